This is an optimization exercise on Yosys and OpenROAD, whose aim is small area, a short achievable clock period and few clock cycles per item, not a production implementation.
In this exercise RTL edits were held to simulation tests only and were not proved equivalent to the original.
The runs stand in the order in which they began. Some may have run side by side, so a run need not build on the results above it, and the first need not be the original design.
The series may have gaps, and a smaller design here may also do less where the tests do not look.

==> flow/design.v <==
module lstm #(parameter INPUT_SZ   =  2,
                  parameter HIDDEN_SZ  =  4,
                  parameter OUTPUT_SZ  =  1, 
                  parameter QN        =  6,
                  parameter QM        = 11,
                  parameter DSP48_PER_ROW_G = 4,
                  parameter DSP48_PER_ROW_M = 2)
                 (inputVec,
                  trainingFlag,
                  clock,
                  reset,
                  newSample,
                  dataoutReady,
                  outputVec);
    parameter BITWIDTH           = QN + QM + 1;
    parameter INPUT_BITWIDTH     = BITWIDTH*INPUT_SZ;
    parameter LAYER_BITWIDTH     = BITWIDTH*HIDDEN_SZ;
    parameter MULT_BITWIDTH      = (2*BITWIDTH+2);
    parameter ELEMWISE_BITWIDTH  = MULT_BITWIDTH*HIDDEN_SZ;
    parameter OUTPUT_BITWIDTH    = OUTPUT_SZ * BITWIDTH;  
	parameter ADDR_BITWIDTH      = log2(HIDDEN_SZ);
	parameter ADDR_BITWIDTH_X    = log2(INPUT_SZ);
	parameter MUX_BITWIDTH		  = log2(DSP48_PER_ROW_M);
	parameter N_DSP48            = HIDDEN_SZ/DSP48_PER_ROW_M;
    input [INPUT_BITWIDTH-1:0]       inputVec;
    input                            trainingFlag;
    input                            clock;
    input                            reset;
    input                            newSample;
    output reg                       dataoutReady;
    output reg [LAYER_BITWIDTH-1:0] outputVec;
    wire   [ADDR_BITWIDTH_X-1:0] colAddressRead_wZX;
    wire   [ADDR_BITWIDTH-1:0]   colAddressRead_wZY;
    wire   [ADDR_BITWIDTH_X-1:0] colAddressRead_wIX;
    wire   [ADDR_BITWIDTH-1:0]   colAddressRead_wIY;
    wire   [ADDR_BITWIDTH_X-1:0] colAddressRead_wFX;
    wire   [ADDR_BITWIDTH-1:0]   colAddressRead_wFY;
    wire   [ADDR_BITWIDTH_X-1:0] colAddressRead_wOX;
    wire   [ADDR_BITWIDTH-1:0]   colAddressRead_wOY;
    wire   [LAYER_BITWIDTH-1:0]  wZX_out;
    wire   [LAYER_BITWIDTH-1:0]  wZY_out;
    wire   [LAYER_BITWIDTH-1:0]  wIX_out;
    wire   [LAYER_BITWIDTH-1:0]  wIY_out;
    wire   [LAYER_BITWIDTH-1:0]  wFX_out;
    wire   [LAYER_BITWIDTH-1:0]  wFY_out;
    wire   [LAYER_BITWIDTH-1:0]  wOX_out;
    wire   [LAYER_BITWIDTH-1:0]  wOY_out;
    wire   [LAYER_BITWIDTH-1:0]  gate_Z;
    wire   [LAYER_BITWIDTH-1:0]  gate_I;
    wire   [LAYER_BITWIDTH-1:0]  gate_F;
    wire   [LAYER_BITWIDTH-1:0]  gate_O;
    wire                         gateReady_Z;
    wire                         gateReady_I;
    wire                         gateReady_F;
    wire                         gateReady_O;
    reg                          beginCalc;
    reg                          z_ready;
    reg                          f_ready;
    reg                          y_ready;
    reg signed [LAYER_BITWIDTH-1:0]    prevLayerOut;
    reg signed [BITWIDTH-1:0]    inputVecSample;
    reg signed [BITWIDTH-1:0]    prevOutVecSample;
    wire signed [LAYER_BITWIDTH-1:0] bZ;
    wire signed [LAYER_BITWIDTH-1:0] bI;
    wire signed [LAYER_BITWIDTH-1:0] bF;
    wire signed [LAYER_BITWIDTH-1:0] bO;
    reg                          endState;
    reg [LAYER_BITWIDTH-1:0] biasROM [0:31];
    initial begin
        $readmemh("weights.hex", biasROM);
    end
    assign bZ = biasROM[6];
    assign bI = biasROM[14];
    assign bF = biasROM[22];
    assign bO = biasROM[30];
    reg signed [ELEMWISE_BITWIDTH-1:0] elemWiseMult_out;
    reg [1:0] muxStageSelector;
    reg signed  [LAYER_BITWIDTH-1:0] ZI_prod;
    reg signed  [LAYER_BITWIDTH-1:0] CF_prod;
    reg signed [LAYER_BITWIDTH-1:0] layer_C;
    reg signed  [LAYER_BITWIDTH-1:0] prev_C;
    reg signed  [MUX_BITWIDTH-1:0] rowMux;
    reg signed  [MUX_BITWIDTH-1:0] NEXTrowMux;
    reg signed  [LAYER_BITWIDTH-1:0] elemWise_op1;
    reg signed  [LAYER_BITWIDTH-1:0] elemWise_op2;
    reg signed  [LAYER_BITWIDTH-1:0] elemWise_mult1;
    wire signed  [LAYER_BITWIDTH-1:0] elemWise_mult2;
    reg  signed  [LAYER_BITWIDTH-1:0] elemWise_mult1_FF;
    reg  signed  [LAYER_BITWIDTH-1:0] elemWise_mult2_FF;
    wire signed  [LAYER_BITWIDTH-1:0] tanh_result;
    wire reset_sigm;
    wire reset_tanh;
    reg  sigmoidEnable;
    reg  tanhEnable;
	  assign reset_sigm = reset || !sigmoidEnable;
	  assign reset_tanh = reset || !tanhEnable;
    integer j;
    gate #(INPUT_SZ, HIDDEN_SZ, QN, QM, DSP48_PER_ROW_G) GATE_Z (inputVecSample, prevOutVecSample, wZX_out, wZY_out, bZ, beginCalc,
                                                             clock, reset, colAddressRead_wZX, colAddressRead_wZY, gateReady_Z, gate_Z);
    weightRAM  #(HIDDEN_SZ,  INPUT_SZ, BITWIDTH, 0)  WRAM_Z_X (colAddressRead_wZX, clock, wZX_out);
    weightRAM  #(HIDDEN_SZ, HIDDEN_SZ, BITWIDTH, 2)  WRAM_Z_Y (colAddressRead_wZY, clock, wZY_out);
    gate #(INPUT_SZ, HIDDEN_SZ, QN, QM, DSP48_PER_ROW_G) GATE_I (inputVecSample, prevOutVecSample, wIX_out, wIY_out, bI, beginCalc,
                                                             clock, reset, colAddressRead_wIX, colAddressRead_wIY, gateReady_I, gate_I);
    weightRAM  #(HIDDEN_SZ,  INPUT_SZ, BITWIDTH, 8)  WRAM_I_X (colAddressRead_wIX, clock, wIX_out);
    weightRAM  #(HIDDEN_SZ, HIDDEN_SZ, BITWIDTH, 10)  WRAM_I_Y (colAddressRead_wIY, clock, wIY_out);
    gate #(INPUT_SZ, HIDDEN_SZ, QN, QM, DSP48_PER_ROW_G) GATE_F (inputVecSample, prevOutVecSample, wFX_out, wFY_out, bF, beginCalc,
                                                             clock, reset, colAddressRead_wFX, colAddressRead_wFY, gateReady_F, gate_F);
    weightRAM  #(HIDDEN_SZ,  INPUT_SZ, BITWIDTH, 16)  WRAM_F_X (colAddressRead_wFX, clock, wFX_out);
    weightRAM  #(HIDDEN_SZ, HIDDEN_SZ, BITWIDTH, 18)  WRAM_F_Y (colAddressRead_wFY, clock, wFY_out);
    gate #(INPUT_SZ, HIDDEN_SZ, QN, QM, DSP48_PER_ROW_G) GATE_O (inputVecSample, prevOutVecSample, wOX_out, wOY_out, bO, beginCalc,
                                                             clock, reset, colAddressRead_wOX, colAddressRead_wOY, gateReady_O, gate_O);
    weightRAM  #(HIDDEN_SZ,  INPUT_SZ, BITWIDTH, 24)  WRAM_O_X (colAddressRead_wOX, clock, wOX_out);
    weightRAM  #(HIDDEN_SZ, HIDDEN_SZ, BITWIDTH, 26)  WRAM_O_Y (colAddressRead_wOY, clock, wOY_out);
    genvar i;
    generate
        for (i = 0; i < HIDDEN_SZ; i = i + 1) begin
            sigmoid #(QN,QM) sigmoid_i (elemWise_op2[i*BITWIDTH +: BITWIDTH], clock, reset_sigm, elemWise_mult2[i*BITWIDTH +: BITWIDTH]);
        end
    endgenerate
    generate
        for (i = 0; i < HIDDEN_SZ; i = i + 1) begin
            tanh #(QN,QM) tanh_i (elemWise_op1[i*BITWIDTH +: BITWIDTH], clock, reset_tanh, tanh_result[i*BITWIDTH +: BITWIDTH]);
        end
    endgenerate
	always @(posedge clock) begin
        if( reset == 1'b1) begin
            inputVecSample   <= {BITWIDTH{1'b0}};
            prevOutVecSample <= {BITWIDTH{1'b0}};
        end
        else begin
            inputVecSample   <= inputVec[colAddressRead_wZX*BITWIDTH +: BITWIDTH];
            prevOutVecSample <= prevLayerOut[colAddressRead_wZY*BITWIDTH +: BITWIDTH]; 
        end
    end
    always @(posedge clock) begin
        case (muxStageSelector)
            2'd0 : begin
                elemWise_op1 <= gate_Z;
                elemWise_op2 <= gate_I;
            end
            2'd1 : begin
                elemWise_op1 <= 18'b0;
                elemWise_op2 <= gate_F;
            end
            2'd2 : begin
                elemWise_op1 <= layer_C;
                elemWise_op2 <= gate_O;
            end
            default : begin
				elemWise_op1 <= gate_Z;
                elemWise_op2 <= gate_I;
            end
        endcase
    end
    always @(posedge clock) begin
        if(muxStageSelector == 2'd1)
            elemWise_mult1 <= prev_C;
        else
            elemWise_mult1 <= tanh_result;
    end
    always @(posedge clock) begin
		if(reset) begin
			ZI_prod <= {LAYER_BITWIDTH{1'b0}};
		end
        else if (z_ready) begin
            for(j=0; j < HIDDEN_SZ; j = j + 1) begin
                ZI_prod[j*BITWIDTH +: BITWIDTH] <= elemWiseMult_out[j*MULT_BITWIDTH +: MULT_BITWIDTH] >>> QM;
            end
        end
	end
    always @(posedge clock) begin
		if(reset) begin
			CF_prod <= {LAYER_BITWIDTH{1'b0}};
		end
        else if (f_ready) begin
            for(j=0; j < HIDDEN_SZ; j = j + 1) begin
                CF_prod[j*BITWIDTH +: BITWIDTH] <= elemWiseMult_out[j*MULT_BITWIDTH +: MULT_BITWIDTH] >>> QM;
            end
        end
	end
    always @(posedge clock) begin
		if(reset) begin
			prevLayerOut <= {LAYER_BITWIDTH{1'b0}};
		end
        else if (y_ready) begin
            for(j=0; j < HIDDEN_SZ; j = j + 1) begin
                prevLayerOut[j*BITWIDTH +: BITWIDTH] <= elemWiseMult_out[j*MULT_BITWIDTH +: MULT_BITWIDTH] >>> QM;
            end
        end
	end
    always @(*) begin
        for(j=0; j < HIDDEN_SZ; j = j + 1) begin
            layer_C[j*BITWIDTH +: BITWIDTH] = ZI_prod[j*BITWIDTH +: BITWIDTH] +  CF_prod[j*BITWIDTH +: BITWIDTH];
        end
    end
    always @(posedge clock) begin
        if (reset)
    		prev_C <= {LAYER_BITWIDTH{1'b0}};
        else if(y_ready)
            prev_C <= layer_C;
	end
    always @(posedge clock) begin
		elemWise_mult2_FF <= elemWise_mult2;
	end
    always @(posedge clock) begin
        for(j=0; j < HIDDEN_SZ; j = j + 1) begin
            elemWiseMult_out[j*MULT_BITWIDTH +: MULT_BITWIDTH] <= ($signed(elemWise_mult2_FF[j*BITWIDTH +: BITWIDTH]) *
																							 $signed(elemWise_mult1[j*BITWIDTH +: BITWIDTH]));
        end
    end
	always @(*) begin
		outputVec = prevLayerOut;
	end
    always @(posedge clock) begin
        if (reset)
            dataoutReady <= 1'b0;
        else
            dataoutReady <= endState;
    end
    parameter IDLE             = 5'd0;
    parameter GATE_CALC_INIT   = 5'd1;
    parameter GATE_CALC        = 5'd2;
    parameter NON_LIN_1A_PIPE  = 5'd3;
    parameter NON_LIN_1A       = 5'd4;
    parameter NON_LIN_2A       = 5'd5;
    parameter NON_LIN_3A       = 5'd6;
    parameter NON_LIN_4A       = 5'd7;
    parameter NON_LIN_5A       = 5'd8;
    parameter ELEM_PROD_A_PIPE = 5'd9;
    parameter ELEM_PROD_A      = 5'd10;
    parameter NON_LIN_1B_PIPE  = 5'd11;
    parameter NON_LIN_1B       = 5'd12;
    parameter NON_LIN_2B       = 5'd13;
    parameter NON_LIN_3B       = 5'd14;
    parameter NON_LIN_4B       = 5'd15;
    parameter NON_LIN_5B       = 5'd16;
    parameter ELEM_PROD_B_PIPE = 5'd17;
    parameter ELEM_PROD_B      = 5'd18;
    parameter NON_LIN_1C_PIPE  = 5'd19;
    parameter NON_LIN_1C_PIPE2 = 5'd20;
    parameter NON_LIN_1C       = 5'd21;
    parameter NON_LIN_2C       = 5'd22;
    parameter NON_LIN_3C       = 5'd23;
    parameter NON_LIN_4C       = 5'd24;
    parameter NON_LIN_5C       = 5'd25;
    parameter ELEM_PROD_C_PIPE = 5'd26;
    parameter ELEM_PROD_C      = 5'd27;
    parameter END              = 5'd28;
    reg [4:0] state;
    reg [4:0] NEXTstate;
    always @(posedge clock) begin
		if (reset == 1'b1) begin
			state  <= IDLE;
		end
		else begin
			state  <= NEXTstate;
		end
	end
	always @(*) begin
		case(state)
			IDLE :
			begin
				if ( newSample == 1'b1) begin
					NEXTstate = GATE_CALC_INIT;
				end
				else begin
					NEXTstate = IDLE;
				end
			end
			GATE_CALC_INIT:
			begin
				NEXTstate = GATE_CALC;
			end
			GATE_CALC:
			begin
				if (gateReady_Z == 1'b1 || gateReady_I == 1'b1 || gateReady_F == 1'b1 || gateReady_O == 1'b1) begin
					NEXTstate = NON_LIN_1A_PIPE;
				end
				else begin
					NEXTstate = GATE_CALC;
				end
			end
			NON_LIN_1A_PIPE:
			begin
				NEXTstate = NON_LIN_1A;
			end
			NON_LIN_1A:
			begin
				NEXTstate = NON_LIN_2A;
			end
			NON_LIN_2A:
			begin
				NEXTstate = NON_LIN_3A;
			end
			NON_LIN_3A:
			begin
				NEXTstate = NON_LIN_4A;
			end
			NON_LIN_4A:
			begin
				NEXTstate = NON_LIN_5A;
			end
			NON_LIN_5A:
			begin
				NEXTstate = ELEM_PROD_A_PIPE;
			end
			ELEM_PROD_A_PIPE:
			begin
					NEXTstate  = ELEM_PROD_A;
			end
			ELEM_PROD_A:
			begin
					NEXTstate  = NON_LIN_1B_PIPE;
			end
			NON_LIN_1B_PIPE:
			begin
				NEXTstate = NON_LIN_1B;
			end
			NON_LIN_1B:
			begin
				NEXTstate = NON_LIN_2B;
			end
			NON_LIN_2B:
			begin
				NEXTstate = NON_LIN_3B;
			end
			NON_LIN_3B:
			begin
				NEXTstate = NON_LIN_4B;
			end
			NON_LIN_4B:
			begin
				NEXTstate = NON_LIN_5B;
			end
			NON_LIN_5B:
			begin
				NEXTstate = ELEM_PROD_B_PIPE;
			end
			ELEM_PROD_B_PIPE:
			begin
					NEXTstate  = ELEM_PROD_B;
			end
			ELEM_PROD_B:
			begin
					NEXTstate  = NON_LIN_1C_PIPE;
			end
			NON_LIN_1C_PIPE:
			begin
				NEXTstate = NON_LIN_1C_PIPE2;
			end
			NON_LIN_1C_PIPE2:
			begin
				NEXTstate = NON_LIN_1C;
			end
			NON_LIN_1C:
			begin
				NEXTstate = NON_LIN_2C;
			end
			NON_LIN_2C:
			begin
				NEXTstate = NON_LIN_3C;
			end
			NON_LIN_3C:
			begin
				NEXTstate = NON_LIN_4C;
			end
			NON_LIN_4C:
			begin
				NEXTstate = NON_LIN_5C;
			end
			NON_LIN_5C:
			begin
				NEXTstate = ELEM_PROD_C_PIPE;
			end
			ELEM_PROD_C_PIPE:
			begin
					NEXTstate  = ELEM_PROD_C;
			end
			ELEM_PROD_C:
			begin
					NEXTstate  = END;
			end
			END :
			begin
				NEXTstate = IDLE;
			end
			default:
			begin
				NEXTstate = IDLE;
			end
		endcase
	end
	always @(*) begin
		case(state)
			IDLE :
			begin
				beginCalc        = 1'b0;
				muxStageSelector = 2'b0;
				sigmoidEnable    = 1'b0;
				tanhEnable       = 1'b0;
				z_ready          = 1'b0;
				f_ready          = 1'b0;
				y_ready          = 1'b0;
				endState         = 1'b0;
			end
			GATE_CALC_INIT:
			begin
				beginCalc        = 1'b1;
				muxStageSelector = 2'b0;
				sigmoidEnable    = 1'b0;
				tanhEnable       = 1'b0;
				z_ready          = 1'b0;
				f_ready          = 1'b0;
				y_ready          = 1'b0;
				endState         = 1'b0;
			end
			GATE_CALC:
			begin
				beginCalc        = 1'b0;
				muxStageSelector = 2'b0;
				sigmoidEnable    = 1'b0;
				tanhEnable       = 1'b0;
				z_ready          = 1'b0;
				f_ready          = 1'b0;
				y_ready          = 1'b0;
				endState         = 1'b0;
			end
			NON_LIN_1A_PIPE:
			begin
				beginCalc        = 1'b0;
				muxStageSelector = 2'b0;
				sigmoidEnable    = 1'b0;
				tanhEnable       = 1'b0;
				z_ready          = 1'b0;
				f_ready          = 1'b0;
				y_ready          = 1'b0;
				endState         = 1'b0;
			end
			NON_LIN_1A:
			begin
				beginCalc        = 1'b0;
				muxStageSelector = 2'b0;
				sigmoidEnable    = 1'b1;
				tanhEnable       = 1'b1;
				z_ready          = 1'b0;
				f_ready          = 1'b0;
				y_ready          = 1'b0;
				endState         = 1'b0;
			end
			NON_LIN_2A:
			begin
				beginCalc        = 1'b0;
				muxStageSelector = 2'b0;
				sigmoidEnable    = 1'b1;
				tanhEnable       = 1'b1;
				z_ready          = 1'b0;
				f_ready          = 1'b0;
				y_ready          = 1'b0;
				endState         = 1'b0;
			end
			NON_LIN_3A:
			begin
				beginCalc        = 1'b0;
				muxStageSelector = 2'b0;
				sigmoidEnable    = 1'b1;
				tanhEnable       = 1'b1;
				z_ready          = 1'b0;
				f_ready          = 1'b0;
				y_ready          = 1'b0;
				endState         = 1'b0;
			end
			NON_LIN_4A:
			begin
				beginCalc        = 1'b0;
				muxStageSelector = 2'b0;
				sigmoidEnable    = 1'b1;
				tanhEnable       = 1'b1;
				z_ready          = 1'b0;
				f_ready          = 1'b0;
				y_ready          = 1'b0;
				endState         = 1'b0;
			end
			NON_LIN_5A:
			begin
				beginCalc        = 1'b0;
				muxStageSelector = 2'b0;
				sigmoidEnable    = 1'b1;
				tanhEnable       = 1'b1;
				z_ready          = 1'b0;
				f_ready          = 1'b0;
				y_ready          = 1'b0;
				endState         = 1'b0;
			end
			ELEM_PROD_A_PIPE:
			begin
				beginCalc        = 1'b0;
				muxStageSelector = 2'b0;
				sigmoidEnable    = 1'b0;
				tanhEnable       = 1'b0;
				z_ready          = 1'b0;
				f_ready          = 1'b0;
				y_ready          = 1'b0;
				endState         = 1'b0;
			end
			ELEM_PROD_A:
			begin
				beginCalc        = 1'b0;
				muxStageSelector = 2'b1;
				sigmoidEnable    = 1'b0;
				tanhEnable       = 1'b0;
				z_ready          = 1'b0;
				f_ready          = 1'b0;
				y_ready          = 1'b0;
				endState         = 1'b0;
			end
			NON_LIN_1B_PIPE:
			begin
				beginCalc        = 1'b0;
				muxStageSelector = 2'b1;
				sigmoidEnable    = 1'b0;
				tanhEnable       = 1'b0;
				z_ready          = 1'b1;
				f_ready          = 1'b0;
				y_ready          = 1'b0;
				endState         = 1'b0;
			end
			NON_LIN_1B:
			begin
				beginCalc        = 1'b0;
				muxStageSelector = 2'b1;
				sigmoidEnable    = 1'b1;
				tanhEnable       = 1'b0;
				z_ready          = 1'b0;
				f_ready          = 1'b0;
				y_ready          = 1'b0;
				endState         = 1'b0;
			end
			NON_LIN_2B:
			begin
				beginCalc        = 1'b0;
				muxStageSelector = 2'b1;
				sigmoidEnable    = 1'b1;
				tanhEnable       = 1'b0;
				z_ready          = 1'b0;
				f_ready          = 1'b0;
				y_ready          = 1'b0;
				endState         = 1'b0;
			end
			NON_LIN_3B:
			begin
				beginCalc        = 1'b0;
				muxStageSelector = 2'b1;
				sigmoidEnable    = 1'b1;
				tanhEnable       = 1'b0;
				z_ready          = 1'b0;
				f_ready          = 1'b0;
				y_ready          = 1'b0;
				endState         = 1'b0;
			end
			NON_LIN_4B:
			begin
				beginCalc        = 1'b0;
				muxStageSelector = 2'b1;
				sigmoidEnable    = 1'b1;
				tanhEnable       = 1'b0;
				z_ready          = 1'b0;
				f_ready          = 1'b0;
				y_ready          = 1'b0;
				endState         = 1'b0;
			end
			NON_LIN_5B:
			begin
				beginCalc        = 1'b0;
				muxStageSelector = 2'b1;
				sigmoidEnable    = 1'b1;
				tanhEnable       = 1'b0;
				z_ready          = 1'b0;
				f_ready          = 1'b0;
				y_ready          = 1'b0;
				endState         = 1'b0;
			end
			ELEM_PROD_B_PIPE:
			begin
				beginCalc        = 1'b0;
				muxStageSelector = 2'b1;
				sigmoidEnable    = 1'b0;
				tanhEnable       = 1'b0;
				z_ready          = 1'b0;
				f_ready          = 1'b0;
				y_ready          = 1'b0;
				endState         = 1'b0;
			end
			ELEM_PROD_B:
			begin
				beginCalc        = 1'b0;
				muxStageSelector = 2'd2;
				sigmoidEnable    = 1'b0;
				tanhEnable       = 1'b0;
				z_ready          = 1'b0;
				f_ready          = 1'b0;
				y_ready          = 1'b0;
				endState         = 1'b0;
			end
			NON_LIN_1C_PIPE:
			begin
				beginCalc        = 1'b0;
				muxStageSelector = 2'd2;
				sigmoidEnable    = 1'b0;
				tanhEnable       = 1'b0;
				z_ready          = 1'b0;
				f_ready          = 1'b1;
				y_ready          = 1'b0;
				endState         = 1'b0;
			end
			NON_LIN_1C_PIPE2:
			begin
				beginCalc        = 1'b0;
				muxStageSelector = 2'd2;
				sigmoidEnable    = 1'b0;
				tanhEnable       = 1'b0;
				z_ready          = 1'b0;
				f_ready          = 1'b0;
				y_ready          = 1'b0;
				endState         = 1'b0;
			end
			NON_LIN_1C:
			begin
				beginCalc        = 1'b0;
				muxStageSelector = 2'd2;
				sigmoidEnable    = 1'b1;
				tanhEnable       = 1'b1;
				z_ready          = 1'b0;
				f_ready          = 1'b0;
				y_ready          = 1'b0;
				endState         = 1'b0;
			end
			NON_LIN_2C:
			begin
				beginCalc        = 1'b0;
				muxStageSelector = 2'd2;
				sigmoidEnable    = 1'b1;
				tanhEnable       = 1'b1;
				z_ready          = 1'b0;
				f_ready          = 1'b0;
				y_ready          = 1'b0;
				endState         = 1'b0;
			end
			NON_LIN_3C:
			begin
				beginCalc        = 1'b0;
				muxStageSelector = 2'd2;
				sigmoidEnable    = 1'b1;
				tanhEnable       = 1'b1;
				z_ready          = 1'b0;
				f_ready          = 1'b0;
				y_ready          = 1'b0;
				endState         = 1'b0;
			end
			NON_LIN_4C:
			begin
				beginCalc        = 1'b0;
				muxStageSelector = 2'd2;
				sigmoidEnable    = 1'b1;
				tanhEnable       = 1'b1;
				z_ready          = 1'b0;
				f_ready          = 1'b0;
				y_ready          = 1'b0;
				endState         = 1'b0;
			end
			NON_LIN_5C:
			begin
				beginCalc        = 1'b0;
				muxStageSelector = 2'd2;
				sigmoidEnable    = 1'b1;
				tanhEnable       = 1'b1;
				z_ready          = 1'b0;
				f_ready          = 1'b0;
				y_ready          = 1'b0;
				endState         = 1'b0;
			end
			ELEM_PROD_C_PIPE:
			begin
				beginCalc        = 1'b0;
				muxStageSelector = 2'd2;
				sigmoidEnable    = 1'b0;
				tanhEnable       = 1'b0;
				z_ready          = 1'b0;
				f_ready          = 1'b0;
				y_ready          = 1'b0;
				endState         = 1'b0;
			end
			ELEM_PROD_C:
			begin
				beginCalc        = 1'b0;
				muxStageSelector = 2'd2;
				sigmoidEnable    = 1'b0;
				tanhEnable       = 1'b0;
				z_ready          = 1'b0;
				f_ready          = 1'b0;
				y_ready          = 1'b0;
				endState         = 1'b0;
			end
			END :
			begin
				beginCalc        = 1'b0;
				muxStageSelector = 2'd2;
				sigmoidEnable    = 1'b0;
				tanhEnable       = 1'b0;
				z_ready          = 1'b0;
				f_ready          = 1'b0;
				y_ready          = 1'b1;
				endState         = 1'b1;
			end
			default:
			begin
				beginCalc        = 1'b0;
				muxStageSelector = 2'b0;
				sigmoidEnable    = 1'b0;
				tanhEnable       = 1'b0;
				z_ready          = 1'b0;
				f_ready          = 1'b0;
				y_ready          = 1'b0;
				endState         = 1'b0;
			end
		endcase
	end
	function integer log2;
		input [31:0] argument;
		integer k;
		begin
			 log2 = -1;
			 k = argument;
			 while( k > 0 ) begin
				log2 = log2 + 1;
				k = k >> 1;
			 end
		end
	endfunction
endmodule
module gate     #(parameter INPUT_SZ  = 2, 
				  parameter HIDDEN_SZ = 16, 
				  parameter QN = 6,
                  parameter QM = 11,
				  parameter DSP48_PER_ROW = 4)
                 (inputVec,
                  prevLayerOut,
                  weightMem_X,
                  weightMem_Y,
                  biasVec,
                  beginCalc,
                  clock,
                  reset,
                  colAddress_X,
                  colAddress_Y,
                  dataReady_gate,
                  gateOutput);
    parameter BITWIDTH         = QN + QM + 1;
    parameter LAYER_BITWIDTH   = BITWIDTH*HIDDEN_SZ;
	parameter ADDR_BITWIDTH_X  = log2(INPUT_SZ);
	parameter ADDR_BITWIDTH    = log2(HIDDEN_SZ);
	parameter IDLE       = 3'd0;
	parameter CALC_XandY = 3'd1;
	parameter SUM_X      = 3'd2;
	parameter CALC_Y     = 3'd3;
	parameter SUM_Y      = 3'd4;
	input signed        [BITWIDTH-1:0]  inputVec;
	input signed        [BITWIDTH-1:0]  prevLayerOut;
	input signed  [LAYER_BITWIDTH-1:0]  weightMem_X;
	input signed  [LAYER_BITWIDTH-1:0]  weightMem_Y;
	input signed  [LAYER_BITWIDTH-1:0]  biasVec;
	input signed                        beginCalc;
	input                               clock;
	input                               reset;
	output wire        [ADDR_BITWIDTH_X-1:0] 	colAddress_X;
	output wire        [ADDR_BITWIDTH-1:0]  colAddress_Y;
	output reg	    					    dataReady_gate;
	output reg signed [LAYER_BITWIDTH-1:0]  gateOutput;
	wire signed [LAYER_BITWIDTH-1:0] outputVec_X;
	wire signed [LAYER_BITWIDTH-1:0] outputVec_Y;
	reg signed  [LAYER_BITWIDTH-1:0] adder_X;
	wire dataReady_X;
	wire dataReady_Y;
	wire reset_dotProd_X;
	wire reset_dotProd_Y;
	reg [2:0] state;
	reg [2:0] NEXTstate;
	integer i;
    reg enable_dotprodX;
		reg enable_dotprodY;
	assign reset_dotProd_X = reset || !enable_dotprodX;
	assign reset_dotProd_Y = reset || !enable_dotprodY;
    dot_prod  #(HIDDEN_SZ,INPUT_SZ,QN,QM,DSP48_PER_ROW)  DOTPROD_X (weightMem_X, inputVec, clock, reset_dotProd_X, dataReady_X, colAddress_X, outputVec_X);
    dot_prod  #(HIDDEN_SZ,HIDDEN_SZ,QN,QM,DSP48_PER_ROW) DOTPROD_Y (weightMem_Y, prevLayerOut, clock, reset_dotProd_Y, dataReady_Y, colAddress_Y, outputVec_Y);
    always @(posedge clock) begin
        if (reset == 1'b1) begin
            adder_X    <= {LAYER_BITWIDTH{1'b0}};
        end
        else if(dataReady_X) begin
            for (i = 0; i < HIDDEN_SZ; i = i + 1) begin
                adder_X[i*BITWIDTH +: BITWIDTH] <= outputVec_X[i*BITWIDTH +: BITWIDTH] + biasVec[i*BITWIDTH +: BITWIDTH];
            end
        end
	end
    always @(posedge clock) begin
        if (reset == 1'b1) begin
            gateOutput <= {LAYER_BITWIDTH{1'b0}};
        end
        else if(dataReady_Y) begin
            for (i = 0; i < HIDDEN_SZ; i = i + 1) begin
                gateOutput[i*BITWIDTH +: BITWIDTH] <= adder_X[i*BITWIDTH +: BITWIDTH] + outputVec_Y[i*BITWIDTH +: BITWIDTH];
            end
        end
	end
    always @(posedge clock) begin
		if (reset == 1'b1) begin
			state <= 3'd0;
		end
		else begin
			state <= NEXTstate;
		end
	end
	always @(*) begin
		case(state)
			IDLE :
			begin
				if ( beginCalc == 1'b1)
					NEXTstate = CALC_XandY;
				else
					NEXTstate = IDLE;
			end
			CALC_XandY :
			begin
				if (dataReady_X == 1'b1)
					NEXTstate = SUM_X;
				else
					NEXTstate = CALC_XandY;
			end
			SUM_X :
				NEXTstate = CALC_Y;
			CALC_Y :
			begin
				if (dataReady_Y == 1'b1)
					NEXTstate = SUM_Y;
				else
					NEXTstate = CALC_Y;
			end
			SUM_Y :
				NEXTstate = IDLE;
			default:
				NEXTstate = IDLE;
		endcase
	end
	always @(*) begin
		case (state)
			IDLE :
			begin
				enable_dotprodX = 1'b0;
				enable_dotprodY = 1'b0;
				dataReady_gate  = 1'b0;
			end
			CALC_XandY:
			begin
				enable_dotprodX = 1'b1;
				enable_dotprodY = 1'b1;
				dataReady_gate  = 1'b0;
			end
			SUM_X :
			begin
				enable_dotprodX = 1'b1;
				enable_dotprodY = 1'b1;
				dataReady_gate  = 1'b0;
			end
			CALC_Y :
			begin
				enable_dotprodX = 1'b0;
				enable_dotprodY = 1'b1;
				dataReady_gate  = 1'b0;
			end
			SUM_Y :
			begin
				enable_dotprodX = 1'b0;
				enable_dotprodY = 1'b1;
				dataReady_gate  = 1'b1;
			end
            default :
			begin
				enable_dotprodX = 1'b0;
				enable_dotprodY = 1'b1;
				dataReady_gate  = 1'b1;
			end
		endcase
	end
function integer log2;
    input [31:0] argument;
    integer i;
    begin
         log2 = -1;
         i = argument;
         while( i > 0 ) begin
            log2 = log2 + 1;
            i = i >> 1;
         end
    end
endfunction
endmodule
(* use_dsp48 = "yes" *) 
module dot_prod #(parameter NROW = 16,
                  parameter NCOL = 16,
                  parameter QN   = 6,
                  parameter QM   = 11,
                  parameter DSP48_PER_ROW    = 4)
                 (weightRow,
                  inputVector,
                  clk,
                  reset,
                  dataReadyF,
                  colAddress,
                  outputVector);
  parameter BITWIDTH              = QN + QM + 1;
	parameter ADDR_BITWIDTH         = log2(NCOL);
  parameter LAYER_BITWIDTH        = BITWIDTH*NROW;
  parameter N_DSP48               = NROW/DSP48_PER_ROW;
  parameter DSP48_INPUT_BITWIDTH  = BITWIDTH*N_DSP48;
  parameter DSP48_OUTPUT_BITWIDTH = (2*BITWIDTH+1)*NROW;
  parameter MAC_BITWIDTH          = (2*BITWIDTH+1);
	parameter MUX_BITWIDTH          = log2(DSP48_PER_ROW);
	input signed      [LAYER_BITWIDTH-1:0] weightRow;
	input signed      [BITWIDTH-1:0]       inputVector;
	input         clk;
	input         reset;
	output reg    dataReadyF;
	output reg          [ADDR_BITWIDTH-1:0]  colAddress;
	output reg signed  [LAYER_BITWIDTH-1:0] outputVector;
    reg dataReady;
    reg [MUX_BITWIDTH-1:0] rowMux;
    reg signed [BITWIDTH-1:0] inputVectorPipe;
    reg signed [BITWIDTH-1:0] inputVectorPipe2;
    reg signed [DSP48_INPUT_BITWIDTH -1:0]  weightMAC;
    reg signed [DSP48_OUTPUT_BITWIDTH -1:0] outputMAC;
    integer i;
    reg [2:0] state;
    reg [2:0] NEXTstate;
    reg [ADDR_BITWIDTH-1:0] NEXTcolAddress;
    reg [MUX_BITWIDTH-1:0] NEXTrowMux;
    reg [MUX_BITWIDTH-1:0] rowMuxP;
    reg [MUX_BITWIDTH-1:0] rowMuxP2;
    reg outputEn;
    reg outputEnP;
    reg outputEnP2;
    reg clearMAC;
    parameter IDLE = 3'd0;
    parameter IDLE_RDY = 3'd1;
    parameter CALC = 3'd2;
    parameter END_PIPE  = 3'd3;
    parameter END_PIPE2  = 3'd4;
    parameter END_PIPE3  = 3'd5;
    parameter END  = 3'd6;
    always @(posedge clk) begin
      outputEnP <= outputEn;
      outputEnP2 <= outputEnP;
    end
    always @(posedge clk) begin
      if (reset == 1'b1) begin
          weightMAC       <= {DSP48_INPUT_BITWIDTH{1'b0}};
          inputVectorPipe <= {BITWIDTH{1'b0}};
      end
      else begin
          for(i = 0; i < N_DSP48; i = i + 1) begin
              weightMAC[i*BITWIDTH +: BITWIDTH] <= weightRow[(i*DSP48_PER_ROW+rowMuxP)*BITWIDTH +: BITWIDTH];
          end
          inputVectorPipe  <= inputVector;
          inputVectorPipe2  <= inputVectorPipe;
      end
    end
	always @(posedge clk) begin
		if (reset == 1'b1)
            outputMAC <= {DSP48_OUTPUT_BITWIDTH{1'b0}};
        else
        if(outputEnP) begin
				for (i=0; i < N_DSP48; i = i + 1) begin
					outputMAC[(i*DSP48_PER_ROW+rowMuxP2)*MAC_BITWIDTH +: MAC_BITWIDTH] <= $signed(outputMAC[(i*DSP48_PER_ROW+rowMuxP2)*MAC_BITWIDTH +: MAC_BITWIDTH])
                                                                           + ($signed(weightMAC[i*BITWIDTH +: BITWIDTH]) * $signed(inputVectorPipe));
			  end
        end
  end
  always @(posedge clk) begin
	if (reset == 1'b1) begin
		outputVector <= {LAYER_BITWIDTH{1'b0}};
	end
	else if (dataReady) begin
		for(i = 0; i < NROW; i = i + 1) begin
			outputVector[i*BITWIDTH +: BITWIDTH] <= ($signed(outputMAC[i*MAC_BITWIDTH +: MAC_BITWIDTH]) >>> QM);
		end
	end
  end
	always @(posedge clk) begin
		dataReadyF <= dataReady;
    rowMuxP   <= rowMux;
    rowMuxP2  <= rowMuxP;
	end
  always @(posedge clk) begin
      if( reset == 1'b1) begin
          state <= 3'd0;
          colAddress <= {ADDR_BITWIDTH{1'b0}};
          rowMux     <= {MUX_BITWIDTH{1'b0}};
      end
      else begin
          state      <= NEXTstate;
          colAddress <= NEXTcolAddress;
          rowMux     <= NEXTrowMux;
      end
  end
  always @(*) begin
      case(state)
          IDLE :
              NEXTstate = CALC;
          CALC :
              if (colAddress == NCOL-1 && rowMux == DSP48_PER_ROW-1)
                  NEXTstate = END_PIPE;
              else
                  NEXTstate = CALC;
          END_PIPE :
              NEXTstate = END_PIPE2;
          END_PIPE2:
              NEXTstate = END_PIPE3;
          END_PIPE3:
              NEXTstate = END;
          END :
              NEXTstate = END;
          default:
              NEXTstate = IDLE;
      endcase
  end
  always @(*) begin
      case(state)
          IDLE :
          begin
              dataReady      = 1'b0;
              NEXTcolAddress = 1;
              NEXTrowMux     = {MUX_BITWIDTH{1'b0}};
              outputEn       = 1'b0;
              clearMAC       = 1'b1;
          end
          CALC :
          begin
              dataReady      = 1'b0;
              NEXTcolAddress = colAddress + 1;
              if( (colAddress == NCOL - 1) && (rowMux != DSP48_PER_ROW-1)) begin
                  NEXTrowMux = rowMux + 1;
              end
              else begin
                  NEXTrowMux = rowMux;
              end
              outputEn       = 1'b1;
              clearMAC       = 1'b0;
          end
          END_PIPE :
          begin
              dataReady      = 1'b0;
              NEXTcolAddress = {ADDR_BITWIDTH{1'b0}};
              NEXTrowMux     = DSP48_PER_ROW-1;
              outputEn       = 1'b1;
              clearMAC       = 1'b0;
          end
          END_PIPE2 :
          begin
              dataReady      = 1'b0;
              NEXTcolAddress = {ADDR_BITWIDTH{1'b0}};
              NEXTrowMux     = DSP48_PER_ROW-1;
              outputEn       = 1'b1;
              clearMAC       = 1'b0;
          end
          END_PIPE3 :
          begin
              dataReady      = 1'b1;
              NEXTcolAddress = {ADDR_BITWIDTH{1'b0}};
              NEXTrowMux     = DSP48_PER_ROW-1;
              outputEn       = 1'b0;
              clearMAC       = 1'b0;
          end
          END :
          begin
              dataReady      = 1'b0;
              NEXTcolAddress = {ADDR_BITWIDTH{1'b0}};
              NEXTrowMux     = DSP48_PER_ROW-1;
              outputEn       = 1'b0;
              clearMAC       = 1'b0;
          end
          default:
          begin
              dataReady      = 1'b0;
              NEXTcolAddress = {ADDR_BITWIDTH{1'b0}};
              NEXTrowMux     = {MUX_BITWIDTH{1'b0}};
              outputEn       = 1'b0;
              clearMAC       = 1'b1;
          end
      endcase
  end
function integer log2;
	input [31:0] argument;
	integer k;
	begin
		 log2 = -1;
		 k = argument;
		 while( k > 0 ) begin
			log2 = log2 + 1;
			k = k >> 1;
		 end
	end
endfunction
endmodule
module weightRAM #(parameter NROW = 16,
                   parameter NCOL = 16,
                   parameter BITWIDTH = 18,
                   parameter BASE = 0)
                  (addressOut,
                   clock,
                   rowOut);
    parameter OUTPUT_PORT_SIZE = BITWIDTH*NROW;
    parameter ADDR_BITWIDTH    = log2(NCOL);
    input       [ADDR_BITWIDTH-1:0]     addressOut;
    input                               clock;
    output reg  [OUTPUT_PORT_SIZE-1:0]  rowOut;
    reg [OUTPUT_PORT_SIZE-1:0] ROM_matrix [0:31];
    initial begin
        $readmemh("weights.hex", ROM_matrix);
    end
    always @(posedge clock) begin
        rowOut <= ROM_matrix[BASE + addressOut];
    end
function integer log2;
    input [31:0] argument;
    integer i;
    begin
         log2 = -1;
         i = argument;
         while( i > 0 ) begin
            log2 = log2 + 1;
            i = i >> 1;
         end
    end
endfunction
endmodule
module sigmoid  #(parameter QN = 6,
                  parameter QM = 11) 
                 (input signed  [QN+QM:0] operand,
                  input                 clock,
                  input                 reset,
                  output reg signed [QN+QM:0] result);
    parameter BITWIDTH = QN + QM + 1;
    localparam signed [QN+QM:0] p0_i1 = 18'b000000000110100000;
    localparam signed [QN+QM:0] p1_i1 = 18'b000000000010010011;
    localparam signed [QN+QM:0] p2_i1 = 18'b000000000000001101;
    localparam signed [QN+QM:0] p0_i2 = 18'b000000010000000100;    
    localparam signed [QN+QM:0] p1_i2 = 18'b000000001000101110;
    localparam signed [QN+QM:0] p2_i2 = 18'b000000000001010011;
    localparam signed [QN+QM:0] p0_i3 = 18'b000000001111111100;
    localparam signed [QN+QM:0] p1_i3 = 18'b000000001000101110;
    localparam signed [QN+QM:0] p2_i3 = 18'b111111111110101101;
    localparam signed [QN+QM:0] p0_i4 = 18'b000000011001100000;
    localparam signed [QN+QM:0] p1_i4 = 18'b000000000010010011;
    localparam signed [QN+QM:0] p2_i4 = 18'b111111111111110011;
    reg signed [QN+QM:0] p2;
    reg signed [QN+QM:0] p1;
    reg signed [QN+QM:0] p0;
    reg state;
    reg signed [2*BITWIDTH:0] outputMAC;
    reg signed [BITWIDTH-1:0] multiplierMux;
    reg signed [BITWIDTH-1:0] adderMux;
    reg interval_mux_active;
	reg [2:0] STATE;
	reg [2:0] NEXT_STATE;
	parameter IDLE            = 3'd0;
	parameter INTERVAL_CHOICE = 3'd1;
	parameter COEF_CHOICE     = 3'd2;
	parameter MAC1 = 3'd3;
	parameter MAC2 = 3'd4;
	parameter END  = 3'd5;
    always @(*) begin
		if(reset) begin
			p2 <= 18'd0;
			p1 <= 18'd0;
			p0 <= 18'd0;
		end
		else begin
			if (operand < $signed(18'b111101000000000000)) begin
				p2 <= 18'd0;  
				p1 <= 18'd0;   
				p0 <= 18'd0;   
			end
			else if (operand < $signed(18'b111110100000000000)) begin
				p2 <= p2_i1;
				p1 <= p1_i1;
				p0 <= p0_i1;
			end
			else if (operand < $signed(18'd0)) begin
				p2 <= p2_i2;
				p1 <= p1_i2;
				p0 <= p0_i2;
			end
			else if (operand < $signed(18'b000001100000000000)) begin
				p2 <= p2_i3;
				p1 <= p1_i3;
				p0 <= p0_i3;
			end
			else if (operand < $signed(18'b000011000000000000)) begin
				p2 <= p2_i4;
				p1 <= p1_i4;
				p0 <= p0_i4;
			end
			else begin
				p2 <= 18'd0;
				p1 <= 18'd0;
				p0 <= 18'b000000100000000000;
			end
		end
    end
    always @(posedge clock) begin
        if(reset) begin
            multiplierMux <= 18'd0;
            adderMux      <= 18'd0;
        end
        else begin
            if (state == 1'b0) begin
                multiplierMux <= p2;
                adderMux <= p1;
            end
            else begin
                multiplierMux <= result;
                adderMux <= p0;
            end
        end
    end
    always @(posedge clock) begin
		if(reset) begin
			outputMAC <= 37'b0;
		end 
		else begin
			outputMAC <= operand*multiplierMux;
		end
	end
	always @(*) begin
		result = (outputMAC >>> QM) + adderMux;
	end
    always @(posedge clock) begin
		if(reset) begin
			STATE <= IDLE;
		end
		else begin
			STATE <= NEXT_STATE;
		end
	end
	always @(*) begin
		case(STATE)
		IDLE:
		begin
			interval_mux_active = 1;
			state =0;
		end
		INTERVAL_CHOICE:
		begin
			interval_mux_active = 1;
			state =0;
		end
		COEF_CHOICE:
		begin
			interval_mux_active = 0;
			state =0;
		end
		MAC1:
		begin
			interval_mux_active = 0;
			state = 1;
		end
		MAC2:
		begin
			interval_mux_active = 0;
			state = 1;
		end	
		END:
		begin
			interval_mux_active = 0;
			state = 1;
		end
		default:
		begin
			interval_mux_active = 0;
			state = 0;
		end
		endcase
	end
	always @(*) begin
		case(STATE)
		IDLE:
		begin
			NEXT_STATE = INTERVAL_CHOICE;
		end
		INTERVAL_CHOICE:
		begin
			NEXT_STATE = COEF_CHOICE;
		end
		COEF_CHOICE:
		begin
			NEXT_STATE = MAC1;
		end
		MAC1:
		begin
			NEXT_STATE = MAC2;
		end
		MAC2:
		begin
			NEXT_STATE = END;
		end	
		END:
		begin
			NEXT_STATE = IDLE;
		end
		default:
		begin
			NEXT_STATE = IDLE;
		end
		endcase
	end		
endmodule
module tanh     #(parameter QN = 6,
                  parameter QM = 11) 
                 (input signed  [QN+QM:0] operand,
                  input                 clock,
                  input                 reset,
                  output reg  [QN+QM:0] result);
    parameter BITWIDTH = QN + QM + 1;
    localparam signed [QN+QM:0] p0_i1 = 18'b111111110011010001;
    localparam signed [QN+QM:0] p1_i1 = 18'b000000001110111001;
    localparam signed [QN+QM:0] p2_i1 = 18'b000000000010111000;
    localparam signed [QN+QM:0] p0_i2 = 18'b000000000000000110;    
    localparam signed [QN+QM:0] p1_i2 = 18'b000000100010101100;
    localparam signed [QN+QM:0] p2_i2 = 18'b000000001010000111;
    localparam signed [QN+QM:0] p0_i3 = 18'b111111111111111001;
    localparam signed [QN+QM:0] p1_i3 = 18'b000000100010101111;
    localparam signed [QN+QM:0] p2_i3 = 18'b111111110101110111;
    localparam signed [QN+QM:0] p0_i4 = 18'b000000001100110001;
    localparam signed [QN+QM:0] p1_i4 = 18'b000000001110111001;
    localparam signed [QN+QM:0] p2_i4 = 18'b111111111101000111;
    reg signed [QN+QM:0] p2;
    reg signed [QN+QM:0] p1;
    reg signed [QN+QM:0] p0;
    reg state;
    reg signed [2*BITWIDTH:0] outputMAC;
    reg signed [BITWIDTH-1:0] multiplierMux;
    reg signed [BITWIDTH-1:0] adderMux;
    reg interval_mux_active;
	reg [2:0] STATE;
	reg [2:0] NEXT_STATE;
	parameter IDLE            = 3'd0;
	parameter INTERVAL_CHOICE = 3'd1;
	parameter COEF_CHOICE     = 3'd2;
	parameter MAC1 = 3'd3;
	parameter MAC2 = 3'd4;
	parameter END  = 3'd5;
    always @(*) begin
		if(reset) begin
			p2 <= 18'd0;
			p1 <= 18'd0;
			p0 <= 18'd0; 
		end
		else begin
			if (operand < $signed(18'b111110100000000000)) begin
				p2 <= 18'd0;  
				p1 <= 18'd0;   
				p0 <= 18'b111111100000000000;   
			end
			else if (operand < $signed(18'b111111100000000000)) begin
				p2 <= p2_i1;
				p1 <= p1_i1;
				p0 <= p0_i1;
			end
			else if (operand < $signed(18'd0)) begin
				p2 <= p2_i2;
				p1 <= p1_i2;
				p0 <= p0_i2;
			end
			else if (operand < $signed(18'b000000100000000000)) begin
				p2 <= p2_i3;
				p1 <= p1_i3;
				p0 <= p0_i3;
			end
			else if (operand < $signed(18'b000001100000000000)) begin
				p2 <= p2_i4;
				p1 <= p1_i4;
				p0 <= p0_i4;
			end
			else begin
				p2 <= 18'd0;
				p1 <= 18'd0;
				p0 <= 18'b000000100000000000;
			end
		end
    end
    always @(posedge clock) begin
        if(reset) begin
            multiplierMux <= 18'd0;
            adderMux      <= 18'd0;
        end
        else begin
            if (state == 1'b0) begin
                multiplierMux <= p2;
                adderMux <= p1;
            end
            else begin
                multiplierMux <= result;
                adderMux <= p0;
            end
        end
    end
    always @(posedge clock) begin
		if(reset) begin
			outputMAC <= 37'b0;
		end 
		else begin
			outputMAC <= operand*multiplierMux;
		end
	end
	always @(*) begin
		result = (outputMAC >>> QM) + adderMux;
	end
    always @(posedge clock) begin
		if(reset) begin
			STATE <= IDLE;
		end
		else begin
			STATE <= NEXT_STATE;
		end
	end
	always @(*) begin
		case(STATE)
		IDLE:
		begin
			interval_mux_active = 1;
			state =0;
		end
		INTERVAL_CHOICE:
		begin
			interval_mux_active = 1;
			state =0;
		end
		COEF_CHOICE:
		begin
			interval_mux_active = 0;
			state =0;
		end
		MAC1:
		begin
			interval_mux_active = 0;
			state = 1;
		end
		MAC2:
		begin
			interval_mux_active = 0;
			state = 1;
		end	
		END:
		begin
			interval_mux_active = 0;
			state = 1;
		end
		default:
		begin
			interval_mux_active = 0;
			state = 0;
		end
		endcase
	end
	always @(*) begin
		case(STATE)
		IDLE:
		begin
			NEXT_STATE = INTERVAL_CHOICE;
		end
		INTERVAL_CHOICE:
		begin
			NEXT_STATE = COEF_CHOICE;
		end
		COEF_CHOICE:
		begin
			NEXT_STATE = MAC1;
		end
		MAC1:
		begin
			NEXT_STATE = MAC2;
		end
		MAC2:
		begin
			NEXT_STATE = END;
		end	
		END:
		begin
			NEXT_STATE = IDLE;
		end
		default:
		begin
			NEXT_STATE = IDLE;
		end
		endcase
	end		
endmodule
==> flow/weights.hex <==
001b7ff4ffeac40132
006080396ffb6bfda1
005d7fc8400203fd1e
ff548049100e1bfeb5
000d7fd8500d840451
00f90012000c1ffbfd
ffb7bfea3ffad80010
000000000000000000
ffebfffffff64bfbc6
febdbfff60077ffae8
fea8ffa96004b402b3
ff59003d0ff4980527
004a404f8ff07fff1d
ff5c003c7015bffc39
0078ffefaffe3000fe
000000000000000000
fecb3ffcf0104402e8
ff7f80284ff1cbfe3f
ffa9ffd81014fc0369
ff26c02d2005e003f2
feabbff5aff4a3fb32
00ca00020ff8cbfcef
0207c085f01dd00832
000000000000000000
0069ffb81fed4bfabc
feadffd67002f7fbc9
00aec0563ff7e8006a
fee10047b008e7fc79
ffef8026601233fac0
ff70403540050c044a
0035c00b20047fff81
000000000000000000
==> flow/run.sh <==
#!/bin/bash
# synth_recipe.tcl (not shown) runs the flow's synth.tcl, then flattens the netlist and writes it again
# the make line also repeats each setting of config.mk as NAME=value (left out here)
make -C /OpenROAD-flow-scripts/flow DESIGN_CONFIG=/design/flow/config.mk WORK_HOME=/design/flow/orfs CLKGATE_MAP_FILE= SYNTH_SCRIPT=/design/flow/synth_recipe.tcl finish
==> flow/config.mk <==
export PLATFORM = sky130hd
export DESIGN_NAME = lstm
export DESIGN_NICKNAME = lstm
export VERILOG_FILES = /design/flow/design.v
export SDC_FILE = /design/flow/constraint.sdc
export NUM_CORES = 4
export LEC_CHECK = 0
export CAP_MARGIN = 20
export CORE_MARGIN = 2
export CORE_UTILIZATION = 45
export PLACE_DENSITY = 0.6
export SLEW_MARGIN = 20
==> flow/constraint.sdc <==
create_clock -name core_clock -period 12.0 [get_ports {clock}]
set_input_delay 2.4000 -clock core_clock [delete_from_list [all_inputs] [get_ports {clock}]]
set_output_delay 2.4000 -clock core_clock [all_outputs]
set_load 0.01 [all_outputs]
==> impl_metrics.tcl, run 1 <==
set metrics [dict create \
    cp_common_cell "fa_1" \
    rows 318 \
    area_growth_pct 7.18 \
    syn_inst 36300 \
    hold_viol 0 \
    clock_latency_ps 1100 \
    initial_core_util 0.451 \
    use_met2 0.406 \
    dr.first_iter.drc_count 17300 \
    cts-root-buf "clkbuf_16" \
    max_freq_mhz 127 \
    synth-seq-cells 3649 \
    cp_cell_sequence "and2_1 -> fa_1 -> fa_1 -> inv_1 -> fa_1 -> inv_1 -> fa_1 -> inv_1 -> fa_1 -> inv_1 -> fa_1 -> ha_1 -> ha_1 -> o21a_1 -> o21a_1 -> o21ai_0 -> o21ai_0 -> a21oi_1 -> and3_1 -> o41ai_1 -> a21o_1 -> a21oi_1 -> xnor2_1 -> a32o_1" \
    post_cts_buffers 0 \
    clock_skew_ps 90.2 \
    post_dp_cell_area_um2 348000 \
    synthTopCellsByCount "inv_1, fa_1, nand2_1" \
    cap_violations 0 \
    setup_viol 0 \
    die_h_um 871 \
    synth_nets 43900 \
    cts_tree "done" \
    grt_pass1_wl_um 1480000 \
    reg2regPathDepth 24 \
    crit_type "flop to flop" \
    cts.clk_slew.worst_paths_ps 60 \
    syn_area_um2 338000 \
    place_congestion 0.912 \
    hold_path_class "flop to flop" \
    dp.cells 44900 \
    nFillCells 70500 \
    rsz0062_at_grt "no" \
    critPathMaxStageDelay_ps 910 \
    synth_edf_count 0 \
    min_period_over_period 0.656 \
    via_per_inst 5.33 \
    synth.largest_area_cell "fa_1" \
    first_pass_iters 8 \
    wl_per_cell_um 20.7 \
    final_area_um2 362000 \
    yosys_warnings 14 \
    port_buffers 111 \
    synth.most_common_cell "inv_1" \
    drive_above_1_share 0.0429 \
    crit_path_end_kind "flop" \
    crit_required_ps 12960 \
    tightest_slew_ps 1310 \
    grtUsageMet1 0.335 \
    die-area_um2 758000 \
    finalNonFillerCells 45700 \
    synth_flop_cell "dfxtp_1" \
    clkSinkCount 3649 \
    numCtsBuffers 412 \
    post_cts_resized 0 \
    grt_max_degree 171 \
    hold_slack_ps 374 \
    final_nets 43000 \
    final.setup.tns_ps 0 \
    ctsHoldBuffers 0 \
    h-tree-depth 5 \
    holdPathStages 0 \
    post-route-drc-count 0 \
    grt_overflow 0 \
    synth.distinct_cells 91 \
    critical_path_arrival_ps 8830 \
    grt_pass1_vias 255000 \
    grtUsageTotal 0.248 \
    use_met3 0.0310 \
    async_reset_ff_frac 0 \
    vias 244000 \
    slew_viol_final 0 \
    cp_max_fo 18 \
    netlist.area_leader.share 0.310 \
    ys_seq_area_frac 0.216 \
    grt-busiest-layer "met2" \
    synthTopCellsByArea "fa_1, dfxtp_1, ha_1, inv_1, nand2_1" \
    drtAntennaViolNets 0 \
    coreArea_um2 749000 \
    dp_hpwl_um 737000 \
    slew_headroom 0.116 \
    min_period_ps 7870 \
    slowest_stage "dfxtp_1" \
    clk_path_buf_depth 4 \
    status "finished clean" \
    avgSynthCellArea_um2 9.31 \
    cp-start-kind "flop" \
    die_w_um 871 \
    antenna_found_initial 65 \
    wirelength_um 944000 \
    num_io_pins 113 \
]
-- path summary, 6_finish.rpt --
check	slack, ps	start	to
worst max-delay path	4130	GATE_F.DOTPROD_X.weightMAC[9]	GATE_F.DOTPROD_X.outputMAC[65]
worst min-delay path	370	GATE_Z.DOTPROD_X.rowMux[1]	GATE_Z.DOTPROD_X.rowMuxP[1]
worst max register to register	4130	GATE_F.DOTPROD_X.weightMAC[9]	GATE_F.DOTPROD_X.outputMAC[65]
worst min register to register	370	GATE_Z.DOTPROD_X.rowMux[1]	GATE_Z.DOTPROD_X.rowMuxP[1]
-- state kept, by name, indices dropped and copies added (netlist names), 116 cells and up --
register                    cells
GATE_Z.DOTPROD_X.outputMAC    116
GATE_I.DOTPROD_X.outputMAC    116
GATE_O.DOTPROD_X.outputMAC    116
GATE_I.DOTPROD_Y.outputMAC    116
GATE_O.DOTPROD_Y.outputMAC    116
GATE_F.DOTPROD_Y.outputMAC    116
GATE_Z.DOTPROD_Y.outputMAC    116
GATE_F.DOTPROD_X.outputMAC    116
-- through the flow --
step,worst slack [ps],utilization
final,4130,0.484
after global routing,3850,0.484
after CTS,4200,0.483
after detailed placement,4270,0.464
after global placement,4340,0.464
after floorplan,5290,-
-- area by class of cell --
cell class | count | area, um2 | share of cell area
clock buffers | 577 | 12000 | 0.0330
flip-flops and latches | 3649 | 73100 | 0.202
repair buffers | 439 | 3690 | 0.0102
clock inverters | 181 | 2480 | 0.00684
well taps | 9920 | 12400 | 0.0343
inverters | 5803 | 21800 | 0.0601
multi-input cells | 25100 | 237000 | 0.653
diodes | 60 | 150 | 0.000414
-- critical path: cells and delay by family (launching register included) --
kind / cells / cell delay [ps]
fa+ha+maj: 8 / 3540
compound gates: 9 / 2030
flops: 1 / 910
xor+xnor: 1 / 590
simple gates: 2 / 500
buf+inv: 4 / 220
-- cell usage in the layout, fill, tap and decap left out, types with 36 or more instances in the layout --
master           count
inv_1             5793
diode_2             60
nor4_1              40
a32o_1             112
clkbuf_16          418
or2_2               76
bufinv_16           36
a22oi_1            779
clkbuf_1            69
a21o_1             229
nand2b_1           256
clkinv_2            56
o31ai_1             41
nor2_1            2547
ha_1              2307
nand2_1           4725
and3_1             101
and2_1            2414
clkdlybuf4s50_1    110
a31oi_1             90
dfxtp_1           3625
mux4_2             282
nand3_1            175
o21bai_1            95
nand4_1             62
o21a_1             125
nor2b_1            231
mux2i_1            635
clkbuf_8            90
xor2_1             420
a211oi_1           273
xnor2_1            966
nor3_1             239
o21ai_0            575
or3_1              111
buf_4              318
a22o_1              84
a21oi_1           1283
a311oi_1            73
fa_1              5228
-- cell families after synthesis --
| logic type | after synthesis | share of synthesized area |
|---|---|---|
| AND/OR/NAND/NOR | 11100 | 0.151 |
| buffers and inverters | 7609 | 0.0845 |
| adder cells (fa/ha/maj) | 7537 | 0.395 |
| AO/OA/AOI/OAI | 4069 | 0.0789 |
| flip-flops | 3649 | 0.216 |
| XOR/XNOR | 1388 | 0.0360 |
| multiplexers | 936 | 0.0382 |
| other | 1 | 0.0000111 |
-- layer usage --
layer / part of all wire / wire (um)
met1: 0.43 / 407000
met2: 0.46 / 436000
met3: 0.059 / 56000
met4: 0.048 / 45000
met5: 0.00016 / 151
Testbench counts, summed over its fixed seeds: cycles 15,688, items 320.
Power of run 1 is not shown: the default activity estimate is doubtful for this run.
==> inputs of run 2 (changes only) <==
==> flow/design.v (replaced) <==
module lstm (inputVec, trainingFlag, clock, reset, newSample, dataoutReady, outputVec);
    input  [35:0] inputVec;
    input         trainingFlag;
    input         clock;
    input         reset;
    input         newSample;
    output reg    dataoutReady;
    output [71:0] outputVec;
    localparam LAST = 6'd37;
    localparam A_X0 = 3'd0, A_X1 = 3'd1, A_HB = 3'd2, A_RHI = 3'd3, A_GV = 3'd4, A_C = 3'd5, A_O = 3'd6;
    localparam B_W = 2'd0, B_P2 = 2'd1, B_RLO = 2'd2, B_ZR = 2'd3;
    localparam K_ZERO = 3'd0, K_BIAS = 3'd1, K_ACC = 3'd2, K_MASK = 3'd3, K_P1 = 3'd4, K_P0 = 3'd5, K_ZR = 3'd6;
    localparam I_RHI = 2'd0, I_GV = 2'd1, I_C = 2'd2;
    reg        busy;
    reg [5:0]  cnt;
    reg [17:0] x0, x1;
    reg [2:0] asel;
    reg [1:0] bsel;
    reg [2:0] ksel;
    reg [1:0] isel;
    reg       ntanh;
    reg [4:0] waddr;
    reg [1:0] hidx;
    reg       gv_load, zr_load, c_load, o_load, h_load;
    wire [12:0] h_q [0:3];
    wire [12:0] hb = h_q[hidx];
    wire [71:0] wrow, brow;
    weightRAM ROM (.addr(waddr), .baddr({waddr[4:3], 3'd6}), .word(wrow), .bias(brow));
    always @(*) begin
        asel = 3'd0; bsel = 2'd0; ksel = 3'd0; isel = 2'd0; ntanh = 1'b0;
        waddr = 5'd0; hidx = 2'd0;
        gv_load = 1'b0; zr_load = 1'b0; c_load = 1'b0; o_load = 1'b0; h_load = 1'b0;
        case (cnt)
            6'd1:  begin asel = A_X0; bsel = B_W; ksel = K_BIAS; waddr = 5'd0; end
            6'd2:  begin asel = A_X1; bsel = B_W; ksel = K_ACC;  waddr = 5'd1; end
            6'd3:  begin asel = A_HB; bsel = B_W; ksel = K_MASK; waddr = 5'd2; hidx = 2'd0; end
            6'd4:  begin asel = A_HB; bsel = B_W; ksel = K_ACC;  waddr = 5'd3; hidx = 2'd1; end
            6'd5:  begin asel = A_HB; bsel = B_W; ksel = K_ACC;  waddr = 5'd4; hidx = 2'd2; end
            6'd6:  begin asel = A_HB; bsel = B_W; ksel = K_ACC;  waddr = 5'd5; hidx = 2'd3; end
            6'd7:  begin asel = A_RHI; bsel = B_P2; ksel = K_P1; isel = I_RHI; ntanh = 1'b1; gv_load = 1'b1; end
            6'd8:  begin asel = A_GV;  bsel = B_RLO; ksel = K_P0; isel = I_GV; ntanh = 1'b1; end
            6'd9:  begin asel = A_X0; bsel = B_W; ksel = K_BIAS; waddr = 5'd8; zr_load = 1'b1; end
            6'd10: begin asel = A_X1; bsel = B_W; ksel = K_ACC;  waddr = 5'd9; end
            6'd11: begin asel = A_HB; bsel = B_W; ksel = K_MASK; waddr = 5'd10; hidx = 2'd0; end
            6'd12: begin asel = A_HB; bsel = B_W; ksel = K_ACC;  waddr = 5'd11; hidx = 2'd1; end
            6'd13: begin asel = A_HB; bsel = B_W; ksel = K_ACC;  waddr = 5'd12; hidx = 2'd2; end
            6'd14: begin asel = A_HB; bsel = B_W; ksel = K_ACC;  waddr = 5'd13; hidx = 2'd3; end
            6'd15: begin asel = A_RHI; bsel = B_P2; ksel = K_P1; isel = I_RHI; gv_load = 1'b1; end
            6'd16: begin asel = A_GV;  bsel = B_RLO; ksel = K_P0; isel = I_GV; end
            6'd17: begin asel = A_RHI; bsel = B_ZR; ksel = K_ZERO; end
            6'd18: begin asel = A_X0; bsel = B_W; ksel = K_BIAS; waddr = 5'd16; zr_load = 1'b1; end
            6'd19: begin asel = A_X1; bsel = B_W; ksel = K_ACC;  waddr = 5'd17; end
            6'd20: begin asel = A_HB; bsel = B_W; ksel = K_MASK; waddr = 5'd18; hidx = 2'd0; end
            6'd21: begin asel = A_HB; bsel = B_W; ksel = K_ACC;  waddr = 5'd19; hidx = 2'd1; end
            6'd22: begin asel = A_HB; bsel = B_W; ksel = K_ACC;  waddr = 5'd20; hidx = 2'd2; end
            6'd23: begin asel = A_HB; bsel = B_W; ksel = K_ACC;  waddr = 5'd21; hidx = 2'd3; end
            6'd24: begin asel = A_RHI; bsel = B_P2; ksel = K_P1; isel = I_RHI; gv_load = 1'b1; end
            6'd25: begin asel = A_GV;  bsel = B_RLO; ksel = K_P0; isel = I_GV; end
            6'd26: begin asel = A_C; bsel = B_RLO; ksel = K_ZR; end
            6'd27: begin asel = A_X0; bsel = B_W; ksel = K_BIAS; waddr = 5'd24; c_load = 1'b1; end
            6'd28: begin asel = A_X1; bsel = B_W; ksel = K_ACC;  waddr = 5'd25; end
            6'd29: begin asel = A_HB; bsel = B_W; ksel = K_MASK; waddr = 5'd26; hidx = 2'd0; end
            6'd30: begin asel = A_HB; bsel = B_W; ksel = K_ACC;  waddr = 5'd27; hidx = 2'd1; end
            6'd31: begin asel = A_HB; bsel = B_W; ksel = K_ACC;  waddr = 5'd28; hidx = 2'd2; end
            6'd32: begin asel = A_HB; bsel = B_W; ksel = K_ACC;  waddr = 5'd29; hidx = 2'd3; end
            6'd33: begin asel = A_RHI; bsel = B_P2; ksel = K_P1; isel = I_RHI; gv_load = 1'b1; end
            6'd34: begin asel = A_GV;  bsel = B_RLO; ksel = K_P0; isel = I_GV; end
            6'd35: begin asel = A_C; bsel = B_P2; ksel = K_P1; isel = I_C; ntanh = 1'b1; o_load = 1'b1; end
            6'd36: begin asel = A_C; bsel = B_RLO; ksel = K_P0; isel = I_C; ntanh = 1'b1; end
            6'd37: begin asel = A_O; bsel = B_RLO; ksel = K_ZERO; h_load = 1'b1; end
            default: ;
        endcase
    end
    always @(posedge clock) begin
        x0 <= inputVec[17:0];
        x1 <= inputVec[35:18];
        if (reset) begin
            busy <= 1'b0;
            cnt <= 6'd0;
            dataoutReady <= 1'b0;
        end else begin
            dataoutReady <= busy && cnt == LAST;
            if (busy) begin
                if (cnt == LAST) begin
                    busy <= 1'b0;
                    cnt <= 6'd0;
                end else
                    cnt <= cnt + 6'd1;
            end else if (newSample) begin
                busy <= 1'b1;
                cnt <= 6'd1;
            end
        end
    end
    genvar r;
    generate
        for (r = 0; r < 4; r = r + 1) begin : U
            gate LANE (.clock(clock), .reset(reset),
                       .x0(x0), .x1(x1), .hb(hb),
                       .w(wrow[18*r +: 18]), .bias(brow[18*r +: 18]),
                       .asel(asel), .bsel(bsel), .ksel(ksel), .isel(isel), .ntanh(ntanh),
                       .gv_load(gv_load), .zr_load(zr_load), .c_load(c_load),
                       .o_load(o_load), .h_load(h_load),
                       .h(h_q[r]));
            assign outputVec[18*r +: 18] = {{5{h_q[r][12]}}, h_q[r]};
        end
    endgenerate
endmodule
module gate (clock, reset, x0, x1, hb, w, bias,
             asel, bsel, ksel, isel, ntanh,
             gv_load, zr_load, c_load, o_load, h_load, h);
    input             clock, reset;
    input      [17:0] x0, x1;
    input      [12:0] hb;
    input      [17:0] w, bias;
    input      [2:0]  asel;
    input      [1:0]  bsel;
    input      [2:0]  ksel;
    input      [1:0]  isel;
    input             ntanh;
    input             gv_load, zr_load, c_load, o_load, h_load;
    output reg [12:0] h;
    localparam A_X0 = 3'd0, A_X1 = 3'd1, A_HB = 3'd2, A_RHI = 3'd3, A_GV = 3'd4, A_C = 3'd5, A_O = 3'd6;
    localparam B_W = 2'd0, B_P2 = 2'd1, B_RLO = 2'd2, B_ZR = 2'd3;
    localparam K_ZERO = 3'd0, K_BIAS = 3'd1, K_ACC = 3'd2, K_MASK = 3'd3, K_P1 = 3'd4, K_P0 = 3'd5, K_ZR = 3'd6;
    localparam I_RHI = 2'd0, I_GV = 2'd1, I_C = 2'd2;
    reg  [28:0] R;
    reg  [17:0] gv, c;
    reg  [12:0] zr, o;
    wire [17:0] rhi = R[28:11];
    wire [12:0] rlo = R[23:11];
    reg  [17:0] nv;
    always @(*) begin
        case (isel)
            I_RHI:   nv = rhi;
            I_GV:    nv = gv;
            default: nv = c;
        endcase
    end
    wire [17:0] sp2, sp1, sp0, tp2, tp1, tp0;
    sigmoid SG (.operand(nv), .p2(sp2), .p1(sp1), .p0(sp0));
    tanh    TH (.operand(nv), .p2(tp2), .p1(tp1), .p0(tp0));
    wire [17:0] p2 = ntanh ? tp2 : sp2;
    wire [17:0] p1 = ntanh ? tp1 : sp1;
    wire [17:0] p0 = ntanh ? tp0 : sp0;
    reg [17:0] A;
    reg [12:0] B;
    reg [28:0] K;
    always @(*) begin
        case (asel)
            A_X0:    A = x0;
            A_X1:    A = x1;
            A_HB:    A = {{5{hb[12]}}, hb};
            A_RHI:   A = rhi;
            A_GV:    A = gv;
            A_C:     A = c;
            default: A = {{5{o[12]}}, o};
        endcase
        case (bsel)
            B_W:     B = w[12:0];
            B_P2:    B = p2[12:0];
            B_RLO:   B = rlo;
            default: B = zr;
        endcase
        case (ksel)
            K_BIAS:  K = {bias, 11'd0};
            K_ACC:   K = R;
            K_MASK:  K = {R[28:11], 11'd0};
            K_P1:    K = {p1, 11'd0};
            K_P0:    K = {p0, 11'd0};
            K_ZR:    K = {{5{zr[12]}}, zr, 11'd0};
            default: K = 29'd0;
        endcase
    end
    wire [28:0] Rn;
    dot_prod MAC (.a(A), .b(B), .k(K), .y(Rn));
    always @(posedge clock) begin
        R <= Rn;
        if (gv_load) gv <= rhi;
        if (zr_load) zr <= rlo;
        if (o_load)  o  <= rlo;
        if (reset) begin
            c <= 18'd0;
            h <= 13'd0;
        end else begin
            if (c_load) c <= rhi;
            if (h_load) h <= Rn[23:11];
        end
    end
endmodule
module dot_prod (a, b, k, y);
    input  signed [17:0] a;
    input  signed [12:0] b;
    input  signed [28:0] k;
    output signed [28:0] y;
    assign y = a * b + k;
endmodule
module weightRAM (addr, baddr, word, bias);
    input  [4:0]  addr, baddr;
    output [71:0] word, bias;
    reg [71:0] ROM_matrix [0:31];
    initial begin
        $readmemh("weights.hex", ROM_matrix);
    end
    assign word = ROM_matrix[addr];
    assign bias = ROM_matrix[baddr];
endmodule
module sigmoid (operand, p2, p1, p0);
    input  signed [17:0] operand;
    output reg signed [17:0] p2, p1, p0;
    always @(*) begin
        if (operand < -18'sd12288) begin p2 = 18'sd0; p1 = 18'sd0; p0 = 18'sd0; end
        else if (operand < -18'sd6144) begin p2 = 18'sd13; p1 = 18'sd147; p0 = 18'sd416; end
        else if (operand < 18'sd0) begin p2 = 18'sd83; p1 = 18'sd558; p0 = 18'sd1028; end
        else if (operand < 18'sd6144) begin p2 = -18'sd83; p1 = 18'sd558; p0 = 18'sd1020; end
        else if (operand < 18'sd12288) begin p2 = -18'sd13; p1 = 18'sd147; p0 = 18'sd1632; end
        else begin p2 = 18'sd0; p1 = 18'sd0; p0 = 18'sd2048; end
    end
endmodule
module tanh (operand, p2, p1, p0);
    input  signed [17:0] operand;
    output reg signed [17:0] p2, p1, p0;
    always @(*) begin
        if (operand < -18'sd6144) begin p2 = 18'sd0; p1 = 18'sd0; p0 = -18'sd2048; end
        else if (operand < -18'sd2048) begin p2 = 18'sd184; p1 = 18'sd953; p0 = -18'sd815; end
        else if (operand < 18'sd0) begin p2 = 18'sd647; p1 = 18'sd2220; p0 = 18'sd6; end
        else if (operand < 18'sd2048) begin p2 = -18'sd649; p1 = 18'sd2223; p0 = -18'sd7; end
        else if (operand < 18'sd6144) begin p2 = -18'sd185; p1 = 18'sd953; p0 = 18'sd817; end
        else begin p2 = 18'sd0; p1 = 18'sd0; p0 = 18'sd2048; end
    end
endmodule
==> run 2 against run 1 <==
  * Die area is 82% lower
  * Cell count is 81% lower
  * Sequential cell count is 3167 lower
  * Via count is 80% lower
  * Final area is 81% lower
  * Non-clock buffer count is 161 lower
  * Still clean
  * First-iteration DRC count is 73% lower
  * Global-route usage is 5.2 points higher
==> impl_metrics.tcl, run 2 <==
set metrics [dict create \
    status "finished clean" \
    crit_path_end_kind "flop" \
    wirelength_um 208000 \
    clk_path_buf_depth 3 \
    final_nets 8316 \
    synth.most_common_cell "inv_1" \
    cts-root-buf "clkbuf_16" \
    grt_overflow 0 \
    synthTopCellsByArea "fa_1, dfxtp_1, edfxtp_1, inv_1, ha_1" \
    synth-seq-cells 482 \
    min_period_ps 10800 \
    min_from "U[2].LANE.c[0]" \
    async_reset_ff_frac 0 \
    first_pass_iters 7 \
    wl_per_cell_um 23.7 \
    drive_above_1_share 0.0583 \
    crit_type "flop to flop" \
    num_io_pins 113 \
    final_common_cell "inv_1" \
    cts_tree "done" \
    slew_viol_final 0 \
    rows 135 \
    min_period_over_period 0.900 \
    syn_inst 6916 \
    yosys_warnings 5 \
    largest-register "U.LANE.R" \
    netlist.area_leader.share 0.308 \
    max_freq_mhz 92.6 \
    grt_max_degree 74 \
    largest_reg_flops 116 \
    cp_max_fo 18 \
    synth.largest_area_cell "fa_1" \
    slowest_stage "o31ai_1" \
    crit_required_ps 12560 \
    ys_seq_area_frac 0.185 \
    post_cts_resized 0 \
    drtAntennaViolNets 0 \
    grt_pass1_vias 50800 \
    slew_headroom 0.188 \
    coreArea_um2 136000 \
    reg2regPathDepth 37 \
    vias 49700 \
    final.setup.tns_ps 0 \
    place_congestion 1.03 \
    numCtsBuffers 60 \
    hold_viol 0 \
    port_buffers 111 \
    dr.first_iter.drc_count 4607 \
    post_cts_buffers 0 \
    cp-start-kind "flop" \
    final_cell_mix "inv_1, fa_1, nor2_1" \
    synth.distinct_cells 98 \
    die-area_um2 140000 \
    hold_path_class "flop to flop" \
    reg.largest.list "U.LANE.R x116, U.LANE.c x72, U.LANE.gv x72" \
    r2r_setup_slack_ps 1200 \
    cap_violations 0 \
    path_buf_inv 8 \
    cts.clk_slew.worst_paths_ps 60 \
    h-tree-depth 2 \
    critical_path_arrival_ps 11360 \
    clock_skew_ps 86.8 \
    grt_pass1_wl_um 319000 \
    antenna_found_initial 13 \
    grtUsageTotal 0.300 \
    clkSinkCount 482 \
    dp_hpwl_um 163000 \
    holdPathStages 2 \
    holdPathEnd "U[2].LANE.c[0]" \
    r2r-start "U[0].LANE.isel[1]" \
    post-route-drc-count 0 \
    syn_area_um2 61500 \
    synth_edf_count 176 \
    ctsHoldBuffers 0 \
    synth_nets 8286 \
    tightest_slew_ps 1210 \
    r2r_end "U[0].LANE.R[26]" \
    cp_top_family "adder cells" \
    synthTopCellsByCount "inv_1, fa_1, nor2_1" \
    clock_latency_ps 720 \
    avgSynthCellArea_um2 8.90 \
    via_per_inst 5.65 \
    rsz0062_at_grt "no" \
    initial_core_util 0.454 \
    setup_viol 0 \
    critPathMaxStageDelay_ps 660 \
    die_h_um 374 \
    synth_flop_cell "dfxtp_1" \
    area_growth_pct 9.01 \
    die_w_um 374 \
]
-- run 2: changes by cell type after synthesis, sizes merged, moves of 771 or more --
cell / before / now
a21oi: 1285 / 248
and2: 2414 / 48
nor2: 2559 / 778
clkbuf: 1704 / 209
fa: 5228 / 948
nand2: 4734 / 688
ha: 2309 / 382
a22oi: 779 / 8
xnor2: 967 / 126
inv: 5801 / 1319
dfxtp: 3649 / 306
-- run 2: worst max path at each step --
stage | endpoint | start | cells after the start | slack [ps]
6_report | U[0].LANE.R[26] | U[0].LANE.isel[1] | 37 | 1200
5_1_grt | U[0].LANE.R[26] | U[0].LANE.isel[1] | 37 | 500
4_1_cts | U[0].LANE.R[26] | U[0].LANE.isel[1] | 37 | 1340
3_5_place_dp | U[0].LANE.h[11] | U[0].LANE.isel[1] | 37 | 1420
3_3_place_gp | U[3].LANE.h[12] | U[0].LANE.isel[0] | 33 | 1340
2_1_floorplan | U[0].LANE.R[27] | U[0].LANE.isel[0] | 37 | 2890
-- run 2: layout make-up --
cell class	count	area [um2]
Fill cell	13000	68600
Antenna cell	6	15.0
Tap cell	1781	2230
Inverter	1324	4970
Clock inverter	27	344
Clock buffer	86	1780
Timing Repair Buffer	278	2370
Sequential cell	482	11400
Multi-Input combinational cell	4800	43900
-- run 2: through the flow --
step                       util  cells  setup slack (ps)  area (um2)  hold WS, ps
after CTS                 0.494   8777              1340       67100          499
final                     0.495   8784              1200       67100          495
after floorplan               -   6916              2890       61500          460
after global placement    0.479   8664              1340       64900          472
after global routing      0.494   8779               505       67100          509
after detailed placement  0.479   8664              1420       64900          485
-- run 2: cells by family (layout without fill, tap and decap cells) --
group,count (synthesis),count (layout),share of synthesized area
AOI/OAI and AO/OA,1094,1094,0.116
muxes,308,308,0.0546
xor gates and xnor gates,161,161,0.0236
other,0,6,0
adders and majority gates,1330,1330,0.386
DFF,482,482,0.185
buffers and inverters,1634,1715,0.102
and+or+nand+nor,1907,1907,0.133
-- run 2: routing by layer --
layer,global-route usage,vias to the layer above,share of wire
met5,0,-,0.00012
met4,0.113,4,0.042
met2,0.478,1893,0.46
li1,-,22100,-
met3,0.0435,377,0.073
met1,0.415,25300,0.43
-- run 2: worst min-delay path, stage by stage (launching register included) --
cell,delay [ps]
dfxtp_1,330
mux2i_1,60
nor2_1,70
Testbench counts for the RTL of run 2, summed over its fixed seeds: cycles 12,168, items 320.
Power of run 2 is not shown: default switching activity piles up to over one toggle a cycle in this logic, so the estimate is an artifact.
==> inputs of run 3 (changes only) <==
==> flow/design.v (replaced) <==
module lstm (inputVec, trainingFlag, clock, reset, newSample, dataoutReady, outputVec);
    input  [35:0] inputVec;
    input         trainingFlag;
    input         clock;
    input         reset;
    input         newSample;
    output reg    dataoutReady;
    output [71:0] outputVec;
    localparam LAST = 6'd40;
    reg        busy;
    reg [5:0]  cnt;
    reg [17:0] x0, x1;
    wire       start = !busy && newSample;
    wire [5:0] cnt_n = reset ? 6'd0 : busy ? (cnt == LAST ? 6'd0 : cnt + 6'd1) : (newSample ? 6'd1 : 6'd0);
    wire [5:0] cnt_p = busy ? cnt + 6'd1 : 6'd1;
    reg [2:0] asel_n, bsel_n, esel_n;
    reg       psrc_n, ntanh_n;
    reg [4:0] waddr_n;
    reg [1:0] hidx_n;
    reg [1:0] kk_n;
    reg [7:0] en_n;    
    always @(*) begin
        asel_n = 3'd0; bsel_n = 3'd0; esel_n = 3'd0; psrc_n = 1'b0; ntanh_n = 1'b0;
        waddr_n = 5'd0; hidx_n = 2'd0;
        case (cnt_p)
            6'd1: begin asel_n = 3'd0; bsel_n = 3'd0; esel_n = 3'd1; psrc_n = 1'b0; ntanh_n = 1'b0; waddr_n = 5'd0; hidx_n = 2'd0; end   
            6'd2: begin asel_n = 3'd1; bsel_n = 3'd0; esel_n = 3'd0; psrc_n = 1'b0; ntanh_n = 1'b0; waddr_n = 5'd1; hidx_n = 2'd0; end   
            6'd3: begin asel_n = 3'd2; bsel_n = 3'd0; esel_n = 3'd0; psrc_n = 1'b0; ntanh_n = 1'b0; waddr_n = 5'd2; hidx_n = 2'd0; end   
            6'd4: begin asel_n = 3'd2; bsel_n = 3'd0; esel_n = 3'd0; psrc_n = 1'b0; ntanh_n = 1'b0; waddr_n = 5'd3; hidx_n = 2'd1; end   
            6'd5: begin asel_n = 3'd2; bsel_n = 3'd0; esel_n = 3'd0; psrc_n = 1'b0; ntanh_n = 1'b0; waddr_n = 5'd4; hidx_n = 2'd2; end   
            6'd6: begin asel_n = 3'd2; bsel_n = 3'd0; esel_n = 3'd0; psrc_n = 1'b0; ntanh_n = 1'b0; waddr_n = 5'd5; hidx_n = 2'd3; end   
            6'd7: begin asel_n = 3'd0; bsel_n = 3'd0; esel_n = 3'd1; psrc_n = 1'b0; ntanh_n = 1'b0; waddr_n = 5'd8; hidx_n = 2'd0; end   
            6'd8: begin asel_n = 3'd1; bsel_n = 3'd0; esel_n = 3'd0; psrc_n = 1'b0; ntanh_n = 1'b0; waddr_n = 5'd9; hidx_n = 2'd0; end   
            6'd9: begin asel_n = 3'd3; bsel_n = 3'd1; esel_n = 3'd2; psrc_n = 1'b0; ntanh_n = 1'b1; waddr_n = 5'd0; hidx_n = 2'd0; end   
            6'd10: begin asel_n = 3'd2; bsel_n = 3'd0; esel_n = 3'd0; psrc_n = 1'b0; ntanh_n = 1'b0; waddr_n = 5'd10; hidx_n = 2'd0; end   
            6'd11: begin asel_n = 3'd3; bsel_n = 3'd2; esel_n = 3'd3; psrc_n = 1'b0; ntanh_n = 1'b1; waddr_n = 5'd0; hidx_n = 2'd0; end   
            6'd12: begin asel_n = 3'd2; bsel_n = 3'd0; esel_n = 3'd0; psrc_n = 1'b0; ntanh_n = 1'b0; waddr_n = 5'd11; hidx_n = 2'd1; end   
            6'd13: begin asel_n = 3'd2; bsel_n = 3'd0; esel_n = 3'd0; psrc_n = 1'b0; ntanh_n = 1'b0; waddr_n = 5'd12; hidx_n = 2'd2; end   
            6'd14: begin asel_n = 3'd2; bsel_n = 3'd0; esel_n = 3'd0; psrc_n = 1'b0; ntanh_n = 1'b0; waddr_n = 5'd13; hidx_n = 2'd3; end   
            6'd15: begin asel_n = 3'd0; bsel_n = 3'd0; esel_n = 3'd1; psrc_n = 1'b0; ntanh_n = 1'b0; waddr_n = 5'd16; hidx_n = 2'd0; end   
            6'd16: begin asel_n = 3'd1; bsel_n = 3'd0; esel_n = 3'd0; psrc_n = 1'b0; ntanh_n = 1'b0; waddr_n = 5'd17; hidx_n = 2'd0; end   
            6'd17: begin asel_n = 3'd3; bsel_n = 3'd1; esel_n = 3'd2; psrc_n = 1'b0; ntanh_n = 1'b0; waddr_n = 5'd0; hidx_n = 2'd0; end   
            6'd18: begin asel_n = 3'd2; bsel_n = 3'd0; esel_n = 3'd0; psrc_n = 1'b0; ntanh_n = 1'b0; waddr_n = 5'd18; hidx_n = 2'd0; end   
            6'd19: begin asel_n = 3'd3; bsel_n = 3'd2; esel_n = 3'd3; psrc_n = 1'b0; ntanh_n = 1'b0; waddr_n = 5'd0; hidx_n = 2'd0; end   
            6'd20: begin asel_n = 3'd2; bsel_n = 3'd0; esel_n = 3'd0; psrc_n = 1'b0; ntanh_n = 1'b0; waddr_n = 5'd19; hidx_n = 2'd1; end   
            6'd21: begin asel_n = 3'd5; bsel_n = 3'd3; esel_n = 3'd0; psrc_n = 1'b0; ntanh_n = 1'b0; waddr_n = 5'd0; hidx_n = 2'd0; end   
            6'd22: begin asel_n = 3'd2; bsel_n = 3'd0; esel_n = 3'd0; psrc_n = 1'b0; ntanh_n = 1'b0; waddr_n = 5'd20; hidx_n = 2'd2; end   
            6'd23: begin asel_n = 3'd2; bsel_n = 3'd0; esel_n = 3'd0; psrc_n = 1'b0; ntanh_n = 1'b0; waddr_n = 5'd21; hidx_n = 2'd3; end   
            6'd24: begin asel_n = 3'd0; bsel_n = 3'd0; esel_n = 3'd1; psrc_n = 1'b0; ntanh_n = 1'b0; waddr_n = 5'd24; hidx_n = 2'd0; end   
            6'd25: begin asel_n = 3'd1; bsel_n = 3'd0; esel_n = 3'd0; psrc_n = 1'b0; ntanh_n = 1'b0; waddr_n = 5'd25; hidx_n = 2'd0; end   
            6'd26: begin asel_n = 3'd3; bsel_n = 3'd1; esel_n = 3'd2; psrc_n = 1'b0; ntanh_n = 1'b0; waddr_n = 5'd0; hidx_n = 2'd0; end   
            6'd27: begin asel_n = 3'd2; bsel_n = 3'd0; esel_n = 3'd0; psrc_n = 1'b0; ntanh_n = 1'b0; waddr_n = 5'd26; hidx_n = 2'd0; end   
            6'd28: begin asel_n = 3'd3; bsel_n = 3'd2; esel_n = 3'd3; psrc_n = 1'b0; ntanh_n = 1'b0; waddr_n = 5'd0; hidx_n = 2'd0; end   
            6'd29: begin asel_n = 3'd2; bsel_n = 3'd0; esel_n = 3'd0; psrc_n = 1'b0; ntanh_n = 1'b0; waddr_n = 5'd27; hidx_n = 2'd1; end   
            6'd30: begin asel_n = 3'd4; bsel_n = 3'd4; esel_n = 3'd4; psrc_n = 1'b0; ntanh_n = 1'b0; waddr_n = 5'd0; hidx_n = 2'd0; end   
            6'd31: begin asel_n = 3'd2; bsel_n = 3'd0; esel_n = 3'd0; psrc_n = 1'b0; ntanh_n = 1'b0; waddr_n = 5'd28; hidx_n = 2'd2; end   
            6'd32: begin asel_n = 3'd2; bsel_n = 3'd0; esel_n = 3'd0; psrc_n = 1'b0; ntanh_n = 1'b0; waddr_n = 5'd29; hidx_n = 2'd3; end   
            6'd33: begin asel_n = 3'd4; bsel_n = 3'd1; esel_n = 3'd2; psrc_n = 1'b1; ntanh_n = 1'b1; waddr_n = 5'd0; hidx_n = 2'd0; end   
            6'd35: begin asel_n = 3'd3; bsel_n = 3'd1; esel_n = 3'd2; psrc_n = 1'b0; ntanh_n = 1'b0; waddr_n = 5'd0; hidx_n = 2'd0; end   
            6'd36: begin asel_n = 3'd4; bsel_n = 3'd2; esel_n = 3'd3; psrc_n = 1'b1; ntanh_n = 1'b1; waddr_n = 5'd0; hidx_n = 2'd0; end   
            6'd37: begin asel_n = 3'd3; bsel_n = 3'd2; esel_n = 3'd3; psrc_n = 1'b0; ntanh_n = 1'b0; waddr_n = 5'd0; hidx_n = 2'd0; end   
            6'd39: begin asel_n = 3'd6; bsel_n = 3'd4; esel_n = 3'd0; psrc_n = 1'b0; ntanh_n = 1'b0; waddr_n = 5'd0; hidx_n = 2'd0; end   
            default: ;
        endcase
    end
    always @(*) begin
        kk_n = 2'd0; en_n = 8'd0;
        case (cnt_p)
            6'd2: begin kk_n = 2'd0; en_n = 8'b00000001; end   
            6'd3: begin kk_n = 2'd1; en_n = 8'b00000001; end   
            6'd4: begin kk_n = 2'd2; en_n = 8'b00000001; end   
            6'd5: begin kk_n = 2'd1; en_n = 8'b00000001; end   
            6'd6: begin kk_n = 2'd1; en_n = 8'b00000001; end   
            6'd7: begin kk_n = 2'd1; en_n = 8'b00000011; end   
            6'd8: begin kk_n = 2'd0; en_n = 8'b00000001; end   
            6'd9: begin kk_n = 2'd1; en_n = 8'b00000001; end   
            6'd10: begin kk_n = 2'd0; en_n = 8'b00000100; end   
            6'd11: begin kk_n = 2'd2; en_n = 8'b00000001; end   
            6'd12: begin kk_n = 2'd0; en_n = 8'b00001000; end   
            6'd13: begin kk_n = 2'd1; en_n = 8'b00000001; end   
            6'd14: begin kk_n = 2'd1; en_n = 8'b00000001; end   
            6'd15: begin kk_n = 2'd1; en_n = 8'b00000011; end   
            6'd16: begin kk_n = 2'd0; en_n = 8'b00000001; end   
            6'd17: begin kk_n = 2'd1; en_n = 8'b00000001; end   
            6'd18: begin kk_n = 2'd0; en_n = 8'b00000100; end   
            6'd19: begin kk_n = 2'd2; en_n = 8'b00000001; end   
            6'd20: begin kk_n = 2'd0; en_n = 8'b00010000; end   
            6'd21: begin kk_n = 2'd1; en_n = 8'b00000001; end   
            6'd22: begin kk_n = 2'd0; en_n = 8'b00001000; end   
            6'd23: begin kk_n = 2'd1; en_n = 8'b00000001; end   
            6'd24: begin kk_n = 2'd1; en_n = 8'b00000011; end   
            6'd25: begin kk_n = 2'd0; en_n = 8'b00000001; end   
            6'd26: begin kk_n = 2'd1; en_n = 8'b00000001; end   
            6'd27: begin kk_n = 2'd0; en_n = 8'b00000100; end   
            6'd28: begin kk_n = 2'd2; en_n = 8'b00000001; end   
            6'd29: begin kk_n = 2'd0; en_n = 8'b00010000; end   
            6'd30: begin kk_n = 2'd1; en_n = 8'b00000001; end   
            6'd31: begin kk_n = 2'd0; en_n = 8'b01000000; end   
            6'd32: begin kk_n = 2'd1; en_n = 8'b00000001; end   
            6'd33: begin kk_n = 2'd1; en_n = 8'b00000011; end   
            6'd34: begin kk_n = 2'd0; en_n = 8'b00000100; end   
            6'd36: begin kk_n = 2'd0; en_n = 8'b00000100; end   
            6'd37: begin kk_n = 2'd0; en_n = 8'b00010000; end   
            6'd38: begin kk_n = 2'd0; en_n = 8'b00100000; end   
            6'd40: begin kk_n = 2'd0; en_n = 8'b10000000; end   
            default: ;
        endcase
    end
    reg [2:0] asel, bsel, esel;
    reg       psrc, ntanh;
    reg [4:0] waddr;
    reg [1:0] hidx;
    reg [1:0] kk;
    reg [7:0] en;
    always @(posedge clock) begin
        x0 <= inputVec[17:0];
        x1 <= inputVec[35:18];
        asel <= asel_n; bsel <= bsel_n; esel <= esel_n; psrc <= psrc_n; ntanh <= ntanh_n;
        waddr <= waddr_n; hidx <= hidx_n; kk <= kk_n;
        en <= reset ? 8'd0 : en_n;
        cnt <= cnt_n;
        if (reset) begin
            busy <= 1'b0;
            dataoutReady <= 1'b0;
        end else begin
            dataoutReady <= busy && cnt == LAST;
            if (busy) busy <= cnt != LAST;
            else busy <= newSample;
        end
    end
    wire [12:0] h_q [0:3];
    wire [12:0] hb = h_q[hidx];
    wire [71:0] wrow_n, brow;
    reg  [51:0] wq;
    weightRAM ROM (.addr(waddr_n), .baddr({waddr[4:3], 3'd6}), .word(wrow_n), .bias(brow));
    always @(posedge clock)
        wq <= {wrow_n[66:54], wrow_n[48:36], wrow_n[30:18], wrow_n[12:0]};
    genvar r;
    generate
        for (r = 0; r < 4; r = r + 1) begin : U
            gate LANE (.clock(clock), .reset(reset),
                       .x0(x0), .x1(x1), .hb(hb),
                       .w(wq[13*r +: 13]), .bias(brow[18*r +: 18]),
                       .asel(asel), .bsel(bsel), .esel(esel), .psrc(psrc), .ntanh(ntanh),
                       .kk(kk), .en(en), .h(h_q[r]));
            assign outputVec[18*r +: 18] = {{5{h_q[r][12]}}, h_q[r]};
        end
    endgenerate
endmodule
module gate (clock, reset, x0, x1, hb, w, bias,
             asel, bsel, esel, psrc, ntanh, kk, en, h);
    input             clock, reset;
    input      [17:0] x0, x1;
    input      [12:0] hb;
    input      [12:0] w;
    input      [17:0] bias;
    input      [2:0]  asel, bsel, esel;
    input             psrc, ntanh;
    input      [1:0]  kk;
    input      [7:0]  en;
    output reg [12:0] h;
    localparam A_X0 = 3'd0, A_X1 = 3'd1, A_HB = 3'd2, A_GV = 3'd3, A_C = 3'd4, A_Q = 3'd5, A_O = 3'd6;
    localparam B_W = 3'd0, B_P2 = 3'd1, B_T = 3'd2, B_ZR = 3'd3, B_Q = 3'd4;
    localparam E_ZERO = 3'd0, E_BIAS = 3'd1, E_P1 = 3'd2, E_P0 = 3'd3, E_ZR = 3'd4;
    reg  [28:0] R;
    reg  [17:0] gv, c;
    reg  [12:0] T, zr, q, o;
    wire [2:0] gsi_n, gti_n, cti_n;
    reg  [2:0] gsi, gti, cti;
    wire [17:0] sp2, sp1, sp0, tp2, tp1, tp0, cp2, cp1, cp0;
    sigmoid SG (.operand(gv), .idx(gsi_n), .sel(gsi), .p2(sp2), .p1(sp1), .p0(sp0));
    tanh    TG (.operand(gv), .idx(gti_n), .sel(gti), .p2(tp2), .p1(tp1), .p0(tp0));
    tanh    TC (.operand(c),  .idx(cti_n), .sel(cti), .p2(cp2), .p1(cp1), .p0(cp0));
    always @(posedge clock) begin
        gsi <= gsi_n;
        gti <= gti_n;
        cti <= cti_n;
    end
    wire [17:0] p2 = psrc ? cp2 : ntanh ? tp2 : sp2;
    wire [17:0] p1 = psrc ? cp1 : ntanh ? tp1 : sp1;
    wire [17:0] p0 = psrc ? cp0 : ntanh ? tp0 : sp0;
    reg [17:0] A;
    reg [12:0] B;
    reg [17:0] E;
    always @(*) begin
        case (asel)
            A_X0:    A = x0;
            A_X1:    A = x1;
            A_HB:    A = {{5{hb[12]}}, hb};
            A_GV:    A = gv;
            A_C:     A = c;
            A_Q:     A = {{5{q[12]}}, q};
            default: A = {{5{o[12]}}, o};
        endcase
        case (bsel)
            B_W:     B = w;
            B_P2:    B = p2[12:0];
            B_T:     B = T;
            B_ZR:    B = zr;
            default: B = q;
        endcase
        case (esel)
            E_BIAS:  E = bias;
            E_P1:    E = p1;
            E_P0:    E = p0;
            E_ZR:    E = {{5{zr[12]}}, zr};
            default: E = 18'd0;
        endcase
    end
    wire [28:0] s_n, c_n;
    dot_prod CSA (.a(A), .b(B), .e(E), .s(s_n), .c(c_n));
    reg  [28:0] S, C;
    always @(posedge clock) begin
        S <= s_n;
        C <= c_n;
    end
    wire [28:0] K = kk == 2'd1 ? R : kk == 2'd2 ? {R[28:11], 11'd0} : 29'd0;
    wire [28:0] Y = S + C + K;
    always @(posedge clock) begin
        if (en[0]) R  <= Y;
        if (en[1]) gv <= Y[28:11];
        if (en[2]) T  <= Y[23:11];
        if (en[3]) zr <= Y[23:11];
        if (en[4]) q  <= Y[23:11];
        if (en[5]) o  <= Y[23:11];
        if (reset) begin
            c <= 18'd0;
            h <= 13'd0;
        end else begin
            if (en[6]) c <= Y[28:11];
            if (en[7]) h <= Y[23:11];
        end
    end
endmodule
module dot_prod (a, b, e, s, c);
    input  [17:0] a;
    input  [12:0] b;
    input  [17:0] e;
    output [28:0] s, c;
    wire neg0 = b[1];
    wire one0 = b[0] ^ 1'b0;
    wire two0 = (b[1] & ~b[0] & ~1'b0) | (~b[1] & b[0] & 1'b0);
    wire pp0_0 = ((one0 & a[0])) ^ neg0;
    wire pp0_1 = ((one0 & a[1]) | (two0 & a[0])) ^ neg0;
    wire pp0_2 = ((one0 & a[2]) | (two0 & a[1])) ^ neg0;
    wire pp0_3 = ((one0 & a[3]) | (two0 & a[2])) ^ neg0;
    wire pp0_4 = ((one0 & a[4]) | (two0 & a[3])) ^ neg0;
    wire pp0_5 = ((one0 & a[5]) | (two0 & a[4])) ^ neg0;
    wire pp0_6 = ((one0 & a[6]) | (two0 & a[5])) ^ neg0;
    wire pp0_7 = ((one0 & a[7]) | (two0 & a[6])) ^ neg0;
    wire pp0_8 = ((one0 & a[8]) | (two0 & a[7])) ^ neg0;
    wire pp0_9 = ((one0 & a[9]) | (two0 & a[8])) ^ neg0;
    wire pp0_10 = ((one0 & a[10]) | (two0 & a[9])) ^ neg0;
    wire pp0_11 = ((one0 & a[11]) | (two0 & a[10])) ^ neg0;
    wire pp0_12 = ((one0 & a[12]) | (two0 & a[11])) ^ neg0;
    wire pp0_13 = ((one0 & a[13]) | (two0 & a[12])) ^ neg0;
    wire pp0_14 = ((one0 & a[14]) | (two0 & a[13])) ^ neg0;
    wire pp0_15 = ((one0 & a[15]) | (two0 & a[14])) ^ neg0;
    wire pp0_16 = ((one0 & a[16]) | (two0 & a[15])) ^ neg0;
    wire pp0_17 = ((one0 & a[17]) | (two0 & a[16])) ^ neg0;
    wire pp0_18 = ~(((one0 & a[17]) | (two0 & a[17])) ^ neg0);
    wire neg1 = b[3];
    wire one1 = b[2] ^ b[1];
    wire two1 = (b[3] & ~b[2] & ~b[1]) | (~b[3] & b[2] & b[1]);
    wire pp1_0 = ((one1 & a[0])) ^ neg1;
    wire pp1_1 = ((one1 & a[1]) | (two1 & a[0])) ^ neg1;
    wire pp1_2 = ((one1 & a[2]) | (two1 & a[1])) ^ neg1;
    wire pp1_3 = ((one1 & a[3]) | (two1 & a[2])) ^ neg1;
    wire pp1_4 = ((one1 & a[4]) | (two1 & a[3])) ^ neg1;
    wire pp1_5 = ((one1 & a[5]) | (two1 & a[4])) ^ neg1;
    wire pp1_6 = ((one1 & a[6]) | (two1 & a[5])) ^ neg1;
    wire pp1_7 = ((one1 & a[7]) | (two1 & a[6])) ^ neg1;
    wire pp1_8 = ((one1 & a[8]) | (two1 & a[7])) ^ neg1;
    wire pp1_9 = ((one1 & a[9]) | (two1 & a[8])) ^ neg1;
    wire pp1_10 = ((one1 & a[10]) | (two1 & a[9])) ^ neg1;
    wire pp1_11 = ((one1 & a[11]) | (two1 & a[10])) ^ neg1;
    wire pp1_12 = ((one1 & a[12]) | (two1 & a[11])) ^ neg1;
    wire pp1_13 = ((one1 & a[13]) | (two1 & a[12])) ^ neg1;
    wire pp1_14 = ((one1 & a[14]) | (two1 & a[13])) ^ neg1;
    wire pp1_15 = ((one1 & a[15]) | (two1 & a[14])) ^ neg1;
    wire pp1_16 = ((one1 & a[16]) | (two1 & a[15])) ^ neg1;
    wire pp1_17 = ((one1 & a[17]) | (two1 & a[16])) ^ neg1;
    wire pp1_18 = ~(((one1 & a[17]) | (two1 & a[17])) ^ neg1);
    wire neg2 = b[5];
    wire one2 = b[4] ^ b[3];
    wire two2 = (b[5] & ~b[4] & ~b[3]) | (~b[5] & b[4] & b[3]);
    wire pp2_0 = ((one2 & a[0])) ^ neg2;
    wire pp2_1 = ((one2 & a[1]) | (two2 & a[0])) ^ neg2;
    wire pp2_2 = ((one2 & a[2]) | (two2 & a[1])) ^ neg2;
    wire pp2_3 = ((one2 & a[3]) | (two2 & a[2])) ^ neg2;
    wire pp2_4 = ((one2 & a[4]) | (two2 & a[3])) ^ neg2;
    wire pp2_5 = ((one2 & a[5]) | (two2 & a[4])) ^ neg2;
    wire pp2_6 = ((one2 & a[6]) | (two2 & a[5])) ^ neg2;
    wire pp2_7 = ((one2 & a[7]) | (two2 & a[6])) ^ neg2;
    wire pp2_8 = ((one2 & a[8]) | (two2 & a[7])) ^ neg2;
    wire pp2_9 = ((one2 & a[9]) | (two2 & a[8])) ^ neg2;
    wire pp2_10 = ((one2 & a[10]) | (two2 & a[9])) ^ neg2;
    wire pp2_11 = ((one2 & a[11]) | (two2 & a[10])) ^ neg2;
    wire pp2_12 = ((one2 & a[12]) | (two2 & a[11])) ^ neg2;
    wire pp2_13 = ((one2 & a[13]) | (two2 & a[12])) ^ neg2;
    wire pp2_14 = ((one2 & a[14]) | (two2 & a[13])) ^ neg2;
    wire pp2_15 = ((one2 & a[15]) | (two2 & a[14])) ^ neg2;
    wire pp2_16 = ((one2 & a[16]) | (two2 & a[15])) ^ neg2;
    wire pp2_17 = ((one2 & a[17]) | (two2 & a[16])) ^ neg2;
    wire pp2_18 = ~(((one2 & a[17]) | (two2 & a[17])) ^ neg2);
    wire neg3 = b[7];
    wire one3 = b[6] ^ b[5];
    wire two3 = (b[7] & ~b[6] & ~b[5]) | (~b[7] & b[6] & b[5]);
    wire pp3_0 = ((one3 & a[0])) ^ neg3;
    wire pp3_1 = ((one3 & a[1]) | (two3 & a[0])) ^ neg3;
    wire pp3_2 = ((one3 & a[2]) | (two3 & a[1])) ^ neg3;
    wire pp3_3 = ((one3 & a[3]) | (two3 & a[2])) ^ neg3;
    wire pp3_4 = ((one3 & a[4]) | (two3 & a[3])) ^ neg3;
    wire pp3_5 = ((one3 & a[5]) | (two3 & a[4])) ^ neg3;
    wire pp3_6 = ((one3 & a[6]) | (two3 & a[5])) ^ neg3;
    wire pp3_7 = ((one3 & a[7]) | (two3 & a[6])) ^ neg3;
    wire pp3_8 = ((one3 & a[8]) | (two3 & a[7])) ^ neg3;
    wire pp3_9 = ((one3 & a[9]) | (two3 & a[8])) ^ neg3;
    wire pp3_10 = ((one3 & a[10]) | (two3 & a[9])) ^ neg3;
    wire pp3_11 = ((one3 & a[11]) | (two3 & a[10])) ^ neg3;
    wire pp3_12 = ((one3 & a[12]) | (two3 & a[11])) ^ neg3;
    wire pp3_13 = ((one3 & a[13]) | (two3 & a[12])) ^ neg3;
    wire pp3_14 = ((one3 & a[14]) | (two3 & a[13])) ^ neg3;
    wire pp3_15 = ((one3 & a[15]) | (two3 & a[14])) ^ neg3;
    wire pp3_16 = ((one3 & a[16]) | (two3 & a[15])) ^ neg3;
    wire pp3_17 = ((one3 & a[17]) | (two3 & a[16])) ^ neg3;
    wire pp3_18 = ~(((one3 & a[17]) | (two3 & a[17])) ^ neg3);
    wire neg4 = b[9];
    wire one4 = b[8] ^ b[7];
    wire two4 = (b[9] & ~b[8] & ~b[7]) | (~b[9] & b[8] & b[7]);
    wire pp4_0 = ((one4 & a[0])) ^ neg4;
    wire pp4_1 = ((one4 & a[1]) | (two4 & a[0])) ^ neg4;
    wire pp4_2 = ((one4 & a[2]) | (two4 & a[1])) ^ neg4;
    wire pp4_3 = ((one4 & a[3]) | (two4 & a[2])) ^ neg4;
    wire pp4_4 = ((one4 & a[4]) | (two4 & a[3])) ^ neg4;
    wire pp4_5 = ((one4 & a[5]) | (two4 & a[4])) ^ neg4;
    wire pp4_6 = ((one4 & a[6]) | (two4 & a[5])) ^ neg4;
    wire pp4_7 = ((one4 & a[7]) | (two4 & a[6])) ^ neg4;
    wire pp4_8 = ((one4 & a[8]) | (two4 & a[7])) ^ neg4;
    wire pp4_9 = ((one4 & a[9]) | (two4 & a[8])) ^ neg4;
    wire pp4_10 = ((one4 & a[10]) | (two4 & a[9])) ^ neg4;
    wire pp4_11 = ((one4 & a[11]) | (two4 & a[10])) ^ neg4;
    wire pp4_12 = ((one4 & a[12]) | (two4 & a[11])) ^ neg4;
    wire pp4_13 = ((one4 & a[13]) | (two4 & a[12])) ^ neg4;
    wire pp4_14 = ((one4 & a[14]) | (two4 & a[13])) ^ neg4;
    wire pp4_15 = ((one4 & a[15]) | (two4 & a[14])) ^ neg4;
    wire pp4_16 = ((one4 & a[16]) | (two4 & a[15])) ^ neg4;
    wire pp4_17 = ((one4 & a[17]) | (two4 & a[16])) ^ neg4;
    wire pp4_18 = ~(((one4 & a[17]) | (two4 & a[17])) ^ neg4);
    wire neg5 = b[11];
    wire one5 = b[10] ^ b[9];
    wire two5 = (b[11] & ~b[10] & ~b[9]) | (~b[11] & b[10] & b[9]);
    wire pp5_0 = ((one5 & a[0])) ^ neg5;
    wire pp5_1 = ((one5 & a[1]) | (two5 & a[0])) ^ neg5;
    wire pp5_2 = ((one5 & a[2]) | (two5 & a[1])) ^ neg5;
    wire pp5_3 = ((one5 & a[3]) | (two5 & a[2])) ^ neg5;
    wire pp5_4 = ((one5 & a[4]) | (two5 & a[3])) ^ neg5;
    wire pp5_5 = ((one5 & a[5]) | (two5 & a[4])) ^ neg5;
    wire pp5_6 = ((one5 & a[6]) | (two5 & a[5])) ^ neg5;
    wire pp5_7 = ((one5 & a[7]) | (two5 & a[6])) ^ neg5;
    wire pp5_8 = ((one5 & a[8]) | (two5 & a[7])) ^ neg5;
    wire pp5_9 = ((one5 & a[9]) | (two5 & a[8])) ^ neg5;
    wire pp5_10 = ((one5 & a[10]) | (two5 & a[9])) ^ neg5;
    wire pp5_11 = ((one5 & a[11]) | (two5 & a[10])) ^ neg5;
    wire pp5_12 = ((one5 & a[12]) | (two5 & a[11])) ^ neg5;
    wire pp5_13 = ((one5 & a[13]) | (two5 & a[12])) ^ neg5;
    wire pp5_14 = ((one5 & a[14]) | (two5 & a[13])) ^ neg5;
    wire pp5_15 = ((one5 & a[15]) | (two5 & a[14])) ^ neg5;
    wire pp5_16 = ((one5 & a[16]) | (two5 & a[15])) ^ neg5;
    wire pp5_17 = ((one5 & a[17]) | (two5 & a[16])) ^ neg5;
    wire pp5_18 = ~(((one5 & a[17]) | (two5 & a[17])) ^ neg5);
    wire neg6 = b[12];
    wire one6 = b[12] ^ b[11];
    wire two6 = (b[12] & ~b[12] & ~b[11]) | (~b[12] & b[12] & b[11]);
    wire pp6_0 = ((one6 & a[0])) ^ neg6;
    wire pp6_1 = ((one6 & a[1]) | (two6 & a[0])) ^ neg6;
    wire pp6_2 = ((one6 & a[2]) | (two6 & a[1])) ^ neg6;
    wire pp6_3 = ((one6 & a[3]) | (two6 & a[2])) ^ neg6;
    wire pp6_4 = ((one6 & a[4]) | (two6 & a[3])) ^ neg6;
    wire pp6_5 = ((one6 & a[5]) | (two6 & a[4])) ^ neg6;
    wire pp6_6 = ((one6 & a[6]) | (two6 & a[5])) ^ neg6;
    wire pp6_7 = ((one6 & a[7]) | (two6 & a[6])) ^ neg6;
    wire pp6_8 = ((one6 & a[8]) | (two6 & a[7])) ^ neg6;
    wire pp6_9 = ((one6 & a[9]) | (two6 & a[8])) ^ neg6;
    wire pp6_10 = ((one6 & a[10]) | (two6 & a[9])) ^ neg6;
    wire pp6_11 = ((one6 & a[11]) | (two6 & a[10])) ^ neg6;
    wire pp6_12 = ((one6 & a[12]) | (two6 & a[11])) ^ neg6;
    wire pp6_13 = ((one6 & a[13]) | (two6 & a[12])) ^ neg6;
    wire pp6_14 = ((one6 & a[14]) | (two6 & a[13])) ^ neg6;
    wire pp6_15 = ((one6 & a[15]) | (two6 & a[14])) ^ neg6;
    wire pp6_16 = ((one6 & a[16]) | (two6 & a[15])) ^ neg6;
    wire fs0 = pp0_10 ^ pp1_8;
    wire fc0 = pp0_10 & pp1_8;
    wire fs1 = pp0_11 ^ pp1_9 ^ pp2_7;
    wire fc1 = (pp0_11 & pp1_9) | (pp2_7 & (pp0_11 ^ pp1_9));
    wire fs2 = pp0_12 ^ pp1_10 ^ pp2_8;
    wire fc2 = (pp0_12 & pp1_10) | (pp2_8 & (pp0_12 ^ pp1_10));
    wire fs3 = pp3_6 ^ pp4_4 ^ pp5_2;
    wire fc3 = (pp3_6 & pp4_4) | (pp5_2 & (pp3_6 ^ pp4_4));
    wire fs4 = pp0_13 ^ pp1_11 ^ pp2_9;
    wire fc4 = (pp0_13 & pp1_11) | (pp2_9 & (pp0_13 ^ pp1_11));
    wire fs5 = pp3_7 ^ pp4_5 ^ pp5_3;
    wire fc5 = (pp3_7 & pp4_5) | (pp5_3 & (pp3_7 ^ pp4_5));
    wire fs6 = pp0_14 ^ pp1_12 ^ pp2_10;
    wire fc6 = (pp0_14 & pp1_12) | (pp2_10 & (pp0_14 ^ pp1_12));
    wire fs7 = pp3_8 ^ pp4_6 ^ pp5_4;
    wire fc7 = (pp3_8 & pp4_6) | (pp5_4 & (pp3_8 ^ pp4_6));
    wire fs8 = pp0_15 ^ pp1_13 ^ pp2_11;
    wire fc8 = (pp0_15 & pp1_13) | (pp2_11 & (pp0_15 ^ pp1_13));
    wire fs9 = pp3_9 ^ pp4_7 ^ pp5_5;
    wire fc9 = (pp3_9 & pp4_7) | (pp5_5 & (pp3_9 ^ pp4_7));
    wire fs10 = pp0_16 ^ pp1_14 ^ pp2_12;
    wire fc10 = (pp0_16 & pp1_14) | (pp2_12 & (pp0_16 ^ pp1_14));
    wire fs11 = pp3_10 ^ pp4_8 ^ pp5_6;
    wire fc11 = (pp3_10 & pp4_8) | (pp5_6 & (pp3_10 ^ pp4_8));
    wire fs12 = pp0_17 ^ pp1_15 ^ pp2_13;
    wire fc12 = (pp0_17 & pp1_15) | (pp2_13 & (pp0_17 ^ pp1_15));
    wire fs13 = pp3_11 ^ pp4_9 ^ pp5_7;
    wire fc13 = (pp3_11 & pp4_9) | (pp5_7 & (pp3_11 ^ pp4_9));
    wire fs14 = pp0_18 ^ pp1_16 ^ pp2_14;
    wire fc14 = (pp0_18 & pp1_16) | (pp2_14 & (pp0_18 ^ pp1_16));
    wire fs15 = pp3_12 ^ pp4_10 ^ pp5_8;
    wire fc15 = (pp3_12 & pp4_10) | (pp5_8 & (pp3_12 ^ pp4_10));
    wire fs16 = pp6_6 ^ e[7];
    wire fc16 = pp6_6 & e[7];
    wire fs17 = pp1_17 ^ pp2_15 ^ pp3_13;
    wire fc17 = (pp1_17 & pp2_15) | (pp3_13 & (pp1_17 ^ pp2_15));
    wire fs18 = pp4_11 ^ pp5_9 ^ pp6_7;
    wire fc18 = (pp4_11 & pp5_9) | (pp6_7 & (pp4_11 ^ pp5_9));
    wire fs19 = e[8] ^ 1'b1;
    wire fc19 = e[8] & 1'b1;
    wire fs20 = pp1_18 ^ pp2_16 ^ pp3_14;
    wire fc20 = (pp1_18 & pp2_16) | (pp3_14 & (pp1_18 ^ pp2_16));
    wire fs21 = pp4_12 ^ pp5_10 ^ pp6_8;
    wire fc21 = (pp4_12 & pp5_10) | (pp6_8 & (pp4_12 ^ pp5_10));
    wire fs22 = pp2_17 ^ pp3_15 ^ pp4_13;
    wire fc22 = (pp2_17 & pp3_15) | (pp4_13 & (pp2_17 ^ pp3_15));
    wire fs23 = pp5_11 ^ pp6_9;
    wire fc23 = pp5_11 & pp6_9;
    wire fs24 = pp2_18 ^ pp3_16 ^ pp4_14;
    wire fc24 = (pp2_18 & pp3_16) | (pp4_14 & (pp2_18 ^ pp3_16));
    wire fs25 = pp3_17 ^ pp4_15;
    wire fc25 = pp3_17 & pp4_15;
    wire fs26 = pp0_6 ^ pp1_4;
    wire fc26 = pp0_6 & pp1_4;
    wire fs27 = pp0_7 ^ pp1_5;
    wire fc27 = pp0_7 & pp1_5;
    wire fs28 = pp0_8 ^ pp1_6 ^ pp2_4;
    wire fc28 = (pp0_8 & pp1_6) | (pp2_4 & (pp0_8 ^ pp1_6));
    wire fs29 = pp3_2 ^ pp4_0;
    wire fc29 = pp3_2 & pp4_0;
    wire fs30 = pp0_9 ^ pp1_7 ^ pp2_5;
    wire fc30 = (pp0_9 & pp1_7) | (pp2_5 & (pp0_9 ^ pp1_7));
    wire fs31 = pp3_3 ^ pp4_1;
    wire fc31 = pp3_3 & pp4_1;
    wire fs32 = pp2_6 ^ pp3_4 ^ pp4_2;
    wire fc32 = (pp2_6 & pp3_4) | (pp4_2 & (pp2_6 ^ pp3_4));
    wire fs33 = pp5_0 ^ neg5 ^ fs0;
    wire fc33 = (pp5_0 & neg5) | (fs0 & (pp5_0 ^ neg5));
    wire fs34 = pp3_5 ^ pp4_3 ^ pp5_1;
    wire fc34 = (pp3_5 & pp4_3) | (pp5_1 & (pp3_5 ^ pp4_3));
    wire fs35 = e[0] ^ fs1 ^ fc0;
    wire fc35 = (e[0] & fs1) | (fc0 & (e[0] ^ fs1));
    wire fs36 = pp6_0 ^ neg6 ^ e[1];
    wire fc36 = (pp6_0 & neg6) | (e[1] & (pp6_0 ^ neg6));
    wire fs37 = fs2 ^ fs3 ^ fc1;
    wire fc37 = (fs2 & fs3) | (fc1 & (fs2 ^ fs3));
    wire fs38 = pp6_1 ^ e[2] ^ fs4;
    wire fc38 = (pp6_1 & e[2]) | (fs4 & (pp6_1 ^ e[2]));
    wire fs39 = fs5 ^ fc2 ^ fc3;
    wire fc39 = (fs5 & fc2) | (fc3 & (fs5 ^ fc2));
    wire fs40 = pp6_2 ^ e[3] ^ fs6;
    wire fc40 = (pp6_2 & e[3]) | (fs6 & (pp6_2 ^ e[3]));
    wire fs41 = fs7 ^ fc4 ^ fc5;
    wire fc41 = (fs7 & fc4) | (fc5 & (fs7 ^ fc4));
    wire fs42 = pp6_3 ^ e[4] ^ fs8;
    wire fc42 = (pp6_3 & e[4]) | (fs8 & (pp6_3 ^ e[4]));
    wire fs43 = fs9 ^ fc6 ^ fc7;
    wire fc43 = (fs9 & fc6) | (fc7 & (fs9 ^ fc6));
    wire fs44 = pp6_4 ^ e[5] ^ fs10;
    wire fc44 = (pp6_4 & e[5]) | (fs10 & (pp6_4 ^ e[5]));
    wire fs45 = fs11 ^ fc8 ^ fc9;
    wire fc45 = (fs11 & fc8) | (fc9 & (fs11 ^ fc8));
    wire fs46 = pp6_5 ^ e[6] ^ fs12;
    wire fc46 = (pp6_5 & e[6]) | (fs12 & (pp6_5 ^ e[6]));
    wire fs47 = fs13 ^ fc10 ^ fc11;
    wire fc47 = (fs13 & fc10) | (fc11 & (fs13 ^ fc10));
    wire fs48 = 1'b1 ^ fs14 ^ fs15;
    wire fc48 = (1'b1 & fs14) | (fs15 & (1'b1 ^ fs14));
    wire fs49 = fs16 ^ fc12 ^ fc13;
    wire fc49 = (fs16 & fc12) | (fc13 & (fs16 ^ fc12));
    wire fs50 = fs17 ^ fs18 ^ fs19;
    wire fc50 = (fs17 & fs18) | (fs19 & (fs17 ^ fs18));
    wire fs51 = fc14 ^ fc15 ^ fc16;
    wire fc51 = (fc14 & fc15) | (fc16 & (fc14 ^ fc15));
    wire fs52 = e[9] ^ fs20 ^ fs21;
    wire fc52 = (e[9] & fs20) | (fs21 & (e[9] ^ fs20));
    wire fs53 = fc17 ^ fc18 ^ fc19;
    wire fc53 = (fc17 & fc18) | (fc19 & (fc17 ^ fc18));
    wire fs54 = e[10] ^ 1'b1 ^ fs22;
    wire fc54 = (e[10] & 1'b1) | (fs22 & (e[10] ^ 1'b1));
    wire fs55 = fs23 ^ fc20 ^ fc21;
    wire fc55 = (fs23 & fc20) | (fc21 & (fs23 ^ fc20));
    wire fs56 = pp5_12 ^ pp6_10 ^ e[11];
    wire fc56 = (pp5_12 & pp6_10) | (e[11] & (pp5_12 ^ pp6_10));
    wire fs57 = fs24 ^ fc22 ^ fc23;
    wire fc57 = (fs24 & fc22) | (fc23 & (fs24 ^ fc22));
    wire fs58 = pp5_13 ^ pp6_11 ^ e[12];
    wire fc58 = (pp5_13 & pp6_11) | (e[12] & (pp5_13 ^ pp6_11));
    wire fs59 = 1'b1 ^ fs25 ^ fc24;
    wire fc59 = (1'b1 & fs25) | (fc24 & (1'b1 ^ fs25));
    wire fs60 = pp3_18 ^ pp4_16 ^ pp5_14;
    wire fc60 = (pp3_18 & pp4_16) | (pp5_14 & (pp3_18 ^ pp4_16));
    wire fs61 = pp6_12 ^ e[13] ^ fc25;
    wire fc61 = (pp6_12 & e[13]) | (fc25 & (pp6_12 ^ e[13]));
    wire fs62 = pp4_17 ^ pp5_15 ^ pp6_13;
    wire fc62 = (pp4_17 & pp5_15) | (pp6_13 & (pp4_17 ^ pp5_15));
    wire fs63 = e[14] ^ 1'b1;
    wire fc63 = e[14] & 1'b1;
    wire fs64 = pp4_18 ^ pp5_16 ^ pp6_14;
    wire fc64 = (pp4_18 & pp5_16) | (pp6_14 & (pp4_18 ^ pp5_16));
    wire fs65 = pp5_17 ^ pp6_15;
    wire fc65 = pp5_17 & pp6_15;
    wire fs66 = pp0_4 ^ pp1_2;
    wire fc66 = pp0_4 & pp1_2;
    wire fs67 = pp0_5 ^ pp1_3;
    wire fc67 = pp0_5 & pp1_3;
    wire fs68 = pp2_2 ^ pp3_0 ^ neg3;
    wire fc68 = (pp2_2 & pp3_0) | (neg3 & (pp2_2 ^ pp3_0));
    wire fs69 = pp2_3 ^ pp3_1 ^ fs27;
    wire fc69 = (pp2_3 & pp3_1) | (fs27 & (pp2_3 ^ pp3_1));
    wire fs70 = neg4 ^ fs28 ^ fs29;
    wire fc70 = (neg4 & fs28) | (fs29 & (neg4 ^ fs28));
    wire fs71 = fs30 ^ fs31 ^ fc28;
    wire fc71 = (fs30 & fs31) | (fc28 & (fs30 ^ fs31));
    wire fs72 = fs32 ^ fs33 ^ fc30;
    wire fc72 = (fs32 & fs33) | (fc30 & (fs32 ^ fs33));
    wire fs73 = fs34 ^ fs35 ^ fc32;
    wire fc73 = (fs34 & fs35) | (fc32 & (fs34 ^ fs35));
    wire fs74 = fs36 ^ fs37 ^ fc34;
    wire fc74 = (fs36 & fs37) | (fc34 & (fs36 ^ fs37));
    wire fs75 = fs38 ^ fs39 ^ fc36;
    wire fc75 = (fs38 & fs39) | (fc36 & (fs38 ^ fs39));
    wire fs76 = fs40 ^ fs41 ^ fc38;
    wire fc76 = (fs40 & fs41) | (fc38 & (fs40 ^ fs41));
    wire fs77 = fs42 ^ fs43 ^ fc40;
    wire fc77 = (fs42 & fs43) | (fc40 & (fs42 ^ fs43));
    wire fs78 = fs44 ^ fs45 ^ fc42;
    wire fc78 = (fs44 & fs45) | (fc42 & (fs44 ^ fs45));
    wire fs79 = fs46 ^ fs47 ^ fc44;
    wire fc79 = (fs46 & fs47) | (fc44 & (fs46 ^ fs47));
    wire fs80 = fs48 ^ fs49 ^ fc46;
    wire fc80 = (fs48 & fs49) | (fc46 & (fs48 ^ fs49));
    wire fs81 = fs50 ^ fs51 ^ fc48;
    wire fc81 = (fs50 & fs51) | (fc48 & (fs50 ^ fs51));
    wire fs82 = fs52 ^ fs53 ^ fc50;
    wire fc82 = (fs52 & fs53) | (fc50 & (fs52 ^ fs53));
    wire fs83 = fs54 ^ fs55 ^ fc52;
    wire fc83 = (fs54 & fs55) | (fc52 & (fs54 ^ fs55));
    wire fs84 = fs56 ^ fs57 ^ fc54;
    wire fc84 = (fs56 & fs57) | (fc54 & (fs56 ^ fs57));
    wire fs85 = fs58 ^ fs59 ^ fc56;
    wire fc85 = (fs58 & fs59) | (fc56 & (fs58 ^ fs59));
    wire fs86 = fs60 ^ fs61 ^ fc58;
    wire fc86 = (fs60 & fs61) | (fc58 & (fs60 ^ fs61));
    wire fs87 = fs62 ^ fs63 ^ fc60;
    wire fc87 = (fs62 & fs63) | (fc60 & (fs62 ^ fs63));
    wire fs88 = e[15] ^ fs64 ^ fc62;
    wire fc88 = (e[15] & fs64) | (fc62 & (e[15] ^ fs64));
    wire fs89 = e[16] ^ 1'b1 ^ fs65;
    wire fc89 = (e[16] & 1'b1) | (fs65 & (e[16] ^ 1'b1));
    wire fs90 = pp5_18 ^ pp6_16 ^ e[17];
    wire fc90 = (pp5_18 & pp6_16) | (e[17] & (pp5_18 ^ pp6_16));
    wire fs91 = pp0_2 ^ pp1_0;
    wire fc91 = pp0_2 & pp1_0;
    wire fs92 = pp0_3 ^ pp1_1;
    wire fc92 = pp0_3 & pp1_1;
    wire fs93 = pp2_0 ^ neg2 ^ fs66;
    wire fc93 = (pp2_0 & neg2) | (fs66 & (pp2_0 ^ neg2));
    wire fs94 = pp2_1 ^ fs67 ^ fc66;
    wire fc94 = (pp2_1 & fs67) | (fc66 & (pp2_1 ^ fs67));
    wire fs95 = fs26 ^ fs68 ^ fc67;
    wire fc95 = (fs26 & fs68) | (fc67 & (fs26 ^ fs68));
    wire fs96 = fc26 ^ fs69 ^ fc68;
    wire fc96 = (fc26 & fs69) | (fc68 & (fc26 ^ fs69));
    wire fs97 = fc27 ^ fs70 ^ fc69;
    wire fc97 = (fc27 & fs70) | (fc69 & (fc27 ^ fs70));
    wire fs98 = fc29 ^ fs71 ^ fc70;
    wire fc98 = (fc29 & fs71) | (fc70 & (fc29 ^ fs71));
    wire fs99 = fc31 ^ fs72 ^ fc71;
    wire fc99 = (fc31 & fs72) | (fc71 & (fc31 ^ fs72));
    wire fs100 = fc33 ^ fs73 ^ fc72;
    wire fc100 = (fc33 & fs73) | (fc72 & (fc33 ^ fs73));
    wire fs101 = fc35 ^ fs74 ^ fc73;
    wire fc101 = (fc35 & fs74) | (fc73 & (fc35 ^ fs74));
    wire fs102 = fc37 ^ fs75 ^ fc74;
    wire fc102 = (fc37 & fs75) | (fc74 & (fc37 ^ fs75));
    wire fs103 = fc39 ^ fs76 ^ fc75;
    wire fc103 = (fc39 & fs76) | (fc75 & (fc39 ^ fs76));
    wire fs104 = fc41 ^ fs77 ^ fc76;
    wire fc104 = (fc41 & fs77) | (fc76 & (fc41 ^ fs77));
    wire fs105 = fc43 ^ fs78 ^ fc77;
    wire fc105 = (fc43 & fs78) | (fc77 & (fc43 ^ fs78));
    wire fs106 = fc45 ^ fs79 ^ fc78;
    wire fc106 = (fc45 & fs79) | (fc78 & (fc45 ^ fs79));
    wire fs107 = fc47 ^ fs80 ^ fc79;
    wire fc107 = (fc47 & fs80) | (fc79 & (fc47 ^ fs80));
    wire fs108 = fc49 ^ fs81 ^ fc80;
    wire fc108 = (fc49 & fs81) | (fc80 & (fc49 ^ fs81));
    wire fs109 = fc51 ^ fs82 ^ fc81;
    wire fc109 = (fc51 & fs82) | (fc81 & (fc51 ^ fs82));
    wire fs110 = fc53 ^ fs83 ^ fc82;
    wire fc110 = (fc53 & fs83) | (fc82 & (fc53 ^ fs83));
    wire fs111 = fc55 ^ fs84 ^ fc83;
    wire fc111 = (fc55 & fs84) | (fc83 & (fc55 ^ fs84));
    wire fs112 = fc57 ^ fs85 ^ fc84;
    wire fc112 = (fc57 & fs85) | (fc84 & (fc57 ^ fs85));
    wire fs113 = fc59 ^ fs86 ^ fc85;
    wire fc113 = (fc59 & fs86) | (fc85 & (fc59 ^ fs86));
    wire fs114 = fc61 ^ fs87 ^ fc86;
    wire fc114 = (fc61 & fs87) | (fc86 & (fc61 ^ fs87));
    wire fs115 = fc63 ^ fs88 ^ fc87;
    wire fc115 = (fc63 & fs88) | (fc87 & (fc63 ^ fs88));
    wire fs116 = fc64 ^ fs89 ^ fc88;
    wire fc116 = (fc64 & fs89) | (fc88 & (fc64 ^ fs89));
    wire fs117 = fc65 ^ fs90 ^ fc89;
    wire fc117 = (fc65 & fs90) | (fc89 & (fc65 ^ fs90));
    assign s[0] = pp0_0;
    assign c[0] = neg0;
    assign s[1] = pp0_1;
    assign c[1] = 1'b0;
    assign s[2] = neg1;
    assign c[2] = fs91;
    assign s[3] = fs92;
    assign c[3] = fc91;
    assign s[4] = fs93;
    assign c[4] = fc92;
    assign s[5] = fs94;
    assign c[5] = fc93;
    assign s[6] = fs95;
    assign c[6] = fc94;
    assign s[7] = fs96;
    assign c[7] = fc95;
    assign s[8] = fs97;
    assign c[8] = fc96;
    assign s[9] = fs98;
    assign c[9] = fc97;
    assign s[10] = fs99;
    assign c[10] = fc98;
    assign s[11] = fs100;
    assign c[11] = fc99;
    assign s[12] = fs101;
    assign c[12] = fc100;
    assign s[13] = fs102;
    assign c[13] = fc101;
    assign s[14] = fs103;
    assign c[14] = fc102;
    assign s[15] = fs104;
    assign c[15] = fc103;
    assign s[16] = fs105;
    assign c[16] = fc104;
    assign s[17] = fs106;
    assign c[17] = fc105;
    assign s[18] = fs107;
    assign c[18] = fc106;
    assign s[19] = fs108;
    assign c[19] = fc107;
    assign s[20] = fs109;
    assign c[20] = fc108;
    assign s[21] = fs110;
    assign c[21] = fc109;
    assign s[22] = fs111;
    assign c[22] = fc110;
    assign s[23] = fs112;
    assign c[23] = fc111;
    assign s[24] = fs113;
    assign c[24] = fc112;
    assign s[25] = fs114;
    assign c[25] = fc113;
    assign s[26] = fs115;
    assign c[26] = fc114;
    assign s[27] = fs116;
    assign c[27] = fc115;
    assign s[28] = fs117;
    assign c[28] = fc116;
endmodule
module weightRAM (addr, baddr, word, bias);
    input  [4:0]  addr, baddr;
    output [71:0] word, bias;
    reg [71:0] ROM_matrix [0:31];
    initial begin
        $readmemh("weights.hex", ROM_matrix);
    end
    assign word = ROM_matrix[addr];
    assign bias = ROM_matrix[baddr];
endmodule
module sigmoid (operand, idx, sel, p2, p1, p0);
    input  signed [17:0] operand;
    output [2:0] idx;
    input  [2:0] sel;
    output reg signed [17:0] p2, p1, p0;
    assign idx = operand < -18'sd12288 ? 3'd0 :
                 operand < -18'sd6144 ? 3'd1 :
                 operand < 18'sd0 ? 3'd2 :
                 operand < 18'sd6144 ? 3'd3 :
                 operand < 18'sd12288 ? 3'd4 :
                 3'd5;
    always @(*) begin
        case (sel)
            3'd0: begin p2 = 18'sd0; p1 = 18'sd0; p0 = 18'sd0; end
            3'd1: begin p2 = 18'sd13; p1 = 18'sd147; p0 = 18'sd416; end
            3'd2: begin p2 = 18'sd83; p1 = 18'sd558; p0 = 18'sd1028; end
            3'd3: begin p2 = -18'sd83; p1 = 18'sd558; p0 = 18'sd1020; end
            3'd4: begin p2 = -18'sd13; p1 = 18'sd147; p0 = 18'sd1632; end
            default: begin p2 = 18'sd0; p1 = 18'sd0; p0 = 18'sd2048; end
        endcase
    end
endmodule
module tanh (operand, idx, sel, p2, p1, p0);
    input  signed [17:0] operand;
    output [2:0] idx;
    input  [2:0] sel;
    output reg signed [17:0] p2, p1, p0;
    assign idx = operand < -18'sd6144 ? 3'd0 :
                 operand < -18'sd2048 ? 3'd1 :
                 operand < 18'sd0 ? 3'd2 :
                 operand < 18'sd2048 ? 3'd3 :
                 operand < 18'sd6144 ? 3'd4 :
                 3'd5;
    always @(*) begin
        case (sel)
            3'd0: begin p2 = 18'sd0; p1 = 18'sd0; p0 = -18'sd2048; end
            3'd1: begin p2 = 18'sd184; p1 = 18'sd953; p0 = -18'sd815; end
            3'd2: begin p2 = 18'sd647; p1 = 18'sd2220; p0 = 18'sd6; end
            3'd3: begin p2 = -18'sd649; p1 = 18'sd2223; p0 = -18'sd7; end
            3'd4: begin p2 = -18'sd185; p1 = 18'sd953; p0 = 18'sd817; end
            default: begin p2 = 18'sd0; p1 = 18'sd0; p0 = 18'sd2048; end
        endcase
    end
endmodule
--- a/flow/config.mk
+++ b/flow/config.mk
@@ -5,8 +5,10 @@
 export SDC_FILE = /design/flow/constraint.sdc
 export NUM_CORES = 4
 export LEC_CHECK = 0
+export ABC_CLOCK_PERIOD_IN_PS = 5000
 export CAP_MARGIN = 20
 export CORE_MARGIN = 2
 export CORE_UTILIZATION = 45
 export PLACE_DENSITY = 0.6
+export SETUP_SLACK_MARGIN = 5
 export SLEW_MARGIN = 20
==> run 3 against run 2 <==
  * Via count increased by 34%
  * Wire length up 35%
  * Hold slack worse by 18 ps
  * Synthesized cell count rose by 20%
  * Register-to-register slack gained 3900 ps
  * First-iteration DRC count increased by 96%
  * Non-clock buffer count grew 62
  * Worst setup slack better by 3900 ps
==> impl_metrics.tcl, run 3 <==
set metrics [dict create \
    via_per_inst 6.45 \
    slew_viol_final 0 \
    coreArea_um2 161000 \
    crit_path_end_kind "flop" \
    grt_overflow 0 \
    final.setup.tns_ps 0 \
    yosys_warnings 5 \
    avgSynthCellArea_um2 8.76 \
    synthTopCellsByArea "edfxtp_1, dfxtp_1, fa_1, a21oi_1, inv_1" \
    wl_per_cell_um 27.2 \
    hold_viol 0 \
    cts.clk_slew.worst_paths_ps 60 \
    clock_skew_ps 50.8 \
    syn_area_um2 73000 \
    port_buffers 111 \
    first_pass_iters 9 \
    cap_violations 0 \
    rows 147 \
    post-route-drc-count 0 \
    crit_type "flop to flop" \
    dr.first_iter.drc_count 9027 \
    tightest_slew_ps 1360 \
    clk_path_buf_depth 3 \
    ys_seq_area_frac 0.306 \
    num_io_pins 113 \
    numCtsBuffers 107 \
    crit_required_ps 12630 \
    area_growth_pct 9.05 \
    cp_max_fo 55 \
    async_reset_ff_frac 0 \
    synth.distinct_cells 117 \
    dp_hpwl_um 199000 \
    cp-start-kind "flop" \
    status "finished clean" \
    clkSinkCount 916 \
    final_nets 8804 \
    die-area_um2 165000 \
    setup_viol 0 \
    grt_max_degree 75 \
    synth_edf_count 396 \
    cts-root-buf "clkbuf_16" \
    grt_pass1_wl_um 415000 \
    synth_flop_cell "dfxtp_1" \
    synthTopCellsByCount "inv_1, a21oi_1, nand2_1" \
    initial_core_util 0.454 \
    netlist.area_leader.share 0.163 \
    place_congestion 0.992 \
    drive_above_1_share 0.0803 \
    synth.most_common_cell "inv_1" \
    post_cts_buffers 0 \
    die_h_um 407 \
    wirelength_um 281000 \
    synth.largest_area_cell "edfxtp_1" \
    cts_tree "done" \
    hold_path_class "flop to flop" \
    syn_inst 8326 \
    final_common_cell "inv_1" \
    slew_headroom 0.0899 \
    antenna_found_initial 20 \
    final_cell_mix "inv_1, a21oi_1, nand2_1" \
    drtAntennaViolNets 0 \
    clock_latency_ps 790 \
    critical_path_arrival_ps 7540 \
    grt_pass1_vias 62400 \
    grtUsageTotal 0.334 \
    vias 66500 \
    min_period_ps 6910 \
    synth-seq-cells 916 \
    h-tree-depth 3 \
    synth_nets 9080 \
    min_period_over_period 0.576 \
    max_freq_mhz 145 \
    reg.largest.list "U.LANE.R x116, U.LANE.S x116, U.LANE.C x112" \
    rsz0062_at_grt "yes" \
    die_w_um 407 \
]
-- run 3: cell types whose count changed in the layout (fill, tap and decap cells not counted), sizes merged, moves of 89 or more --
cell	before	now
a22oi	8	97
inv	1327	849
nor2	778	483
o221ai	14	153
fa	948	488
o21ai	314	624
o22ai	65	334
a221oi	22	121
dfxtp	306	520
a21oi	248	717
ha	382	226
edfxtp	176	396
a31oi	30	124
-- run 3: stage by stage --
stage          setup slack (ps)  hold WS, ps  area, um2   util  cells
6_report                   5090          477      79600  0.495  10300
5_1_grt                    4960          492      79500  0.495  10300
4_1_cts                    5010          479      79400  0.494  10300
3_5_place_dp               4940          462      75800  0.471  10100
3_3_place_gp               4960          461      75700  0.471  10100
2_1_floorplan              7350          445      73000      -   8326
-- run 3: final cells by class --
type | instances | area (um2)
sequential | 916 | 22300
clock inverter | 54 | 652
multi-input combinational | 5838 | 44800
antenna | 14 | 35.0
timing repair buffer | 340 | 2840
tap | 2160 | 2700
clock buffer | 150 | 3030
inverter | 847 | 3200
fill | 15200 | 81200
-- run 3: path summary, 6_finish.rpt --
| kind | startpoint | end | slack, ps | cells past startpoint |
|---|---|---|---|---|
| max | ntanh | U[3].LANE.S[19] | 5090 | 17 |
| min | U[3].LANE.c[7] | U[3].LANE.c[7] | 480 | 2 |
| max reg2reg | ntanh | U[3].LANE.S[19] | 5090 | 17 |
| min reg2reg | U[3].LANE.c[7] | U[3].LANE.c[7] | 480 | 2 |
-- run 3: per-layer routing --
metal | vias to the layer above | GRT usage | part of all wire
met5 | - | 0 | 0.00026
li1 | 29300 | - | -
met2 | 3990 | 0.493 | 0.43
met4 | 10 | 0.135 | 0.042
met3 | 640 | 0.0683 | 0.11
met1 | 32600 | 0.475 | 0.42
-- run 3: cell families after synthesis --
kind of cell | count (synthesis) | synth area share
AOI/OAI and AO/OA | 2833 | 0.252
and+or+nand+nor | 1781 | 0.112
buffers and inverters | 1572 | 0.0872
DFF | 916 | 0.306
adders and majority gates | 762 | 0.179
muxes | 244 | 0.0366
xor gates and xnor gates | 218 | 0.0273
-- run 3: timing repair --
action,CTS,global route
hold buffers,0,0
setup endpoints to repair,8,53
gates resized for setup,1,8
-- run 3: worst max-delay path, cell delays in order (launching register included) --
cell,delay (ps)
dfxtp_1,570
buf_4,410
inv_1,320
buf_4,300
a311oi_1,120
o311a_1,380
o31ai_4,220
buf_4,540
inv_2,450
nand2_1,670
o22ai_1,180
o21ai_0,210
o21ai_1,120
fa_1,590
fa_1,460
fa_1,560
inv_1,60
fa_1,510
Testbench counts for the RTL of run 3, summed over its fixed seeds: cycles 13,128, items 320.
Power of run 3 is not shown: the default activity estimate is doubtful for this run.
==> inputs of run 4 (changes only) <==
--- a/flow/design.v
+++ b/flow/design.v
@@ -9,115 +9,160 @@
     localparam LAST = 6'd40;
     reg        busy;
     reg [5:0]  cnt;
-    reg [17:0] x0, x1;
-    wire       start = !busy && newSample;
     wire [5:0] cnt_n = reset ? 6'd0 : busy ? (cnt == LAST ? 6'd0 : cnt + 6'd1) : (newSample ? 6'd1 : 6'd0);
     wire [5:0] cnt_p = busy ? cnt + 6'd1 : 6'd1;
-    reg [2:0] asel_n, bsel_n, esel_n;
-    reg       psrc_n, ntanh_n;
-    reg [4:0] waddr_n;
-    reg [1:0] hidx_n;
+    wire [5:0] cnt_pp = (busy && !reset && cnt != LAST) ? cnt + 6'd2 : 6'd1;
+    reg  [2:0] xsrc_n, bsrc_n, esrc_n;
+    reg        psrc_n, ntanh_n;
+    reg  [4:0] waddr_n;
+    reg  [2:0] xsrc, bsrc, esrc;
+    reg        psrc, ntanh;
+    reg  [4:0] waddr;
+    always @(*) begin
+        xsrc_n = 3'd0; bsrc_n = 3'd0; esrc_n = 3'd0; psrc_n = 1'b0; ntanh_n = 1'b0; waddr_n = 5'd0;
+        case (cnt_pp)
+            6'd1: begin xsrc_n = 3'd0; bsrc_n = 3'd0; esrc_n = 3'd1; psrc_n = 1'b0; ntanh_n = 1'b0; waddr_n = 5'd0; end   
+            6'd2: begin xsrc_n = 3'd1; bsrc_n = 3'd0; esrc_n = 3'd0; psrc_n = 1'b0; ntanh_n = 1'b0; waddr_n = 5'd1; end   
+            6'd3: begin xsrc_n = 3'd2; bsrc_n = 3'd0; esrc_n = 3'd0; psrc_n = 1'b0; ntanh_n = 1'b0; waddr_n = 5'd2; end   
+            6'd4: begin xsrc_n = 3'd3; bsrc_n = 3'd0; esrc_n = 3'd0; psrc_n = 1'b0; ntanh_n = 1'b0; waddr_n = 5'd3; end   
+            6'd5: begin xsrc_n = 3'd4; bsrc_n = 3'd0; esrc_n = 3'd0; psrc_n = 1'b0; ntanh_n = 1'b0; waddr_n = 5'd4; end   
+            6'd6: begin xsrc_n = 3'd5; bsrc_n = 3'd0; esrc_n = 3'd0; psrc_n = 1'b0; ntanh_n = 1'b0; waddr_n = 5'd5; end   
+            6'd7: begin xsrc_n = 3'd0; bsrc_n = 3'd0; esrc_n = 3'd1; psrc_n = 1'b0; ntanh_n = 1'b0; waddr_n = 5'd8; end   
+            6'd8: begin xsrc_n = 3'd1; bsrc_n = 3'd0; esrc_n = 3'd0; psrc_n = 1'b0; ntanh_n = 1'b0; waddr_n = 5'd9; end   
+            6'd9: begin xsrc_n = 3'd0; bsrc_n = 3'd1; esrc_n = 3'd2; psrc_n = 1'b0; ntanh_n = 1'b1; waddr_n = 5'd0; end   
+            6'd10: begin xsrc_n = 3'd2; bsrc_n = 3'd0; esrc_n = 3'd0; psrc_n = 1'b0; ntanh_n = 1'b0; waddr_n = 5'd10; end   
+            6'd11: begin xsrc_n = 3'd0; bsrc_n = 3'd2; esrc_n = 3'd3; psrc_n = 1'b0; ntanh_n = 1'b1; waddr_n = 5'd0; end   
+            6'd12: begin xsrc_n = 3'd3; bsrc_n = 3'd0; esrc_n = 3'd0; psrc_n = 1'b0; ntanh_n = 1'b0; waddr_n = 5'd11; end   
+            6'd13: begin xsrc_n = 3'd4; bsrc_n = 3'd0; esrc_n = 3'd0; psrc_n = 1'b0; ntanh_n = 1'b0; waddr_n = 5'd12; end   
+            6'd14: begin xsrc_n = 3'd5; bsrc_n = 3'd0; esrc_n = 3'd0; psrc_n = 1'b0; ntanh_n = 1'b0; waddr_n = 5'd13; end   
+            6'd15: begin xsrc_n = 3'd0; bsrc_n = 3'd0; esrc_n = 3'd1; psrc_n = 1'b0; ntanh_n = 1'b0; waddr_n = 5'd16; end   
+            6'd16: begin xsrc_n = 3'd1; bsrc_n = 3'd0; esrc_n = 3'd0; psrc_n = 1'b0; ntanh_n = 1'b0; waddr_n = 5'd17; end   
+            6'd17: begin xsrc_n = 3'd0; bsrc_n = 3'd1; esrc_n = 3'd2; psrc_n = 1'b0; ntanh_n = 1'b0; waddr_n = 5'd0; end   
+            6'd18: begin xsrc_n = 3'd2; bsrc_n = 3'd0; esrc_n = 3'd0; psrc_n = 1'b0; ntanh_n = 1'b0; waddr_n = 5'd18; end   
+            6'd19: begin xsrc_n = 3'd0; bsrc_n = 3'd2; esrc_n = 3'd3; psrc_n = 1'b0; ntanh_n = 1'b0; waddr_n = 5'd0; end   
+            6'd20: begin xsrc_n = 3'd3; bsrc_n = 3'd0; esrc_n = 3'd0; psrc_n = 1'b0; ntanh_n = 1'b0; waddr_n = 5'd19; end   
+            6'd21: begin xsrc_n = 3'd0; bsrc_n = 3'd2; esrc_n = 3'd0; psrc_n = 1'b0; ntanh_n = 1'b0; waddr_n = 5'd0; end   
+            6'd22: begin xsrc_n = 3'd4; bsrc_n = 3'd0; esrc_n = 3'd0; psrc_n = 1'b0; ntanh_n = 1'b0; waddr_n = 5'd20; end   
+            6'd23: begin xsrc_n = 3'd5; bsrc_n = 3'd0; esrc_n = 3'd0; psrc_n = 1'b0; ntanh_n = 1'b0; waddr_n = 5'd21; end   
+            6'd24: begin xsrc_n = 3'd0; bsrc_n = 3'd0; esrc_n = 3'd1; psrc_n = 1'b0; ntanh_n = 1'b0; waddr_n = 5'd24; end   
+            6'd25: begin xsrc_n = 3'd1; bsrc_n = 3'd0; esrc_n = 3'd0; psrc_n = 1'b0; ntanh_n = 1'b0; waddr_n = 5'd25; end   
+            6'd26: begin xsrc_n = 3'd0; bsrc_n = 3'd1; esrc_n = 3'd2; psrc_n = 1'b0; ntanh_n = 1'b0; waddr_n = 5'd0; end   
+            6'd27: begin xsrc_n = 3'd2; bsrc_n = 3'd0; esrc_n = 3'd0; psrc_n = 1'b0; ntanh_n = 1'b0; waddr_n = 5'd26; end   
+            6'd28: begin xsrc_n = 3'd0; bsrc_n = 3'd2; esrc_n = 3'd3; psrc_n = 1'b0; ntanh_n = 1'b0; waddr_n = 5'd0; end   
+            6'd29: begin xsrc_n = 3'd3; bsrc_n = 3'd0; esrc_n = 3'd0; psrc_n = 1'b0; ntanh_n = 1'b0; waddr_n = 5'd27; end   
+            6'd30: begin xsrc_n = 3'd0; bsrc_n = 3'd2; esrc_n = 3'd4; psrc_n = 1'b0; ntanh_n = 1'b0; waddr_n = 5'd0; end   
+            6'd31: begin xsrc_n = 3'd4; bsrc_n = 3'd0; esrc_n = 3'd0; psrc_n = 1'b0; ntanh_n = 1'b0; waddr_n = 5'd28; end   
+            6'd32: begin xsrc_n = 3'd5; bsrc_n = 3'd0; esrc_n = 3'd0; psrc_n = 1'b0; ntanh_n = 1'b0; waddr_n = 5'd29; end   
+            6'd34: begin xsrc_n = 3'd0; bsrc_n = 3'd1; esrc_n = 3'd2; psrc_n = 1'b1; ntanh_n = 1'b1; waddr_n = 5'd0; end   
+            6'd35: begin xsrc_n = 3'd0; bsrc_n = 3'd1; esrc_n = 3'd2; psrc_n = 1'b0; ntanh_n = 1'b0; waddr_n = 5'd0; end   
+            6'd36: begin xsrc_n = 3'd0; bsrc_n = 3'd2; esrc_n = 3'd3; psrc_n = 1'b1; ntanh_n = 1'b1; waddr_n = 5'd0; end   
+            6'd37: begin xsrc_n = 3'd0; bsrc_n = 3'd2; esrc_n = 3'd3; psrc_n = 1'b0; ntanh_n = 1'b0; waddr_n = 5'd0; end   
+            6'd39: begin xsrc_n = 3'd0; bsrc_n = 3'd2; esrc_n = 3'd0; psrc_n = 1'b0; ntanh_n = 1'b0; waddr_n = 5'd0; end   
+            default: ;
+        endcase
+    end
+    always @(posedge clock) begin
+        if (!busy && newSample && !reset) begin
+            xsrc <= 3'd1; bsrc <= 3'd0; esrc <= 3'd0; psrc <= 1'b0; ntanh <= 1'b0; waddr <= 5'd1;
+        end else begin
+            xsrc <= xsrc_n; bsrc <= bsrc_n; esrc <= esrc_n; psrc <= psrc_n; ntanh <= ntanh_n; waddr <= waddr_n;
+        end
+    end
+    reg [1:0] asel_n;
     reg [1:0] kk_n;
-    reg [7:0] en_n;    
+    reg [4:0] en_n;    
     always @(*) begin
-        asel_n = 3'd0; bsel_n = 3'd0; esel_n = 3'd0; psrc_n = 1'b0; ntanh_n = 1'b0;
-        waddr_n = 5'd0; hidx_n = 2'd0;
+        asel_n = 2'd0;
         case (cnt_p)
-            6'd1: begin asel_n = 3'd0; bsel_n = 3'd0; esel_n = 3'd1; psrc_n = 1'b0; ntanh_n = 1'b0; waddr_n = 5'd0; hidx_n = 2'd0; end   
-            6'd2: begin asel_n = 3'd1; bsel_n = 3'd0; esel_n = 3'd0; psrc_n = 1'b0; ntanh_n = 1'b0; waddr_n = 5'd1; hidx_n = 2'd0; end   
-            6'd3: begin asel_n = 3'd2; bsel_n = 3'd0; esel_n = 3'd0; psrc_n = 1'b0; ntanh_n = 1'b0; waddr_n = 5'd2; hidx_n = 2'd0; end   
-            6'd4: begin asel_n = 3'd2; bsel_n = 3'd0; esel_n = 3'd0; psrc_n = 1'b0; ntanh_n = 1'b0; waddr_n = 5'd3; hidx_n = 2'd1; end   
-            6'd5: begin asel_n = 3'd2; bsel_n = 3'd0; esel_n = 3'd0; psrc_n = 1'b0; ntanh_n = 1'b0; waddr_n = 5'd4; hidx_n = 2'd2; end   
-            6'd6: begin asel_n = 3'd2; bsel_n = 3'd0; esel_n = 3'd0; psrc_n = 1'b0; ntanh_n = 1'b0; waddr_n = 5'd5; hidx_n = 2'd3; end   
-            6'd7: begin asel_n = 3'd0; bsel_n = 3'd0; esel_n = 3'd1; psrc_n = 1'b0; ntanh_n = 1'b0; waddr_n = 5'd8; hidx_n = 2'd0; end   
-            6'd8: begin asel_n = 3'd1; bsel_n = 3'd0; esel_n = 3'd0; psrc_n = 1'b0; ntanh_n = 1'b0; waddr_n = 5'd9; hidx_n = 2'd0; end   
-            6'd9: begin asel_n = 3'd3; bsel_n = 3'd1; esel_n = 3'd2; psrc_n = 1'b0; ntanh_n = 1'b1; waddr_n = 5'd0; hidx_n = 2'd0; end   
-            6'd10: begin asel_n = 3'd2; bsel_n = 3'd0; esel_n = 3'd0; psrc_n = 1'b0; ntanh_n = 1'b0; waddr_n = 5'd10; hidx_n = 2'd0; end   
-            6'd11: begin asel_n = 3'd3; bsel_n = 3'd2; esel_n = 3'd3; psrc_n = 1'b0; ntanh_n = 1'b1; waddr_n = 5'd0; hidx_n = 2'd0; end   
-            6'd12: begin asel_n = 3'd2; bsel_n = 3'd0; esel_n = 3'd0; psrc_n = 1'b0; ntanh_n = 1'b0; waddr_n = 5'd11; hidx_n = 2'd1; end   
-            6'd13: begin asel_n = 3'd2; bsel_n = 3'd0; esel_n = 3'd0; psrc_n = 1'b0; ntanh_n = 1'b0; waddr_n = 5'd12; hidx_n = 2'd2; end   
-            6'd14: begin asel_n = 3'd2; bsel_n = 3'd0; esel_n = 3'd0; psrc_n = 1'b0; ntanh_n = 1'b0; waddr_n = 5'd13; hidx_n = 2'd3; end   
-            6'd15: begin asel_n = 3'd0; bsel_n = 3'd0; esel_n = 3'd1; psrc_n = 1'b0; ntanh_n = 1'b0; waddr_n = 5'd16; hidx_n = 2'd0; end   
-            6'd16: begin asel_n = 3'd1; bsel_n = 3'd0; esel_n = 3'd0; psrc_n = 1'b0; ntanh_n = 1'b0; waddr_n = 5'd17; hidx_n = 2'd0; end   
-            6'd17: begin asel_n = 3'd3; bsel_n = 3'd1; esel_n = 3'd2; psrc_n = 1'b0; ntanh_n = 1'b0; waddr_n = 5'd0; hidx_n = 2'd0; end   
-            6'd18: begin asel_n = 3'd2; bsel_n = 3'd0; esel_n = 3'd0; psrc_n = 1'b0; ntanh_n = 1'b0; waddr_n = 5'd18; hidx_n = 2'd0; end   
-            6'd19: begin asel_n = 3'd3; bsel_n = 3'd2; esel_n = 3'd3; psrc_n = 1'b0; ntanh_n = 1'b0; waddr_n = 5'd0; hidx_n = 2'd0; end   
-            6'd20: begin asel_n = 3'd2; bsel_n = 3'd0; esel_n = 3'd0; psrc_n = 1'b0; ntanh_n = 1'b0; waddr_n = 5'd19; hidx_n = 2'd1; end   
-            6'd21: begin asel_n = 3'd5; bsel_n = 3'd3; esel_n = 3'd0; psrc_n = 1'b0; ntanh_n = 1'b0; waddr_n = 5'd0; hidx_n = 2'd0; end   
-            6'd22: begin asel_n = 3'd2; bsel_n = 3'd0; esel_n = 3'd0; psrc_n = 1'b0; ntanh_n = 1'b0; waddr_n = 5'd20; hidx_n = 2'd2; end   
-            6'd23: begin asel_n = 3'd2; bsel_n = 3'd0; esel_n = 3'd0; psrc_n = 1'b0; ntanh_n = 1'b0; waddr_n = 5'd21; hidx_n = 2'd3; end   
-            6'd24: begin asel_n = 3'd0; bsel_n = 3'd0; esel_n = 3'd1; psrc_n = 1'b0; ntanh_n = 1'b0; waddr_n = 5'd24; hidx_n = 2'd0; end   
-            6'd25: begin asel_n = 3'd1; bsel_n = 3'd0; esel_n = 3'd0; psrc_n = 1'b0; ntanh_n = 1'b0; waddr_n = 5'd25; hidx_n = 2'd0; end   
-            6'd26: begin asel_n = 3'd3; bsel_n = 3'd1; esel_n = 3'd2; psrc_n = 1'b0; ntanh_n = 1'b0; waddr_n = 5'd0; hidx_n = 2'd0; end   
-            6'd27: begin asel_n = 3'd2; bsel_n = 3'd0; esel_n = 3'd0; psrc_n = 1'b0; ntanh_n = 1'b0; waddr_n = 5'd26; hidx_n = 2'd0; end   
-            6'd28: begin asel_n = 3'd3; bsel_n = 3'd2; esel_n = 3'd3; psrc_n = 1'b0; ntanh_n = 1'b0; waddr_n = 5'd0; hidx_n = 2'd0; end   
-            6'd29: begin asel_n = 3'd2; bsel_n = 3'd0; esel_n = 3'd0; psrc_n = 1'b0; ntanh_n = 1'b0; waddr_n = 5'd27; hidx_n = 2'd1; end   
-            6'd30: begin asel_n = 3'd4; bsel_n = 3'd4; esel_n = 3'd4; psrc_n = 1'b0; ntanh_n = 1'b0; waddr_n = 5'd0; hidx_n = 2'd0; end   
-            6'd31: begin asel_n = 3'd2; bsel_n = 3'd0; esel_n = 3'd0; psrc_n = 1'b0; ntanh_n = 1'b0; waddr_n = 5'd28; hidx_n = 2'd2; end   
-            6'd32: begin asel_n = 3'd2; bsel_n = 3'd0; esel_n = 3'd0; psrc_n = 1'b0; ntanh_n = 1'b0; waddr_n = 5'd29; hidx_n = 2'd3; end   
-            6'd33: begin asel_n = 3'd4; bsel_n = 3'd1; esel_n = 3'd2; psrc_n = 1'b1; ntanh_n = 1'b1; waddr_n = 5'd0; hidx_n = 2'd0; end   
-            6'd35: begin asel_n = 3'd3; bsel_n = 3'd1; esel_n = 3'd2; psrc_n = 1'b0; ntanh_n = 1'b0; waddr_n = 5'd0; hidx_n = 2'd0; end   
-            6'd36: begin asel_n = 3'd4; bsel_n = 3'd2; esel_n = 3'd3; psrc_n = 1'b1; ntanh_n = 1'b1; waddr_n = 5'd0; hidx_n = 2'd0; end   
-            6'd37: begin asel_n = 3'd3; bsel_n = 3'd2; esel_n = 3'd3; psrc_n = 1'b0; ntanh_n = 1'b0; waddr_n = 5'd0; hidx_n = 2'd0; end   
-            6'd39: begin asel_n = 3'd6; bsel_n = 3'd4; esel_n = 3'd0; psrc_n = 1'b0; ntanh_n = 1'b0; waddr_n = 5'd0; hidx_n = 2'd0; end   
+            6'd1: asel_n = 2'd0;   
+            6'd2: asel_n = 2'd0;   
+            6'd3: asel_n = 2'd0;   
+            6'd4: asel_n = 2'd0;   
+            6'd5: asel_n = 2'd0;   
+            6'd6: asel_n = 2'd0;   
+            6'd7: asel_n = 2'd0;   
+            6'd8: asel_n = 2'd0;   
+            6'd9: asel_n = 2'd1;   
+            6'd10: asel_n = 2'd0;   
+            6'd11: asel_n = 2'd1;   
+            6'd12: asel_n = 2'd0;   
+            6'd13: asel_n = 2'd0;   
+            6'd14: asel_n = 2'd0;   
+            6'd15: asel_n = 2'd0;   
+            6'd16: asel_n = 2'd0;   
+            6'd17: asel_n = 2'd1;   
+            6'd18: asel_n = 2'd0;   
+            6'd19: asel_n = 2'd1;   
+            6'd20: asel_n = 2'd0;   
+            6'd21: asel_n = 2'd3;   
+            6'd22: asel_n = 2'd0;   
+            6'd23: asel_n = 2'd0;   
+            6'd24: asel_n = 2'd0;   
+            6'd25: asel_n = 2'd0;   
+            6'd26: asel_n = 2'd1;   
+            6'd27: asel_n = 2'd0;   
+            6'd28: asel_n = 2'd1;   
+            6'd29: asel_n = 2'd0;   
+            6'd30: asel_n = 2'd2;   
+            6'd31: asel_n = 2'd0;   
+            6'd32: asel_n = 2'd0;   
+            6'd34: asel_n = 2'd2;   
+            6'd35: asel_n = 2'd1;   
+            6'd36: asel_n = 2'd2;   
+            6'd37: asel_n = 2'd1;   
+            6'd39: asel_n = 2'd3;   
             default: ;
         endcase
     end
     always @(*) begin
-        kk_n = 2'd0; en_n = 8'd0;
+        kk_n = 2'd0; en_n = 5'd0;
         case (cnt_p)
-            6'd2: begin kk_n = 2'd0; en_n = 8'b00000001; end   
-            6'd3: begin kk_n = 2'd1; en_n = 8'b00000001; end   
-            6'd4: begin kk_n = 2'd2; en_n = 8'b00000001; end   
-            6'd5: begin kk_n = 2'd1; en_n = 8'b00000001; end   
-            6'd6: begin kk_n = 2'd1; en_n = 8'b00000001; end   
-            6'd7: begin kk_n = 2'd1; en_n = 8'b00000011; end   
-            6'd8: begin kk_n = 2'd0; en_n = 8'b00000001; end   
-            6'd9: begin kk_n = 2'd1; en_n = 8'b00000001; end   
-            6'd10: begin kk_n = 2'd0; en_n = 8'b00000100; end   
-            6'd11: begin kk_n = 2'd2; en_n = 8'b00000001; end   
-            6'd12: begin kk_n = 2'd0; en_n = 8'b00001000; end   
-            6'd13: begin kk_n = 2'd1; en_n = 8'b00000001; end   
-            6'd14: begin kk_n = 2'd1; en_n = 8'b00000001; end   
-            6'd15: begin kk_n = 2'd1; en_n = 8'b00000011; end   
-            6'd16: begin kk_n = 2'd0; en_n = 8'b00000001; end   
-            6'd17: begin kk_n = 2'd1; en_n = 8'b00000001; end   
-            6'd18: begin kk_n = 2'd0; en_n = 8'b00000100; end   
-            6'd19: begin kk_n = 2'd2; en_n = 8'b00000001; end   
-            6'd20: begin kk_n = 2'd0; en_n = 8'b00010000; end   
-            6'd21: begin kk_n = 2'd1; en_n = 8'b00000001; end   
-            6'd22: begin kk_n = 2'd0; en_n = 8'b00001000; end   
-            6'd23: begin kk_n = 2'd1; en_n = 8'b00000001; end   
-            6'd24: begin kk_n = 2'd1; en_n = 8'b00000011; end   
-            6'd25: begin kk_n = 2'd0; en_n = 8'b00000001; end   
-            6'd26: begin kk_n = 2'd1; en_n = 8'b00000001; end   
-            6'd27: begin kk_n = 2'd0; en_n = 8'b00000100; end   
-            6'd28: begin kk_n = 2'd2; en_n = 8'b00000001; end   
-            6'd29: begin kk_n = 2'd0; en_n = 8'b00010000; end   
-            6'd30: begin kk_n = 2'd1; en_n = 8'b00000001; end   
-            6'd31: begin kk_n = 2'd0; en_n = 8'b01000000; end   
-            6'd32: begin kk_n = 2'd1; en_n = 8'b00000001; end   
-            6'd33: begin kk_n = 2'd1; en_n = 8'b00000011; end   
-            6'd34: begin kk_n = 2'd0; en_n = 8'b00000100; end   
-            6'd36: begin kk_n = 2'd0; en_n = 8'b00000100; end   
-            6'd37: begin kk_n = 2'd0; en_n = 8'b00010000; end   
-            6'd38: begin kk_n = 2'd0; en_n = 8'b00100000; end   
-            6'd40: begin kk_n = 2'd0; en_n = 8'b10000000; end   
+            6'd2: begin kk_n = 2'd0; en_n = 5'b00001; end   
+            6'd3: begin kk_n = 2'd1; en_n = 5'b00001; end   
+            6'd4: begin kk_n = 2'd2; en_n = 5'b00001; end   
+            6'd5: begin kk_n = 2'd1; en_n = 5'b00001; end   
+            6'd6: begin kk_n = 2'd1; en_n = 5'b00001; end   
+            6'd7: begin kk_n = 2'd1; en_n = 5'b00011; end   
+            6'd8: begin kk_n = 2'd0; en_n = 5'b00001; end   
+            6'd9: begin kk_n = 2'd1; en_n = 5'b00001; end   
+            6'd10: begin kk_n = 2'd0; en_n = 5'b00000; end   
+            6'd11: begin kk_n = 2'd2; en_n = 5'b00001; end   
+            6'd12: begin kk_n = 2'd0; en_n = 5'b00100; end   
+            6'd13: begin kk_n = 2'd1; en_n = 5'b00001; end   
+            6'd14: begin kk_n = 2'd1; en_n = 5'b00001; end   
+            6'd15: begin kk_n = 2'd1; en_n = 5'b00011; end   
+            6'd16: begin kk_n = 2'd0; en_n = 5'b00001; end   
+            6'd17: begin kk_n = 2'd1; en_n = 5'b00001; end   
+            6'd18: begin kk_n = 2'd0; en_n = 5'b00000; end   
+            6'd19: begin kk_n = 2'd2; en_n = 5'b00001; end   
+            6'd20: begin kk_n = 2'd0; en_n = 5'b00000; end   
+            6'd21: begin kk_n = 2'd1; en_n = 5'b00001; end   
+            6'd22: begin kk_n = 2'd0; en_n = 5'b00100; end   
+            6'd23: begin kk_n = 2'd1; en_n = 5'b00001; end   
+            6'd24: begin kk_n = 2'd1; en_n = 5'b00011; end   
+            6'd25: begin kk_n = 2'd0; en_n = 5'b00001; end   
+            6'd26: begin kk_n = 2'd1; en_n = 5'b00001; end   
+            6'd27: begin kk_n = 2'd0; en_n = 5'b00000; end   
+            6'd28: begin kk_n = 2'd2; en_n = 5'b00001; end   
+            6'd29: begin kk_n = 2'd0; en_n = 5'b00000; end   
+            6'd30: begin kk_n = 2'd1; en_n = 5'b00001; end   
+            6'd31: begin kk_n = 2'd0; en_n = 5'b01000; end   
+            6'd32: begin kk_n = 2'd1; en_n = 5'b00001; end   
+            6'd33: begin kk_n = 2'd1; en_n = 5'b00011; end   
+            6'd35: begin kk_n = 2'd0; en_n = 5'b00000; end   
+            6'd36: begin kk_n = 2'd0; en_n = 5'b00000; end   
+            6'd37: begin kk_n = 2'd0; en_n = 5'b00100; end   
+            6'd38: begin kk_n = 2'd0; en_n = 5'b00000; end   
+            6'd40: begin kk_n = 2'd0; en_n = 5'b10000; end   
             default: ;
         endcase
     end
-    reg [2:0] asel, bsel, esel;
-    reg       psrc, ntanh;
-    reg [4:0] waddr;
-    reg [1:0] hidx;
-    reg [1:0] kk;
-    reg [7:0] en;
-    always @(posedge clock) begin
-        x0 <= inputVec[17:0];
-        x1 <= inputVec[35:18];
-        asel <= asel_n; bsel <= bsel_n; esel <= esel_n; psrc <= psrc_n; ntanh <= ntanh_n;
-        waddr <= waddr_n; hidx <= hidx_n; kk <= kk_n;
-        en <= reset ? 8'd0 : en_n;
+    reg [1:0] asel, kk;
+    reg [4:0] en;
+    always @(posedge clock) begin
+        asel <= asel_n;
+        kk <= kk_n;
+        en <= reset ? 5'd0 : en_n;
         cnt <= cnt_n;
         if (reset) begin
             busy <= 1'b0;
@@ -129,106 +174,102 @@
         end
     end
     wire [12:0] h_q [0:3];
-    wire [12:0] hb = h_q[hidx];
-    wire [71:0] wrow_n, brow;
-    reg  [51:0] wq;
-    weightRAM ROM (.addr(waddr_n), .baddr({waddr[4:3], 3'd6}), .word(wrow_n), .bias(brow));
-    always @(posedge clock)
-        wq <= {wrow_n[66:54], wrow_n[48:36], wrow_n[30:18], wrow_n[12:0]};
+    reg  [17:0] xb;
+    always @(posedge clock) begin
+        case (xsrc)
+            3'd0:    xb <= inputVec[17:0];
+            3'd1:    xb <= inputVec[35:18];
+            3'd2:    xb <= {{5{h_q[0][12]}}, h_q[0]};
+            3'd3:    xb <= {{5{h_q[1][12]}}, h_q[1]};
+            3'd4:    xb <= {{5{h_q[2][12]}}, h_q[2]};
+            default: xb <= {{5{h_q[3][12]}}, h_q[3]};
+        endcase
+    end
+    wire [71:0] wrow, brow;
+    weightRAM ROM (.addr(waddr), .baddr({waddr[4:3], 3'd6}), .word(wrow), .bias(brow));
     genvar r;
     generate
         for (r = 0; r < 4; r = r + 1) begin : U
-            gate LANE (.clock(clock), .reset(reset),
-                       .x0(x0), .x1(x1), .hb(hb),
-                       .w(wq[13*r +: 13]), .bias(brow[18*r +: 18]),
-                       .asel(asel), .bsel(bsel), .esel(esel), .psrc(psrc), .ntanh(ntanh),
-                       .kk(kk), .en(en), .h(h_q[r]));
+            gate LANE (.clock(clock), .reset(reset), .xb(xb),
+                       .w_n(wrow[18*r +: 13]), .bias_n(brow[18*r +: 18]),
+                       .bsrc(bsrc), .esrc(esrc), .psrc(psrc), .ntanh(ntanh),
+                       .asel(asel), .kk(kk), .en(en), .h(h_q[r]));
             assign outputVec[18*r +: 18] = {{5{h_q[r][12]}}, h_q[r]};
         end
     endgenerate
 endmodule
-module gate (clock, reset, x0, x1, hb, w, bias,
-             asel, bsel, esel, psrc, ntanh, kk, en, h);
+module gate (clock, reset, xb, w_n, bias_n, bsrc, esrc, psrc, ntanh,
+             asel, kk, en, h);
     input             clock, reset;
-    input      [17:0] x0, x1;
-    input      [12:0] hb;
-    input      [12:0] w;
-    input      [17:0] bias;
-    input      [2:0]  asel, bsel, esel;
+    input      [17:0] xb;
+    input      [12:0] w_n;
+    input      [17:0] bias_n;
+    input      [2:0]  bsrc, esrc;
     input             psrc, ntanh;
+    input      [1:0]  asel;
     input      [1:0]  kk;
-    input      [7:0]  en;
+    input      [4:0]  en;
     output reg [12:0] h;
-    localparam A_X0 = 3'd0, A_X1 = 3'd1, A_HB = 3'd2, A_GV = 3'd3, A_C = 3'd4, A_Q = 3'd5, A_O = 3'd6;
-    localparam B_W = 3'd0, B_P2 = 3'd1, B_T = 3'd2, B_ZR = 3'd3, B_Q = 3'd4;
+    localparam A_XB = 2'd0, A_GV = 2'd1, A_C = 2'd2, A_ZR = 2'd3;
+    localparam B_W = 3'd0, B_P2 = 3'd1, B_Y = 3'd2, B_ZR = 3'd3;
     localparam E_ZERO = 3'd0, E_BIAS = 3'd1, E_P1 = 3'd2, E_P0 = 3'd3, E_ZR = 3'd4;
     reg  [28:0] R;
     reg  [17:0] gv, c;
-    reg  [12:0] T, zr, q, o;
-    wire [2:0] gsi_n, gti_n, cti_n;
-    reg  [2:0] gsi, gti, cti;
-    wire [17:0] sp2, sp1, sp0, tp2, tp1, tp0, cp2, cp1, cp0;
-    sigmoid SG (.operand(gv), .idx(gsi_n), .sel(gsi), .p2(sp2), .p1(sp1), .p0(sp0));
-    tanh    TG (.operand(gv), .idx(gti_n), .sel(gti), .p2(tp2), .p1(tp1), .p0(tp0));
-    tanh    TC (.operand(c),  .idx(cti_n), .sel(cti), .p2(cp2), .p1(cp1), .p0(cp0));
-    always @(posedge clock) begin
-        gsi <= gsi_n;
-        gti <= gti_n;
-        cti <= cti_n;
-    end
-    wire [17:0] p2 = psrc ? cp2 : ntanh ? tp2 : sp2;
-    wire [17:0] p1 = psrc ? cp1 : ntanh ? tp1 : sp1;
-    wire [17:0] p0 = psrc ? cp0 : ntanh ? tp0 : sp0;
+    reg  [12:0] zr;
+    wire [28:0] Y;
+    wire [17:0] pv = psrc ? c : gv;
+    wire [2:0]  si, ti;
+    wire [17:0] sp2, sp1, sp0, tp2, tp1, tp0;
+    sigmoid SG (.operand(pv), .idx(si), .sel(si), .p2(sp2), .p1(sp1), .p0(sp0));
+    tanh    TG (.operand(pv), .idx(ti), .sel(ti), .p2(tp2), .p1(tp1), .p0(tp0));
+    wire [17:0] p2 = ntanh ? tp2 : sp2;
+    wire [17:0] p1 = ntanh ? tp1 : sp1;
+    wire [17:0] p0 = ntanh ? tp0 : sp0;
+    reg [12:0] bq;
+    reg [17:0] eq;
+    always @(posedge clock) begin
+        case (bsrc)
+            B_W:     bq <= w_n;
+            B_P2:    bq <= p2[12:0];
+            B_Y:     bq <= Y[23:11];
+            default: bq <= zr;
+        endcase
+        case (esrc)
+            E_BIAS:  eq <= bias_n;
+            E_P1:    eq <= p1;
+            E_P0:    eq <= p0;
+            E_ZR:    eq <= {{5{zr[12]}}, zr};
+            default: eq <= 18'd0;
+        endcase
+    end
     reg [17:0] A;
-    reg [12:0] B;
-    reg [17:0] E;
     always @(*) begin
         case (asel)
-            A_X0:    A = x0;
-            A_X1:    A = x1;
-            A_HB:    A = {{5{hb[12]}}, hb};
+            A_XB:    A = xb;
             A_GV:    A = gv;
             A_C:     A = c;
-            A_Q:     A = {{5{q[12]}}, q};
-            default: A = {{5{o[12]}}, o};
-        endcase
-        case (bsel)
-            B_W:     B = w;
-            B_P2:    B = p2[12:0];
-            B_T:     B = T;
-            B_ZR:    B = zr;
-            default: B = q;
-        endcase
-        case (esel)
-            E_BIAS:  E = bias;
-            E_P1:    E = p1;
-            E_P0:    E = p0;
-            E_ZR:    E = {{5{zr[12]}}, zr};
-            default: E = 18'd0;
+            default: A = {{5{zr[12]}}, zr};
         endcase
     end
     wire [28:0] s_n, c_n;
-    dot_prod CSA (.a(A), .b(B), .e(E), .s(s_n), .c(c_n));
+    dot_prod CSA (.a(A), .b(bq), .e(eq), .s(s_n), .c(c_n));
     reg  [28:0] S, C;
     always @(posedge clock) begin
         S <= s_n;
         C <= c_n;
     end
     wire [28:0] K = kk == 2'd1 ? R : kk == 2'd2 ? {R[28:11], 11'd0} : 29'd0;
-    wire [28:0] Y = S + C + K;
+    assign Y = S + C + K;
     always @(posedge clock) begin
         if (en[0]) R  <= Y;
         if (en[1]) gv <= Y[28:11];
-        if (en[2]) T  <= Y[23:11];
-        if (en[3]) zr <= Y[23:11];
-        if (en[4]) q  <= Y[23:11];
-        if (en[5]) o  <= Y[23:11];
+        if (en[2]) zr <= Y[23:11];
         if (reset) begin
             c <= 18'd0;
             h <= 13'd0;
         end else begin
-            if (en[6]) c <= Y[28:11];
-            if (en[7]) h <= Y[23:11];
+            if (en[3]) c <= Y[28:11];
+            if (en[4]) h <= Y[23:11];
         end
     end
 endmodule
==> run 4 against run 3 <==
  * Wire length fell by 14%
  * Synthesized cell count is 6.3% higher
  * Still clean
  * Critical path depth shrank 4
  * Via count shrank 2.6%
  * Maximum frequency grew 22%
==> impl_metrics.tcl, run 4 <==
set metrics [dict create \
    area_growth_pct 7.23 \
    min_period_ps 5650 \
    cts_tree "done" \
    final_cell_mix "a21oi_1, inv_1, nor2_1" \
    final_area_um2 75000 \
    cp_cell_sequence "buf_12 -> mux2_2 -> a21oi_1 -> nor2_1 -> a211oi_1 -> o22ai_1 -> fa_1 -> inv_1 -> fa_1 -> inv_1 -> fa_1 -> inv_1 -> fa_1" \
    endpoint "U[3].LANE.S[15]" \
    ctsHoldBuffers 0 \
    wirelength_um 241000 \
    tightest_slew_ps 1290 \
    synth.distinct_cells 101 \
    synth_nets 9609 \
    vias 64800 \
    r2r_setup_slack_ps 6350 \
    post-route-drc-count 0 \
    grt_overflow 0 \
    clock_skew_ps 24.6 \
    min_period_over_period 0.470 \
    hold_path_class "flop to flop" \
    grtUsageTotal 0.298 \
    slew_viol_final 0 \
    final_common_cell "a21oi_1" \
    synthTopCellsByArea "dfxtp_1, fa_1, edfxtp_1, a21oi_1, inv_1" \
    pre_cts_slack_ps 6190 \
    syn_inst 8847 \
    status "finished clean" \
    final.setup.tns_ps 0 \
    final_nets 9157 \
    hold_viol 0 \
    die-area_um2 159000 \
    cp_max_fo 127 \
    ys_seq_area_frac 0.247 \
    cap_violations 0 \
    grt_pass1_wl_um 367000 \
    r2r_end "U[3].LANE.S[15]" \
    clkSinkCount 743 \
    synth.most_common_cell "a21oi_1" \
    seq_area_um2 17400 \
    synth_top_family_by_area "compound AO/OA/AOI/OAI gates" \
    reg2regPathDepth 13 \
    place_congestion 1.02 \
    cp_common_cell "fa_1" \
    async_reset_ff_frac 0 \
    avgSynthCellArea_um2 7.90 \
    synth-adder-area-share 0.193 \
    synth_flop_cell "dfxtp_1" \
    cts.clk_slew.worst_paths_ps 60 \
    grt_pass1_vias 59500 \
    h-tree-depth 3 \
    holdPathStages 2 \
    rows 144 \
    clk_path_buf_depth 3 \
    rsz0062_at_grt "no" \
    post_cts_buffers 0 \
    cts-root-buf "clkbuf_16" \
    synth.largest_area_cell "dfxtp_1" \
    dp.cells 10300 \
    multi_input_area_um2 46100 \
    grt_max_degree 128 \
    reg.largest.list "U.LANE.R x116, U.LANE.S x116, U.LANE.C x112" \
    numCtsBuffers 86 \
    netlist.area_leader.share 0.144 \
    crit_start "asel[0]" \
    num_io_pins 113 \
    yosys_warnings 5 \
    nFillCells 15000 \
    die_w_um 398 \
    synthTopCellsByCount "a21oi_1, inv_1, nor2_1" \
    crit_type "flop to flop" \
    drtAntennaViolNets 0 \
    die_h_um 398 \
    crit_path_end_kind "flop" \
    synth-seq-cells 743 \
    r2r-start "asel[0]" \
    initial_core_util 0.453 \
    clock_latency_ps 700 \
    worst_slack_ps 6350 \
    synthSimpleGateAreaFrac 0.138 \
    dp_hpwl_um 174000 \
    syn_area_um2 69900 \
    dr.first_iter.drc_count 6852 \
    max_freq_mhz 177 \
    first_pass_iters 8 \
    crit_required_ps 12570 \
    post_dp_cell_area_um2 71900 \
    finalNonFillerCells 10500 \
    drive_above_1_share 0.0657 \
    setup_viol 0 \
    synth_edf_count 240 \
    critPathMaxStageDelay_ps 850 \
    coreArea_um2 154000 \
    wl_per_cell_um 22.9 \
    slowest_stage "a21oi_1" \
    port_buffers 111 \
    slew_headroom 0.141 \
    post_cts_resized 0 \
    synth_xor_area_frac 0.0317 \
    cp-start-kind "flop" \
    critical_path_arrival_ps 6220 \
    via_per_inst 6.16 \
    synthMuxAreaShare 0.0334 \
    synth_compound_area_frac 0.260 \
    antenna_found_initial 13 \
]
==> run 4: cell types whose count changed in the layout (fill, tap and decap cells not counted), moves of 95 or more <==
cell | previous run | this run
a211oi_1 | 88 | 301
nand2_1 | 669 | 777
edfxtp_1 | 396 | 240
a221oi_1 | 119 | 23
nor3_1 | 103 | 204
o21ai_0 | 585 | 348
o311a_1 | 3 | 98
a21oi_1 | 706 | 1073
nor2_1 | 463 | 807
==> run 4: area by class of cell <==
class	count	area share
flip-flops and latches	743	0.232
clock inverters	40	0.00519
well taps	2044	0.0341
clock buffers	122	0.0335
inverters	921	0.0461
multi-input cells	6353	0.615
repair buffers	290	0.0340
diodes	1	0.0000334
==> run 4: kinds of logic after synthesis <==
group | Yosys count
compound gates | 2877
xor+xnor | 253
fa+ha+maj | 802
buf+inv | 1751
flops | 743
mux | 199
simple gates | 2222
==> run 4: per-stage QoR <==
| step | hold WS (ps) | utilization |
|---|---|---|
| floorplan | 329 | - |
| global placement | 449 | 0.466 |
| detailed placement | 460 | 0.466 |
| CTS | 468 | 0.485 |
| global route | 498 | 0.486 |
| finish | 473 | 0.486 |
==> run 4: worst max-delay path: cells and delay by family (launching register included) <==
kind	cells	cell delay [ps]
AOI/OAI and AO/OA	3	1260
and+or+nand+nor	1	120
DFF	1	670
adders and majority gates	4	2070
buffers and inverters	4	560
muxes	1	440
==> run 4: worst min-delay path by stage <==
stage / from / endpoint
2_1_floorplan: U[0].LANE.bq[1] / U[0].LANE.C[0]
5_1_grt: U[2].LANE.c[9] / U[2].LANE.c[9]
3_5_place_dp: U[1].LANE.c[9] / U[1].LANE.c[9]
6_report: U[1].LANE.c[9] / U[1].LANE.c[9]
3_3_place_gp: U[1].LANE.c[9] / U[1].LANE.c[9]
4_1_cts: U[1].LANE.c[9] / U[1].LANE.c[9]
==> run 4: metal layers <==
| layer | track usage | vias up | share of wire |
|---|---|---|---|
| li1 | - | 29900 | - |
| met1 | 0.417 | 31600 | 0.44 |
| met2 | 0.469 | 2883 | 0.45 |
| met3 | 0.0497 | 385 | 0.081 |
| met4 | 0.0913 | 6 | 0.031 |
| met5 | 0 | - | 0.00021 |
Testbench counts for the RTL of run 4, summed over its fixed seeds: cycles 13,128, items 320.
Power of run 4 is not shown: the default activity estimate is doubtful for this run.
==> inputs of run 5 (changes only) <==
==> flow/flow/run.sh (new file) <==
#!/bin/bash
# The standard layout (standard.sh: the standard synthesis and ORFS
# flow, unchanged), with a larger setup-repair margin so that repair_timing
# keeps improving paths past what the 12 ns period alone asks for.
# ORFS writes each step's full log under orfs/logs; make's output goes to
# standard.log here.
bash standard.sh SETUP_SLACK_MARGIN=${FLOW_SETUP_MARGIN:-7.3} finish > standard.log 2>&1
==> flow/standard.sh (new file) <==
#!/bin/bash
# synth_recipe.tcl (not shown) runs the flow's synth.tcl, then flattens the netlist and writes it again
# the make line also repeats each setting of config.mk as NAME=value (left out here)
make -C /OpenROAD-flow-scripts/flow DESIGN_CONFIG=/design/flow/config.mk WORK_HOME=/design/flow/orfs CLKGATE_MAP_FILE= SYNTH_SCRIPT=/design/flow/synth_recipe.tcl "${@:-finish}"
removed: flow/run.sh
==> run 5 against run 4 <==
  * Wire length up 4.0%
  * Sequential share of layout area fell by 0.56 points
  * Non-clock buffer count rose by 61
  * Clock-buffer cell count unchanged
  * Core utilization up 1.2 points
==> impl_metrics.tcl, run 5 <==
set metrics [dict create \
    status "finished clean" \
    ctsHoldBuffers 0 \
    synth-seq-cells 743 \
    use_met3 0.0522 \
    via_per_inst 6.19 \
    async_reset_ff_frac 0 \
    rsz0062_at_grt "yes" \
    h-tree-depth 3 \
    synth_compound_area_frac 0.260 \
    num_io_pins 113 \
    avgSynthCellArea_um2 7.90 \
    critical_path_arrival_ps 5230 \
    synthMuxAreaShare 0.0334 \
    min_period_ps 4650 \
    cap_violations 0 \
    grt-busiest-layer "met2" \
    crit_required_ps 12590 \
    syn_inst 8847 \
    grtUsageMet1 0.424 \
    synth_edf_count 240 \
    first_pass_iters 9 \
    area_growth_pct 9.95 \
    synth.most_common_cell "a21oi_1" \
    final_nets 9227 \
    hold_viol 0 \
    wirelength_um 251000 \
    slew_headroom 0.110 \
    dp_hpwl_um 174000 \
    final.setup.tns_ps 0 \
    slew_viol_final 0 \
    netlist.area_leader.share 0.144 \
    antenna_found_initial 14 \
    synth_top_family_by_area "compound AO/OA/AOI/OAI gates" \
    die-area_um2 159000 \
    cts.clk_slew.worst_paths_ps 60 \
    ys_seq_area_frac 0.247 \
    synthTopCellsByArea "dfxtp_1, fa_1, edfxtp_1, a21oi_1, inv_1" \
    yosys_warnings 5 \
    grtUsageTotal 0.304 \
    clock_skew_ps 27.1 \
    rows 144 \
    grt_pass1_vias 60000 \
    hold_path_class "flop to flop" \
    initial_core_util 0.453 \
    cts_tree "done" \
    clock_latency_ps 710 \
    final_cell_mix "a21oi_1, inv_1, nor2_1" \
    grt_overflow 0 \
    drtAntennaViolNets 0 \
    use_met2 0.475 \
    grt_pass1_wl_um 374000 \
    tightest_slew_ps 1330 \
    port_buffers 111 \
    place_congestion 1.02 \
    reg.largest.list "U.LANE.R x116, U.LANE.S x116, U.LANE.C x112" \
    synth_xor_area_frac 0.0317 \
    synth_nets 9609 \
    wl_per_cell_um 23.7 \
    crit_path_end_kind "flop" \
    cp-start-kind "flop" \
    drive_above_1_share 0.0894 \
    post-route-drc-count 0 \
    setup_viol 0 \
    crit_type "flop to flop" \
    synthSimpleGateAreaFrac 0.138 \
    synth-adder-area-share 0.193 \
    syn_area_um2 69900 \
    synthTopCellsByCount "a21oi_1, inv_1, nor2_1" \
    die_h_um 398 \
    clk_path_buf_depth 3 \
    cp_max_fo 7 \
    cts-root-buf "clkbuf_16" \
    max_freq_mhz 215 \
    grt_max_degree 108 \
    synth.largest_area_cell "dfxtp_1" \
    coreArea_um2 154000 \
    numCtsBuffers 86 \
    min_period_over_period 0.387 \
    clkSinkCount 743 \
    die_w_um 398 \
    final_common_cell "a21oi_1" \
    synth.distinct_cells 101 \
    dr.first_iter.drc_count 7287 \
    vias 65600 \
    synth_flop_cell "dfxtp_1" \
]
==> run 5: cell counts after synthesis <==
No cell type changed its count.
==> run 5: critical path: stages (launching register included) <==
cell and delay [ps]:
dfxtp_4 430, buf_4 170, buf_12 140, nor2_2 390, buf_4 280, nor3_1 90, a21oi_1 150, buf_4 200
nor2_1 80, a211oi_1 240, o22ai_1 150, fa_1 570, inv_1 50, fa_1 500, fa_1 520, inv_1 50
fa_1 490, inv_1 30
==> run 5: worst paths after layout <==
kind	start	endpoint	slack [ps]	depth (start not counted)
min reg2reg	U[2].LANE.c[9]	U[2].LANE.c[9]	490	2
max	asel[0]	U[0].LANE.S[12]	7350	17
min	U[2].LANE.c[9]	U[2].LANE.c[9]	490	2
max reg2reg	asel[0]	U[0].LANE.S[12]	7350	17
==> run 5: metal layers <==
| metal | up-vias | share of wire |
|---|---|---|
| met1 | 31900 | 0.43 |
| li1 | 30100 | - |
| met4 | 10 | 0.036 |
| met5 | - | 0.00028 |
| met2 | 3101 | 0.45 |
| met3 | 469 | 0.088 |
==> run 5: per-stage QoR <==
stage          area (um2)  hold slack [ps]  instances  worst slack, ps  utilization
2_1_floorplan       69900              329       8847             7540            -
3_3_place_gp        71800              449      10300             6110        0.466
3_5_place_dp        71900              460      10300             6190        0.466
4_1_cts             75500              468      10500             7180        0.490
5_1_grt             76800              498      10600             7180        0.498
6_report            76900              486      10600             7350        0.498
==> run 5: cell families (layout without fill, tap and decap cells) <==
logic type,Yosys count,count (layout)
AOI/OAI and AO/OA,2877,2881
xor gates and xnor gates,253,253
adders and majority gates,802,802
buffers and inverters,1751,1435
DFF,743,743
muxes,199,203
other,0,6
and+or+nand+nor,2222,2222
==> run 5: timing repair <==
action                     in CTS  in global routing
gates cloned                    6                 10
pin swaps                       3                 20
buffers inserted               14                 45
resized for setup             113                149
setup endpoints to repair     417                222
==> run 5: final cells by class <==
cell class / count / area, um2
sequential: 743 / 17400
multi-input combinational: 6361 / 47100
fill: 14900 / 77400
timing repair inverter: 1 / 5.00
antenna: 6 / 15.0
clock inverter: 40 / 389
tap: 2044 / 2560
clock buffer: 122 / 2510
inverter: 921 / 3480
timing repair buffer: 351 / 3390
Power of run 5 is not shown: the default activity estimate is doubtful for this run.
==> inputs of run 6 (changes only) <==
--- a/flow/design.v
+++ b/flow/design.v
@@ -11,12 +11,13 @@
     reg [5:0]  cnt;
     wire [5:0] cnt_n = reset ? 6'd0 : busy ? (cnt == LAST ? 6'd0 : cnt + 6'd1) : (newSample ? 6'd1 : 6'd0);
     wire [5:0] cnt_p = busy ? cnt + 6'd1 : 6'd1;
-    wire [5:0] cnt_pp = (busy && !reset && cnt != LAST) ? cnt + 6'd2 : 6'd1;
+    wire [5:0] cnt_pp = (busy && cnt != LAST) ? cnt + 6'd2 : 6'd1;
     reg  [2:0] xsrc_n, bsrc_n, esrc_n;
     reg        psrc_n, ntanh_n;
     reg  [4:0] waddr_n;
-    reg  [2:0] xsrc, bsrc, esrc;
-    reg        psrc, ntanh;
+    reg  [2:0] xsrc;
+    reg  [2:0] bsrc_r, esrc_r;
+    reg        psrc_r, ntanh_r;
     reg  [4:0] waddr;
     always @(*) begin
         xsrc_n = 3'd0; bsrc_n = 3'd0; esrc_n = 3'd0; psrc_n = 1'b0; ntanh_n = 1'b0; waddr_n = 5'd0;
@@ -61,11 +62,23 @@
             default: ;
         endcase
     end
+    wire start = !busy && newSample && !reset;
+    always @(*) begin
+        if (reset) begin
+            bsrc_r = 3'd0; esrc_r = 3'd1; psrc_r = 1'b0; ntanh_r = 1'b0;
+        end else if (start) begin
+            bsrc_r = 3'd0; esrc_r = 3'd0; psrc_r = 1'b0; ntanh_r = 1'b0;
+        end else begin
+            bsrc_r = bsrc_n; esrc_r = esrc_n; psrc_r = psrc_n; ntanh_r = ntanh_n;
+        end
+    end
     always @(posedge clock) begin
-        if (!busy && newSample && !reset) begin
-            xsrc <= 3'd1; bsrc <= 3'd0; esrc <= 3'd0; psrc <= 1'b0; ntanh <= 1'b0; waddr <= 5'd1;
+        if (reset) begin
+            xsrc <= 3'd0; waddr <= 5'd0;
+        end else if (start) begin
+            xsrc <= 3'd1; waddr <= 5'd1;
         end else begin
-            xsrc <= xsrc_n; bsrc <= bsrc_n; esrc <= esrc_n; psrc <= psrc_n; ntanh <= ntanh_n; waddr <= waddr_n;
+            xsrc <= xsrc_n; waddr <= waddr_n;
         end
     end
     reg [1:0] asel_n;
@@ -157,12 +170,8 @@
             default: ;
         endcase
     end
-    reg [1:0] asel, kk;
-    reg [4:0] en;
+    wire [4:0] en_r = reset ? 5'd0 : en_n;
     always @(posedge clock) begin
-        asel <= asel_n;
-        kk <= kk_n;
-        en <= reset ? 5'd0 : en_n;
         cnt <= cnt_n;
         if (reset) begin
             busy <= 1'b0;
@@ -175,14 +184,14 @@
     end
     wire [12:0] h_q [0:3];
     reg  [17:0] xb;
-    always @(posedge clock) begin
+    always @(*) begin
         case (xsrc)
-            3'd0:    xb <= inputVec[17:0];
-            3'd1:    xb <= inputVec[35:18];
-            3'd2:    xb <= {{5{h_q[0][12]}}, h_q[0]};
-            3'd3:    xb <= {{5{h_q[1][12]}}, h_q[1]};
-            3'd4:    xb <= {{5{h_q[2][12]}}, h_q[2]};
-            default: xb <= {{5{h_q[3][12]}}, h_q[3]};
+            3'd0:    xb = inputVec[17:0];
+            3'd1:    xb = inputVec[35:18];
+            3'd2:    xb = {{5{h_q[0][12]}}, h_q[0]};
+            3'd3:    xb = {{5{h_q[1][12]}}, h_q[1]};
+            3'd4:    xb = {{5{h_q[2][12]}}, h_q[2]};
+            default: xb = {{5{h_q[3][12]}}, h_q[3]};
         endcase
     end
     wire [71:0] wrow, brow;
@@ -192,27 +201,35 @@
         for (r = 0; r < 4; r = r + 1) begin : U
             gate LANE (.clock(clock), .reset(reset), .xb(xb),
                        .w_n(wrow[18*r +: 13]), .bias_n(brow[18*r +: 18]),
-                       .bsrc(bsrc), .esrc(esrc), .psrc(psrc), .ntanh(ntanh),
-                       .asel(asel), .kk(kk), .en(en), .h(h_q[r]));
+                       .bsrc_n(bsrc_r), .esrc_n(esrc_r), .psrc_n(psrc_r), .ntanh_n(ntanh_r),
+                       .asel_n(asel_n), .kk_n(kk_n), .en_n(en_r), .h(h_q[r]));
             assign outputVec[18*r +: 18] = {{5{h_q[r][12]}}, h_q[r]};
         end
     endgenerate
 endmodule
-module gate (clock, reset, xb, w_n, bias_n, bsrc, esrc, psrc, ntanh,
-             asel, kk, en, h);
+module gate (clock, reset, xb, w_n, bias_n, bsrc_n, esrc_n, psrc_n, ntanh_n,
+             asel_n, kk_n, en_n, h);
     input             clock, reset;
     input      [17:0] xb;
     input      [12:0] w_n;
     input      [17:0] bias_n;
-    input      [2:0]  bsrc, esrc;
-    input             psrc, ntanh;
-    input      [1:0]  asel;
-    input      [1:0]  kk;
-    input      [4:0]  en;
+    input      [2:0]  bsrc_n, esrc_n;
+    input             psrc_n, ntanh_n;
+    input      [1:0]  asel_n;
+    input      [1:0]  kk_n;
+    input      [4:0]  en_n;
     output reg [12:0] h;
     localparam A_XB = 2'd0, A_GV = 2'd1, A_C = 2'd2, A_ZR = 2'd3;
     localparam B_W = 3'd0, B_P2 = 3'd1, B_Y = 3'd2, B_ZR = 3'd3;
     localparam E_ZERO = 3'd0, E_BIAS = 3'd1, E_P1 = 3'd2, E_P0 = 3'd3, E_ZR = 3'd4;
+    reg  [2:0]  bsrc, esrc;
+    reg         psrc, ntanh;
+    reg  [1:0]  kk;
+    reg  [4:0]  en;
+    always @(posedge clock) begin
+        bsrc <= bsrc_n; esrc <= esrc_n; psrc <= psrc_n; ntanh <= ntanh_n;
+        kk <= kk_n; en <= en_n;
+    end
     reg  [28:0] R;
     reg  [17:0] gv, c;
     reg  [12:0] zr;
@@ -225,15 +242,23 @@
     wire [17:0] p2 = ntanh ? tp2 : sp2;
     wire [17:0] p1 = ntanh ? tp1 : sp1;
     wire [17:0] p0 = ntanh ? tp0 : sp0;
-    reg [12:0] bq;
-    reg [17:0] eq;
-    always @(posedge clock) begin
+    reg  [12:0] b_n;
+    always @(*) begin
         case (bsrc)
-            B_W:     bq <= w_n;
-            B_P2:    bq <= p2[12:0];
-            B_Y:     bq <= Y[23:11];
-            default: bq <= zr;
+            B_W:     b_n = w_n;
+            B_P2:    b_n = p2[12:0];
+            B_Y:     b_n = Y[23:11];
+            default: b_n = zr;
         endcase
+    end
+    wire [6:0] bone_n, btwo_n, bneg_n;
+    booth_enc ENC (.b(b_n), .bone(bone_n), .btwo(btwo_n), .bneg(bneg_n));
+    reg  [6:0] bone, btwo, bneg;
+    reg [17:0] eq;
+    always @(posedge clock) begin
+        bone <= bone_n;
+        btwo <= btwo_n;
+        bneg <= bneg_n;
         case (esrc)
             E_BIAS:  eq <= bias_n;
             E_P1:    eq <= p1;
@@ -243,16 +268,16 @@
         endcase
     end
     reg [17:0] A;
-    always @(*) begin
-        case (asel)
-            A_XB:    A = xb;
-            A_GV:    A = gv;
-            A_C:     A = c;
-            default: A = {{5{zr[12]}}, zr};
+    always @(posedge clock) begin
+        case (asel_n)
+            A_XB:    A <= xb;
+            A_GV:    A <= gv;
+            A_C:     A <= c;
+            default: A <= {{5{zr[12]}}, zr};
         endcase
     end
     wire [28:0] s_n, c_n;
-    dot_prod CSA (.a(A), .b(bq), .e(eq), .s(s_n), .c(c_n));
+    dot_prod CSA (.a(A), .bone(bone), .btwo(btwo), .bneg(bneg), .e(eq), .s(s_n), .c(c_n));
     reg  [28:0] S, C;
     always @(posedge clock) begin
         S <= s_n;
@@ -273,14 +298,14 @@
         end
     end
 endmodule
-module dot_prod (a, b, e, s, c);
+module dot_prod (a, bone, btwo, bneg, e, s, c);
     input  [17:0] a;
-    input  [12:0] b;
+    input  [6:0] bone, btwo, bneg;
     input  [17:0] e;
     output [28:0] s, c;
-    wire neg0 = b[1];
-    wire one0 = b[0] ^ 1'b0;
-    wire two0 = (b[1] & ~b[0] & ~1'b0) | (~b[1] & b[0] & 1'b0);
+    wire neg0 = bneg[0];
+    wire one0 = bone[0];
+    wire two0 = btwo[0];
     wire pp0_0 = ((one0 & a[0])) ^ neg0;
     wire pp0_1 = ((one0 & a[1]) | (two0 & a[0])) ^ neg0;
     wire pp0_2 = ((one0 & a[2]) | (two0 & a[1])) ^ neg0;
@@ -300,9 +325,9 @@
     wire pp0_16 = ((one0 & a[16]) | (two0 & a[15])) ^ neg0;
     wire pp0_17 = ((one0 & a[17]) | (two0 & a[16])) ^ neg0;
     wire pp0_18 = ~(((one0 & a[17]) | (two0 & a[17])) ^ neg0);
-    wire neg1 = b[3];
-    wire one1 = b[2] ^ b[1];
-    wire two1 = (b[3] & ~b[2] & ~b[1]) | (~b[3] & b[2] & b[1]);
+    wire neg1 = bneg[1];
+    wire one1 = bone[1];
+    wire two1 = btwo[1];
     wire pp1_0 = ((one1 & a[0])) ^ neg1;
     wire pp1_1 = ((one1 & a[1]) | (two1 & a[0])) ^ neg1;
     wire pp1_2 = ((one1 & a[2]) | (two1 & a[1])) ^ neg1;
@@ -322,9 +347,9 @@
     wire pp1_16 = ((one1 & a[16]) | (two1 & a[15])) ^ neg1;
     wire pp1_17 = ((one1 & a[17]) | (two1 & a[16])) ^ neg1;
     wire pp1_18 = ~(((one1 & a[17]) | (two1 & a[17])) ^ neg1);
-    wire neg2 = b[5];
-    wire one2 = b[4] ^ b[3];
-    wire two2 = (b[5] & ~b[4] & ~b[3]) | (~b[5] & b[4] & b[3]);
+    wire neg2 = bneg[2];
+    wire one2 = bone[2];
+    wire two2 = btwo[2];
     wire pp2_0 = ((one2 & a[0])) ^ neg2;
     wire pp2_1 = ((one2 & a[1]) | (two2 & a[0])) ^ neg2;
     wire pp2_2 = ((one2 & a[2]) | (two2 & a[1])) ^ neg2;
@@ -344,9 +369,9 @@
     wire pp2_16 = ((one2 & a[16]) | (two2 & a[15])) ^ neg2;
     wire pp2_17 = ((one2 & a[17]) | (two2 & a[16])) ^ neg2;
     wire pp2_18 = ~(((one2 & a[17]) | (two2 & a[17])) ^ neg2);
-    wire neg3 = b[7];
-    wire one3 = b[6] ^ b[5];
-    wire two3 = (b[7] & ~b[6] & ~b[5]) | (~b[7] & b[6] & b[5]);
+    wire neg3 = bneg[3];
+    wire one3 = bone[3];
+    wire two3 = btwo[3];
     wire pp3_0 = ((one3 & a[0])) ^ neg3;
     wire pp3_1 = ((one3 & a[1]) | (two3 & a[0])) ^ neg3;
     wire pp3_2 = ((one3 & a[2]) | (two3 & a[1])) ^ neg3;
@@ -366,9 +391,9 @@
     wire pp3_16 = ((one3 & a[16]) | (two3 & a[15])) ^ neg3;
     wire pp3_17 = ((one3 & a[17]) | (two3 & a[16])) ^ neg3;
     wire pp3_18 = ~(((one3 & a[17]) | (two3 & a[17])) ^ neg3);
-    wire neg4 = b[9];
-    wire one4 = b[8] ^ b[7];
-    wire two4 = (b[9] & ~b[8] & ~b[7]) | (~b[9] & b[8] & b[7]);
+    wire neg4 = bneg[4];
+    wire one4 = bone[4];
+    wire two4 = btwo[4];
     wire pp4_0 = ((one4 & a[0])) ^ neg4;
     wire pp4_1 = ((one4 & a[1]) | (two4 & a[0])) ^ neg4;
     wire pp4_2 = ((one4 & a[2]) | (two4 & a[1])) ^ neg4;
@@ -388,9 +413,9 @@
     wire pp4_16 = ((one4 & a[16]) | (two4 & a[15])) ^ neg4;
     wire pp4_17 = ((one4 & a[17]) | (two4 & a[16])) ^ neg4;
     wire pp4_18 = ~(((one4 & a[17]) | (two4 & a[17])) ^ neg4);
-    wire neg5 = b[11];
-    wire one5 = b[10] ^ b[9];
-    wire two5 = (b[11] & ~b[10] & ~b[9]) | (~b[11] & b[10] & b[9]);
+    wire neg5 = bneg[5];
+    wire one5 = bone[5];
+    wire two5 = btwo[5];
     wire pp5_0 = ((one5 & a[0])) ^ neg5;
     wire pp5_1 = ((one5 & a[1]) | (two5 & a[0])) ^ neg5;
     wire pp5_2 = ((one5 & a[2]) | (two5 & a[1])) ^ neg5;
@@ -410,9 +435,9 @@
     wire pp5_16 = ((one5 & a[16]) | (two5 & a[15])) ^ neg5;
     wire pp5_17 = ((one5 & a[17]) | (two5 & a[16])) ^ neg5;
     wire pp5_18 = ~(((one5 & a[17]) | (two5 & a[17])) ^ neg5);
-    wire neg6 = b[12];
-    wire one6 = b[12] ^ b[11];
-    wire two6 = (b[12] & ~b[12] & ~b[11]) | (~b[12] & b[12] & b[11]);
+    wire neg6 = bneg[6];
+    wire one6 = bone[6];
+    wire two6 = btwo[6];
     wire pp6_0 = ((one6 & a[0])) ^ neg6;
     wire pp6_1 = ((one6 & a[1]) | (two6 & a[0])) ^ neg6;
     wire pp6_2 = ((one6 & a[2]) | (two6 & a[1])) ^ neg6;
@@ -725,6 +750,31 @@
     assign s[28] = fs117;
     assign c[28] = fc116;
 endmodule
+module booth_enc (b, bone, btwo, bneg);
+    input  [12:0] b;
+    output [6:0] bone, btwo, bneg;
+    assign bneg[0] = b[1];
+    assign bone[0] = b[0] ^ 1'b0;
+    assign btwo[0] = (b[1] & ~b[0] & ~1'b0) | (~b[1] & b[0] & 1'b0);
+    assign bneg[1] = b[3];
+    assign bone[1] = b[2] ^ b[1];
+    assign btwo[1] = (b[3] & ~b[2] & ~b[1]) | (~b[3] & b[2] & b[1]);
+    assign bneg[2] = b[5];
+    assign bone[2] = b[4] ^ b[3];
+    assign btwo[2] = (b[5] & ~b[4] & ~b[3]) | (~b[5] & b[4] & b[3]);
+    assign bneg[3] = b[7];
+    assign bone[3] = b[6] ^ b[5];
+    assign btwo[3] = (b[7] & ~b[6] & ~b[5]) | (~b[7] & b[6] & b[5]);
+    assign bneg[4] = b[9];
+    assign bone[4] = b[8] ^ b[7];
+    assign btwo[4] = (b[9] & ~b[8] & ~b[7]) | (~b[9] & b[8] & b[7]);
+    assign bneg[5] = b[11];
+    assign bone[5] = b[10] ^ b[9];
+    assign btwo[5] = (b[11] & ~b[10] & ~b[9]) | (~b[11] & b[10] & b[9]);
+    assign bneg[6] = b[12];
+    assign bone[6] = b[12] ^ b[11];
+    assign btwo[6] = (b[12] & ~b[12] & ~b[11]) | (~b[12] & b[12] & b[11]);
+endmodule
 module weightRAM (addr, baddr, word, bias);
     input  [4:0]  addr, baddr;
     output [71:0] word, bias;
==> flow/run.sh (new file) <==
#!/bin/bash
# synth_recipe.tcl (not shown) runs the flow's synth.tcl, then flattens the netlist and writes it again
# the make line also repeats each setting of config.mk as NAME=value (left out here)
make -C /OpenROAD-flow-scripts/flow DESIGN_CONFIG=/design/flow/config.mk WORK_HOME=/design/flow/orfs CLKGATE_MAP_FILE= SYNTH_SCRIPT=/design/flow/synth_recipe.tcl finish
removed: flow/flow/run.sh
removed: flow/standard.sh
==> run 6 against run 5 <==
  * Hold slack improved by 8.2 ps
  * Synthesized area shrank 12%
  * Maximum frequency is 16% lower
  * Critical path type unchanged
==> impl_metrics.tcl, run 6 <==
set metrics [dict create \
    status "finished clean" \
    synth_nets 7377 \
    first_pass_iters 11 \
    critical_path_arrival_ps 6130 \
    drtAntennaViolNets 0 \
    cap_violations 0 \
    cts_tree "done" \
    crit_start "U[3].LANE.kk[0]" \
    clock_latency_ps 720 \
    synth-seq-cells 837 \
    area_growth_pct 9.55 \
    hold_slack_ps 494 \
    synth.largest_area_cell "dfxtp_1" \
    cts.clk_slew.worst_paths_ps 60 \
    initial_core_util 0.452 \
    place_congestion 1.04 \
    netlist.area_leader.share 0.195 \
    coreArea_um2 135000 \
    yosys_warnings 5 \
    ys_seq_area_frac 0.313 \
    vias 49000 \
    tightest_slew_ps 1220 \
    numCtsBuffers 96 \
    synth_edf_count 240 \
    hold_viol 0 \
    r2r_setup_slack_ps 6470 \
    port_buffers 111 \
    drive_above_1_share 0.0573 \
    grt_overflow 0 \
    r2r_end "U[3].LANE.bone[5]" \
    min_from "U[3].LANE.c[9]" \
    final_nets 7233 \
    post_cts_resized 0 \
    wirelength_um 202000 \
    antenna_found_initial 18 \
    num_io_pins 113 \
    dr.first_iter.drc_count 5355 \
    wl_per_cell_um 24.2 \
    max_freq_mhz 181 \
    die-area_um2 139000 \
    ctsHoldBuffers 0 \
    crit_type "flop to flop" \
    slew_viol_final 0 \
    synth_flop_cell "dfxtp_1" \
    grtUsageTotal 0.287 \
    setup_viol 0 \
    nFillCells 12700 \
    post_cts_buffers 0 \
    reg.largest.list "U.LANE.R x116, U.LANE.S x116, U.LANE.C x112" \
    h-tree-depth 3 \
    post-route-drc-count 0 \
    cp-start-kind "flop" \
    hold_path_class "flop to flop" \
    crit_path_end_kind "flop" \
    synth.most_common_cell "inv_1" \
    dp_hpwl_um 146000 \
    grt_max_degree 81 \
    slew_headroom 0.185 \
    grt_pass1_wl_um 305000 \
    syn_inst 6629 \
    syn_area_um2 61200 \
    rows 135 \
    clk_path_buf_depth 3 \
    die_h_um 373 \
    final_cell_mix "inv_1, dfxtp_1, fa_1" \
    synth.distinct_cells 92 \
    cp_max_fo 44 \
    min_period_ps 5530 \
    holdPathEnd "U[3].LANE.c[9]" \
    synthTopCellsByArea "dfxtp_1, fa_1, edfxtp_1, inv_1, a22oi_1" \
    rsz0062_at_grt "no" \
    r2r-start "U[3].LANE.kk[0]" \
    holdPathStages 2 \
    min_period_over_period 0.461 \
    cts-root-buf "clkbuf_16" \
    reg2regPathDepth 15 \
    crit_required_ps 12600 \
    final.setup.tns_ps 0 \
    grt_pass1_vias 48300 \
    die_w_um 373 \
    clkSinkCount 837 \
    avgSynthCellArea_um2 9.23 \
    synthTopCellsByCount "inv_1, dfxtp_1, fa_1" \
    final_common_cell "inv_1" \
    via_per_inst 5.87 \
    clock_skew_ps 26.7 \
    async_reset_ff_frac 0 \
]
[run 6: cell count changes after synthesis, moves of 258 or more]
| cell | delta |
|---|---|
| a22oi_1 | +378 |
| o22ai_1 | -258 |
| nand2_1 | -296 |
| nor2_1 | -448 |
| xor2_1 | +287 |
| a21oi_1 | -729 |
| a211oi_1 | -267 |
| clkbuf_1 | -360 |
[run 6: logic make-up (layout without fill, tap and decap cells)]
logic type                 count (synthesis)  after routing  share of synthesized area
and+or+nand+nor                         1293           1293                     0.0955
adders and majority gates                708            708                      0.204
buffers and inverters                   1383           1321                     0.0866
AOI/OAI and AO/OA                       1541           1541                      0.171
muxes                                    186            186                     0.0319
DFF                                      837            837                      0.313
other                                      0              6                          0
xor gates and xnor gates                 681            681                     0.0975
[run 6: cell type report]
type,count,area [um2],share of cell area
multi-input cells,4409,36900,0.550
flip-flops and latches,837,19200,0.286
inverters,923,3460,0.0517
clock buffers,141,2930,0.0437
well taps,1781,2230,0.0332
repair buffers,218,1910,0.0285
clock inverters,39,414,0.00618
diodes,6,15.0,0.000224
[run 6: critical path, cell delays in order, from the launching register on]
cell and delay, ps:
dfxtp_1 430, nor2b_4 170, buf_4 540, and2_1 250, fa_1 430, ha_1 420
and4_1 250, nor3b_1 400, nor3_1 150, o21ai_1 650, nor4b_1 110, a211o_1 340
mux2_2 290, o21ai_0 620, nand2b_1 140, and2_1 190
[run 6: how the worst max path moves through the flow]
stage,to,cells past startpoint
final,U[3].LANE.bone[5],15
after global routing,U[2].LANE.bone[2],16
after CTS,U[3].LANE.bone[5],15
after detailed placement,U[2].LANE.bone[2],16
after global placement,U[3].LANE.bone[5],15
after floorplan,U[2].LANE.btwo[5],17
[run 6: metal layers]
layer	GRT usage	up-vias	part of all wire
li1	-	22000	-
met5	0	-	0.00046
met4	0.117	14	0.039
met1	0.402	24400	0.43
met2	0.436	2225	0.44
met3	0.0531	380	0.088
[run 6: stage by stage]
step | setup slack (ps) | util | instances | cell area (um2)
6_report | 6470 | 0.496 | 8354 | 67000
5_1_grt | 6180 | 0.495 | 8348 | 67000
4_1_cts | 6480 | 0.495 | 8348 | 67000
3_5_place_dp | 6540 | 0.471 | 8168 | 63700
3_3_place_gp | 6580 | 0.471 | 8167 | 63700
2_1_floorplan | 7780 | - | 6629 | 61200
Testbench counts for the RTL of run 6, summed over its fixed seeds: cycles 13,128, items 320.
Power of run 6 is not shown: the default activity estimate is doubtful for this run.
==> inputs of run 7 (changes only) <==
==> flow/flow/run.sh (new file) <==
#!/bin/bash
# The standard layout (standard.sh: the standard synthesis and ORFS
# flow, unchanged), with a larger setup-repair margin so that repair_timing
# keeps improving paths past what the 12 ns period alone asks for.
# ORFS writes each step's full log under orfs/logs; make's output goes to
# standard.log here.
bash standard.sh SETUP_SLACK_MARGIN=${FLOW_SETUP_MARGIN:-7.8} finish > standard.log 2>&1
==> flow/standard.sh (new file) <==
#!/bin/bash
# synth_recipe.tcl (not shown) runs the flow's synth.tcl, then flattens the netlist and writes it again
# the make line also repeats each setting of config.mk as NAME=value (left out here)
make -C /OpenROAD-flow-scripts/flow DESIGN_CONFIG=/design/flow/config.mk WORK_HOME=/design/flow/orfs CLKGATE_MAP_FILE= SYNTH_SCRIPT=/design/flow/synth_recipe.tcl "${@:-finish}"
removed: flow/run.sh
==> run 7 against run 6 <==
  * Synthesized cell count unchanged
  * Critical endpoint is now U[0].LANE.c[16]
  * Critical path type unchanged
  * Non-clock buffer count increased by 198
  * First-iteration DRC count decreased by 6.9%
  * Via count increased by 2.3%
==> impl_metrics.tcl, run 7 <==
set metrics [dict create \
    rsz0062_at_grt "yes" \
    grt_pass1_vias 48900 \
    seq_area_um2 19300 \
    cap_violations 0 \
    via_per_inst 5.87 \
    multi_input_area_um2 39400 \
    final_cell_mix "inv_1, dfxtp_1, fa_1" \
    clock_latency_ps 740 \
    cp_cell_sequence "nor2b_4 -> buf_12 -> buf_12 -> buf_16 -> nand2_4 -> fa_1 -> fa_2 -> nor2b_4 -> o31a_1 -> o211ai_1 -> o221ai_4 -> a221o_2 -> a21oi_4 -> o221ai_2 -> xor2_2 -> mux2i_1 -> nor2_1" \
    async_reset_ff_frac 0 \
    synth.most_common_cell "inv_1" \
    synth-seq-cells 837 \
    crit_type "flop to flop" \
    grt_pass1_wl_um 318000 \
    hold_path_class "flop to flop" \
    num_io_pins 113 \
    rows 135 \
    drive_above_1_share 0.134 \
    post-route-drc-count 0 \
    status "finished clean" \
    yosys_warnings 5 \
    first_pass_iters 7 \
    netlist.area_leader.share 0.195 \
    syn_area_um2 61200 \
    nFillCells 12100 \
    synth_nets 7377 \
    min_period_over_period 0.369 \
    synth.largest_area_cell "dfxtp_1" \
    dp_hpwl_um 147000 \
    synthTopCellsByArea "dfxtp_1, fa_1, edfxtp_1, inv_1, a22oi_1" \
    die_w_um 373 \
    h-tree-depth 3 \
    slew_headroom 0.215 \
    dr.first_iter.drc_count 4985 \
    crit_path_end_kind "flop" \
    clkSinkCount 837 \
    clk_path_buf_depth 3 \
    drtAntennaViolNets 0 \
    area_growth_pct 17.2 \
    final.setup.tns_ps 0 \
    clock_skew_ps 37.2 \
    synth_edf_count 240 \
    die-area_um2 139000 \
    antenna_found_initial 12 \
    cts_tree "done" \
    coreArea_um2 135000 \
    ys_seq_area_frac 0.313 \
    critPathMaxStageDelay_ps 550 \
    syn_inst 6629 \
    wirelength_um 214000 \
    hold_viol 0 \
    grtUsageTotal 0.301 \
    port_buffers 111 \
    avgSynthCellArea_um2 9.23 \
    initial_core_util 0.452 \
    synthTopCellsByCount "inv_1, dfxtp_1, fa_1" \
    vias 50100 \
    grt_max_degree 82 \
    synth_flop_cell "dfxtp_1" \
    final_common_cell "inv_1" \
    min_period_ps 4430 \
    setup_viol 0 \
    wl_per_cell_um 25.1 \
    cp-start-kind "flop" \
    grt_overflow 0 \
    numCtsBuffers 94 \
    final_nets 7429 \
    slowest_stage "a221o_2" \
    die_h_um 373 \
    tightest_slew_ps 1180 \
    cp_max_fo 7 \
    max_freq_mhz 226 \
    reg.largest.list "U.LANE.R x116, U.LANE.S x116, U.LANE.C x112" \
    critical_path_arrival_ps 5010 \
    place_congestion 1.03 \
    synth.distinct_cells 92 \
    crit_required_ps 12580 \
    slew_viol_final 0 \
    cts.clk_slew.worst_paths_ps 60 \
    cts-root-buf "clkbuf_16" \
]
## run 7: path summary, 6_finish.rpt
check                                     start               to  slack [ps]  cells past startpoint
worst max-delay path            U[3].LANE.kk[0]  U[0].LANE.c[16]        7570                     17
worst min-delay path             U[3].LANE.c[1]   U[3].LANE.c[1]         500                      2
worst max register to register  U[3].LANE.kk[0]  U[0].LANE.c[16]        7570                     17
worst min register to register   U[3].LANE.c[1]   U[3].LANE.c[1]         500                      2
## run 7: through the flow
step / instances / cell area [um2] / util / worst slack, ps / hold slack [ps]
floorplan: 6629 / 61200 / - / 7820 / 329
global placement: 8174 / 63700 / 0.471 / 6550 / 473
detailed placement: 8174 / 63700 / 0.471 / 6520 / 482
CTS: 8450 / 69700 / 0.515 / 7650 / 497
global route: 8544 / 71700 / 0.530 / 7520 / 516
finish: 8547 / 71700 / 0.530 / 7570 / 497
## run 7: layer usage
layer	up-vias	wire, um	GRT usage
met1	25100	91200	0.420
met2	2236	95000	0.457
li1	22400	-	-
met3	384	18900	0.0578
met5	-	45	0
met4	6	9300	0.122
## run 7: critical path, delay by kind of cell (launching register included)
family	cells	cell delay, ps
simple gates	4	300
fa+ha+maj	2	780
xor+xnor	1	200
flops	1	360
buf+inv	3	450
mux	1	160
compound gates	6	1980
## run 7: what timing repair did
item,CTS,global route
pin swaps,77,97
endpoints found under the setup margin,487,213
cloned,9,4
buffers inserted,90,88
resized for setup,345,251
hold buffers,0,0
## run 7: final cells by class
type                    count  share of cell area
multi-input cells        4409               0.549
flip-flops and latches    837               0.269
repair buffers            416              0.0587
inverters                 923              0.0483
clock buffers             129              0.0370
well taps                1781              0.0311
clock inverters            48             0.00746
diodes                      4            0.000140
## run 7: cells by family (layout without fill, tap and decap cells)
group,Yosys count,count (layout),share of synthesized area
compound gates,1541,1541,0.171
buf+inv,1383,1516,0.0866
simple gates,1293,1293,0.0955
flops,837,837,0.313
fa+ha+maj,708,708,0.204
xor+xnor,681,681,0.0975
mux,186,186,0.0319
other cells,0,4,0
Power of run 7 is not shown: the default activity estimate is doubtful for this run.
==> inputs of run 8 (changes only) <==
--- a/flow/design.v
+++ b/flow/design.v
@@ -131,37 +131,37 @@
         kk_n = 2'd0; en_n = 5'd0;
         case (cnt_p)
             6'd2: begin kk_n = 2'd0; en_n = 5'b00001; end   
-            6'd3: begin kk_n = 2'd1; en_n = 5'b00001; end   
+            6'd3: begin kk_n = 2'd3; en_n = 5'b00001; end   
             6'd4: begin kk_n = 2'd2; en_n = 5'b00001; end   
-            6'd5: begin kk_n = 2'd1; en_n = 5'b00001; end   
-            6'd6: begin kk_n = 2'd1; en_n = 5'b00001; end   
-            6'd7: begin kk_n = 2'd1; en_n = 5'b00011; end   
+            6'd5: begin kk_n = 2'd3; en_n = 5'b00001; end   
+            6'd6: begin kk_n = 2'd3; en_n = 5'b00001; end   
+            6'd7: begin kk_n = 2'd3; en_n = 5'b00011; end   
             6'd8: begin kk_n = 2'd0; en_n = 5'b00001; end   
-            6'd9: begin kk_n = 2'd1; en_n = 5'b00001; end   
+            6'd9: begin kk_n = 2'd3; en_n = 5'b00001; end   
             6'd10: begin kk_n = 2'd0; en_n = 5'b00000; end   
             6'd11: begin kk_n = 2'd2; en_n = 5'b00001; end   
             6'd12: begin kk_n = 2'd0; en_n = 5'b00100; end   
-            6'd13: begin kk_n = 2'd1; en_n = 5'b00001; end   
-            6'd14: begin kk_n = 2'd1; en_n = 5'b00001; end   
-            6'd15: begin kk_n = 2'd1; en_n = 5'b00011; end   
+            6'd13: begin kk_n = 2'd3; en_n = 5'b00001; end   
+            6'd14: begin kk_n = 2'd3; en_n = 5'b00001; end   
+            6'd15: begin kk_n = 2'd3; en_n = 5'b00011; end   
             6'd16: begin kk_n = 2'd0; en_n = 5'b00001; end   
-            6'd17: begin kk_n = 2'd1; en_n = 5'b00001; end   
+            6'd17: begin kk_n = 2'd3; en_n = 5'b00001; end   
             6'd18: begin kk_n = 2'd0; en_n = 5'b00000; end   
             6'd19: begin kk_n = 2'd2; en_n = 5'b00001; end   
             6'd20: begin kk_n = 2'd0; en_n = 5'b00000; end   
-            6'd21: begin kk_n = 2'd1; en_n = 5'b00001; end   
+            6'd21: begin kk_n = 2'd3; en_n = 5'b00001; end   
             6'd22: begin kk_n = 2'd0; en_n = 5'b00100; end   
-            6'd23: begin kk_n = 2'd1; en_n = 5'b00001; end   
-            6'd24: begin kk_n = 2'd1; en_n = 5'b00011; end   
+            6'd23: begin kk_n = 2'd3; en_n = 5'b00001; end   
+            6'd24: begin kk_n = 2'd3; en_n = 5'b00011; end   
             6'd25: begin kk_n = 2'd0; en_n = 5'b00001; end   
-            6'd26: begin kk_n = 2'd1; en_n = 5'b00001; end   
+            6'd26: begin kk_n = 2'd3; en_n = 5'b00001; end   
             6'd27: begin kk_n = 2'd0; en_n = 5'b00000; end   
             6'd28: begin kk_n = 2'd2; en_n = 5'b00001; end   
             6'd29: begin kk_n = 2'd0; en_n = 5'b00000; end   
-            6'd30: begin kk_n = 2'd1; en_n = 5'b00001; end   
+            6'd30: begin kk_n = 2'd3; en_n = 5'b00001; end   
             6'd31: begin kk_n = 2'd0; en_n = 5'b01000; end   
-            6'd32: begin kk_n = 2'd1; en_n = 5'b00001; end   
-            6'd33: begin kk_n = 2'd1; en_n = 5'b00011; end   
+            6'd32: begin kk_n = 2'd3; en_n = 5'b00001; end   
+            6'd33: begin kk_n = 2'd3; en_n = 5'b00011; end   
             6'd35: begin kk_n = 2'd0; en_n = 5'b00000; end   
             6'd36: begin kk_n = 2'd0; en_n = 5'b00000; end   
             6'd37: begin kk_n = 2'd0; en_n = 5'b00100; end   
@@ -283,11 +283,14 @@
         S <= s_n;
         C <= c_n;
     end
-    wire [28:0] K = kk == 2'd1 ? R : kk == 2'd2 ? {R[28:11], 11'd0} : 29'd0;
-    assign Y = S + C + K;
+    wire [28:0] K = {R[28:11] & {18{kk[1]}}, R[10:0] & {11{kk[0]}}};
+    wire [28:0] ks = S ^ C ^ K;
+    wire [28:0] kc = (S & C) | (S & K) | (C & K);
+    wire [28:0] Y3 = ks + {kc[27:0], 1'b0};
+    assign Y = S + C;              
     always @(posedge clock) begin
-        if (en[0]) R  <= Y;
-        if (en[1]) gv <= Y[28:11];
+        if (en[0]) R  <= Y3;
+        if (en[1]) gv <= Y3[28:11];
         if (en[2]) zr <= Y[23:11];
         if (reset) begin
             c <= 18'd0;
==> flow/flow/run.sh (replaced) <==
#!/bin/bash
# The standard layout (standard.sh: the standard synthesis and ORFS
# flow, unchanged), with a larger setup-repair margin so that repair_timing
# keeps improving paths past what the 12 ns period alone asks for.
# ORFS writes each step's full log under orfs/logs; make's output goes to
# standard.log here.
bash standard.sh SETUP_SLACK_MARGIN=${FLOW_SETUP_MARGIN:-8.0} finish > standard.log 2>&1
==> run 8 against run 7 <==
  * Still clean on timing, DRC and antenna
  * Via count up 4.8%
  * Non-clock buffer count down 63
  * Sequential share of layout area is 0.27 points lower
  * Die area up 3.8%
  * Clock skew grew 6.7 ps
  * Critical endpoint is now U[1].LANE.gv[17]
==> impl_metrics.tcl, run 8 <==
set metrics [dict create \
    final_nets 7596 \
    utilization 0.520 \
    cap_violations 0 \
    num_io_pins 113 \
    clock_skew_ps 43.9 \
    critPathMaxStageDelay_ps 500 \
    drive_above_1_share 0.119 \
    rsz0062_at_grt "yes" \
    antenna_found_initial 27 \
    synth.largest_area_cell "dfxtp_1" \
    final.setup.tns_ps 0 \
    final_area_um2 72700 \
    syn_inst 6741 \
    cp_max_fo 8 \
    place_congestion 1.05 \
    avgSynthCellArea_um2 9.43 \
    reg.largest.list "U.LANE.R x116, U.LANE.S x116, U.LANE.C x112" \
    min_period_ps 4170 \
    grtUsageTotal 0.307 \
    cts_tree "done" \
    synthTopCellsByCount "inv_1, dfxtp_1, nand2_1" \
    yosys_warnings 5 \
    cp_top_family "compound AO/OA/AOI/OAI gates" \
    first_pass_iters 6 \
    final_cell_mix "inv_1, dfxtp_1, nand2_1" \
    tightest_slew_ps 1380 \
    final_common_cell "inv_1" \
    grt_pass1_vias 51500 \
    async_reset_ff_frac 0 \
    min_period_over_period 0.347 \
    cts.clk_slew.worst_paths_ps 70 \
    cp-start-kind "flop" \
    max_freq_mhz 240 \
    dp.cells 8358 \
    ctsHoldBuffers 0 \
    crit_path_end_kind "flop" \
    ys_seq_area_frac 0.301 \
    slew_headroom 0.0758 \
    netlist.area_leader.share 0.188 \
    die-area_um2 144000 \
    multi_input_area_um2 42000 \
    synthTopCellsByArea "dfxtp_1, fa_1, edfxtp_1, ha_1, a22oi_1" \
    clk_path_buf_depth 3 \
    status "finished clean" \
    dr.first_iter.drc_count 6413 \
    critical_path_arrival_ps 4630 \
    vias 52500 \
    hold_path_class "flop to flop" \
    initial_core_util 0.454 \
    synth-seq-cells 837 \
    coreArea_um2 140000 \
    post_dp_cell_area_um2 66000 \
    nFillCells 12900 \
    syn_area_um2 63600 \
    setup_viol 0 \
    die_h_um 380 \
    grt_max_degree 89 \
    cp_cell_sequence "buf_12 -> buf_4 -> buf_16 -> buf_12 -> and2_4 -> fa_1 -> ha_4 -> o211ai_1 -> o211ai_1 -> a221oi_2 -> buf_4 -> o21ai_4 -> a41oi_2 -> buf_6 -> a211o_1 -> nand2_2 -> nor2_1 -> o21bai_2 -> xnor2_2" \
    crit_type "flop to flop" \
    rows 137 \
    path_buf_inv 6 \
    area_growth_pct 14.3 \
    cts-root-buf "clkbuf_16" \
    clock_latency_ps 750 \
    synth.distinct_cells 100 \
    port_buffers 111 \
    synth_edf_count 240 \
    h-tree-depth 3 \
    wirelength_um 227000 \
    die_w_um 380 \
    slew_viol_final 0 \
    finalNonFillerCells 8714 \
    dp_hpwl_um 158000 \
    synth_flop_cell "dfxtp_1" \
    numCtsBuffers 97 \
    seq_area_um2 19300 \
    grt_overflow 0 \
    hold_viol 0 \
    slowest_stage "fa_1" \
    synth.most_common_cell "inv_1" \
    post-route-drc-count 0 \
    synth_nets 7597 \
    grt_pass1_wl_um 335000 \
    wl_per_cell_um 26.1 \
    via_per_inst 6.03 \
    drtAntennaViolNets 0 \
    clkSinkCount 837 \
    crit_required_ps 12460 \
]
==> run 8: cell types whose count changed in the layout (fill, tap and decap cells not counted), moves of 33 or more <==
cell and change:
clkdlybuf4s50_1 -70, dlygate4sd2_1 +69, xnor2_1 +50, ha_1 +117
a32oi_1 +46, o221ai_1 -43, inv_1 -288, o21ai_0 +51
xor2_1 +33, a21oi_1 -33, and2_1 +66
==> run 8: what timing repair did <==
action / CTS / global route
setup buffers: 83 / 62
setup endpoints to repair: 356 / 176
cloned: 11 / 3
pin swaps: 73 / 110
resized for setup: 378 / 147
==> run 8: path summary, 6_finish.rpt <==
check | startpoint | endpoint | slack, ps | cells after the start
worst max-delay path | U[3].LANE.kk[0] | U[1].LANE.gv[17] | 7830 | 19
worst min-delay path | U[3].LANE.c[6] | U[3].LANE.A[6] | 470 | 2
worst max register to register | U[3].LANE.kk[0] | U[1].LANE.gv[17] | 7830 | 19
worst min register to register | U[3].LANE.c[6] | U[3].LANE.A[6] | 470 | 2
==> run 8: cell type report <==
class,instances,area share
well taps,1876,0.0323
clock inverters,53,0.00609
inverters,630,0.0327
multi-input cells,4821,0.578
clock buffers,131,0.0381
repair buffers,353,0.0468
flip-flops and latches,837,0.266
diodes,13,0.000448
==> run 8: logic make-up after synthesis <==
logic type	share of synthesized area
compound gates	0.176
mux	0.0292
fa+ha+maj	0.218
xor+xnor	0.101
simple gates	0.108
flops	0.301
buf+inv	0.0659
==> run 8: per-layer routing <==
| layer | vias to the layer above | wire length (um) | global-route usage | part of all wire |
|---|---|---|---|---|
| met5 | - | 156 | 0 | 0.00069 |
| li1 | 23300 | - | - | - |
| met1 | 26300 | 97100 | 0.428 | 0.43 |
| met3 | 440 | 21500 | 0.0656 | 0.095 |
| met4 | 24 | 9280 | 0.127 | 0.041 |
| met2 | 2517 | 99400 | 0.461 | 0.44 |
==> run 8: per-stage QoR <==
stage / setup WS [ps] / hold WS (ps)
after floorplan: 8060 / 329
after global placement: 6440 / 468
after detailed placement: 6420 / 477
after CTS: 7850 / 473
after global routing: 7660 / 505
final: 7830 / 475
==> run 8: worst min-delay path, cell delays in order, from the launching register on <==
cell and delay, ps:
dfxtp_1 310, nand2_1 50, a32oi_1 90
Testbench counts for the RTL of run 8, summed over its fixed seeds: cycles 13,128, items 320.
Power of run 8 is not shown: the default activity estimate is doubtful for this run.
==> inputs of run 9 (changes only) <==
--- a/flow/config.mk
+++ b/flow/config.mk
@@ -5,7 +5,7 @@
 export SDC_FILE = /design/flow/constraint.sdc
 export NUM_CORES = 4
 export LEC_CHECK = 0
-export ABC_CLOCK_PERIOD_IN_PS = 5000
+export ABC_AREA = 1
 export CAP_MARGIN = 20
 export CORE_MARGIN = 2
 export CORE_UTILIZATION = 45
==> run 9 against run 8 <==
  * Still clean
  * Highest routed layer unchanged
  * Final area is 0.90% lower
  * Maximum frequency rose by 5.3%
  * Worst setup slack improved by 210 ps
  * Die area increased by 3.3%
  * Sequential share of layout area up 0.17 points
  * Wire length increased by 8.2%
  * Synthesized cell count rose by 22%
  * Sequential cell count unchanged
  * Global-route usage rose by 1.9 points
==> impl_metrics.tcl, run 9 <==
set metrics [dict create \
    hold_viol 0 \
    tightest_slew_ps 1130 \
    clock_skew_ps 30.6 \
    synth_flop_cell "dfxtp_1" \
    hold_path_class "flop to flop" \
    crit_type "input port to flop" \
    grtUsageTotal 0.326 \
    ys_seq_area_frac 0.292 \
    met1Wirelength_um 106000 \
    dp_hpwl_um 191000 \
    synth-seq-cells 837 \
    max_freq_mhz 253 \
    dr_wl_met3_um 22400 \
    cap_violations 0 \
    cts.clk_slew.worst_paths_ps 70 \
    avgSynthCellArea_um2 7.97 \
    cp_cell_sequence "buf_4 -> inv_1 -> nand3_1 -> o21ai_0" \
    final_cell_mix "nand2_1, inv_1, xor2_1" \
    async_reset_ff_frac 0 \
    clock_latency_ps 730 \
    critPathMaxStageDelay_ps 790 \
    clk_path_buf_depth 3 \
    netlist.area_leader.share 0.182 \
    final_common_cell "nand2_1" \
    die_h_um 386 \
    r2r_end "U[3].LANE.A[12]" \
    synthTopCellsByArea "dfxtp_1, fa_1, edfxtp_1, nand2_1, xor2_1" \
    final.setup.tns_ps 0 \
    num_io_pins 113 \
    slowest_stage "inv_1" \
    nFillCells 14100 \
    critical_path_arrival_ps 4570 \
    reg.largest.list "U.LANE.R x116, U.LANE.S x116, U.LANE.C x112" \
    grt_max_degree 77 \
    reg2regPathDepth 9 \
    met2_length_um 108000 \
    slew_headroom 0.249 \
    crit_path_end_kind "flop" \
    vias 57700 \
    grt_overflow 0 \
    coreArea_um2 145000 \
    post-route-drc-count 0 \
    drive_above_1_share 0.0549 \
    synth.distinct_cells 63 \
    cts_tree "done" \
    die-area_um2 149000 \
    initial_core_util 0.452 \
    rows 140 \
    ctsHoldBuffers 0 \
    antenna_found_initial 24 \
    grt_pass1_wl_um 361000 \
    first_pass_iters 6 \
    cp_max_fo 61 \
    synth_edf_count 240 \
    wirelength_um 246000 \
    status "finished clean" \
    crit_start "reset" \
    setup_viol 0 \
    clkSinkCount 837 \
    port_buffers 111 \
    final_nets 9043 \
    die_w_um 386 \
    h-tree-depth 3 \
    cp-start-kind "input port" \
    synth.most_common_cell "nand2_1" \
    min_period_ps 3960 \
    slew_viol_final 0 \
    grt_pass1_vias 55100 \
    drtAntennaViolNets 0 \
    via_per_inst 5.66 \
    syn_area_um2 65700 \
    yosys_warnings 5 \
    place_congestion 1.05 \
    numCtsBuffers 97 \
    r2r-start "xsrc[1]" \
    synthTopCellsByCount "nand2_1, inv_1, xor2_1" \
    crit_required_ps 12610 \
    r2r_setup_slack_ps 8060 \
    wl_per_cell_um 24.1 \
    dr.first_iter.drc_count 6532 \
    endpoint "cnt[0]" \
    cts-root-buf "clkbuf_16" \
    top_layer "met5" \
    rsz0062_at_grt "yes" \
    min_period_over_period 0.330 \
    synth_nets 9094 \
    area_growth_pct 9.66 \
    syn_inst 8238 \
    synth.largest_area_cell "dfxtp_1" \
]
## run 9: metrics by stage
stage	cells	util	area (um2)	hold slack, ps	setup slack [ps]
final	10200	0.496	72000	456	8040
after floorplan	8238	-	65700	329	8390
after detailed placement	9973	0.470	68200	447	6980
after global placement	9972	0.470	68200	443	6990
after CTS	10200	0.494	71700	456	8010
after global routing	10200	0.496	72000	474	7940
## run 9: worst max-delay path, delay by kind of cell
family	cells	cell delay (ps)
AO/OA/AOI/OAI	1	120
buffers and inverters	2	1410
AND/OR/NAND/NOR	1	520
## run 9: cell families after synthesis
group,synth area share
flip-flops,0.292
buffers and inverters,0.101
AO/OA/AOI/OAI,0.121
XOR/XNOR,0.0940
AND/OR/NAND/NOR,0.179
adder cells (fa/ha/maj),0.211
multiplexers,0.00181
## run 9: layer usage
layer | up-vias | track usage
met4 | 14 | 0.104
met1 | 28000 | 0.458
met5 | - | 0
met2 | 2668 | 0.506
met3 | 418 | 0.0617
li1 | 26500 | -
## run 9: cell type report
type                    instances  area (um2)  share of cell area
diodes                          1        2.50           0.0000347
clock inverters                49         410             0.00570
clock buffers                 135        2870              0.0399
multi-input cells            5670       40100               0.556
flip-flops and latches        837       19300               0.268
well taps                    1917        2400              0.0333
repair buffers                194        1710              0.0237
inverters                    1387        5290              0.0734
## run 9: repair_timing
item,CTS,global route
pin swaps,1,2
buffers inserted,13,18
resized for setup,158,41
setup endpoints to repair,232,95
cloned,1,0
## run 9: worst min-delay path by stage
| stage | slack, ps | depth (start not counted) | startpoint | endpoint |
|---|---|---|---|---|
| 2_1_floorplan | 330 | 0 | U[0].LANE.bneg[0] | U[0].LANE.C[0] |
| 3_3_place_gp | 440 | 2 | U[3].LANE.c[10] | U[3].LANE.A[10] |
| 3_5_place_dp | 450 | 2 | U[0].LANE.c[3] | U[0].LANE.A[3] |
| 6_report | 460 | 2 | U[0].LANE.c[3] | U[0].LANE.A[3] |
| 5_1_grt | 470 | 2 | U[0].LANE.gv[8] | U[0].LANE.A[8] |
| 4_1_cts | 460 | 2 | U[0].LANE.gv[8] | U[0].LANE.A[8] |
Power of run 9 is not shown: the default activity estimate is doubtful for this run.
==> inputs of run 10 (changes only) <==
==> flow/flow/run.sh (replaced) <==
#!/bin/bash
# The standard layout (standard.sh: the standard synthesis and ORFS
# flow, unchanged), with a larger setup-repair margin so that repair_timing
# keeps improving paths past what the 12 ns period alone asks for.
# ORFS writes each step's full log under orfs/logs; make's output goes to
# standard.log here.
bash standard.sh SETUP_SLACK_MARGIN=${FLOW_SETUP_MARGIN:-8.4} finish > standard.log 2>&1
==> run 10 against run 9 <==
  * Clock skew up 14 ps
  * Worst setup slack better by 180 ps
  * First-iteration DRC count increased by 1.9%
  * Largest cell class unchanged
  * Cell count increased by 2.2%
  * Wire length increased by 9.8%
  * Still clean on timing, DRC and antenna
  * Sequential cell count did not move
  * Maximum frequency is 4.8% higher
  * Global-route usage up 2.7 points
  * Critical path depth shrank 2
  * Final area increased by 4.7%
==> impl_metrics.tcl, run 10 <==
set metrics [dict create \
    ctsHoldBuffers 0 \
    hold_viol 0 \
    synthTopCellsByArea "dfxtp_1, fa_1, edfxtp_1, nand2_1, xor2_1" \
    min_period_ps 3780 \
    h-tree-depth 3 \
    dr.first_iter.drc_count 6653 \
    cp_cell_sequence "buf_6 -> buf_6" \
    wirelength_um 270000 \
    cts_tree "done" \
    min_from "U[0].LANE.gv[10]" \
    critPathMaxStageDelay_ps 450 \
    final_nets 9264 \
    cp-start-kind "flop" \
    wl_per_cell_um 25.9 \
    crit_required_ps 9600 \
    async_reset_ff_frac 0 \
    crit_type "flop to output port" \
    clock_latency_ps 740 \
    grt_pass1_wl_um 384000 \
    cap_violations 0 \
    pre_cts_slack_ps 7010 \
    port_buffers 111 \
    cts-root-buf "clkbuf_16" \
    via_per_inst 5.69 \
    synth-seq-cells 837 \
    dp_hpwl_um 208000 \
    crit_start "U[3].LANE.h[12]" \
    final_common_cell "nand2_1" \
    grt_overflow 0 \
    area_growth_pct 14.8 \
    place_congestion 1.01 \
    hold_path_class "flop to flop" \
    ys_seq_area_frac 0.292 \
    slew_viol_final 0 \
    antenna_found_initial 13 \
    grt_pass1_vias 56400 \
    synth_flop_cell "dfxtp_1" \
    rows 140 \
    synth.most_common_cell "nand2_1" \
    slowest_stage "dfxtp_4" \
    clock_skew_ps 45.0 \
    syn_area_um2 65700 \
    drtAntennaViolNets 0 \
    final.setup.tns_ps 0 \
    clk_path_buf_depth 3 \
    synth.largest_area_cell "dfxtp_1" \
    slew_headroom 0.278 \
    status "finished clean" \
    worst_slack_ps 8220 \
    synth_edf_count 240 \
    rsz0062_at_grt "yes" \
    syn_inst 8238 \
    post-route-drc-count 0 \
    setup_viol 0 \
    grt_max_degree 77 \
    tightest_slew_ps 1080 \
    cts.clk_slew.worst_paths_ps 60 \
    crit_path_end_kind "output port" \
    die_w_um 386 \
    synth_nets 9094 \
    synthTopCellsByCount "nand2_1, inv_1, xor2_1" \
    cp_max_fo 7 \
    r2r-start "U[3].LANE.kk[0]" \
    coreArea_um2 145000 \
    synth.distinct_cells 63 \
    max_freq_mhz 265 \
    netlist.area_leader.share 0.182 \
    first_pass_iters 6 \
    die_h_um 386 \
    yosys_warnings 5 \
    cp_common_cell "buf_6" \
    avgSynthCellArea_um2 7.97 \
    critical_path_arrival_ps 1380 \
    die-area_um2 149000 \
    clkSinkCount 837 \
    num_io_pins 113 \
    final_cell_mix "nand2_1, inv_1, xor2_1" \
    numCtsBuffers 98 \
    vias 59300 \
    initial_core_util 0.452 \
    reg.largest.list "U.LANE.R x116, U.LANE.S x116, U.LANE.C x112" \
    drive_above_1_share 0.116 \
    min_period_over_period 0.315 \
    grtUsageTotal 0.353 \
]
-- run 10: cell counts after synthesis --
Identical to the previous run, type by type.
-- run 10: final timing paths --
path,end,slack [ps],cells after the start
hold / removal,U[0].LANE.A[10],460,2
setup / recovery,outputVec[66],8220,2
setup reg to reg,U[2].LANE.R[25],8340,18
hold reg to reg,U[0].LANE.A[10],460,2
-- run 10: worst max-delay path, delay by kind of cell, from the launching register on --
kind | cells | cell delay [ps]
buffers and inverters | 2 | 220
flip-flops | 1 | 450
-- run 10: repair_timing --
item,CTS,global route
setup endpoints to repair,529,352
pin swaps,14,33
resized for setup,685,220
hold endpoints to repair,0,0
buffers inserted,101,131
gates cloned,6,7
-- run 10: logic make-up after synthesis --
family	after synthesis	share of synthesized area
AOI/OAI and AO/OA	1382	0.121
xor gates and xnor gates	705	0.0940
adders and majority gates	816	0.211
buffers and inverters	1732	0.101
DFF	837	0.292
muxes	11	0.00181
and+or+nand+nor	2755	0.179
-- run 10: metal layers --
layer | wire length [um] | vias to the layer above | global-route usage
met5 | 42 | - | 0
met4 | 11800 | 6 | 0.123
met3 | 25000 | 478 | 0.0672
met2 | 122000 | 2918 | 0.562
met1 | 112000 | 28900 | 0.478
li1 | - | 27000 | -
-- run 10: cell type report --
| class | count | area, um2 |
|---|---|---|
| sequential | 837 | 19400 |
| clock buffer | 131 | 2770 |
| antenna | 7 | 17.5 |
| timing repair inverter | 5 | 30.0 |
| timing repair buffer | 407 | 3900 |
| multi-input combinational | 5672 | 40800 |
| inverter | 1387 | 5550 |
| fill | 14000 | 69800 |
| clock inverter | 51 | 512 |
| tap | 1917 | 2400 |
-- run 10: through the flow --
step,cells,hold WS (ps),area [um2],util
floorplan,8238,329,65700,-
global placement,9980,444,68300,0.470
detailed placement,9980,447,68300,0.470
CTS,10300,463,73400,0.505
global route,10400,468,75400,0.519
finish,10400,461,75400,0.519
Power of run 10 is not shown: the default activity estimate is doubtful for this run.
==> inputs of run 11 (changes only) <==
==> flow/flow/run.sh (replaced) <==
#!/bin/bash
# The standard layout (standard.sh: the standard synthesis and ORFS
# flow, unchanged), with a larger setup-repair margin so that repair_timing
# keeps improving paths past what the 12 ns period alone asks for.
# ORFS writes each step's full log under orfs/logs; make's output goes to
# standard.log here.
bash standard.sh SETUP_SLACK_MARGIN=${FLOW_SETUP_MARGIN:-8.0} finish > standard.log 2>&1
--- a/flow/config.mk
+++ b/flow/config.mk
@@ -8,7 +8,7 @@
 export ABC_AREA = 1
 export CAP_MARGIN = 20
 export CORE_MARGIN = 2
-export CORE_UTILIZATION = 45
-export PLACE_DENSITY = 0.6
+export CORE_UTILIZATION = 60
+export PLACE_DENSITY = 0.75
 export SETUP_SLACK_MARGIN = 5
 export SLEW_MARGIN = 20
==> run 11 against run 10 <==
  * Still clean on timing, DRC and antenna
  * Worst setup slack worse by 190 ps
  * Clock skew fell by 12 ps
  * Maximum frequency decreased by 4.9%
  * Final area is 5.6% lower
  * Sequential cell count stayed put
  * Global-route usage increased by 6.5 points
  * Clock-buffer cell count is 3 lower
  * Register-to-register slack got worse by 260 ps
  * Synthesized cell count unchanged
  * Critical path type is now input port to flop
==> impl_metrics.tcl, run 11 <==
set metrics [dict create \
    r2r_setup_slack_ps 8080 \
    slew_headroom 0.277 \
    grt_max_degree 73 \
    tightest_slew_ps 1080 \
    avgSynthCellArea_um2 7.97 \
    cp-start-kind "input port" \
    drive_above_1_share 0.0532 \
    critical_path_arrival_ps 4530 \
    setup_viol 0 \
    reg2regPathDepth 10 \
    synthTopCellsByArea "dfxtp_1, fa_1, edfxtp_1, nand2_1, xor2_1" \
    reg.largest.list "U.LANE.R x116, U.LANE.S x116, U.LANE.C x112" \
    slew_viol_final 0 \
    status "finished clean" \
    wl_per_cell_um 24.6 \
    worst_slack_ps 8030 \
    min_from "U[2].LANE.c[3]" \
    clock_skew_ps 32.9 \
    vias 59400 \
    crit_path_end_kind "flop" \
    netlist.area_leader.share 0.182 \
    cts.clk_slew.worst_paths_ps 60 \
    pre_cts_slack_ps 7330 \
    synth.most_common_cell "nand2_1" \
    via_per_inst 6.14 \
    final_cell_mix "nand2_1, inv_1, xor2_1" \
    final_nets 9037 \
    rsz0062_at_grt "yes" \
    synth.largest_area_cell "dfxtp_1" \
    antenna_found_initial 19 \
    cts-root-buf "clkbuf_16" \
    rows 121 \
    syn_inst 8238 \
    die_h_um 335 \
    dr.first_iter.drc_count 7966 \
    r2r-start "U[2].LANE.bone[3]" \
    wirelength_um 238000 \
    coreArea_um2 109000 \
    die-area_um2 112000 \
    synth_nets 9094 \
    die_w_um 335 \
    dp.cells 9473 \
    cts_tree "done" \
    clkSinkCount 837 \
    grt_pass1_wl_um 352000 \
    post-route-drc-count 0 \
    final.setup.tns_ps 0 \
    crit_type "input port to flop" \
    ctsHoldBuffers 0 \
    min_period_over_period 0.331 \
    numCtsBuffers 92 \
    yosys_warnings 5 \
    first_pass_iters 15 \
    hold_path_class "flop to flop" \
    synth_flop_cell "dfxtp_1" \
    max_freq_mhz 252 \
    clk_path_buf_depth 3 \
    finalNonFillerCells 9681 \
    place_congestion 1.07 \
    cp_max_fo 2 \
    cap_violations 0 \
    clock_latency_ps 700 \
    grt_overflow 0 \
    utilization 0.655 \
    syn_area_um2 65700 \
    drtAntennaViolNets 0 \
    synth_edf_count 240 \
    ys_seq_area_frac 0.292 \
    synthTopCellsByCount "nand2_1, inv_1, xor2_1" \
    hold_viol 0 \
    crit_required_ps 12560 \
    grtUsageTotal 0.418 \
    initial_core_util 0.604 \
    min_period_ps 3970 \
    final_common_cell "nand2_1" \
    async_reset_ff_frac 0 \
    holdPathEnd "U[2].LANE.A[3]" \
    dp_hpwl_um 183000 \
    area_growth_pct 8.38 \
    num_io_pins 113 \
    synth.distinct_cells 63 \
    holdPathStages 2 \
    h-tree-depth 3 \
    grt_pass1_vias 56600 \
    port_buffers 111 \
    r2r_end "U[2].LANE.S[20]" \
    synth-seq-cells 837 \
]
-- run 11: changes by cell type in the layout (fill, tap and decap cells not counted), sizes merged --
| cell | delta |
|---|---|
| clkbuf | -6 |
| dlymetal6s2s | -4 |
| clkinvlp | -44 |
| diode | +1 |
| nor2 | -1 |
| clkdlybuf4s50 | +7 |
| dlygate4sd2 | +67 |
| bufinv | +1 |
| inv | +14 |
| clkinv | +17 |
| buf | -282 |
-- run 11: cell families (layout without fill, tap and decap cells) --
family / Yosys count / in the layout / synth area share
mux: 11 / 11 / 0.00181
flops: 837 / 837 / 0.292
simple gates: 2755 / 2757 / 0.179
other cells: 0 / 8 / 0
xor+xnor: 705 / 705 / 0.0940
fa+ha+maj: 816 / 816 / 0.211
compound gates: 1382 / 1382 / 0.121
buf+inv: 1732 / 1751 / 0.101
-- run 11: what timing repair did --
item,4_1_cts,5_1_grt
pin swaps,1,2
endpoints found under the setup margin,220,148
gates cloned,1,1
buffers inserted,11,15
gates resized for setup,153,39
-- run 11: routing by layer --
metal / part of all wire / wire length, um / GRT usage
met1: 0.40 / 96400 / 0.590
met2: 0.42 / 99500 / 0.610
met3: 0.13 / 31800 / 0.119
met4: 0.043 / 10200 / 0.152
met5: 0.00077 / 184 / 0
-- run 11: area by class of cell --
class	count	area, um2
Clock inverter	44	483
Clock buffer	128	2680
Fill cell	9295	37500
Timing Repair Buffer	192	1680
Sequential cell	837	19300
Multi-Input combinational cell	5671	40000
Inverter	1387	5270
Tap cell	1414	1770
Antenna cell	8	20.0
-- run 11: worst max path at each step --
stage               depth (start not counted)         endpoint               from  slack (ps)
CTS                                         1    outputVec[16]    U[0].LANE.h[12]        7920
global placement                            6   U[1].LANE.A[8]       inputVec[26]        7030
floorplan                                  11  U[1].LANE.S[19]  U[1].LANE.bneg[4]        8390
global route                               15  U[3].LANE.A[17]             cnt[0]        8000
finish                                      7   U[0].LANE.A[8]       inputVec[26]        8030
detailed placement                          6  U[3].LANE.A[10]       inputVec[28]        7330
-- run 11: metrics by stage --
stage | hold WS, ps | area (um2)
6_report | 457 | 71200
5_1_grt | 480 | 71200
4_1_cts | 460 | 70900
3_5_place_dp | 447 | 67600
3_3_place_gp | 439 | 67600
2_1_floorplan | 329 | 65700
-- run 11: worst max-delay path, stage by stage --
cell and delay, ps:
clkdlybuf4s50_1 590, a221oi_1 370, nand2_1 130, o21ai_0 420, buf_2 290, buf_4 210
nand4_1 100
Power of run 11 is not shown: the default activity estimate is doubtful for this run.
==> inputs of run 12 (changes only) <==
--- a/flow/design.v
+++ b/flow/design.v
@@ -182,16 +182,16 @@
             else busy <= newSample;
         end
     end
-    wire [12:0] h_q [0:3];
+    wire [17:0] h_q [0:3];
     reg  [17:0] xb;
     always @(*) begin
         case (xsrc)
             3'd0:    xb = inputVec[17:0];
             3'd1:    xb = inputVec[35:18];
-            3'd2:    xb = {{5{h_q[0][12]}}, h_q[0]};
-            3'd3:    xb = {{5{h_q[1][12]}}, h_q[1]};
-            3'd4:    xb = {{5{h_q[2][12]}}, h_q[2]};
-            default: xb = {{5{h_q[3][12]}}, h_q[3]};
+            3'd2:    xb = h_q[0];
+            3'd3:    xb = h_q[1];
+            3'd4:    xb = h_q[2];
+            default: xb = h_q[3];
         endcase
     end
     wire [71:0] wrow, brow;
@@ -203,7 +203,7 @@
                        .w_n(wrow[18*r +: 13]), .bias_n(brow[18*r +: 18]),
                        .bsrc_n(bsrc_r), .esrc_n(esrc_r), .psrc_n(psrc_r), .ntanh_n(ntanh_r),
                        .asel_n(asel_n), .kk_n(kk_n), .en_n(en_r), .h(h_q[r]));
-            assign outputVec[18*r +: 18] = {{5{h_q[r][12]}}, h_q[r]};
+            assign outputVec[18*r +: 18] = h_q[r];
         end
     endgenerate
 endmodule
@@ -218,7 +218,7 @@
     input      [1:0]  asel_n;
     input      [1:0]  kk_n;
     input      [4:0]  en_n;
-    output reg [12:0] h;
+    output reg [17:0] h;
     localparam A_XB = 2'd0, A_GV = 2'd1, A_C = 2'd2, A_ZR = 2'd3;
     localparam B_W = 3'd0, B_P2 = 3'd1, B_Y = 3'd2, B_ZR = 3'd3;
     localparam E_ZERO = 3'd0, E_BIAS = 3'd1, E_P1 = 3'd2, E_P0 = 3'd3, E_ZR = 3'd4;
@@ -294,10 +294,10 @@
         if (en[2]) zr <= Y[23:11];
         if (reset) begin
             c <= 18'd0;
-            h <= 13'd0;
+            h <= 18'd0;
         end else begin
             if (en[3]) c <= Y[28:11];
-            if (en[4]) h <= Y[23:11];
+            if (en[4]) h <= Y[28:11];
         end
     end
 endmodule
==> flow/flow/run.sh (replaced) <==
#!/bin/bash
# The standard layout (standard.sh: the standard synthesis and ORFS
# flow, unchanged), with a larger setup-repair margin so that repair_timing
# keeps improving paths past what the 12 ns period alone asks for.
# ORFS writes each step's full log under orfs/logs; make's output goes to
# standard.log here.
bash standard.sh SETUP_SLACK_MARGIN=${FLOW_SETUP_MARGIN:-8.4} finish > standard.log 2>&1
--- a/flow/config.mk
+++ b/flow/config.mk
@@ -8,7 +8,7 @@
 export ABC_AREA = 1
 export CAP_MARGIN = 20
 export CORE_MARGIN = 2
-export CORE_UTILIZATION = 60
-export PLACE_DENSITY = 0.75
+export CORE_UTILIZATION = 45
+export PLACE_DENSITY = 0.6
 export SETUP_SLACK_MARGIN = 5
 export SLEW_MARGIN = 20
==> run 12 against run 11 <==
  * Still clean on timing, DRC and antenna
  * Final area is 6.1% higher
  * Worst setup slack better by 260 ps
  * Cell count is 7.9% higher
  * Via count is 0.37% lower
  * Sequential cell count is 20 higher
  * Wire length is 9.8% higher
  * Die area is 35% higher
  * Hold slack better by 19 ps
  * Global-route usage is 7.9 points lower
  * Register-to-register slack better by 330 ps
  * First-iteration DRC count is 23% lower
  * Critical path type is now flop to output port
  * Critical endpoint is now outputVec[29]
  * Highest routed layer unchanged
==> impl_metrics.tcl, run 12 <==
set metrics [dict create \
    cp-start-kind "flop" \
    port_buffers 111 \
    die_h_um 389 \
    area_growth_pct 13.4 \
    clkSinkCount 857 \
    vias 59200 \
    critical_path_arrival_ps 1320 \
    max_freq_mhz 269 \
    tightest_slew_ps 1360 \
    initial_core_util 0.452 \
    post-route-drc-count 0 \
    final_cell_mix "nand2_1, inv_1, xor2_1" \
    synth_edf_count 240 \
    final.setup.tns_ps 0 \
    holdPathStages 0 \
    clock_skew_ps 40.5 \
    rows 141 \
    cp_top_family "flip-flops" \
    min_period_ps 3720 \
    slowest_stage "dfxtp_4" \
    cts-root-buf "clkbuf_16" \
    wl_per_cell_um 25.0 \
    reg.largest.list "U.LANE.R x116, U.LANE.S x116, U.LANE.C x112" \
    synth.most_common_cell "nand2_1" \
    drive_above_1_share 0.111 \
    antenna_found_initial 16 \
    clock_latency_ps 730 \
    synth-seq-cells 857 \
    die_w_um 389 \
    async_reset_ff_frac 0 \
    r2r_setup_slack_ps 8410 \
    grtUsageTotal 0.339 \
    cts.clk_slew.worst_paths_ps 60 \
    crit_type "flop to output port" \
    hold_viol 0 \
    ctsHoldBuffers 0 \
    cap_violations 0 \
    min_period_over_period 0.310 \
    grt_max_degree 75 \
    synthTopCellsByArea "dfxtp_1, fa_1, edfxtp_1, xor2_1, nand2_1" \
    yosys_warnings 5 \
    synth_nets 9135 \
    grt_overflow 0 \
    hold_path_class "flop to flop" \
    dp_hpwl_um 203000 \
    r2r-start "U[3].LANE.A[7]" \
    grt_pass1_wl_um 380000 \
    crit_required_ps 9600 \
    r2r_end "U[3].LANE.S[15]" \
    path_buf_inv 1 \
    nFillCells 14200 \
    final_common_cell "nand2_1" \
    reg2regPathDepth 10 \
    setup_viol 0 \
    synth_flop_cell "dfxtp_1" \
    cts_tree "done" \
    rsz0062_at_grt "yes" \
    synthTopCellsByCount "nand2_1, inv_1, xor2_1" \
    critPathMaxStageDelay_ps 460 \
    num_io_pins 113 \
    min_from "U[3].LANE.bneg[1]" \
    dr.first_iter.drc_count 6153 \
    ys_seq_area_frac 0.293 \
    clk_path_buf_depth 3 \
    final_nets 9277 \
    drtAntennaViolNets 0 \
    h-tree-depth 3 \
    crit_path_end_kind "output port" \
    die-area_um2 151000 \
    wirelength_um 261000 \
    holdPathEnd "U[3].LANE.S[2]" \
    synth.distinct_cells 70 \
    grt_pass1_vias 56600 \
    numCtsBuffers 99 \
    cp_max_fo 2 \
    place_congestion 1.03 \
    avgSynthCellArea_um2 8.05 \
    via_per_inst 5.67 \
    first_pass_iters 6 \
    netlist.area_leader.share 0.185 \
    slew_headroom 0.0838 \
    status "finished clean" \
    cp_cell_sequence "buf_6" \
    coreArea_um2 147000 \
    synth.largest_area_cell "dfxtp_1" \
    slew_viol_final 0 \
    syn_area_um2 66700 \
    syn_inst 8279 \
]
-- run 12: cell type report --
type	instances	area, um2	area share
Timing Repair Buffer	374	3390	0.0449
Clock inverter	51	438	0.00580
Multi-Input combinational cell	5626	40800	0.540
Antenna cell	6	15.0	0.000199
Timing Repair inverter	4	22.5	0.000298
Clock buffer	134	2820	0.0373
Tap cell	1930	2410	0.0320
Inverter	1459	5770	0.0764
Sequential cell	857	19900	0.263
-- run 12: metrics by stage --
step,util,instances,hold slack (ps),setup WS [ps],instance area [um2]
2_1_floorplan,-,8279,329,8400,66700
3_3_place_gp,0.471,10000,467,7100,69300
3_5_place_dp,0.471,10000,459,7100,69300
4_1_cts,0.505,10400,476,8280,74300
5_1_grt,0.513,10400,476,8300,75500
6_report,0.513,10400,477,8280,75600
-- run 12: worst max path at each step --
stage,cells past startpoint,slack [ps],end,start
after floorplan,11,8400,ROM.bias[47],reset
after global placement,7,7100,U[0].LANE.A[8],inputVec[8]
after detailed placement,7,7100,U[2].LANE.A[8],inputVec[8]
after CTS,1,8280,outputVec[29],U[1].LANE.h[11]
after global routing,1,8300,outputVec[29],U[1].LANE.h[11]
final,1,8280,outputVec[29],U[1].LANE.h[11]
-- run 12: cells by family (layout without fill, tap and decap cells) --
| logic type | after synthesis | in the layout | share of synthesized area |
|---|---|---|---|
| compound gates | 1504 | 1504 | 0.133 |
| xor+xnor | 704 | 704 | 0.0926 |
| fa+ha+maj | 816 | 816 | 0.208 |
| buf+inv | 1796 | 2022 | 0.103 |
| flops | 857 | 857 | 0.293 |
| mux | 12 | 12 | 0.00195 |
| other cells | 0 | 6 | 0 |
| simple gates | 2590 | 2590 | 0.168 |
-- run 12: repair_timing --
action	CTS	global route
endpoints found under the setup margin	525	312
cloned	0	4
buffers inserted	124	75
gates resized for setup	647	168
pin swaps	19	17
-- run 12: per-layer routing --
layer	GRT usage	vias up	share of wire
met5	0	-	0.00015
met1	0.492	28900	0.44
met3	0.0710	357	0.10
met2	0.503	2769	0.42
li1	-	27200	-
met4	0.109	6	0.036
Testbench counts for the RTL of run 12, summed over its fixed seeds: cycles 13,128, items 320.
Power of run 12 is not shown: the default activity estimate is doubtful for this run.
==> inputs of run 13 (changes only) <==
--- a/flow/design.v
+++ b/flow/design.v
@@ -30,35 +30,35 @@
             6'd6: begin xsrc_n = 3'd5; bsrc_n = 3'd0; esrc_n = 3'd0; psrc_n = 1'b0; ntanh_n = 1'b0; waddr_n = 5'd5; end   
             6'd7: begin xsrc_n = 3'd0; bsrc_n = 3'd0; esrc_n = 3'd1; psrc_n = 1'b0; ntanh_n = 1'b0; waddr_n = 5'd8; end   
             6'd8: begin xsrc_n = 3'd1; bsrc_n = 3'd0; esrc_n = 3'd0; psrc_n = 1'b0; ntanh_n = 1'b0; waddr_n = 5'd9; end   
-            6'd9: begin xsrc_n = 3'd0; bsrc_n = 3'd1; esrc_n = 3'd2; psrc_n = 1'b0; ntanh_n = 1'b1; waddr_n = 5'd0; end   
+            6'd9: begin xsrc_n = 3'd2; bsrc_n = 3'd1; esrc_n = 3'd2; psrc_n = 1'b0; ntanh_n = 1'b1; waddr_n = 5'd0; end   
             6'd10: begin xsrc_n = 3'd2; bsrc_n = 3'd0; esrc_n = 3'd0; psrc_n = 1'b0; ntanh_n = 1'b0; waddr_n = 5'd10; end   
-            6'd11: begin xsrc_n = 3'd0; bsrc_n = 3'd2; esrc_n = 3'd3; psrc_n = 1'b0; ntanh_n = 1'b1; waddr_n = 5'd0; end   
+            6'd11: begin xsrc_n = 3'd2; bsrc_n = 3'd2; esrc_n = 3'd3; psrc_n = 1'b0; ntanh_n = 1'b1; waddr_n = 5'd0; end   
             6'd12: begin xsrc_n = 3'd3; bsrc_n = 3'd0; esrc_n = 3'd0; psrc_n = 1'b0; ntanh_n = 1'b0; waddr_n = 5'd11; end   
             6'd13: begin xsrc_n = 3'd4; bsrc_n = 3'd0; esrc_n = 3'd0; psrc_n = 1'b0; ntanh_n = 1'b0; waddr_n = 5'd12; end   
             6'd14: begin xsrc_n = 3'd5; bsrc_n = 3'd0; esrc_n = 3'd0; psrc_n = 1'b0; ntanh_n = 1'b0; waddr_n = 5'd13; end   
             6'd15: begin xsrc_n = 3'd0; bsrc_n = 3'd0; esrc_n = 3'd1; psrc_n = 1'b0; ntanh_n = 1'b0; waddr_n = 5'd16; end   
             6'd16: begin xsrc_n = 3'd1; bsrc_n = 3'd0; esrc_n = 3'd0; psrc_n = 1'b0; ntanh_n = 1'b0; waddr_n = 5'd17; end   
-            6'd17: begin xsrc_n = 3'd0; bsrc_n = 3'd1; esrc_n = 3'd2; psrc_n = 1'b0; ntanh_n = 1'b0; waddr_n = 5'd0; end   
+            6'd17: begin xsrc_n = 3'd2; bsrc_n = 3'd1; esrc_n = 3'd2; psrc_n = 1'b0; ntanh_n = 1'b0; waddr_n = 5'd0; end   
             6'd18: begin xsrc_n = 3'd2; bsrc_n = 3'd0; esrc_n = 3'd0; psrc_n = 1'b0; ntanh_n = 1'b0; waddr_n = 5'd18; end   
-            6'd19: begin xsrc_n = 3'd0; bsrc_n = 3'd2; esrc_n = 3'd3; psrc_n = 1'b0; ntanh_n = 1'b0; waddr_n = 5'd0; end   
+            6'd19: begin xsrc_n = 3'd2; bsrc_n = 3'd2; esrc_n = 3'd3; psrc_n = 1'b0; ntanh_n = 1'b0; waddr_n = 5'd0; end   
             6'd20: begin xsrc_n = 3'd3; bsrc_n = 3'd0; esrc_n = 3'd0; psrc_n = 1'b0; ntanh_n = 1'b0; waddr_n = 5'd19; end   
-            6'd21: begin xsrc_n = 3'd0; bsrc_n = 3'd2; esrc_n = 3'd0; psrc_n = 1'b0; ntanh_n = 1'b0; waddr_n = 5'd0; end   
+            6'd21: begin xsrc_n = 3'd2; bsrc_n = 3'd2; esrc_n = 3'd0; psrc_n = 1'b0; ntanh_n = 1'b0; waddr_n = 5'd0; end   
             6'd22: begin xsrc_n = 3'd4; bsrc_n = 3'd0; esrc_n = 3'd0; psrc_n = 1'b0; ntanh_n = 1'b0; waddr_n = 5'd20; end   
             6'd23: begin xsrc_n = 3'd5; bsrc_n = 3'd0; esrc_n = 3'd0; psrc_n = 1'b0; ntanh_n = 1'b0; waddr_n = 5'd21; end   
             6'd24: begin xsrc_n = 3'd0; bsrc_n = 3'd0; esrc_n = 3'd1; psrc_n = 1'b0; ntanh_n = 1'b0; waddr_n = 5'd24; end   
             6'd25: begin xsrc_n = 3'd1; bsrc_n = 3'd0; esrc_n = 3'd0; psrc_n = 1'b0; ntanh_n = 1'b0; waddr_n = 5'd25; end   
-            6'd26: begin xsrc_n = 3'd0; bsrc_n = 3'd1; esrc_n = 3'd2; psrc_n = 1'b0; ntanh_n = 1'b0; waddr_n = 5'd0; end   
+            6'd26: begin xsrc_n = 3'd2; bsrc_n = 3'd1; esrc_n = 3'd2; psrc_n = 1'b0; ntanh_n = 1'b0; waddr_n = 5'd0; end   
             6'd27: begin xsrc_n = 3'd2; bsrc_n = 3'd0; esrc_n = 3'd0; psrc_n = 1'b0; ntanh_n = 1'b0; waddr_n = 5'd26; end   
-            6'd28: begin xsrc_n = 3'd0; bsrc_n = 3'd2; esrc_n = 3'd3; psrc_n = 1'b0; ntanh_n = 1'b0; waddr_n = 5'd0; end   
+            6'd28: begin xsrc_n = 3'd2; bsrc_n = 3'd2; esrc_n = 3'd3; psrc_n = 1'b0; ntanh_n = 1'b0; waddr_n = 5'd0; end   
             6'd29: begin xsrc_n = 3'd3; bsrc_n = 3'd0; esrc_n = 3'd0; psrc_n = 1'b0; ntanh_n = 1'b0; waddr_n = 5'd27; end   
-            6'd30: begin xsrc_n = 3'd0; bsrc_n = 3'd2; esrc_n = 3'd4; psrc_n = 1'b0; ntanh_n = 1'b0; waddr_n = 5'd0; end   
+            6'd30: begin xsrc_n = 3'd2; bsrc_n = 3'd2; esrc_n = 3'd4; psrc_n = 1'b0; ntanh_n = 1'b0; waddr_n = 5'd0; end   
             6'd31: begin xsrc_n = 3'd4; bsrc_n = 3'd0; esrc_n = 3'd0; psrc_n = 1'b0; ntanh_n = 1'b0; waddr_n = 5'd28; end   
             6'd32: begin xsrc_n = 3'd5; bsrc_n = 3'd0; esrc_n = 3'd0; psrc_n = 1'b0; ntanh_n = 1'b0; waddr_n = 5'd29; end   
-            6'd34: begin xsrc_n = 3'd0; bsrc_n = 3'd1; esrc_n = 3'd2; psrc_n = 1'b1; ntanh_n = 1'b1; waddr_n = 5'd0; end   
-            6'd35: begin xsrc_n = 3'd0; bsrc_n = 3'd1; esrc_n = 3'd2; psrc_n = 1'b0; ntanh_n = 1'b0; waddr_n = 5'd0; end   
-            6'd36: begin xsrc_n = 3'd0; bsrc_n = 3'd2; esrc_n = 3'd3; psrc_n = 1'b1; ntanh_n = 1'b1; waddr_n = 5'd0; end   
-            6'd37: begin xsrc_n = 3'd0; bsrc_n = 3'd2; esrc_n = 3'd3; psrc_n = 1'b0; ntanh_n = 1'b0; waddr_n = 5'd0; end   
-            6'd39: begin xsrc_n = 3'd0; bsrc_n = 3'd2; esrc_n = 3'd0; psrc_n = 1'b0; ntanh_n = 1'b0; waddr_n = 5'd0; end   
+            6'd34: begin xsrc_n = 3'd2; bsrc_n = 3'd1; esrc_n = 3'd2; psrc_n = 1'b1; ntanh_n = 1'b1; waddr_n = 5'd0; end   
+            6'd35: begin xsrc_n = 3'd2; bsrc_n = 3'd1; esrc_n = 3'd2; psrc_n = 1'b0; ntanh_n = 1'b0; waddr_n = 5'd0; end   
+            6'd36: begin xsrc_n = 3'd2; bsrc_n = 3'd2; esrc_n = 3'd3; psrc_n = 1'b1; ntanh_n = 1'b1; waddr_n = 5'd0; end   
+            6'd37: begin xsrc_n = 3'd2; bsrc_n = 3'd2; esrc_n = 3'd3; psrc_n = 1'b0; ntanh_n = 1'b0; waddr_n = 5'd0; end   
+            6'd39: begin xsrc_n = 3'd2; bsrc_n = 3'd2; esrc_n = 3'd0; psrc_n = 1'b0; ntanh_n = 1'b0; waddr_n = 5'd0; end   
             default: ;
         endcase
     end
@@ -185,21 +185,21 @@
     wire [17:0] h_q [0:3];
     reg  [17:0] xb;
     always @(*) begin
-        case (xsrc)
-            3'd0:    xb = inputVec[17:0];
-            3'd1:    xb = inputVec[35:18];
-            3'd2:    xb = h_q[0];
-            3'd3:    xb = h_q[1];
-            3'd4:    xb = h_q[2];
+        case (xsrc[1:0])
+            2'd2:    xb = h_q[0];
+            2'd3:    xb = h_q[1];
+            2'd0:    xb = h_q[2];
             default: xb = h_q[3];
         endcase
     end
+    wire        use_x = xsrc[2:1] == 2'd0;
+    wire [17:0] xin = xsrc[0] ? inputVec[35:18] : inputVec[17:0];
     wire [71:0] wrow, brow;
     weightRAM ROM (.addr(waddr), .baddr({waddr[4:3], 3'd6}), .word(wrow), .bias(brow));
     genvar r;
     generate
         for (r = 0; r < 4; r = r + 1) begin : U
-            gate LANE (.clock(clock), .reset(reset), .xb(xb),
+            gate LANE (.clock(clock), .reset(reset), .xb(xb), .xin(xin), .use_x(use_x),
                        .w_n(wrow[18*r +: 13]), .bias_n(brow[18*r +: 18]),
                        .bsrc_n(bsrc_r), .esrc_n(esrc_r), .psrc_n(psrc_r), .ntanh_n(ntanh_r),
                        .asel_n(asel_n), .kk_n(kk_n), .en_n(en_r), .h(h_q[r]));
@@ -207,10 +207,11 @@
         end
     endgenerate
 endmodule
-module gate (clock, reset, xb, w_n, bias_n, bsrc_n, esrc_n, psrc_n, ntanh_n,
+module gate (clock, reset, xb, xin, use_x, w_n, bias_n, bsrc_n, esrc_n, psrc_n, ntanh_n,
              asel_n, kk_n, en_n, h);
     input             clock, reset;
-    input      [17:0] xb;
+    input      [17:0] xb, xin;
+    input             use_x;
     input      [12:0] w_n;
     input      [17:0] bias_n;
     input      [2:0]  bsrc_n, esrc_n;
@@ -268,14 +269,17 @@
         endcase
     end
     reg [17:0] A;
-    always @(posedge clock) begin
+    reg [17:0] A_n;
+    always @(*) begin
         case (asel_n)
-            A_XB:    A <= xb;
-            A_GV:    A <= gv;
-            A_C:     A <= c;
-            default: A <= {{5{zr[12]}}, zr};
+            A_XB:    A_n = xb;
+            A_GV:    A_n = gv;
+            A_C:     A_n = c;
+            default: A_n = {{5{zr[12]}}, zr};
         endcase
     end
+    always @(posedge clock)
+        A <= use_x ? xin : A_n;
     wire [28:0] s_n, c_n;
     dot_prod CSA (.a(A), .bone(bone), .btwo(btwo), .bneg(bneg), .e(eq), .s(s_n), .c(c_n));
     reg  [28:0] S, C;
==> flow/flow/run.sh (replaced) <==
#!/bin/bash
# The standard layout (standard.sh: the standard synthesis and ORFS
# flow, unchanged), with a larger setup-repair margin so that repair_timing
# keeps improving paths past what the 12 ns period alone asks for.
# ORFS writes each step's full log under orfs/logs; make's output goes to
# standard.log here.
bash standard.sh SETUP_SLACK_MARGIN=${FLOW_SETUP_MARGIN:-8.6} finish > standard.log 2>&1
==> run 13 against run 12 <==
  * Now fails the layout checks on antenna violations
  * Worst setup slack lost 14 ps
  * Cell count grew 6.1%
  * Critical path depth is the same
  * Synthesized area grew 1.7%
  * First-iteration DRC count grew 20%
  * Die area grew 1.7%
  * Sequential share of layout area shrank 1.5 points
  * Clock skew grew 3.0 ps
  * Critical endpoint is now outputVec[67]
  * Largest cell class unchanged
==> impl_metrics.tcl, run 13 <==
set metrics [dict create \
    ctsHoldBuffers 0 \
    vias 64100 \
    clkSinkCount 858 \
    initial_core_util 0.453 \
    synthMuxAreaShare 0.00175 \
    num_io_pins 113 \
    synth-seq-cells 858 \
    antenna_found_initial 12 \
    synth.distinct_cells 59 \
    cp_cell_sequence "buf_6" \
    seq_area_um2 20100 \
    synth_top_family_by_area "adder cells" \
    die_h_um 392 \
    dr.first_iter.drc_count 7386 \
    final.setup.tns_ps 0 \
    first_pass_iters 9 \
    syn_inst 8636 \
    yosys_warnings 5 \
    synth_compound_area_frac 0.139 \
    port_buffers 111 \
    critPathMaxStageDelay_ps 450 \
    setup_viol 0 \
    wirelength_um 290000 \
    avgSynthCellArea_um2 7.85 \
    grtUsageTotal 0.363 \
    clock_latency_ps 750 \
    syn_area_um2 67800 \
    dp_hpwl_um 215000 \
    drtAntennaViolNets 1 \
    tightest_slew_ps 1200 \
    nFillCells 14200 \
    synth_nets 9495 \
    min_period_ps 3730 \
    crit_type "flop to output port" \
    critical_path_arrival_ps 1330 \
    die-area_um2 154000 \
    worst_slack_ps 8270 \
    slew_headroom 0.191 \
    rows 142 \
    synthSimpleGateAreaFrac 0.169 \
    hold_path_class "flop to flop" \
    post-route-drc-count 0 \
    numCtsBuffers 100 \
    final_common_cell "nand2_1" \
    place_congestion 1.04 \
    slowest_stage "dfxtp_4" \
    wl_per_cell_um 26.2 \
    cp_top_family "flip-flops" \
    final_cell_mix "nand2_1, inv_1, xor2_1" \
    violations "antenna violations" \
    pre_cts_slack_ps 7280 \
    hold_viol 0 \
    grt_pass1_wl_um 407000 \
    synth_flop_cell "dfxtp_1" \
    synth_xor_area_frac 0.0908 \
    cts-root-buf "clkbuf_16" \
    grt_max_degree 90 \
    synthTopCellsByCount "nand2_1, inv_1, xor2_1" \
    status "complete, but fails checks" \
    clock_skew_ps 43.5 \
    async_reset_ff_frac 0 \
    max_freq_mhz 268 \
    drive_above_1_share 0.162 \
    synth.most_common_cell "nand2_1" \
    cts.clk_slew.worst_paths_ps 60 \
    min_period_over_period 0.311 \
    cp_max_fo 2 \
    synthTopCellsByArea "dfxtp_1, fa_1, edfxtp_1, nand2_1, xor2_1" \
    cp-start-kind "flop" \
    area_growth_pct 19.4 \
    multi_input_area_um2 43000 \
    via_per_inst 5.79 \
    netlist.area_leader.share 0.182 \
    slew_viol_final 0 \
    reg.largest.list "U.LANE.R x116, U.LANE.S x116, U.LANE.C x112" \
    grt_pass1_vias 61000 \
    crit_required_ps 9600 \
    final_nets 9819 \
    h-tree-depth 3 \
    synth_edf_count 240 \
    rsz0062_at_grt "yes" \
    grt_overflow 0 \
    path_buf_inv 1 \
    coreArea_um2 150000 \
    cap_violations 0 \
    clk_path_buf_depth 3 \
    die_w_um 392 \
    crit_path_end_kind "output port" \
    ys_seq_area_frac 0.289 \
    synth-adder-area-share 0.205 \
    cts_tree "done" \
    synth.largest_area_cell "dfxtp_1" \
]
## run 13: changes by cell type after synthesis, moves of 19 or more
cell / change
nor2_1: +38
o21ai_0: +40
nand3_1: +28
a21oi_1: +109
nand3b_1: -45
o2111ai_1: -19
nand2_1: +123
inv_1: +53
o21ai_1: +39
## run 13: repair_timing
item,in CTS,in global routing
setup endpoints to repair,638,498
buffers inserted,198,163
gates resized for setup,942,432
pin swaps,39,98
endpoints found under the hold margin,0,0
gates cloned,13,11
## run 13: kinds of logic (layout without fill, tap and decap cells)
family / Yosys count / after routing
muxes: 11 / 11
buffers and inverters: 1869 / 2278
xor gates and xnor gates: 701 / 701
other: 0 / 11
adders and majority gates: 819 / 819
DFF: 858 / 858
AOI/OAI and AO/OA: 1660 / 1660
and+or+nand+nor: 2718 / 2720
## run 13: through the flow
step,hold slack (ps),cells,util,instance area [um2]
3_3_place_gp,495,10500,0.472,70600
2_1_floorplan,330,8636,-,67900
5_1_grt,497,11100,0.540,80900
3_5_place_dp,508,10500,0.472,70600
6_report,506,11100,0.540,80900
4_1_cts,443,10900,0.519,77700
## run 13: final cells by class
class,instances,share of cell area
Multi-Input combinational cell,5911,0.531
Sequential cell,858,0.248
Inverter,1518,0.0772
Timing Repair Buffer,567,0.0679
Clock buffer,120,0.0338
Tap cell,2016,0.0312
Clock inverter,69,0.00966
Timing Repair inverter,4,0.000371
Antenna cell,11,0.000340
## run 13: layer usage
| layer | GRT usage | part of all wire | vias up |
|---|---|---|---|
| met5 | 0 | 0.00017 | - |
| met1 | 0.454 | 0.38 | 31000 |
| li1 | - | - | 28600 |
| met2 | 0.569 | 0.44 | 3610 |
| met4 | 0.219 | 0.074 | 8 |
| met3 | 0.0836 | 0.11 | 873 |
## run 13: worst paths after layout
check / cells after the start / endpoint / slack [ps] / startpoint
worst min register to register: 0 / U[0].LANE.C[0] / 510 / U[0].LANE.bneg[0]
worst min-delay path: 0 / U[0].LANE.C[0] / 510 / U[0].LANE.bneg[0]
worst max-delay path: 1 / outputVec[67] / 8270 / U[3].LANE.h[13]
worst max register to register: 10 / U[1].LANE.S[16] / 8560 / U[1].LANE.A[16]
Testbench counts for the RTL of run 13, summed over its fixed seeds: cycles 13,128, items 320.
Power of run 13 is not shown: the default activity estimate is doubtful for this run.
==> inputs of run 14 (changes only) <==
==> flow/flow/run.sh (replaced) <==
#!/bin/bash
# The standard layout (standard.sh: the standard synthesis and ORFS
# flow, unchanged), with a larger setup-repair margin so that repair_timing
# keeps improving paths past what the 12 ns period alone asks for, and
# plain buffers (buf_4) as the port buffers instead of the delay cells the
# resizer picks by default.  ORFS writes each step's full log under
# orfs/logs; make's output goes to standard.log here.
bash standard.sh SETUP_SLACK_MARGIN=${FLOW_SETUP_MARGIN:-8.6} \
  "BUFFER_PORTS_ARGS=-buffer_cell sky130_fd_sc_hd__buf_4" finish > standard.log 2>&1
==> run 14 against run 13 <==
  * Highest routed layer is now met4
  * Cell count did not move
  * Hold slack improved by 11 ps
  * Wire length rose by 1.6%
  * Maximum frequency rose by 1.0%
  * Sequential cell count did not move
  * Worst setup slack improved by 38 ps
  * Global-route usage rose by 1.0 points
  * Non-clock buffer count fell by 4
  * Largest cell class unchanged
  * Register-to-register slack improved by 30 ps
  * The run now finishes clean
  * Critical path depth did not move
  * Clock-buffer cell count rose by 14
  * First-iteration DRC count fell by 3.6%
==> impl_metrics.tcl, run 14 <==
set metrics [dict create \
    syn_inst 8636 \
    final.setup.tns_ps 0 \
    use_met3 0.0841 \
    synth.largest_area_cell "dfxtp_1" \
    avgSynthCellArea_um2 7.85 \
    grtUsageTotal 0.373 \
    clkSinkCount 858 \
    ys_seq_area_frac 0.289 \
    vias 64000 \
    critical_path_arrival_ps 1290 \
    rows 142 \
    rsz0062_at_grt "yes" \
    synth-seq-cells 858 \
    status "finished clean" \
    dr.first_iter.drc_count 7119 \
    crit_path_end_kind "output port" \
    final_common_cell "nand2_1" \
    clock_skew_ps 39.9 \
    min_period_over_period 0.308 \
    synthTopCellsByArea "dfxtp_1, fa_1, edfxtp_1, nand2_1, xor2_1" \
    min_period_ps 3690 \
    port_buffers 111 \
    netlist.area_leader.share 0.182 \
    place_congestion 1.03 \
    synth_flop_cell "dfxtp_1" \
    die-area_um2 154000 \
    drtAntennaViolNets 0 \
    yosys_warnings 5 \
    cap_violations 0 \
    cts.clk_slew.worst_paths_ps 60 \
    path_buf_inv 1 \
    clk_path_buf_depth 3 \
    cp_top_family "flip-flops" \
    grt-busiest-layer "met2" \
    h-tree-depth 3 \
    synth.distinct_cells 59 \
    crit_type "flop to output port" \
    grt_max_degree 102 \
    hold_path_class "flop to flop" \
    grt_pass1_wl_um 416000 \
    grt_overflow 0 \
    utilization 0.539 \
    slew_viol_final 0 \
    crit_required_ps 9600 \
    dp_hpwl_um 220000 \
    setup_viol 0 \
    max_freq_mhz 271 \
    hold_viol 0 \
    synth_edf_count 240 \
    grt_pass1_vias 61200 \
    first_pass_iters 7 \
    slew_headroom 0.239 \
    async_reset_ff_frac 0 \
    wl_per_cell_um 26.6 \
    syn_area_um2 67800 \
    final_cell_mix "nand2_1, inv_1, xor2_1" \
    die_w_um 392 \
    post-route-drc-count 0 \
    via_per_inst 5.78 \
    final_nets 9824 \
    num_io_pins 113 \
    use_met2 0.583 \
    coreArea_um2 150000 \
    synth.most_common_cell "nand2_1" \
    initial_core_util 0.453 \
    antenna_found_initial 11 \
    cp-start-kind "flop" \
    clock_latency_ps 720 \
    die_h_um 392 \
    synthTopCellsByCount "nand2_1, inv_1, xor2_1" \
    numCtsBuffers 101 \
    tightest_slew_ps 1140 \
    cp_cell_sequence "buf_6" \
    drive_above_1_share 0.170 \
    ctsHoldBuffers 0 \
    reg.largest.list "U.LANE.R x116, U.LANE.S x116, U.LANE.C x112" \
    critPathMaxStageDelay_ps 450 \
    area_growth_pct 19.1 \
    slowest_stage "dfxtp_4" \
    wirelength_um 295000 \
    cp_max_fo 2 \
    synth_nets 9495 \
    cts-root-buf "clkbuf_16" \
    grtUsageMet1 0.468 \
    cts_tree "done" \
]
-- run 14: changes by cell type in the layout (fill, tap and decap cells not counted), sizes merged --
cell / before / now
clkinvlp: 88 / 97
clkbuf: 135 / 137
bufinv: 10 / 3
buf: 510 / 555
diode: 11 / 6
clkdlybuf4s50: 37 / 0
clkinv: 77 / 71
inv: 1416 / 1414
nand2: 1576 / 1577
-- run 14: final timing paths --
path	startpoint	end	slack (ps)	cells past startpoint
worst min-delay path	U[0].LANE.c[14]	U[0].LANE.c[14]	520	2
worst max-delay path	U[3].LANE.h[16]	outputVec[70]	8310	1
worst min register to register	U[0].LANE.c[14]	U[0].LANE.c[14]	520	2
worst max register to register	U[1].LANE.A[16]	U[1].LANE.S[16]	8590	11
-- run 14: area by class of cell --
type	instances	area (um2)
multi-input combinational	5912	43100
antenna	6	15.0
fill	14200	69000
clock buffer	134	2920
tap	2016	2520
timing repair buffer	563	5280
inverter	1518	6280
clock inverter	56	479
sequential	858	20100
timing repair inverter	11	70.1
-- run 14: per-stage QoR --
| step | std cells | setup WS [ps] | hold slack (ps) | instance area (um2) |
|---|---|---|---|---|
| floorplan | 8636 | 8560 | 330 | 67900 |
| global placement | 10500 | 7260 | 494 | 70300 |
| detailed placement | 10500 | 7210 | 502 | 70300 |
| CTS | 10900 | 8310 | 447 | 77700 |
| global route | 11100 | 8300 | 518 | 80800 |
| finish | 11100 | 8310 | 517 | 80800 |
-- run 14: logic make-up after synthesis --
group	Yosys count	synth area share
mux	11	0.00175
simple gates	2718	0.169
compound gates	1660	0.139
flops	858	0.289
xor+xnor	701	0.0908
fa+ha+maj	819	0.205
buf+inv	1869	0.105
-- run 14: routing by layer --
layer / up-vias / part of all wire
li1: 28700 / -
met1: 31000 / 0.38
met2: 3525 / 0.44
met3: 842 / 0.10
met4: 0 / 0.075
met5: - / 0
-- run 14: timing repair --
item / 4_1_cts / 5_1_grt
gates cloned: 15 / 10
pin swaps: 42 / 123
setup endpoints to repair: 655 / 438
setup buffers: 208 / 156
gates resized for setup: 652 / 459
Power of run 14 is not shown: the default activity estimate is doubtful for this run.
==> inputs of run 15 (changes only) <==
--- a/flow/flow/run.sh
+++ b/flow/flow/run.sh
@@ -5,5 +5,5 @@
 # plain buffers (buf_4) as the port buffers instead of the delay cells the
 # resizer picks by default.  ORFS writes each step's full log under
 # orfs/logs; make's output goes to standard.log here.
-bash standard.sh SETUP_SLACK_MARGIN=${FLOW_SETUP_MARGIN:-8.6} \
+bash standard.sh SETUP_SLACK_MARGIN=${FLOW_SETUP_MARGIN:-8.4} \
   "BUFFER_PORTS_ARGS=-buffer_cell sky130_fd_sc_hd__buf_4" finish > standard.log 2>&1
--- a/flow/config.mk
+++ b/flow/config.mk
@@ -12,3 +12,4 @@
 export PLACE_DENSITY = 0.6
 export SETUP_SLACK_MARGIN = 5
 export SLEW_MARGIN = 20
+export TNS_END_PERCENT = 5
==> run 15 against run 14 <==
  * Die area stayed put
  * Still clean
  * Maximum frequency is 3.0% lower
  * Global-route usage is 1.1 points lower
  * Clock skew is 7.4 ps lower
  * Clock-buffer cell count is 7 higher
  * Wire length is 3.4% lower
  * Synthesized area stayed put
==> impl_metrics.tcl, run 15 <==
set metrics [dict create \
    grt_max_degree 87 \
    final.setup.tns_ps 0 \
    initial_core_util 0.453 \
    drtAntennaViolNets 0 \
    drive_above_1_share 0.0907 \
    hold_path_class "flop to flop" \
    slew_headroom 0.214 \
    synth.largest_area_cell "dfxtp_1" \
    die_w_um 392 \
    cts.clk_slew.worst_paths_ps 60 \
    final_common_cell "nand2_1" \
    synth.most_common_cell "nand2_1" \
    cp-start-kind "flop" \
    die_h_um 392 \
    wl_per_cell_um 26.4 \
    min_period_over_period 0.317 \
    num_io_pins 113 \
    grt_pass1_wl_um 404000 \
    cts_tree "done" \
    numCtsBuffers 102 \
    seq_area_um2 19700 \
    slew_viol_final 0 \
    ys_seq_area_frac 0.289 \
    synthTopCellsByArea "dfxtp_1, fa_1, edfxtp_1, nand2_1, xor2_1" \
    path_buf_inv 2 \
    clkSinkCount 858 \
    final_cell_mix "nand2_1, inv_1, xor2_1" \
    port_buffers 111 \
    dr.first_iter.drc_count 7077 \
    synth.distinct_cells 59 \
    grtUsageTotal 0.362 \
    crit_required_ps 12600 \
    crit_path_end_kind "flop" \
    synth_flop_cell "dfxtp_1" \
    first_pass_iters 6 \
    slowest_stage "o22ai_1" \
    final_nets 9544 \
    status "finished clean" \
    min_period_ps 3810 \
    rsz0062_at_grt "yes" \
    hold_viol 0 \
    antenna_found_initial 36 \
    h-tree-depth 3 \
    async_reset_ff_frac 0 \
    hold_slack_ps 507 \
    synth_nets 9495 \
    rows 142 \
    synth_edf_count 240 \
    cp_max_fo 11 \
    die-area_um2 154000 \
    setup_viol 0 \
    avgSynthCellArea_um2 7.85 \
    vias 62100 \
    cts-root-buf "clkbuf_16" \
    syn_inst 8636 \
    utilization 0.507 \
    clock_skew_ps 32.5 \
    cp_top_family "compound AO/OA/AOI/OAI gates" \
    synthTopCellsByCount "nand2_1, inv_1, xor2_1" \
    clk_path_buf_depth 3 \
    cp_cell_sequence "buf_4 -> nor2_1 -> clkinv_1 -> o22ai_1 -> a21oi_1 -> o21ai_0 -> nand2_2 -> nand2_1 -> nor2_1 -> o21ai_0" \
    critical_path_arrival_ps 4410 \
    crit_type "flop to flop" \
    grt_pass1_vias 58600 \
    tightest_slew_ps 1180 \
    clock_latency_ps 750 \
    syn_area_um2 67800 \
    cap_violations 0 \
    critPathMaxStageDelay_ps 860 \
    wirelength_um 285000 \
    dp_hpwl_um 218000 \
    grt_overflow 0 \
    via_per_inst 5.75 \
    post-route-drc-count 0 \
    reg.largest.list "U.LANE.R x116, U.LANE.S x116, U.LANE.C x112" \
    max_freq_mhz 263 \
    area_growth_pct 12.0 \
    place_congestion 1.08 \
    netlist.area_leader.share 0.182 \
    nFillCells 14700 \
    coreArea_um2 150000 \
    ctsHoldBuffers 0 \
    synth-seq-cells 858 \
    yosys_warnings 5 \
    multi_input_area_um2 41600 \
]
run 15: routing by layer:
layer  wire length [um]  global-route usage  share of wire
met3              29500              0.0774           0.10
met2             120000               0.538           0.42
met5                 74                   0        0.00026
met1             120000               0.501           0.42
met4              14800               0.170          0.052
run 15: final timing paths:
check	start	to	slack, ps	cells after the start
hold / removal	U[2].LANE.bneg[0]	U[2].LANE.C[0]	510	0
hold reg to reg	U[2].LANE.bneg[0]	U[2].LANE.C[0]	510	0
setup / recovery	xsrc[0]	U[3].LANE.A[1]	8190	10
setup reg to reg	xsrc[0]	U[3].LANE.A[1]	8190	10
run 15: cell type report:
type,count,area share
Multi-Input combinational cell,5910,0.547
Clock inverter,52,0.00746
Inverter,1518,0.0782
Antenna cell,12,0.000395
Tap cell,2016,0.0332
Clock buffer,141,0.0397
Timing Repair Buffer,295,0.0338
Sequential cell,858,0.260
run 15: metrics by stage:
stage	std cells	area [um2]	setup WS (ps)
after floorplan	8636	67800	8390
after global placement	10500	70300	7240
after detailed placement	10500	70300	7210
after CTS	10700	74800	8170
after global routing	10800	75900	8240
final	10800	75900	8190
run 15: cells by family after synthesis:
kind of cell	Yosys count	synth area share
compound gates	1660	0.139
xor+xnor	701	0.0908
fa+ha+maj	819	0.205
buf+inv	1869	0.105
flops	858	0.289
mux	11	0.00175
simple gates	2718	0.169
run 15: timing repair:
action / CTS / global route
gates resized for setup: 158 / 139
setup buffers: 37 / 71
cloned: 5 / 2
pin swaps: 7 / 12
endpoints found under the setup margin: 567 / 524
Power of run 15 is not shown: the default activity estimate is doubtful for this run.
==> inputs of run 16 (changes only) <==
--- a/flow/config.mk
+++ b/flow/config.mk
@@ -12,4 +12,4 @@
 export PLACE_DENSITY = 0.6
 export SETUP_SLACK_MARGIN = 5
 export SLEW_MARGIN = 20
-export TNS_END_PERCENT = 5
+export TNS_END_PERCENT = 20
==> run 16 against run 15 <==
  * Sequential cell count stayed put
  * Final area rose by 1.5%
  * Hold slack got worse by 28 ps
  * Maximum frequency about the same
  * Core utilization increased by 0.77 points
  * Critical path type is now flop to output port
  * Critical endpoint is now outputVec[8]
  * Largest cell class unchanged
==> impl_metrics.tcl, run 16 <==
set metrics [dict create \
    final_common_cell "nand2_1" \
    synth_edf_count 240 \
    drive_above_1_share 0.111 \
    synth.distinct_cells 59 \
    pre_cts_slack_ps 7160 \
    r2r-start "U[1].LANE.A[11]" \
    grtUsageMet1 0.502 \
    die-area_um2 154000 \
    crit_start "U[0].LANE.h[8]" \
    cp_top_family "flip-flops" \
    clk_path_buf_depth 3 \
    cts_tree "done" \
    syn_inst 8636 \
    synth.most_common_cell "nand2_1" \
    cap_violations 0 \
    post-route-drc-count 0 \
    grt-busiest-layer "met2" \
    die_h_um 392 \
    drtAntennaViolNets 0 \
    antenna_found_initial 25 \
    r2r_setup_slack_ps 8290 \
    min_period_ps 3810 \
    die_w_um 392 \
    holdPathStages 0 \
    critPathMaxStageDelay_ps 480 \
    cts-root-buf "clkbuf_16" \
    wl_per_cell_um 26.3 \
    setup_viol 0 \
    hold_viol 0 \
    place_congestion 1.07 \
    synth.largest_area_cell "dfxtp_1" \
    grtUsageTotal 0.364 \
    first_pass_iters 8 \
    grt_overflow 0 \
    final_cell_mix "nand2_1, inv_1, xor2_1" \
    cp-start-kind "flop" \
    via_per_inst 5.73 \
    coreArea_um2 150000 \
    ys_seq_area_frac 0.289 \
    r2r_end "U[1].LANE.S[15]" \
    use_met2 0.548 \
    avgSynthCellArea_um2 7.85 \
    vias 62600 \
    slew_headroom 0.274 \
    area_growth_pct 13.7 \
    use_met3 0.0778 \
    netlist.area_leader.share 0.182 \
    async_reset_ff_frac 0 \
    endpoint "outputVec[8]" \
    synthTopCellsByCount "nand2_1, inv_1, xor2_1" \
    worst_slack_ps 8190 \
    wirelength_um 287000 \
    grt_pass1_vias 59200 \
    yosys_warnings 5 \
    dr.first_iter.drc_count 6669 \
    reg.largest.list "U.LANE.R x116, U.LANE.S x116, U.LANE.C x112" \
    min_period_over_period 0.317 \
    initial_core_util 0.453 \
    nFillCells 14700 \
    port_buffers 111 \
    path_buf_inv 1 \
    final.setup.tns_ps 0 \
    grt_pass1_wl_um 407000 \
    rsz0062_at_grt "yes" \
    tightest_slew_ps 1080 \
    ctsHoldBuffers 0 \
    grt_max_degree 71 \
    crit_required_ps 9600 \
    status "finished clean" \
    hold_path_class "flop to flop" \
    crit_type "flop to output port" \
    slowest_stage "dfxtp_1" \
    num_io_pins 113 \
    clock_latency_ps 750 \
    max_freq_mhz 263 \
    utilization 0.515 \
    synth_flop_cell "dfxtp_1" \
    crit_path_end_kind "output port" \
    cp_max_fo 2 \
    h-tree-depth 3 \
    numCtsBuffers 103 \
    syn_area_um2 67800 \
    reg2regPathDepth 10 \
    path_depth 1 \
    rows 142 \
    slew_viol_final 0 \
    synth-seq-cells 858 \
    synth_nets 9495 \
    critical_path_arrival_ps 1410 \
    cp_cell_sequence "buf_4" \
    synthTopCellsByArea "dfxtp_1, fa_1, edfxtp_1, nand2_1, xor2_1" \
    clkSinkCount 858 \
    clock_skew_ps 30.7 \
    final_nets 9673 \
    dp_hpwl_um 220000 \
    cts.clk_slew.worst_paths_ps 60 \
]
==> run 16: cell counts after synthesis <==
No cell type changed its count.
==> run 16: per-stage QoR <==
stage | hold WS, ps | std cells | instance area (um2)
final | 479 | 10900 | 77100
after global routing | 484 | 10900 | 77100
after CTS | 514 | 10700 | 74700
after detailed placement | 501 | 10500 | 70400
after global placement | 491 | 10500 | 70400
after floorplan | 329 | 8636 | 67800
==> run 16: what timing repair did <==
| item | 4_1_cts | 5_1_grt |
|---|---|---|
| cloned | 1 | 8 |
| setup endpoints to repair | 509 | 437 |
| setup buffers | 33 | 187 |
| pin swaps | 8 | 12 |
| gates resized for setup | 142 | 250 |
==> run 16: final cells by class <==
| type | count | area, um2 | area share |
|---|---|---|---|
| repair buffers | 416 | 3450 | 0.0448 |
| inverters | 1518 | 6050 | 0.0785 |
| clock buffers | 141 | 2970 | 0.0385 |
| multi-input cells | 5910 | 41600 | 0.539 |
| repair inverters | 7 | 42.5 | 0.000552 |
| well taps | 2016 | 2520 | 0.0327 |
| flip-flops and latches | 858 | 19800 | 0.257 |
| diodes | 10 | 25.0 | 0.000325 |
| clock inverters | 55 | 647 | 0.00839 |
==> run 16: worst min-delay path by stage <==
stage | from | to | slack (ps)
floorplan | U[0].LANE.bneg[0] | U[0].LANE.C[0] | 330
global placement | U[2].LANE.c[16] | U[2].LANE.c[16] | 490
detailed placement | U[0].LANE.c[14] | U[0].LANE.c[14] | 500
CTS | U[0].LANE.bneg[1] | U[0].LANE.S[2] | 510
global route | U[1].LANE.bneg[0] | U[1].LANE.C[0] | 480
finish | U[1].LANE.bneg[0] | U[1].LANE.C[0] | 480
==> run 16: worst register-to-register path: stages, from the launching register on <==
cell	delay, ps
dfxtp_2	440
clkinvlp_2	430
o22ai_1	340
xor2_1	110
fa_1	510
inv_1	70
fa_1	500
inv_1	50
fa_1	530
inv_1	50
fa_1	520
==> run 16: cells by family (layout without fill, tap and decap cells) <==
logic type,after synthesis,count (layout),share of synthesized area
mux,11,11,0.00175
compound gates,1660,1660,0.139
other cells,0,10,0
buf+inv,1869,2137,0.105
flops,858,858,0.289
simple gates,2718,2719,0.169
xor+xnor,701,701,0.0908
fa+ha+maj,819,819,0.205
==> run 16: layer usage <==
| metal | vias to the layer above | wire, um |
|---|---|---|
| met1 | 30300 | 120000 |
| li1 | 28300 | - |
| met4 | 2 | 14500 |
| met3 | 574 | 29700 |
| met5 | - | 11 |
| met2 | 3353 | 123000 |
Power of run 16 is not shown: the default activity estimate is doubtful for this run.
==> inputs of run 17 (changes only) <==
==> flow/design.v: back to that of run 12 <==
==> flow/flow/run.sh (replaced) <==
#!/bin/bash
# The standard layout (standard.sh: the standard synthesis and ORFS
# flow, unchanged), with a larger setup-repair margin so that repair_timing
# keeps improving paths past what the 12 ns period alone asks for.
# ORFS writes each step's full log under orfs/logs; make's output goes to
# standard.log here.
bash standard.sh SETUP_SLACK_MARGIN=${FLOW_SETUP_MARGIN:-8.4} finish > standard.log 2>&1
--- a/flow/config.mk
+++ b/flow/config.mk
@@ -8,8 +8,7 @@
 export ABC_AREA = 1
 export CAP_MARGIN = 20
 export CORE_MARGIN = 2
-export CORE_UTILIZATION = 45
-export PLACE_DENSITY = 0.6
+export CORE_UTILIZATION = 60
+export PLACE_DENSITY = 0.75
 export SETUP_SLACK_MARGIN = 5
 export SLEW_MARGIN = 20
-export TNS_END_PERCENT = 20
==> run 17 against run 16 <==
  * Largest cell class unchanged
  * Critical path depth rose by 14
  * Critical path type is now flop to flop
  * Still clean on timing, DRC and antenna
  * Via count down 0.48%
  * Sequential share of layout area rose by 0.67 points
  * Die area down 26%
  * Hold slack lost 18 ps
==> impl_metrics.tcl, run 17 <==
set metrics [dict create \
    synthTopCellsByCount "nand2_1, inv_1, xor2_1" \
    cp_cell_sequence "buf_12 -> buf_16 -> buf_4 -> nand2_1 -> inv_1 -> fa_1 -> ha_2 -> nand2_1 -> o21ai_0 -> a21oi_2 -> inv_1 -> a21oi_4 -> buf_4 -> o41ai_1 -> xor2_1" \
    drive_above_1_share 0.116 \
    final_common_cell "nand2_1" \
    crit_required_ps 12420 \
    synth-seq-cells 857 \
    numCtsBuffers 95 \
    slowest_stage "o41ai_1" \
    slew_viol_final 0 \
    via_per_inst 6.22 \
    post-route-drc-count 0 \
    first_pass_iters 12 \
    final_nets 9289 \
    cp_max_fo 10 \
    cp-start-kind "flop" \
    avgSynthCellArea_um2 8.05 \
    hold_path_class "flop to flop" \
    syn_area_um2 66700 \
    yosys_warnings 5 \
    hold_viol 0 \
    grt_max_degree 74 \
    path_buf_inv 6 \
    clock_latency_ps 720 \
    dp_hpwl_um 187000 \
    vias 62300 \
    ctsHoldBuffers 0 \
    cts_tree "done" \
    tightest_slew_ps 1070 \
    final.setup.tns_ps 0 \
    place_congestion 1.09 \
    met1Wirelength_um 97400 \
    wl_per_cell_um 25.7 \
    area_growth_pct 13.1 \
    clk_path_buf_depth 3 \
    critical_path_arrival_ps 4100 \
    async_reset_ff_frac 0 \
    netlist.area_leader.share 0.185 \
    synth_nets 9135 \
    h-tree-depth 3 \
    ys_seq_area_frac 0.293 \
    die_w_um 337 \
    cts-root-buf "clkbuf_16" \
    drtAntennaViolNets 0 \
    top_layer "met5" \
    synth.largest_area_cell "dfxtp_1" \
    grt_overflow 0 \
    min_period_ps 3680 \
    coreArea_um2 110000 \
    clkSinkCount 857 \
    num_io_pins 113 \
    rows 122 \
    initial_core_util 0.604 \
    max_freq_mhz 272 \
    synth.distinct_cells 70 \
    dr_wl_met3_um 38100 \
    grt_pass1_wl_um 366000 \
    grt_pass1_vias 58700 \
    reg.largest.list "U.LANE.R x116, U.LANE.S x116, U.LANE.C x112" \
    status "finished clean" \
    clock_skew_ps 32.3 \
    r2r_setup_slack_ps 8320 \
    syn_inst 8279 \
    dr.first_iter.drc_count 8505 \
    wirelength_um 257000 \
    slew_headroom 0.281 \
    synthTopCellsByArea "dfxtp_1, fa_1, edfxtp_1, xor2_1, nand2_1" \
    synth_flop_cell "dfxtp_1" \
    min_period_over_period 0.306 \
    cts.clk_slew.worst_paths_ps 60 \
    cap_violations 0 \
    grtUsageTotal 0.433 \
    final_cell_mix "nand2_1, inv_1, xor2_1" \
    setup_viol 0 \
    critPathMaxStageDelay_ps 470 \
    port_buffers 111 \
    synth_edf_count 240 \
    die-area_um2 114000 \
    crit_type "flop to flop" \
    met2_length_um 106000 \
    crit_path_end_kind "flop" \
    die_h_um 337 \
    synth.most_common_cell "nand2_1" \
    antenna_found_initial 21 \
    cp_top_family "buffers and inverters" \
    rsz0062_at_grt "yes" \
]
-- run 17: metal layers --
layer  up-vias  track usage
met5         -            0
met3       993        0.155
met1     29600        0.579
li1      27200            -
met4        28        0.192
met2      4429        0.630
-- run 17: cell families after synthesis --
| family | synth area share |
|---|---|
| flip-flops | 0.293 |
| XOR/XNOR | 0.0926 |
| adder cells (fa/ha/maj) | 0.208 |
| AND/OR/NAND/NOR | 0.168 |
| AO/OA/AOI/OAI | 0.133 |
| multiplexers | 0.00195 |
| buffers and inverters | 0.103 |
-- run 17: final cells by class --
type / instances / area, um2
repair inverters: 5 / 30.0
clock buffers: 124 / 2780
well taps: 1488 / 1860
flip-flops and latches: 857 / 19900
fillers: 8872 / 35000
diodes: 14 / 35.0
clock inverters: 54 / 572
multi-input cells: 5626 / 40800
repair buffers: 389 / 3650
inverters: 1459 / 5820
-- run 17: final timing paths --
path | from | endpoint | depth (start not counted)
worst max-delay path | U[3].LANE.kk[0] | U[3].LANE.gv[16] | 15
worst min register to register | U[1].LANE.gv[0] | U[1].LANE.A[0] | 2
worst min-delay path | U[1].LANE.gv[0] | U[1].LANE.A[0] | 2
worst max register to register | U[3].LANE.kk[0] | U[3].LANE.gv[16] | 15
-- run 17: worst reg2reg max path, stage by stage, from the launching register on --
cell and delay (ps):
dfxtp_4 360, buf_12 160, buf_16 240, buf_4 210
nand2_1 70, inv_1 80, fa_1 420, ha_2 400
nand2_1 120, o21ai_0 270, a21oi_2 70, inv_1 110
a21oi_4 90, buf_4 140, o41ai_1 470, xor2_1 170
-- run 17: stage by stage --
stage	utilization	area [um2]	worst slack [ps]	std cells	hold WS, ps
2_1_floorplan	-	66700	8400	8279	329
3_3_place_gp	0.623	68800	7270	9601	446
3_5_place_dp	0.623	68800	7360	9601	446
4_1_cts	0.666	73600	8300	9889	462
5_1_grt	0.683	75400	8230	10000	474
6_report	0.683	75400	8320	10000	461
-- run 17: what timing repair did --
item | in CTS | in global routing
setup endpoints to repair | 452 | 350
pin swaps | 5 | 28
gates resized for setup | 603 | 222
setup buffers | 107 | 105
gates cloned | 3 | 8
Testbench counts for the RTL of run 17, summed over its fixed seeds: cycles 13,128, items 320.
Power of run 17 is not shown: the default activity estimate is doubtful for this run.

separate check: timing with driven ports:
The results above use ideal ports. As a check the final layouts listed here were re-extracted and re-timed, cells and wires unchanged.
Step 1 (the two cells are an assumption about what drives the block):
set clk [get_ports {clock}]
set_driving_cell -lib_cell sky130_fd_sc_hd__clkbuf_16 $clk
set_driving_cell -lib_cell sky130_fd_sc_hd__buf_2 [delete_from_list [all_inputs] $clk]
Step 2 times the ports against the registers' clock, not the clock port: input delays grow and output delays shrink by t, the midpoint of the rising clock arrivals with the driver on.
Three values: ideal ports, drivers, drivers and shift; two values: the first two.
| run | t, ns | setup WS [ns] | clock arrival spread, ns |
|---|---|---|---|
| run 1 | 1.180 | 4.133 / 4.133 / 4.133 | 0.116 / 0.116 |
| run 2 | 0.762 | 1.198 / 1.198 / 1.198 | 0.087 / 0.086 |
| run 3 | 0.853 | 5.094 / 5.094 / 5.094 | 0.051 / 0.052 |
| run 4 | 0.764 | 6.354 / 6.354 / 6.255 | 0.029 / 0.029 |
| run 5 | 0.769 | 7.352 / 7.352 / 6.849 | 0.028 / 0.028 |
| run 6 | 0.784 | 6.470 / 6.470 / 6.470 | 0.032 / 0.031 |
| run 7 | 0.801 | 7.569 / 7.569 / 7.089 | 0.043 / 0.043 |
| run 8 | 0.803 | 7.832 / 7.832 / 7.261 | 0.045 / 0.044 |
| run 9 | 0.794 | 8.041 / 7.996 / 7.301 | 0.031 / 0.031 |
| run 10 | 0.809 | 8.222 / 8.127 / 7.558 | 0.047 / 0.048 |
| run 11 | 0.764 | 8.028 / 7.978 / 7.322 | 0.035 / 0.035 |
| run 12 | 0.784 | 8.284 / 8.208 / 7.659 | 0.041 / 0.041 |
| run 13 | 0.813 | 8.269 / 8.183 / 7.855 | 0.043 / 0.044 |
| run 14 | 0.799 | 8.307 / 8.217 / 7.948 | 0.049 / 0.050 |
| run 15 | 0.824 | 8.193 / 8.138 / 7.499 | 0.038 / 0.038 |
| run 16 | 0.825 | 8.193 / 8.106 / 7.574 | 0.035 / 0.035 |
| run 17 | 0.792 | 8.322 / 8.241 / 7.634 | 0.033 / 0.033 |
The setup slack of run 9, which loses most, moves by -0.045 ns with the drivers and by -0.740 ns with both steps.
